Background: an optimization exercise with open tools, aiming at small area and a short achievable clock period. Do not read the settings as production practice. RTL that was checked went through simulation tests only; none was proved equivalent to the original. The runs stand in the order in which they began. Some may have run side by side, so a run need not build on the results above it, and the first need not be the original design. Not every run is shown, and edits may drop behaviour that the tests do not exercise. The RTL of runs 5 to 10, 18 to 20, 26 to 28 and 31 was laid out without a check of its function. No activity file was given, so power comes from the tool's default toggle rates.

## design/flow/config.mk

```make
export PLATFORM = sky130hd
export DESIGN_NAME = m6502_org
export DESIGN_NICKNAME = m6502_org
export VERILOG_FILES = /design/flow/design.v
export SDC_FILE = /design/flow/constraint.sdc
export NUM_CORES = 4
export LEC_CHECK = 0
export CAP_MARGIN = 20
export CORE_MARGIN = 2
export CORE_UTILIZATION = 40
export PLACE_DENSITY = 0.6
export SLEW_MARGIN = 20
```

## design/flow/constraint.sdc

```tcl
create_clock -name core_clock -period 10.0 [get_ports {clk}]
set_input_delay 2.0000 -clock core_clock [delete_from_list [all_inputs] [get_ports {clk}]]
set_output_delay 2.0000 -clock core_clock [all_outputs]
set_load 0.01 [all_outputs]
```

## design/flow/design.v

```verilog
`timescale 1 ns / 1 ns 
module add4rpl (a,
   b,
   cin,
   cout,
   sum);
input   [3:0] a;  
input   [3:0] b;  
input   cin;  
output  cout;  
output  [3:0] sum;  
wire    cout; 
wire    [3:0] sum; 
wire    [3:0] cry;  
assign sum[0] = a[0] ^ b[0] ^ cry[0]; 
assign sum[1] = a[1] ^ b[1] ^ cry[1]; 
assign sum[2] = a[2] ^ b[2] ^ cry[2]; 
assign sum[3] = a[3] ^ b[3] ^ cry[3]; 
assign cry[0] = cin; 
assign cry[1] = a[0] & b[0] | cry[0] & a[0] | cry[0] & b[0]; 
assign cry[2] = a[1] & b[1] | cry[1] & a[1] | cry[1] & b[1]; 
assign cry[3] = a[2] & b[2] | cry[2] & a[2] | cry[2] & b[2]; 
assign cout = a[3] & b[3] | cry[3] & a[3] | cry[3] & b[3]; 
endmodule  
`timescale 1 ns / 1 ns  
module addsub8 (a,
   b,
   cin,
   cout4,
   cout8,
   sub,
   sum);
input   [7:0] a;  
input   [7:0] b;  
input   cin;  
output  cout4;  
output  cout8;  
input   sub;  
output  [7:0] sum;  
wire    cout4; 
wire    cout8; 
wire    [7:0] sum; 
wire    [7:0] b_sub;  
wire    [7:0] sub_v;  
wire    cout4l;  
assign sub_v = {{{{{{{sub , sub} , sub} , sub} , sub} , sub} , sub} , sub}; 
assign b_sub = b ^ sub_v; 
assign cout4 = cout4l; 
add4rpl addh (.a(a[7:4]),
          .b(b_sub[7:4]),
          .cin(cout4l),
          .cout(cout8),
.sum(sum[7:4]));
add4rpl addl (.a(a[3:0]),
          .b(b_sub[3:0]),
          .cin(cin),
          .cout(cout4l),
          .sum(sum[3:0]));
endmodule  
`timescale 1 ns / 1 ns  
module alu_log (a,
   b,
   cin,
   cout,
   ctl,
   y);
input   [7:0] a;  
input   [7:0] b;  
input   cin;  
output  cout;  
input   [2:0] ctl;  
output  [7:0] y;  
wire    cout; 
wire    [7:0] y; 
assign y = ctl == 3'b 010 ? {a[6:0] , cin} : 
	ctl == 3'b 011 ? {cin , a[7:1]} : 
	ctl == 3'b 100 ? a & b : 
	ctl == 3'b 101 ? a | b : 
	ctl == 3'b 110 ? a ^ b : 
	~a & b; 
assign cout = ctl == 3'b 010 ? a[7] : 
	a[0]; 
endmodule  
`timescale 1 ns / 1 ns  
module bcd_adj (datai,
   datao,
   bcd_en,
   cin4,
   cin8,
   cout,
   sub);
input   [7:0] datai;  
output  [7:0] datao;  
input   bcd_en;  
input   cin4;  
input   cin8;  
output  cout;  
input   sub;  
wire    [7:0] datao; 
wire    cout; 
wire    [7:0] b;  
wire    cout4;  
wire    cin4l;  
wire    cout8;  
wire    gnd;  
wire    lo_adj;  
wire    hi_adj;  
wire    lo_adj_sub;  
wire    hi_adj_sub;  
assign lo_adj = bcd_en & ~sub & (cin4 | 
		datai[3] & ~(~datai[2] & ~datai[1])); 
assign lo_adj_sub = bcd_en & sub & ~cin4; 
assign hi_adj = bcd_en & ~sub & (cin8 | 
		datai[7] & ~(~cout4 & 
		~datai[6] & ~datai[5] | cout4 & ~datai[6] & ~datai[5] & ~datai[4])); 
assign hi_adj_sub = bcd_en & sub & ~cin8; 
assign b[7:4] = hi_adj_sub == 1'b 1 ? 4'b 1010 : 
	hi_adj == 1'b 1 ? 4'b 0110 : 
	4'b 0000; 
assign b[3:0] = lo_adj_sub == 1'b 1 ? 4'b 1010 : 
	lo_adj == 1'b 1 ? 4'b 0110 : 
	4'b 0000; 
assign cout = cin8 | cout8 & ~hi_adj_sub; 
assign cin4l = cout4 & ~lo_adj_sub; 
assign gnd = 1'b 0; 
add4rpl addh (.a(datai[7:4]),
          .b(b[7:4]),
          .cin(cin4l),
          .cout(cout8),
.sum(datao[7:4]));
add4rpl addl (.a(datai[3:0]),
          .b(b[3:0]),
.cin(gnd),
          .cout(cout4),
          .sum(datao[3:0]));
endmodule  
`timescale 1 ns / 1 ns  
module mx81_8 (a,
   b,
   c,
   d,
   e,
   f,
   g,
   h,
   s,
   y);
input   [7:0] a;  
input   [7:0] b;  
input   [7:0] c;  
input   [7:0] d;  
input   [7:0] e;  
input   [7:0] f;  
input   [7:0] g;  
input   [7:0] h;  
input   [2:0] s;  
output  [7:0] y;  
reg     [7:0] y; 
always @(a or b or c or d or e
 or f or g or h or s)
   begin
   case (s)
   3'b 000:
      begin
      y <= a;
      end
   3'b 001:
      begin
      y <= b;
      end
   3'b 010:
      begin
      y <= c;
      end
   3'b 011:
      begin
      y <= d;
      end
   3'b 100:
      begin
      y <= e;
      end
   3'b 101:
      begin
      y <= f;
      end
   3'b 110:
      begin
      y <= g;
      end
   3'b 111:
      begin
      y <= h;
      end
   default:
      begin
      y <= {{{{{{{1'b x , 1'b x} , 1'b x} , 1'b x} , 1'b x} , 1'b x} , 1'b x} , 1'b x};
      end
   endcase
   end
endmodule  
`timescale 1 ns / 1 ns  
module rg8l (di,
   ld,
   dout,
   clk);
input   [7:0] di;  
input   ld;  
output  [7:0] dout;  
input   clk;  
wire    [7:0] dout; 
reg     [7:0] ido;  
assign dout = ido; 
always @(posedge clk)
   begin : ff1
   if (ld == 1'b 1)
      begin
      ido <= di;
      end
   end
endmodule  
`timescale 1 ns / 1 ns  
module rg8l2 (dia,
   dib,
   lda,
   ldb,
   dout,
   clk);
input   [7:0] dia;  
input   [7:0] dib;  
input   lda;  
input   ldb;  
output  [7:0] dout;  
input   clk;  
wire    [7:0] dout; 
reg     [7:0] ido; 
wire    [7:0] idi; 
wire    ld; 
assign dout = ido; 
assign ld = lda | ldb; 
assign idi = lda == 1'b 1 ? dia : 
	dib; 
always @(posedge clk)
   begin : ff1
   if (ld == 1'b 1)
      begin
      ido <= idi;
      end
   end
endmodule  
`timescale 1 ns / 1 ns  
module s_reg (clk,
   reset,
   datai,
   datao,
   load,
   up,
   cnt_enb);
input   clk;  
input   reset; 
input   [7:0] datai;  
output  [7:0] datao;  
input   load;  
input   up;  
input   cnt_enb; 
wire    [7:0] datao; 
reg     [7:0] dataol;  
assign datao = dataol; 
always @(posedge clk)
   begin
   if (reset == 1'b 1)
      begin
      dataol <= 8'b 00000000;
      end
   else if (load == 1'b 1 )
      begin
      dataol <= datai;
      end
   else if (cnt_enb == 1'b 1 & up == 1'b 1 )
      begin
      dataol <= dataol + 1;
      end
   else if (cnt_enb == 1'b 1 & up == 1'b 0 )
      begin
      dataol <= dataol - 1;
      end
   else
      begin
      dataol <= dataol;
      end
   end
endmodule  
`timescale 1 ns / 1 ns  
module adl_mux (alu,
   pcl,
   dreg,
   sreg,
   clk,
   lreg_ld,
   sel,
   y);
input   [7:0] alu;  
input   [7:0] pcl;  
input   [7:0] dreg;  
input   [7:0] sreg;  
input   clk;  
input   lreg_ld;  
input   [1:0] sel;  
output  [7:0] y;  
wire    [7:0] y; 
wire    [7:0] lreg;  
assign y = sel == 2'b 00 ? pcl : 
	sel == 2'b 01 ? dreg : 
	sel == 2'b 10 ? sreg : 
	sel == 2'b 11 ? lreg : 
	{{{{{{{1'b x , 1'b x} , 1'b x} , 1'b x} , 1'b x} , 1'b x} , 1'b x} , 1'b x}; 
rg8l lrg (.di(alu),
          .ld(lreg_ld),
          .dout(lreg),
          .clk(clk));
endmodule  
`timescale 1 ns / 1 ns  
module adh_mux (alu,
   pch,
   dreg,
   sel,
   y);
input   [7:0] alu;  
input   [7:0] pch;  
input   [7:0] dreg;  
input   [3:0] sel;  
output  [7:0] y;  
parameter zero = 8'b 00000000;  
parameter one = 8'b 00000001;  
wire    [7:0] y; 
wire    [7:0] pre_y;  
assign y = sel == 4'b 0000 ? pch : 
	pre_y; 
assign pre_y[0] = (alu[0] & sel[3] | dreg[0] & sel[2] | sel[0]) & ~sel[1]; 
assign pre_y[1] = (alu[1] & sel[3] | dreg[1] & sel[2]) & ~(sel[1] | sel[0]); 
assign pre_y[2] = (alu[2] & sel[3] | dreg[2] & sel[2]) & ~(sel[1] | sel[0]); 
assign pre_y[3] = (alu[3] & sel[3] | dreg[3] & sel[2]) & ~(sel[1] | sel[0]); 
assign pre_y[4] = (alu[4] & sel[3] | dreg[4] & sel[2]) & ~(sel[1] | sel[0]); 
assign pre_y[5] = (alu[5] & sel[3] | dreg[5] & sel[2]) & ~(sel[1] | sel[0]); 
assign pre_y[6] = (alu[6] & sel[3] | dreg[6] & sel[2]) & ~(sel[1] | sel[0]); 
assign pre_y[7] = (alu[7] & sel[3] | dreg[7] & sel[2]) & ~(sel[1] | sel[0]); 
endmodule  
`timescale 1 ns / 1 ns  
module prog_cnt (clk,
   reset,
   alu,
   cntoh,
   cntol,
   datai,
   datao,
   prog_ctl);
input   clk;  
input   reset;  
input   [7:0] alu;  
output  [7:0] cntoh;  
output  [7:0] cntol;  
input   [7:0] datai;  
input   [7:0] datao;  
input   [6:0] prog_ctl;  
parameter RST_vec_hi = 8'b 11111111;  
parameter NMI_vec_lo = 8'b 11111010; 
parameter RST_vec_lo = 8'b 11111100; 
parameter IRQ_vec_lo = 8'b 11111110; 
wire    [7:0] cntoh; 
wire    [7:0] cntol; 
wire    [7:0] cntih;  
wire    [7:0] cntil;  
reg     [7:0] hreg;  
wire    [7:0] hreg_in;  
reg     [15:0] pc;  
assign cntoh = pc[15:8]; 
assign cntol = pc[7:0]; 
assign hreg_in = prog_ctl[3] == 1'b 1 ? datai : 
	alu; 
assign cntil = prog_ctl[6:5] == 2'b 10 ? RST_vec_lo : 
	prog_ctl[6:5] == 2'b 01 ? NMI_vec_lo : 
	prog_ctl[6:5] == 2'b 11 ? IRQ_vec_lo : 
	prog_ctl[4] == 1'b 1 ? alu : 
	hreg; 
assign cntih = prog_ctl[6:5] != 2'b 00 ? RST_vec_hi : 
	prog_ctl[3] == 1'b 1 ? datai : 
	datao; 
always @(posedge clk)
   begin : counter
   if (reset == 1'b 1)
      begin
      pc <= {RST_vec_hi , RST_vec_lo};
      end
   else if (prog_ctl[2] == 1'b 1 | prog_ctl[4] == 1'b 1 )
      begin
      pc <= {cntih , cntil};
      end
   else if (prog_ctl[0] == 1'b 1 )
      begin
      pc <= pc + 1;
      end
   else
      begin
      pc <= pc;
      end
   if (reset == 1'b 1)
      begin
      hreg <= RST_vec_lo;
      end
   else if (prog_ctl[1] == 1'b 1 )
      begin
      hreg <= hreg_in;
      end
   else
      begin
      hreg <= hreg;
      end
   end
endmodule  
`timescale 1 ns / 1 ns  
module m6502alu (clk,
   datai,
   datao,
   alu_ctl,
   alu_ld,
   alu2op,
   alu_out);
input   clk;  
input   [7:0] datai;  
input   [7:0] datao;  
input   [11:0] alu_ctl;  
input   [2:0] alu_ld;  
output  [5:0] alu2op;  
output  [7:0] alu_out;  
parameter zero = 8'b 00000000; 
parameter XES = 8'b xxxxxxxx; 
wire    [5:0] alu2op; 
wire    [7:0] alu_out; 
wire    [7:0] jreg;  
wire    [7:0] kreg;  
wire    [7:0] add_b;  
wire    [7:0] log_b_preinv;  
wire    [7:0] log_b;  
wire    [7:0] add_out;  
wire    [7:0] log_out;  
wire    [7:0] bcd_out;  
wire    [7:0] dcd;  
wire    [2:0] log_ctl;  
wire    [7:0] alu_outl;  
wire    add_sub;  
wire    add_cin;  
wire    add_cout4;  
wire    add_cout;  
wire    alu_cout;  
wire    log_cin;  
wire    log_cout;  
wire    bcd_en;  
wire    bcd_cout;  
wire    [7:0] sign_ext;  
wire    z_flag;  
wire    n_flag;  
wire    v_flag;  
wire    bra_carry;  
rg8l2 jrg (.dia(datai),
          .dib(datao),
          .lda(alu_ld[0]),
          .ldb(alu_ld[1]),
          .dout(jreg),
          .clk(clk));
rg8l krg (.di(datai),
          .ld(alu_ld[2]),
          .dout(kreg),
          .clk(clk));
addsub8 adder (.a(jreg),
          .b(add_b),
          .cin(add_cin),
          .cout4(add_cout4),
          .cout8(add_cout),
          .sub(add_sub),
          .sum(add_out));
alu_log logic_r (.a(jreg),
          .b(log_b),
          .cin(log_cin),
          .cout(log_cout),
          .ctl(log_ctl),
          .y(log_out));
bcd_adj bcd (.datai(add_out),
          .datao(bcd_out),
          .bcd_en(bcd_en),
          .cin4(add_cout4),
          .cin8(add_cout),
          .cout(bcd_cout),
          .sub(add_sub));
assign alu_outl = alu_ctl[5] == 1'b 1 ? zero : 
	alu_ctl[2:1] == 2'b 00 ? bcd_out : 
	log_out; 
assign alu_out = alu_outl; 
assign add_b = alu_ctl[7:6] == 2'b 00 ? zero : 
	alu_ctl[7:6] == 2'b 01 ? sign_ext : 
	alu_ctl[7:6] == 2'b 10 ? kreg : 
	alu_ctl[7:6] == 2'b 11 ? kreg : 
	XES; 
assign log_b_preinv = alu_ctl[7:6] == 2'b 00 ? zero : 
	alu_ctl[7:6] == 2'b 01 ? dcd : 
	alu_ctl[7:6] == 2'b 10 ? kreg : 
	alu_ctl[7:6] == 2'b 11 ? kreg : 
	XES; 
assign log_b = alu_ctl[11] == 1'b 1 ? ~log_b_preinv : 
	log_b_preinv; 
assign dcd[0] = alu_ctl[10:8] == 3'b 000 ? 1'b 1 : 
	1'b 0; 
assign dcd[1] = alu_ctl[10:8] == 3'b 001 ? 1'b 1 : 
	1'b 0; 
assign dcd[2] = alu_ctl[10:8] == 3'b 010 ? 1'b 1 : 
	1'b 0; 
assign dcd[3] = alu_ctl[10:8] == 3'b 011 ? 1'b 1 : 
	1'b 0; 
assign dcd[4] = alu_ctl[10:8] == 3'b 100 ? 1'b 1 : 
	1'b 0; 
assign dcd[5] = alu_ctl[10:8] == 3'b 101 ? 1'b 1 : 
	1'b 0; 
assign dcd[6] = alu_ctl[10:8] == 3'b 110 ? 1'b 1 : 
	1'b 0; 
assign dcd[7] = alu_ctl[10:8] == 3'b 111 ? 1'b 1 : 
	1'b 0; 
assign alu2op = {{{{{n_flag , v_flag} , add_cout} , bra_carry} , z_flag} , alu_cout}; 
assign bcd_en = alu_ctl[3]; 
assign sign_ext = {{{{{{{kreg[7] , kreg[7]} , kreg[7]} , kreg[7]} , kreg[7]} , kreg[7]} , kreg[7]} , 1'b 1}; 
assign z_flag = alu_outl == 8'b 00000000 ? 1'b 1 : 
	1'b 0; 
assign n_flag = alu_outl[7]; 
assign v_flag = (~alu_ctl[0] ^ jreg[7] ^ kreg[7]) & (add_out[7] ^ jreg[7]); 
assign add_sub = alu_ctl[0]; 
assign log_cin = add_cin; 
assign log_ctl = alu_ctl[2:0]; 
assign add_cin = alu_ctl[4]; 
assign alu_cout = alu_ctl[2:1] == 2'b 00 ? bcd_cout : 
	log_cout; 
assign bra_carry = add_cout ^ kreg[7] ^ jreg[7] & jreg[6] & jreg[5] & jreg[4] & jreg[3] & jreg[2] & jreg[1] & jreg[0]; 
endmodule  
`timescale 1 ns / 1 ns  
module op_dcd (clk,
   datai,
   irq_n,
   nmi_n,
   res_n,
   rdy,
   sob_n,
   sync,
   vpa,
   we_n,
   dataenb,
   alu_ctl,
   alu_ld,
   sreg_up,
   sreg_cen,
   prog_ctl,
   reset,
   rg_load,
   adl_sel,
   adh_sel,
   domux_sel,
   alu2op,
   psr,
   opcde,
   cycle);
input   clk;  
input   [7:0] datai;  
input   irq_n;  
input   nmi_n;  
input   res_n;  
input   rdy;  
input   sob_n;  
output  sync;  
output  vpa;  
output  we_n;  
output  dataenb;  
output  [11:0] alu_ctl;  
output  [2:0] alu_ld;  
output  sreg_up;  
output  sreg_cen;  
output  [6:0] prog_ctl;  
output  reset;  
output  [6:0] rg_load;  
output  [1:0] adl_sel;  
output  [3:0] adh_sel;  
output  [2:0] domux_sel;  
input   [5:0] alu2op;  
output  [7:0] psr;  
output  [7:0] opcde;  
output  [8:1] cycle;  
parameter BRK = 8'b 00000000; 
parameter ORAINX = 8'b 00000001; 
parameter TSBZPG = 8'b 00000100; 
parameter ORAZPG = 8'b 00000101; 
parameter ASLZPG = 8'b 00000110; 
parameter RMB0 = 8'b 00000111; 
parameter BBR0 = 8'b 00001111; 
parameter PHP = 8'b 00001000; 
parameter ORAIMM = 8'b 00001001; 
parameter ASLACC = 8'b 00001010; 
parameter TSBABS = 8'b 00001100; 
parameter ORAABS = 8'b 00001101; 
parameter ASLABS = 8'b 00001110; 
parameter BPL = 8'b 00010000; 
parameter ORAINY = 8'b 00010001; 
parameter ORAIND = 8'b 00010010; 
parameter TRBZPG = 8'b 00010100; 
parameter ORAZPX = 8'b 00010101; 
parameter ASLZPX = 8'b 00010110; 
parameter RMB1 = 8'b 00010111; 
parameter CLC = 8'b 00011000; 
parameter ORAABY = 8'b 00011001; 
parameter INCA = 8'b 00011010; 
parameter TRBABS = 8'b 00011100; 
parameter ORAABX = 8'b 00011101; 
parameter ASLABX = 8'b 00011110; 
parameter JSR = 8'b 00100000; 
parameter BITZPG = 8'b 00100100; 
parameter ROLZPG = 8'b 00100110; 
parameter RMB2 = 8'b 00100111; 
parameter PLP = 8'b 00101000; 
parameter ANDIMM = 8'b 00101001; 
parameter ROLACC = 8'b 00101010; 
parameter BITABS = 8'b 00101100; 
parameter BMI = 8'b 00110000; 
parameter BITZPX = 8'b 00110100; 
parameter ANDIND = 8'b 00110010; 
parameter RMB3 = 8'b 00110111; 
parameter SEC = 8'b 00111000; 
parameter DECA = 8'b 00111010; 
parameter BITABX = 8'b 00111100; 
parameter RTI = 8'b 01000000; 
parameter LSRZPG = 8'b 01000110; 
parameter RMB4 = 8'b 01000111; 
parameter LSRACC = 8'b 01001010; 
parameter PHA = 8'b 01001000; 
parameter EORIMM = 8'b 01001001; 
parameter JMP = 8'b 01001100; 
parameter BVC = 8'b 01010000; 
parameter EORIND = 8'b 01010010; 
parameter RMB5 = 8'b 01010111; 
parameter CLI = 8'b 01011000; 
parameter PHY = 8'b 01011010; 
parameter RTS = 8'b 01100000; 
parameter ADCINX = 8'b 01100001; 
parameter STZZPG = 8'b 01100100; 
parameter ADCZPG = 8'b 01100101; 
parameter RORZPG = 8'b 01100110; 
parameter RMB6 = 8'b 01100111; 
parameter RORACC = 8'b 01101010; 
parameter JMPIND = 8'b 01101100; 
parameter PLA = 8'b 01101000; 
parameter ADCIMM = 8'b 01101001; 
parameter BVS = 8'b 01110000; 
parameter ADCINY = 8'b 01110001; 
parameter ADCIND = 8'b 01110010; 
parameter STZZPX = 8'b 01110100; 
parameter RMB7 = 8'b 01110111; 
parameter SEI = 8'b 01111000; 
parameter PLY = 8'b 01111010; 
parameter JMPAIX = 8'b 01111100; 
parameter BRA = 8'b 10000000; 
parameter STAINX = 8'b 10000001; 
parameter STYZPG = 8'b 10000100; 
parameter STAZPG = 8'b 10000101; 
parameter STXZPG = 8'b 10000110; 
parameter SMB0 = 8'b 10000111; 
parameter DEY = 8'b 10001000; 
parameter BITIMM = 8'b 10001001; 
parameter TXA = 8'b 10001010; 
parameter STYABS = 8'b 10001100; 
parameter STAABS = 8'b 10001101; 
parameter STXABS = 8'b 10001110; 
parameter BCC = 8'b 10010000; 
parameter STAINY = 8'b 10010001; 
parameter STAIND = 8'b 10010010; 
parameter STYZPX = 8'b 10010100; 
parameter STAZPX = 8'b 10010101; 
parameter STXZPY = 8'b 10010110; 
parameter SMB1 = 8'b 10010111; 
parameter TYA = 8'b 10011000; 
parameter STAABY = 8'b 10011001; 
parameter TXS = 8'b 10011010; 
parameter STZABS = 8'b 10011100; 
parameter STAABX = 8'b 10011101; 
parameter STZABX = 8'b 10011110; 
parameter LDYIMM = 8'b 10100000; 
parameter LDXIMM = 8'b 10100010; 
parameter LDYZPG = 8'b 10100100; 
parameter LDXZPG = 8'b 10100110; 
parameter SMB2 = 8'b 10100111; 
parameter TAY = 8'b 10101000; 
parameter LDAIMM = 8'b 10101001; 
parameter TAX = 8'b 10101010; 
parameter LDYABS = 8'b 10101100; 
parameter LDXABS = 8'b 10101110; 
parameter BCS = 8'b 10110000; 
parameter LDAIND = 8'b 10110010; 
parameter LDYZPX = 8'b 10110100; 
parameter LDXZPY = 8'b 10110110; 
parameter SMB3 = 8'b 10110111; 
parameter CLV = 8'b 10111000; 
parameter TSX = 8'b 10111010; 
parameter LDYABX = 8'b 10111100; 
parameter LDXABY = 8'b 10111110; 
parameter CPYIMM = 8'b 11000000; 
parameter CPYZPG = 8'b 11000100; 
parameter DECZPG = 8'b 11000110; 
parameter SMB4 = 8'b 11000111; 
parameter INY = 8'b 11001000; 
parameter CMPIMM = 8'b 11001001; 
parameter DEX = 8'b 11001010; 
parameter CPYABS = 8'b 11001100; 
parameter DECABS = 8'b 11001110; 
parameter BNE = 8'b 11010000; 
parameter CMPIND = 8'b 11010010; 
parameter DECZPX = 8'b 11010110; 
parameter SMB5 = 8'b 11010111; 
parameter CLD = 8'b 11011000; 
parameter PHX = 8'b 11011010; 
parameter DECABX = 8'b 11011110; 
parameter CPXIMM = 8'b 11100000; 
parameter CPXZPG = 8'b 11100100; 
parameter INCZPG = 8'b 11100110; 
parameter SMB6 = 8'b 11100111; 
parameter CPXABS = 8'b 11101100; 
parameter INX = 8'b 11101000; 
parameter SBCIMM = 8'b 11101001; 
parameter NOP = 8'b 11101010; 
parameter INCABS = 8'b 11101110; 
parameter BEQ = 8'b 11110000; 
parameter SBCIND = 8'b 11110010; 
parameter INCZPX = 8'b 11110110; 
parameter SMB7 = 8'b 11110111; 
parameter SED = 8'b 11111000; 
parameter PLX = 8'b 11111010; 
parameter INCABX = 8'b 11111110; 
wire    sync; 
wire    vpa; 
wire    we_n; 
wire    dataenb; 
reg     [11:0] alu_ctl; 
wire    [2:0] alu_ld; 
wire    sreg_up; 
wire    sreg_cen; 
wire    [6:0] prog_ctl; 
wire    reset; 
wire    [6:0] rg_load; 
wire    [1:0] adl_sel; 
wire    [3:0] adh_sel; 
wire    [2:0] domux_sel; 
wire    [7:0] psr; 
wire    [7:0] opcde; 
wire    [8:1] cycle; 
wire    [7:0] opcode;  
wire    [7:0] opcode_in;  
wire    opcode_ld;  
wire    [8:1] state;  
wire    [8:1] state_in;  
wire    syncl;  
reg     wel_n;  
wire    we_d_n;  
wire    pc_load;  
wire    pc_h_load;  
wire    pc_cen;  
wire    pc_sel_datai;  
wire    [1:0] pc_vec_sel;  
wire    pcl_alu_ld;  
reg     [7:0] psrl;  
reg     sob_n_f;  
wire    aregd_load;  
wire    dregi_load;  
wire    drego_load;  
wire    sreg_load;  
wire    xreg_load;  
wire    yreg_load;  
wire    lreg_load;  
wire    jregi_load;  
wire    jrego_load;  
wire    kregi_load;  
reg     z_flag_f;  
reg     branch_carry_f;  
wire    adh_alu;  
wire    adh_dreg;  
wire    adh_zpg;  
wire    adh_onepg;  
wire    [2:0] domux_001; 
wire    [2:0] domux_010; 
wire    [2:0] domux_011; 
wire    [2:0] domux_100; 
wire    [2:0] domux_101; 
wire    [2:0] domux_110; 
wire    [2:0] domux_111; 
reg     resetl;  
wire    interrupt;  
reg     reset_proc;  
reg     nmi_proc;  
reg     irq_proc;  
reg     irq;  
wire    irq_pend;  
reg     nmi_pend;  
reg     nmi1;  
reg     nmi2;  
reg     addr_carry;  
wire    imp2psr;  
wire    imp2tx;  
wire    imp2inc;  
wire    imm_1_addr;  
wire    rel_addr;  
wire    zpg_1_addr;  
wire    zpx_1_addr;  
wire    abs_1_addr;  
wire    abx_1_addr;  
wire    aby_1_addr;  
wire    inx_1_addr;  
wire    iny_1_addr;  
wire    ind_1_addr;  
wire    imm_3_addr;  
wire    zpg_3_addr;  
wire    zpx_3_addr;  
wire    abs_3_addr;  
wire    abx_3_addr;  
wire    acc_addr;  
wire    zpg_rmw_addr;  
wire    zpx_rmw_addr;  
wire    abs_rmw_addr;  
wire    abx_rmw_addr;  
wire    type1_read;  
reg     type1_calc;  
wire    type2_read;  
reg     type2_calc;  
reg     type2_write;  
reg     type2_done;  
wire    type3_read;  
reg     type3_calc;  
wire    branch_take;  
wire    adc_op;  
wire    lda_op;  
wire    cmp_op;  
wire    cpx_op;  
wire    cpy_op;  
wire    ora_op;  
wire    and_op;  
wire    eor_op;  
wire    sta_op;  
wire    sbc_op;  
wire    asl_op;  
wire    lsr_op;  
wire    rol_op;  
wire    ror_op;  
wire    inc_op;  
wire    dec_op;  
wire    ldx_op;  
wire    ldy_op;  
wire    stx_op;  
wire    sty_op;  
wire    bit_op;  
wire    rmb_op;  
wire    smb_op;  
wire    bbx_op;  
wire    stz_op;  
wire    trb_op;  
wire    tsb_op;  
wire    [11:0] alu_ctl_d;  
wire    [1:0] alu_ctl_bsel;  
wire    alu_ctl_carry;  
wire    alu_ctl_bcd;  
wire    [2:0] alu_ctl_mode;  
wire    log_b_inv;  
assign psr = psrl; 
assign sync = syncl; 
assign we_d_n = opcode == BRK & reset_proc == 1'b 0 & 
		(state[1] == 1'b 1 | state[2] == 1'b 1 | state[3] == 1'b 1) | 
		(opcode == PHA | opcode == PHP | 
		opcode == PHX | opcode == PHY) & 
		state[1] == 1'b 1 | opcode == JSR & 
		(state[2] == 1'b 1 | state[3] == 1'b 1) | opcode == STAZPG & 
		state[1] == 1'b 1 | opcode == STAZPX & 
		state[2] == 1'b 1 | opcode == STAABS & 
		state[2] == 1'b 1 | opcode == STAABX & 
		state[2] == 1'b 1 | opcode == STAABY & 
		state[2] == 1'b 1 | opcode == STAIND & 
		state[3] == 1'b 1 | opcode == STAINX & 
		state[4] == 1'b 1 | opcode == STAINY & 
		state[3] == 1'b 1 | opcode == STXZPG & 
		state[1] == 1'b 1 | opcode == STXZPY & 
		state[2] == 1'b 1 | opcode == STXABS & 
		state[2] == 1'b 1 | opcode == STYZPG & 
		state[1] == 1'b 1 | opcode == STYZPX & 
		state[2] == 1'b 1 | opcode == STYABS & 
		state[2] == 1'b 1 | opcode == STZZPG & 
		state[1] == 1'b 1 | opcode == STZZPX & 
		state[2] == 1'b 1 | opcode == STZABS & 
		state[2] == 1'b 1 | opcode == STZABX & 
		state[3] == 1'b 1 | type2_calc == 1'b 1 ? 1'b 0 : 
	1'b 1; 
assign we_n = wel_n; 
assign dataenb = ~wel_n; 
assign reset = resetl; 
always @(posedge clk)
   begin : elr
   if (resetl == 1'b 1)
      begin
      psrl[7] <= 1'b 0;
      end
   else
      begin
      if (rdy == 1'b 1 & (
		(opcode == PLP | opcode == RTI) & 
		state[2] == 1'b 1 | type3_read == 1'b 1 & 
		bit_op == 1'b 1))
         begin
         psrl[7] <= datai[7];
         end
      else if (rdy == 1'b 1 & (type1_calc == 1'b 1 & 
		(adc_op == 1'b 1 | sbc_op == 1'b 1 | 
		asl_op == 1'b 1 | lsr_op == 1'b 1 | 
		ror_op == 1'b 1 | rol_op == 1'b 1 | 
		cmp_op == 1'b 1 | eor_op == 1'b 1 | 
		and_op == 1'b 1 | ora_op == 1'b 1 | 
		lda_op == 1'b 1) | type3_calc == 1'b 1 & 
		(cpx_op == 1'b 1 | cpy_op == 1'b 1 | 
		ldx_op == 1'b 1 | ldy_op == 1'b 1) | 
		type2_write == 1'b 1 & (asl_op == 1'b 1 | 
		lsr_op == 1'b 1 | ror_op == 1'b 1 | 
		rol_op == 1'b 1 | dec_op == 1'b 1 | 
		inc_op == 1'b 1) | state[2] == 1'b 1 & (imp2inc == 1'b 1 | 
		imp2tx == 1'b 1 & ~(opcode == 
		TXS)) | state[3] == 1'b 1 & (opcode == PLA | 
		opcode == PLX | opcode == PLY)) )
         begin
         psrl[7] <= alu2op[5];
         end
      else
         begin
         psrl[7] <= psrl[7];
         end
      end
   if (resetl == 1'b 1)
      begin
      psrl[6] <= 1'b 0;
      end
   else
      begin
      if (sob_n == 1'b 0 & sob_n_f == 1'b 1)
         begin
         psrl[6] <= 1'b 1;
         end
      else if (rdy == 1'b 1 & (
		(opcode == PLP | opcode == RTI) & 
		state[2] == 1'b 1 | type3_read == 1'b 1 & 
		bit_op == 1'b 1) )
         begin
         psrl[6] <= datai[6];
         end
      else if (rdy == 1'b 1 & opcode == CLV & 
		state[2] == 1'b 1 )
         begin
         psrl[6] <= 1'b 0;
         end
      else if (rdy == 1'b 1 & type1_calc == 1'b 1 & 
		(adc_op == 1'b 1 | sbc_op == 1'b 1) )
         begin
         psrl[6] <= alu2op[4];
         end
      else
         begin
         psrl[6] <= psrl[6];
         end
      end
   if (resetl == 1'b 1)
      begin
      psrl[5] <= 1'b 0;
      end
   else
      begin
      if (rdy == 1'b 1 & (opcode == PLP | 
		opcode == RTI) & state[2] == 1'b 1)
         begin
         psrl[5] <= datai[5];
         end
      else
         begin
         psrl[5] <= psrl[5];
         end
      end
   if (resetl == 1'b 1)
      begin
      psrl[4] <= 1'b 0;
      end
   else
      begin
      if (rdy == 1'b 1 & opcode == RTI & 
		state[2] == 1'b 1)
         begin
         psrl[4] <= 1'b 0;
         end
      else if (rdy == 1'b 1 & opcode == PLP & 
		state[2] == 1'b 1 )
         begin
         psrl[4] <= datai[4];
         end
      else if (rdy == 1'b 1 & opcode == BRK & 
		state[1] == 1'b 1 & interrupt == 1'b 0 )
         begin
         psrl[4] <= 1'b 1;
         end
      else
         begin
         psrl[4] <= psrl[4];
         end
      end
   if (resetl == 1'b 1)
      begin
      psrl[3] <= 1'b 0;
      end
   else
      begin
      if (rdy == 1'b 1 & (opcode == PLP | 
		opcode == RTI) & state[2] == 1'b 1)
         begin
         psrl[3] <= datai[3];
         end
      else if (rdy == 1'b 1 & opcode == CLD & 
		state[2] == 1'b 1 )
         begin
         psrl[3] <= 1'b 0;
         end
      else if (rdy == 1'b 1 & opcode == SED & 
		state[2] == 1'b 1 )
         begin
         psrl[3] <= 1'b 1;
         end
      else
         begin
         psrl[3] <= psrl[3];
         end
      end
   if (resetl == 1'b 1)
      begin
      psrl[2] <= 1'b 1;
      end
   else
      begin
      if (rdy == 1'b 1 & (opcode == PLP | 
		opcode == RTI) & state[2] == 1'b 1)
         begin
         psrl[2] <= datai[2];
         end
      else if (rdy == 1'b 1 & (state[5] == 1'b 1 & opcode == BRK | 
		opcode == SEI & state[2] == 1'b 1) )
         begin
         psrl[2] <= 1'b 1;
         end
      else if (rdy == 1'b 1 & opcode == CLI & 
		state[2] == 1'b 1 )
         begin
         psrl[2] <= 1'b 0;
         end
      else
         begin
         psrl[2] <= psrl[2];
         end
      end
   if (resetl == 1'b 1)
      begin
      psrl[1] <= 1'b 0;
      end
   else
      begin
      if (rdy == 1'b 1 & (opcode == PLP | 
		opcode == RTI) & state[2] == 1'b 1)
         begin
         psrl[1] <= datai[1];
         end
      else if (rdy == 1'b 1 & (type1_calc == 1'b 1 & 
		(adc_op == 1'b 1 | sbc_op == 1'b 1 | 
		asl_op == 1'b 1 | lsr_op == 1'b 1 | 
		ror_op == 1'b 1 | rol_op == 1'b 1 | 
		cmp_op == 1'b 1 | eor_op == 1'b 1 | 
		and_op == 1'b 1 | ora_op == 1'b 1 | 
		lda_op == 1'b 1) | type3_calc == 1'b 1 & 
		(cpx_op == 1'b 1 | cpy_op == 1'b 1 | 
		ldx_op == 1'b 1 | ldy_op == 1'b 1) | 
		type2_write == 1'b 1 & (asl_op == 1'b 1 | 
		lsr_op == 1'b 1 | ror_op == 1'b 1 | 
		rol_op == 1'b 1 | dec_op == 1'b 1 | 
		inc_op == 1'b 1) | state[2] == 1'b 1 & (imp2inc == 1'b 1 | 
		imp2tx == 1'b 1 & ~(opcode == 
		TXS)) | type3_calc == 1'b 1 & bit_op == 
		1'b 1 | type2_done == 1'b 1 & (tsb_op == 
		1'b 1 | trb_op == 1'b 1) | state[3] == 1'b 1 & (opcode == PLA | 
		opcode == PLX | opcode == PLY)) )
         begin
         psrl[1] <= alu2op[1];
         end
      else
         begin
         psrl[1] <= psrl[1];
         end
      end
   if (resetl == 1'b 1)
      begin
      psrl[0] <= 1'b 0;
      end
   else
      begin
      if (rdy == 1'b 1 & opcode == CLC & 
		state[2] == 1'b 1)
         begin
         psrl[0] <= 1'b 0;
         end
      else if (rdy == 1'b 1 & opcode == SEC & 
		state[2] == 1'b 1 )
         begin
         psrl[0] <= 1'b 1;
         end
      else if (rdy == 1'b 1 & (opcode == PLP | 
		opcode == RTI) & state[2] == 1'b 1 )
         begin
         psrl[0] <= datai[0];
         end
      else if (rdy == 1'b 1 & (type1_calc == 1'b 1 & 
		(adc_op == 1'b 1 | sbc_op == 1'b 1 | 
		asl_op == 1'b 1 | lsr_op == 1'b 1 | 
		ror_op == 1'b 1 | rol_op == 1'b 1 | 
		cmp_op == 1'b 1) | type3_calc == 1'b 1 & 
		(cpx_op == 1'b 1 | cpy_op == 1'b 1) | 
		type2_write == 1'b 1 & (asl_op == 1'b 1 | 
		lsr_op == 1'b 1 | ror_op == 1'b 1 | 
		rol_op == 1'b 1)) )
         begin
         psrl[0] <= alu2op[0];
         end
      else
         begin
         psrl[0] <= psrl[0];
         end
      end
   end
assign cycle = state; 
assign opcde = opcode; 
always @(posedge clk)
   begin : misc
   if (resetl == 1'b 1)
      begin
      reset_proc <= 1'b 1;
      end
   else if (state[6] == 1'b 1 )
      begin
      reset_proc <= 1'b 0;
      end
   if (irq_pend == 1'b 1 & syncl == 1'b 1 & 
		rdy == 1'b 1)
      begin
      irq_proc <= 1'b 1;
      end
   else if (state[6] == 1'b 1 | resetl == 1'b 1 )
      begin
      irq_proc <= 1'b 0;
      end
   if (nmi_pend == 1'b 1 & syncl == 1'b 1 & 
		rdy == 1'b 1)
      begin
      nmi_proc <= 1'b 1;
      end
   else if (state[6] == 1'b 1 | resetl == 1'b 1 )
      begin
      nmi_proc <= 1'b 0;
      end
   resetl <= ~res_n;
   irq <= ~irq_n;
   if (nmi2 == 1'b 0 & nmi1 == 1'b 1)
      begin
      nmi_pend <= 1'b 1;
      end
   else if (nmi_proc == 1'b 1 | resetl == 1'b 1 )
      begin
      nmi_pend <= 1'b 0;
      end
   nmi2 <= nmi1;
   nmi1 <= ~nmi_n;
   if (resetl == 1'b 1)
      begin
      addr_carry <= 1'b 0;
      end
   else if (rdy == 1'b 1 & (opcode == JMPAIX & 
		state[1] == 1'b 1 | iny_1_addr == 1'b 1 & 
		state[2] == 1'b 1 | abx_rmw_addr == 1'b 1 & 
		state[1] == 1'b 1 | abx_1_addr == 1'b 1 & 
		state[1] == 1'b 1 | abx_3_addr == 1'b 1 & 
		state[1] == 1'b 1 | aby_1_addr == 1'b 1 & 
		state[1] == 1'b 1) )
      begin
      addr_carry <= alu2op[3];
      end
   else
      begin
      addr_carry <= addr_carry;
      end
   end
always @(posedge clk)
   begin : pipe
   if (rdy == 1'b 1)
      begin
      alu_ctl <= alu_ctl_d;
      wel_n <= we_d_n;
      z_flag_f <= alu2op[1];
      branch_carry_f <= alu2op[2];
      type1_calc <= type1_read;
      type2_done <= type2_write;
      type2_write <= type2_calc;
      type2_calc <= type2_read;
      type3_calc <= type3_read;
      sob_n_f <= sob_n;
      end
   end
rg8l opcd (.di(opcode_in),
          .ld(opcode_ld),
          .dout(opcode),
          .clk(clk));
assign opcode_ld = syncl & rdy | resetl; 
assign opcode_in = resetl == 1'b 1 | nmi_pend == 1'b 1 | 
		irq_pend == 1'b 1 ? BRK : 
	datai; 
assign irq_pend = irq & ~psrl[2] & ~nmi_pend; 
rg8l st ( 
.di(state_in),
.ld(rdy),
.dout(state),
          .clk(clk));
assign state_in = opcode_ld == 1'b 1 ? 8'b 00000001 : 
	{state[7:1] , 1'b 0}; 
assign syncl = opcode == BRK & state[7] == 1'b 1 | opcode == RTI & 
		state[5] == 1'b 1 | opcode == RTS & 
		state[5] == 1'b 1 | opcode == JSR & 
		state[6] == 1'b 1 | opcode == JMPIND & 
		state[5] == 1'b 1 | opcode == JMPAIX & 
		state[6] == 1'b 1 | opcode == STZABX & 
		state[5] == 1'b 1 | state[4] == 1'b 1 & bbx_op == 1'b 1 & 
		branch_take == 1'b 0 | state[5] == 1'b 1 & bbx_op == 1'b 1 & 
		branch_carry_f == 1'b 0 | state[6] == 1'b 1 & bbx_op == 1'b 1 | 
		state[2] == 1'b 1 & rel_addr == 1'b 1 & 
		branch_take == 1'b 0 | state[3] == 1'b 1 & rel_addr == 1'b 1 & 
		branch_carry_f == 1'b 0 | state[4] == 1'b 1 & rel_addr == 1'b 1 | 
		state[3] == 1'b 1 & (opcode == JMP | 
		opcode == PLX | opcode == PLY | 
		opcode == PHX | opcode == PHY | 
		opcode == PLA | opcode == PLP | 
		opcode == PHA | opcode == PHP) | 
		state[2] == 1'b 1 & (opcode == NOP | 
		imp2psr == 1'b 1 | imp2tx == 1'b 1 | 
		imp2inc == 1'b 1) | type3_calc == 1'b 1 | 
		type2_done == 1'b 1 | type1_calc == 1'b 1 | 
		state[8] == 1'b 1 ? 1'b 1 : 
	1'b 0; 
assign domux_001 = opcode == TAY | opcode == TAX | 
		type1_read == 1'b 1 | acc_addr == 1'b 1 & 
		state[1] == 1'b 1 | 
		(tsb_op == 1'b 1 | trb_op == 1'b 1) & 
		type2_read == 1'b 1 | bit_op == 1'b 1 & 
		type3_read == 1'b 1 | 
		(opcode == INCA | opcode == DECA) & 
		state[1] == 1'b 1 | opcode == PHA & 
		state[2] == 1'b 1 ? 3'b 001 : 
	3'b 000; 
assign domux_010 = opcode == PHP & state[2] == 1'b 1 | opcode == BRK & 
		state[4] == 1'b 1 ? 3'b 010 : 
	3'b 000; 
assign domux_011 = opcode == TSX ? 3'b 011 : 
	3'b 000; 
assign domux_101 = opcode == PHY & state[2] == 1'b 1 | opcode == TYA | 
		cpy_op == 1'b 1 & type3_read == 1'b 1 | 
		sty_op == 1'b 1 & type3_read == 1'b 1 | 
		(opcode == INY | opcode == DEY) & 
		state[1] == 1'b 1 | aby_1_addr == 1'b 1 & 
		state[1] == 1'b 1 | iny_1_addr == 1'b 1 & 
		state[2] == 1'b 1 | opcode == TYA | 
		opcode == STXZPY & state[1] == 1'b 1 | opcode == LDXZPY & 
		state[1] == 1'b 1 | opcode == LDXABY & 
		state[1] == 1'b 1 ? 3'b 101 : 
	3'b 000; 
assign domux_100 = opcode == PHX & state[2] == 1'b 1 | cpx_op == 1'b 1 & 
		type3_read == 1'b 1 | stx_op == 1'b 1 & 
		type3_read == 1'b 1 | opcode == TXA | 
		opcode == TXS | 
		(opcode == INX | opcode == DEX) & 
		state[1] == 1'b 1 | opcode == JMPAIX & 
		state[1] == 1'b 1 | opcode == STZABX & 
		state[1] == 1'b 1 | zpx_rmw_addr == 1'b 1 & 
		state[1] == 1'b 1 | abx_rmw_addr == 1'b 1 & 
		state[1] == 1'b 1 | inx_1_addr == 1'b 1 & 
		state[1] == 1'b 1 | abx_1_addr == 1'b 1 & 
		state[1] == 1'b 1 | abx_3_addr == 1'b 1 & 
		state[1] == 1'b 1 | zpx_1_addr == 1'b 1 & 
		state[1] == 1'b 1 | zpx_3_addr == 1'b 1 & 
		state[1] == 1'b 1 ? 3'b 100 : 
	3'b 000; 
assign domux_110 = opcode == BRK & state[2] == 1'b 1 | bbx_op == 1'b 1 & 
		state[4] == 1'b 1 | rel_addr == 1'b 1 & 
		state[2] == 1'b 1 | opcode == JSR & 
		state[3] == 1'b 1 ? 3'b 110 : 
	3'b 000; 
assign domux_111 = opcode == BRK & state[3] == 1'b 1 | bbx_op == 1'b 1 & 
		state[3] == 1'b 1 | rel_addr == 1'b 1 & 
		state[1] == 1'b 1 | opcode == JSR & 
		state[4] == 1'b 1 ? 3'b 111 : 
	3'b 000; 
assign domux_sel = domux_001 | domux_010 | domux_011 | domux_100 | 
		domux_101 | domux_110 | domux_111; 
assign adh_alu = abx_3_addr == 1'b 1 & state[3] == 1'b 1 | 
		(abx_1_addr == 1'b 1 | aby_1_addr == 1'b 1) & 
		state[3] == 1'b 1 | iny_1_addr == 1'b 1 & 
		state[4] == 1'b 1 ? 1'b 1 : 
	1'b 0; 
assign adh_dreg = abs_rmw_addr == 1'b 1 & (state[3] == 1'b 1 | state[4] == 1'b 1 | state[5] == 1'b 1) | abx_rmw_addr == 1'b 1 & 
		(state[4] == 1'b 1 | state[5] == 1'b 1 | state[6] == 1'b 1) | opcode == STZABX & 
		state[4] == 1'b 1 | abs_1_addr == 1'b 1 & 
		state[3] == 1'b 1 | abs_3_addr == 1'b 1 & 
		state[3] == 1'b 1 | ind_1_addr == 1'b 1 & 
		state[4] == 1'b 1 | inx_1_addr == 1'b 1 & 
		state[5] == 1'b 1 ? 1'b 1 : 
	1'b 0; 
assign adh_zpg = zpg_rmw_addr == 1'b 1 & (state[2] == 1'b 1 | state[3] == 1'b 1 | state[4] == 1'b 1) | zpx_rmw_addr == 1'b 1 & 
		(state[3] == 1'b 1 | state[4] == 1'b 1 | state[5] == 1'b 1) | zpg_1_addr == 1'b 1 & 
		state[2] == 1'b 1 | zpg_3_addr == 1'b 1 & 
		state[2] == 1'b 1 | zpx_1_addr == 1'b 1 & 
		state[3] == 1'b 1 | zpx_3_addr == 1'b 1 & 
		state[3] == 1'b 1 | bbx_op == 1'b 1 & 
		state[2] == 1'b 1 | ind_1_addr == 1'b 1 & 
		(state[2] == 1'b 1 | state[3] == 1'b 1) | inx_1_addr == 1'b 1 & 
		(state[3] == 1'b 1 | state[4] == 1'b 1) | iny_1_addr == 1'b 1 & 
		(state[2] == 1'b 1 | state[3] == 1'b 1) ? 1'b 1 : 
	1'b 0; 
assign adh_onepg = opcode == BRK & (state[2] == 1'b 1 | state[3] == 1'b 1 | state[4] == 1'b 1) | 
		(opcode == PHA | opcode == PHP | 
		opcode == PLA | opcode == PLP | 
		opcode == PLX | opcode == PHX | 
		opcode == PLY | opcode == PHY) & 
		state[2] == 1'b 1 | opcode == RTI & 
		~(state[5] == 1'b 1) | opcode == RTS & 
		~(state[5] == 1'b 1) | opcode == JSR & 
		(state[3] == 1'b 1 | state[4] == 1'b 1) ? 1'b 1 : 
	1'b 0; 
assign adh_sel = {{{adh_alu , adh_dreg} , adh_zpg} , adh_onepg}; 
assign adl_sel = bbx_op == 1'b 1 & state[2] == 1'b 1 | zpg_1_addr == 1'b 1 & 
		state[2] == 1'b 1 | zpg_3_addr == 1'b 1 & 
		state[2] == 1'b 1 | iny_1_addr == 1'b 1 & 
		state[2] == 1'b 1 | ind_1_addr == 1'b 1 & 
		state[2] == 1'b 1 | 
		(type2_read == 1'b 1 | type2_calc == 1'b 1 | 
		type2_write == 1'b 1) & zpg_rmw_addr == 1'b 1 ? 2'b 01 : 
	opcode == BITABS & state[3] == 1'b 1 | opcode == STZABX & 
		state[4] == 1'b 1 | zpx_1_addr == 1'b 1 & 
		state[3] == 1'b 1 | zpx_3_addr == 1'b 1 & 
		state[3] == 1'b 1 | abs_1_addr == 1'b 1 & 
		state[3] == 1'b 1 | abs_3_addr == 1'b 1 & 
		state[3] == 1'b 1 | abx_1_addr == 1'b 1 & 
		state[3] == 1'b 1 | abx_3_addr == 1'b 1 & 
		state[3] == 1'b 1 | aby_1_addr == 1'b 1 & 
		state[3] == 1'b 1 | ind_1_addr == 1'b 1 & 
		(state[3] == 1'b 1 | state[4] == 1'b 1) | iny_1_addr == 1'b 1 & 
		(state[3] == 1'b 1 | state[4] == 1'b 1) | inx_1_addr == 1'b 1 & 
		(state[3] == 1'b 1 | state[4] == 1'b 1 | state[5] == 1'b 1) | type2_read == 1'b 1 | 
		type2_calc == 1'b 1 | type2_write == 1'b 1 ? 2'b 11 : 
	opcode == BRK & (state[2] == 1'b 1 | state[3] == 1'b 1 | state[4] == 1'b 1) | 
		(opcode == PHA | opcode == PHP | 
		opcode == PLA | opcode == PLP | 
		opcode == PLX | opcode == PHX | 
		opcode == PLY | opcode == PHY) & 
		state[2] == 1'b 1 | opcode == RTI & 
		~(state[5] == 1'b 1) | opcode == RTS & 
		~(state[5] == 1'b 1) | opcode == JSR & 
		(state[3] == 1'b 1 | state[4] == 1'b 1) ? 2'b 10 : 
	2'b 00; 
assign pc_cen = rdy == 1'b 1 & (syncl == 1'b 1 & 
		nmi_pend == 1'b 0 & irq_pend == 1'b 0 | 
		opcode == BRK & interrupt == 1'b 0 & 
		state[1] == 1'b 1 | opcode == BRK & 
		state[5] == 1'b 1 | imm_1_addr == 1'b 1 & 
		state[1] == 1'b 1 | imm_3_addr == 1'b 1 & 
		state[1] == 1'b 1 | bbx_op == 1'b 1 & 
		state[1] == 1'b 1 | bbx_op == 1'b 1 & 
		state[3] == 1'b 1 | rel_addr == 1'b 1 & 
		state[1] == 1'b 1 | zpg_1_addr == 1'b 1 & 
		state[1] == 1'b 1 | zpg_3_addr == 1'b 1 & 
		state[1] == 1'b 1 | zpg_rmw_addr == 1'b 1 & 
		state[1] == 1'b 1 | zpx_rmw_addr == 1'b 1 & 
		state[1] == 1'b 1 | zpx_1_addr == 1'b 1 & 
		state[1] == 1'b 1 | zpx_3_addr == 1'b 1 & 
		state[1] == 1'b 1 | iny_1_addr == 1'b 1 & 
		state[1] == 1'b 1 | ind_1_addr == 1'b 1 & 
		state[1] == 1'b 1 | 
		(abs_1_addr == 1'b 1 | abx_1_addr == 1'b 1 | 
		aby_1_addr == 1'b 1 | abs_3_addr == 1'b 1 | 
		abx_3_addr == 1'b 1 | opcode == STZABX | 
		abs_rmw_addr == 1'b 1 | abx_rmw_addr == 1'b 1) & 
		(state[1] == 1'b 1 | state[2] == 1'b 1) | inx_1_addr == 1'b 1 & 
		state[1] == 1'b 1 | opcode == JMPAIX & 
		(state[1] == 1'b 1 | state[4] == 1'b 1) | opcode == JSR & 
		state[1] == 1'b 1 | opcode == RTS & 
		state[4] == 1'b 1 | opcode == JMP & 
		state[1] == 1'b 1 | opcode == JMPIND & 
		(state[1] == 1'b 1 | state[3] == 1'b 1)) ? 1'b 1 : 
	1'b 0; 
assign pc_load = resetl == 1'b 1 | rdy == 1'b 1 & 
		(opcode == BRK & state[4] == 1'b 1 | opcode == BRK & 
		state[6] == 1'b 1 | bbx_op == 1'b 1 & 
		state[5] == 1'b 1 & branch_carry_f == 1'b 1 | 
		rel_addr == 1'b 1 & state[3] == 1'b 1 & branch_carry_f == 1'b 1 | 
		opcode == RTI & state[4] == 1'b 1 | opcode == RTS & 
		state[3] == 1'b 1 | opcode == JMP & 
		state[2] == 1'b 1 | opcode == JMPAIX & 
		state[3] == 1'b 1 | opcode == JMPAIX & 
		state[5] == 1'b 1 | opcode == JMPIND & 
		state[2] == 1'b 1 | opcode == JSR & 
		state[5] == 1'b 1 | opcode == JMPIND & 
		state[4] == 1'b 1) ? 1'b 1 : 
	1'b 0; 
assign pc_h_load = resetl == 1'b 1 | bbx_op == 1'b 1 & 
		state[4] == 1'b 1 | rel_addr == 1'b 1 & 
		state[2] == 1'b 1 | opcode == BRK & 
		state[5] == 1'b 1 | opcode == RTI & 
		state[3] == 1'b 1 | opcode == RTS & 
		state[2] == 1'b 1 | opcode == JMP & 
		state[1] == 1'b 1 | opcode == JMPIND & 
		state[1] == 1'b 1 | opcode == JMPAIX & 
		state[2] == 1'b 1 | opcode == JMPAIX & 
		state[4] == 1'b 1 | opcode == JSR & 
		state[1] == 1'b 1 | opcode == JMPIND & 
		state[3] == 1'b 1 ? 1'b 1 : 
	1'b 0; 
assign pc_sel_datai = bbx_op == 1'b 1 & (state[4] == 1'b 1 | state[5] == 1'b 1) | rel_addr == 1'b 1 & 
		(state[2] == 1'b 1 | state[3] == 1'b 1) | opcode == JMPAIX & 
		(state[2] == 1'b 1 | state[3] == 1'b 1) | opcode == JSR & 
		state[5] == 1'b 1 ? 1'b 0 : 
	1'b 1; 
assign pc_vec_sel = resetl == 1'b 1 | opcode == BRK & 
		state[4] == 1'b 1 & reset_proc == 1'b 1 ? 2'b 10 : 
	opcode == BRK & state[4] == 1'b 1 & nmi_proc == 1'b 1 ? 2'b 01 : 
	opcode == BRK & state[4] == 1'b 1 ? 2'b 11 : 
	2'b 00; 
assign vpa = opcode == BRK & (state[5] == 1'b 1 | state[6] == 1'b 1) ? 1'b 1 : 
	1'b 0; 
assign pcl_alu_ld = bbx_op == 1'b 1 & branch_take == 1'b 1 & 
		alu2op[2] == 1'b 0 & state[4] == 1'b 1 | rel_addr == 1'b 1 & 
		branch_take == 1'b 1 & alu2op[2] == 1'b 0 & state[2] == 1'b 1 ? 1'b 1 : 
	1'b 0; 
assign prog_ctl = {{{{{pc_vec_sel , pcl_alu_ld} , pc_sel_datai} , pc_load} , pc_h_load} , pc_cen}; 
assign sreg_cen = rdy == 1'b 1 & (opcode == BRK & 
		state[2] == 1'b 1 | opcode == BRK & 
		state[3] == 1'b 1 | opcode == BRK & 
		state[4] == 1'b 1 | 
		(opcode == PHA | opcode == PHP | 
		opcode == PHX | opcode == PHY) & 
		state[2] == 1'b 1 | opcode == RTI & 
		(state[1] == 1'b 1 | state[2] == 1'b 1 | state[3] == 1'b 1) | opcode == RTS & 
		(state[1] == 1'b 1 | state[2] == 1'b 1) | opcode == JSR & 
		(state[3] == 1'b 1 | state[4] == 1'b 1) | 
		(opcode == PLA | opcode == PLP | 
		opcode == PLX | opcode == PLY) & 
		state[1] == 1'b 1) ? 1'b 1 : 
	1'b 0; 
assign sreg_up = opcode == RTS | opcode == RTI | 
		(opcode == PLA | opcode == PLP | 
		opcode == PLX | opcode == PLY) & 
		state[1] == 1'b 1 ? 1'b 1 : 
	1'b 0; 
assign interrupt = reset_proc | nmi_proc | irq_proc; 
assign aregd_load = resetl == 1'b 1 | type1_calc == 1'b 1 & 
		(adc_op == 1'b 1 | ora_op == 1'b 1 | 
		eor_op == 1'b 1 | and_op == 1'b 1 | 
		sbc_op == 1'b 1 | lda_op == 1'b 1 | 
		acc_addr == 1'b 1) | 
		(opcode == DECA | opcode == INCA) & 
		state[2] == 1'b 1 | 
		(opcode == TXA | opcode == TYA) & 
		state[1] == 1'b 1 | opcode == PLA & 
		state[3] == 1'b 1 ? 1'b 1 : 
	1'b 0; 
assign dregi_load = rdy == 1'b 1 & (bbx_op == 1'b 1 & 
		state[1] == 1'b 1 | zpg_1_addr == 1'b 1 & 
		state[1] == 1'b 1 | zpg_3_addr == 1'b 1 & 
		state[1] == 1'b 1 | abs_1_addr == 1'b 1 & 
		state[2] == 1'b 1 | abs_3_addr == 1'b 1 & 
		state[2] == 1'b 1 | abs_rmw_addr == 1'b 1 & 
		state[2] == 1'b 1 | zpg_rmw_addr == 1'b 1 & 
		state[1] == 1'b 1 | ind_1_addr == 1'b 1 & 
		state[1] == 1'b 1 | ind_1_addr == 1'b 1 & 
		state[3] == 1'b 1 | inx_1_addr == 1'b 1 & 
		state[4] == 1'b 1 | iny_1_addr == 1'b 1 & 
		state[1] == 1'b 1) ? 1'b 1 : 
	1'b 0; 
assign drego_load = resetl == 1'b 1 | rdy == 1'b 1 & 
		(opcode == STZABX & state[3] == 1'b 1 | abx_rmw_addr == 1'b 1 & 
		state[3] == 1'b 1) ? 1'b 1 : 
	1'b 0; 
assign sreg_load = opcode == TXS & state[1] == 1'b 1 ? 1'b 1 : 
	1'b 0; 
assign xreg_load = resetl == 1'b 1 | type3_calc == 1'b 1 & 
		ldx_op == 1'b 1 | opcode == PLX & 
		state[3] == 1'b 1 | 
		(opcode == INX | opcode == DEX) & 
		state[2] == 1'b 1 | 
		(opcode == TAX | opcode == TSX) & 
		state[1] == 1'b 1 ? 1'b 1 : 
	1'b 0; 
assign yreg_load = resetl == 1'b 1 | type3_calc == 1'b 1 & 
		ldy_op == 1'b 1 | 
		(opcode == INY | opcode == DEY) & 
		state[2] == 1'b 1 | opcode == PLY & 
		state[3] == 1'b 1 | opcode == TAY & 
		state[1] == 1'b 1 ? 1'b 1 : 
	1'b 0; 
assign lreg_load = resetl == 1'b 1 | rdy == 1'b 1 & 
		(abs_1_addr == 1'b 1 & state[2] == 1'b 1 | abs_3_addr == 1'b 1 & 
		state[2] == 1'b 1 | zpx_rmw_addr == 1'b 1 & 
		state[2] == 1'b 1 | abs_rmw_addr == 1'b 1 & 
		state[2] == 1'b 1 | abx_rmw_addr == 1'b 1 & 
		state[2] == 1'b 1 | 
		(abx_1_addr == 1'b 1 | aby_1_addr == 1'b 1 | 
		abx_3_addr == 1'b 1 | opcode == STZABX) & 
		state[2] == 1'b 1 | inx_1_addr == 1'b 1 & 
		(state[2] == 1'b 1 | state[3] == 1'b 1 | state[4] == 1'b 1) | iny_1_addr == 1'b 1 & 
		(state[2] == 1'b 1 | state[3] == 1'b 1) | ind_1_addr == 1'b 1 & 
		(state[2] == 1'b 1 | state[3] == 1'b 1) | opcode == BITABS & 
		state[2] == 1'b 1 | zpx_1_addr == 1'b 1 & 
		state[2] == 1'b 1 | zpx_3_addr == 1'b 1 & 
		state[2] == 1'b 1) ? 1'b 1 : 
	1'b 0; 
assign rg_load = {{{{{{lreg_load , yreg_load} , xreg_load} , sreg_load} , drego_load} , dregi_load} , aregd_load}; 
assign alu_ctl_d = {{{{{{log_b_inv , opcode[6:4]} , alu_ctl_bsel} , resetl} , alu_ctl_carry} , alu_ctl_bcd} , alu_ctl_mode}; 
assign alu_ctl_mode = trb_op == 1'b 1 & type2_calc == 1'b 1 ? 3'b 111 : 
	type1_read == 1'b 1 & eor_op == 1'b 1 ? 3'b 110 : 
	opcode == STZZPG & state[1] == 1'b 1 | opcode == STZZPX & 
		state[2] == 1'b 1 | opcode == STZABS & 
		state[2] == 1'b 1 | opcode == STZABX & 
		state[3] == 1'b 1 | bbx_op == 1'b 1 & 
		state[2] == 1'b 1 | type1_read == 1'b 1 & 
		and_op == 1'b 1 | bit_op == 1'b 1 & 
		type3_read == 1'b 1 | trb_op == 1'b 1 & 
		type2_write == 1'b 1 | tsb_op == 1'b 1 & 
		type2_write == 1'b 1 | rmb_op == 1'b 1 & 
		type2_calc == 1'b 1 ? 3'b 100 : 
	(type1_read == 1'b 1 | type2_read == 1'b 1 | 
		type2_calc == 1'b 1) & (asl_op == 1'b 1 | 
		rol_op == 1'b 1) ? 3'b 010 : 
	(type1_read == 1'b 1 | type2_read == 1'b 1 | 
		type2_calc == 1'b 1) & (lsr_op == 1'b 1 | 
		ror_op == 1'b 1) ? 3'b 011 : 
	(type2_read == 1'b 1 | type2_calc == 1'b 1) & 
		dec_op == 1'b 1 | 
		(opcode == DEX | opcode == DEY | 
		opcode == DECA) & state[1] == 1'b 1 | type1_read == 1'b 1 & 
		(sbc_op == 1'b 1 | cmp_op == 1'b 1) | 
		type3_read == 1'b 1 & (cpx_op == 1'b 1 | 
		cpy_op == 1'b 1) ? 3'b 001 : 
	bbx_op == 1'b 1 & (state[3] == 1'b 1 | state[4] == 1'b 1) | rel_addr == 1'b 1 & 
		(state[1] == 1'b 1 | state[2] == 1'b 1) | 
		(opcode == INX | opcode == INY | 
		opcode == INCA) & state[1] == 1'b 1 | opcode == JMPAIX & 
		(state[1] == 1'b 1 | state[2] == 1'b 1) | zpx_1_addr == 1'b 1 & 
		state[1] == 1'b 1 | zpx_3_addr == 1'b 1 & 
		state[1] == 1'b 1 | inx_1_addr == 1'b 1 & 
		(state[1] == 1'b 1 | state[2] == 1'b 1) | 
		(abx_1_addr == 1'b 1 | aby_1_addr == 1'b 1 | 
		abx_3_addr == 1'b 1 | opcode == STZABX) & 
		(state[1] == 1'b 1 | state[2] == 1'b 1) | ind_1_addr == 1'b 1 & 
		state[1] == 1'b 1 | iny_1_addr == 1'b 1 & 
		(state[1] == 1'b 1 | state[2] == 1'b 1 | state[3] == 1'b 1) | zpx_rmw_addr == 1'b 1 & 
		state[1] == 1'b 1 | abx_rmw_addr == 1'b 1 & 
		(state[1] == 1'b 1 | state[2] == 1'b 1) | 
		(type2_read == 1'b 1 | type2_calc == 1'b 1) & 
		inc_op == 1'b 1 | type1_read == 1'b 1 & 
		adc_op == 1'b 1 ? 3'b 000 : 
	3'b 101; 
assign alu_ctl_bcd = psrl[3] == 1'b 1 & type1_read == 1'b 1 & 
		(adc_op == 1'b 1 | sbc_op == 1'b 1) ? 1'b 1 : 
	1'b 0; 
assign alu_ctl_carry = (opcode == INX | opcode == INY | 
		opcode == INCA) & state[1] == 1'b 1 | bbx_op == 1'b 1 & 
		state[3] == 1'b 1 | rel_addr == 1'b 1 & 
		state[1] == 1'b 1 | inx_1_addr == 1'b 1 & 
		state[2] == 1'b 1 | iny_1_addr == 1'b 1 & 
		state[1] == 1'b 1 | ind_1_addr == 1'b 1 & 
		state[1] == 1'b 1 | 
		(type2_read == 1'b 1 | type2_calc == 1'b 1) & 
		inc_op == 1'b 1 | type1_read == 1'b 1 & 
		cmp_op == 1'b 1 | type3_read == 1'b 1 & 
		(cpx_op == 1'b 1 | cpy_op == 1'b 1) ? 1'b 1 : 
	type1_read == 1'b 1 & (adc_op == 1'b 1 | 
		sbc_op == 1'b 1) | 
		(type2_read == 1'b 1 | type2_calc == 1'b 1 | 
		type1_read == 1'b 1) & (ror_op == 1'b 1 | 
		rol_op == 1'b 1) ? psrl[0] : 
	opcode == JMPAIX & state[2] == 1'b 1 | abx_rmw_addr == 1'b 1 & 
		state[2] == 1'b 1 | iny_1_addr == 1'b 1 & 
		state[3] == 1'b 1 | 
		(abx_1_addr == 1'b 1 | aby_1_addr == 1'b 1 | 
		abx_3_addr == 1'b 1 | opcode == STZABX) & 
		state[2] == 1'b 1 ? alu2op[3] : 
	1'b 0; 
assign alu_ctl_bsel = bbx_op == 1'b 1 & state[4] == 1'b 1 | rel_addr == 1'b 1 & 
		state[2] == 1'b 1 | bbx_op == 1'b 1 & 
		state[2] == 1'b 1 | smb_op == 1'b 1 & 
		type2_calc == 1'b 1 | rmb_op == 1'b 1 & 
		type2_calc == 1'b 1 ? 2'b 01 : 
	type1_read == 1'b 1 & ~(lda_op == 
		1'b 1) | type3_read == 1'b 1 & (cpx_op == 
		1'b 1 | cpy_op == 1'b 1 | bit_op == 
		1'b 1) | opcode == JMPAIX & state[1] == 1'b 1 | opcode == STZABX & 
		state[1] == 1'b 1 | bbx_op == 1'b 1 & 
		state[3] == 1'b 1 | trb_op == 1'b 1 & 
		(type2_calc == 1'b 1 | type2_write == 1'b 1) | 
		tsb_op == 1'b 1 & (type2_calc == 1'b 1 | 
		type2_write == 1'b 1) | rel_addr == 1'b 1 & 
		state[1] == 1'b 1 | inx_1_addr == 1'b 1 & 
		(state[1] == 1'b 1 | state[2] == 1'b 1) | abx_3_addr == 1'b 1 & 
		state[1] == 1'b 1 | abx_1_addr == 1'b 1 & 
		state[1] == 1'b 1 | aby_1_addr == 1'b 1 & 
		state[1] == 1'b 1 | iny_1_addr == 1'b 1 & 
		state[2] == 1'b 1 | zpx_rmw_addr == 1'b 1 & 
		state[1] == 1'b 1 | abx_rmw_addr == 1'b 1 & 
		state[1] == 1'b 1 | zpx_3_addr == 1'b 1 & 
		state[1] == 1'b 1 | zpx_1_addr == 1'b 1 & 
		state[1] == 1'b 1 ? 2'b 10 : 
	2'b 00; 
assign log_b_inv = rmb_op == 1'b 1 & type2_calc == 1'b 1 ? 1'b 1 : 
	1'b 0; 
assign jregi_load = rdy == 1'b 1 & (type2_read == 1'b 1 & 
		~(tsb_op == 1'b 1 | trb_op == 
		1'b 1) | opcode == JMPAIX & state[2] == 1'b 1 | opcode == JSR & 
		state[2] == 1'b 1 | 
		(opcode == PLA | opcode == PLX | 
		opcode == PLY) & state[2] == 1'b 1 | opcode == STZABX & 
		state[2] == 1'b 1 | bbx_op == 1'b 1 & 
		state[2] == 1'b 1 | abs_1_addr == 1'b 1 & 
		state[1] == 1'b 1 | abs_3_addr == 1'b 1 & 
		state[1] == 1'b 1 | inx_1_addr == 1'b 1 & 
		state[3] == 1'b 1 | ind_1_addr == 1'b 1 & 
		(state[1] == 1'b 1 | state[2] == 1'b 1) | iny_1_addr == 1'b 1 & 
		(state[1] == 1'b 1 | state[3] == 1'b 1) | 
		(abx_1_addr == 1'b 1 | aby_1_addr == 1'b 1) & 
		state[2] == 1'b 1 | abx_3_addr == 1'b 1 & 
		state[2] == 1'b 1 | abs_rmw_addr == 1'b 1 & 
		state[1] == 1'b 1 | abx_rmw_addr == 1'b 1 & 
		state[2] == 1'b 1 | lda_op == 1'b 1 & 
		type1_read == 1'b 1 | ldx_op == 1'b 1 & 
		type3_read == 1'b 1 | ldy_op == 1'b 1 & 
		type3_read == 1'b 1) ? 1'b 1 : 
	1'b 0; 
assign jrego_load = resetl == 1'b 1 | rdy == 1'b 1 & 
		(state[1] == 1'b 1 & (imp2inc == 1'b 1 | 
		imp2tx == 1'b 1) | opcode == STZABX & 
		state[1] == 1'b 1 | type1_read == 1'b 1 | 
		type3_read == 1'b 1 | type2_read == 1'b 1 & 
		(tsb_op == 1'b 1 | trb_op == 1'b 1) | 
		zpx_1_addr == 1'b 1 & state[1] == 1'b 1 | zpx_3_addr == 1'b 1 & 
		state[1] == 1'b 1 | abx_1_addr == 1'b 1 & 
		state[1] == 1'b 1 | abx_3_addr == 1'b 1 & 
		state[1] == 1'b 1 | aby_1_addr == 1'b 1 & 
		state[1] == 1'b 1 | inx_1_addr == 1'b 1 & 
		state[1] == 1'b 1 | iny_1_addr == 1'b 1 & 
		state[2] == 1'b 1 | zpx_rmw_addr == 1'b 1 & 
		state[1] == 1'b 1 | abx_rmw_addr == 1'b 1 & 
		state[1] == 1'b 1 | opcode == JMPAIX & 
		state[1] == 1'b 1 | bbx_op == 1'b 1 & 
		(state[3] == 1'b 1 | state[4] == 1'b 1) | rel_addr == 1'b 1 & 
		(state[1] == 1'b 1 | state[2] == 1'b 1)) ? 1'b 1 : 
	1'b 0; 
assign kregi_load = resetl == 1'b 1 | rdy == 1'b 1 & 
		(type1_read == 1'b 1 | type3_read == 1'b 1 | 
		opcode == JMPAIX & state[1] == 1'b 1 | opcode == STZABX & 
		state[1] == 1'b 1 | bbx_op == 1'b 1 & 
		state[3] == 1'b 1 | type2_read == 1'b 1 & 
		(tsb_op == 1'b 1 | trb_op == 1'b 1) | 
		rel_addr == 1'b 1 & state[1] == 1'b 1 | zpx_rmw_addr == 1'b 1 & 
		state[1] == 1'b 1 | abx_rmw_addr == 1'b 1 & 
		state[1] == 1'b 1 | zpx_1_addr == 1'b 1 & 
		state[1] == 1'b 1 | zpx_3_addr == 1'b 1 & 
		state[1] == 1'b 1 | abx_1_addr == 1'b 1 & 
		state[1] == 1'b 1 | abx_3_addr == 1'b 1 & 
		state[1] == 1'b 1 | aby_1_addr == 1'b 1 & 
		state[1] == 1'b 1 | iny_1_addr == 1'b 1 & 
		state[2] == 1'b 1 | inx_1_addr == 1'b 1 & 
		state[1] == 1'b 1) ? 1'b 1 : 
	1'b 0; 
assign alu_ld = {{kregi_load , jrego_load} , jregi_load}; 
assign imp2psr = opcode == CLC | opcode == SEC | 
		opcode == CLI | opcode == SEI | 
		opcode == CLV | opcode == CLD | 
		opcode == SED ? 1'b 1 : 
	1'b 0; 
assign imp2tx = opcode == TXA | opcode == TXS | 
		opcode == TAX | opcode == TSX | 
		opcode == TYA | opcode == TAY ? 1'b 1 : 
	1'b 0; 
assign imp2inc = opcode == DECA | opcode == INCA | 
		opcode == DEX | opcode == DEY | 
		opcode == INX | opcode == INY ? 1'b 1 : 
	1'b 0; 
assign imm_1_addr = opcode[4:0] == 5'b 01001 ? 1'b 1 : 
	1'b 0; 
assign rel_addr = opcode[4:0] == BPL[4:0] | opcode == BRA ? 1'b 1 : 
	1'b 0; 
assign branch_take = opcode[3] == BPL[3] & (opcode[7:5] == BPL[7:5] & psrl[7] == 1'b 0 | opcode[7:5] == BMI[7:5] & psrl[7] == 1'b 1 | opcode[7:5] == BVC[7:5] & psrl[6] == 1'b 0 | opcode[7:5] == BVS[7:5] & psrl[6] == 1'b 1 | opcode[7:5] == BCC[7:5] & psrl[0] == 1'b 0 | opcode[7:5] == BCS[7:5] & psrl[0] == 1'b 1 | opcode[7:5] == BNE[7:5] & psrl[1] == 1'b 0 | opcode[7:5] == BEQ[7:5] & psrl[1] == 1'b 1 | opcode[7:4] == BRA[7:4]) | opcode[3] == BBR0[3] & ~z_flag_f == opcode[7] ? 1'b 1 : 
	1'b 0; 
assign zpg_1_addr = opcode[4:0] == ADCZPG[4:0] ? 1'b 1 : 
	1'b 0; 
assign zpx_1_addr = opcode[4:0] == ORAZPX[4:0] ? 1'b 1 : 
	1'b 0; 
assign abs_1_addr = opcode[4:0] == ORAABS[4:0] ? 1'b 1 : 
	1'b 0; 
assign abx_1_addr = opcode[4:0] == ORAABX[4:0] ? 1'b 1 : 
	1'b 0; 
assign aby_1_addr = opcode[4:0] == ORAABY[4:0] ? 1'b 1 : 
	1'b 0; 
assign inx_1_addr = opcode[4:0] == ADCINX[4:0] ? 1'b 1 : 
	1'b 0; 
assign iny_1_addr = opcode[4:0] == ADCINY[4:0] ? 1'b 1 : 
	1'b 0; 
assign ind_1_addr = opcode[4:0] == ADCIND[4:0] ? 1'b 1 : 
	1'b 0; 
assign acc_addr = opcode[7] == ASLACC[7] & opcode[4:0] == ASLACC[4:0] ? 1'b 1 : 
	1'b 0; 
assign zpg_rmw_addr = opcode[7] == ASLZPG[7] & opcode[4:0] == ASLZPG[4:0] | opcode == DECZPG | opcode == 
		INCZPG | rmb_op == 1'b 1 | smb_op == 
		1'b 1 | opcode == TRBZPG | opcode == 
		TSBZPG ? 1'b 1 : 
	1'b 0; 
assign zpx_rmw_addr = opcode[7] == ASLZPX[7] & opcode[4:0] == ASLZPX[4:0] | opcode == DECZPX | opcode == 
		INCZPX ? 1'b 1 : 
	1'b 0; 
assign abs_rmw_addr = opcode[7] == ASLABS[7] & opcode[4:0] == ASLABS[4:0] | opcode == DECABS | opcode == 
		INCABS | opcode == TRBABS | opcode == 
		TSBABS ? 1'b 1 : 
	1'b 0; 
assign abx_rmw_addr = opcode[7] == ASLABX[7] & opcode[4:0] == ASLABX[4:0] | opcode == DECABX | opcode == 
		INCABX ? 1'b 1 : 
	1'b 0; 
assign imm_3_addr = opcode == LDYIMM | opcode == LDXIMM | 
		opcode == CPXIMM | opcode == CPYIMM | 
		opcode == BITIMM ? 1'b 1 : 
	1'b 0; 
assign zpg_3_addr = opcode == BITZPG | opcode == STYZPG | 
		opcode == LDYZPG | opcode == CPYZPG | 
		opcode == CPXZPG | opcode == LDXZPG | 
		opcode == STXZPG | opcode == STZZPG ? 1'b 1 : 
	1'b 0; 
assign zpx_3_addr = opcode == LDXZPY | opcode == LDYZPX | 
		opcode == STXZPY | opcode == STYZPX | 
		opcode == BITZPX | opcode == STZZPX ? 1'b 1 : 
	1'b 0; 
assign abs_3_addr = opcode == STYABS | opcode == STXABS | 
		opcode == CPXABS | opcode == CPYABS | 
		opcode == BITABS | opcode == LDXABS | 
		opcode == LDYABS | opcode == STZABS ? 1'b 1 : 
	1'b 0; 
assign abx_3_addr = opcode == LDYABX | opcode == LDXABY | 
		opcode == BITABX ? 1'b 1 : 
	1'b 0; 
assign type1_read = imm_1_addr == 1'b 1 & state[1] == 1'b 1 | acc_addr == 1'b 1 & 
		state[1] == 1'b 1 | inx_1_addr == 1'b 1 & 
		state[5] == 1'b 1 | iny_1_addr == 1'b 1 & 
		state[4] == 1'b 1 | ind_1_addr == 1'b 1 & 
		state[4] == 1'b 1 | zpx_1_addr == 1'b 1 & 
		state[3] == 1'b 1 | abs_1_addr == 1'b 1 & 
		state[3] == 1'b 1 | abx_1_addr == 1'b 1 & 
		state[3] == 1'b 1 | aby_1_addr == 1'b 1 & 
		state[3] == 1'b 1 | zpg_1_addr == 1'b 1 & 
		state[2] == 1'b 1 ? 1'b 1 : 
	1'b 0; 
assign type2_read = zpg_rmw_addr == 1'b 1 & state[2] == 1'b 1 | zpx_rmw_addr == 1'b 1 & 
		state[3] == 1'b 1 | abs_rmw_addr == 1'b 1 & 
		state[3] == 1'b 1 | abx_rmw_addr == 1'b 1 & 
		state[4] == 1'b 1 ? 1'b 1 : 
	1'b 0; 
assign type3_read = imm_3_addr & state[1] | zpg_3_addr & state[2] | zpx_3_addr & state[3] | abs_3_addr & state[3] | abx_3_addr & state[3]; 
assign adc_op = opcode[7:5] == ADCIMM[7:5] & opcode[1:0] == ADCIMM[1:0] | opcode == ADCIND ? 1'b 1 : 
	1'b 0; 
assign sbc_op = opcode[7:5] == SBCIMM[7:5] & opcode[1:0] == SBCIMM[1:0] | opcode == SBCIND ? 1'b 1 : 
	1'b 0; 
assign ora_op = opcode[7:5] == ORAIMM[7:5] & opcode[1:0] == ORAIMM[1:0] | opcode == ORAIND ? 1'b 1 : 
	1'b 0; 
assign and_op = opcode[7:5] == ANDIMM[7:5] & opcode[1:0] == ANDIMM[1:0] | opcode == ANDIND ? 1'b 1 : 
	1'b 0; 
assign eor_op = opcode[7:5] == EORIMM[7:5] & opcode[1:0] == EORIMM[1:0] | opcode == EORIND ? 1'b 1 : 
	1'b 0; 
assign sta_op = opcode[7:5] == STAZPG[7:5] & opcode[1:0] == STAZPG[1:0] | opcode == STAIND ? 1'b 1 : 
	1'b 0; 
assign lda_op = opcode[7:5] == LDAIMM[7:5] & opcode[1:0] == LDAIMM[1:0] | opcode == LDAIND ? 1'b 1 : 
	1'b 0; 
assign cmp_op = opcode[7:5] == CMPIMM[7:5] & opcode[1:0] == CMPIMM[1:0] | opcode == CMPIND ? 1'b 1 : 
	1'b 0; 
assign asl_op = opcode[7:5] == ASLZPG[7:5] & opcode[2:0] == ASLZPG[2:0] | opcode == ASLACC ? 1'b 1 : 
	1'b 0; 
assign lsr_op = opcode[7:5] == LSRZPG[7:5] & opcode[2:0] == LSRZPG[2:0] | opcode == LSRACC ? 1'b 1 : 
	1'b 0; 
assign ror_op = opcode[7:5] == RORZPG[7:5] & opcode[2:0] == RORZPG[2:0] | opcode == RORACC ? 1'b 1 : 
	1'b 0; 
assign rol_op = opcode[7:5] == ROLZPG[7:5] & opcode[2:0] == ROLZPG[2:0] | opcode == ROLACC ? 1'b 1 : 
	1'b 0; 
assign inc_op = opcode[7:5] == INCZPG[7:5] & opcode[2:0] == INCZPG[2:0] ? 1'b 1 : 
	1'b 0; 
assign dec_op = opcode[7:5] == DECZPG[7:5] & opcode[2:0] == DECZPG[2:0] ? 1'b 1 : 
	1'b 0; 
assign cpx_op = opcode == CPXIMM | opcode == CPXZPG | 
		opcode == CPXABS ? 1'b 1 : 
	1'b 0; 
assign cpy_op = opcode == CPYIMM | opcode == CPYZPG | 
		opcode == CPYABS ? 1'b 1 : 
	1'b 0; 
assign ldx_op = opcode == LDXIMM | opcode == LDXZPG | 
		opcode == LDXZPY | opcode == LDXABS | 
		opcode == LDXABY ? 1'b 1 : 
	1'b 0; 
assign ldy_op = opcode == LDYIMM | opcode == LDYZPG | 
		opcode == LDYZPX | opcode == LDYABS | 
		opcode == LDYABX ? 1'b 1 : 
	1'b 0; 
assign stx_op = opcode == STXZPG | opcode == STXZPY | 
		opcode == STXABS ? 1'b 1 : 
	1'b 0; 
assign sty_op = opcode == STYZPG | opcode == STYZPX | 
		opcode == STYABS ? 1'b 1 : 
	1'b 0; 
assign bit_op = opcode == BITZPG | opcode == BITABS | 
		opcode == BITIMM | opcode == BITZPX | 
		opcode == BITABX ? 1'b 1 : 
	1'b 0; 
assign rmb_op = opcode == RMB0 | opcode == RMB1 | 
		opcode == RMB2 | opcode == RMB3 | 
		opcode == RMB4 | opcode == RMB5 | 
		opcode == RMB6 | opcode == RMB7 ? 1'b 1 : 
	1'b 0; 
assign smb_op = opcode == SMB0 | opcode == SMB1 | 
		opcode == SMB2 | opcode == SMB3 | 
		opcode == SMB4 | opcode == SMB5 | 
		opcode == SMB6 | opcode == SMB7 ? 1'b 1 : 
	1'b 0; 
assign bbx_op = opcode[3:0] == BBR0[3:0] ? 1'b 1 : 
	1'b 0; 
assign stz_op = opcode == STZZPG | opcode == STZZPX | 
		opcode == STZABS | opcode == STZABX ? 1'b 1 : 
	1'b 0; 
assign trb_op = opcode == TRBZPG | opcode == TRBABS ? 1'b 1 : 
	1'b 0; 
assign tsb_op = opcode == TSBZPG | opcode == TSBABS ? 1'b 1 : 
	1'b 0; 
endmodule  
`timescale 1 ns / 1 ns  
module m6502_org (clk,
   addr,
   dataenb,
   datai,
   datao,
   irq_n,
   nmi_n,
   sob_n,
   res_n,
   rdy,
   vpa,
   sync,
   we_n
   );
parameter LEFT = 0;
parameter RIGHT = 1;
input   clk;  
output  [15:0] addr;  
output  dataenb;  
input   [7:0] datai;  
output  [7:0] datao;  
input   irq_n;  
input   nmi_n;  
input   sob_n;  
input   res_n;  
input   rdy;  
output  vpa;  
output  sync;  
output  we_n;  
wire    [15:0] addr; 
wire    dataenb; 
wire    [7:0] datao; 
wire    vpa; 
wire    sync; 
wire    we_n; 
wire    [7:0] areg; 
wire    [7:0] sreg; 
wire    [7:0] xreg; 
wire    [7:0] yreg; 
wire    [7:0] pch; 
wire    [7:0] pcl; 
wire    [7:0] alu_out; 
wire    [7:0] dreg; 
wire    [7:0] psr; 
wire    [7:0] addrh;  
wire    [7:0] addrl;  
wire    [7:0] dataol;  
wire    [7:0] xregl;  
wire    [7:0] yregl;  
wire    [7:0] sregl;  
wire    [7:0] aregl;  
wire    [7:0] dregl;  
wire    [7:0] alu_outl;  
wire    [7:0] pchl;  
wire    [7:0] pcll;  
wire    [7:0] psrl;  
wire    [11:0] alu_ctl;  
wire    [5:0] alu2op;  
wire    [2:0] alu_ld;  
wire    [6:0] rg_load;  
wire    sreg_up;  
wire    sreg_cen;  
wire    [6:0] pc_ctl;  
wire    [1:0] adl_sel;  
wire    [3:0] adh_sel;  
wire    [2:0] domux_sel;  
wire    reset;  
wire    [7:0] opcde;  
wire    [8:1] cycle;  
assign areg = aregl; 
assign xreg = xregl; 
assign yreg = yregl; 
assign sreg = sregl; 
assign dreg = dregl; 
assign pch = pchl; 
assign pcl = pcll; 
assign psr = psrl; 
assign alu_out = alu_outl; 
assign datao = dataol; 
assign addr = {addrh , addrl}; 
op_dcd sm (.clk(clk),
          .datai(datai),
          .irq_n(irq_n),
          .nmi_n(nmi_n),
          .res_n(res_n),
          .rdy(rdy),
          .sob_n(sob_n),
          .sync(sync),
          .vpa(vpa),
.we_n(we_n),
          .dataenb(dataenb),
          .alu_ctl(alu_ctl),
          .alu_ld(alu_ld),
          .sreg_up(sreg_up),
          .sreg_cen(sreg_cen),
          .prog_ctl(pc_ctl),
          .reset(reset),
          .rg_load(rg_load),
          .adl_sel(adl_sel),
          .adh_sel(adh_sel),
          .domux_sel(domux_sel),
          .alu2op(alu2op),
          .psr(psrl),
          .opcde(opcde),
.cycle(cycle));
m6502alu alu (.clk(clk),
          .datai(datai),
          .datao(dataol),
          .alu_ctl(alu_ctl),
          .alu_ld(alu_ld),
          .alu2op(alu2op),
.alu_out(alu_outl));
rg8l arg (.di(dataol),
          .ld(rg_load[0]),
          .dout(aregl),
.clk(clk));
rg8l2 drg (.dia(datai),
          .dib(dataol),
          .lda(rg_load[1]),
          .ldb(rg_load[2]),
          .dout(dregl),
.clk(clk));
s_reg srg (.datai(dataol),
          .datao(sregl),
          .load(rg_load[3]),
          .up(sreg_up),
          .cnt_enb(sreg_cen),
          .reset(reset),
.clk(clk));
rg8l xrg (.di(dataol),
          .ld(rg_load[4]),
          .dout(xregl),
.clk(clk));
rg8l yrg (.di(dataol),
          .ld(rg_load[5]),
          .dout(yregl),
.clk(clk));
prog_cnt pc (.clk(clk),
          .reset(reset),
          .alu(alu_outl),
          .cntoh(pchl),
          .cntol(pcll),
          .datai(datai),
          .datao(dataol),
.prog_ctl(pc_ctl));
mx81_8 domx ( 
.a(alu_outl),
.b(aregl),
.c(psrl),
          .d(sregl),
          .e(xregl),
          .f(yregl),
          .g(pchl),
          .h(pcll),
          .s(domux_sel),
.y(dataol));
adl_mux adlmx (.alu(alu_outl),
          .pcl(pcll),
          .dreg(dregl),
          .sreg(sregl),
          .clk(clk),
          .lreg_ld(rg_load[6]),
          .sel(adl_sel),
.y(addrl));
adh_mux adhmx (.alu(alu_outl),
          .pch(pchl),
          .dreg(dregl),
          .sel(adh_sel),
          .y(addrh));
endmodule  
```

## design/flow/run.sh

```bash
#!/bin/bash
# synth_recipe.tcl (not shown) runs the flow's synth.tcl, then flattens the netlist and writes it again
# the make line also repeats each setting of config.mk as NAME=value (left out here)
make -C /OpenROAD-flow-scripts/flow DESIGN_CONFIG=/design/flow/config.mk WORK_HOME=/design/flow/orfs CLKGATE_MAP_FILE= SYNTH_SCRIPT=/design/flow/synth_recipe.tcl finish
```

==> results of run 1 <==
==> worst reg2reg max path: cells and delay by family (launching register included) <==
kind	cells	cell delay [ns]
AOI/OAI and AO/OA	6	0.73
xor gates and xnor gates	1	0.22
adders and majority gates	11	3.93
buffers and inverters	7	0.57
DFF	1	0.49
and+or+nand+nor	6	1.15
==> per-stage QoR <==
step | worst slack, ns | instances
after floorplan | 0.715 | 1432
after global placement | 0.790 | 1798
after detailed placement | 0.587 | 1798
after CTS | 0.0953 | 1830
after global routing | 0.185 | 1833
final | 0.557 | 1833
==> Yosys cell counts (12+ instances only) <==
master      n  area [um2]
o31ai_1    12        90.1
clkbuf_1   56         210
a221o_1    12         120
or2_2      12        75.1
inv_1      59         221
dfxtp_1    48         961
nand2b_1   32         200
nand3_1    53         265
a21o_1     24         180
o21ai_0    87         435
mux2_2     13         146
nor2b_1    18         113
a211oi_1   22         165
buf_2      28         140
a31oi_1    17         106
or3_1      15        93.8
a22oi_1    15         113
xor2_1     15         131
a21oi_1    97         485
ha_1       33         413
xnor2_1    24         210
nand2_1   176         661
nor3_1     29         145
nor2_1    114         428
edfxtp_1   93        2790
mux2i_1    36         360
nand4_1    20         125
a221oi_1   15         131
fa_1       14         280
and2_1     29         181
==> flip-flops by register name, indices dropped and copies added, names as in the netlist, 8 cells and up <==
| name | flops |
|---|---|
| xrg.ido | 8 |
| sm.psrl | 8 |
| sm.opcd.ido | 8 |
| alu.krg.ido | 8 |
| pc.pc | 16 |
| adlmx.lrg.ido | 8 |
| alu.jrg.ido | 8 |
| srg.dataol | 8 |
| sm.alu_ctl | 12 |
| sm.st.ido | 8 |
| yrg.ido | 8 |
| drg.ido | 8 |
| arg.ido | 8 |
| pc.hreg | 8 |
==> area by class of cell <==
| cell class | instances | area (um2) | area share (%) |
|---|---|---|---|
| tap | 384 | 480 | 3.65 |
| multi-input combinational | 1128 | 7340 | 55.7 |
| clock inverter | 11 | 118 | 0.893 |
| sequential | 141 | 3750 | 28.5 |
| timing repair buffer | 87 | 756 | 5.74 |
| inverter | 61 | 229 | 1.74 |
| clock buffer | 21 | 493 | 3.74 |
==> worst max path at each step <==
stage | endpoint | slack, ns | depth (start not counted)
after floorplan | datao[7] | 0.71 | 31
after global placement | datao[7] | 0.79 | 31
after detailed placement | datao[7] | 0.59 | 31
after CTS | datao[7] | 0.1 | 31
after global routing | datao[7] | 0.18 | 31
final | datao[6] | 0.56 | 29
==> power breakdown <==
part	leakage (nW)	total (mW)	internal [mW]	switching (mW)
combinational	3.45	1.16	0.443	0.713
clock	0.294	0.678	0.386	0.292
sequential	1.33	0.881	0.770	0.111
==> cells by family (layout without fill, tap and decap cells) <==
logic type / count (synthesis) / in the layout / share of synthesized area, %
AOI/OAI and AO/OA: 422 / 422 / 24.4
xor gates and xnor gates: 39 / 39 / 2.91
adders and majority gates: 47 / 47 / 5.90
buffers and inverters: 163 / 180 / 5.80
DFF: 141 / 141 / 31.9
muxes: 49 / 49 / 4.31
and+or+nand+nor: 571 / 571 / 24.7
==> what timing repair did <==
| action | CTS | global route |
|---|---|---|
| gates resized for setup | 0 | 5 |
| endpoints found under the setup margin | 0 | 2 |
| hold endpoints to repair | 0 | 0 |
| buffers inserted | 0 | 3 |
==> metal layers <==
metal,vias to the layer above,track usage (%),part of all wire [%]
met1,5859,46.3,42
li1,5333,-,-
met2,887,47.7,43
met3,144,5.71,11
met4,2,13.8,4.7
met5,-,0,0.026
==> results.cfg, run 1 <==
[clock_network]
cts_root_buf = clkbuf_16
cts_buffer_depth = 2
cts_inserted_buffers = 17
clk_latency_ns = 0.44
h-tree-depth = 4
clk_pin_slew_ns = 0.06
cts_hold_buf = 0
cts_tree = yes
clock-sinks = 141

[setup_path]
cp_common_cell = fa_1
path_buf_inv = 8
arrival_ns = 7.44
r2r_slack_ns = 2.83
reg2reg_depth = 31
setup.worst_path.end_class = primary output
cp.required_ns = 8.00
r2r_end = sm.psrl[1]
worstSetupStartpoint = sm.alu_ctl[7]
worstSetupStartpointType = flop
crit_path_max_fanout = 7
crit_family = adder cells
crit_type = flop to primary output
slowest_stage = clkdlybuf4s50_1
rr_startpoint = sm.alu_ctl[7]
cp_slowest_stage_delay_ns = 0.55

[timing]
finalMaxSlewViolations = 0
clock_skew_ns = 0.0167
fmax_ghz = 0.106
holdWs_ns = 0.351
relSlewSlack_pct = 23.2
min_period_ns = 9.44
fin_crit_sh_pct = 94.4
hold_viol = 0
worstMarginPinSlew_ns = 1.14
setup_viol = 0
fin_setup_tns_ns = 0
grt_setup_unrepaired = no

[routing]
drt_iter0_markers = 2196
antenna_left = 0
vias_per_cell = 6.67
firstDrtPassIters = 6
drt-total-wl_um = 49700
vias = 12225
drc = 0
wire_per_inst_um = 27.1

[place]
gp_congestion = 1.02
io_buffers = 41
dpl-instance-area_mm2 = 0.0125
hpwlAfterDp_um = 36100

[worst_hold_path]
worstHoldStart = sm.nmi1
min_path_cells = 0
hp-class = flop to flop
hold_end = sm.nmi2

[floorplan]
boundaryPins = 42
die_w_um = 175
start_util_pct = 40.7
num_rows = 62
die_area_mm2 = 0.0308
die_h_um = 175
coreArea_mm2 = 0.0289

[finish]
mostFrequentLayoutCells = nand2_1, nor2_1, a21oi_1
diodes = 0
drive_above_1_share_pct = 8.97
layout_commonest_cell = nand2_1
final_area_mm2 = 0.0132
final_nets = 1497
final_util_pct = 45.7
n_fill_cell = 2854
area_growth_syn_to_layout_pct = 12.1

[grt]
grt_pass1_wl_um = 74500
grt_usage_pct = 32.3
gr-total-overflow = 0
grt_antenna_before_repair = 1
grt_start_max_net_pins = 52
first_global_vias = 11282

[power_and_ir_drop]
p_leak_nw = 5.08
fin_total_pwr_mw = 2.71
ir_drop_mv = 0.112
power_density_mw_per_mm2 = 206

[synthesis]
synth-main-ff-cell = edfxtp_1
synth_edf_count = 93
synthCells = 1432
synth-warning-count = 6
synthArstFlopShare_pct = 0
ys_seq_elements = 141
avgSynthCellArea_um2 = 8.21
ys_types = 94
synth_area_mm2 = 0.0118
yosysSeqAreaShare_pct = 31.9

[status]
outcome = complete, no violations

[flow_run]
max_cap_viol_count = 0
==> inputs of run 2 (changes only) <==
--- a/design/flow/design.v
+++ b/design/flow/design.v
@@ -417,126 +417,110 @@
       end
    end
 endmodule  
-`timescale 1 ns / 1 ns  
+`timescale 1 ns / 1 ns
 module m6502alu (clk,
    datai,
    datao,
    alu_ctl,
+   alu_ctl_nx,
    alu_ld,
    alu2op,
    alu_out);
-input   clk;  
-input   [7:0] datai;  
-input   [7:0] datao;  
-input   [11:0] alu_ctl;  
-input   [2:0] alu_ld;  
-output  [5:0] alu2op;  
-output  [7:0] alu_out;  
-parameter zero = 8'b 00000000; 
-parameter XES = 8'b xxxxxxxx; 
-wire    [5:0] alu2op; 
-wire    [7:0] alu_out; 
-wire    [7:0] jreg;  
-wire    [7:0] kreg;  
-wire    [7:0] add_b;  
-wire    [7:0] log_b_preinv;  
-wire    [7:0] log_b;  
-wire    [7:0] add_out;  
-wire    [7:0] log_out;  
-wire    [7:0] bcd_out;  
-wire    [7:0] dcd;  
-wire    [2:0] log_ctl;  
-wire    [7:0] alu_outl;  
-wire    add_sub;  
-wire    add_cin;  
-wire    add_cout4;  
-wire    add_cout;  
-wire    alu_cout;  
-wire    log_cin;  
-wire    log_cout;  
-wire    bcd_en;  
-wire    bcd_cout;  
-wire    [7:0] sign_ext;  
-wire    z_flag;  
-wire    n_flag;  
-wire    v_flag;  
-wire    bra_carry;  
-rg8l2 jrg (.dia(datai),
-          .dib(datao),
-          .lda(alu_ld[0]),
-          .ldb(alu_ld[1]),
-          .dout(jreg),
-          .clk(clk));
-rg8l krg (.di(datai),
-          .ld(alu_ld[2]),
-          .dout(kreg),
-          .clk(clk));
-addsub8 adder (.a(jreg),
-          .b(add_b),
-          .cin(add_cin),
-          .cout4(add_cout4),
-          .cout8(add_cout),
-          .sub(add_sub),
-          .sum(add_out));
-alu_log logic_r (.a(jreg),
-          .b(log_b),
-          .cin(log_cin),
-          .cout(log_cout),
-          .ctl(log_ctl),
-          .y(log_out));
-bcd_adj bcd (.datai(add_out),
-          .datao(bcd_out),
-          .bcd_en(bcd_en),
-          .cin4(add_cout4),
-          .cin8(add_cout),
-          .cout(bcd_cout),
-          .sub(add_sub));
-assign alu_outl = alu_ctl[5] == 1'b 1 ? zero : 
-	alu_ctl[2:1] == 2'b 00 ? bcd_out : 
-	log_out; 
-assign alu_out = alu_outl; 
-assign add_b = alu_ctl[7:6] == 2'b 00 ? zero : 
-	alu_ctl[7:6] == 2'b 01 ? sign_ext : 
-	alu_ctl[7:6] == 2'b 10 ? kreg : 
-	alu_ctl[7:6] == 2'b 11 ? kreg : 
-	XES; 
-assign log_b_preinv = alu_ctl[7:6] == 2'b 00 ? zero : 
-	alu_ctl[7:6] == 2'b 01 ? dcd : 
-	alu_ctl[7:6] == 2'b 10 ? kreg : 
-	alu_ctl[7:6] == 2'b 11 ? kreg : 
-	XES; 
-assign log_b = alu_ctl[11] == 1'b 1 ? ~log_b_preinv : 
-	log_b_preinv; 
-assign dcd[0] = alu_ctl[10:8] == 3'b 000 ? 1'b 1 : 
-	1'b 0; 
-assign dcd[1] = alu_ctl[10:8] == 3'b 001 ? 1'b 1 : 
-	1'b 0; 
-assign dcd[2] = alu_ctl[10:8] == 3'b 010 ? 1'b 1 : 
-	1'b 0; 
-assign dcd[3] = alu_ctl[10:8] == 3'b 011 ? 1'b 1 : 
-	1'b 0; 
-assign dcd[4] = alu_ctl[10:8] == 3'b 100 ? 1'b 1 : 
-	1'b 0; 
-assign dcd[5] = alu_ctl[10:8] == 3'b 101 ? 1'b 1 : 
-	1'b 0; 
-assign dcd[6] = alu_ctl[10:8] == 3'b 110 ? 1'b 1 : 
-	1'b 0; 
-assign dcd[7] = alu_ctl[10:8] == 3'b 111 ? 1'b 1 : 
-	1'b 0; 
-assign alu2op = {{{{{n_flag , v_flag} , add_cout} , bra_carry} , z_flag} , alu_cout}; 
-assign bcd_en = alu_ctl[3]; 
-assign sign_ext = {{{{{{{kreg[7] , kreg[7]} , kreg[7]} , kreg[7]} , kreg[7]} , kreg[7]} , kreg[7]} , 1'b 1}; 
-assign z_flag = alu_outl == 8'b 00000000 ? 1'b 1 : 
-	1'b 0; 
-assign n_flag = alu_outl[7]; 
-assign v_flag = (~alu_ctl[0] ^ jreg[7] ^ kreg[7]) & (add_out[7] ^ jreg[7]); 
-assign add_sub = alu_ctl[0]; 
-assign log_cin = add_cin; 
-assign log_ctl = alu_ctl[2:0]; 
-assign add_cin = alu_ctl[4]; 
-assign alu_cout = alu_ctl[2:1] == 2'b 00 ? bcd_cout : 
-	log_cout; 
-assign bra_carry = add_cout ^ kreg[7] ^ jreg[7] & jreg[6] & jreg[5] & jreg[4] & jreg[3] & jreg[2] & jreg[1] & jreg[0]; 
+input   clk;
+input   [7:0] datai;
+input   [7:0] datao;
+input   [11:0] alu_ctl;
+input   [11:0] alu_ctl_nx;    
+input   [2:0] alu_ld;
+output  [5:0] alu2op;
+output  [7:0] alu_out;
+reg     [7:0] jreg;
+reg     [7:0] kreg;
+reg     [7:0] bx;      
+function [7:0] addb;
+   input [11:0] ctl;
+   input [7:0]  k;
+   reg   [7:0]  b;
+   begin
+      b = ctl[7:6] == 2'b00 ? 8'h00 :
+          ctl[7:6] == 2'b01 ? {{7{k[7]}}, 1'b1} : k;
+      addb = b ^ {8{ctl[0]}};
+   end
+endfunction
+wire [7:0] kreg_nx = alu_ld[2] ? datai : kreg;
+always @(posedge clk) begin
+   if (alu_ld[0] | alu_ld[1])
+      jreg <= alu_ld[0] ? datai : datao;
+   kreg <= kreg_nx;
+   bx   <= addb(alu_ctl_nx, kreg_nx);
+end
+wire       sub    = alu_ctl[0];
+wire       cin    = alu_ctl[4];
+wire       bcd_en = alu_ctl[3];
+wire [1:0] bsel   = alu_ctl[7:6];
+wire       addbcd = bcd_en & ~sub;
+wire       subbcd = bcd_en & sub;
+wire [4:0] lo_sum = {1'b0, jreg[3:0]} + {1'b0, bx[3:0]} + {4'b0, cin};
+wire [3:0] sl = lo_sum[3:0];
+wire       c4 = lo_sum[4];           
+wire       sl_ge10 = sl[3] & (sl[2] | sl[1]);
+wire [3:0] lo_b = subbcd & ~c4 ? 4'b1010 :
+                  addbcd & (c4 | sl_ge10) ? 4'b0110 : 4'b0000;
+wire [3:0] out_lo = sl + lo_b;
+wire       cin4l = addbcd & sl_ge10;
+function [5:0] hi_bcd;    
+   input [3:0] j;
+   input [3:0] b;
+   input       k;         
+   input       m;         
+   input       aen;       
+   input       sen;       
+   reg   [4:0] hs;
+   reg         hadj, hadj_sub;
+   reg   [3:0] hb;
+   reg   [4:0] hf;
+   begin
+      hs       = {1'b0, j} + {1'b0, b} + {4'b0, k};
+      hadj     = aen & (hs[4] | hs[3] & (hs[2] | hs[1] | m & hs[0]));
+      hadj_sub = sen & ~hs[4];
+      hb       = hadj_sub ? 4'b1010 : hadj ? 4'b0110 : 4'b0000;
+      hf       = {1'b0, hs[3:0]} + {1'b0, hb} + {4'b0, m};
+      hi_bcd   = {hs[4], hs[4] | hf[4] & ~hadj_sub, hf[3:0]};
+   end
+endfunction
+wire [5:0] h00 = hi_bcd(jreg[7:4], bx[7:4], 1'b0, 1'b0, addbcd, subbcd);
+wire [5:0] h01 = hi_bcd(jreg[7:4], bx[7:4], 1'b0, 1'b1, addbcd, subbcd);
+wire [5:0] h10 = hi_bcd(jreg[7:4], bx[7:4], 1'b1, 1'b0, addbcd, subbcd);
+wire [5:0] h11 = hi_bcd(jreg[7:4], bx[7:4], 1'b1, 1'b1, addbcd, subbcd);
+wire [5:0] hsel = c4 ? (cin4l ? h11 : h10) : (cin4l ? h01 : h00);
+wire [3:0] out_hi   = hsel[3:0];
+wire       bcd_cout = hsel[4];
+wire [4:0] hb0 = {1'b0, jreg[7:4]} + {1'b0, bx[7:4]};
+wire [4:0] hb1 = {1'b0, jreg[7:4]} + {1'b0, bx[7:4]} + 5'd1;
+wire       add_cout = c4 ? hb1[4] : hb0[4];
+wire       add_out7 = c4 ? hb1[3] : hb0[3];
+wire [7:0] dcd = 8'b1 << alu_ctl[10:8];
+wire [7:0] log_b_preinv = bsel == 2'b00 ? 8'h00 :
+                          bsel == 2'b01 ? dcd : kreg;
+wire [7:0] log_b = alu_ctl[11] ? ~log_b_preinv : log_b_preinv;
+wire [2:0] log_ctl = alu_ctl[2:0];
+wire [7:0] log_out = log_ctl == 3'b010 ? {jreg[6:0], cin} :
+                     log_ctl == 3'b011 ? {cin, jreg[7:1]} :
+                     log_ctl == 3'b100 ? jreg & log_b :
+                     log_ctl == 3'b101 ? jreg | log_b :
+                     log_ctl == 3'b110 ? jreg ^ log_b :
+                     ~jreg & log_b;
+wire log_cout = log_ctl == 3'b010 ? jreg[7] : jreg[0];
+wire arith = alu_ctl[2:1] == 2'b00;
+wire [7:0] alu_outl = alu_ctl[5] ? 8'h00 :
+                      arith ? {out_hi, out_lo} : log_out;
+assign alu_out = alu_outl;
+wire alu_cout  = arith ? bcd_cout : log_cout;
+wire z_flag    = alu_outl == 8'h00;
+wire n_flag    = alu_outl[7];
+wire v_flag    = (~sub ^ jreg[7] ^ kreg[7]) & (add_out7 ^ jreg[7]);
+wire bra_carry = add_cout ^ kreg[7] ^ (&jreg);
+assign alu2op = {n_flag, v_flag, add_cout, bra_carry, z_flag, alu_cout};
 endmodule  
 `timescale 1 ns / 1 ns  
 module op_dcd (clk,
@@ -563,7 +547,8 @@
    alu2op,
    psr,
    opcde,
-   cycle);
+   cycle,
+   alu_ctl_nx);
 input   clk;  
 input   [7:0] datai;  
 input   irq_n;  
@@ -576,6 +561,7 @@
 output  we_n;  
 output  dataenb;  
 output  [11:0] alu_ctl;  
+output  [11:0] alu_ctl_nx;  
 output  [2:0] alu_ld;  
 output  sreg_up;  
 output  sreg_cen;  
@@ -868,6 +854,7 @@
 wire    alu_ctl_bcd;  
 wire    [2:0] alu_ctl_mode;  
 wire    log_b_inv;  
+assign alu_ctl_nx = rdy ? alu_ctl_d : alu_ctl;
 assign psr = psrl; 
 assign sync = syncl; 
 assign we_d_n = opcode == BRK & reset_proc == 1'b 0 & 
@@ -1907,6 +1894,7 @@
 wire    [7:0] pcll;  
 wire    [7:0] psrl;  
 wire    [11:0] alu_ctl;  
+wire    [11:0] alu_ctl_nx;  
 wire    [5:0] alu2op;  
 wire    [2:0] alu_ld;  
 wire    [6:0] rg_load;  
@@ -1942,6 +1930,7 @@
 .we_n(we_n),
           .dataenb(dataenb),
           .alu_ctl(alu_ctl),
+          .alu_ctl_nx(alu_ctl_nx),
           .alu_ld(alu_ld),
           .sreg_up(sreg_up),
           .sreg_cen(sreg_cen),
@@ -1959,6 +1948,7 @@
           .datai(datai),
           .datao(dataol),
           .alu_ctl(alu_ctl),
+          .alu_ctl_nx(alu_ctl_nx),
           .alu_ld(alu_ld),
           .alu2op(alu2op),
 .alu_out(alu_outl));
--- a/design/flow/config.mk
+++ b/design/flow/config.mk
@@ -5,8 +5,10 @@
 export SDC_FILE = /design/flow/constraint.sdc
 export NUM_CORES = 4
 export LEC_CHECK = 0
+export ABC_AREA = 1
 export CAP_MARGIN = 20
 export CORE_MARGIN = 2
 export CORE_UTILIZATION = 40
 export PLACE_DENSITY = 0.6
+export SETUP_SLACK_MARGIN = 4
 export SLEW_MARGIN = 20
==> results.cfg, run 2 <==
[finish]
diodes = 0
stdcell_count = 2432
final_nets = 2089
drive_above_1_share_pct = 16.0
area_growth_syn_to_layout_pct = 20.0
largestRegisters = pc.pc (16), sm.alu_ctl (12)
mostFrequentLayoutCells = nand2_1, inv_1, nor2_1
largest_register_ffs = 16
largest-register = pc.pc
layout_commonest_cell = nand2_1

[synthesis]
avgSynthCellArea_um2 = 6.61
synthTopCellsByArea = edfxtp_1, nand2_1, dfxtp_1, inv_1, nor2_1
synth_area_mm2 = 0.0126
synthArstFlopShare_pct = 0
synth-warning-count = 7
synth_edf_count = 82
yosys.area_share.adder_pct = 6.22
synthSimpleGateAreaFrac_pct = 34.1
synth_largest_area_cell = edfxtp_1
synthCells = 1912
ys_seq_elements = 149
synth_most_common_cell = nand2_1
synth_top_family_by_area = simple AND/OR/NAND/NOR gates
synth_top_area_share_pct = 19.5
synth-main-ff-cell = edfxtp_1
synthMuxAreaShare_pct = 0
synth-xor-area-share_pct = 2.43
synth_commonest_cells = nand2_1, inv_1, nor2_1
synth-compound-area-share_pct = 17.2
ys_types = 61
yosysSeqAreaShare_pct = 30.1

[setup_path]
setup.worst_path.end_class = primary output
r2r_end = pc.pc[7]
worstPathCellList = ha_4 > fa_2 > ha_4 > nand3_4 > inv_2 > nand3_2 > nand2_2 > nand2_4 > a21oi_2 > inv_1 > nand2_1 > ha_2 > inv_2 > fa_2 > nand2_2 > o21ai_2 > a21oi_1 > o21ai_1 > a21oi_2 > nor2_4 > nand2_1 > nand3_4 > clkdlybuf4s15_2
arrival_ns = 4.20
crit_type = flop to primary output
cp.required_ns = 8.00
worstSetupStartpointType = flop
rr_startpoint = alu.jreg[4]
r2r_slack_ns = 4.54
cp_slowest_stage_delay_ns = 0.65
slowest_stage = fa_2
reg2reg_depth = 19
crit_path_max_fanout = 4

[place]
post-place-ws_ns = 3.08
place_inst = 2313
hpwlAfterDp_um = 40600
io_buffers = 41
gp_congestion = 1.01

[timing]
grt_setup_unrepaired = yes
clock_skew_ns = 0.0145
finalMaxSlewViolations = 0
min_period_ns = 6.20
fin_setup_tns_ns = 0
setup_viol = 0
fin_crit_sh_pct = 62.0
hold_viol = 0
relSlewSlack_pct = 21.9
worstMarginPinSlew_ns = 1.17
fmax_ghz = 0.161
layout_setup_ws_ns = 3.80

[worst_hold_path]
worstHoldStart = sm.nmi1
hold_end = sm.nmi2
hp-class = flop to flop
min_path_cells = 0

[routing]
drt_iter0_markers = 1763
antenna_left = 0
drt-total-wl_um = 54200
vias_per_cell = 5.82
firstDrtPassIters = 6
drc = 0
vias = 14164
wire_per_inst_um = 22.3

[flow_run]
max_cap_viol_count = 0

[clock_network]
cts_buffer_depth = 2
clk_latency_ns = 0.45
cts_root_buf = clkbuf_16
clock-sinks = 149
h-tree-depth = 4
clk_pin_slew_ns = 0.07
cts_inserted_buffers = 17
cts_tree = yes

[power_and_ir_drop]
fin_total_pwr_mw = 3.78
seq_power_share_pct = 25.3
clkPwrFrac_pct = 17.2
p_sw_share_pct = 47.1
p_leak_nw = 7.18
ir_drop_mv = 0.170
combinationalPowerShare_pct = 57.5
power_density_mw_per_mm2 = 249
p_int_mw = 2.00
p_sw_mw = 1.78

[floorplan]
die_w_um = 182
coreArea_mm2 = 0.0313
start_util_pct = 40.4
boundaryPins = 42
num_rows = 65
die_h_um = 182
die_area_mm2 = 0.0330

[grt]
grt_pass1_wl_um = 82000
gr-total-overflow = 0
first_global_vias = 13395
grt_util_met3_pct = 5.09
grt_start_max_net_pins = 45
busiest_layer = met2
grt_usage_pct = 32.9
grtUsageMet1_pct = 43.7
grt_util_met2_pct = 53.4
grt_antenna_before_repair = 1

[status]
outcome = complete, no violations
[run 2: changes by cell type after synthesis, moves of 36 or more]
cell,before,now
mux2i_1,36,0
o21ai_0,87,152
inv_1,59,244
nand3_1,53,109
nor2_1,114,215
nand2_1,176,508
[run 2: how the worst max path moves through the flow]
stage	to	slack, ns	startpoint
2_1_floorplan	addr[10]	4.10	sm.alu_ctl[4]
3_3_place_gp	addr[15]	3.16	alu.jreg[4]
3_5_place_dp	datao[2]	3.08	sm.alu_ctl[4]
4_1_cts	datao[7]	3.88	alu.jreg[4]
5_1_grt	addr[15]	3.56	alu.jreg[4]
6_report	datao[7]	3.80	alu.jreg[4]
[run 2: timing repair]
action | CTS | global route
pin swaps | 34 | 30
setup endpoints to repair | 24 | 24
gates resized for setup | 148 | 64
setup buffers | 62 | 23
hold buffers | 0 | 0
cloned | 2 | 0
[run 2: stage by stage]
step	utilization, %	hold slack (ns)	cell area, um2
floorplan	-	0.331	12600
global placement	42.7	0.340	13400
detailed placement	42.7	0.344	13400
CTS	47.2	0.356	14800
global route	48.4	0.364	15200
finish	48.4	0.354	15200
[run 2: layout make-up]
type | count | area [um2]
clock buffers | 23 | 478
clock inverters | 9 | 93.8
fillers | 3216 | 16100
inverters | 260 | 996
multi-input cells | 1450 | 8150
flip-flops and latches | 149 | 3800
well taps | 402 | 503
repair buffers | 139 | 1140
[run 2: worst max-delay path, delay by kind of cell, from the launching register on]
kind | cells | cell delay (ns)
AO/OA/AOI/OAI | 5 | 0.63
adder cells (fa/ha/maj) | 5 | 1.54
buffers and inverters | 4 | 0.42
flip-flops | 1 | 0.43
AND/OR/NAND/NOR | 9 | 0.72
[run 2: routing by layer]
| metal | routed length [um] | part of all wire [%] | vias up |
|---|---|---|---|
| met5 | 11 | 0.020 | - |
| met4 | 2290 | 4.2 | 2 |
| met3 | 4520 | 8.3 | 136 |
| met2 | 24700 | 46 | 719 |
| met1 | 22600 | 42 | 6718 |
| li1 | - | - | 6589 |
[run 2: logic make-up (layout without fill, tap and decap cells)]
logic type      Yosys count  count (layout)
buf+inv                 315             431
xor+xnor                 35              35
flops                   149             149
fa+ha+maj                58              58
simple gates            989             991
compound gates          366             366
[run 2: power by group through the flow]
stage               combinational, mW  clock, mW  sequential [mW]
floorplan                        1.19          0            0.909
global placement                 1.74          0            0.964
detailed placement               1.74          0            0.966
CTS                              2.02      0.656            0.948
global route                     2.39      0.682            0.967
finish                           2.17      0.651            0.955
==> inputs of run 3 (changes only) <==
--- a/design/flow/design.v
+++ b/design/flow/design.v
@@ -460,45 +460,56 @@
 wire [1:0] bsel   = alu_ctl[7:6];
 wire       addbcd = bcd_en & ~sub;
 wire       subbcd = bcd_en & sub;
-wire [4:0] lo_sum = {1'b0, jreg[3:0]} + {1'b0, bx[3:0]} + {4'b0, cin};
-wire [3:0] sl = lo_sum[3:0];
-wire       c4 = lo_sum[4];           
+wire [7:0] p = jreg ^ bx;
+wire [7:0] g = jreg & bx;
+wire c1 = g[0] | p[0] & cin;
+wire c2 = g[1] | p[1] & g[0] | p[1] & p[0] & cin;
+wire c3 = g[2] | p[2] & g[1] | p[2] & p[1] & g[0] | p[2] & p[1] & p[0] & cin;
+wire c4 = g[3] | p[3] & g[2] | p[3] & p[2] & g[1] | p[3] & p[2] & p[1] & g[0] |
+          p[3] & p[2] & p[1] & p[0] & cin;           
+wire [3:0] sl = p[3:0] ^ {c3, c2, c1, cin};
 wire       sl_ge10 = sl[3] & (sl[2] | sl[1]);
-wire [3:0] lo_b = subbcd & ~c4 ? 4'b1010 :
-                  addbcd & (c4 | sl_ge10) ? 4'b0110 : 4'b0000;
-wire [3:0] out_lo = sl + lo_b;
+wire lo_a6 = addbcd & (c4 | sl_ge10);
+wire lo_aa = subbcd & ~c4;
+wire [3:0] lo6 = {sl[3] ^ (sl[2] | sl[1]), ~(sl[2] ^ sl[1]), ~sl[1], sl[0]};
+wire [3:0] loa = {~(sl[3] ^ (sl[2] & sl[1])), sl[2] ^ sl[1], ~sl[1], sl[0]};
+wire [3:0] out_lo = lo_aa ? loa : lo_a6 ? lo6 : sl;
 wire       cin4l = addbcd & sl_ge10;
-function [5:0] hi_bcd;    
-   input [3:0] j;
-   input [3:0] b;
-   input       k;         
-   input       m;         
-   input       aen;       
-   input       sen;       
-   reg   [4:0] hs;
+wire h5g = g[4];
+wire h5p = p[4];
+wire h6g = g[5] | p[5] & g[4];
+wire h6p = p[5] & p[4];
+wire h7g = g[6] | p[6] & g[5] | p[6] & p[5] & g[4];
+wire h7p = p[6] & p[5] & p[4];
+wire h8g = g[7] | p[7] & g[6] | p[7] & p[6] & g[5] | p[7] & p[6] & p[5] & g[4];
+wire h8p = p[7] & p[6] & p[5] & p[4];
+wire [4:0] hs0 = {h8g,       p[7:4] ^ {h7g, h6g, h5g, 1'b0}};
+wire [4:0] hs1 = {h8g | h8p, p[7:4] ^ {h7g | h7p, h6g | h6p, h5g | h5p, 1'b1}};
+function [4:0] hi_bcd;    
+   input [4:0] hs;
+   input       m;
+   input       aen;
+   input       sen;
    reg         hadj, hadj_sub;
    reg   [3:0] hb;
    reg   [4:0] hf;
    begin
-      hs       = {1'b0, j} + {1'b0, b} + {4'b0, k};
       hadj     = aen & (hs[4] | hs[3] & (hs[2] | hs[1] | m & hs[0]));
       hadj_sub = sen & ~hs[4];
       hb       = hadj_sub ? 4'b1010 : hadj ? 4'b0110 : 4'b0000;
       hf       = {1'b0, hs[3:0]} + {1'b0, hb} + {4'b0, m};
-      hi_bcd   = {hs[4], hs[4] | hf[4] & ~hadj_sub, hf[3:0]};
+      hi_bcd   = {hs[4] | hf[4] & ~hadj_sub, hf[3:0]};
    end
 endfunction
-wire [5:0] h00 = hi_bcd(jreg[7:4], bx[7:4], 1'b0, 1'b0, addbcd, subbcd);
-wire [5:0] h01 = hi_bcd(jreg[7:4], bx[7:4], 1'b0, 1'b1, addbcd, subbcd);
-wire [5:0] h10 = hi_bcd(jreg[7:4], bx[7:4], 1'b1, 1'b0, addbcd, subbcd);
-wire [5:0] h11 = hi_bcd(jreg[7:4], bx[7:4], 1'b1, 1'b1, addbcd, subbcd);
-wire [5:0] hsel = c4 ? (cin4l ? h11 : h10) : (cin4l ? h01 : h00);
+wire [4:0] h00 = hi_bcd(hs0, 1'b0, addbcd, subbcd);
+wire [4:0] h01 = hi_bcd(hs0, 1'b1, addbcd, subbcd);
+wire [4:0] h10 = hi_bcd(hs1, 1'b0, addbcd, subbcd);
+wire [4:0] h11 = hi_bcd(hs1, 1'b1, addbcd, subbcd);
+wire [4:0] hsel = c4 ? (cin4l ? h11 : h10) : (cin4l ? h01 : h00);
 wire [3:0] out_hi   = hsel[3:0];
 wire       bcd_cout = hsel[4];
-wire [4:0] hb0 = {1'b0, jreg[7:4]} + {1'b0, bx[7:4]};
-wire [4:0] hb1 = {1'b0, jreg[7:4]} + {1'b0, bx[7:4]} + 5'd1;
-wire       add_cout = c4 ? hb1[4] : hb0[4];
-wire       add_out7 = c4 ? hb1[3] : hb0[3];
+wire       add_cout = c4 ? hs1[4] : hs0[4];
+wire       add_out7 = c4 ? hs1[3] : hs0[3];
 wire [7:0] dcd = 8'b1 << alu_ctl[10:8];
 wire [7:0] log_b_preinv = bsel == 2'b00 ? 8'h00 :
                           bsel == 2'b01 ? dcd : kreg;
==> results.cfg, run 3 <==
[status]
outcome = complete, no violations

[finish]
diodes = 0
drive_above_1_share_pct = 17.3
largest-register = pc.pc
stdcell_count = 2391
largestRegisters = pc.pc (16), sm.alu_ctl (12)
mostFrequentLayoutCells = nand2_1, inv_1, nor2_1
final_nets = 2056
layout_commonest_cell = nand2_1
largest_register_ffs = 16
area_growth_syn_to_layout_pct = 22.8
n_fill_cell = 3133

[clock_network]
cts_inserted_buffers = 17
clk_pin_slew_ns = 0.07
cts_root_buf = clkbuf_16
clk_latency_ns = 0.46
clock-sinks = 149
cts_buffer_depth = 2
cts_tree = yes
h-tree-depth = 4

[power_and_ir_drop]
p_sw_mw = 1.71
seq_power_share_pct = 24.8
p_sw_share_pct = 45.2
power_density_mw_per_mm2 = 248
clkPwrFrac_pct = 18.3
p_leak_nw = 7.22
ir_drop_mv = 0.159
p_int_mw = 2.08
combinationalPowerShare_pct = 56.9

[synthesis]
synth_edf_count = 82
ys_types = 64
synth_most_common_cell = nand2_1
synthArstFlopShare_pct = 0
synth_largest_area_cell = edfxtp_1
synth-main-ff-cell = edfxtp_1
synthCells = 1853
avgSynthCellArea_um2 = 6.70
synthTopCellsByArea = edfxtp_1, nand2_1, dfxtp_1, inv_1, nor2_1
synth_commonest_cells = nand2_1, inv_1, nor2_1
synth_top_area_share_pct = 19.8
synth_area_mm2 = 0.0124
synth-warning-count = 7
ys_seq_elements = 149
yosysSeqAreaShare_pct = 30.6

[timing]
fmax_ghz = 0.161
fin_setup_tns_ns = 0
grt_setup_unrepaired = yes
hold_viol = 0
relSlewSlack_pct = 28.1
clock_skew_ns = 0.0150
setup_viol = 0
fin_crit_sh_pct = 62.0
worstMarginPinSlew_ns = 1.08
finalMaxSlewViolations = 0
min_period_ns = 6.20

[setup_path]
crit_type = flop to primary output
setup.worst_path.end_class = primary output
arrival_ns = 4.20
cp.required_ns = 8.00
crit_path_max_fanout = 3
worstSetupStartpointType = flop

[floorplan]
start_util_pct = 40.6
die_h_um = 180
coreArea_mm2 = 0.0306
num_rows = 64
die_w_um = 180
boundaryPins = 42
die_area_mm2 = 0.0325

[grt]
gr-total-overflow = 0
grt_usage_pct = 32.6
first_global_vias = 13241
grt_start_max_net_pins = 30
grt_pass1_wl_um = 80800
grt_antenna_before_repair = 0

[routing]
drc = 0
wire_per_inst_um = 22.6
antenna_left = 0
vias = 14059
drt-total-wl_um = 54000
firstDrtPassIters = 8
drt_iter0_markers = 1727
vias_per_cell = 5.88

[place]
io_buffers = 41
hpwlAfterDp_um = 40400
gp_congestion = 1.02
place_inst = 2254

[worst_hold_path]
hp-class = flop to flop

[flow_run]
max_cap_viol_count = 0
## run 3: final timing paths
path	start	to	slack, ns	cells past startpoint
worst max-delay path	alu.jreg[5]	addr[15]	3.80	27
worst min register to register	sm.nmi1	sm.nmi2	0.35	0
worst max register to register	sm.opcd.ido[3]	srg.dataol[7]	5.08	28
worst min-delay path	sm.nmi1	sm.nmi2	0.35	0
## run 3: power groups by stage
stage,clock network [mW],registers (mW),logic (mW)
3_5_place_dp,0,0.956,1.60
4_1_cts,0.694,0.936,1.86
5_1_grt,0.715,0.952,2.36
2_1_floorplan,0,0.896,1.09
3_3_place_gp,0,0.956,1.58
6_report,0.692,0.941,2.15
## run 3: repair_timing
action | in CTS | in global routing
resized for setup | 125 | 97
endpoints found under the setup margin | 24 | 24
buffers inserted | 59 | 46
pin swaps | 34 | 42
hold buffers | 0 | 0
## run 3: through the flow
stage	instance area, um2	total power [mW]	hold slack (ns)	util (%)	setup WS [ns]
6_report	15200	3.79	0.351	49.8	3.80
5_1_grt	15200	4.03	0.365	49.8	3.58
4_1_cts	14600	3.48	0.354	47.7	3.86
3_5_place_dp	13200	2.56	0.342	43.1	3.17
3_3_place_gp	13200	2.54	0.335	43.1	3.23
2_1_floorplan	12400	1.98	0.331	-	4.45
## run 3: worst max-delay path, stage by stage, from the launching register on
cell and delay, ns:
edfxtp_1 0.47, ha_4 0.32, a21oi_2 0.05, o21bai_1 0.20
inv_2 0.09, nor2_4 0.15, nor2_2 0.07, o21ai_2 0.07
inv_1 0.08, nand2_1 0.09, a21oi_2 0.08, inv_2 0.11
o31ai_4 0.08, nor2_2 0.11, inv_1 0.05, ha_1 0.28
a21oi_2 0.12, nor2_1 0.05, o31ai_2 0.20, xnor2_1 0.16
nand2_1 0.07, o211ai_1 0.11, nand3_2 0.12, buf_6 0.15
o21ai_2 0.10, nand2_1 0.09, o21ai_1 0.09, buf_2 0.15
## run 3: layout make-up
type / instances / area, um2 / area share [%]
Multi-Input combinational cell: 1406 / 8060 / 52.8
Sequential cell: 149 / 3800 / 25.0
Clock inverter: 11 / 134 / 0.878
Timing Repair Buffer: 157 / 1310 / 8.62
Clock buffer: 21 / 472 / 3.09
Tap cell: 396 / 495 / 3.25
Inverter: 251 / 968 / 6.35
## run 3: metal layers
| metal | vias to the layer above | track usage [%] | routed length, um |
|---|---|---|---|
| li1 | 6443 | - | - |
| met1 | 6707 | 42.5 | 22000 |
| met2 | 752 | 52.5 | 24700 |
| met3 | 157 | 5.98 | 4640 |
| met4 | 0 | 14.8 | 2690 |
| met5 | - | 0 | 0 |
## run 3: cell families after synthesis
logic type	Yosys count	share of synthesized area (%)
adder cells (fa/ha/maj)	60	6.47
buffers and inverters	298	9.37
XOR/XNOR	46	3.25
flip-flops	149	30.6
AO/OA/AOI/OAI	358	17.2
AND/OR/NAND/NOR	942	33.1
==> inputs of run 4 (changes only) <==
==> design/flow/flow/run.sh (new file) <==
#!/bin/bash
set -e
cp standard.sh standard_copy.sh.txt
export BUFFER_PORTS_ARGS="-buffer_cell sky130_fd_sc_hd__buf_4"
bash standard.sh > standard.log 2>&1
==> design/flow/standard.sh (new file) <==
#!/bin/bash
# synth_recipe.tcl (not shown) runs the flow's synth.tcl, then flattens the netlist and writes it again
# the make line also repeats each setting of config.mk as NAME=value (left out here)
make -C /OpenROAD-flow-scripts/flow DESIGN_CONFIG=/design/flow/config.mk WORK_HOME=/design/flow/orfs CLKGATE_MAP_FILE= SYNTH_SCRIPT=/design/flow/synth_recipe.tcl "${@:-finish}"
removed: design/flow/run.sh
==> results.cfg, run 4 <==
[status]
outcome = complete, no violations

[synthesis]
synth_top_area_share_pct = 19.8
yosysSeqAreaShare_pct = 30.6
synth-main-ff-cell = edfxtp_1
ys_types = 64
synth_commonest_cells = nand2_1, inv_1, nor2_1
synth_most_common_cell = nand2_1
synthTopCellsByArea = edfxtp_1, nand2_1, dfxtp_1, inv_1, nor2_1
synthCells = 1853
ys_seq_elements = 149
synth-warning-count = 7
synth_largest_area_cell = edfxtp_1
avgSynthCellArea_um2 = 6.70
synthArstFlopShare_pct = 0
synth_edf_count = 82
synth_area_mm2 = 0.0124

[timing]
min_period_ns = 6.04
finalMaxSlewViolations = 0
clock_skew_ns = 0.0183
fin_crit_sh_pct = 60.4
fmax_ghz = 0.166
worstMarginPinSlew_ns = 0.992
fin_setup_tns_ns = 0
hold_viol = 0
setup_viol = 0
relSlewSlack_pct = 33.6
grt_setup_unrepaired = yes

[finish]
largestRegisters = pc.pc (16), sm.alu_ctl (12)
n_fill_cell = 3175
area_growth_syn_to_layout_pct = 16.2
mostFrequentLayoutCells = nand2_1, inv_1, nor2_1
largest_register_ffs = 16
largest-register = pc.pc
diodes = 0
drive_above_1_share_pct = 14.8
final_nets = 2001
stdcell_count = 2336
layout_commonest_cell = nand2_1

[routing]
firstDrtPassIters = 8
drt-total-wl_um = 52000
drc = 0
drt_iter0_markers = 1625
wire_per_inst_um = 22.2
antenna_left = 0
vias_per_cell = 5.81
vias = 13566

[floorplan]
coreArea_mm2 = 0.0306
die_h_um = 180
boundaryPins = 42
start_util_pct = 40.6
die_area_mm2 = 0.0325
die_w_um = 180
num_rows = 64

[clock_network]
cts_inserted_buffers = 17
cts_root_buf = clkbuf_16
clk_pin_slew_ns = 0.07
clock-sinks = 149
h-tree-depth = 4
clk_latency_ns = 0.45
cts_buffer_depth = 2
cts_hold_buf = 0
cts_tree = yes

[place]
hpwlAfterDp_um = 40100
place_inst = 2252
gp_congestion = 1.02
io_buffers = 41

[setup_path]
setup.worst_path.end_class = primary output
crit_path_max_fanout = 4
path_depth = 22
cp_common_cell = nand2_1
cp.required_ns = 8.00
worstPathCellList = ha_2 > inv_2 > fa_2 > inv_2 > nor2_4 > nor2_4 > o21ai_0 > a21oi_1 > inv_1 > nand2_1 > ha_1 > inv_1 > fa_1 > nand2_1 > o21ai_0 > xor2_1 > o211ai_1 > nand3_2 > o21ai_1 > nand2_1 > o21ai_1 > buf_4
worstSetupStartpointType = flop
arrival_ns = 4.04
crit_family = adder cells
slowest_stage = fa_2
cp_slowest_stage_delay_ns = 0.42
reg2reg_depth = 29
path_buf_inv = 5
crit_type = flop to primary output

[worst_hold_path]
min_path_cells = 0
hp-class = flop to flop

[grt]
grt_antenna_before_repair = 0
grt_start_max_net_pins = 45
first_global_vias = 12832
grt_usage_pct = 31.5
grt_pass1_wl_um = 78300
gr-total-overflow = 0

[power_and_ir_drop]
power_density_mw_per_mm2 = 244
p_leak_nw = 6.85
ir_drop_mv = 0.158

[flow_run]
max_cap_viol_count = 0
==> run 4: cell counts after synthesis <==
Identical to the previous run, type by type.
==> run 4: power breakdown <==
part | internal, mW | total (mW) | switching [mW]
clock | 0.350 | 0.646 | 0.295
combinational | 0.712 | 1.92 | 1.21
sequential | 0.822 | 0.950 | 0.128
total | 1.88 | 3.52 | 1.63
==> run 4: what timing repair did <==
item	4_1_cts	5_1_grt
setup endpoints to repair	23	24
pin swaps	22	17
setup buffers	27	24
gates resized for setup	61	49
==> run 4: layout make-up <==
type                       instances  area [um2]  area share, %
sequential                       149        3800           26.4
clock buffer                      18         429           2.98
timing repair buffer             102         782           5.42
multi-input combinational       1406        7820           54.2
inverter                         251         948           6.57
clock inverter                    14         143          0.989
tap                              396         495           3.43
==> run 4: through the flow <==
step           worst slack (ns)  hold WS (ns)  instance area (um2)  power (mW)  util [%]
6_report                   3.96         0.356                14400        3.52      47.2
5_1_grt                    3.69         0.364                14400        3.76      47.2
4_1_cts                    3.96         0.356                14100        3.35      46.0
3_5_place_dp               3.53         0.344                13100        2.52      42.7
3_3_place_gp               3.64         0.336                13100        2.51      42.7
2_1_floorplan              4.45         0.331                12400        1.98         -
==> run 4: metal layers <==
layer	routed length (um)	GRT usage (%)
met2	23400	50.8
met3	4200	5.03
met5	0	0
met4	2810	14.5
met1	21500	41.5
==> run 4: kinds of logic after synthesis <==
kind of cell    after synthesis  share of synthesized area [%]
buf+inv                     298                           9.37
xor+xnor                     46                           3.25
flops                       149                           30.6
simple gates                942                           33.1
compound gates              358                           17.2
fa+ha+maj                    60                           6.47
==> run 4: worst paths after layout <==
| check | from | endpoint | slack (ns) |
|---|---|---|---|
| setup / recovery | alu.jreg[4] | addr[15] | 3.96 |
| hold / removal | sm.nmi1 | sm.nmi2 | 0.36 |
| setup reg to reg | sm.opcd.ido[2] | srg.dataol[7] | 5.04 |
| hold reg to reg | sm.nmi1 | sm.nmi2 | 0.36 |
==> inputs of run 5 (changes only) <==
--- a/design/flow/design.v
+++ b/design/flow/design.v
@@ -425,7 +425,8 @@
    alu_ctl_nx,
    alu_ld,
    alu2op,
-   alu_out);
+   alu_out,
+   alu_bin);
 input   clk;
 input   [7:0] datai;
 input   [7:0] datao;
@@ -434,6 +435,7 @@
 input   [2:0] alu_ld;
 output  [5:0] alu2op;
 output  [7:0] alu_out;
+output  [7:0] alu_bin;       
 reg     [7:0] jreg;
 reg     [7:0] kreg;
 reg     [7:0] bx;      
@@ -526,6 +528,9 @@
 wire [7:0] alu_outl = alu_ctl[5] ? 8'h00 :
                       arith ? {out_hi, out_lo} : log_out;
 assign alu_out = alu_outl;
+wire [3:0] hbin_s = c4 ? hs1[3:0] : hs0[3:0];
+assign alu_bin = alu_ctl[5] ? 8'h00 :
+                 arith ? {hbin_s, sl} : log_out;
 wire alu_cout  = arith ? bcd_cout : log_cout;
 wire z_flag    = alu_outl == 8'h00;
 wire n_flag    = alu_outl[7];
@@ -734,7 +739,7 @@
 parameter PLX = 8'b 11111010; 
 parameter INCABX = 8'b 11111110; 
 wire    sync; 
-wire    vpa; 
+reg     vpa; 
 wire    we_n; 
 wire    dataenb; 
 reg     [11:0] alu_ctl; 
@@ -744,9 +749,9 @@
 wire    [6:0] prog_ctl; 
 wire    reset; 
 wire    [6:0] rg_load; 
-wire    [1:0] adl_sel; 
-wire    [3:0] adh_sel; 
-wire    [2:0] domux_sel; 
+reg     [1:0] adl_sel; 
+reg     [3:0] adh_sel; 
+reg     [2:0] domux_sel; 
 wire    [7:0] psr; 
 wire    [7:0] opcde; 
 wire    [8:1] cycle; 
@@ -778,17 +783,6 @@
 wire    kregi_load;  
 reg     z_flag_f;  
 reg     branch_carry_f;  
-wire    adh_alu;  
-wire    adh_dreg;  
-wire    adh_zpg;  
-wire    adh_onepg;  
-wire    [2:0] domux_001; 
-wire    [2:0] domux_010; 
-wire    [2:0] domux_011; 
-wire    [2:0] domux_100; 
-wire    [2:0] domux_101; 
-wire    [2:0] domux_110; 
-wire    [2:0] domux_111; 
 reg     resetl;  
 wire    interrupt;  
 reg     reset_proc;  
@@ -1253,125 +1247,6 @@
 		type2_done == 1'b 1 | type1_calc == 1'b 1 | 
 		state[8] == 1'b 1 ? 1'b 1 : 
 	1'b 0; 
-assign domux_001 = opcode == TAY | opcode == TAX | 
-		type1_read == 1'b 1 | acc_addr == 1'b 1 & 
-		state[1] == 1'b 1 | 
-		(tsb_op == 1'b 1 | trb_op == 1'b 1) & 
-		type2_read == 1'b 1 | bit_op == 1'b 1 & 
-		type3_read == 1'b 1 | 
-		(opcode == INCA | opcode == DECA) & 
-		state[1] == 1'b 1 | opcode == PHA & 
-		state[2] == 1'b 1 ? 3'b 001 : 
-	3'b 000; 
-assign domux_010 = opcode == PHP & state[2] == 1'b 1 | opcode == BRK & 
-		state[4] == 1'b 1 ? 3'b 010 : 
-	3'b 000; 
-assign domux_011 = opcode == TSX ? 3'b 011 : 
-	3'b 000; 
-assign domux_101 = opcode == PHY & state[2] == 1'b 1 | opcode == TYA | 
-		cpy_op == 1'b 1 & type3_read == 1'b 1 | 
-		sty_op == 1'b 1 & type3_read == 1'b 1 | 
-		(opcode == INY | opcode == DEY) & 
-		state[1] == 1'b 1 | aby_1_addr == 1'b 1 & 
-		state[1] == 1'b 1 | iny_1_addr == 1'b 1 & 
-		state[2] == 1'b 1 | opcode == TYA | 
-		opcode == STXZPY & state[1] == 1'b 1 | opcode == LDXZPY & 
-		state[1] == 1'b 1 | opcode == LDXABY & 
-		state[1] == 1'b 1 ? 3'b 101 : 
-	3'b 000; 
-assign domux_100 = opcode == PHX & state[2] == 1'b 1 | cpx_op == 1'b 1 & 
-		type3_read == 1'b 1 | stx_op == 1'b 1 & 
-		type3_read == 1'b 1 | opcode == TXA | 
-		opcode == TXS | 
-		(opcode == INX | opcode == DEX) & 
-		state[1] == 1'b 1 | opcode == JMPAIX & 
-		state[1] == 1'b 1 | opcode == STZABX & 
-		state[1] == 1'b 1 | zpx_rmw_addr == 1'b 1 & 
-		state[1] == 1'b 1 | abx_rmw_addr == 1'b 1 & 
-		state[1] == 1'b 1 | inx_1_addr == 1'b 1 & 
-		state[1] == 1'b 1 | abx_1_addr == 1'b 1 & 
-		state[1] == 1'b 1 | abx_3_addr == 1'b 1 & 
-		state[1] == 1'b 1 | zpx_1_addr == 1'b 1 & 
-		state[1] == 1'b 1 | zpx_3_addr == 1'b 1 & 
-		state[1] == 1'b 1 ? 3'b 100 : 
-	3'b 000; 
-assign domux_110 = opcode == BRK & state[2] == 1'b 1 | bbx_op == 1'b 1 & 
-		state[4] == 1'b 1 | rel_addr == 1'b 1 & 
-		state[2] == 1'b 1 | opcode == JSR & 
-		state[3] == 1'b 1 ? 3'b 110 : 
-	3'b 000; 
-assign domux_111 = opcode == BRK & state[3] == 1'b 1 | bbx_op == 1'b 1 & 
-		state[3] == 1'b 1 | rel_addr == 1'b 1 & 
-		state[1] == 1'b 1 | opcode == JSR & 
-		state[4] == 1'b 1 ? 3'b 111 : 
-	3'b 000; 
-assign domux_sel = domux_001 | domux_010 | domux_011 | domux_100 | 
-		domux_101 | domux_110 | domux_111; 
-assign adh_alu = abx_3_addr == 1'b 1 & state[3] == 1'b 1 | 
-		(abx_1_addr == 1'b 1 | aby_1_addr == 1'b 1) & 
-		state[3] == 1'b 1 | iny_1_addr == 1'b 1 & 
-		state[4] == 1'b 1 ? 1'b 1 : 
-	1'b 0; 
-assign adh_dreg = abs_rmw_addr == 1'b 1 & (state[3] == 1'b 1 | state[4] == 1'b 1 | state[5] == 1'b 1) | abx_rmw_addr == 1'b 1 & 
-		(state[4] == 1'b 1 | state[5] == 1'b 1 | state[6] == 1'b 1) | opcode == STZABX & 
-		state[4] == 1'b 1 | abs_1_addr == 1'b 1 & 
-		state[3] == 1'b 1 | abs_3_addr == 1'b 1 & 
-		state[3] == 1'b 1 | ind_1_addr == 1'b 1 & 
-		state[4] == 1'b 1 | inx_1_addr == 1'b 1 & 
-		state[5] == 1'b 1 ? 1'b 1 : 
-	1'b 0; 
-assign adh_zpg = zpg_rmw_addr == 1'b 1 & (state[2] == 1'b 1 | state[3] == 1'b 1 | state[4] == 1'b 1) | zpx_rmw_addr == 1'b 1 & 
-		(state[3] == 1'b 1 | state[4] == 1'b 1 | state[5] == 1'b 1) | zpg_1_addr == 1'b 1 & 
-		state[2] == 1'b 1 | zpg_3_addr == 1'b 1 & 
-		state[2] == 1'b 1 | zpx_1_addr == 1'b 1 & 
-		state[3] == 1'b 1 | zpx_3_addr == 1'b 1 & 
-		state[3] == 1'b 1 | bbx_op == 1'b 1 & 
-		state[2] == 1'b 1 | ind_1_addr == 1'b 1 & 
-		(state[2] == 1'b 1 | state[3] == 1'b 1) | inx_1_addr == 1'b 1 & 
-		(state[3] == 1'b 1 | state[4] == 1'b 1) | iny_1_addr == 1'b 1 & 
-		(state[2] == 1'b 1 | state[3] == 1'b 1) ? 1'b 1 : 
-	1'b 0; 
-assign adh_onepg = opcode == BRK & (state[2] == 1'b 1 | state[3] == 1'b 1 | state[4] == 1'b 1) | 
-		(opcode == PHA | opcode == PHP | 
-		opcode == PLA | opcode == PLP | 
-		opcode == PLX | opcode == PHX | 
-		opcode == PLY | opcode == PHY) & 
-		state[2] == 1'b 1 | opcode == RTI & 
-		~(state[5] == 1'b 1) | opcode == RTS & 
-		~(state[5] == 1'b 1) | opcode == JSR & 
-		(state[3] == 1'b 1 | state[4] == 1'b 1) ? 1'b 1 : 
-	1'b 0; 
-assign adh_sel = {{{adh_alu , adh_dreg} , adh_zpg} , adh_onepg}; 
-assign adl_sel = bbx_op == 1'b 1 & state[2] == 1'b 1 | zpg_1_addr == 1'b 1 & 
-		state[2] == 1'b 1 | zpg_3_addr == 1'b 1 & 
-		state[2] == 1'b 1 | iny_1_addr == 1'b 1 & 
-		state[2] == 1'b 1 | ind_1_addr == 1'b 1 & 
-		state[2] == 1'b 1 | 
-		(type2_read == 1'b 1 | type2_calc == 1'b 1 | 
-		type2_write == 1'b 1) & zpg_rmw_addr == 1'b 1 ? 2'b 01 : 
-	opcode == BITABS & state[3] == 1'b 1 | opcode == STZABX & 
-		state[4] == 1'b 1 | zpx_1_addr == 1'b 1 & 
-		state[3] == 1'b 1 | zpx_3_addr == 1'b 1 & 
-		state[3] == 1'b 1 | abs_1_addr == 1'b 1 & 
-		state[3] == 1'b 1 | abs_3_addr == 1'b 1 & 
-		state[3] == 1'b 1 | abx_1_addr == 1'b 1 & 
-		state[3] == 1'b 1 | abx_3_addr == 1'b 1 & 
-		state[3] == 1'b 1 | aby_1_addr == 1'b 1 & 
-		state[3] == 1'b 1 | ind_1_addr == 1'b 1 & 
-		(state[3] == 1'b 1 | state[4] == 1'b 1) | iny_1_addr == 1'b 1 & 
-		(state[3] == 1'b 1 | state[4] == 1'b 1) | inx_1_addr == 1'b 1 & 
-		(state[3] == 1'b 1 | state[4] == 1'b 1 | state[5] == 1'b 1) | type2_read == 1'b 1 | 
-		type2_calc == 1'b 1 | type2_write == 1'b 1 ? 2'b 11 : 
-	opcode == BRK & (state[2] == 1'b 1 | state[3] == 1'b 1 | state[4] == 1'b 1) | 
-		(opcode == PHA | opcode == PHP | 
-		opcode == PLA | opcode == PLP | 
-		opcode == PLX | opcode == PHX | 
-		opcode == PLY | opcode == PHY) & 
-		state[2] == 1'b 1 | opcode == RTI & 
-		~(state[5] == 1'b 1) | opcode == RTS & 
-		~(state[5] == 1'b 1) | opcode == JSR & 
-		(state[3] == 1'b 1 | state[4] == 1'b 1) ? 2'b 10 : 
-	2'b 00; 
 assign pc_cen = rdy == 1'b 1 & (syncl == 1'b 1 & 
 		nmi_pend == 1'b 0 & irq_pend == 1'b 0 | 
 		opcode == BRK & interrupt == 1'b 0 & 
@@ -1439,8 +1314,6 @@
 	opcode == BRK & state[4] == 1'b 1 & nmi_proc == 1'b 1 ? 2'b 01 : 
 	opcode == BRK & state[4] == 1'b 1 ? 2'b 11 : 
 	2'b 00; 
-assign vpa = opcode == BRK & (state[5] == 1'b 1 | state[6] == 1'b 1) ? 1'b 1 : 
-	1'b 0; 
 assign pcl_alu_ld = bbx_op == 1'b 1 & branch_take == 1'b 1 & 
 		alu2op[2] == 1'b 0 & state[4] == 1'b 1 | rel_addr == 1'b 1 & 
 		branch_take == 1'b 1 & alu2op[2] == 1'b 0 & state[2] == 1'b 1 ? 1'b 1 : 
@@ -1846,6 +1719,539 @@
 	1'b 0; 
 assign tsb_op = opcode == TSBZPG | opcode == TSBABS ? 1'b 1 : 
 	1'b 0; 
+wire    [1:0] adl_sel_a, adl_sel_b, adl_sel_c;
+wire    [3:0] adh_sel_a, adh_sel_b, adh_sel_c;
+wire    [2:0] domux_sel_a, domux_sel_b, domux_sel_c;
+wire    vpa_a, vpa_b, vpa_c;
+op_sel sel_a (.opcode(opcode_in), .state(8'b 00000001),
+          .type2_calc(type2_read), .type2_write(type2_calc),
+          .adl_sel(adl_sel_a), .adh_sel(adh_sel_a), .domux_sel(domux_sel_a), .vpa(vpa_a));
+op_sel sel_b (.opcode(opcode), .state({state[7:1], 1'b 0}),
+          .type2_calc(type2_read), .type2_write(type2_calc),
+          .adl_sel(adl_sel_b), .adh_sel(adh_sel_b), .domux_sel(domux_sel_b), .vpa(vpa_b));
+op_sel sel_c (.opcode(BRK), .state(state),
+          .type2_calc(type2_calc), .type2_write(type2_write),
+          .adl_sel(adl_sel_c), .adh_sel(adh_sel_c), .domux_sel(domux_sel_c), .vpa(vpa_c));
+always @(posedge clk)
+   begin : selr
+   if (rdy == 1'b 1)
+      begin
+      if (opcode_ld == 1'b 1)
+         begin
+         adl_sel <= adl_sel_a; adh_sel <= adh_sel_a; domux_sel <= domux_sel_a; vpa <= vpa_a;
+         end
+      else
+         begin
+         adl_sel <= adl_sel_b; adh_sel <= adh_sel_b; domux_sel <= domux_sel_b; vpa <= vpa_b;
+         end
+      end
+   else if (opcode_ld == 1'b 1)
+      begin
+      adl_sel <= adl_sel_c; adh_sel <= adh_sel_c; domux_sel <= domux_sel_c; vpa <= vpa_c;
+      end
+   end
+endmodule  
+`timescale 1 ns / 1 ns
+module op_sel (opcode, state, type2_calc, type2_write, adl_sel, adh_sel, domux_sel, vpa);
+input   [7:0] opcode;
+input   [8:1] state;
+input   type2_calc;
+input   type2_write;
+output  [1:0] adl_sel;
+output  [3:0] adh_sel;
+output  [2:0] domux_sel;
+output  vpa;
+parameter BRK = 8'b 00000000;
+parameter ORAINX = 8'b 00000001;
+parameter TSBZPG = 8'b 00000100;
+parameter ORAZPG = 8'b 00000101;
+parameter ASLZPG = 8'b 00000110;
+parameter RMB0 = 8'b 00000111;
+parameter BBR0 = 8'b 00001111;
+parameter PHP = 8'b 00001000;
+parameter ORAIMM = 8'b 00001001;
+parameter ASLACC = 8'b 00001010;
+parameter TSBABS = 8'b 00001100;
+parameter ORAABS = 8'b 00001101;
+parameter ASLABS = 8'b 00001110;
+parameter BPL = 8'b 00010000;
+parameter ORAINY = 8'b 00010001;
+parameter ORAIND = 8'b 00010010;
+parameter TRBZPG = 8'b 00010100;
+parameter ORAZPX = 8'b 00010101;
+parameter ASLZPX = 8'b 00010110;
+parameter RMB1 = 8'b 00010111;
+parameter CLC = 8'b 00011000;
+parameter ORAABY = 8'b 00011001;
+parameter INCA = 8'b 00011010;
+parameter TRBABS = 8'b 00011100;
+parameter ORAABX = 8'b 00011101;
+parameter ASLABX = 8'b 00011110;
+parameter JSR = 8'b 00100000;
+parameter BITZPG = 8'b 00100100;
+parameter ROLZPG = 8'b 00100110;
+parameter RMB2 = 8'b 00100111;
+parameter PLP = 8'b 00101000;
+parameter ANDIMM = 8'b 00101001;
+parameter ROLACC = 8'b 00101010;
+parameter BITABS = 8'b 00101100;
+parameter BMI = 8'b 00110000;
+parameter BITZPX = 8'b 00110100;
+parameter ANDIND = 8'b 00110010;
+parameter RMB3 = 8'b 00110111;
+parameter SEC = 8'b 00111000;
+parameter DECA = 8'b 00111010;
+parameter BITABX = 8'b 00111100;
+parameter RTI = 8'b 01000000;
+parameter LSRZPG = 8'b 01000110;
+parameter RMB4 = 8'b 01000111;
+parameter LSRACC = 8'b 01001010;
+parameter PHA = 8'b 01001000;
+parameter EORIMM = 8'b 01001001;
+parameter JMP = 8'b 01001100;
+parameter BVC = 8'b 01010000;
+parameter EORIND = 8'b 01010010;
+parameter RMB5 = 8'b 01010111;
+parameter CLI = 8'b 01011000;
+parameter PHY = 8'b 01011010;
+parameter RTS = 8'b 01100000;
+parameter ADCINX = 8'b 01100001;
+parameter STZZPG = 8'b 01100100;
+parameter ADCZPG = 8'b 01100101;
+parameter RORZPG = 8'b 01100110;
+parameter RMB6 = 8'b 01100111;
+parameter RORACC = 8'b 01101010;
+parameter JMPIND = 8'b 01101100;
+parameter PLA = 8'b 01101000;
+parameter ADCIMM = 8'b 01101001;
+parameter BVS = 8'b 01110000;
+parameter ADCINY = 8'b 01110001;
+parameter ADCIND = 8'b 01110010;
+parameter STZZPX = 8'b 01110100;
+parameter RMB7 = 8'b 01110111;
+parameter SEI = 8'b 01111000;
+parameter PLY = 8'b 01111010;
+parameter JMPAIX = 8'b 01111100;
+parameter BRA = 8'b 10000000;
+parameter STAINX = 8'b 10000001;
+parameter STYZPG = 8'b 10000100;
+parameter STAZPG = 8'b 10000101;
+parameter STXZPG = 8'b 10000110;
+parameter SMB0 = 8'b 10000111;
+parameter DEY = 8'b 10001000;
+parameter BITIMM = 8'b 10001001;
+parameter TXA = 8'b 10001010;
+parameter STYABS = 8'b 10001100;
+parameter STAABS = 8'b 10001101;
+parameter STXABS = 8'b 10001110;
+parameter BCC = 8'b 10010000;
+parameter STAINY = 8'b 10010001;
+parameter STAIND = 8'b 10010010;
+parameter STYZPX = 8'b 10010100;
+parameter STAZPX = 8'b 10010101;
+parameter STXZPY = 8'b 10010110;
+parameter SMB1 = 8'b 10010111;
+parameter TYA = 8'b 10011000;
+parameter STAABY = 8'b 10011001;
+parameter TXS = 8'b 10011010;
+parameter STZABS = 8'b 10011100;
+parameter STAABX = 8'b 10011101;
+parameter STZABX = 8'b 10011110;
+parameter LDYIMM = 8'b 10100000;
+parameter LDXIMM = 8'b 10100010;
+parameter LDYZPG = 8'b 10100100;
+parameter LDXZPG = 8'b 10100110;
+parameter SMB2 = 8'b 10100111;
+parameter TAY = 8'b 10101000;
+parameter LDAIMM = 8'b 10101001;
+parameter TAX = 8'b 10101010;
+parameter LDYABS = 8'b 10101100;
+parameter LDXABS = 8'b 10101110;
+parameter BCS = 8'b 10110000;
+parameter LDAIND = 8'b 10110010;
+parameter LDYZPX = 8'b 10110100;
+parameter LDXZPY = 8'b 10110110;
+parameter SMB3 = 8'b 10110111;
+parameter CLV = 8'b 10111000;
+parameter TSX = 8'b 10111010;
+parameter LDYABX = 8'b 10111100;
+parameter LDXABY = 8'b 10111110;
+parameter CPYIMM = 8'b 11000000;
+parameter CPYZPG = 8'b 11000100;
+parameter DECZPG = 8'b 11000110;
+parameter SMB4 = 8'b 11000111;
+parameter INY = 8'b 11001000;
+parameter CMPIMM = 8'b 11001001;
+parameter DEX = 8'b 11001010;
+parameter CPYABS = 8'b 11001100;
+parameter DECABS = 8'b 11001110;
+parameter BNE = 8'b 11010000;
+parameter CMPIND = 8'b 11010010;
+parameter DECZPX = 8'b 11010110;
+parameter SMB5 = 8'b 11010111;
+parameter CLD = 8'b 11011000;
+parameter PHX = 8'b 11011010;
+parameter DECABX = 8'b 11011110;
+parameter CPXIMM = 8'b 11100000;
+parameter CPXZPG = 8'b 11100100;
+parameter INCZPG = 8'b 11100110;
+parameter SMB6 = 8'b 11100111;
+parameter CPXABS = 8'b 11101100;
+parameter INX = 8'b 11101000;
+parameter SBCIMM = 8'b 11101001;
+parameter NOP = 8'b 11101010;
+parameter INCABS = 8'b 11101110;
+parameter BEQ = 8'b 11110000;
+parameter SBCIND = 8'b 11110010;
+parameter INCZPX = 8'b 11110110;
+parameter SMB7 = 8'b 11110111;
+parameter SED = 8'b 11111000;
+parameter PLX = 8'b 11111010;
+parameter INCABX = 8'b 11111110;
+wire    [2:0] domux_001;
+wire    [2:0] domux_010;
+wire    [2:0] domux_011;
+wire    [2:0] domux_101;
+wire    [2:0] domux_100;
+wire    [2:0] domux_110;
+wire    [2:0] domux_111;
+wire    adh_alu;
+wire    adh_dreg;
+wire    adh_zpg;
+wire    adh_onepg;
+wire    imp2psr;
+wire    imp2tx;
+wire    imp2inc;
+wire    imm_1_addr;
+wire    rel_addr;
+wire    zpg_1_addr;
+wire    zpx_1_addr;
+wire    abs_1_addr;
+wire    abx_1_addr;
+wire    aby_1_addr;
+wire    inx_1_addr;
+wire    iny_1_addr;
+wire    ind_1_addr;
+wire    acc_addr;
+wire    zpg_rmw_addr;
+wire    zpx_rmw_addr;
+wire    abs_rmw_addr;
+wire    abx_rmw_addr;
+wire    imm_3_addr;
+wire    zpg_3_addr;
+wire    zpx_3_addr;
+wire    abs_3_addr;
+wire    abx_3_addr;
+wire    type1_read;
+wire    type2_read;
+wire    type3_read;
+wire    adc_op;
+wire    sbc_op;
+wire    ora_op;
+wire    and_op;
+wire    eor_op;
+wire    sta_op;
+wire    lda_op;
+wire    cmp_op;
+wire    asl_op;
+wire    lsr_op;
+wire    ror_op;
+wire    rol_op;
+wire    inc_op;
+wire    dec_op;
+wire    cpx_op;
+wire    cpy_op;
+wire    ldx_op;
+wire    ldy_op;
+wire    stx_op;
+wire    sty_op;
+wire    bit_op;
+wire    rmb_op;
+wire    smb_op;
+wire    bbx_op;
+wire    stz_op;
+wire    trb_op;
+wire    tsb_op;
+assign imp2psr = opcode == CLC | opcode == SEC | 
+		opcode == CLI | opcode == SEI | 
+		opcode == CLV | opcode == CLD | 
+		opcode == SED ? 1'b 1 : 
+	1'b 0;
+assign imp2tx = opcode == TXA | opcode == TXS | 
+		opcode == TAX | opcode == TSX | 
+		opcode == TYA | opcode == TAY ? 1'b 1 : 
+	1'b 0;
+assign imp2inc = opcode == DECA | opcode == INCA | 
+		opcode == DEX | opcode == DEY | 
+		opcode == INX | opcode == INY ? 1'b 1 : 
+	1'b 0;
+assign imm_1_addr = opcode[4:0] == 5'b 01001 ? 1'b 1 : 
+	1'b 0;
+assign rel_addr = opcode[4:0] == BPL[4:0] | opcode == BRA ? 1'b 1 : 
+	1'b 0;
+assign zpg_1_addr = opcode[4:0] == ADCZPG[4:0] ? 1'b 1 : 
+	1'b 0;
+assign zpx_1_addr = opcode[4:0] == ORAZPX[4:0] ? 1'b 1 : 
+	1'b 0;
+assign abs_1_addr = opcode[4:0] == ORAABS[4:0] ? 1'b 1 : 
+	1'b 0;
+assign abx_1_addr = opcode[4:0] == ORAABX[4:0] ? 1'b 1 : 
+	1'b 0;
+assign aby_1_addr = opcode[4:0] == ORAABY[4:0] ? 1'b 1 : 
+	1'b 0;
+assign inx_1_addr = opcode[4:0] == ADCINX[4:0] ? 1'b 1 : 
+	1'b 0;
+assign iny_1_addr = opcode[4:0] == ADCINY[4:0] ? 1'b 1 : 
+	1'b 0;
+assign ind_1_addr = opcode[4:0] == ADCIND[4:0] ? 1'b 1 : 
+	1'b 0;
+assign acc_addr = opcode[7] == ASLACC[7] & opcode[4:0] == ASLACC[4:0] ? 1'b 1 : 
+	1'b 0;
+assign zpg_rmw_addr = opcode[7] == ASLZPG[7] & opcode[4:0] == ASLZPG[4:0] | opcode == DECZPG | opcode == 
+		INCZPG | rmb_op == 1'b 1 | smb_op == 
+		1'b 1 | opcode == TRBZPG | opcode == 
+		TSBZPG ? 1'b 1 : 
+	1'b 0;
+assign zpx_rmw_addr = opcode[7] == ASLZPX[7] & opcode[4:0] == ASLZPX[4:0] | opcode == DECZPX | opcode == 
+		INCZPX ? 1'b 1 : 
+	1'b 0;
+assign abs_rmw_addr = opcode[7] == ASLABS[7] & opcode[4:0] == ASLABS[4:0] | opcode == DECABS | opcode == 
+		INCABS | opcode == TRBABS | opcode == 
+		TSBABS ? 1'b 1 : 
+	1'b 0;
+assign abx_rmw_addr = opcode[7] == ASLABX[7] & opcode[4:0] == ASLABX[4:0] | opcode == DECABX | opcode == 
+		INCABX ? 1'b 1 : 
+	1'b 0;
+assign imm_3_addr = opcode == LDYIMM | opcode == LDXIMM | 
+		opcode == CPXIMM | opcode == CPYIMM | 
+		opcode == BITIMM ? 1'b 1 : 
+	1'b 0;
+assign zpg_3_addr = opcode == BITZPG | opcode == STYZPG | 
+		opcode == LDYZPG | opcode == CPYZPG | 
+		opcode == CPXZPG | opcode == LDXZPG | 
+		opcode == STXZPG | opcode == STZZPG ? 1'b 1 : 
+	1'b 0;
+assign zpx_3_addr = opcode == LDXZPY | opcode == LDYZPX | 
+		opcode == STXZPY | opcode == STYZPX | 
+		opcode == BITZPX | opcode == STZZPX ? 1'b 1 : 
+	1'b 0;
+assign abs_3_addr = opcode == STYABS | opcode == STXABS | 
+		opcode == CPXABS | opcode == CPYABS | 
+		opcode == BITABS | opcode == LDXABS | 
+		opcode == LDYABS | opcode == STZABS ? 1'b 1 : 
+	1'b 0;
+assign abx_3_addr = opcode == LDYABX | opcode == LDXABY | 
+		opcode == BITABX ? 1'b 1 : 
+	1'b 0;
+assign type1_read = imm_1_addr == 1'b 1 & state[1] == 1'b 1 | acc_addr == 1'b 1 & 
+		state[1] == 1'b 1 | inx_1_addr == 1'b 1 & 
+		state[5] == 1'b 1 | iny_1_addr == 1'b 1 & 
+		state[4] == 1'b 1 | ind_1_addr == 1'b 1 & 
+		state[4] == 1'b 1 | zpx_1_addr == 1'b 1 & 
+		state[3] == 1'b 1 | abs_1_addr == 1'b 1 & 
+		state[3] == 1'b 1 | abx_1_addr == 1'b 1 & 
+		state[3] == 1'b 1 | aby_1_addr == 1'b 1 & 
+		state[3] == 1'b 1 | zpg_1_addr == 1'b 1 & 
+		state[2] == 1'b 1 ? 1'b 1 : 
+	1'b 0;
+assign type2_read = zpg_rmw_addr == 1'b 1 & state[2] == 1'b 1 | zpx_rmw_addr == 1'b 1 & 
+		state[3] == 1'b 1 | abs_rmw_addr == 1'b 1 & 
+		state[3] == 1'b 1 | abx_rmw_addr == 1'b 1 & 
+		state[4] == 1'b 1 ? 1'b 1 : 
+	1'b 0;
+assign type3_read = imm_3_addr & state[1] | zpg_3_addr & state[2] | zpx_3_addr & state[3] | abs_3_addr & state[3] | abx_3_addr & state[3];
+assign adc_op = opcode[7:5] == ADCIMM[7:5] & opcode[1:0] == ADCIMM[1:0] | opcode == ADCIND ? 1'b 1 : 
+	1'b 0;
+assign sbc_op = opcode[7:5] == SBCIMM[7:5] & opcode[1:0] == SBCIMM[1:0] | opcode == SBCIND ? 1'b 1 : 
+	1'b 0;
+assign ora_op = opcode[7:5] == ORAIMM[7:5] & opcode[1:0] == ORAIMM[1:0] | opcode == ORAIND ? 1'b 1 : 
+	1'b 0;
+assign and_op = opcode[7:5] == ANDIMM[7:5] & opcode[1:0] == ANDIMM[1:0] | opcode == ANDIND ? 1'b 1 : 
+	1'b 0;
+assign eor_op = opcode[7:5] == EORIMM[7:5] & opcode[1:0] == EORIMM[1:0] | opcode == EORIND ? 1'b 1 : 
+	1'b 0;
+assign sta_op = opcode[7:5] == STAZPG[7:5] & opcode[1:0] == STAZPG[1:0] | opcode == STAIND ? 1'b 1 : 
+	1'b 0;
+assign lda_op = opcode[7:5] == LDAIMM[7:5] & opcode[1:0] == LDAIMM[1:0] | opcode == LDAIND ? 1'b 1 : 
+	1'b 0;
+assign cmp_op = opcode[7:5] == CMPIMM[7:5] & opcode[1:0] == CMPIMM[1:0] | opcode == CMPIND ? 1'b 1 : 
+	1'b 0;
+assign asl_op = opcode[7:5] == ASLZPG[7:5] & opcode[2:0] == ASLZPG[2:0] | opcode == ASLACC ? 1'b 1 : 
+	1'b 0;
+assign lsr_op = opcode[7:5] == LSRZPG[7:5] & opcode[2:0] == LSRZPG[2:0] | opcode == LSRACC ? 1'b 1 : 
+	1'b 0;
+assign ror_op = opcode[7:5] == RORZPG[7:5] & opcode[2:0] == RORZPG[2:0] | opcode == RORACC ? 1'b 1 : 
+	1'b 0;
+assign rol_op = opcode[7:5] == ROLZPG[7:5] & opcode[2:0] == ROLZPG[2:0] | opcode == ROLACC ? 1'b 1 : 
+	1'b 0;
+assign inc_op = opcode[7:5] == INCZPG[7:5] & opcode[2:0] == INCZPG[2:0] ? 1'b 1 : 
+	1'b 0;
+assign dec_op = opcode[7:5] == DECZPG[7:5] & opcode[2:0] == DECZPG[2:0] ? 1'b 1 : 
+	1'b 0;
+assign cpx_op = opcode == CPXIMM | opcode == CPXZPG | 
+		opcode == CPXABS ? 1'b 1 : 
+	1'b 0;
+assign cpy_op = opcode == CPYIMM | opcode == CPYZPG | 
+		opcode == CPYABS ? 1'b 1 : 
+	1'b 0;
+assign ldx_op = opcode == LDXIMM | opcode == LDXZPG | 
+		opcode == LDXZPY | opcode == LDXABS | 
+		opcode == LDXABY ? 1'b 1 : 
+	1'b 0;
+assign ldy_op = opcode == LDYIMM | opcode == LDYZPG | 
+		opcode == LDYZPX | opcode == LDYABS | 
+		opcode == LDYABX ? 1'b 1 : 
+	1'b 0;
+assign stx_op = opcode == STXZPG | opcode == STXZPY | 
+		opcode == STXABS ? 1'b 1 : 
+	1'b 0;
+assign sty_op = opcode == STYZPG | opcode == STYZPX | 
+		opcode == STYABS ? 1'b 1 : 
+	1'b 0;
+assign bit_op = opcode == BITZPG | opcode == BITABS | 
+		opcode == BITIMM | opcode == BITZPX | 
+		opcode == BITABX ? 1'b 1 : 
+	1'b 0;
+assign rmb_op = opcode == RMB0 | opcode == RMB1 | 
+		opcode == RMB2 | opcode == RMB3 | 
+		opcode == RMB4 | opcode == RMB5 | 
+		opcode == RMB6 | opcode == RMB7 ? 1'b 1 : 
+	1'b 0;
+assign smb_op = opcode == SMB0 | opcode == SMB1 | 
+		opcode == SMB2 | opcode == SMB3 | 
+		opcode == SMB4 | opcode == SMB5 | 
+		opcode == SMB6 | opcode == SMB7 ? 1'b 1 : 
+	1'b 0;
+assign bbx_op = opcode[3:0] == BBR0[3:0] ? 1'b 1 : 
+	1'b 0;
+assign stz_op = opcode == STZZPG | opcode == STZZPX | 
+		opcode == STZABS | opcode == STZABX ? 1'b 1 : 
+	1'b 0;
+assign trb_op = opcode == TRBZPG | opcode == TRBABS ? 1'b 1 : 
+	1'b 0;
+assign tsb_op = opcode == TSBZPG | opcode == TSBABS ? 1'b 1 : 
+	1'b 0;
+assign domux_001 = opcode == TAY | opcode == TAX | 
+		type1_read == 1'b 1 | acc_addr == 1'b 1 & 
+		state[1] == 1'b 1 | 
+		(tsb_op == 1'b 1 | trb_op == 1'b 1) & 
+		type2_read == 1'b 1 | bit_op == 1'b 1 & 
+		type3_read == 1'b 1 | 
+		(opcode == INCA | opcode == DECA) & 
+		state[1] == 1'b 1 | opcode == PHA & 
+		state[2] == 1'b 1 ? 3'b 001 : 
+	3'b 000;
+assign domux_010 = opcode == PHP & state[2] == 1'b 1 | opcode == BRK & 
+		state[4] == 1'b 1 ? 3'b 010 : 
+	3'b 000;
+assign domux_011 = opcode == TSX ? 3'b 011 : 
+	3'b 000;
+assign domux_101 = opcode == PHY & state[2] == 1'b 1 | opcode == TYA | 
+		cpy_op == 1'b 1 & type3_read == 1'b 1 | 
+		sty_op == 1'b 1 & type3_read == 1'b 1 | 
+		(opcode == INY | opcode == DEY) & 
+		state[1] == 1'b 1 | aby_1_addr == 1'b 1 & 
+		state[1] == 1'b 1 | iny_1_addr == 1'b 1 & 
+		state[2] == 1'b 1 | opcode == TYA | 
+		opcode == STXZPY & state[1] == 1'b 1 | opcode == LDXZPY & 
+		state[1] == 1'b 1 | opcode == LDXABY & 
+		state[1] == 1'b 1 ? 3'b 101 : 
+	3'b 000;
+assign domux_100 = opcode == PHX & state[2] == 1'b 1 | cpx_op == 1'b 1 & 
+		type3_read == 1'b 1 | stx_op == 1'b 1 & 
+		type3_read == 1'b 1 | opcode == TXA | 
+		opcode == TXS | 
+		(opcode == INX | opcode == DEX) & 
+		state[1] == 1'b 1 | opcode == JMPAIX & 
+		state[1] == 1'b 1 | opcode == STZABX & 
+		state[1] == 1'b 1 | zpx_rmw_addr == 1'b 1 & 
+		state[1] == 1'b 1 | abx_rmw_addr == 1'b 1 & 
+		state[1] == 1'b 1 | inx_1_addr == 1'b 1 & 
+		state[1] == 1'b 1 | abx_1_addr == 1'b 1 & 
+		state[1] == 1'b 1 | abx_3_addr == 1'b 1 & 
+		state[1] == 1'b 1 | zpx_1_addr == 1'b 1 & 
+		state[1] == 1'b 1 | zpx_3_addr == 1'b 1 & 
+		state[1] == 1'b 1 ? 3'b 100 : 
+	3'b 000;
+assign domux_110 = opcode == BRK & state[2] == 1'b 1 | bbx_op == 1'b 1 & 
+		state[4] == 1'b 1 | rel_addr == 1'b 1 & 
+		state[2] == 1'b 1 | opcode == JSR & 
+		state[3] == 1'b 1 ? 3'b 110 : 
+	3'b 000;
+assign domux_111 = opcode == BRK & state[3] == 1'b 1 | bbx_op == 1'b 1 & 
+		state[3] == 1'b 1 | rel_addr == 1'b 1 & 
+		state[1] == 1'b 1 | opcode == JSR & 
+		state[4] == 1'b 1 ? 3'b 111 : 
+	3'b 000;
+assign domux_sel = domux_001 | domux_010 | domux_011 | domux_100 | 
+		domux_101 | domux_110 | domux_111;
+assign adh_alu = abx_3_addr == 1'b 1 & state[3] == 1'b 1 | 
+		(abx_1_addr == 1'b 1 | aby_1_addr == 1'b 1) & 
+		state[3] == 1'b 1 | iny_1_addr == 1'b 1 & 
+		state[4] == 1'b 1 ? 1'b 1 : 
+	1'b 0;
+assign adh_dreg = abs_rmw_addr == 1'b 1 & (state[3] == 1'b 1 | state[4] == 1'b 1 | state[5] == 1'b 1) | abx_rmw_addr == 1'b 1 & 
+		(state[4] == 1'b 1 | state[5] == 1'b 1 | state[6] == 1'b 1) | opcode == STZABX & 
+		state[4] == 1'b 1 | abs_1_addr == 1'b 1 & 
+		state[3] == 1'b 1 | abs_3_addr == 1'b 1 & 
+		state[3] == 1'b 1 | ind_1_addr == 1'b 1 & 
+		state[4] == 1'b 1 | inx_1_addr == 1'b 1 & 
+		state[5] == 1'b 1 ? 1'b 1 : 
+	1'b 0;
+assign adh_zpg = zpg_rmw_addr == 1'b 1 & (state[2] == 1'b 1 | state[3] == 1'b 1 | state[4] == 1'b 1) | zpx_rmw_addr == 1'b 1 & 
+		(state[3] == 1'b 1 | state[4] == 1'b 1 | state[5] == 1'b 1) | zpg_1_addr == 1'b 1 & 
+		state[2] == 1'b 1 | zpg_3_addr == 1'b 1 & 
+		state[2] == 1'b 1 | zpx_1_addr == 1'b 1 & 
+		state[3] == 1'b 1 | zpx_3_addr == 1'b 1 & 
+		state[3] == 1'b 1 | bbx_op == 1'b 1 & 
+		state[2] == 1'b 1 | ind_1_addr == 1'b 1 & 
+		(state[2] == 1'b 1 | state[3] == 1'b 1) | inx_1_addr == 1'b 1 & 
+		(state[3] == 1'b 1 | state[4] == 1'b 1) | iny_1_addr == 1'b 1 & 
+		(state[2] == 1'b 1 | state[3] == 1'b 1) ? 1'b 1 : 
+	1'b 0;
+assign adh_onepg = opcode == BRK & (state[2] == 1'b 1 | state[3] == 1'b 1 | state[4] == 1'b 1) | 
+		(opcode == PHA | opcode == PHP | 
+		opcode == PLA | opcode == PLP | 
+		opcode == PLX | opcode == PHX | 
+		opcode == PLY | opcode == PHY) & 
+		state[2] == 1'b 1 | opcode == RTI & 
+		~(state[5] == 1'b 1) | opcode == RTS & 
+		~(state[5] == 1'b 1) | opcode == JSR & 
+		(state[3] == 1'b 1 | state[4] == 1'b 1) ? 1'b 1 : 
+	1'b 0;
+assign adh_sel = {{{adh_alu , adh_dreg} , adh_zpg} , adh_onepg};
+assign adl_sel = bbx_op == 1'b 1 & state[2] == 1'b 1 | zpg_1_addr == 1'b 1 & 
+		state[2] == 1'b 1 | zpg_3_addr == 1'b 1 & 
+		state[2] == 1'b 1 | iny_1_addr == 1'b 1 & 
+		state[2] == 1'b 1 | ind_1_addr == 1'b 1 & 
+		state[2] == 1'b 1 | 
+		(type2_read == 1'b 1 | type2_calc == 1'b 1 | 
+		type2_write == 1'b 1) & zpg_rmw_addr == 1'b 1 ? 2'b 01 : 
+	opcode == BITABS & state[3] == 1'b 1 | opcode == STZABX & 
+		state[4] == 1'b 1 | zpx_1_addr == 1'b 1 & 
+		state[3] == 1'b 1 | zpx_3_addr == 1'b 1 & 
+		state[3] == 1'b 1 | abs_1_addr == 1'b 1 & 
+		state[3] == 1'b 1 | abs_3_addr == 1'b 1 & 
+		state[3] == 1'b 1 | abx_1_addr == 1'b 1 & 
+		state[3] == 1'b 1 | abx_3_addr == 1'b 1 & 
+		state[3] == 1'b 1 | aby_1_addr == 1'b 1 & 
+		state[3] == 1'b 1 | ind_1_addr == 1'b 1 & 
+		(state[3] == 1'b 1 | state[4] == 1'b 1) | iny_1_addr == 1'b 1 & 
+		(state[3] == 1'b 1 | state[4] == 1'b 1) | inx_1_addr == 1'b 1 & 
+		(state[3] == 1'b 1 | state[4] == 1'b 1 | state[5] == 1'b 1) | type2_read == 1'b 1 | 
+		type2_calc == 1'b 1 | type2_write == 1'b 1 ? 2'b 11 : 
+	opcode == BRK & (state[2] == 1'b 1 | state[3] == 1'b 1 | state[4] == 1'b 1) | 
+		(opcode == PHA | opcode == PHP | 
+		opcode == PLA | opcode == PLP | 
+		opcode == PLX | opcode == PHX | 
+		opcode == PLY | opcode == PHY) & 
+		state[2] == 1'b 1 | opcode == RTI & 
+		~(state[5] == 1'b 1) | opcode == RTS & 
+		~(state[5] == 1'b 1) | opcode == JSR & 
+		(state[3] == 1'b 1 | state[4] == 1'b 1) ? 2'b 10 : 
+	2'b 00;
+assign vpa = opcode == BRK & (state[5] == 1'b 1 | state[6] == 1'b 1) ? 1'b 1 : 
+	1'b 0;
 endmodule  
 `timescale 1 ns / 1 ns  
 module m6502_org (clk,
@@ -1901,6 +2307,8 @@
 wire    [7:0] aregl;  
 wire    [7:0] dregl;  
 wire    [7:0] alu_outl;  
+wire    [7:0] alu_binl;  
+wire    [7:0] dataop;  
 wire    [7:0] pchl;  
 wire    [7:0] pcll;  
 wire    [7:0] psrl;  
@@ -1927,7 +2335,7 @@
 assign pcl = pcll; 
 assign psr = psrl; 
 assign alu_out = alu_outl; 
-assign datao = dataol; 
+assign datao = dataop; 
 assign addr = {addrh , addrl}; 
 op_dcd sm (.clk(clk),
           .datai(datai),
@@ -1962,6 +2370,7 @@
           .alu_ctl_nx(alu_ctl_nx),
           .alu_ld(alu_ld),
           .alu2op(alu2op),
+          .alu_bin(alu_binl),
 .alu_out(alu_outl));
 rg8l arg (.di(dataol),
           .ld(rg_load[0]),
@@ -1996,6 +2405,16 @@
           .datai(datai),
           .datao(dataol),
 .prog_ctl(pc_ctl));
+mx81_8 domxp (.a(alu_binl),
+          .b(aregl),
+          .c(psrl),
+          .d(sregl),
+          .e(xregl),
+          .f(yregl),
+          .g(pchl),
+          .h(pcll),
+          .s(domux_sel),
+          .y(dataop));
 mx81_8 domx ( 
 .a(alu_outl),
 .b(aregl),
@@ -2015,7 +2434,7 @@
           .lreg_ld(rg_load[6]),
           .sel(adl_sel),
 .y(addrl));
-adh_mux adhmx (.alu(alu_outl),
+adh_mux adhmx (.alu(alu_binl),
           .pch(pchl),
           .dreg(dregl),
           .sel(adh_sel),
--- a/design/flow/config.mk
+++ b/design/flow/config.mk
@@ -10,5 +10,5 @@
 export CORE_MARGIN = 2
 export CORE_UTILIZATION = 40
 export PLACE_DENSITY = 0.6
-export SETUP_SLACK_MARGIN = 4
+export SETUP_SLACK_MARGIN = 3
 export SLEW_MARGIN = 20
==> results.cfg, run 5 <==
[clock_network]
postCtsResizedCells = 0
cts_buffer_depth = 2
clock-sinks = 159
h-tree-depth = 4
cts_root_buf = clkbuf_16
cts_inserted_buffers = 17
cts_tree = yes
post_cts_buffers = 0
clk_pin_slew_ns = 0.07
clk_latency_ns = 0.46
cts_hold_buf = 0

[routing]
vias_per_cell = 5.88
wire_per_inst_um = 22.4
firstDrtPassIters = 7
vias = 15395
drc = 0
antenna_left = 0
drt_iter0_markers = 1912
drt-total-wl_um = 58700

[grt]
busiest_layer = met2
grt_antenna_before_repair = 2
grt_pass1_wl_um = 88500
grt_util_met2_pct = 50.0
grt_util_met3_pct = 7.17
grt_usage_pct = 32.8
first_global_vias = 14362
grtUsageMet1_pct = 45.6
grt_start_max_net_pins = 49
gr-total-overflow = 0

[setup_path]
reg2reg_depth = 20
rr_startpoint = alu.jreg[4]
crit_path_max_fanout = 8
slowest_stage = dfxtp_1
worstSetupStartpointType = flop
critical_path.endpoint = datao[0]
crit_type = flop to primary output
worstSetupStartpoint = sm.alu_ctl[7]
cp_common_cell = nand2_1
worstPathCellList = inv_1 > nand2_1 > nor2_1 > a32o_1 > xor2_1 > inv_1 > ha_1 > o211ai_1 > nand3_1 > nand3_1 > nand2_1 > nand2_1 > nand2_1 > inv_1 > nand2_1 > nand2_1 > buf_4
path_buf_inv = 4
cp.required_ns = 8.00
setup.worst_path.end_class = primary output
crit_family = simple AND/OR/NAND/NOR gates
r2r_slack_ns = 5.25
r2r_end = drg.ido[5]
arrival_ns = 3.55
path_depth = 17
cp_slowest_stage_delay_ns = 0.33

[finish]
layout_commonest_cell = nand2_1
n_fill_cell = 3561
seq_area_mm2 = 0.00410
largestRegisters = pc.pc (16), sm.alu_ctl (12)
drive_above_1_share_pct = 6.87
largest-register = pc.pc
mostFrequentLayoutCells = nand2_1, inv_1, nor2_1
multi_input_area_mm2 = 0.00826
largest_register_ffs = 16
final_nets = 2230
final_util_pct = 44.7
area_growth_syn_to_layout_pct = 9.45

[floorplan]
die_h_um = 189
die_area_mm2 = 0.0358
coreArea_mm2 = 0.0336
start_util_pct = 40.8
num_rows = 67
die_w_um = 189
boundaryPins = 42

[status]
outcome = complete, no violations

[flow_run]
max_cap_viol_count = 0

[synthesis]
ys_types = 59
yosysSeqAreaShare_pct = 29.9
synthCells = 2141
synth-main-ff-cell = edfxtp_1
ys_seq_elements = 159
avgSynthCellArea_um2 = 6.41
synth_area_mm2 = 0.0137
synth_edf_count = 92
synthArstFlopShare_pct = 0
synth_top_area_share_pct = 20.1
synth-warning-count = 7
synth_commonest_cells = nand2_1, inv_1, nor2_1
synthTopCellsByArea = edfxtp_1, nand2_1, dfxtp_1, inv_1, nor2_1
synth_largest_area_cell = edfxtp_1
synth_most_common_cell = nand2_1

[place]
hpwlAfterDp_um = 46200
io_buffers = 41
gp_congestion = 1.03

[timing]
setup_viol = 0
worstMarginPinSlew_ns = 1.17
finalMaxSlewViolations = 0
fin_setup_tns_ns = 0
clock_skew_ns = 0.0214
grt_setup_unrepaired = no
fin_crit_sh_pct = 55.5
relSlewSlack_pct = 21.7
hold_viol = 0
min_period_ns = 5.55
fmax_ghz = 0.180
holdWs_ns = 0.364

[worst_hold_path]
hp-class = flop to flop

[power_and_ir_drop]
ir_drop_mv = 0.138
fin_total_pwr_mw = 3.25
p_leak_nw = 7.22
power_density_mw_per_mm2 = 217
-- run 5: cell types whose count changed in the layout (fill, tap and decap cells not counted), sizes merged, moves of 7 or more --
cell,before,now
nand3b,1,10
and2,2,9
a31oi,18,9
buf,101,51
a21oi,76,89
xnor2,15,4
xor2,31,20
edfxtp,82,92
nand2,502,633
inv,255,286
nand3,128,188
o211ai,37,30
nor2,226,270
-- run 5: kinds of logic after synthesis --
group | after synthesis | share of synthesized area [%]
xor+xnor | 24 | 1.53
buf+inv | 339 | 9.87
simple gates | 1184 | 36.8
compound gates | 375 | 16.0
fa+ha+maj | 60 | 5.85
flops | 159 | 29.9
-- run 5: report_power, final --
group	total (mW)	leakage (nW)	switching [mW]	internal (mW)
Clock	0.708	0.309	0.341	0.367
Combinational	1.56	5.42	1.07	0.488
Sequential	0.987	1.50	0.138	0.849
-- run 5: how the worst min path moves through the flow --
stage | startpoint | to | slack (ns) | depth (start not counted)
after floorplan | sm.nmi1 | sm.nmi2 | 0.33 | 0
after global routing | sm.nmi1 | sm.nmi2 | 0.37 | 0
after global placement | sm.nmi1 | sm.nmi2 | 0.35 | 0
after detailed placement | sm.nmi1 | sm.nmi2 | 0.36 | 0
final | sm.nmi1 | sm.nmi2 | 0.36 | 0
after CTS | sm.nmi1 | sm.nmi2 | 0.37 | 0
-- run 5: final cells by class --
type                            instances  share of cell area, %
Clock inverter                         15                   1.40
Timing Repair Buffer                   51                   2.55
Antenna cell                            1                 0.0167
Clock buffer                           17                   2.83
Tap cell                              448                   3.73
Multi-Input combinational cell       1643                   55.0
Inverter                              284                   7.12
Sequential cell                       159                   27.3
-- run 5: metrics by stage --
stage	cells	cell area (um2)	setup slack, ns
floorplan	2141	13700	5.70
global placement	2585	14400	5.10
detailed placement	2585	14400	5.01
CTS	2617	15000	4.50
global route	2617	15000	4.21
finish	2618	15000	4.45
-- run 5: routing by layer --
| metal | up-vias | wire length (um) | share of wire [%] |
|---|---|---|---|
| met4 | 2 | 1920 | 3.3 |
| met2 | 882 | 25300 | 43 |
| met1 | 7234 | 25600 | 44 |
| met3 | 129 | 5900 | 10 |
| met5 | - | 11 | 0.019 |
| li1 | 7148 | - | - |
==> inputs of run 6 (changes only) <==
--- a/design/flow/config.mk
+++ b/design/flow/config.mk
@@ -10,5 +10,5 @@
 export CORE_MARGIN = 2
 export CORE_UTILIZATION = 40
 export PLACE_DENSITY = 0.6
-export SETUP_SLACK_MARGIN = 3
+export SETUP_SLACK_MARGIN = 4
 export SLEW_MARGIN = 20
==> results.cfg, run 6 <==
[clock_network]
cts_hold_buf = 0
clock-sinks = 159
post_cts_buffers = 0
clk_pin_slew_ns = 0.07
cts_tree = yes
cts_buffer_depth = 2
clk_latency_ns = 0.46
postCtsResizedCells = 0
cts_root_buf = clkbuf_16
cts_inserted_buffers = 17
h-tree-depth = 4

[floorplan]
die_w_um = 189
start_util_pct = 40.8
coreArea_mm2 = 0.0336
boundaryPins = 42
die_area_mm2 = 0.0358
die_h_um = 189
num_rows = 67

[routing]
vias_per_cell = 5.88
firstDrtPassIters = 7
drt-met1-wl_um = 25600
vias = 15395
antenna_left = 0
met3_wirelength_um = 5900
wl_met2_um = 25300
wire_per_inst_um = 22.4
top_layer = met5
drt-total-wl_um = 58700
drc = 0
drt_iter0_markers = 1912

[synthesis]
synthTopCellsByArea = edfxtp_1, nand2_1, dfxtp_1, inv_1, nor2_1
synth-xor-area-share_pct = 1.53
synthArstFlopShare_pct = 0
synth_area_mm2 = 0.0137
synth_largest_area_cell = edfxtp_1
yosysSeqAreaShare_pct = 29.9
ys_types = 59
yosys.area_share.adder_pct = 5.85
synth_edf_count = 92
synth_top_area_share_pct = 20.1
avgSynthCellArea_um2 = 6.41
synth_top_family_by_area = simple AND/OR/NAND/NOR gates
synth_commonest_cells = nand2_1, inv_1, nor2_1
synth-main-ff-cell = edfxtp_1
synth_most_common_cell = nand2_1
synthMuxAreaShare_pct = 0
synth-compound-area-share_pct = 16.0
synth-warning-count = 7
synthSimpleGateAreaFrac_pct = 36.8
synthCells = 2141
ys_seq_elements = 159

[finish]
area_growth_syn_to_layout_pct = 9.45
stdcell_count = 2618
largestRegisters = pc.pc (16), sm.alu_ctl (12)
largest_register_ffs = 16
layout_commonest_cell = nand2_1
final_nets = 2230
final_util_pct = 44.7
drive_above_1_share_pct = 6.87
mostFrequentLayoutCells = nand2_1, inv_1, nor2_1
largest-register = pc.pc
n_fill_cell = 3561

[setup_path]
crit_family = simple AND/OR/NAND/NOR gates
crit_type = flop to primary output
worstPathCellList = inv_1 > nand2_1 > nor2_1 > a32o_1 > xor2_1 > inv_1 > ha_1 > o211ai_1 > nand3_1 > nand3_1 > nand2_1 > nand2_1 > nand2_1 > inv_1 > nand2_1 > nand2_1 > buf_4
cp_slowest_stage_delay_ns = 0.33
path_buf_inv = 4
cp.required_ns = 8.00
arrival_ns = 3.55
setup.worst_path.end_class = primary output
worstSetupStartpointType = flop
cp_common_cell = nand2_1
slowest_stage = dfxtp_1
crit_path_max_fanout = 8

[timing]
fmax_ghz = 0.180
setup_viol = 0
grt_setup_unrepaired = no
fin_crit_sh_pct = 55.5
layout_setup_ws_ns = 4.45
holdWs_ns = 0.364
hold_viol = 0
clock_skew_ns = 0.0214
finalMaxSlewViolations = 0
min_period_ns = 5.55
fin_setup_tns_ns = 0
worstMarginPinSlew_ns = 1.17
relSlewSlack_pct = 21.7

[grt]
gr-total-overflow = 0
grt_usage_pct = 32.8
first_global_vias = 14362
grt_antenna_before_repair = 2
grt_pass1_wl_um = 88500
grt_start_max_net_pins = 49

[power_and_ir_drop]
p_leak_nw = 7.22
power_density_mw_per_mm2 = 217
ir_drop_mv = 0.138

[worst_hold_path]
hp-class = flop to flop

[place]
gp_congestion = 1.03
place_inst = 2585
post-place-ws_ns = 5.01
hpwlAfterDp_um = 46200
io_buffers = 41

[flow_run]
max_cap_viol_count = 0

[status]
outcome = complete, no violations
## run 6: cell counts after synthesis
No cell type changed its count.
## run 6: logic make-up after synthesis
kind of cell               count (synthesis)
and+or+nand+nor                         1184
AOI/OAI and AO/OA                        375
DFF                                      159
adders and majority gates                 60
xor gates and xnor gates                  24
buffers and inverters                    339
## run 6: power by group
part | internal [mW] | switching, mW | leakage, nW
Combinational | 0.488 | 1.07 | 5.42
Sequential | 0.849 | 0.138 | 1.50
Clock | 0.367 | 0.341 | 0.309
Total | 1.70 | 1.55 | 7.22
## run 6: final timing paths
check                                    from  depth (start not counted)  slack (ns)    endpoint
worst min-delay path                  sm.nmi1                          0        0.36     sm.nmi2
worst min register to register        sm.nmi1                          0        0.36     sm.nmi2
worst max-delay path            sm.alu_ctl[7]                         17        4.45    datao[0]
worst max register to register    alu.jreg[4]                         20        5.25  drg.ido[5]
## run 6: routing by layer
metal / track usage [%] / vias to the layer above
met4: 11.6 / 2
met1: 45.6 / 7234
met2: 50.0 / 882
li1: - / 7148
met5: 0 / -
met3: 7.17 / 129
## run 6: area by class of cell
cell class              instances  area, um2  share of cell area, %
flip-flops and latches        159       4100                   27.3
repair buffers                 51        383                   2.55
diodes                          1       2.50                 0.0167
inverters                     284       1070                   7.12
multi-input cells            1643       8260                   55.0
clock buffers                  17        425                   2.83
well taps                     448        561                   3.73
clock inverters                15        210                   1.40
## run 6: metrics by stage
stage,instance area (um2),power [mW]
2_1_floorplan,13700,2.00
3_3_place_gp,14400,2.51
3_5_place_dp,14400,2.52
4_1_cts,15000,3.23
5_1_grt,15000,3.48
6_report,15000,3.25
==> inputs of run 7 (changes only) <==
--- a/design/flow/config.mk
+++ b/design/flow/config.mk
@@ -10,5 +10,5 @@
 export CORE_MARGIN = 2
 export CORE_UTILIZATION = 40
 export PLACE_DENSITY = 0.6
-export SETUP_SLACK_MARGIN = 4
+export SETUP_SLACK_MARGIN = 5
 export SLEW_MARGIN = 20
==> results.cfg, run 7 <==
[status]
outcome = complete, no violations

[floorplan]
start_util_pct = 40.8
boundaryPins = 42
num_rows = 67
die_area_mm2 = 0.0358
die_w_um = 189
die_h_um = 189
coreArea_mm2 = 0.0336

[setup_path]
worstSetupStartpointType = flop
rr_startpoint = sm.alu_ctl[8]
r2r_slack_ns = 5.08
arrival_ns = 3.07
cp.required_ns = 8.00
crit_path_max_fanout = 3
reg2reg_depth = 34
setup.worst_path.end_class = primary output
crit_type = flop to primary output
r2r_end = alu.jreg[7]

[finish]
area_growth_syn_to_layout_pct = 15.6
layout_commonest_cell = nand2_1
final_util_pct = 47.2
n_fill_cell = 3497
largest-register = pc.pc
largestRegisters = pc.pc (16), sm.alu_ctl (12)
seq_area_mm2 = 0.00411
drive_above_1_share_pct = 13.0
multi_input_area_mm2 = 0.00858
diodes = 0
largest_register_ffs = 16
mostFrequentLayoutCells = nand2_1, inv_1, nor2_1
final_nets = 2293

[synthesis]
synth_commonest_cells = nand2_1, inv_1, nor2_1
yosysSeqAreaShare_pct = 29.9
synth_largest_area_cell = edfxtp_1
synth_edf_count = 92
ys_seq_elements = 159
synth_area_mm2 = 0.0137
ys_types = 59
synth-warning-count = 7
synth-main-ff-cell = edfxtp_1
synth_most_common_cell = nand2_1
synthTopCellsByArea = edfxtp_1, nand2_1, dfxtp_1, inv_1, nor2_1
synthArstFlopShare_pct = 0
avgSynthCellArea_um2 = 6.41
synth_top_area_share_pct = 20.1
synthCells = 2141

[routing]
firstDrtPassIters = 7
vias_per_cell = 5.88
drt_iter0_markers = 1945
antenna_left = 0
wire_per_inst_um = 22.3
drc = 0
drt-total-wl_um = 59800
vias = 15766

[worst_hold_path]
hold_end = sm.nmi2
worstHoldStart = sm.nmi1
min_path_cells = 0
hp-class = flop to flop

[grt]
busiest_layer = met2
grt_start_max_net_pins = 49
first_global_vias = 14679
grt_pass1_wl_um = 89800
grt_antenna_before_repair = 1
grt_util_met2_pct = 50.9
grtUsageMet1_pct = 46.5
grt_util_met3_pct = 6.38
gr-total-overflow = 0
grt_usage_pct = 33.2

[clock_network]
clk_pin_slew_ns = 0.07
cts_hold_buf = 0
h-tree-depth = 4
cts_tree = yes
cts_inserted_buffers = 17
clk_latency_ns = 0.46
cts_root_buf = clkbuf_16
cts_buffer_depth = 2
clock-sinks = 159

[place]
gp_congestion = 1.03
hpwlAfterDp_um = 46200
io_buffers = 41

[timing]
relSlewSlack_pct = 25.9
hold_viol = 0
setup_viol = 0
clock_skew_ns = 0.0201
min_period_ns = 5.07
finalMaxSlewViolations = 0
fmax_ghz = 0.197
fin_crit_sh_pct = 50.7
worstMarginPinSlew_ns = 1.11
grt_setup_unrepaired = yes
fin_setup_tns_ns = 0

[flow_run]
max_cap_viol_count = 0

[power_and_ir_drop]
power_density_mw_per_mm2 = 219
p_leak_nw = 7.61
ir_drop_mv = 0.154
==> run 7: cell counts after synthesis <==
Identical to the previous run, type by type.
==> run 7: per-layer routing <==
metal	routed length, um	up-vias	part of all wire, %
met2	26100	902	44
met5	13	-	0.022
met3	5860	127	9.8
met1	25900	7451	43
met4	1960	2	3.3
li1	-	7284	-
==> run 7: stage by stage <==
stage | cell area (um2) | setup slack [ns] | hold WS (ns) | std cells | power [mW]
after floorplan | 13700 | 5.70 | 0.331 | 2141 | 2.00
after CTS | 15500 | 4.94 | 0.366 | 2667 | 3.34
after global routing | 15900 | 4.77 | 0.370 | 2680 | 3.70
after detailed placement | 14400 | 5.01 | 0.356 | 2585 | 2.52
final | 15900 | 4.93 | 0.364 | 2680 | 3.47
after global placement | 14400 | 5.10 | 0.351 | 2585 | 2.51
==> run 7: cell families after synthesis <==
| group | count (synthesis) | synth area share [%] |
|---|---|---|
| buffers and inverters | 339 | 9.87 |
| XOR/XNOR | 24 | 1.53 |
| adder cells (fa/ha/maj) | 60 | 5.85 |
| flip-flops | 159 | 29.9 |
| AND/OR/NAND/NOR | 1184 | 36.8 |
| AO/OA/AOI/OAI | 375 | 16.0 |
==> run 7: worst max path at each step <==
stage                        from        to  slack [ns]  cells past startpoint
floorplan           sm.alu_ctl[7]  datao[0]        5.70                     17
global placement    sm.alu_ctl[7]  datao[0]        5.10                     17
detailed placement  sm.alu_ctl[7]  datao[0]        5.01                     17
CTS                 sm.alu_ctl[9]  addr[14]        4.94                     19
global route        sm.alu_ctl[8]  addr[14]        4.77                     18
finish              sm.alu_ctl[8]  addr[14]        4.93                     20
==> run 7: layout make-up <==
class / count / area share (%)
Clock buffer: 17 / 2.68
Sequential cell: 159 / 25.9
Clock inverter: 15 / 1.33
Inverter: 284 / 6.78
Multi-Input combinational cell: 1643 / 54.1
Timing Repair Buffer: 114 / 5.67
Tap cell: 448 / 3.54
==> run 7: timing repair <==
action / 4_1_cts / 5_1_grt
gates resized for setup: 47 / 68
pin swaps: 34 / 33
setup buffers: 50 / 13
setup endpoints to repair: 17 / 30
==> run 7: report_power, final <==
part	total, mW	switching [mW]	internal, mW
Sequential	0.984	0.135	0.850
Combinational	1.78	1.15	0.624
Clock	0.711	0.343	0.367
==> run 7: critical path, cell delays in order (launching register included) <==
cell	delay, ns
edfxtp_1	0.47
nor2_4	0.17
nand2_2	0.07
o21ai_2	0.07
xor2_1	0.27
inv_1	0.10
buf_4	0.14
buf_4	0.12
buf_4	0.12
ha_1	0.19
nand2_1	0.09
nand3_2	0.10
nand2_2	0.11
nand2_2	0.07
nand2_2	0.08
nor2_4	0.04
nand2_1	0.06
o21ai_1	0.06
nand2_1	0.06
o21ai_1	0.06
buf_4	0.15
==> inputs of run 8 (changes only) <==
--- a/design/flow/config.mk
+++ b/design/flow/config.mk
@@ -10,5 +10,5 @@
 export CORE_MARGIN = 2
 export CORE_UTILIZATION = 40
 export PLACE_DENSITY = 0.6
-export SETUP_SLACK_MARGIN = 5
+export SETUP_SLACK_MARGIN = 4.7
 export SLEW_MARGIN = 20
==> results.cfg, run 8 <==
[status]
outcome = complete, no violations

[power_and_ir_drop]
ir_drop_mv = 0.140
power_density_mw_per_mm2 = 217
p_leak_nw = 7.31

[clock_network]
cts_tree = yes
clock-sinks = 159
cts_buffer_depth = 2
cts_inserted_buffers = 17
clk_latency_ns = 0.47
cts_root_buf = clkbuf_16
clk_pin_slew_ns = 0.07
h-tree-depth = 4
cts_hold_buf = 0

[timing]
worstMarginPinSlew_ns = 1.18
relSlewSlack_pct = 20.8
min_period_ns = 5.20
clock_skew_ns = 0.0256
fmax_ghz = 0.192
grt_setup_unrepaired = yes
hold_viol = 0
setup_viol = 0
fin_crit_sh_pct = 52.0
finalMaxSlewViolations = 0
fin_setup_tns_ns = 0

[finish]
final_nets = 2241
mostFrequentLayoutCells = nand2_1, inv_1, nor2_1
drive_above_1_share_pct = 9.04
stdcell_count = 2629
layout_commonest_cell = nand2_1
seq_area_mm2 = 0.00411
multi_input_area_mm2 = 0.00841
n_fill_cell = 3543
largestRegisters = pc.pc (16), sm.alu_ctl (12)
largest_register_ffs = 16
area_growth_syn_to_layout_pct = 11.2
largest-register = pc.pc

[place]
place_inst = 2585
hpwlAfterDp_um = 46200
gp_congestion = 1.03
io_buffers = 41

[synthesis]
synth_area_mm2 = 0.0137
ys_seq_elements = 159
synth_most_common_cell = nand2_1
yosysSeqAreaShare_pct = 29.9
synthTopCellsByArea = edfxtp_1, nand2_1, dfxtp_1, inv_1, nor2_1
synthCells = 2141
synth_commonest_cells = nand2_1, inv_1, nor2_1
synth_top_area_share_pct = 20.1
synth-warning-count = 7
synth-main-ff-cell = edfxtp_1
ys_types = 59
avgSynthCellArea_um2 = 6.41
synthArstFlopShare_pct = 0
synth_edf_count = 92
synth_largest_area_cell = edfxtp_1

[routing]
vias_per_cell = 5.87
drt-total-wl_um = 58900
antenna_left = 0
drt_iter0_markers = 1900
vias = 15432
wire_per_inst_um = 22.4
firstDrtPassIters = 6
drc = 0

[setup_path]
path_buf_inv = 3
cp.required_ns = 8.00
cp_slowest_stage_delay_ns = 0.44
setup.worst_path.end_class = primary output
worstPathCellList = inv_1 > nor2_2 > nand2_2 > o21ai_2 > xor2_1 > inv_1 > ha_1 > o211ai_1 > nand3_1 > nand2_1 > nand2_1 > nand2_2 > nand2_1 > nor2_2 > nand2_1 > o21ai_0 > a22o_1 > buf_6
slowest_stage = edfxtp_1
crit_family = simple AND/OR/NAND/NOR gates
worstSetupStartpointType = flop
cp_common_cell = nand2_1
crit_type = flop to primary output
crit_path_max_fanout = 3
arrival_ns = 3.20

[floorplan]
coreArea_mm2 = 0.0336
die_w_um = 189
boundaryPins = 42
num_rows = 67
die_area_mm2 = 0.0358
start_util_pct = 40.8
die_h_um = 189

[flow_run]
max_cap_viol_count = 0

[grt]
gr-total-overflow = 0
grt_pass1_wl_um = 88600
first_global_vias = 14371
grt_usage_pct = 32.8
grt_antenna_before_repair = 2
grt_start_max_net_pins = 49

[worst_hold_path]
hp-class = flop to flop
-- run 8: cell count changes in the layout (fill, tap and decap cells not counted), moves of 3 or more --
| cell | change |
|---|---|
| nand2_2 | -11 |
| nor2_2 | -3 |
| ha_4 | -4 |
| o21ai_2 | -7 |
| inv_2 | -6 |
| buf_6 | -4 |
| o21ai_0 | +9 |
| buf_4 | -46 |
| nand2_1 | +12 |
| ha_1 | +6 |
| inv_1 | +6 |
| nor2_1 | +3 |
-- run 8: final cells by class --
cell class	count	share of cell area, %
flip-flops and latches	159	26.9
diodes	1	0.0164
clock inverters	15	1.38
clock buffers	17	2.79
inverters	284	7.04
repair buffers	62	3.07
well taps	448	3.67
multi-input cells	1643	55.1
-- run 8: what timing repair did --
action,4_1_cts,5_1_grt
resized for setup,4,54
endpoints found under the setup margin,8,17
buffers inserted,1,10
pin swaps,1,16
-- run 8: worst reg2reg max path, cell delays in order, from the launching register on --
cell and delay [ns]:
edfxtp_1 0.47, ha_1 0.26, fa_1 0.44, nand2_1 0.10
inv_1 0.04, nor2_1 0.18, inv_1 0.13, nand2_1 0.08
nand2_1 0.05, a21oi_1 0.18, inv_1 0.11, nand2_1 0.11
nor2_1 0.08, inv_1 0.06, ha_1 0.21, nand2_1 0.06
inv_1 0.04, o21ai_0 0.16, nand2_1 0.11, nand3_1 0.08
nand3_1 0.08, nand3_1 0.10, nand3_1 0.33, o21ai_1 0.80
nand2_1 0.11, nand2_1 0.12, nand3_1 0.08, o21ai_1 0.08
-- run 8: kinds of logic (layout without fill, tap and decap cells) --
group | count (synthesis) | after routing | share of synthesized area, %
AOI/OAI and AO/OA | 375 | 375 | 16.0
xor gates and xnor gates | 24 | 24 | 1.53
adders and majority gates | 60 | 60 | 5.85
buffers and inverters | 339 | 378 | 9.87
DFF | 159 | 159 | 29.9
other | 0 | 1 | 0
and+or+nand+nor | 1184 | 1184 | 36.8
-- run 8: final timing paths --
check	from	to	slack (ns)	depth (start not counted)
worst min register to register	sm.nmi1	sm.nmi2	0.36	0
worst min-delay path	sm.nmi1	sm.nmi2	0.36	0
worst max register to register	alu.jreg[4]	pc.pc[15]	5.30	27
worst max-delay path	sm.alu_ctl[8]	addr[13]	4.80	18
-- run 8: through the flow --
step / util, % / area [um2] / worst slack, ns / power [mW] / hold WS, ns
2_1_floorplan: - / 13700 / 5.70 / 2.00 / 0.331
3_3_place_gp: 42.8 / 14400 / 5.10 / 2.51 / 0.351
3_5_place_dp: 42.8 / 14400 / 5.01 / 2.52 / 0.356
4_1_cts: 44.7 / 15000 / 4.65 / 3.23 / 0.366
5_1_grt: 45.4 / 15300 / 4.58 / 3.54 / 0.370
6_report: 45.4 / 15300 / 4.80 / 3.31 / 0.364
-- run 8: routing by layer --
layer,track usage (%),up-vias,routed length (um)
li1,-,7187,-
met1,45.6,7225,25500
met2,50.1,878,25500
met3,7.17,140,5910
met4,11.4,2,1970
met5,0,-,11
-- run 8: power by group --
part           internal [mW]  switching [mW]  total, mW  leakage (nW)
clock                  0.367           0.340      0.707         0.309
sequential             0.850           0.138      0.988          1.50
combinational          0.515            1.10       1.61          5.50
==> inputs of run 9 (changes only) <==
--- a/design/flow/design.v
+++ b/design/flow/design.v
@@ -439,6 +439,7 @@
 reg     [7:0] jreg;
 reg     [7:0] kreg;
 reg     [7:0] bx;      
+reg     [7:0] log_b;   
 function [7:0] addb;
    input [11:0] ctl;
    input [7:0]  k;
@@ -449,12 +450,23 @@
       addb = b ^ {8{ctl[0]}};
    end
 endfunction
+function [7:0] logb;
+   input [11:0] ctl;
+   input [7:0]  k;
+   reg   [7:0]  b;
+   begin
+      b = ctl[7:6] == 2'b00 ? 8'h00 :
+          ctl[7:6] == 2'b01 ? 8'b1 << ctl[10:8] : k;
+      logb = ctl[11] ? ~b : b;
+   end
+endfunction
 wire [7:0] kreg_nx = alu_ld[2] ? datai : kreg;
 always @(posedge clk) begin
    if (alu_ld[0] | alu_ld[1])
       jreg <= alu_ld[0] ? datai : datao;
    kreg <= kreg_nx;
    bx   <= addb(alu_ctl_nx, kreg_nx);
+   log_b <= logb(alu_ctl_nx, kreg_nx);
 end
 wire       sub    = alu_ctl[0];
 wire       cin    = alu_ctl[4];
@@ -512,10 +524,6 @@
 wire       bcd_cout = hsel[4];
 wire       add_cout = c4 ? hs1[4] : hs0[4];
 wire       add_out7 = c4 ? hs1[3] : hs0[3];
-wire [7:0] dcd = 8'b1 << alu_ctl[10:8];
-wire [7:0] log_b_preinv = bsel == 2'b00 ? 8'h00 :
-                          bsel == 2'b01 ? dcd : kreg;
-wire [7:0] log_b = alu_ctl[11] ? ~log_b_preinv : log_b_preinv;
 wire [2:0] log_ctl = alu_ctl[2:0];
 wire [7:0] log_out = log_ctl == 3'b010 ? {jreg[6:0], cin} :
                      log_ctl == 3'b011 ? {cin, jreg[7:1]} :
==> results.cfg, run 9 <==
[synthesis]
synth_edf_count = 88
synth_most_common_cell = nand2_1
synth_largest_area_cell = edfxtp_1
avgSynthCellArea_um2 = 6.41
synth_area_mm2 = 0.0139
synthTopCellsByArea = edfxtp_1, nand2_1, dfxtp_1, nand3_1, inv_1
synth-main-ff-cell = edfxtp_1
yosysSeqAreaShare_pct = 30.4
synth_commonest_cells = nand2_1, inv_1, nor2_1
synthArstFlopShare_pct = 0
synthCells = 2170
synth_top_area_share_pct = 19.0
synth-warning-count = 7
ys_seq_elements = 167
ys_types = 55

[finish]
largestRegisters = pc.pc (16), sm.alu_ctl (12)
final_nets = 2276
multi_input_area_mm2 = 0.00836
n_fill_cell = 3730
diodes = 0
area_growth_syn_to_layout_pct = 10.4
layout_commonest_cell = nand2_1
mostFrequentLayoutCells = nand2_1, inv_1, nor2_1
largest-register = pc.pc
seq_area_mm2 = 0.00423
final_util_pct = 44.6
largest_register_ffs = 16
drive_above_1_share_pct = 7.72

[grt]
gr-total-overflow = 0
grt_antenna_before_repair = 2
grt_pass1_wl_um = 91500
grt_start_max_net_pins = 51
grt_usage_pct = 33.9
first_global_vias = 14558

[floorplan]
coreArea_mm2 = 0.0344
boundaryPins = 42
die_h_um = 190
die_w_um = 190
die_area_mm2 = 0.0363
num_rows = 68
start_util_pct = 40.4

[timing]
grt_setup_unrepaired = yes
min_period_ns = 5.16
worstMarginPinSlew_ns = 1.09
fin_crit_sh_pct = 51.6
fin_setup_tns_ns = 0
hold_viol = 0
fmax_ghz = 0.194
relSlewSlack_pct = 26.8
clock_skew_ns = 0.0173
setup_viol = 0
finalMaxSlewViolations = 0

[clock_network]
h-tree-depth = 4
cts_buffer_depth = 2
cts_inserted_buffers = 17
clk_latency_ns = 0.46
cts_root_buf = clkbuf_16
cts_tree = yes
clk_pin_slew_ns = 0.07
clock-sinks = 167

[routing]
firstDrtPassIters = 6
drt_iter0_markers = 2013
drt-total-wl_um = 61300
vias = 15657
vias_per_cell = 5.86
drc = 0
wire_per_inst_um = 23.0
antenna_left = 0

[place]
gp_congestion = 1.02
io_buffers = 41
hpwlAfterDp_um = 48400

[setup_path]
crit_path_max_fanout = 15
cp_slowest_stage_delay_ns = 0.51
cp_common_cell = nand2_1
worstSetupStartpointType = flop
slowest_stage = edfxtp_1
crit_type = flop to primary output
setup.worst_path.end_class = primary output
cp.required_ns = 8.00
worstPathCellList = ha_1 > nand2_1 > inv_1 > a21oi_1 > nand3_4 > nand2_1 > o21ai_2 > o211ai_1 > o22ai_1 > nand2_1 > o21ai_0 > buf_4
arrival_ns = 3.16

[power_and_ir_drop]
p_leak_nw = 7.33
power_density_mw_per_mm2 = 212
ir_drop_mv = 0.130

[flow_run]
max_cap_viol_count = 0

[status]
outcome = complete, no violations

[worst_hold_path]
hp-class = flop to flop
run 9: changes by cell type after synthesis, moves of 6 or more:
cell,previous run,this run
a21oi_1,88,100
and2_1,9,1
dfxtp_1,67,79
inv_1,259,267
nand2_1,614,637
nand3_1,180,201
nand3b_1,10,3
nand4_1,29,41
nor2_1,256,220
nor3_1,27,35
o211ai_1,30,19
o21ai_0,141,157
o22ai_1,15,21
run 9: what timing repair did:
action                     in CTS  in global routing
hold buffers                    0                  0
setup endpoints to repair       2                 15
setup buffers                   0                 18
gates resized for setup         2                  9
gates cloned                    0                  0
pin swaps                       0                  1
run 9: per-layer routing:
metal | part of all wire (%) | vias up | wire (um) | global-route usage [%]
met5 | 0.031 | - | 19 | 0
met4 | 5.2 | 4 | 3160 | 15.6
met3 | 9.3 | 186 | 5730 | 6.68
met2 | 45 | 885 | 27500 | 54.3
met1 | 41 | 7280 | 24900 | 43.9
li1 | - | 7302 | - | -
run 9: cell families (layout without fill, tap and decap cells):
family | count (synthesis) | count (layout) | share of synthesized area, %
DFF | 167 | 167 | 30.4
and+or+nand+nor | 1186 | 1186 | 36.2
xor gates and xnor gates | 23 | 23 | 1.45
buffers and inverters | 344 | 389 | 9.86
adders and majority gates | 60 | 60 | 5.78
AOI/OAI and AO/OA | 390 | 390 | 16.3
run 9: area by class of cell:
type                            instances  area share [%]
Multi-Input combinational cell       1659            54.5
Sequential cell                       167            27.5
Inverter                              289            7.07
Tap cell                              455            3.71
Timing Repair Buffer                   68            3.33
Clock buffer                           18            2.80
Clock inverter                         14            1.03
run 9: per-stage QoR:
step / power [mW] / cell area, um2 / hold WS, ns / cells / setup slack [ns]
global route: 3.47 / 15300 / 0.368 / 2670 / 4.64
detailed placement: 2.51 / 14600 / 0.348 / 2620 / 5.07
CTS: 3.19 / 15200 / 0.360 / 2652 / 4.70
global placement: 2.50 / 14600 / 0.340 / 2620 / 5.06
finish: 3.25 / 15300 / 0.359 / 2670 / 4.84
floorplan: 2.01 / 13900 / 0.331 / 2170 / 5.97
run 9: worst max-delay path, delay by kind of cell, from the launching register on:
family                     cells  cell delay [ns]
AOI/OAI and AO/OA              5             0.99
and+or+nand+nor                4             0.60
adders and majority gates      1             0.40
DFF                            1             0.51
buffers and inverters          2             0.20
run 9: power breakdown:
| part | leakage (nW) | switching, mW | internal [mW] |
|---|---|---|---|
| sequential | 1.56 | 0.124 | 0.887 |
| combinational | 5.48 | 1.07 | 0.491 |
| clock | 0.288 | 0.349 | 0.335 |
| total | 7.33 | 1.54 | 1.71 |
run 9: final timing paths:
kind                from   endpoint  slack (ns)  cells past startpoint
max          alu.jreg[2]   addr[15]        4.84                     12
min              sm.nmi1    sm.nmi2        0.36                      0
max reg2reg  alu.jreg[4]  pc.pc[15]        5.08                     25
min reg2reg      sm.nmi1    sm.nmi2        0.36                      0
==> inputs of run 10 (changes only) <==
--- a/design/flow/config.mk
+++ b/design/flow/config.mk
@@ -10,5 +10,5 @@
 export CORE_MARGIN = 2
 export CORE_UTILIZATION = 40
 export PLACE_DENSITY = 0.6
-export SETUP_SLACK_MARGIN = 4.7
+export SETUP_SLACK_MARGIN = 5
 export SLEW_MARGIN = 20
==> results.cfg, run 10 <==
[status]
outcome = complete, no violations

[finish]
area_growth_syn_to_layout_pct = 12.9
mostFrequentLayoutCells = nand2_1, inv_1, nor2_1
drive_above_1_share_pct = 9.83
largest-register = pc.pc
layout_commonest_cell = nand2_1
largest_register_ffs = 16
final_area_mm2 = 0.0157
final_nets = 2299
stdcell_count = 2694
largestRegisters = pc.pc (16), sm.alu_ctl (12)

[setup_path]
setup.worst_path.end_class = primary output
worstSetupStartpointType = flop
crit_path_max_fanout = 7
arrival_ns = 2.95
r2r_end = pc.pc[14]
reg2reg_depth = 21
path_buf_inv = 4
crit_family = simple AND/OR/NAND/NOR gates
r2r_slack_ns = 5.31
crit_type = flop to primary output
cp_slowest_stage_delay_ns = 0.51
cp.required_ns = 8.00
cp_common_cell = nand2_1
worstPathCellList = buf_4 > nor2_2 > nand2_2 > nand2_1 > nand2_1 > inv_2 > nand2_1 > nand2_1 > nand2_1 > nand2_1 > nor2_4 > inv_1 > buf_4
rr_startpoint = alu.jreg[5]
slowest_stage = edfxtp_1
path_depth = 13

[routing]
firstDrtPassIters = 9
wire_per_inst_um = 23.0
vias = 15816
antenna_left = 0
drc = 0
drt_iter0_markers = 2027
drt-total-wl_um = 62100
vias_per_cell = 5.87

[place]
io_buffers = 41
gp_congestion = 1.02
post-place-ws_ns = 5.07
place_inst = 2620
hpwlAfterDp_um = 48400
dpl-instance-area_mm2 = 0.0146

[synthesis]
synth_edf_count = 88
synthArstFlopShare_pct = 0
avgSynthCellArea_um2 = 6.41
synth_top_area_share_pct = 19.0
synth-main-ff-cell = edfxtp_1
yosysSeqAreaShare_pct = 30.4
synth-warning-count = 7
synth_most_common_cell = nand2_1
synthCells = 2170
ys_seq_elements = 167
ys_types = 55
synth_largest_area_cell = edfxtp_1
synthTopCellsByArea = edfxtp_1, nand2_1, dfxtp_1, nand3_1, inv_1
synth_area_mm2 = 0.0139
synth_commonest_cells = nand2_1, inv_1, nor2_1

[power_and_ir_drop]
ir_drop_mv = 0.144
power_density_mw_per_mm2 = 215
p_leak_nw = 7.49

[worst_hold_path]
hold_end = sm.nmi2
worstHoldStart = sm.nmi1
hp-class = flop to flop
min_path_cells = 0

[timing]
fin_setup_tns_ns = 0
relSlewSlack_pct = 28.8
worstMarginPinSlew_ns = 1.06
grt_setup_unrepaired = yes
fmax_ghz = 0.202
fin_crit_sh_pct = 49.5
setup_viol = 0
min_period_ns = 4.95
clock_skew_ns = 0.0185
finalMaxSlewViolations = 0
hold_viol = 0
layout_setup_ws_ns = 5.05

[floorplan]
num_rows = 68
die_area_mm2 = 0.0363
die_w_um = 190
boundaryPins = 42
start_util_pct = 40.4
coreArea_mm2 = 0.0344
die_h_um = 190

[grt]
first_global_vias = 14645
grt_antenna_before_repair = 1
grt_pass1_wl_um = 91800
grt_start_max_net_pins = 51
gr-total-overflow = 0
grt_usage_pct = 34.0

[clock_network]
cts_tree = yes
cts_buffer_depth = 2
clk_latency_ns = 0.46
clock-sinks = 167
cts_root_buf = clkbuf_16
clk_pin_slew_ns = 0.09
cts_inserted_buffers = 17
h-tree-depth = 4

[flow_run]
max_cap_viol_count = 0
run 10: cell counts after synthesis:
No cell type changed its count.
run 10: per-layer routing:
layer / vias up / routed length (um) / track usage, %
li1: 7347 / - / -
met1: 7374 / 25400 / 44.3
met2: 901 / 27800 / 54.5
met3: 192 / 5490 / 6.13
met4: 2 / 3320 / 16.2
met5: - / 13 / 0
run 10: kinds of logic after synthesis:
group                      synth area share, %
and+or+nand+nor                           36.2
AOI/OAI and AO/OA                         16.3
buffers and inverters                     9.86
DFF                                       30.4
adders and majority gates                 5.78
xor gates and xnor gates                  1.45
run 10: worst register-to-register path, stage by stage, from the launching register on:
cell	delay [ns]
edfxtp_1	0.52
ha_1	0.40
nand2_1	0.09
nor2_1	0.16
inv_1	0.09
o21ai_0	0.39
inv_1	0.08
a21oi_1	0.22
inv_1	0.12
o21ai_0	0.10
ha_1	0.20
inv_1	0.06
fa_1	0.42
nand2_1	0.07
o211ai_1	0.10
o211ai_1	0.12
nand3_1	0.32
o21ai_1	0.76
nand2_1	0.11
nand3_1	0.17
nand3_1	0.09
nand2_1	0.08
run 10: timing repair:
action / CTS / global route
pin swaps: 5 / 6
setup buffers: 15 / 26
endpoints found under the setup margin: 15 / 18
resized for setup: 15 / 29
hold buffers: 0 / 0
run 10: through the flow:
stage / hold slack, ns / utilization, % / power (mW)
2_1_floorplan: 0.331 / - / 2.01
3_3_place_gp: 0.340 / 42.4 / 2.50
3_5_place_dp: 0.348 / 42.4 / 2.51
4_1_cts: 0.360 / 44.6 / 3.24
5_1_grt: 0.368 / 45.7 / 3.59
6_report: 0.359 / 45.7 / 3.38
run 10: final cells by class:
type / count / area, um2
antenna: 1 / 2.50
clock inverter: 14 / 158
sequential: 167 / 4230
clock buffer: 18 / 429
inverter: 289 / 1080
multi-input combinational: 1659 / 8490
timing repair buffer: 91 / 737
tap: 455 / 569
fill: 3672 / 18700
run 10: worst max-delay path by stage:
stage	startpoint	endpoint	slack (ns)
floorplan	rdy	srg.dataol[7]	5.97
global placement	rdy	sm.domux_sel[2]	5.06
detailed placement	rdy	srg.dataol[7]	5.07
CTS	alu.jreg[1]	addr[15]	4.87
global route	alu.jreg[4]	addr[14]	4.93
finish	sm.opcd.ido[4]	sync	5.05
run 10: power breakdown:
| group | switching (mW) | internal (mW) | total, mW |
|---|---|---|---|
| Clock | 0.350 | 0.335 | 0.685 |
| Combinational | 1.11 | 0.576 | 1.69 |
| Sequential | 0.121 | 0.887 | 1.01 |
| Total | 1.58 | 1.80 | 3.38 |
==> inputs of run 11 (changes only) <==
--- a/design/flow/design.v
+++ b/design/flow/design.v
@@ -768,7 +768,7 @@
 wire    opcode_ld;  
 wire    [8:1] state;  
 wire    [8:1] state_in;  
-wire    syncl;  
+reg     syncl;  
 reg     wel_n;  
 wire    we_d_n;  
 wire    pc_load;  
@@ -778,6 +778,7 @@
 wire    [1:0] pc_vec_sel;  
 wire    pcl_alu_ld;  
 reg     [7:0] psrl;  
+reg     [7:0] psr_nx;  
 reg     sob_n_f;  
 wire    aregd_load;  
 wire    dregi_load;  
@@ -898,11 +899,11 @@
 assign we_n = wel_n; 
 assign dataenb = ~wel_n; 
 assign reset = resetl; 
-always @(posedge clk)
+always @(*)
    begin : elr
    if (resetl == 1'b 1)
       begin
-      psrl[7] <= 1'b 0;
+      psr_nx[7] = 1'b 0;
       end
    else
       begin
@@ -911,7 +912,7 @@
 		state[2] == 1'b 1 | type3_read == 1'b 1 & 
 		bit_op == 1'b 1))
          begin
-         psrl[7] <= datai[7];
+         psr_nx[7] = datai[7];
          end
       else if (rdy == 1'b 1 & (type1_calc == 1'b 1 & 
 		(adc_op == 1'b 1 | sbc_op == 1'b 1 | 
@@ -930,149 +931,149 @@
 		TXS)) | state[3] == 1'b 1 & (opcode == PLA | 
 		opcode == PLX | opcode == PLY)) )
          begin
-         psrl[7] <= alu2op[5];
+         psr_nx[7] = alu2op[5];
          end
       else
          begin
-         psrl[7] <= psrl[7];
+         psr_nx[7] = psrl[7];
          end
       end
    if (resetl == 1'b 1)
       begin
-      psrl[6] <= 1'b 0;
+      psr_nx[6] = 1'b 0;
       end
    else
       begin
       if (sob_n == 1'b 0 & sob_n_f == 1'b 1)
          begin
-         psrl[6] <= 1'b 1;
+         psr_nx[6] = 1'b 1;
          end
       else if (rdy == 1'b 1 & (
 		(opcode == PLP | opcode == RTI) & 
 		state[2] == 1'b 1 | type3_read == 1'b 1 & 
 		bit_op == 1'b 1) )
          begin
-         psrl[6] <= datai[6];
+         psr_nx[6] = datai[6];
          end
       else if (rdy == 1'b 1 & opcode == CLV & 
 		state[2] == 1'b 1 )
          begin
-         psrl[6] <= 1'b 0;
+         psr_nx[6] = 1'b 0;
          end
       else if (rdy == 1'b 1 & type1_calc == 1'b 1 & 
 		(adc_op == 1'b 1 | sbc_op == 1'b 1) )
          begin
-         psrl[6] <= alu2op[4];
+         psr_nx[6] = alu2op[4];
          end
       else
          begin
-         psrl[6] <= psrl[6];
+         psr_nx[6] = psrl[6];
          end
       end
    if (resetl == 1'b 1)
       begin
-      psrl[5] <= 1'b 0;
+      psr_nx[5] = 1'b 0;
       end
    else
       begin
       if (rdy == 1'b 1 & (opcode == PLP | 
 		opcode == RTI) & state[2] == 1'b 1)
          begin
-         psrl[5] <= datai[5];
+         psr_nx[5] = datai[5];
          end
       else
          begin
-         psrl[5] <= psrl[5];
+         psr_nx[5] = psrl[5];
          end
       end
    if (resetl == 1'b 1)
       begin
-      psrl[4] <= 1'b 0;
+      psr_nx[4] = 1'b 0;
       end
    else
       begin
       if (rdy == 1'b 1 & opcode == RTI & 
 		state[2] == 1'b 1)
          begin
-         psrl[4] <= 1'b 0;
+         psr_nx[4] = 1'b 0;
          end
       else if (rdy == 1'b 1 & opcode == PLP & 
 		state[2] == 1'b 1 )
          begin
-         psrl[4] <= datai[4];
+         psr_nx[4] = datai[4];
          end
       else if (rdy == 1'b 1 & opcode == BRK & 
 		state[1] == 1'b 1 & interrupt == 1'b 0 )
          begin
-         psrl[4] <= 1'b 1;
+         psr_nx[4] = 1'b 1;
          end
       else
          begin
-         psrl[4] <= psrl[4];
+         psr_nx[4] = psrl[4];
          end
       end
    if (resetl == 1'b 1)
       begin
-      psrl[3] <= 1'b 0;
+      psr_nx[3] = 1'b 0;
       end
    else
       begin
       if (rdy == 1'b 1 & (opcode == PLP | 
 		opcode == RTI) & state[2] == 1'b 1)
          begin
-         psrl[3] <= datai[3];
+         psr_nx[3] = datai[3];
          end
       else if (rdy == 1'b 1 & opcode == CLD & 
 		state[2] == 1'b 1 )
          begin
-         psrl[3] <= 1'b 0;
+         psr_nx[3] = 1'b 0;
          end
       else if (rdy == 1'b 1 & opcode == SED & 
 		state[2] == 1'b 1 )
          begin
-         psrl[3] <= 1'b 1;
+         psr_nx[3] = 1'b 1;
          end
       else
          begin
-         psrl[3] <= psrl[3];
+         psr_nx[3] = psrl[3];
          end
       end
    if (resetl == 1'b 1)
       begin
-      psrl[2] <= 1'b 1;
+      psr_nx[2] = 1'b 1;
       end
    else
       begin
       if (rdy == 1'b 1 & (opcode == PLP | 
 		opcode == RTI) & state[2] == 1'b 1)
          begin
-         psrl[2] <= datai[2];
+         psr_nx[2] = datai[2];
          end
       else if (rdy == 1'b 1 & (state[5] == 1'b 1 & opcode == BRK | 
 		opcode == SEI & state[2] == 1'b 1) )
          begin
-         psrl[2] <= 1'b 1;
+         psr_nx[2] = 1'b 1;
          end
       else if (rdy == 1'b 1 & opcode == CLI & 
 		state[2] == 1'b 1 )
          begin
-         psrl[2] <= 1'b 0;
+         psr_nx[2] = 1'b 0;
          end
       else
          begin
-         psrl[2] <= psrl[2];
+         psr_nx[2] = psrl[2];
          end
       end
    if (resetl == 1'b 1)
       begin
-      psrl[1] <= 1'b 0;
+      psr_nx[1] = 1'b 0;
       end
    else
       begin
       if (rdy == 1'b 1 & (opcode == PLP | 
 		opcode == RTI) & state[2] == 1'b 1)
          begin
-         psrl[1] <= datai[1];
+         psr_nx[1] = datai[1];
          end
       else if (rdy == 1'b 1 & (type1_calc == 1'b 1 & 
 		(adc_op == 1'b 1 | sbc_op == 1'b 1 | 
@@ -1093,33 +1094,33 @@
 		1'b 1 | trb_op == 1'b 1) | state[3] == 1'b 1 & (opcode == PLA | 
 		opcode == PLX | opcode == PLY)) )
          begin
-         psrl[1] <= alu2op[1];
+         psr_nx[1] = alu2op[1];
          end
       else
          begin
-         psrl[1] <= psrl[1];
+         psr_nx[1] = psrl[1];
          end
       end
    if (resetl == 1'b 1)
       begin
-      psrl[0] <= 1'b 0;
+      psr_nx[0] = 1'b 0;
       end
    else
       begin
       if (rdy == 1'b 1 & opcode == CLC & 
 		state[2] == 1'b 1)
          begin
-         psrl[0] <= 1'b 0;
+         psr_nx[0] = 1'b 0;
          end
       else if (rdy == 1'b 1 & opcode == SEC & 
 		state[2] == 1'b 1 )
          begin
-         psrl[0] <= 1'b 1;
+         psr_nx[0] = 1'b 1;
          end
       else if (rdy == 1'b 1 & (opcode == PLP | 
 		opcode == RTI) & state[2] == 1'b 1 )
          begin
-         psrl[0] <= datai[0];
+         psr_nx[0] = datai[0];
          end
       else if (rdy == 1'b 1 & (type1_calc == 1'b 1 & 
 		(adc_op == 1'b 1 | sbc_op == 1'b 1 | 
@@ -1131,14 +1132,16 @@
 		lsr_op == 1'b 1 | ror_op == 1'b 1 | 
 		rol_op == 1'b 1)) )
          begin
-         psrl[0] <= alu2op[0];
+         psr_nx[0] = alu2op[0];
          end
       else
          begin
-         psrl[0] <= psrl[0];
+         psr_nx[0] = psrl[0];
          end
       end
    end
+always @(posedge clk)
+   psrl <= psr_nx;
 assign cycle = state; 
 assign opcde = opcode; 
 always @(posedge clk)
@@ -1232,29 +1235,6 @@
           .clk(clk));
 assign state_in = opcode_ld == 1'b 1 ? 8'b 00000001 : 
 	{state[7:1] , 1'b 0}; 
-assign syncl = opcode == BRK & state[7] == 1'b 1 | opcode == RTI & 
-		state[5] == 1'b 1 | opcode == RTS & 
-		state[5] == 1'b 1 | opcode == JSR & 
-		state[6] == 1'b 1 | opcode == JMPIND & 
-		state[5] == 1'b 1 | opcode == JMPAIX & 
-		state[6] == 1'b 1 | opcode == STZABX & 
-		state[5] == 1'b 1 | state[4] == 1'b 1 & bbx_op == 1'b 1 & 
-		branch_take == 1'b 0 | state[5] == 1'b 1 & bbx_op == 1'b 1 & 
-		branch_carry_f == 1'b 0 | state[6] == 1'b 1 & bbx_op == 1'b 1 | 
-		state[2] == 1'b 1 & rel_addr == 1'b 1 & 
-		branch_take == 1'b 0 | state[3] == 1'b 1 & rel_addr == 1'b 1 & 
-		branch_carry_f == 1'b 0 | state[4] == 1'b 1 & rel_addr == 1'b 1 | 
-		state[3] == 1'b 1 & (opcode == JMP | 
-		opcode == PLX | opcode == PLY | 
-		opcode == PHX | opcode == PHY | 
-		opcode == PLA | opcode == PLP | 
-		opcode == PHA | opcode == PHP) | 
-		state[2] == 1'b 1 & (opcode == NOP | 
-		imp2psr == 1'b 1 | imp2tx == 1'b 1 | 
-		imp2inc == 1'b 1) | type3_calc == 1'b 1 | 
-		type2_done == 1'b 1 | type1_calc == 1'b 1 | 
-		state[8] == 1'b 1 ? 1'b 1 : 
-	1'b 0; 
 assign pc_cen = rdy == 1'b 1 & (syncl == 1'b 1 & 
 		nmi_pend == 1'b 0 & irq_pend == 1'b 0 | 
 		opcode == BRK & interrupt == 1'b 0 & 
@@ -1758,6 +1738,23 @@
       adl_sel <= adl_sel_c; adh_sel <= adh_sel_c; domux_sel <= domux_sel_c; vpa <= vpa_c;
       end
    end
+wire    sync_b;
+op_sync syn_b (.opcode(opcode_ld == 1'b 1 ? BRK : opcode),
+          .state(rdy == 1'b 1 ? {state[7:1], 1'b 0} : state),
+          .psr(psr_nx),
+          .z_flag_f(rdy == 1'b 1 ? alu2op[1] : z_flag_f),
+          .branch_carry_f(rdy == 1'b 1 ? alu2op[2] : branch_carry_f),
+          .type1_calc(rdy == 1'b 1 ? type1_read : type1_calc),
+          .type2_done(rdy == 1'b 1 ? type2_write : type2_done),
+          .type3_calc(rdy == 1'b 1 ? type3_read : type3_calc),
+          .syncl(sync_b));
+always @(posedge clk)
+   begin : syncr
+   if (rdy == 1'b 1 & opcode_ld == 1'b 1)
+      syncl <= type1_read | type2_write | type3_read;
+   else
+      syncl <= sync_b;
+   end
 endmodule  
 `timescale 1 ns / 1 ns
 module op_sel (opcode, state, type2_calc, type2_write, adl_sel, adh_sel, domux_sel, vpa);
@@ -2261,6 +2258,215 @@
 assign vpa = opcode == BRK & (state[5] == 1'b 1 | state[6] == 1'b 1) ? 1'b 1 : 
 	1'b 0;
 endmodule  
+`timescale 1 ns / 1 ns
+module op_sync (opcode, state, psr, z_flag_f, branch_carry_f, type1_calc, type2_done, type3_calc, syncl);
+input   [7:0] opcode;
+input   [8:1] state;
+input   [7:0] psr;
+input   z_flag_f;
+input   branch_carry_f;
+input   type1_calc;
+input   type2_done;
+input   type3_calc;
+output  syncl;
+wire    [7:0] psrl;
+assign psrl = psr;
+parameter BRK = 8'b 00000000;
+parameter ORAINX = 8'b 00000001;
+parameter TSBZPG = 8'b 00000100;
+parameter ORAZPG = 8'b 00000101;
+parameter ASLZPG = 8'b 00000110;
+parameter RMB0 = 8'b 00000111;
+parameter BBR0 = 8'b 00001111;
+parameter PHP = 8'b 00001000;
+parameter ORAIMM = 8'b 00001001;
+parameter ASLACC = 8'b 00001010;
+parameter TSBABS = 8'b 00001100;
+parameter ORAABS = 8'b 00001101;
+parameter ASLABS = 8'b 00001110;
+parameter BPL = 8'b 00010000;
+parameter ORAINY = 8'b 00010001;
+parameter ORAIND = 8'b 00010010;
+parameter TRBZPG = 8'b 00010100;
+parameter ORAZPX = 8'b 00010101;
+parameter ASLZPX = 8'b 00010110;
+parameter RMB1 = 8'b 00010111;
+parameter CLC = 8'b 00011000;
+parameter ORAABY = 8'b 00011001;
+parameter INCA = 8'b 00011010;
+parameter TRBABS = 8'b 00011100;
+parameter ORAABX = 8'b 00011101;
+parameter ASLABX = 8'b 00011110;
+parameter JSR = 8'b 00100000;
+parameter BITZPG = 8'b 00100100;
+parameter ROLZPG = 8'b 00100110;
+parameter RMB2 = 8'b 00100111;
+parameter PLP = 8'b 00101000;
+parameter ANDIMM = 8'b 00101001;
+parameter ROLACC = 8'b 00101010;
+parameter BITABS = 8'b 00101100;
+parameter BMI = 8'b 00110000;
+parameter BITZPX = 8'b 00110100;
+parameter ANDIND = 8'b 00110010;
+parameter RMB3 = 8'b 00110111;
+parameter SEC = 8'b 00111000;
+parameter DECA = 8'b 00111010;
+parameter BITABX = 8'b 00111100;
+parameter RTI = 8'b 01000000;
+parameter LSRZPG = 8'b 01000110;
+parameter RMB4 = 8'b 01000111;
+parameter LSRACC = 8'b 01001010;
+parameter PHA = 8'b 01001000;
+parameter EORIMM = 8'b 01001001;
+parameter JMP = 8'b 01001100;
+parameter BVC = 8'b 01010000;
+parameter EORIND = 8'b 01010010;
+parameter RMB5 = 8'b 01010111;
+parameter CLI = 8'b 01011000;
+parameter PHY = 8'b 01011010;
+parameter RTS = 8'b 01100000;
+parameter ADCINX = 8'b 01100001;
+parameter STZZPG = 8'b 01100100;
+parameter ADCZPG = 8'b 01100101;
+parameter RORZPG = 8'b 01100110;
+parameter RMB6 = 8'b 01100111;
+parameter RORACC = 8'b 01101010;
+parameter JMPIND = 8'b 01101100;
+parameter PLA = 8'b 01101000;
+parameter ADCIMM = 8'b 01101001;
+parameter BVS = 8'b 01110000;
+parameter ADCINY = 8'b 01110001;
+parameter ADCIND = 8'b 01110010;
+parameter STZZPX = 8'b 01110100;
+parameter RMB7 = 8'b 01110111;
+parameter SEI = 8'b 01111000;
+parameter PLY = 8'b 01111010;
+parameter JMPAIX = 8'b 01111100;
+parameter BRA = 8'b 10000000;
+parameter STAINX = 8'b 10000001;
+parameter STYZPG = 8'b 10000100;
+parameter STAZPG = 8'b 10000101;
+parameter STXZPG = 8'b 10000110;
+parameter SMB0 = 8'b 10000111;
+parameter DEY = 8'b 10001000;
+parameter BITIMM = 8'b 10001001;
+parameter TXA = 8'b 10001010;
+parameter STYABS = 8'b 10001100;
+parameter STAABS = 8'b 10001101;
+parameter STXABS = 8'b 10001110;
+parameter BCC = 8'b 10010000;
+parameter STAINY = 8'b 10010001;
+parameter STAIND = 8'b 10010010;
+parameter STYZPX = 8'b 10010100;
+parameter STAZPX = 8'b 10010101;
+parameter STXZPY = 8'b 10010110;
+parameter SMB1 = 8'b 10010111;
+parameter TYA = 8'b 10011000;
+parameter STAABY = 8'b 10011001;
+parameter TXS = 8'b 10011010;
+parameter STZABS = 8'b 10011100;
+parameter STAABX = 8'b 10011101;
+parameter STZABX = 8'b 10011110;
+parameter LDYIMM = 8'b 10100000;
+parameter LDXIMM = 8'b 10100010;
+parameter LDYZPG = 8'b 10100100;
+parameter LDXZPG = 8'b 10100110;
+parameter SMB2 = 8'b 10100111;
+parameter TAY = 8'b 10101000;
+parameter LDAIMM = 8'b 10101001;
+parameter TAX = 8'b 10101010;
+parameter LDYABS = 8'b 10101100;
+parameter LDXABS = 8'b 10101110;
+parameter BCS = 8'b 10110000;
+parameter LDAIND = 8'b 10110010;
+parameter LDYZPX = 8'b 10110100;
+parameter LDXZPY = 8'b 10110110;
+parameter SMB3 = 8'b 10110111;
+parameter CLV = 8'b 10111000;
+parameter TSX = 8'b 10111010;
+parameter LDYABX = 8'b 10111100;
+parameter LDXABY = 8'b 10111110;
+parameter CPYIMM = 8'b 11000000;
+parameter CPYZPG = 8'b 11000100;
+parameter DECZPG = 8'b 11000110;
+parameter SMB4 = 8'b 11000111;
+parameter INY = 8'b 11001000;
+parameter CMPIMM = 8'b 11001001;
+parameter DEX = 8'b 11001010;
+parameter CPYABS = 8'b 11001100;
+parameter DECABS = 8'b 11001110;
+parameter BNE = 8'b 11010000;
+parameter CMPIND = 8'b 11010010;
+parameter DECZPX = 8'b 11010110;
+parameter SMB5 = 8'b 11010111;
+parameter CLD = 8'b 11011000;
+parameter PHX = 8'b 11011010;
+parameter DECABX = 8'b 11011110;
+parameter CPXIMM = 8'b 11100000;
+parameter CPXZPG = 8'b 11100100;
+parameter INCZPG = 8'b 11100110;
+parameter SMB6 = 8'b 11100111;
+parameter CPXABS = 8'b 11101100;
+parameter INX = 8'b 11101000;
+parameter SBCIMM = 8'b 11101001;
+parameter NOP = 8'b 11101010;
+parameter INCABS = 8'b 11101110;
+parameter BEQ = 8'b 11110000;
+parameter SBCIND = 8'b 11110010;
+parameter INCZPX = 8'b 11110110;
+parameter SMB7 = 8'b 11110111;
+parameter SED = 8'b 11111000;
+parameter PLX = 8'b 11111010;
+parameter INCABX = 8'b 11111110;
+wire    imp2psr;
+wire    imp2tx;
+wire    imp2inc;
+wire    rel_addr;
+wire    bbx_op;
+wire    branch_take;
+assign imp2psr = opcode == CLC | opcode == SEC | 
+		opcode == CLI | opcode == SEI | 
+		opcode == CLV | opcode == CLD | 
+		opcode == SED ? 1'b 1 : 
+	1'b 0;
+assign imp2tx = opcode == TXA | opcode == TXS | 
+		opcode == TAX | opcode == TSX | 
+		opcode == TYA | opcode == TAY ? 1'b 1 : 
+	1'b 0;
+assign imp2inc = opcode == DECA | opcode == INCA | 
+		opcode == DEX | opcode == DEY | 
+		opcode == INX | opcode == INY ? 1'b 1 : 
+	1'b 0;
+assign rel_addr = opcode[4:0] == BPL[4:0] | opcode == BRA ? 1'b 1 : 
+	1'b 0;
+assign bbx_op = opcode[3:0] == BBR0[3:0] ? 1'b 1 : 
+	1'b 0;
+assign branch_take = opcode[3] == BPL[3] & (opcode[7:5] == BPL[7:5] & psrl[7] == 1'b 0 | opcode[7:5] == BMI[7:5] & psrl[7] == 1'b 1 | opcode[7:5] == BVC[7:5] & psrl[6] == 1'b 0 | opcode[7:5] == BVS[7:5] & psrl[6] == 1'b 1 | opcode[7:5] == BCC[7:5] & psrl[0] == 1'b 0 | opcode[7:5] == BCS[7:5] & psrl[0] == 1'b 1 | opcode[7:5] == BNE[7:5] & psrl[1] == 1'b 0 | opcode[7:5] == BEQ[7:5] & psrl[1] == 1'b 1 | opcode[7:4] == BRA[7:4]) | opcode[3] == BBR0[3] & ~z_flag_f == opcode[7] ? 1'b 1 : 
+	1'b 0;
+assign syncl = opcode == BRK & state[7] == 1'b 1 | opcode == RTI & 
+		state[5] == 1'b 1 | opcode == RTS & 
+		state[5] == 1'b 1 | opcode == JSR & 
+		state[6] == 1'b 1 | opcode == JMPIND & 
+		state[5] == 1'b 1 | opcode == JMPAIX & 
+		state[6] == 1'b 1 | opcode == STZABX & 
+		state[5] == 1'b 1 | state[4] == 1'b 1 & bbx_op == 1'b 1 & 
+		branch_take == 1'b 0 | state[5] == 1'b 1 & bbx_op == 1'b 1 & 
+		branch_carry_f == 1'b 0 | state[6] == 1'b 1 & bbx_op == 1'b 1 | 
+		state[2] == 1'b 1 & rel_addr == 1'b 1 & 
+		branch_take == 1'b 0 | state[3] == 1'b 1 & rel_addr == 1'b 1 & 
+		branch_carry_f == 1'b 0 | state[4] == 1'b 1 & rel_addr == 1'b 1 | 
+		state[3] == 1'b 1 & (opcode == JMP | 
+		opcode == PLX | opcode == PLY | 
+		opcode == PHX | opcode == PHY | 
+		opcode == PLA | opcode == PLP | 
+		opcode == PHA | opcode == PHP) | 
+		state[2] == 1'b 1 & (opcode == NOP | 
+		imp2psr == 1'b 1 | imp2tx == 1'b 1 | 
+		imp2inc == 1'b 1) | type3_calc == 1'b 1 | 
+		type2_done == 1'b 1 | type1_calc == 1'b 1 | 
+		state[8] == 1'b 1 ? 1'b 1 : 
+	1'b 0;
+endmodule  
 `timescale 1 ns / 1 ns  
 module m6502_org (clk,
    addr,
@@ -2413,7 +2619,8 @@
           .datai(datai),
           .datao(dataol),
 .prog_ctl(pc_ctl));
-mx81_8 domxp (.a(alu_binl),
+wire    [7:0] dataor;  
+mx81_8 domr (.a(8'h 00),
           .b(aregl),
           .c(psrl),
           .d(sregl),
@@ -2422,18 +2629,9 @@
           .g(pchl),
           .h(pcll),
           .s(domux_sel),
-          .y(dataop));
-mx81_8 domx ( 
-.a(alu_outl),
-.b(aregl),
-.c(psrl),
-          .d(sregl),
-          .e(xregl),
-          .f(yregl),
-          .g(pchl),
-          .h(pcll),
-          .s(domux_sel),
-.y(dataol));
+          .y(dataor));
+assign dataol = domux_sel == 3'b 000 ? alu_outl : dataor;
+assign dataop = domux_sel == 3'b 000 ? alu_binl : dataor;
 adl_mux adlmx (.alu(alu_outl),
           .pcl(pcll),
           .dreg(dregl),
--- a/design/flow/config.mk
+++ b/design/flow/config.mk
@@ -10,5 +10,5 @@
 export CORE_MARGIN = 2
 export CORE_UTILIZATION = 40
 export PLACE_DENSITY = 0.6
-export SETUP_SLACK_MARGIN = 5
+export SETUP_SLACK_MARGIN = 4.7
 export SLEW_MARGIN = 20
==> results.cfg, run 11 <==
[grt]
grt_start_max_net_pins = 55
gr-total-overflow = 0
grt_antenna_before_repair = 0
grt_usage_pct = 32.2
first_global_vias = 14076
grt_pass1_wl_um = 87300

[floorplan]
die_w_um = 190
die_h_um = 190
num_rows = 68
coreArea_mm2 = 0.0344
start_util_pct = 40.4
die_area_mm2 = 0.0362
boundaryPins = 42

[place]
gp_congestion = 1.02
place_inst = 2514
dpl-instance-area_mm2 = 0.0146
io_buffers = 41
hpwlAfterDp_um = 46100
post-place-ws_ns = 4.50

[synthesis]
ys_seq_elements = 168
synth_commonest_cells = nand2_1, inv_1, nor2_1
synth-warning-count = 7
synth_largest_area_cell = edfxtp_1
synthSimpleGateAreaFrac_pct = 31.0
ys_types = 69
synth-main-ff-cell = dfxtp_1
yosysSeqAreaShare_pct = 30.2
synth-compound-area-share_pct = 19.7
synthCells = 2068
synthArstFlopShare_pct = 0
synth_top_area_share_pct = 18.0
synth_top_family_by_area = simple AND/OR/NAND/NOR gates
synth_area_mm2 = 0.0139
synth_most_common_cell = nand2_1
yosys.area_share.adder_pct = 5.79
synthMuxAreaShare_pct = 0
synth_edf_count = 83
synthTopCellsByArea = edfxtp_1, dfxtp_1, nand2_1, inv_1, nor2_1
avgSynthCellArea_um2 = 6.71
synth-xor-area-share_pct = 2.72

[clock_network]
cts_tree = yes
cts_hold_buf = 0
cts_buffer_depth = 2
cts_inserted_buffers = 17
clock-sinks = 168
cts_root_buf = clkbuf_16
clk_latency_ns = 0.45
h-tree-depth = 4
clk_pin_slew_ns = 0.08

[setup_path]
setup.worst_path.end_class = flop
crit_path_max_fanout = 54
worstSetupStartpointType = primary input
cp.required_ns = 10.33
arrival_ns = 5.44
crit_type = primary input to flop
rr_startpoint = alu.jreg[4]
worstSetupStartpoint = rdy

[power_and_ir_drop]
p_leak_nw = 6.91
combinationalPowerShare_pct = 51.7
ir_drop_mv = 0.183
seq_power_share_pct = 29.1
p_sw_share_pct = 47.6
power_density_mw_per_mm2 = 234
p_sw_mw = 1.70
clkPwrFrac_pct = 19.3
p_int_mw = 1.87
fin_total_pwr_mw = 3.58

[worst_hold_path]
worstHoldStart = sm.nmi1
hp-class = flop to flop

[finish]
final_util_pct = 44.4
layout_commonest_cell = nand2_1
area_growth_syn_to_layout_pct = 9.96
mostFrequentLayoutCells = nand2_1, inv_1, nor2_1
largest-register = pc.pc
final_area_mm2 = 0.0153
stdcell_count = 2553
diodes = 0
largestRegisters = pc.pc (16), sm.alu_ctl (12)
drive_above_1_share_pct = 9.20
final_nets = 2159
largest_register_ffs = 16

[timing]
min_period_ns = 5.11
fmax_ghz = 0.196
fin_crit_sh_pct = 51.1
layout_setup_ws_ns = 4.89
finalMaxSlewViolations = 0
hold_viol = 0
worstMarginPinSlew_ns = 1.10
setup_viol = 0
holdWs_ns = 0.355
grt_setup_unrepaired = yes
relSlewSlack_pct = 26.4
clock_skew_ns = 0.0230
fin_setup_tns_ns = 0

[flow_run]
max_cap_viol_count = 0

[routing]
firstDrtPassIters = 6
drt_iter0_markers = 1831
drc = 0
wire_per_inst_um = 23.0
drt-total-wl_um = 58600
vias = 15057
antenna_left = 0
vias_per_cell = 5.90

[status]
outcome = complete, no violations
## run 11: cells by family after synthesis
kind of cell | after synthesis
compound gates | 442
xor+xnor | 43
fa+ha+maj | 60
buf+inv | 375
flops | 168
simple gates | 980
## run 11: metal layers
layer  wire [um]  vias to the layer above  share of wire [%]  GRT usage, %
met2       27100                      818                 46          53.1
met1       24300                     7071                 41          42.4
li1            -                     7031                  -             -
met4        2360                        0                4.0          14.1
met5           0                        -                  0             0
met3        4950                      137                8.4          4.03
## run 11: worst paths after layout
kind,end,slack [ns],cells past startpoint
hold / removal,sm.nmi2,0.36,0
setup / recovery,sm.syncl,4.89,11
hold reg to reg,sm.nmi2,0.36,0
setup reg to reg,pc.pc[14],5.06,21
## run 11: power by group through the flow
stage,logic [mW],clock network (mW),registers [mW]
final,1.85,0.689,1.04
after global routing,2.04,0.719,1.05
after CTS,1.80,0.691,1.04
after detailed placement,1.79,0,1.05
after global placement,1.77,0,1.05
after floorplan,1.27,0,0.981
## run 11: layout make-up
type,instances,area [um2]
clock buffers,17,425
clock inverters,15,168
fillers,3729,19100
inverters,314,1190
multi-input cells,1525,8260
flip-flops and latches,168,4190
well taps,455,569
repair buffers,59,443
## run 11: critical path, cell delays in order
cell,delay [ns]
buf_4,0.18
buf_4,0.33
nand2_1,0.20
inv_1,0.05
nor2_1,0.75
inv_1,0.78
nor2_1,0.32
o311ai_0,0.19
or3_1,0.38
a21oi_1,0.14
a21oi_1,0.08
## run 11: timing repair
item	in CTS	in global routing
setup buffers	0	7
setup endpoints to repair	2	17
resized for setup	2	11
==> inputs of run 12 (changes only) <==
--- a/design/flow/config.mk
+++ b/design/flow/config.mk
@@ -10,5 +10,5 @@
 export CORE_MARGIN = 2
 export CORE_UTILIZATION = 40
 export PLACE_DENSITY = 0.6
-export SETUP_SLACK_MARGIN = 4.7
+export SETUP_SLACK_MARGIN = 5
 export SLEW_MARGIN = 20
==> results.cfg, run 12 <==
[status]
outcome = complete, no violations

[clock_network]
cts_hold_buf = 0
cts_buffer_depth = 2
cts_inserted_buffers = 17
cts_root_buf = clkbuf_16
h-tree-depth = 4
clock-sinks = 168
clk_pin_slew_ns = 0.08
cts_tree = yes
clk_latency_ns = 0.45

[routing]
vias_per_cell = 5.89
wire_per_inst_um = 23.0
drt-total-wl_um = 59000
top_layer = met4
drt-met1-wl_um = 24700
drc = 0
firstDrtPassIters = 6
wl_met2_um = 27300
antenna_left = 0
vias = 15143
drt_iter0_markers = 1898
met3_wirelength_um = 4560

[finish]
diodes = 0
mostFrequentLayoutCells = nand2_1, inv_1, nor2_1
final_util_pct = 45.1
final_nets = 2175
stdcell_count = 2569
largest_register_ffs = 16
layout_commonest_cell = nand2_1
n_fill_cell = 3719
largestRegisters = pc.pc (16), sm.alu_ctl (12)
drive_above_1_share_pct = 10.9
final_area_mm2 = 0.0155
area_growth_syn_to_layout_pct = 11.7
largest-register = pc.pc

[timing]
worstMarginPinSlew_ns = 1.16
fmax_ghz = 0.204
relSlewSlack_pct = 22.4
hold_viol = 0
min_period_ns = 4.91
grt_setup_unrepaired = yes
finalMaxSlewViolations = 0
clock_skew_ns = 0.0234
fin_crit_sh_pct = 49.1
fin_setup_tns_ns = 0
setup_viol = 0

[floorplan]
die_w_um = 190
die_area_mm2 = 0.0362
die_h_um = 190
boundaryPins = 42
num_rows = 68
start_util_pct = 40.4
coreArea_mm2 = 0.0344

[grt]
grt_pass1_wl_um = 87600
gr-total-overflow = 0
grt_start_max_net_pins = 55
grt_usage_pct = 32.3
grt_antenna_before_repair = 0
first_global_vias = 14129

[synthesis]
synth-xor-area-share_pct = 2.72
synth-main-ff-cell = dfxtp_1
yosysSeqAreaShare_pct = 30.2
synthArstFlopShare_pct = 0
synth_top_family_by_area = simple AND/OR/NAND/NOR gates
synthSimpleGateAreaFrac_pct = 31.0
synth-compound-area-share_pct = 19.7
synthCells = 2068
yosys.area_share.adder_pct = 5.79
synth_largest_area_cell = edfxtp_1
synth_most_common_cell = nand2_1
synth_area_mm2 = 0.0139
synthTopCellsByArea = edfxtp_1, dfxtp_1, nand2_1, inv_1, nor2_1
synth_commonest_cells = nand2_1, inv_1, nor2_1
synth-warning-count = 7
synth_edf_count = 83
synth_top_area_share_pct = 18.0
ys_types = 69
ys_seq_elements = 168
avgSynthCellArea_um2 = 6.71
synthMuxAreaShare_pct = 0

[setup_path]
worstSetupStartpoint = alu.jreg[4]
worstPathCellList = ha_1 > inv_1 > fa_1 > nor2_1 > inv_1 > nand3_1 > inv_2 > a21oi_1 > o21ai_1 > nand3_2 > o22ai_1 > nand2_1 > o21ai_0 > buf_4
cp_common_cell = inv_1
arrival_ns = 2.91
path_buf_inv = 4
cp_slowest_stage_delay_ns = 0.44
crit_family = adder cells
crit_type = flop to primary output
cp.required_ns = 8.00
crit_path_max_fanout = 4
slowest_stage = fa_1
rr_startpoint = sm.opcd.ido[5]
worstSetupStartpointType = flop
setup.worst_path.end_class = primary output

[place]
hpwlAfterDp_um = 46100
gp_congestion = 1.02
place_inst = 2514
io_buffers = 41
dpl-instance-area_mm2 = 0.0146

[power_and_ir_drop]
p_leak_nw = 7.00
power_density_mw_per_mm2 = 237
ir_drop_mv = 0.177

[worst_hold_path]
worstHoldStart = sm.nmi1
hp-class = flop to flop

[flow_run]
max_cap_viol_count = 0
run 12: cell counts after synthesis:
No cell type changed its count.
run 12: timing repair:
item / in CTS / in global routing
endpoints found under the hold margin: 0 / 0
buffers inserted: 3 / 18
gates cloned: 1 / 1
endpoints found under the setup margin: 16 / 38
pin swaps: 1 / 1
resized for setup: 15 / 31
run 12: cell type report:
cell class / instances / area, um2 / share of cell area (%)
Inverter: 314 / 1200 / 7.75
Sequential cell: 168 / 4200 / 27.1
Clock buffer: 17 / 425 / 2.75
Clock inverter: 15 / 168 / 1.08
Tap cell: 455 / 569 / 3.67
Timing Repair Buffer: 73 / 548 / 3.54
Timing Repair inverter: 1 / 5.00 / 0.0323
Multi-Input combinational cell: 1526 / 8380 / 54.1
run 12: layer usage:
metal | vias up | track usage (%)
met3 | 141 | 3.72
met4 | 0 | 13.9
met1 | 7160 | 42.6
li1 | 7047 | -
met5 | - | 0
met2 | 795 | 53.5
run 12: final timing paths:
kind | to | slack [ns] | cells past startpoint
setup / recovery | addr[14] | 5.09 | 14
hold / removal | sm.nmi2 | 0.36 | 0
setup reg to reg | srg.dataol[6] | 5.39 | 21
hold reg to reg | sm.nmi2 | 0.36 | 0
run 12: through the flow:
stage | power (mW) | worst slack (ns) | hold WS, ns
floorplan | 2.25 | 5.54 | 0.331
global placement | 2.82 | 4.71 | 0.337
detailed placement | 2.83 | 4.50 | 0.345
CTS | 3.55 | 5.00 | 0.358
global route | 3.92 | 4.93 | 0.362
finish | 3.68 | 5.09 | 0.358
run 12: where the power goes:
part	leakage (nW)	total [mW]	internal (mW)	switching [mW]
Combinational	5.15	1.95	0.652	1.30
Clock	0.288	0.692	0.375	0.317
Sequential	1.56	1.04	0.903	0.132
run 12: cell families after synthesis:
kind of cell / Yosys count
AOI/OAI and AO/OA: 442
xor gates and xnor gates: 43
adders and majority gates: 60
buffers and inverters: 375
DFF: 168
and+or+nand+nor: 980
run 12: worst register-to-register path: stages, from the launching register on:
cell	delay, ns
edfxtp_1	0.75
inv_2	0.27
nor2_1	0.30
nand2_2	0.21
nor2_1	0.38
nand2_1	0.11
o21ai_0	0.09
a221oi_1	0.07
nand3_1	0.08
nand2_1	0.10
inv_1	0.29
o21ai_2	0.25
ha_1	0.42
a21oi_1	0.16
inv_1	0.05
a31oi_1	0.20
nor2_1	0.07
o21ai_0	0.19
nand2_1	0.09
xor2_1	0.12
o21ai_0	0.11
a211oi_1	0.22
==> inputs of run 13 (changes only) <==
--- a/design/flow/config.mk
+++ b/design/flow/config.mk
@@ -8,7 +8,7 @@
 export ABC_AREA = 1
 export CAP_MARGIN = 20
 export CORE_MARGIN = 2
-export CORE_UTILIZATION = 40
-export PLACE_DENSITY = 0.6
+export CORE_UTILIZATION = 55
+export PLACE_DENSITY = 0.75
 export SETUP_SLACK_MARGIN = 5
 export SLEW_MARGIN = 20
==> results.cfg, run 13 <==
[clock_network]
cts_buffer_depth = 2
clk_latency_ns = 0.44
h-tree-depth = 4
clk_pin_slew_ns = 0.08
clock-sinks = 168
cts_root_buf = clkbuf_16
cts_tree = yes
cts_inserted_buffers = 17

[synthesis]
synth_edf_count = 83
synth_top_area_share_pct = 18.0
synth-main-ff-cell = dfxtp_1
ys_seq_elements = 168
synth_area_mm2 = 0.0139
synthTopCellsByArea = edfxtp_1, dfxtp_1, nand2_1, inv_1, nor2_1
synth_largest_area_cell = edfxtp_1
ys_types = 69
yosysSeqAreaShare_pct = 30.2
synth_most_common_cell = nand2_1
synth_commonest_cells = nand2_1, inv_1, nor2_1
synthArstFlopShare_pct = 0
avgSynthCellArea_um2 = 6.71
synth-warning-count = 7
synthCells = 2068

[grt]
grt_pass1_wl_um = 86300
gr-total-overflow = 0
grt_start_max_net_pins = 38
grt_usage_pct = 43.4
grt_antenna_before_repair = 0
first_global_vias = 14581

[routing]
drc = 0
wire_per_inst_um = 24.2
antenna_left = 0
firstDrtPassIters = 7
drt_iter0_markers = 2536
vias = 16063
vias_per_cell = 6.55
drt-total-wl_um = 59400

[timing]
hold_viol = 0
finalMaxSlewViolations = 0
min_period_ns = 4.92
relSlewSlack_pct = 25.4
fin_crit_sh_pct = 49.2
holdWs_ns = 0.358
fmax_ghz = 0.203
worstMarginPinSlew_ns = 1.12
fin_setup_tns_ns = 0
clock_skew_ns = 0.0185
grt_setup_unrepaired = yes
setup_viol = 0

[place]
gp_congestion = 1.05
hpwlAfterDp_um = 45000
io_buffers = 41

[finish]
mostFrequentLayoutCells = nand2_1, inv_1, nor2_1
area_growth_syn_to_layout_pct = 10.6
drive_above_1_share_pct = 10.8
layout_commonest_cell = nand2_1
largestRegisters = pc.pc (16), sm.alu_ctl (12)
largest-register = pc.pc
final_nets = 2181
largest_register_ffs = 16

[floorplan]
die_area_mm2 = 0.0265
start_util_pct = 55.6
coreArea_mm2 = 0.0250
boundaryPins = 42
die_h_um = 163
die_w_um = 163
num_rows = 58

[status]
outcome = complete, no violations

[power_and_ir_drop]
power_density_mw_per_mm2 = 239
ir_drop_mv = 0.266
p_leak_nw = 7.03

[setup_path]
setup.worst_path.end_class = primary output
crit_path_max_fanout = 4
cp.required_ns = 8.00
worstSetupStartpointType = flop
crit_type = flop to primary output
arrival_ns = 2.92

[worst_hold_path]
hp-class = flop to flop

[flow_run]
max_cap_viol_count = 0
-- run 13: cell count changes in the layout (fill, tap and decap cells not counted), sizes merged, moves of 2 or more --
cell	before	now
clkinvlp	5	1
inv	309	312
clkinv	14	16
buf	73	81
bufinv	2	0
-- run 13: per-layer routing --
metal  GRT usage, %  up-vias  share of wire, %
met5              0        -                 0
met4           30.9        0               8.7
met3           7.23      329                11
met2           70.4     1302                45
met1           52.3     7334                36
li1               -     7098                 -
-- run 13: timing repair --
item / 4_1_cts / 5_1_grt
endpoints found under the hold margin: 0 / 0
gates resized for setup: 7 / 24
buffers inserted: 0 / 21
pin swaps: 0 / 1
hold buffers: 0 / 0
endpoints found under the setup margin: 8 / 27
cloned: 0 / 0
-- run 13: final timing paths --
check | from | end | slack (ns) | cells past startpoint
worst max-delay path | alu.jreg[4] | addr[14] | 5.08 | 15
worst min-delay path | sm.nmi1 | sm.nmi2 | 0.36 | 0
worst max register to register | alu.jreg[4] | sm.syncl | 5.22 | 28
worst min register to register | sm.nmi1 | sm.nmi2 | 0.36 | 0
-- run 13: stage by stage --
step                      std cells  setup WS (ns)  total power, mW  instance area (um2)  utilization, %
after CTS                      2429           4.98             3.49                15100            60.4
after detailed placement       2397           4.92             2.81                14500            57.9
final                          2451           5.08             3.67                15300            61.4
after global placement         2397           4.98             2.74                14500            57.9
after global routing           2450           4.81             3.86                15300            61.4
after floorplan                2068           5.54             2.25                13900               -
-- run 13: power breakdown --
part           leakage [nW]  internal, mW  switching, mW
Clock                 0.296         0.341          0.334
Sequential             1.56         0.903          0.127
Combinational          5.18         0.643           1.32
Total                  7.03          1.89           1.78
-- run 13: logic make-up (layout without fill, tap and decap cells) --
group / count (synthesis) / count (layout) / share of synthesized area, %
flops: 168 / 168 / 30.2
other cells: 0 / 1 / 0
xor+xnor: 43 / 43 / 2.72
simple gates: 980 / 980 / 31.0
buf+inv: 375 / 427 / 10.5
fa+ha+maj: 60 / 60 / 5.79
compound gates: 442 / 442 / 19.7
-- run 13: layout make-up --
| type | count | area [um2] |
|---|---|---|
| tap | 330 | 413 |
| fill | 2313 | 9630 |
| inverter | 314 | 1190 |
| sequential | 168 | 4200 |
| timing repair buffer | 81 | 608 |
| clock inverter | 15 | 178 |
| clock buffer | 17 | 425 |
| antenna | 1 | 2.50 |
| multi-input combinational | 1525 | 8320 |
-- run 13: critical path, stage by stage (launching register included) --
cell and delay, ns:
edfxtp_1 0.43, ha_1 0.22, inv_1 0.07, fa_1 0.45, inv_1 0.07, nor2_1 0.05, nand2_1 0.06, nand3_1 0.13
inv_2 0.12, a21oi_1 0.06, o21ai_0 0.11, nand3_1 0.21, o22ai_1 0.18, nand2_1 0.08, o21ai_0 0.10, buf_4 0.15
==> inputs of run 14 (changes only) <==
==> design/flow/config.mk (replaced) <==
export PLATFORM = sky130hd
export DESIGN_NAME = m6502_org
export DESIGN_NICKNAME = m6502_org
export VERILOG_FILES = /design/flow/design.v
export SDC_FILE = /design/flow/constraint.sdc
export NUM_CORES = 4
export LEC_CHECK = 0
export ABC_AREA = 1
export CAP_MARGIN = 5
export CORE_MARGIN = 2
export CORE_UTILIZATION = 40
export PLACE_DENSITY = 0.6
export SETUP_SLACK_MARGIN = 5
export SLEW_MARGIN = 5
==> results.cfg, run 14 <==
[timing]
relSlewSlack_pct = 22.4
clock_skew_ns = 0.0234
hold_viol = 0
fin_crit_sh_pct = 49.1
min_period_ns = 4.91
fmax_ghz = 0.204
layout_setup_ws_ns = 5.09
finalMaxSlewViolations = 0
setup_viol = 0
grt_setup_unrepaired = yes
fin_setup_tns_ns = 0
worstMarginPinSlew_ns = 1.16

[finish]
final_util_pct = 45.1
final_area_mm2 = 0.0155
final_nets = 2175
largestRegisters = pc.pc (16), sm.alu_ctl (12)
diodes = 0
layout_commonest_cell = nand2_1
area_growth_syn_to_layout_pct = 11.7
largest_register_ffs = 16
mostFrequentLayoutCells = nand2_1, inv_1, nor2_1
drive_above_1_share_pct = 10.9
largest-register = pc.pc

[setup_path]
worstSetupStartpointType = flop
rr_startpoint = sm.opcd.ido[5]
crit_type = flop to primary output
setup.worst_path.end_class = primary output
cp.required_ns = 8.00
arrival_ns = 2.91
reg2reg_depth = 21
r2r_end = srg.dataol[6]
r2r_slack_ns = 5.39
crit_path_max_fanout = 4

[grt]
grt_usage_pct = 32.3
grt_antenna_before_repair = 0
first_global_vias = 14129
grt_start_max_net_pins = 55
grt_pass1_wl_um = 87600
gr-total-overflow = 0

[clock_network]
cts_tree = yes
clock-sinks = 168
cts_root_buf = clkbuf_16
cts_hold_buf = 0
cts_buffer_depth = 2
h-tree-depth = 4
clk_pin_slew_ns = 0.08
clk_latency_ns = 0.45
cts_inserted_buffers = 17

[synthesis]
synth_top_area_share_pct = 18.0
synth_edf_count = 83
synthCells = 2068
synth_commonest_cells = nand2_1, inv_1, nor2_1
synth_most_common_cell = nand2_1
synth_area_mm2 = 0.0139
yosysSeqAreaShare_pct = 30.2
synthArstFlopShare_pct = 0
ys_seq_elements = 168
synth-main-ff-cell = dfxtp_1
synthTopCellsByArea = edfxtp_1, dfxtp_1, nand2_1, inv_1, nor2_1
avgSynthCellArea_um2 = 6.71
synth-warning-count = 7
ys_types = 69
synth_largest_area_cell = edfxtp_1

[power_and_ir_drop]
fin_total_pwr_mw = 3.68
ir_drop_mv = 0.177
p_leak_nw = 7.00
power_density_mw_per_mm2 = 237

[floorplan]
die_area_mm2 = 0.0362
coreArea_mm2 = 0.0344
boundaryPins = 42
start_util_pct = 40.4
num_rows = 68
die_w_um = 190
die_h_um = 190

[worst_hold_path]
hp-class = flop to flop
worstHoldStart = sm.nmi1
min_path_cells = 0
hold_end = sm.nmi2

[place]
gp_congestion = 1.02
io_buffers = 41
hpwlAfterDp_um = 46100
dpl-instance-area_mm2 = 0.0146
post-place-ws_ns = 4.50

[status]
outcome = complete, no violations

[routing]
firstDrtPassIters = 6
drc = 0
vias_per_cell = 5.89
wire_per_inst_um = 23.0
vias = 15143
antenna_left = 0
drt-total-wl_um = 59000
drt_iter0_markers = 1898

[flow_run]
max_cap_viol_count = 0
[run 14: cell types whose count changed in the layout (fill, tap and decap cells not counted), moves of 3 or more]
cell	before	now
buf_4	81	73
clkinv_8	3	0
clkinvlp_4	1	4
nand3_2	5	8
o21ai_0	160	157
[run 14: worst max-delay path by stage]
stage / start / end
finish: alu.jreg[4] / addr[14]
global route: alu.jreg[4] / addr[14]
CTS: sm.alu_ctl[2] / addr[11]
detailed placement: rdy / sm.syncl
global placement: rdy / sm.syncl
floorplan: rdy / srg.dataol[6]
[run 14: cells by family after synthesis]
kind of cell / share of synthesized area (%)
buf+inv: 10.5
flops: 30.2
simple gates: 31.0
fa+ha+maj: 5.79
compound gates: 19.7
xor+xnor: 2.72
[run 14: worst max-delay path, cell delays in order, from the launching register on]
cell	delay, ns
edfxtp_1	0.42
ha_1	0.22
inv_1	0.07
fa_1	0.44
nor2_1	0.19
inv_1	0.06
nand3_1	0.17
inv_2	0.09
a21oi_1	0.17
o21ai_1	0.11
nand3_2	0.12
o22ai_1	0.09
nand2_1	0.07
o21ai_0	0.09
buf_4	0.16
[run 14: power breakdown]
group | internal (mW) | switching, mW | total, mW
clock | 0.375 | 0.317 | 0.692
sequential | 0.903 | 0.132 | 1.04
combinational | 0.652 | 1.30 | 1.95
total | 1.93 | 1.74 | 3.68
[run 14: area by class of cell]
cell class	instances	area [um2]
Clock buffer	17	425
Tap cell	455	569
Multi-Input combinational cell	1526	8380
Timing Repair inverter	1	5.00
Timing Repair Buffer	73	548
Fill cell	3719	18900
Inverter	314	1200
Clock inverter	15	168
Sequential cell	168	4200
[run 14: through the flow]
| stage | instances | hold slack (ns) |
|---|---|---|
| 5_1_grt | 2569 | 0.362 |
| 6_report | 2569 | 0.358 |
| 2_1_floorplan | 2068 | 0.331 |
| 4_1_cts | 2550 | 0.358 |
| 3_5_place_dp | 2514 | 0.345 |
| 3_3_place_gp | 2514 | 0.337 |
[run 14: timing repair]
item                       4_1_cts  5_1_grt
gates cloned                     1        1
pin swaps                        1        1
gates resized for setup         15       31
buffers inserted                 3       18
setup endpoints to repair       16       38
[run 14: per-layer routing]
layer	share of wire [%]	track usage (%)	up-vias
li1	-	-	7047
met1	42	42.6	7160
met2	46	53.5	795
met3	7.7	3.72	141
met4	4.1	13.9	0
met5	0	0	-
==> inputs of run 15 (changes only) <==
--- a/design/flow/config.mk
+++ b/design/flow/config.mk
@@ -6,9 +6,12 @@
 export NUM_CORES = 4
 export LEC_CHECK = 0
 export ABC_AREA = 1
-export CAP_MARGIN = 5
+export CAP_MARGIN = 20
 export CORE_MARGIN = 2
 export CORE_UTILIZATION = 40
+export CTS_BUF_LIST = sky130_fd_sc_hd__clkbuf_8
+export CTS_CLUSTER_DIAMETER = 100
+export CTS_CLUSTER_SIZE = 30
 export PLACE_DENSITY = 0.6
 export SETUP_SLACK_MARGIN = 5
-export SLEW_MARGIN = 5
+export SLEW_MARGIN = 20
==> results.cfg, run 15 <==
[grt]
grt_usage_pct = 32.3
grtUsageMet1_pct = 42.7
grt_pass1_wl_um = 87800
gr-total-overflow = 0
grt_antenna_before_repair = 0
busiest_layer = met2
grt_start_max_net_pins = 55
grt_util_met3_pct = 4.01
first_global_vias = 14132
grt_util_met2_pct = 53.4

[routing]
drt-total-wl_um = 58900
firstDrtPassIters = 9
vias = 15138
drt_iter0_markers = 1979
antenna_left = 0
drc = 0
wire_per_inst_um = 22.9
vias_per_cell = 5.89

[floorplan]
die_w_um = 190
boundaryPins = 42
die_h_um = 190
num_rows = 68
start_util_pct = 40.4
die_area_mm2 = 0.0362
coreArea_mm2 = 0.0344

[status]
outcome = complete, no violations

[power_and_ir_drop]
power_density_mw_per_mm2 = 230
p_leak_nw = 6.90
clkPwrFrac_pct = 14.8
p_sw_share_pct = 49.1
combinationalPowerShare_pct = 55.8
p_int_mw = 1.79
ir_drop_mv = 0.179
p_sw_mw = 1.73
seq_power_share_pct = 29.4

[synthesis]
synth_edf_count = 83
synthCells = 2068
synth_commonest_cells = nand2_1, inv_1, nor2_1
synth-main-ff-cell = dfxtp_1
ys_types = 69
ys_seq_elements = 168
synthTopCellsByArea = edfxtp_1, dfxtp_1, nand2_1, inv_1, nor2_1
synth_largest_area_cell = edfxtp_1
yosysSeqAreaShare_pct = 30.2
synthArstFlopShare_pct = 0
synth_top_area_share_pct = 18.0
avgSynthCellArea_um2 = 6.71
synth-warning-count = 7
synth_most_common_cell = nand2_1
synth_area_mm2 = 0.0139

[clock_network]
clock-sinks = 168
clk_pin_slew_ns = 0.11
cts_inserted_buffers = 17
cts_tree = yes
cts_buffer_depth = 2
cts_root_buf = clkbuf_8
clk_latency_ns = 0.51
h-tree-depth = 4

[setup_path]
crit_path_max_fanout = 10
cp.required_ns = 8.00
r2r_end = srg.dataol[6]
setup.worst_path.end_class = primary output
crit_type = flop to primary output
worstSetupStartpoint = alu.jreg[4]
critical_path.endpoint = addr[15]
rr_startpoint = sm.opcd.ido[7]
worstSetupStartpointType = flop
arrival_ns = 2.90
r2r_slack_ns = 5.24
reg2reg_depth = 20

[place]
place_inst = 2514
gp_congestion = 1.02
io_buffers = 41
dpl-instance-area_mm2 = 0.0146
hpwlAfterDp_um = 46100

[timing]
hold_viol = 0
clock_skew_ns = 0.0325
setup_viol = 0
fin_setup_tns_ns = 0
fin_crit_sh_pct = 49.0
finalMaxSlewViolations = 0
relSlewSlack_pct = 23.0
worstMarginPinSlew_ns = 1.15
fmax_ghz = 0.204
min_period_ns = 4.90
grt_setup_unrepaired = yes

[finish]
area_growth_syn_to_layout_pct = 10.2
mostFrequentLayoutCells = nand2_1, inv_1, nor2_1
layout_commonest_cell = nand2_1
largest_register_ffs = 16
final_nets = 2174
seq_area_mm2 = 0.00420
multi_input_area_mm2 = 0.00837
largest-register = pc.pc
n_fill_cell = 3748
largestRegisters = pc.pc (16), sm.alu_ctl (12)
final_util_pct = 44.5
final_area_mm2 = 0.0153
drive_above_1_share_pct = 10.8
stdcell_count = 2568
diodes = 0

[flow_run]
max_cap_viol_count = 0

[worst_hold_path]
hp-class = flop to flop
-- run 15: final cells by class --
type	count	area share, %
Clock buffer	17	1.53
Timing Repair Buffer	73	3.57
Multi-Input combinational cell	1525	54.8
Clock inverter	15	1.10
Inverter	314	7.83
Timing Repair inverter	1	0.0327
Tap cell	455	3.72
Sequential cell	168	27.4
-- run 15: critical path: stages (launching register included) --
cell      delay [ns]
edfxtp_1        0.44
inv_1           0.16
ha_4            0.40
nand3_1         0.16
nand3_1         0.12
nand2_1         0.07
nand2_1         0.15
nand2_1         0.10
nand3_1         0.09
nand3_1         0.17
o21ai_0         0.22
nand2_1         0.07
o21ai_0         0.12
buf_4           0.17
-- run 15: how the worst min path moves through the flow --
stage	startpoint	end	slack (ns)	cells after the start
3_3_place_gp	sm.nmi1	sm.nmi2	0.34	0
5_1_grt	sm.nmi1	sm.nmi2	0.37	0
3_5_place_dp	sm.nmi1	sm.nmi2	0.34	0
6_report	sm.nmi1	sm.nmi2	0.36	0
2_1_floorplan	sm.nmi1	sm.nmi2	0.33	0
4_1_cts	sm.nmi1	sm.nmi2	0.36	0
-- run 15: power groups by stage --
stage	Clock, mW	Combinational [mW]	Sequential, mW
after global placement	0	1.77	1.05
after CTS	0.524	1.85	1.03
after floorplan	0	1.27	0.981
after detailed placement	0	1.79	1.05
after global routing	0.552	2.16	1.05
final	0.522	1.96	1.03
-- run 15: kinds of logic (layout without fill, tap and decap cells) --
kind of cell | after synthesis | in the layout | share of synthesized area (%)
flip-flops | 168 | 168 | 30.2
AO/OA/AOI/OAI | 442 | 442 | 19.7
AND/OR/NAND/NOR | 980 | 980 | 31.0
adder cells (fa/ha/maj) | 60 | 60 | 5.79
XOR/XNOR | 43 | 43 | 2.72
buffers and inverters | 375 | 420 | 10.5
-- run 15: routing by layer --
layer / vias up / wire length, um
li1: 7065 / -
met1: 7090 / 24700
met2: 829 / 27100
met3: 154 / 4550
met4: 0 / 2540
met5: - / 0
-- run 15: through the flow --
stage	hold slack [ns]	power, mW	setup slack [ns]
2_1_floorplan	0.331	2.25	5.54
3_3_place_gp	0.337	2.82	4.71
3_5_place_dp	0.345	2.83	4.50
6_report	0.361	3.52	5.10
4_1_cts	0.363	3.41	5.02
5_1_grt	0.367	3.76	4.89
-- run 15: repair_timing --
item / CTS / global route
gates cloned: 0 / 1
gates resized for setup: 19 / 25
hold buffers: 0 / 0
setup endpoints to repair: 15 / 26
pin swaps: 2 / 4
buffers inserted: 8 / 13
==> inputs of run 16 (changes only) <==
==> design/flow/flow/run.sh (replaced) <==
#!/bin/bash
set -e
cp standard.sh standard_copy.sh.txt
export BUFFER_PORTS_ARGS="-buffer_cell sky130_fd_sc_hd__buf_4"
export SETUP_SLACK_MARGIN=5.5
bash standard.sh > standard.log 2>&1
--- a/design/flow/config.mk
+++ b/design/flow/config.mk
@@ -9,9 +9,5 @@
 export CAP_MARGIN = 20
 export CORE_MARGIN = 2
 export CORE_UTILIZATION = 40
-export CTS_BUF_LIST = sky130_fd_sc_hd__clkbuf_8
-export CTS_CLUSTER_DIAMETER = 100
-export CTS_CLUSTER_SIZE = 30
 export PLACE_DENSITY = 0.6
-export SETUP_SLACK_MARGIN = 5
 export SLEW_MARGIN = 20
==> results.cfg, run 16 <==
[worst_hold_path]
hp-class = flop to flop
min_path_cells = 0

[setup_path]
rr_startpoint = alu.jreg[4]
r2r_end = sm.syncl
cp.required_ns = 8.00
worstSetupStartpointType = flop
r2r_slack_ns = 5.54
worstSetupStartpoint = alu.jreg[4]
reg2reg_depth = 22
critical_path.endpoint = addr[14]
setup.worst_path.end_class = primary output
crit_path_max_fanout = 4
crit_type = flop to primary output
arrival_ns = 2.68

[timing]
grt_setup_unrepaired = yes
min_period_ns = 4.68
finalMaxSlewViolations = 0
worstMarginPinSlew_ns = 1.18
fmax_ghz = 0.214
relSlewSlack_pct = 21.1
hold_viol = 0
setup_viol = 0
fin_crit_sh_pct = 46.8
fin_setup_tns_ns = 0
clock_skew_ns = 0.0199
layout_setup_ws_ns = 5.32

[routing]
wire_per_inst_um = 23.3
firstDrtPassIters = 9
drt-total-wl_um = 61300
vias = 15698
vias_per_cell = 5.96
antenna_left = 0
drt_iter0_markers = 1644
drc = 0

[finish]
largest-register = pc.pc
stdcell_count = 2632
layout_commonest_cell = nand2_1
diodes = 0
area_growth_syn_to_layout_pct = 19.2
largest_register_ffs = 16
drive_above_1_share_pct = 17.4
largestRegisters = pc.pc (16), sm.alu_ctl (12)
final_util_pct = 48.1
mostFrequentLayoutCells = nand2_1, inv_1, nor2_1
final_nets = 2238

[grt]
grt_antenna_before_repair = 0
grt_pass1_wl_um = 89900
grt_usage_pct = 33.1
gr-total-overflow = 0
first_global_vias = 14641
grt_start_max_net_pins = 55

[floorplan]
num_rows = 68
boundaryPins = 42
die_area_mm2 = 0.0362
coreArea_mm2 = 0.0344
die_h_um = 190
start_util_pct = 40.4
die_w_um = 190

[synthesis]
synth_area_mm2 = 0.0139
yosysSeqAreaShare_pct = 30.2
synth_largest_area_cell = edfxtp_1
synthTopCellsByArea = edfxtp_1, dfxtp_1, nand2_1, inv_1, nor2_1
synth-main-ff-cell = dfxtp_1
avgSynthCellArea_um2 = 6.71
ys_seq_elements = 168
synth_commonest_cells = nand2_1, inv_1, nor2_1
synth_edf_count = 83
synthCells = 2068
ys_types = 69
synthArstFlopShare_pct = 0
synth_most_common_cell = nand2_1
synth_top_area_share_pct = 18.0
synth-warning-count = 7

[place]
post-place-ws_ns = 4.50
io_buffers = 41
place_inst = 2514
gp_congestion = 1.02
hpwlAfterDp_um = 46100

[clock_network]
clk_pin_slew_ns = 0.08
h-tree-depth = 4
cts_inserted_buffers = 17
cts_root_buf = clkbuf_16
cts_buffer_depth = 2
cts_tree = yes
clock-sinks = 168
clk_latency_ns = 0.45
cts_hold_buf = 0

[power_and_ir_drop]
power_density_mw_per_mm2 = 252
p_leak_nw = 7.42
ir_drop_mv = 0.184
fin_total_pwr_mw = 4.17

[status]
outcome = complete, no violations

[flow_run]
max_cap_viol_count = 0
run 16: timing repair:
item,4_1_cts,5_1_grt
setup endpoints to repair,77,57
cloned,3,0
buffers inserted,54,29
gates resized for setup,117,85
pin swaps,24,26
run 16: cells by family after synthesis:
family | after synthesis | share of synthesized area, %
compound gates | 442 | 19.7
xor+xnor | 43 | 2.72
fa+ha+maj | 60 | 5.79
buf+inv | 375 | 10.5
flops | 168 | 30.2
simple gates | 980 | 31.0
run 16: worst min-delay path by stage:
stage / slack (ns) / start / end
after floorplan: 0.33 / sm.nmi1 / sm.nmi2
after global placement: 0.34 / sm.nmi1 / sm.nmi2
after detailed placement: 0.34 / sm.nmi1 / sm.nmi2
after CTS: 0.36 / sm.nmi1 / sm.nmi2
after global routing: 0.36 / sm.nmi1 / sm.nmi2
final: 0.36 / sm.nmi1 / sm.nmi2
run 16: layout make-up:
type | count | area (um2)
timing repair buffer | 136 | 1120
inverter | 314 | 1220
sequential | 168 | 4200
tap | 455 | 569
clock buffer | 17 | 425
multi-input combinational | 1526 | 8830
fill | 3602 | 17800
clock inverter | 15 | 168
timing repair inverter | 1 | 5.00
run 16: where the power goes:
group	switching (mW)	internal, mW
sequential	0.128	0.904
clock	0.319	0.375
combinational	1.51	0.936
run 16: metrics by stage:
step,area [um2],hold WS (ns)
floorplan,13900,0.331
global placement,14600,0.337
detailed placement,14600,0.345
CTS,16000,0.358
global route,16500,0.362
finish,16500,0.356
run 16: critical path, cell delays in order, from the launching register on:
cell and delay, ns:
edfxtp_1 0.44, ha_2 0.22, inv_1 0.06, fa_2 0.39, inv_1 0.06, nor2_1 0.05, nor2_2 0.14, inv_2 0.08
o21ai_2 0.17, nand3_2 0.14, o22ai_1 0.17, nand2_1 0.07, o21ai_0 0.10, buf_4 0.16
run 16: metal layers:
metal | GRT usage, % | vias to the layer above | wire length [um]
li1 | - | 7203 | -
met1 | 42.7 | 7417 | 25100
met2 | 55.1 | 888 | 28400
met3 | 4.53 | 190 | 4980
met4 | 15.2 | 0 | 2900
met5 | 0 | - | 0
==> inputs of run 17 (changes only) <==
==> design/flow/flow/run.sh (replaced) <==
#!/bin/bash
set -e
cp standard.sh standard_copy.sh.txt
export BUFFER_PORTS_ARGS="-buffer_cell sky130_fd_sc_hd__buf_4"
bash standard.sh > standard.log 2>&1
--- a/design/flow/config.mk
+++ b/design/flow/config.mk
@@ -5,9 +5,9 @@
 export SDC_FILE = /design/flow/constraint.sdc
 export NUM_CORES = 4
 export LEC_CHECK = 0
-export ABC_AREA = 1
 export CAP_MARGIN = 20
 export CORE_MARGIN = 2
 export CORE_UTILIZATION = 40
 export PLACE_DENSITY = 0.6
+export SETUP_SLACK_MARGIN = 5
 export SLEW_MARGIN = 20
==> results.cfg, run 17 <==
[setup_path]
worstSetupStartpoint = alu.jreg[0]
crit_path_max_fanout = 7
arrival_ns = 2.98
cp_slowest_stage_delay_ns = 0.54
cp.required_ns = 8.00
rr_startpoint = sm.opcd.ido[1]
worstSetupStartpointType = flop
crit_type = flop to primary output
slowest_stage = edfxtp_1
r2r_slack_ns = 5.20
r2r_end = alu.jreg[4]
critical_path.endpoint = datao[0]
reg2reg_depth = 10
setup.worst_path.end_class = primary output
worstPathCellList = fa_1 > o221ai_1 > a211o_2 > inv_1 > mux4_2 > mux2_4 > buf_4

[routing]
firstDrtPassIters = 5
vias_per_cell = 6.50
drc = 0
drt_iter0_markers = 1802
drt-total-wl_um = 58100
wire_per_inst_um = 26.9
vias = 14062
antenna_left = 0

[finish]
final_area_mm2 = 0.0158
largest-register = pc.pc
final_nets = 1770
area_growth_syn_to_layout_pct = 12.0
mostFrequentLayoutCells = nand2_1, nor2_1, buf_4
drive_above_1_share_pct = 16.7
layout_commonest_cell = nand2_1
largestRegisters = pc.pc (16), sm.alu_ctl (12)
largest_register_ffs = 16

[floorplan]
num_rows = 68
coreArea_mm2 = 0.0347
die_h_um = 192
boundaryPins = 42
die_area_mm2 = 0.0369
start_util_pct = 40.7
die_w_um = 192

[timing]
fmax_ghz = 0.201
setup_viol = 0
holdWs_ns = 0.353
relSlewSlack_pct = 22.8
min_period_ns = 4.98
worstMarginPinSlew_ns = 1.15
layout_setup_ws_ns = 5.02
grt_setup_unrepaired = yes
hold_viol = 0
finalMaxSlewViolations = 0
fin_crit_sh_pct = 49.8
fin_setup_tns_ns = 0
clock_skew_ns = 0.0216

[synthesis]
synth_commonest_cells = nand2_1, nor2_1, a21oi_1
synth_top_area_share_pct = 17.6
synthTopCellsByArea = edfxtp_1, dfxtp_1, ha_1, nand2_1, nor2_1
synth_largest_area_cell = edfxtp_1
synthArstFlopShare_pct = 0
ys_seq_elements = 168
synth_area_mm2 = 0.0141
yosys.area_share.adder_pct = 5.75
synth-main-ff-cell = dfxtp_1
synth-warning-count = 7
synth_most_common_cell = nand2_1
ys_types = 115
avgSynthCellArea_um2 = 8.40
synth_top_family_by_area = compound AO/OA/AOI/OAI gates
synth-compound-area-share_pct = 26.3
synth-xor-area-share_pct = 2.57
synthMuxAreaShare_pct = 8.44
synth_edf_count = 83
synthCells = 1683
synthSimpleGateAreaFrac_pct = 20.9
yosysSeqAreaShare_pct = 29.7

[grt]
first_global_vias = 13464
grt_start_max_net_pins = 66
grt_usage_pct = 31.8
busiest_layer = met2
grt_util_met3_pct = 5.43
gr-total-overflow = 0
grt_util_met2_pct = 50.1
grt_antenna_before_repair = 1
grt_pass1_wl_um = 87300
grtUsageMet1_pct = 42.2

[clock_network]
cts_tree = yes
clk_pin_slew_ns = 0.09
h-tree-depth = 4
clk_latency_ns = 0.47
cts_hold_buf = 0
cts_inserted_buffers = 17
cts_buffer_depth = 2
clock-sinks = 168
cts_root_buf = clkbuf_16

[power_and_ir_drop]
fin_total_pwr_mw = 3.92
p_leak_nw = 6.23
power_density_mw_per_mm2 = 247
ir_drop_mv = 0.245

[flow_run]
max_cap_viol_count = 0

[place]
post-place-ws_ns = 4.81
gp_congestion = 0.986
io_buffers = 41
dpl-instance-area_mm2 = 0.0147
hpwlAfterDp_um = 42900

[status]
outcome = complete, no violations

[worst_hold_path]
hp-class = flop to flop
[run 17: worst min-delay path by stage]
stage | startpoint | to | cells past startpoint
6_report | sm.nmi1 | sm.nmi2 | 0
5_1_grt | sm.nmi1 | sm.nmi2 | 0
3_3_place_gp | sm.nmi1 | sm.nmi2 | 0
2_1_floorplan | sm.nmi1 | sm.nmi2 | 0
3_5_place_dp | sm.nmi1 | sm.nmi2 | 0
4_1_cts | sm.nmi1 | sm.nmi2 | 0
[run 17: power by group]
group	switching [mW]	total (mW)	internal (mW)
clock	0.358	0.721	0.363
combinational	1.29	2.18	0.882
sequential	0.135	1.02	0.886
total	1.79	3.92	2.13
[run 17: per-layer routing]
metal	vias to the layer above	wire [um]	share of wire (%)
met4	0	3070	5.3
met2	814	26300	45
met5	-	0	0
li1	6299	-	-
met1	6789	23900	41
met3	160	4900	8.4
[run 17: final cells by class]
cell class              instances  area, um2
fillers                      3395      18900
multi-input cells            1298       9200
flip-flops and latches        168       4200
repair buffers                115        876
well taps                     455        569
clock buffers                  17        425
inverters                      96        364
clock inverters                15        203
diodes                          1       2.50
[run 17: worst max-delay path: cells and delay by family, from the launching register on]
kind / cells / cell delay (ns)
buffers and inverters: 2 / 0.26
DFF: 1 / 0.54
adders and majority gates: 1 / 0.48
AOI/OAI and AO/OA: 2 / 0.42
muxes: 2 / 0.80
[run 17: cell families (layout without fill, tap and decap cells)]
group                      Yosys count  count (layout)
other                                0               1
adders and majority gates           61              61
buffers and inverters              217             243
AOI/OAI and AO/OA                  520             520
and+or+nand+nor                    584             584
muxes                               93              93
DFF                                168             168
xor gates and xnor gates            40              40
[run 17: what timing repair did]
| action | CTS | global route |
|---|---|---|
| pin swaps | 2 | 9 |
| gates cloned | 0 | 0 |
| setup buffers | 10 | 30 |
| endpoints found under the hold margin | 0 | 0 |
| endpoints found under the setup margin | 15 | 21 |
| gates resized for setup | 9 | 25 |
[run 17: through the flow]
stage	cells	util, %
finish	2165	45.6
global route	2164	45.6
CTS	2133	44.5
detailed placement	2091	42.4
global placement	2091	42.4
floorplan	1683	-
==> inputs of run 18 (changes only) <==
--- a/design/flow/design.v
+++ b/design/flow/design.v
@@ -515,11 +515,8 @@
       hi_bcd   = {hs[4] | hf[4] & ~hadj_sub, hf[3:0]};
    end
 endfunction
-wire [4:0] h00 = hi_bcd(hs0, 1'b0, addbcd, subbcd);
-wire [4:0] h01 = hi_bcd(hs0, 1'b1, addbcd, subbcd);
-wire [4:0] h10 = hi_bcd(hs1, 1'b0, addbcd, subbcd);
-wire [4:0] h11 = hi_bcd(hs1, 1'b1, addbcd, subbcd);
-wire [4:0] hsel = c4 ? (cin4l ? h11 : h10) : (cin4l ? h01 : h00);
+wire [4:0] hs  = c4 ? hs1 : hs0;
+wire [4:0] hsel = hi_bcd(hs, cin4l, addbcd, subbcd);
 wire [3:0] out_hi   = hsel[3:0];
 wire       bcd_cout = hsel[4];
 wire       add_cout = c4 ? hs1[4] : hs0[4];
--- a/design/flow/config.mk
+++ b/design/flow/config.mk
@@ -5,6 +5,7 @@
 export SDC_FILE = /design/flow/constraint.sdc
 export NUM_CORES = 4
 export LEC_CHECK = 0
+export ABC_AREA = 1
 export CAP_MARGIN = 20
 export CORE_MARGIN = 2
 export CORE_UTILIZATION = 40
==> results.cfg, run 18 <==
[status]
outcome = complete, no violations

[power_and_ir_drop]
power_density_mw_per_mm2 = 218
fin_total_pwr_mw = 3.34
ir_drop_mv = 0.155
p_leak_nw = 6.95

[floorplan]
die_w_um = 188
die_h_um = 188
start_util_pct = 40.6
die_area_mm2 = 0.0354
boundaryPins = 42
num_rows = 67
coreArea_mm2 = 0.0334

[setup_path]
crit_path_max_fanout = 6
r2r_slack_ns = 5.17
path_buf_inv = 3
setup.worst_path.end_class = primary output
worstPathCellList = ha_4 > inv_1 > nor2_2 > nand3_2 > nand3_4 > buf_4 > xor2_1 > o211ai_1 > o22ai_1 > nand2_1 > o21ai_0 > buf_4
worstSetupStartpointType = flop
crit_family = simple AND/OR/NAND/NOR gates
arrival_ns = 2.89
cp_common_cell = buf_4
cp.required_ns = 8.00
crit_type = flop to primary output
cp_slowest_stage_delay_ns = 0.49
slowest_stage = edfxtp_1

[finish]
mostFrequentLayoutCells = nand2_1, inv_1, nor2_1
diodes = 0
drive_above_1_share_pct = 10.4
largest_register_ffs = 16
final_nets = 2172
final_area_mm2 = 0.0153
largestRegisters = pc.pc (16), sm.alu_ctl (12)
area_growth_syn_to_layout_pct = 12.6
layout_commonest_cell = nand2_1
largest-register = pc.pc

[timing]
layout_setup_ws_ns = 5.11
worstMarginPinSlew_ns = 0.980
fin_crit_sh_pct = 48.9
finalMaxSlewViolations = 0
setup_viol = 0
clock_skew_ns = 0.0237
fin_setup_tns_ns = 0
fmax_ghz = 0.205
min_period_ns = 4.89
hold_viol = 0
grt_setup_unrepaired = yes
relSlewSlack_pct = 34.1
holdWs_ns = 0.358

[synthesis]
synth_edf_count = 83
avgSynthCellArea_um2 = 6.60
synthArstFlopShare_pct = 0
synth_most_common_cell = nand2_1
synth_largest_area_cell = edfxtp_1
synth_commonest_cells = nand2_1, inv_1, nor2_1
synthCells = 2056
synth-main-ff-cell = dfxtp_1
synth_area_mm2 = 0.0136
ys_types = 65
synth_top_area_share_pct = 18.4
ys_seq_elements = 168
synth-warning-count = 7
yosysSeqAreaShare_pct = 30.9
synthTopCellsByArea = edfxtp_1, nand2_1, dfxtp_1, inv_1, o21ai_0

[grt]
grt_util_met2_pct = 51.8
busiest_layer = met2
grt_antenna_before_repair = 0
first_global_vias = 14191
grt_usage_pct = 32.7
grt_pass1_wl_um = 87900
grtUsageMet1_pct = 43.1
grt_start_max_net_pins = 58
grt_util_met3_pct = 5.25
gr-total-overflow = 0

[clock_network]
cts_buffer_depth = 2
cts_root_buf = clkbuf_16
cts_inserted_buffers = 17
cts_tree = yes
cts_hold_buf = 0
clk_latency_ns = 0.45
h-tree-depth = 4
clk_pin_slew_ns = 0.07
clock-sinks = 168

[place]
dpl-instance-area_mm2 = 0.0143
hpwlAfterDp_um = 45900
gp_congestion = 1.08
post-place-ws_ns = 4.56
io_buffers = 41

[routing]
drc = 0
vias = 15353
wire_per_inst_um = 22.9
drt-total-wl_um = 58900
vias_per_cell = 5.98
firstDrtPassIters = 8
antenna_left = 0
drt_iter0_markers = 2181

[worst_hold_path]
hp-class = flop to flop

[flow_run]
max_cap_viol_count = 0
==> run 18: cell types whose count changed in the layout (fill, tap and decap cells not counted), sizes merged, moves of 30 or more <==
cell	change
inv	+200
mux2	-30
mux2i	-45
nand2	+356
nand3	+111
nor2	+81
o21ai	+75
==> run 18: cell type report <==
type	count	area [um2]
Clock inverter	13	97.6
Timing Repair Buffer	87	661
Fill cell	3501	18200
Clock buffer	19	433
Multi-Input combinational cell	1528	8180
Sequential cell	168	4200
Inverter	304	1160
Tap cell	448	561
==> run 18: through the flow <==
step	utilization, %	std cells
floorplan	-	2056
global placement	42.7	2503
detailed placement	42.8	2504
CTS	44.8	2548
global route	45.7	2567
finish	45.7	2567
==> run 18: final timing paths <==
path / start / end / cells past startpoint
min reg2reg: sm.nmi1 / sm.nmi2 / 0
max reg2reg: sm.opcd.ido[7] / srg.dataol[7] / 27
max: alu.jreg[1] / addr[12] / 12
min: sm.nmi1 / sm.nmi2 / 0
==> run 18: power by group <==
part           internal (mW)  switching, mW
combinational          0.580           1.10
sequential             0.899          0.139
clock                  0.320          0.305
total                   1.80           1.54
==> run 18: metal layers <==
metal / routed length (um) / share of wire, %
met5: 0 / 0
met2: 26100 / 44
met1: 24300 / 41
met4: 3560 / 6.1
met3: 4930 / 8.4
==> run 18: timing repair <==
action                     CTS  global route
hold endpoints to repair     0             0
gates cloned                 0             0
resized for setup           12            43
setup buffers               12            18
pin swaps                    2            10
setup endpoints to repair   19            24
==> run 18: kinds of logic (layout without fill, tap and decap cells) <==
logic type | count (synthesis) | in the layout | synth area share (%)
and+or+nand+nor | 1018 | 1018 | 32.3
AOI/OAI and AO/OA | 428 | 428 | 19.5
buffers and inverters | 360 | 423 | 10.3
DFF | 168 | 168 | 30.9
adders and majority gates | 52 | 52 | 5.01
xor gates and xnor gates | 29 | 29 | 1.87
muxes | 1 | 1 | 0.0737
==> inputs of run 19 (changes only) <==
--- a/design/flow/config.mk
+++ b/design/flow/config.mk
@@ -9,6 +9,7 @@
 export CAP_MARGIN = 20
 export CORE_MARGIN = 2
 export CORE_UTILIZATION = 40
+export CTS_BUF_LIST = sky130_fd_sc_hd__clkbuf_8 sky130_fd_sc_hd__clkbuf_16
 export PLACE_DENSITY = 0.6
 export SETUP_SLACK_MARGIN = 5
 export SLEW_MARGIN = 20
==> results.cfg, run 19 <==
[floorplan]
boundaryPins = 42
die_w_um = 188
coreArea_mm2 = 0.0334
num_rows = 67
start_util_pct = 40.6
die_h_um = 188
die_area_mm2 = 0.0354

[routing]
vias = 15418
drc = 0
drt-total-wl_um = 58900
top_layer = met4
wl_met2_um = 26200
antenna_left = 0
vias_per_cell = 6.00
firstDrtPassIters = 7
drt-met1-wl_um = 24100
drt_iter0_markers = 2119
met3_wirelength_um = 5230
wire_per_inst_um = 22.9

[timing]
relSlewSlack_pct = 34.0
fin_crit_sh_pct = 48.8
clock_skew_ns = 0.0238
fmax_ghz = 0.205
hold_viol = 0
grt_setup_unrepaired = yes
holdWs_ns = 0.358
fin_setup_tns_ns = 0
min_period_ns = 4.88
finalMaxSlewViolations = 0
setup_viol = 0
worstMarginPinSlew_ns = 0.980
layout_setup_ws_ns = 5.12

[power_and_ir_drop]
power_density_mw_per_mm2 = 218
p_leak_nw = 6.96
ir_drop_mv = 0.154
fin_total_pwr_mw = 3.33

[status]
outcome = complete, no violations

[clock_network]
cts_hold_buf = 0
cts_buffer_depth = 2
h-tree-depth = 4
cts_inserted_buffers = 17
clk_latency_ns = 0.45
clock-sinks = 168
clk_pin_slew_ns = 0.08
cts_tree = yes
cts_root_buf = clkbuf_16

[synthesis]
synth-warning-count = 7
yosysSeqAreaShare_pct = 30.9
synth_top_area_share_pct = 18.4
synth_most_common_cell = nand2_1
synth_commonest_cells = nand2_1, inv_1, nor2_1
avgSynthCellArea_um2 = 6.60
synth_edf_count = 83
synthArstFlopShare_pct = 0
synth_largest_area_cell = edfxtp_1
synth_area_mm2 = 0.0136
ys_seq_elements = 168
synthCells = 2056
synth-main-ff-cell = dfxtp_1
synthTopCellsByArea = edfxtp_1, nand2_1, dfxtp_1, inv_1, o21ai_0
ys_types = 65

[grt]
grt_start_max_net_pins = 58
grt_usage_pct = 32.7
grt_pass1_wl_um = 87900
first_global_vias = 14187
gr-total-overflow = 0
grt_antenna_before_repair = 0

[setup_path]
crit_type = flop to primary output
worstSetupStartpointType = flop
slowest_stage = edfxtp_1
arrival_ns = 2.88
cp.required_ns = 8.00
cp_common_cell = buf_4
cp_slowest_stage_delay_ns = 0.49
r2r_slack_ns = 5.17
worstPathCellList = ha_4 > inv_1 > nor2_2 > nand3_2 > nand3_4 > buf_4 > xor2_1 > o211ai_1 > o22ai_1 > nand2_1 > o21ai_0 > buf_4
crit_path_max_fanout = 6
setup.worst_path.end_class = primary output

[finish]
mostFrequentLayoutCells = nand2_1, inv_1, nor2_1
largestRegisters = pc.pc (16), sm.alu_ctl (12)
largest_register_ffs = 16
area_growth_syn_to_layout_pct = 12.7
layout_commonest_cell = nand2_1
largest-register = pc.pc
drive_above_1_share_pct = 10.4
final_area_mm2 = 0.0153
final_nets = 2172

[place]
io_buffers = 41
gp_congestion = 1.08
post-place-ws_ns = 4.56
dpl-instance-area_mm2 = 0.0143
hpwlAfterDp_um = 45900

[worst_hold_path]
hp-class = flop to flop

[flow_run]
max_cap_viol_count = 0
run 19: changes by cell type in the layout (fill, tap and decap cells not counted):
cell	delta
clkbuf_1	-2
inv_1	+2
diode_2	+1
run 19: per-layer routing:
| metal | GRT usage [%] | up-vias |
|---|---|---|
| met2 | 51.8 | 920 |
| li1 | - | 7049 |
| met4 | 16.9 | 0 |
| met3 | 5.25 | 196 |
| met5 | 0 | - |
| met1 | 43.1 | 7253 |
run 19: worst max-delay path, delay by kind of cell, from the launching register on:
kind,cells,cell delay (ns)
AOI/OAI and AO/OA,3,0.46
xor gates and xnor gates,1,0.28
adders and majority gates,1,0.36
buffers and inverters,3,0.34
DFF,1,0.49
and+or+nand+nor,4,0.53
run 19: worst paths after layout:
check / startpoint / end / cells past startpoint
max: alu.jreg[1] / addr[12] / 12
min: sm.nmi1 / sm.nmi2 / 0
max reg2reg: sm.opcd.ido[7] / srg.dataol[7] / 27
min reg2reg: sm.nmi1 / sm.nmi2 / 0
run 19: logic make-up after synthesis:
group / Yosys count / share of synthesized area, %
adder cells (fa/ha/maj): 52 / 5.01
buffers and inverters: 360 / 10.3
AO/OA/AOI/OAI: 428 / 19.5
XOR/XNOR: 29 / 1.87
AND/OR/NAND/NOR: 1018 / 32.3
multiplexers: 1 / 0.0737
flip-flops: 168 / 30.9
run 19: through the flow:
step / utilization, % / std cells
2_1_floorplan: - / 2056
3_3_place_gp: 42.7 / 2503
3_5_place_dp: 42.8 / 2504
4_1_cts: 44.8 / 2548
5_1_grt: 45.7 / 2567
6_report: 45.7 / 2568
run 19: final cells by class:
cell class / instances / area [um2]
Clock inverter: 15 / 105
Inverter: 304 / 1160
Fill cell: 3502 / 18200
Clock buffer: 17 / 425
Sequential cell: 168 / 4200
Tap cell: 448 / 561
Multi-Input combinational cell: 1528 / 8180
Timing Repair Buffer: 87 / 661
Antenna cell: 1 / 2.50
run 19: timing repair:
| item | in CTS | in global routing |
|---|---|---|
| setup endpoints to repair | 19 | 24 |
| pin swaps | 2 | 10 |
| gates resized for setup | 12 | 43 |
| buffers inserted | 12 | 18 |
run 19: report_power, final:
part,internal [mW],switching [mW],leakage (nW)
registers,0.898,0.139,1.56
clock network,0.318,0.306,0.256
logic,0.580,1.09,5.14
==> inputs of run 20 (changes only) <==
==> design/flow/flow/run.sh (replaced) <==
#!/bin/bash
set -e
cp standard.sh standard_copy.sh.txt
export BUFFER_PORTS_ARGS="-buffer_cell sky130_fd_sc_hd__buf_2"
bash standard.sh > standard.log 2>&1
--- a/design/flow/config.mk
+++ b/design/flow/config.mk
@@ -9,7 +9,6 @@
 export CAP_MARGIN = 20
 export CORE_MARGIN = 2
 export CORE_UTILIZATION = 40
-export CTS_BUF_LIST = sky130_fd_sc_hd__clkbuf_8 sky130_fd_sc_hd__clkbuf_16
 export PLACE_DENSITY = 0.6
 export SETUP_SLACK_MARGIN = 5
 export SLEW_MARGIN = 20
==> results.cfg, run 20 <==
[synthesis]
synthCells = 2056
synth_commonest_cells = nand2_1, inv_1, nor2_1
synthTopCellsByArea = edfxtp_1, nand2_1, dfxtp_1, inv_1, o21ai_0
synth-warning-count = 7
ys_seq_elements = 168
synth_top_family_by_area = simple AND/OR/NAND/NOR gates
yosys.area_share.adder_pct = 5.01
synthMuxAreaShare_pct = 0.0737
synth_most_common_cell = nand2_1
synth-xor-area-share_pct = 1.87
yosysSeqAreaShare_pct = 30.9
avgSynthCellArea_um2 = 6.60
synthArstFlopShare_pct = 0
synthSimpleGateAreaFrac_pct = 32.3
synth_edf_count = 83
synth-compound-area-share_pct = 19.5
ys_types = 65
synth-main-ff-cell = dfxtp_1
synth_largest_area_cell = edfxtp_1
synth_area_mm2 = 0.0136
synth_top_area_share_pct = 18.4

[setup_path]
cp.required_ns = 8.00
crit_family = compound AO/OA/AOI/OAI gates
arrival_ns = 2.90
reg2reg_depth = 22
crit_path_max_fanout = 4
setup.worst_path.end_class = primary output
slowest_stage = edfxtp_1
worstPathCellList = ha_4 > nand2_2 > nor2_1 > nor2_2 > nand3_2 > a31o_2 > xnor2_1 > inv_1 > o211ai_1 > buf_4 > o22ai_1 > nand2_1 > o21ai_0 > buf_2
path_buf_inv = 3
worstSetupStartpointType = flop
cp_slowest_stage_delay_ns = 0.51
path_depth = 14
crit_type = flop to primary output

[power_and_ir_drop]
p_leak_nw = 6.95
combinationalPowerShare_pct = 49.2
p_int_mw = 1.81
clkPwrFrac_pct = 19.7
ir_drop_mv = 0.138
power_density_mw_per_mm2 = 219
fin_total_pwr_mw = 3.34
p_sw_share_pct = 45.9
p_sw_mw = 1.54
seq_power_share_pct = 31.1

[timing]
grt_setup_unrepaired = yes
fin_crit_sh_pct = 49.0
worstMarginPinSlew_ns = 1.24
relSlewSlack_pct = 16.5
fmax_ghz = 0.204
clock_skew_ns = 0.0118
min_period_ns = 4.90
hold_viol = 0
setup_viol = 0
finalMaxSlewViolations = 0
fin_setup_tns_ns = 0

[routing]
drt-met1-wl_um = 24400
top_layer = met4
drt-total-wl_um = 58800
vias_per_cell = 5.98
antenna_left = 0
met3_wirelength_um = 4940
wl_met2_um = 26200
drc = 0
vias = 15345
drt_iter0_markers = 1730
wire_per_inst_um = 22.9
firstDrtPassIters = 6

[grt]
gr-total-overflow = 0
first_global_vias = 14158
grt_start_max_net_pins = 45
grt_usage_pct = 32.7
grt_antenna_before_repair = 0
grt_pass1_wl_um = 87500

[worst_hold_path]
hp-class = flop to flop
min_path_cells = 0

[finish]
final_area_mm2 = 0.0152
multi_input_area_mm2 = 0.00819
largest_register_ffs = 16
largest-register = pc.pc
n_fill_cell = 3510
mostFrequentLayoutCells = nand2_1, inv_1, nor2_1
final_nets = 2171
drive_above_1_share_pct = 10.4
diodes = 0
area_growth_syn_to_layout_pct = 12.2
seq_area_mm2 = 0.00420
largestRegisters = pc.pc (16), sm.alu_ctl (12)
layout_commonest_cell = nand2_1

[floorplan]
start_util_pct = 40.6
die_h_um = 188
die_area_mm2 = 0.0354
num_rows = 67
boundaryPins = 42
coreArea_mm2 = 0.0334
die_w_um = 188

[place]
hpwlAfterDp_um = 45800
dpl-instance-area_mm2 = 0.0142
io_buffers = 41
gp_congestion = 1.08

[clock_network]
cts_tree = yes
clk_latency_ns = 0.46
clk_pin_slew_ns = 0.07
cts_inserted_buffers = 17
h-tree-depth = 4
cts_root_buf = clkbuf_16
clock-sinks = 168
cts_buffer_depth = 2

[status]
outcome = complete, no violations

[flow_run]
max_cap_viol_count = 0
-- run 20: per-stage QoR --
stage	hold WS, ns	util (%)	setup slack, ns	cells
detailed placement	0.344	42.4	4.26	2503
floorplan	0.331	-	5.17	2056
finish	0.355	45.5	5.10	2566
global placement	0.337	42.4	4.33	2502
CTS	0.357	44.5	4.92	2548
global route	0.359	45.5	4.91	2566
-- run 20: layout make-up --
cell class / count / area share (%)
Clock inverter: 9 / 0.427
Timing Repair Buffer: 86 / 3.69
Tap cell: 448 / 3.68
Clock buffer: 23 / 3.24
Multi-Input combinational cell: 1528 / 53.8
Sequential cell: 168 / 27.5
Inverter: 304 / 7.65
-- run 20: cell families (layout without fill, tap and decap cells) --
kind of cell	after synthesis	in the layout
compound gates	428	428
xor+xnor	29	29
fa+ha+maj	52	52
buf+inv	360	422
flops	168	168
mux	1	1
simple gates	1018	1018
-- run 20: power by group through the flow --
stage / Sequential, mW / Combinational (mW) / Clock, mW
finish: 1.04 / 1.64 / 0.659
global placement: 1.05 / 1.41 / 0
global route: 1.05 / 1.82 / 0.681
CTS: 1.03 / 1.49 / 0.655
floorplan: 0.979 / 1.01 / 0
detailed placement: 1.05 / 1.43 / 0
-- run 20: final timing paths --
check                    from   endpoint  slack (ns)
setup / recovery  alu.jreg[2]   addr[14]        5.10
hold / removal        sm.nmi1    sm.nmi2        0.35
setup reg to reg  alu.jreg[0]  pc.pc[14]        5.25
hold reg to reg       sm.nmi1    sm.nmi2        0.35
-- run 20: what timing repair did --
| action | 4_1_cts | 5_1_grt |
|---|---|---|
| gates resized for setup | 13 | 46 |
| buffers inserted | 13 | 16 |
| endpoints found under the setup margin | 19 | 29 |
| hold buffers | 0 | 0 |
| pin swaps | 3 | 10 |
-- run 20: worst register-to-register path, stage by stage, from the launching register on --
cell and delay (ns):
edfxtp_1 0.52, buf_4 0.20, fa_1 0.40, xor2_2 0.27, inv_1 0.09, ha_1 0.18
inv_1 0.05, ha_1 0.13, inv_1 0.06, nor2_1 0.11, ha_1 0.22, o31ai_2 0.07
a21oi_1 0.18, nor2_1 0.10, fa_1 0.39, nand2_1 0.09, a21oi_1 0.06, nand3b_1 0.31
o21ai_1 0.76, nand2_1 0.12, nand3_1 0.14, o211ai_1 0.09, o21ai_0 0.11
-- run 20: per-layer routing --
metal	vias up	track usage [%]
met1	7202	43.5
li1	7072	-
met5	-	0
met4	0	16.5
met2	886	52.1
met3	185	4.19
==> inputs of run 21 (changes only) <==
--- a/design/flow/design.v
+++ b/design/flow/design.v
@@ -266,6 +266,24 @@
 wire    [7:0] datao; 
 reg     [7:0] dataol;  
 assign datao = dataol; 
+wire    [7:0] s_inc; 
+wire    [7:0] s_dec; 
+genvar  gi;
+generate
+   for (gi = 0; gi < 8; gi = gi + 1)
+      begin : incdec
+      if (gi == 0)
+         begin : b0
+         assign s_inc[0] = ~dataol[0];
+         assign s_dec[0] = ~dataol[0];
+         end
+      else
+         begin : bn
+         assign s_inc[gi] = dataol[gi] ^ (&dataol[gi - 1:0]);
+         assign s_dec[gi] = dataol[gi] ^ ~(|dataol[gi - 1:0]);
+         end
+      end
+endgenerate
 always @(posedge clk)
    begin
    if (reset == 1'b 1)
@@ -276,17 +294,9 @@
       begin
       dataol <= datai;
       end
-   else if (cnt_enb == 1'b 1 & up == 1'b 1 )
-      begin
-      dataol <= dataol + 1;
-      end
-   else if (cnt_enb == 1'b 1 & up == 1'b 0 )
-      begin
-      dataol <= dataol - 1;
-      end
-   else
+   else if (cnt_enb == 1'b 1 )
       begin
-      dataol <= dataol;
+      dataol <= up == 1'b 1 ? s_inc : s_dec;
       end
    end
 endmodule  
==> design/flow/flow/run.sh (replaced) <==
#!/bin/bash
set -e
cp standard.sh standard_copy.sh.txt
export BUFFER_PORTS_ARGS="-buffer_cell sky130_fd_sc_hd__buf_4"
bash standard.sh > standard.log 2>&1
==> results.cfg, run 21 <==
[power_and_ir_drop]
power_density_mw_per_mm2 = 215
seq_power_share_pct = 31.2
fin_total_pwr_mw = 3.24
p_sw_share_pct = 45.6
clkPwrFrac_pct = 21.6
p_leak_nw = 6.89
p_int_mw = 1.76
ir_drop_mv = 0.134
p_sw_mw = 1.48
combinationalPowerShare_pct = 47.2

[routing]
antenna_left = 0
wl_met2_um = 26400
wire_per_inst_um = 23.8
drt-total-wl_um = 60000
vias = 14958
met3_wirelength_um = 5230
vias_per_cell = 5.92
drt_iter0_markers = 1902
top_layer = met5
drc = 0
firstDrtPassIters = 8
drt-met1-wl_um = 25000

[synthesis]
avgSynthCellArea_um2 = 6.63
synth_edf_count = 83
synth_most_common_cell = nand2_1
synthCells = 2020
synthArstFlopShare_pct = 0
synth-main-ff-cell = dfxtp_1
ys_seq_elements = 168
synth_area_mm2 = 0.0134
ys_types = 67
synth_top_area_share_pct = 18.6
synthTopCellsByArea = edfxtp_1, nand2_1, dfxtp_1, inv_1, nor2_1
synth_commonest_cells = nand2_1, inv_1, nor2_1
synth-warning-count = 7
yosysSeqAreaShare_pct = 31.3
synth_largest_area_cell = edfxtp_1

[setup_path]
r2r_end = pc.pc[15]
worstSetupStartpointType = flop
rr_startpoint = alu.jreg[0]
cp_slowest_stage_delay_ns = 0.47
cp.required_ns = 8.00
reg2reg_depth = 26
arrival_ns = 2.86
worstPathCellList = inv_1 > nand3_2 > inv_2 > nand2_1 > nand3_1 > nand2_1 > a21oi_1 > o21ai_0 > o21ai_0 > nand2_1 > o21ai_0 > buf_4
slowest_stage = edfxtp_1
crit_type = flop to primary output
crit_path_max_fanout = 9
r2r_slack_ns = 5.24
setup.worst_path.end_class = primary output

[timing]
clock_skew_ns = 0.0240
fmax_ghz = 0.206
relSlewSlack_pct = 33.9
layout_setup_ws_ns = 5.14
fin_crit_sh_pct = 48.6
worstMarginPinSlew_ns = 0.985
min_period_ns = 4.86
setup_viol = 0
fin_setup_tns_ns = 0
hold_viol = 0
grt_setup_unrepaired = no
holdWs_ns = 0.362
finalMaxSlewViolations = 0

[floorplan]
coreArea_mm2 = 0.0328
start_util_pct = 40.8
die_w_um = 187
die_h_um = 187
boundaryPins = 42
num_rows = 66
die_area_mm2 = 0.0349

[grt]
first_global_vias = 13956
grt_usage_pct = 33.7
grt_antenna_before_repair = 1
gr-total-overflow = 0
grt_start_max_net_pins = 50
grt_pass1_wl_um = 88700

[status]
outcome = complete, no violations

[finish]
final_nets = 2129
layout_commonest_cell = nand2_1
largest_register_ffs = 16
largest-register = pc.pc
drive_above_1_share_pct = 10.3
largestRegisters = pc.pc (16), sm.alu_ctl (12)
final_util_pct = 45.9
n_fill_cell = 3477
diodes = 0
mostFrequentLayoutCells = nand2_1, inv_1, nor2_1
final_area_mm2 = 0.0151
stdcell_count = 2525
area_growth_syn_to_layout_pct = 12.5

[clock_network]
h-tree-depth = 4
cts_hold_buf = 0
cts_inserted_buffers = 17
clock-sinks = 168
cts_root_buf = clkbuf_16
clk_pin_slew_ns = 0.09
cts_buffer_depth = 2
clk_latency_ns = 0.46
cts_tree = yes

[flow_run]
max_cap_viol_count = 0

[worst_hold_path]
min_path_cells = 0
hold_end = sm.nmi2
worstHoldStart = sm.nmi1
hp-class = flop to flop

[place]
post-place-ws_ns = 4.79
place_inst = 2467
hpwlAfterDp_um = 46500
dpl-instance-area_mm2 = 0.0141
io_buffers = 41
gp_congestion = 1.09
## run 21: kinds of logic (layout without fill, tap and decap cells)
family	after synthesis	in the layout	synth area share [%]
buf+inv	361	424	10.6
compound gates	417	417	19.1
xor+xnor	36	36	2.36
simple gates	993	993	32.3
fa+ha+maj	45	45	4.38
flops	168	168	31.3
## run 21: worst max path at each step
stage / from / end / slack [ns] / depth (start not counted)
floorplan: alu.jreg[1] / sm.syncl / 5.65 / 30
global placement: rdy / sm.domux_sel[0] / 4.80 / 9
detailed placement: rdy / sm.domux_sel[0] / 4.79 / 9
CTS: alu.jreg[2] / addr[14] / 5.02 / 13
global route: alu.jreg[0] / sm.syncl / 4.94 / 33
finish: sm.alu_ctl[1] / addr[9] / 5.14 / 12
## run 21: layer usage
metal	GRT usage (%)	vias up
li1	-	6913
met1	44.6	6930
met2	53.4	932
met3	5.40	181
met4	16.8	2
met5	0	-
## run 21: what timing repair did
item | CTS | global route
pin swaps | 0 | 4
setup endpoints to repair | 15 | 41
setup buffers | 6 | 20
resized for setup | 5 | 23
## run 21: final cells by class
cell class	instances	area (um2)	area share [%]
multi-input cells	1491	7890	52.4
flip-flops and latches	168	4200	27.9
clock inverters	13	134	0.889
well taps	442	553	3.67
repair buffers	84	643	4.27
inverters	308	1160	7.71
clock buffers	19	475	3.16
## run 21: power by group through the flow
| stage | registers (mW) | logic (mW) | clock network [mW] |
|---|---|---|---|
| 2_1_floorplan | 0.968 | 0.967 | 0 |
| 3_3_place_gp | 1.03 | 1.38 | 0 |
| 3_5_place_dp | 1.03 | 1.39 | 0 |
| 4_1_cts | 1.01 | 1.42 | 0.706 |
| 5_1_grt | 1.02 | 1.69 | 0.732 |
| 6_report | 1.01 | 1.53 | 0.699 |
## run 21: critical path: cells and delay by family (launching register included)
family	cells	cell delay, ns
AOI/OAI and AO/OA	4	0.78
buffers and inverters	3	0.61
DFF	1	0.47
and+or+nand+nor	5	0.54
==> inputs of run 22 (changes only) <==
==> design/flow/flow/run.sh (replaced) <==
#!/bin/bash
set -e
cp standard.sh standard_copy.sh.txt
export BUFFER_PORTS_ARGS="-buffer_cell sky130_fd_sc_hd__buf_2"
bash standard.sh > standard.log 2>&1
==> results.cfg, run 22 <==
[place]
io_buffers = 41
gp_congestion = 1.04
place_inst = 2467
dpl-instance-area_mm2 = 0.0140
hpwlAfterDp_um = 45200

[grt]
first_global_vias = 13923
gr-total-overflow = 0
grt_pass1_wl_um = 86900
grt_start_max_net_pins = 37
grt_antenna_before_repair = 0
grt_usage_pct = 32.8

[routing]
drc = 0
antenna_left = 0
drt_iter0_markers = 2215
wire_per_inst_um = 23.2
vias_per_cell = 5.99
drt-total-wl_um = 58400
vias = 15073
firstDrtPassIters = 7

[clock_network]
cts_inserted_buffers = 17
clk_latency_ns = 0.45
cts_buffer_depth = 2
h-tree-depth = 4
cts_root_buf = clkbuf_16
cts_tree = yes
clock-sinks = 168
clk_pin_slew_ns = 0.09

[finish]
diodes = 0
mostFrequentLayoutCells = nand2_1, inv_1, nor2_1
drive_above_1_share_pct = 9.88
layout_commonest_cell = nand2_1
stdcell_count = 2517
final_nets = 2121
largest_register_ffs = 16
largestRegisters = pc.pc (16), sm.alu_ctl (12)
area_growth_syn_to_layout_pct = 11.1
largest-register = pc.pc
final_area_mm2 = 0.0149

[synthesis]
synthTopCellsByArea = edfxtp_1, nand2_1, dfxtp_1, inv_1, nor2_1
synth_area_mm2 = 0.0134
yosysSeqAreaShare_pct = 31.3
ys_types = 67
synth_most_common_cell = nand2_1
synth-warning-count = 7
avgSynthCellArea_um2 = 6.63
synth_commonest_cells = nand2_1, inv_1, nor2_1
synth_edf_count = 83
synthArstFlopShare_pct = 0
synth-main-ff-cell = dfxtp_1
synth_top_area_share_pct = 18.6
synthCells = 2020
synth_largest_area_cell = edfxtp_1
ys_seq_elements = 168

[setup_path]
rr_startpoint = sm.alu_ctl[4]
cp.required_ns = 8.00
reg2reg_depth = 28
r2r_end = sm.syncl
crit_path_max_fanout = 16
setup.worst_path.end_class = primary output
r2r_slack_ns = 5.18
arrival_ns = 2.89
crit_type = flop to primary output
worstSetupStartpointType = flop

[timing]
min_period_ns = 4.89
setup_viol = 0
finalMaxSlewViolations = 0
worstMarginPinSlew_ns = 1.01
clock_skew_ns = 0.0156
fin_crit_sh_pct = 48.9
grt_setup_unrepaired = yes
fmax_ghz = 0.204
fin_setup_tns_ns = 0
relSlewSlack_pct = 31.8
hold_viol = 0

[power_and_ir_drop]
p_leak_nw = 6.81
p_sw_share_pct = 46.0
p_sw_mw = 1.48
combinationalPowerShare_pct = 46.7
seq_power_share_pct = 31.6
power_density_mw_per_mm2 = 216
clkPwrFrac_pct = 21.7
ir_drop_mv = 0.112
p_int_mw = 1.74

[status]
outcome = complete, no violations

[floorplan]
die_w_um = 187
boundaryPins = 42
coreArea_mm2 = 0.0328
num_rows = 66
die_area_mm2 = 0.0349
die_h_um = 187
start_util_pct = 40.8

[worst_hold_path]
worstHoldStart = sm.nmi1
hold_end = sm.nmi2
min_path_cells = 0
hp-class = flop to flop

[flow_run]
max_cap_viol_count = 0
run 22: cell counts after synthesis:
Identical to the previous run, type by type.
run 22: layout make-up:
cell class                      count  area [um2]
Fill cell                        3469       17900
Multi-Input combinational cell   1491        7880
Sequential cell                   168        4200
Inverter                          308        1160
Tap cell                          442         553
Timing Repair Buffer               76         480
Clock buffer                       17         425
Clock inverter                     15         176
run 22: worst max-delay path by stage:
stage,startpoint,to,slack [ns],depth (start not counted)
2_1_floorplan,alu.jreg[1],sm.syncl,5.65,30
3_3_place_gp,alu.jreg[1],pc.pc[15],5.03,25
3_5_place_dp,alu.jreg[1],pc.pc[15],4.95,25
4_1_cts,sm.alu_ctl[1],datao[0],4.98,14
5_1_grt,alu.jreg[1],sm.syncl,4.90,30
6_report,sm.alu_ctl[2],datao[0],5.11,12
run 22: critical path, stage by stage (launching register included):
cell	delay [ns]
edfxtp_1	0.53
buf_4	0.23
nor2_1	0.05
buf_4	0.20
inv_1	0.28
nor2_1	0.07
nor2_1	0.09
nand2_1	0.20
inv_1	0.20
nor2_1	0.07
a31oi_1	0.16
buf_4	0.21
buf_2	0.16
run 22: metal layers:
metal  vias to the layer above  wire (um)  global-route usage (%)  share of wire (%)
li1                       6912          -                       -                  -
met1                      6970      23600                    42.8                 40
met2                       973      25600                    51.3                 44
met3                       218       5420                    5.87                9.3
met4                         0       3820                    18.3                6.5
met5                         -          0                       0                  0
run 22: cells by family (layout without fill, tap and decap cells):
kind of cell	after synthesis	in the layout	synth area share (%)
XOR/XNOR	36	36	2.36
AND/OR/NAND/NOR	993	993	32.3
flip-flops	168	168	31.3
buffers and inverters	361	416	10.6
adder cells (fa/ha/maj)	45	45	4.38
AO/OA/AOI/OAI	417	417	19.1
run 22: through the flow:
step / setup slack [ns] / utilization, % / power, mW / hold WS (ns)
final: 5.11 / 45.4 / 3.21 / 0.358
after global routing: 4.90 / 45.4 / 3.40 / 0.376
after CTS: 4.98 / 44.8 / 3.10 / 0.359
after detailed placement: 4.95 / 42.8 / 2.39 / 0.344
after global placement: 5.03 / 42.8 / 2.38 / 0.339
after floorplan: 5.65 / - / 1.94 / 0.331
run 22: power by group through the flow:
stage | clock (mW) | sequential (mW) | combinational (mW)
2_1_floorplan | 0 | 0.968 | 0.967
3_3_place_gp | 0 | 1.03 | 1.35
3_5_place_dp | 0 | 1.03 | 1.36
4_1_cts | 0.698 | 1.01 | 1.39
5_1_grt | 0.721 | 1.03 | 1.65
6_report | 0.697 | 1.02 | 1.50
run 22: what timing repair did:
| item | in CTS | in global routing |
|---|---|---|
| gates resized for setup | 7 | 21 |
| pin swaps | 1 | 3 |
| cloned | 0 | 0 |
| setup endpoints to repair | 16 | 50 |
| setup buffers | 5 | 13 |
| hold buffers | 0 | 0 |
==> inputs of run 23 (changes only) <==
==> design/flow/flow/run.sh (replaced) <==
#!/bin/bash
set -e
export BUFFER_PORTS_ARGS="-buffer_cell sky130_fd_sc_hd__buf_2"
bash standard.sh > standard.log 2>&1
==> results.cfg, run 23 <==
[setup_path]
crit_path_max_fanout = 16
cp_common_cell = nor2_1
rr_startpoint = sm.alu_ctl[4]
arrival_ns = 2.89
critical_path.endpoint = datao[0]
worstSetupStartpointType = flop
worstPathCellList = buf_4 > nor2_1 > buf_4 > inv_1 > nor2_1 > nor2_1 > nand2_1 > inv_1 > nor2_1 > a31oi_1 > buf_4 > buf_2
reg2reg_depth = 28
path_depth = 12
setup.worst_path.end_class = primary output
cp_slowest_stage_delay_ns = 0.53
worstSetupStartpoint = sm.alu_ctl[2]
r2r_end = sm.syncl
crit_family = buffers and inverters
r2r_slack_ns = 5.18
crit_type = flop to primary output
cp.required_ns = 8.00
slowest_stage = edfxtp_1
path_buf_inv = 6

[power_and_ir_drop]
p_leak_nw = 6.81
p_sw_mw = 1.48
p_sw_share_pct = 46.0
fin_total_pwr_mw = 3.21
ir_drop_mv = 0.112
combinationalPowerShare_pct = 46.7
p_int_mw = 1.74
clkPwrFrac_pct = 21.7
seq_power_share_pct = 31.6
power_density_mw_per_mm2 = 216

[clock_network]
cts_tree = yes
clock-sinks = 168
clk_pin_slew_ns = 0.09
clk_latency_ns = 0.45
cts_hold_buf = 0
cts_root_buf = clkbuf_16
cts_inserted_buffers = 17
cts_buffer_depth = 2
h-tree-depth = 4

[timing]
fmax_ghz = 0.204
fin_crit_sh_pct = 48.9
min_period_ns = 4.89
layout_setup_ws_ns = 5.11
holdWs_ns = 0.358
setup_viol = 0
fin_setup_tns_ns = 0
clock_skew_ns = 0.0156
relSlewSlack_pct = 31.8
worstMarginPinSlew_ns = 1.01
grt_setup_unrepaired = yes
finalMaxSlewViolations = 0
hold_viol = 0

[floorplan]
start_util_pct = 40.8
die_area_mm2 = 0.0349
die_h_um = 187
die_w_um = 187
num_rows = 66
coreArea_mm2 = 0.0328
boundaryPins = 42

[place]
hpwlAfterDp_um = 45200
gp_congestion = 1.04
io_buffers = 41
dpl-instance-area_mm2 = 0.0140
place_inst = 2467
post-place-ws_ns = 4.95

[synthesis]
synth-warning-count = 7
synth_top_area_share_pct = 18.6
synth_commonest_cells = nand2_1, inv_1, nor2_1
ys_types = 67
synth_most_common_cell = nand2_1
ys_seq_elements = 168
synth_edf_count = 83
synth_largest_area_cell = edfxtp_1
synth_area_mm2 = 0.0134
synthArstFlopShare_pct = 0
avgSynthCellArea_um2 = 6.63
synthTopCellsByArea = edfxtp_1, nand2_1, dfxtp_1, inv_1, nor2_1
synth-main-ff-cell = dfxtp_1
synthCells = 2020
yosysSeqAreaShare_pct = 31.3

[grt]
grt_pass1_wl_um = 86900
grt_start_max_net_pins = 37
grt_util_met2_pct = 51.3
grt_util_met3_pct = 5.87
grt_antenna_before_repair = 0
grt_usage_pct = 32.8
grtUsageMet1_pct = 42.8
gr-total-overflow = 0
busiest_layer = met2
first_global_vias = 13923

[finish]
largest-register = pc.pc
final_util_pct = 45.4
mostFrequentLayoutCells = nand2_1, inv_1, nor2_1
final_area_mm2 = 0.0149
diodes = 0
largestRegisters = pc.pc (16), sm.alu_ctl (12)
final_nets = 2121
layout_commonest_cell = nand2_1
drive_above_1_share_pct = 9.88
stdcell_count = 2517
area_growth_syn_to_layout_pct = 11.1
largest_register_ffs = 16

[routing]
drc = 0
vias_per_cell = 5.99
firstDrtPassIters = 7
vias = 15073
drt-total-wl_um = 58400
antenna_left = 0
wire_per_inst_um = 23.2
drt_iter0_markers = 2215

[flow_run]
max_cap_viol_count = 0

[status]
outcome = complete, no violations

[worst_hold_path]
hp-class = flop to flop
-- run 23: what timing repair did --
action,4_1_cts,5_1_grt
buffers inserted,5,13
endpoints found under the setup margin,16,50
gates resized for setup,7,21
pin swaps,1,3
-- run 23: power groups by stage --
stage / sequential (mW) / clock [mW] / combinational, mW
after floorplan: 0.968 / 0 / 0.967
after global placement: 1.03 / 0 / 1.35
after detailed placement: 1.03 / 0 / 1.36
after CTS: 1.01 / 0.698 / 1.39
after global routing: 1.03 / 0.721 / 1.65
final: 1.02 / 0.697 / 1.50
-- run 23: how the worst min path moves through the flow --
stage	startpoint	to	cells past startpoint
final	sm.nmi1	sm.nmi2	0
after global routing	sm.nmi1	sm.nmi2	0
after CTS	sm.nmi1	sm.nmi2	0
after detailed placement	sm.nmi1	sm.nmi2	0
after global placement	sm.nmi1	sm.nmi2	0
after floorplan	sm.nmi1	sm.nmi2	0
-- run 23: kinds of logic (layout without fill, tap and decap cells) --
family	Yosys count	after routing	share of synthesized area (%)
flip-flops	168	168	31.3
buffers and inverters	361	416	10.6
AND/OR/NAND/NOR	993	993	32.3
adder cells (fa/ha/maj)	45	45	4.38
XOR/XNOR	36	36	2.36
AO/OA/AOI/OAI	417	417	19.1
-- run 23: metal layers --
| layer | vias up | routed length (um) |
|---|---|---|
| met5 | - | 0 |
| met4 | 0 | 3820 |
| met3 | 218 | 5420 |
| met2 | 973 | 25600 |
| met1 | 6970 | 23600 |
| li1 | 6912 | - |
-- run 23: cell type report --
cell class              count  area (um2)
multi-input cells        1491        7880
clock inverters            15         176
inverters                 308        1160
repair buffers             76         480
clock buffers              17         425
flip-flops and latches    168        4200
well taps                 442         553
fillers                  3469       17900
-- run 23: worst reg2reg max path: cells and delay by family (launching register included) --
kind	cells	cell delay, ns
compound gates	8	1.13
buf+inv	3	0.21
flops	1	0.52
simple gates	11	1.35
xor+xnor	1	0.20
fa+ha+maj	5	1.29
==> inputs of run 24 (changes only) <==
==> design/flow/flow/run.sh (replaced) <==
#!/bin/bash
set -e
export BUFFER_PORTS_ARGS="-buffer_cell sky130_fd_sc_hd__buf_1"
bash standard.sh > standard.log 2>&1
==> results.cfg, run 24 <==
[power_and_ir_drop]
p_sw_share_pct = 45.8
fin_total_pwr_mw = 3.19
seq_power_share_pct = 31.6
p_sw_mw = 1.46
clkPwrFrac_pct = 22.1
power_density_mw_per_mm2 = 216
combinationalPowerShare_pct = 46.3
p_leak_nw = 6.69
p_int_mw = 1.73
ir_drop_mv = 0.129

[setup_path]
slowest_stage = edfxtp_1
cp_slowest_stage_delay_ns = 0.40
crit_type = flop to primary output
cp_common_cell = nand2_1
setup.worst_path.end_class = primary output
worstPathCellList = ha_2 > nand2_1 > nor2_1 > nand3_1 > nand3_4 > nand3_1 > nand2_1 > xor2_2 > o21bai_1 > o22ai_1 > nand2_1 > o21ai_0 > buf_1
worstSetupStartpointType = flop
crit_path_max_fanout = 8
cp.required_ns = 8.00
arrival_ns = 2.87

[timing]
relSlewSlack_pct = 37.8
grt_setup_unrepaired = yes
fin_crit_sh_pct = 48.7
min_period_ns = 4.87
hold_viol = 0
fin_setup_tns_ns = 0
fmax_ghz = 0.205
layout_setup_ws_ns = 5.13
finalMaxSlewViolations = 0
worstMarginPinSlew_ns = 0.927
clock_skew_ns = 0.0216
setup_viol = 0

[synthesis]
synthTopCellsByArea = edfxtp_1, nand2_1, dfxtp_1, inv_1, nor2_1
synth_edf_count = 83
synth_top_area_share_pct = 18.6
synth_commonest_cells = nand2_1, inv_1, nor2_1
synth_area_mm2 = 0.0134
synth-warning-count = 7
yosysSeqAreaShare_pct = 31.3
synth_most_common_cell = nand2_1
ys_types = 67
ys_seq_elements = 168
synth_largest_area_cell = edfxtp_1
synthArstFlopShare_pct = 0
avgSynthCellArea_um2 = 6.63
synthCells = 2020
synth-main-ff-cell = dfxtp_1

[finish]
largest-register = pc.pc
layout_commonest_cell = nand2_1
final_area_mm2 = 0.0148
largest_register_ffs = 16
area_growth_syn_to_layout_pct = 10.7
final_nets = 2125
diodes = 0
final_util_pct = 45.2
largestRegisters = pc.pc (16), sm.alu_ctl (12)
mostFrequentLayoutCells = nand2_1, inv_1, nor2_1
drive_above_1_share_pct = 8.08

[routing]
firstDrtPassIters = 6
drt-total-wl_um = 58300
drt_iter0_markers = 2109
wire_per_inst_um = 23.1
vias_per_cell = 5.97
vias = 15052
antenna_left = 0
drc = 0

[grt]
grt_pass1_wl_um = 87400
grt_start_max_net_pins = 50
first_global_vias = 14114
grt_antenna_before_repair = 0
grt_usage_pct = 32.9
gr-total-overflow = 0

[clock_network]
cts_root_buf = clkbuf_16
clk_latency_ns = 0.46
cts_inserted_buffers = 17
cts_buffer_depth = 2
clock-sinks = 168
h-tree-depth = 4
cts_hold_buf = 0
cts_tree = yes
clk_pin_slew_ns = 0.07

[place]
gp_congestion = 1.06
io_buffers = 41
post-place-ws_ns = 4.80
hpwlAfterDp_um = 44900
dpl-instance-area_mm2 = 0.0140

[floorplan]
coreArea_mm2 = 0.0328
die_w_um = 187
boundaryPins = 42
die_h_um = 187
num_rows = 66
die_area_mm2 = 0.0349
start_util_pct = 40.8

[status]
outcome = complete, no violations

[flow_run]
max_cap_viol_count = 0

[worst_hold_path]
hp-class = flop to flop
==> run 24: worst max-delay path, delay by kind of cell, from the launching register on <==
family,cells,cell delay [ns]
AND/OR/NAND/NOR,7,0.80
AO/OA/AOI/OAI,3,0.41
flip-flops,1,0.40
adder cells (fa/ha/maj),1,0.39
XOR/XNOR,1,0.23
buffers and inverters,1,0.18
==> run 24: final timing paths <==
check             cells past startpoint  endpoint         from  slack, ns
setup / recovery                     13  addr[14]  alu.jreg[2]       5.13
hold / removal                        0   sm.nmi2      sm.nmi1       0.36
setup reg to reg                     30  sm.syncl  alu.jreg[0]       5.16
hold reg to reg                       0   sm.nmi2      sm.nmi1       0.36
==> run 24: repair_timing <==
| item | 4_1_cts | 5_1_grt |
|---|---|---|
| buffers inserted | 2 | 21 |
| gates resized for setup | 6 | 20 |
| cloned | 0 | 0 |
| setup endpoints to repair | 16 | 40 |
| endpoints found under the hold margin | 0 | 0 |
| pin swaps | 0 | 3 |
==> run 24: power groups by stage <==
stage          clock, mW  combinational [mW]  sequential [mW]
6_report           0.706                1.48             1.01
5_1_grt            0.734                1.63             1.02
4_1_cts            0.705                1.38             1.01
3_5_place_dp           0                1.36             1.03
3_3_place_gp           0                1.34             1.03
2_1_floorplan          0               0.967            0.968
==> run 24: metal layers <==
layer / up-vias / track usage, % / routed length, um / share of wire (%)
met5: - / 0 / 0 / 0
met4: 0 / 18.1 / 3410 / 5.8
met3: 200 / 5.08 / 5100 / 8.7
met2: 910 / 51.6 / 25800 / 44
met1: 7025 / 43.4 / 24000 / 41
li1: 6917 / - / - / -
==> run 24: cell families (layout without fill, tap and decap cells) <==
kind of cell | after synthesis | after routing | share of synthesized area (%)
fa+ha+maj | 45 | 45 | 4.38
simple gates | 993 | 993 | 32.3
xor+xnor | 36 | 36 | 2.36
compound gates | 417 | 417 | 19.1
buf+inv | 361 | 420 | 10.6
flops | 168 | 168 | 31.3
==> run 24: final cells by class <==
class | count | area [um2]
flip-flops and latches | 168 | 4200
fillers | 3486 | 18000
multi-input cells | 1491 | 7850
clock buffers | 18 | 429
inverters | 308 | 1160
clock inverters | 14 | 163
repair buffers | 80 | 464
well taps | 442 | 553
==> run 24: per-stage QoR <==
| stage | instances | hold WS, ns |
|---|---|---|
| 2_1_floorplan | 2020 | 0.331 |
| 3_3_place_gp | 2466 | 0.343 |
| 3_5_place_dp | 2466 | 0.351 |
| 4_1_cts | 2500 | 0.361 |
| 5_1_grt | 2521 | 0.373 |
| 6_report | 2521 | 0.358 |
==> inputs of run 25 (changes only) <==
==> design/flow/flow/run.sh (replaced) <==
#!/bin/bash
set -e
export BUFFER_PORTS_ARGS="-buffer_cell sky130_fd_sc_hd__buf_2"
bash standard.sh > standard.log 2>&1
--- a/design/flow/config.mk
+++ b/design/flow/config.mk
@@ -9,6 +9,6 @@
 export CAP_MARGIN = 20
 export CORE_MARGIN = 2
 export CORE_UTILIZATION = 40
-export PLACE_DENSITY = 0.6
+export PLACE_DENSITY = 0.5
 export SETUP_SLACK_MARGIN = 5
 export SLEW_MARGIN = 20
==> results.cfg, run 25 <==
[synthesis]
synth_top_area_share_pct = 18.6
synth-compound-area-share_pct = 19.1
synth-warning-count = 7
yosys.area_share.adder_pct = 4.38
avgSynthCellArea_um2 = 6.63
synth_edf_count = 83
ys_seq_elements = 168
synthArstFlopShare_pct = 0
yosysSeqAreaShare_pct = 31.3
synthSimpleGateAreaFrac_pct = 32.3
synthMuxAreaShare_pct = 0
ys_types = 67
synth-xor-area-share_pct = 2.36
synth_commonest_cells = nand2_1, inv_1, nor2_1
synthCells = 2020
synth_area_mm2 = 0.0134
synth_top_family_by_area = simple AND/OR/NAND/NOR gates
synth_most_common_cell = nand2_1
synth-main-ff-cell = dfxtp_1
synthTopCellsByArea = edfxtp_1, nand2_1, dfxtp_1, inv_1, nor2_1
synth_largest_area_cell = edfxtp_1

[grt]
grt_start_max_net_pins = 59
grt_pass1_wl_um = 89300
grt_usage_pct = 34.0
grt_util_met3_pct = 4.17
first_global_vias = 13842
grt_util_met2_pct = 53.2
busiest_layer = met2
grt_antenna_before_repair = 1
grtUsageMet1_pct = 47.0
gr-total-overflow = 0

[floorplan]
boundaryPins = 42
start_util_pct = 40.8
coreArea_mm2 = 0.0328
die_area_mm2 = 0.0349
die_h_um = 187
die_w_um = 187
num_rows = 66

[routing]
drt_iter0_markers = 1877
vias_per_cell = 5.92
vias = 14891
wire_per_inst_um = 24.0
firstDrtPassIters = 7
drc = 0
drt-total-wl_um = 60200
antenna_left = 0

[setup_path]
worstSetupStartpoint = alu.jreg[0]
setup.worst_path.end_class = primary output
rr_startpoint = alu.jreg[0]
arrival_ns = 2.91
crit_path_max_fanout = 6
r2r_end = sm.syncl
worstSetupStartpointType = flop
r2r_slack_ns = 5.21
cp.required_ns = 8.00
crit_type = flop to primary output
reg2reg_depth = 30

[clock_network]
clk_pin_slew_ns = 0.08
cts_root_buf = clkbuf_16
clk_latency_ns = 0.47
cts_inserted_buffers = 17
h-tree-depth = 4
clock-sinks = 168
cts_tree = yes
cts_buffer_depth = 2

[place]
io_buffers = 41
hpwlAfterDp_um = 47000
place_inst = 2466
dpl-instance-area_mm2 = 0.0140
gp_congestion = 0.991

[flow_run]
max_cap_viol_count = 0

[status]
outcome = complete, no violations

[worst_hold_path]
hold_end = sm.nmi2
min_path_cells = 0
worstHoldStart = sm.nmi1
hp-class = flop to flop

[finish]
diodes = 0
final_area_mm2 = 0.0149
layout_commonest_cell = nand2_1
stdcell_count = 2514
n_fill_cell = 3503
seq_area_mm2 = 0.00420
largestRegisters = pc.pc (16), sm.alu_ctl (12)
largest-register = pc.pc
final_nets = 2118
largest_register_ffs = 16
final_util_pct = 45.3
area_growth_syn_to_layout_pct = 11.0
mostFrequentLayoutCells = nand2_1, inv_1, nor2_1
multi_input_area_mm2 = 0.00790
drive_above_1_share_pct = 9.85

[timing]
fmax_ghz = 0.204
relSlewSlack_pct = 25.0
setup_viol = 0
fin_setup_tns_ns = 0
finalMaxSlewViolations = 0
grt_setup_unrepaired = yes
fin_crit_sh_pct = 49.1
clock_skew_ns = 0.0335
min_period_ns = 4.91
worstMarginPinSlew_ns = 1.11
hold_viol = 0

[power_and_ir_drop]
fin_total_pwr_mw = 3.24
ir_drop_mv = 0.150
p_leak_nw = 6.79
power_density_mw_per_mm2 = 218
## run 25: cell types whose count changed in the layout (fill, tap and decap cells not counted), moves of 2 or more
cell	delta
inv_2	-2
buf_1	-40
bufinv_16	-2
buf_4	-5
clkbuf_16	+2
o21ai_2	+2
o21ai_1	-3
inv_1	+2
buf_2	+41
ha_4	+3
ha_1	-2
clkinvlp_4	-2
## run 25: logic make-up (layout without fill, tap and decap cells)
kind of cell,after synthesis,after routing
AND/OR/NAND/NOR,993,993
flip-flops,168,168
XOR/XNOR,36,36
buffers and inverters,361,413
adder cells (fa/ha/maj),45,45
AO/OA/AOI/OAI,417,417
## run 25: per-stage QoR
step,hold slack [ns],worst slack [ns]
CTS,0.353,5.00
floorplan,0.331,5.65
global route,0.362,4.81
detailed placement,0.336,4.78
global placement,0.335,4.76
finish,0.352,5.09
## run 25: worst max-delay path, cell delays in order, from the launching register on
cell and delay (ns):
edfxtp_1 0.51, buf_4 0.17, buf_4 0.09, inv_1 0.06, ha_1 0.27, nand4_1 0.09, nand3_1 0.10, nand3_1 0.07
nand3_1 0.07, nand2_1 0.06, nand2_1 0.06, nand2_1 0.18, inv_1 0.21, nor2_1 0.09, a31oi_2 0.25, buf_2 0.18
## run 25: final cells by class
| type | count | share of cell area, % |
|---|---|---|
| flip-flops and latches | 168 | 28.2 |
| multi-input cells | 1491 | 53.2 |
| clock inverters | 12 | 0.809 |
| inverters | 308 | 7.80 |
| repair buffers | 73 | 3.00 |
| well taps | 442 | 3.72 |
| clock buffers | 20 | 3.23 |
## run 25: per-layer routing
layer  part of all wire, %  vias to the layer above  routed length [um]
met1                    44                     7036               26200
li1                      -                     6890                   -
met5                     0                        -                   0
met2                    44                      811               26400
met3                   7.8                      154                4720
met4                   4.8                        0                2890
## run 25: worst max path at each step
stage                                  to  slack [ns]
after floorplan                  sm.syncl        5.65
after global placement    sm.domux_sel[0]        4.76
after detailed placement  sm.domux_sel[0]        4.78
after CTS                        addr[15]        5.00
after global routing             sm.syncl        4.81
final                            datao[0]        5.09
## run 25: timing repair
item                       CTS  global route
hold buffers                 0             0
gates resized for setup      6            23
setup endpoints to repair   16            51
pin swaps                    0             2
buffers inserted             3            13
## run 25: report_power, final
group	internal [mW]	switching [mW]	total, mW
clock network	0.361	0.340	0.701
logic	0.487	1.02	1.51
registers	0.892	0.134	1.03
total	1.74	1.50	3.24
==> inputs of run 26 (changes only) <==
--- a/design/flow/design.v
+++ b/design/flow/design.v
@@ -766,7 +766,7 @@
 wire    [6:0] rg_load; 
 reg     [1:0] adl_sel; 
 reg     [3:0] adh_sel; 
-reg     [2:0] domux_sel; 
+wire    [2:0] domux_sel; 
 wire    [7:0] psr; 
 wire    [7:0] opcde; 
 wire    [8:1] cycle; 
@@ -1727,22 +1727,25 @@
 op_sel sel_c (.opcode(BRK), .state(state),
           .type2_calc(type2_calc), .type2_write(type2_write),
           .adl_sel(adl_sel_c), .adh_sel(adh_sel_c), .domux_sel(domux_sel_c), .vpa(vpa_c));
+op_sel sel_d (.opcode(opcode), .state(state),
+          .type2_calc(type2_calc), .type2_write(type2_write),
+          .adl_sel(), .adh_sel(), .domux_sel(domux_sel), .vpa());
 always @(posedge clk)
    begin : selr
    if (rdy == 1'b 1)
       begin
       if (opcode_ld == 1'b 1)
          begin
-         adl_sel <= adl_sel_a; adh_sel <= adh_sel_a; domux_sel <= domux_sel_a; vpa <= vpa_a;
+         adl_sel <= adl_sel_a; adh_sel <= adh_sel_a; vpa <= vpa_a;
          end
       else
          begin
-         adl_sel <= adl_sel_b; adh_sel <= adh_sel_b; domux_sel <= domux_sel_b; vpa <= vpa_b;
+         adl_sel <= adl_sel_b; adh_sel <= adh_sel_b; vpa <= vpa_b;
          end
       end
    else if (opcode_ld == 1'b 1)
       begin
-      adl_sel <= adl_sel_c; adh_sel <= adh_sel_c; domux_sel <= domux_sel_c; vpa <= vpa_c;
+      adl_sel <= adl_sel_c; adh_sel <= adh_sel_c; vpa <= vpa_c;
       end
    end
 wire    sync_b;
--- a/design/flow/config.mk
+++ b/design/flow/config.mk
@@ -9,6 +9,6 @@
 export CAP_MARGIN = 20
 export CORE_MARGIN = 2
 export CORE_UTILIZATION = 40
-export PLACE_DENSITY = 0.5
+export PLACE_DENSITY = 0.6
 export SETUP_SLACK_MARGIN = 5
 export SLEW_MARGIN = 20
==> results.cfg, run 26 <==
[status]
outcome = complete, no violations

[timing]
fin_crit_sh_pct = 55.0
setup_viol = 0
finalMaxSlewViolations = 0
relSlewSlack_pct = 32.4
fin_setup_tns_ns = 0
grt_setup_unrepaired = yes
min_period_ns = 5.50
worstMarginPinSlew_ns = 1.00
clock_skew_ns = 0.0301
fmax_ghz = 0.182
hold_viol = 0

[setup_path]
setup.worst_path.end_class = primary output
worstSetupStartpointType = flop
cp_slowest_stage_delay_ns = 0.58
worstPathCellList = nand2_4 > buf_12 > nor2_4 > buf_4 > o21ai_2 > nand2_1 > nand2_1 > nand2_1 > inv_1 > nand2_4 > nor2_8 > buf_6 > nor2_8 > nand2_2 > nor2_2 > nor2_1 > nand2_1 > nand2_2 > o31ai_2 > buf_2
rr_startpoint = sm.opcd.ido[0]
worstSetupStartpoint = sm.opcd.ido[7]
cp.required_ns = 8.00
crit_type = flop to primary output
crit_path_max_fanout = 8
slowest_stage = edfxtp_1
arrival_ns = 3.50
cp_common_cell = nand2_1

[grt]
grt_usage_pct = 35.7
grt_pass1_wl_um = 93600
grt_antenna_before_repair = 0
grt_start_max_net_pins = 36
first_global_vias = 14875
gr-total-overflow = 0

[clock_network]
h-tree-depth = 4
cts_tree = yes
cts_root_buf = clkbuf_16
clock-sinks = 165
cts_hold_buf = 0
cts_buffer_depth = 2
clk_pin_slew_ns = 0.09
cts_inserted_buffers = 17
clk_latency_ns = 0.47

[floorplan]
boundaryPins = 42
coreArea_mm2 = 0.0326
die_h_um = 186
die_w_um = 186
die_area_mm2 = 0.0347
start_util_pct = 40.8
num_rows = 66

[power_and_ir_drop]
p_leak_nw = 7.99
p_sw_mw = 1.86
ir_drop_mv = 0.142
power_density_mw_per_mm2 = 228
seq_power_share_pct = 27.3
p_sw_share_pct = 47.6
clkPwrFrac_pct = 17.1
p_int_mw = 2.04
combinationalPowerShare_pct = 55.6

[routing]
vias_per_cell = 5.96
wire_per_inst_um = 23.8
drt-total-wl_um = 64300
drc = 0
drt_iter0_markers = 2103
antenna_left = 0
vias = 16124
firstDrtPassIters = 8

[synthesis]
synth_largest_area_cell = edfxtp_1
synthArstFlopShare_pct = 0
synth-warning-count = 7
synth_top_area_share_pct = 18.1
synth_area_mm2 = 0.0133
avgSynthCellArea_um2 = 6.52
synthMuxAreaShare_pct = 0.0753
yosysSeqAreaShare_pct = 30.9
synth_most_common_cell = nand2_1
ys_types = 66
synth-main-ff-cell = dfxtp_1
synth_edf_count = 80
synth_top_family_by_area = simple AND/OR/NAND/NOR gates
synthCells = 2039
synth-compound-area-share_pct = 16.3
synthTopCellsByArea = edfxtp_1, nand2_1, dfxtp_1, nor2_1, inv_1
ys_seq_elements = 165
yosys.area_share.adder_pct = 4.40
synth-xor-area-share_pct = 2.57
synthSimpleGateAreaFrac_pct = 36.5
synth_commonest_cells = nand2_1, nor2_1, inv_1

[finish]
drive_above_1_share_pct = 24.1
largest-register = pc.pc
final_area_mm2 = 0.0171
layout_commonest_cell = nand2_1
largestRegisters = pc.pc (16), sm.alu_ctl (12)
final_nets = 2309
largest_register_ffs = 16
n_fill_cell = 3216
mostFrequentLayoutCells = nand2_1, inv_1, nor2_1
stdcell_count = 2705
area_growth_syn_to_layout_pct = 28.7
diodes = 0

[worst_hold_path]
hp-class = flop to flop
worstHoldStart = sm.nmi1

[place]
gp_congestion = 1.03
io_buffers = 41
hpwlAfterDp_um = 46500
dpl-instance-area_mm2 = 0.0139
place_inst = 2479

[flow_run]
max_cap_viol_count = 0
run 26: cell types whose count changed in the layout (fill, tap and decap cells not counted), sizes merged, moves of 8 or more:
| cell | before | now |
|---|---|---|
| buf | 73 | 245 |
| nand2 | 482 | 606 |
| inv | 313 | 246 |
| nand3 | 163 | 132 |
| o22ai | 40 | 15 |
| nand4 | 24 | 40 |
| nor2 | 246 | 262 |
| a21oi | 83 | 97 |
| clkinv | 5 | 15 |
| o21ai | 175 | 185 |
| o211ai | 18 | 9 |
| a31oi | 16 | 8 |
| clkinvlp | 2 | 10 |
| nor3 | 42 | 34 |
run 26: stage by stage:
step / util, % / setup WS, ns / hold WS, ns / total power, mW
2_1_floorplan: - / 5.52 / 0.331 / 2.18
3_3_place_gp: 42.6 / 4.18 / 0.335 / 2.71
3_5_place_dp: 42.6 / 4.10 / 0.344 / 2.74
4_1_cts: 49.4 / 4.63 / 0.356 / 3.63
5_1_grt: 52.5 / 4.37 / 0.370 / 4.13
6_report: 52.5 / 4.50 / 0.355 / 3.90
run 26: path summary, 6_finish.rpt:
check             slack (ns)  cells after the start  endpoint
setup reg to reg        4.63                     44  sm.syncl
hold reg to reg         0.35                      0   sm.nmi2
hold / removal          0.35                      0   sm.nmi2
setup / recovery        4.50                     20  datao[3]
run 26: layer usage:
layer / routed length, um / GRT usage, % / vias up / share of wire (%)
met5: 0 / 0 / - / 0
met4: 4560 / 21.9 / 0 / 7.1
met3: 5920 / 5.85 / 275 / 9.2
met2: 28400 / 56.1 / 1086 / 44
met1: 25400 / 45.9 / 7571 / 40
li1: - / - / 7192 / -
run 26: area by class of cell:
type | instances | area, um2 | area share [%]
multi-input cells | 1562 | 8920 | 52.1
flip-flops and latches | 165 | 4110 | 24.0
repair buffers | 245 | 1950 | 11.4
inverters | 259 | 1020 | 5.95
well taps | 442 | 553 | 3.23
clock buffers | 19 | 433 | 2.53
clock inverters | 13 | 126 | 0.739
run 26: logic make-up after synthesis:
logic type	count (synthesis)
simple gates	1105
buf+inv	313
compound gates	371
mux	1
xor+xnor	39
flops	165
fa+ha+maj	45
run 26: power groups by stage:
stage	Combinational (mW)	Clock, mW	Sequential, mW
floorplan	1.18	0	1.00
global placement	1.63	0	1.08
detailed placement	1.65	0	1.08
CTS	1.90	0.666	1.06
global route	2.36	0.693	1.07
finish	2.17	0.667	1.06
run 26: timing repair:
item                                    CTS  global route
gates resized for setup                 173           127
cloned                                    1             0
pin swaps                                62            87
setup buffers                           131            61
endpoints found under the setup margin   29            63
run 26: worst max-delay path, delay by kind of cell, from the launching register on:
| family | cells | cell delay, ns |
|---|---|---|
| buffers and inverters | 5 | 0.74 |
| DFF | 1 | 0.58 |
| and+or+nand+nor | 13 | 1.56 |
| AOI/OAI and AO/OA | 2 | 0.15 |
==> inputs of run 27 (changes only) <==
--- a/design/flow/design.v
+++ b/design/flow/design.v
@@ -448,7 +448,8 @@
 output  [7:0] alu_bin;       
 reg     [7:0] jreg;
 reg     [7:0] kreg;
-reg     [7:0] bx;      
+reg     [7:0] p;       
+reg     [7:0] g;       
 reg     [7:0] log_b;   
 function [7:0] addb;
    input [11:0] ctl;
@@ -471,11 +472,14 @@
    end
 endfunction
 wire [7:0] kreg_nx = alu_ld[2] ? datai : kreg;
+wire [7:0] jreg_nx = alu_ld[0] | alu_ld[1] ? (alu_ld[0] ? datai : datao) : jreg;
+wire [7:0] bx_nx = addb(alu_ctl_nx, kreg_nx);
 always @(posedge clk) begin
    if (alu_ld[0] | alu_ld[1])
       jreg <= alu_ld[0] ? datai : datao;
    kreg <= kreg_nx;
-   bx   <= addb(alu_ctl_nx, kreg_nx);
+   p    <= jreg_nx ^ bx_nx;
+   g    <= jreg_nx & bx_nx;
    log_b <= logb(alu_ctl_nx, kreg_nx);
 end
 wire       sub    = alu_ctl[0];
@@ -484,8 +488,6 @@
 wire [1:0] bsel   = alu_ctl[7:6];
 wire       addbcd = bcd_en & ~sub;
 wire       subbcd = bcd_en & sub;
-wire [7:0] p = jreg ^ bx;
-wire [7:0] g = jreg & bx;
 wire c1 = g[0] | p[0] & cin;
 wire c2 = g[1] | p[1] & g[0] | p[1] & p[0] & cin;
 wire c3 = g[2] | p[2] & g[1] | p[2] & p[1] & g[0] | p[2] & p[1] & p[0] & cin;
@@ -766,7 +768,7 @@
 wire    [6:0] rg_load; 
 reg     [1:0] adl_sel; 
 reg     [3:0] adh_sel; 
-wire    [2:0] domux_sel; 
+reg     [2:0] domux_sel; 
 wire    [7:0] psr; 
 wire    [7:0] opcde; 
 wire    [8:1] cycle; 
@@ -1727,25 +1729,22 @@
 op_sel sel_c (.opcode(BRK), .state(state),
           .type2_calc(type2_calc), .type2_write(type2_write),
           .adl_sel(adl_sel_c), .adh_sel(adh_sel_c), .domux_sel(domux_sel_c), .vpa(vpa_c));
-op_sel sel_d (.opcode(opcode), .state(state),
-          .type2_calc(type2_calc), .type2_write(type2_write),
-          .adl_sel(), .adh_sel(), .domux_sel(domux_sel), .vpa());
 always @(posedge clk)
    begin : selr
    if (rdy == 1'b 1)
       begin
       if (opcode_ld == 1'b 1)
          begin
-         adl_sel <= adl_sel_a; adh_sel <= adh_sel_a; vpa <= vpa_a;
+         adl_sel <= adl_sel_a; adh_sel <= adh_sel_a; domux_sel <= domux_sel_a; vpa <= vpa_a;
          end
       else
          begin
-         adl_sel <= adl_sel_b; adh_sel <= adh_sel_b; vpa <= vpa_b;
+         adl_sel <= adl_sel_b; adh_sel <= adh_sel_b; domux_sel <= domux_sel_b; vpa <= vpa_b;
          end
       end
    else if (opcode_ld == 1'b 1)
       begin
-      adl_sel <= adl_sel_c; adh_sel <= adh_sel_c; vpa <= vpa_c;
+      adl_sel <= adl_sel_c; adh_sel <= adh_sel_c; domux_sel <= domux_sel_c; vpa <= vpa_c;
       end
    end
 wire    sync_b;
==> results.cfg, run 27 <==
[grt]
grt_antenna_before_repair = 1
first_global_vias = 14040
grt_usage_pct = 33.9
grt_start_max_net_pins = 63
gr-total-overflow = 0
grt_pass1_wl_um = 89300

[setup_path]
cp.required_ns = 8.00
worstSetupStartpointType = flop
setup.worst_path.end_class = primary output
crit_path_max_fanout = 16
cp_slowest_stage_delay_ns = 0.49
slowest_stage = nor2_2
worstPathCellList = buf_4 > nor2_2 > inv_1 > nor2_1 > nor2_1 > nand2_1 > inv_1 > nand2_1 > o21ai_0 > buf_4 > buf_2
path_buf_inv = 5
crit_family = simple AND/OR/NAND/NOR gates
arrival_ns = 2.86
crit_type = flop to primary output

[status]
outcome = complete, no violations

[clock_network]
cts_root_buf = clkbuf_16
clk_pin_slew_ns = 0.07
clk_latency_ns = 0.48
h-tree-depth = 4
cts_inserted_buffers = 17
clock-sinks = 176
cts_tree = yes
cts_buffer_depth = 2
cts_hold_buf = 0

[timing]
clock_skew_ns = 0.0252
grt_setup_unrepaired = yes
setup_viol = 0
holdWs_ns = 0.352
fmax_ghz = 0.206
fin_crit_sh_pct = 48.6
relSlewSlack_pct = 27.7
fin_setup_tns_ns = 0
worstMarginPinSlew_ns = 1.08
min_period_ns = 4.86
layout_setup_ws_ns = 5.14
hold_viol = 0
finalMaxSlewViolations = 0

[floorplan]
boundaryPins = 42
coreArea_mm2 = 0.0327
start_util_pct = 40.8
die_h_um = 187
die_w_um = 187
die_area_mm2 = 0.0348
num_rows = 66

[power_and_ir_drop]
ir_drop_mv = 0.136
power_density_mw_per_mm2 = 221
seq_power_share_pct = 33.7
combinationalPowerShare_pct = 43.7
p_int_mw = 1.74
p_leak_nw = 6.53
clkPwrFrac_pct = 22.6
p_sw_mw = 1.50
fin_total_pwr_mw = 3.24
p_sw_share_pct = 46.2

[synthesis]
synth-warning-count = 7
synth_edf_count = 75
ys_seq_elements = 176
synth_largest_area_cell = edfxtp_1
synthCells = 1993
synth-main-ff-cell = dfxtp_1
synthTopCellsByArea = edfxtp_1, dfxtp_1, nand2_1, inv_1, o21ai_0
avgSynthCellArea_um2 = 6.70
synthArstFlopShare_pct = 0
yosysSeqAreaShare_pct = 32.0
synth_top_area_share_pct = 16.9
synth_most_common_cell = nand2_1
ys_types = 63
synth_commonest_cells = nand2_1, inv_1, nor2_1
synth_area_mm2 = 0.0133

[finish]
final_nets = 2079
n_fill_cell = 3498
layout_commonest_cell = nand2_1
diodes = 0
area_growth_syn_to_layout_pct = 10.0
largest_register_ffs = 16
largest-register = pc.pc
drive_above_1_share_pct = 8.65
mostFrequentLayoutCells = nand2_1, inv_1, nor2_1
largestRegisters = pc.pc (16), sm.alu_ctl (12)

[routing]
wire_per_inst_um = 24.2
antenna_left = 0
drt_iter0_markers = 1870
drc = 0
vias = 15016
firstDrtPassIters = 6
drt-total-wl_um = 60000
vias_per_cell = 6.06

[worst_hold_path]
hp-class = flop to flop

[place]
io_buffers = 41
post-place-ws_ns = 4.94
gp_congestion = 1.02
hpwlAfterDp_um = 46700

[flow_run]
max_cap_viol_count = 0
-- run 27: path summary, 6_finish.rpt --
kind	start	to	slack (ns)	cells after the start
worst max-delay path	sm.alu_ctl[1]	datao[0]	5.14	11
worst min register to register	sm.nmi1	sm.nmi2	0.35	0
worst min-delay path	sm.nmi1	sm.nmi2	0.35	0
worst max register to register	sm.opcd.ido[4]	alu.p[3]	5.15	17
-- run 27: area by class of cell --
cell class / instances / area [um2] / share of cell area [%]
clock buffer: 17 / 425 / 2.90
tap: 442 / 553 / 3.77
clock inverter: 15 / 189 / 1.29
timing repair buffer: 62 / 363 / 2.47
inverter: 305 / 1150 / 7.83
multi-input combinational: 1460 / 7730 / 52.6
sequential: 176 / 4280 / 29.1
-- run 27: logic make-up (layout without fill, tap and decap cells) --
| family | count (synthesis) | in the layout | share of synthesized area [%] |
|---|---|---|---|
| simple gates | 904 | 904 | 29.1 |
| flops | 176 | 176 | 32.0 |
| fa+ha+maj | 43 | 43 | 4.09 |
| compound gates | 470 | 470 | 21.6 |
| xor+xnor | 43 | 43 | 2.82 |
| buf+inv | 357 | 399 | 10.4 |
-- run 27: power groups by stage --
stage	clock network [mW]	registers (mW)	logic [mW]
final	0.732	1.09	1.42
after global routing	0.763	1.11	1.57
after CTS	0.735	1.09	1.37
after detailed placement	0	1.10	1.36
after global placement	0	1.10	1.35
after floorplan	0	1.03	0.927
-- run 27: per-stage QoR --
stage,utilization [%],cells,cell area (um2)
floorplan,-,1993,13300
global placement,42.7,2438,14000
detailed placement,42.7,2438,14000
CTS,44.7,2470,14600
global route,44.9,2477,14700
finish,44.9,2477,14700
-- run 27: routing by layer --
| layer | GRT usage [%] | vias up | share of wire [%] |
|---|---|---|---|
| li1 | - | 6857 | - |
| met1 | 45.2 | 7001 | 42 |
| met5 | 0 | - | 0 |
| met4 | 18.3 | 0 | 5.9 |
| met2 | 52.5 | 979 | 43 |
| met3 | 5.57 | 179 | 9.2 |
-- run 27: timing repair --
item / 4_1_cts / 5_1_grt
gates resized for setup: 5 / 10
setup endpoints to repair: 14 / 36
buffers inserted: 0 / 7
pin swaps: 0 / 1
==> inputs of run 28 (changes only) <==
--- a/design/flow/config.mk
+++ b/design/flow/config.mk
@@ -9,6 +9,6 @@
 export CAP_MARGIN = 20
 export CORE_MARGIN = 2
 export CORE_UTILIZATION = 40
-export PLACE_DENSITY = 0.6
+export PLACE_DENSITY = 0.7
 export SETUP_SLACK_MARGIN = 5
 export SLEW_MARGIN = 20
==> results.cfg, run 28 <==
[setup_path]
path_depth = 9
cp_slowest_stage_delay_ns = 0.56
setup.worst_path.end_class = primary output
crit_type = flop to primary output
worstSetupStartpointType = flop
crit_path_max_fanout = 16
crit_family = simple AND/OR/NAND/NOR gates
slowest_stage = edfxtp_1
arrival_ns = 2.95
worstPathCellList = nor2_2 > inv_1 > nor2_1 > nor2_1 > nand2_1 > inv_1 > nand2_1 > o21ai_0 > buf_2
reg2reg_depth = 27
cp.required_ns = 8.00
path_buf_inv = 3

[clock_network]
cts_tree = yes
clock-sinks = 176
h-tree-depth = 4
cts_buffer_depth = 2
cts_root_buf = clkbuf_16
cts_inserted_buffers = 17
cts_hold_buf = 0
clk_latency_ns = 0.46
clk_pin_slew_ns = 0.07

[synthesis]
synth_largest_area_cell = edfxtp_1
synth_area_mm2 = 0.0133
synthTopCellsByArea = edfxtp_1, dfxtp_1, nand2_1, inv_1, o21ai_0
synth_commonest_cells = nand2_1, inv_1, nor2_1
synth_most_common_cell = nand2_1
synth_top_area_share_pct = 16.9
synth-warning-count = 7
ys_types = 63
ys_seq_elements = 176
synth-main-ff-cell = dfxtp_1
synthCells = 1993
synth_edf_count = 75
yosysSeqAreaShare_pct = 32.0
avgSynthCellArea_um2 = 6.70
synthArstFlopShare_pct = 0

[place]
gp_congestion = 1.05
post-place-ws_ns = 4.53
io_buffers = 41
hpwlAfterDp_um = 45900

[routing]
firstDrtPassIters = 5
vias = 15145
drt-total-wl_um = 58700
drt_iter0_markers = 1866
drc = 0
wire_per_inst_um = 23.7
vias_per_cell = 6.12
antenna_left = 0

[power_and_ir_drop]
p_leak_nw = 6.48
p_sw_mw = 1.46
p_int_mw = 1.69
clkPwrFrac_pct = 20.5
seq_power_share_pct = 34.6
combinationalPowerShare_pct = 44.9
power_density_mw_per_mm2 = 216
fin_total_pwr_mw = 3.15
p_sw_share_pct = 46.4
ir_drop_mv = 0.146

[status]
outcome = complete, no violations

[timing]
clock_skew_ns = 0.0146
fin_setup_tns_ns = 0
hold_viol = 0
relSlewSlack_pct = 31.4
fmax_ghz = 0.202
finalMaxSlewViolations = 0
grt_setup_unrepaired = yes
worstMarginPinSlew_ns = 1.02
fin_crit_sh_pct = 49.5
setup_viol = 0
min_period_ns = 4.95
layout_setup_ws_ns = 5.05

[finish]
largest_register_ffs = 16
mostFrequentLayoutCells = nand2_1, inv_1, nor2_1
seq_area_mm2 = 0.00428
final_nets = 2077
largest-register = pc.pc
multi_input_area_mm2 = 0.00775
n_fill_cell = 3464
largestRegisters = pc.pc (16), sm.alu_ctl (12)
area_growth_syn_to_layout_pct = 9.46
drive_above_1_share_pct = 8.66
layout_commonest_cell = nand2_1

[floorplan]
num_rows = 66
coreArea_mm2 = 0.0327
die_h_um = 187
die_area_mm2 = 0.0348
die_w_um = 187
start_util_pct = 40.8
boundaryPins = 42

[flow_run]
max_cap_viol_count = 0

[grt]
first_global_vias = 13966
grt_usage_pct = 33.0
grt_start_max_net_pins = 64
gr-total-overflow = 0
grt_antenna_before_repair = 1
grt_pass1_wl_um = 87100

[worst_hold_path]
min_path_cells = 0
hp-class = flop to flop
-- run 28: cell counts after synthesis --
Identical to the previous run, type by type.
-- run 28: final timing paths --
kind / from / endpoint / slack [ns]
hold reg to reg: sm.nmi1 / sm.nmi2 / 0.35
setup / recovery: sm.alu_ctl[2] / datao[0] / 5.05
hold / removal: sm.nmi1 / sm.nmi2 / 0.35
setup reg to reg: sm.alu_ctl[4] / pc.pc[15] / 5.23
-- run 28: kinds of logic (layout without fill, tap and decap cells) --
group	Yosys count	in the layout	synth area share (%)
flip-flops	176	176	32.0
adder cells (fa/ha/maj)	43	43	4.09
other	0	1	0
AND/OR/NAND/NOR	904	904	29.1
XOR/XNOR	43	43	2.82
AO/OA/AOI/OAI	470	470	21.6
buffers and inverters	357	397	10.4
-- run 28: final cells by class --
cell class                      count  area share [%]
Multi-Input combinational cell   1460            53.0
Sequential cell                   176            29.3
Inverter                          305            7.88
Tap cell                          442            3.79
Clock buffer                       21            3.08
Timing Repair Buffer               60            2.38
Clock inverter                     11           0.548
Antenna cell                        1          0.0171
-- run 28: per-stage QoR --
stage          instances  hold slack (ns)  cell area (um2)  utilization, %
2_1_floorplan       1993            0.331            13300               -
3_3_place_gp        2435            0.341            14000            42.7
3_5_place_dp        2435            0.345            14000            42.7
4_1_cts             2469            0.358            14500            44.4
5_1_grt             2475            0.364            14600            44.7
6_report            2476            0.355            14600            44.7
-- run 28: layer usage --
layer	vias to the layer above	GRT usage [%]	wire length [um]
met3	208	6.62	5990
met1	7048	42.9	23500
met2	1030	51.1	25600
met4	0	18.7	3630
met5	-	0	0
li1	6859	-	-
-- run 28: power groups by stage --
stage | combinational, mW | clock (mW) | sequential [mW]
finish | 1.41 | 0.647 | 1.09
global route | 1.56 | 0.673 | 1.10
CTS | 1.35 | 0.646 | 1.09
detailed placement | 1.34 | 0 | 1.10
global placement | 1.31 | 0 | 1.10
floorplan | 0.927 | 0 | 1.03
-- run 28: what timing repair did --
action                     CTS  global route
setup endpoints to repair   14            21
buffers inserted             2             6
cloned                       0             0
gates resized for setup      9            11
pin swaps                    0             1
==> inputs of run 29 (changes only) <==
--- a/design/flow/design.v
+++ b/design/flow/design.v
@@ -448,8 +448,7 @@
 output  [7:0] alu_bin;       
 reg     [7:0] jreg;
 reg     [7:0] kreg;
-reg     [7:0] p;       
-reg     [7:0] g;       
+reg     [7:0] bx;      
 reg     [7:0] log_b;   
 function [7:0] addb;
    input [11:0] ctl;
@@ -472,14 +471,11 @@
    end
 endfunction
 wire [7:0] kreg_nx = alu_ld[2] ? datai : kreg;
-wire [7:0] jreg_nx = alu_ld[0] | alu_ld[1] ? (alu_ld[0] ? datai : datao) : jreg;
-wire [7:0] bx_nx = addb(alu_ctl_nx, kreg_nx);
 always @(posedge clk) begin
    if (alu_ld[0] | alu_ld[1])
       jreg <= alu_ld[0] ? datai : datao;
    kreg <= kreg_nx;
-   p    <= jreg_nx ^ bx_nx;
-   g    <= jreg_nx & bx_nx;
+   bx   <= addb(alu_ctl_nx, kreg_nx);
    log_b <= logb(alu_ctl_nx, kreg_nx);
 end
 wire       sub    = alu_ctl[0];
@@ -488,6 +484,8 @@
 wire [1:0] bsel   = alu_ctl[7:6];
 wire       addbcd = bcd_en & ~sub;
 wire       subbcd = bcd_en & sub;
+wire [7:0] p = jreg ^ bx;
+wire [7:0] g = jreg & bx;
 wire c1 = g[0] | p[0] & cin;
 wire c2 = g[1] | p[1] & g[0] | p[1] & p[0] & cin;
 wire c3 = g[2] | p[2] & g[1] | p[2] & p[1] & g[0] | p[2] & p[1] & p[0] & cin;
==> results.cfg, run 29 <==
[place]
io_buffers = 41
gp_congestion = 1.10
hpwlAfterDp_um = 44900

[floorplan]
die_area_mm2 = 0.0349
start_util_pct = 40.8
coreArea_mm2 = 0.0328
num_rows = 66
boundaryPins = 42
die_h_um = 187
die_w_um = 187

[routing]
drt-total-wl_um = 57300
antenna_left = 0
drt_iter0_markers = 2311
drc = 0
firstDrtPassIters = 6
vias_per_cell = 5.99
wire_per_inst_um = 22.8
vias = 15047

[status]
outcome = complete, no violations

[timing]
min_period_ns = 4.86
hold_viol = 0
relSlewSlack_pct = 38.0
setup_viol = 0
finalMaxSlewViolations = 0
fin_crit_sh_pct = 48.6
fmax_ghz = 0.206
grt_setup_unrepaired = yes
fin_setup_tns_ns = 0
worstMarginPinSlew_ns = 0.923
clock_skew_ns = 0.0243
holdWs_ns = 0.352

[synthesis]
synth_edf_count = 83
synth_most_common_cell = nand2_1
synth-warning-count = 7
synth_area_mm2 = 0.0134
ys_seq_elements = 168
ys_types = 67
synthCells = 2020
synth_top_area_share_pct = 18.6
yosysSeqAreaShare_pct = 31.3
synthArstFlopShare_pct = 0
synth_largest_area_cell = edfxtp_1
synth-main-ff-cell = dfxtp_1
synthTopCellsByArea = edfxtp_1, nand2_1, dfxtp_1, inv_1, nor2_1
avgSynthCellArea_um2 = 6.63
synth_commonest_cells = nand2_1, inv_1, nor2_1

[clock_network]
clk_pin_slew_ns = 0.06
clock-sinks = 168
cts_buffer_depth = 2
h-tree-depth = 4
cts_tree = yes
cts_root_buf = clkbuf_16
cts_inserted_buffers = 17
clk_latency_ns = 0.47

[setup_path]
reg2reg_depth = 29
cp_slowest_stage_delay_ns = 0.42
worstPathCellList = ha_2 > nand2_1 > nor2_1 > nand3_1 > nand3_4 > nand3_1 > nand2_1 > xor2_2 > o21bai_1 > o22ai_1 > nand2_1 > o21ai_0 > buf_2
r2r_end = sm.syncl
worstSetupStartpointType = flop
cp.required_ns = 8.00
crit_type = flop to primary output
crit_path_max_fanout = 8
arrival_ns = 2.86
rr_startpoint = alu.jreg[0]
r2r_slack_ns = 5.22
cp_common_cell = nand2_1
setup.worst_path.end_class = primary output
path_buf_inv = 1
crit_family = simple AND/OR/NAND/NOR gates
slowest_stage = edfxtp_1

[finish]
largestRegisters = pc.pc (16), sm.alu_ctl (12)
diodes = 0
seq_area_mm2 = 0.00420
n_fill_cell = 3422
multi_input_area_mm2 = 0.00788
drive_above_1_share_pct = 9.71
mostFrequentLayoutCells = nand2_1, inv_1, nor2_1
layout_commonest_cell = nand2_1
area_growth_syn_to_layout_pct = 10.7
largest_register_ffs = 16
final_nets = 2117
largest-register = pc.pc

[grt]
grt_util_met3_pct = 5.05
grt_antenna_before_repair = 1
first_global_vias = 13810
grt_usage_pct = 32.2
grt_start_max_net_pins = 49
gr-total-overflow = 0
grt_pass1_wl_um = 85800
busiest_layer = met2
grt_util_met2_pct = 50.7
grtUsageMet1_pct = 42.4

[flow_run]
max_cap_viol_count = 0

[power_and_ir_drop]
ir_drop_mv = 0.125
power_density_mw_per_mm2 = 213
p_leak_nw = 6.78

[worst_hold_path]
hold_end = sm.nmi2
worstHoldStart = sm.nmi1
hp-class = flop to flop
min_path_cells = 0
[run 29: changes by cell type in the layout (fill, tap and decap cells not counted), sizes merged, moves of 14 or more]
cell and delta:
o211ai -14, nand3 +28, dfxtp -16, o21ai -47, o221ai -22, nor2 +19
nand2 +43
[run 29: how the worst max path moves through the flow]
stage	from	slack, ns	depth (start not counted)	to
global route	alu.jreg[0]	4.77	29	sm.syncl
finish	alu.jreg[2]	5.14	13	addr[14]
detailed placement	rdy	4.61	12	sm.syncl
CTS	sm.alu_ctl[1]	4.93	14	datao[0]
floorplan	alu.jreg[1]	5.65	30	sm.syncl
global placement	rdy	4.63	12	sm.syncl
[run 29: power by group]
part           internal [mW]  switching [mW]
Sequential             0.892           0.124
Clock                  0.354           0.310
Combinational          0.477            1.00
[run 29: timing repair]
action                                  CTS  global route
endpoints found under the hold margin     0             0
endpoints found under the setup margin   17            45
buffers inserted                          0            18
gates resized for setup                   6            20
pin swaps                                 0             5
hold buffers                              0             0
cloned                                    0             0
[run 29: final cells by class]
class,instances,area share [%]
Inverter,308,7.85
Multi-Input combinational cell,1491,53.2
Sequential cell,168,28.3
Clock inverter,12,0.777
Clock buffer,20,3.02
Tap cell,442,3.73
Timing Repair Buffer,72,3.13
[run 29: worst register-to-register path, delay by kind of cell, from the launching register on]
family | cells | cell delay [ns]
flip-flops | 1 | 0.46
AND/OR/NAND/NOR | 14 | 1.88
AO/OA/AOI/OAI | 8 | 1.12
buffers and inverters | 2 | 0.11
adder cells (fa/ha/maj) | 5 | 1.16
[run 29: cell families after synthesis]
kind of cell    count (synthesis)  synth area share, %
compound gates                417                 19.1
xor+xnor                       36                 2.36
fa+ha+maj                      45                 4.38
buf+inv                       361                 10.6
flops                         168                 31.3
simple gates                  993                 32.3
[run 29: per-stage QoR]
stage / util [%] / worst slack [ns] / power (mW) / cells / cell area [um2]
2_1_floorplan: - / 5.65 / 1.94 / 2020 / 13400
3_3_place_gp: 42.7 / 4.63 / 2.35 / 2463 / 14000
3_5_place_dp: 42.7 / 4.61 / 2.38 / 2463 / 14000
4_1_cts: 44.4 / 4.93 / 3.05 / 2495 / 14600
5_1_grt: 45.2 / 4.77 / 3.36 / 2513 / 14800
6_report: 45.2 / 5.14 / 3.16 / 2513 / 14800
[run 29: layer usage]
layer / part of all wire, % / up-vias
met1: 40 / 6985
li1: - / 6881
met5: 0.023 / -
met3: 9.5 / 196
met2: 44 / 983
met4: 6.3 / 2
==> inputs of run 30 (changes only) <==
--- a/design/flow/config.mk
+++ b/design/flow/config.mk
@@ -9,6 +9,7 @@
 export CAP_MARGIN = 20
 export CORE_MARGIN = 2
 export CORE_UTILIZATION = 40
+export GPL_ROUTABILITY_DRIVEN = 0
 export PLACE_DENSITY = 0.7
 export SETUP_SLACK_MARGIN = 5
 export SLEW_MARGIN = 20
==> results.cfg, run 30 <==
[status]
outcome = complete, no violations

[finish]
largest_register_ffs = 16
area_growth_syn_to_layout_pct = 10.4
final_util_pct = 45.1
mostFrequentLayoutCells = nand2_1, inv_1, nor2_1
largest-register = pc.pc
largestRegisters = pc.pc (16), sm.alu_ctl (12)
final_nets = 2112
layout_commonest_cell = nand2_1
n_fill_cell = 3328
diodes = 0
drive_above_1_share_pct = 9.29

[floorplan]
die_w_um = 187
die_area_mm2 = 0.0349
start_util_pct = 40.8
coreArea_mm2 = 0.0328
die_h_um = 187
boundaryPins = 42
num_rows = 66

[synthesis]
synthCells = 2020
synth-warning-count = 7
synth_largest_area_cell = edfxtp_1
synth-main-ff-cell = dfxtp_1
avgSynthCellArea_um2 = 6.63
synthTopCellsByArea = edfxtp_1, nand2_1, dfxtp_1, inv_1, nor2_1
synth_edf_count = 83
ys_types = 67
synth_commonest_cells = nand2_1, inv_1, nor2_1
synthArstFlopShare_pct = 0
synth_area_mm2 = 0.0134
synth_most_common_cell = nand2_1
ys_seq_elements = 168
yosysSeqAreaShare_pct = 31.3
synth_top_area_share_pct = 18.6

[timing]
fmax_ghz = 0.205
relSlewSlack_pct = 31.4
fin_crit_sh_pct = 48.8
clock_skew_ns = 0.0171
grt_setup_unrepaired = yes
finalMaxSlewViolations = 0
hold_viol = 0
setup_viol = 0
fin_setup_tns_ns = 0
min_period_ns = 4.88
holdWs_ns = 0.354
worstMarginPinSlew_ns = 1.02

[grt]
grt_antenna_before_repair = 1
first_global_vias = 13858
grt_pass1_wl_um = 78900
gr-total-overflow = 0
grt_start_max_net_pins = 58
grt_usage_pct = 28.8

[clock_network]
cts_tree = yes
cts_buffer_depth = 2
clk_pin_slew_ns = 0.08
cts_root_buf = clkbuf_16
clk_latency_ns = 0.45
cts_inserted_buffers = 17
clock-sinks = 168
h-tree-depth = 4

[power_and_ir_drop]
p_leak_nw = 6.76
fin_total_pwr_mw = 3.15
ir_drop_mv = 0.142
power_density_mw_per_mm2 = 213

[setup_path]
crit_type = flop to primary output
worstSetupStartpointType = flop
crit_path_max_fanout = 8
setup.worst_path.end_class = primary output
reg2reg_depth = 30
cp.required_ns = 8.00
arrival_ns = 2.88

[flow_run]
max_cap_viol_count = 0

[place]
hpwlAfterDp_um = 39100
io_buffers = 41

[routing]
drt_iter0_markers = 3068
firstDrtPassIters = 14
drt-total-wl_um = 51800
vias = 15194
antenna_left = 0
vias_per_cell = 6.06
wire_per_inst_um = 20.6
drc = 0

[worst_hold_path]
hp-class = flop to flop
min_path_cells = 0
## run 30: cell counts after synthesis
No cell type changed its count.
## run 30: area by class of cell
| type | count | area, um2 | share of cell area, % |
|---|---|---|---|
| multi-input cells | 1491 | 7870 | 53.3 |
| flip-flops and latches | 168 | 4200 | 28.4 |
| inverters | 308 | 1160 | 7.84 |
| well taps | 442 | 553 | 3.74 |
| clock buffers | 17 | 425 | 2.88 |
| repair buffers | 67 | 413 | 2.79 |
| clock inverters | 15 | 158 | 1.07 |
## run 30: worst max-delay path, stage by stage, from the launching register on
cell and delay (ns):
edfxtp_1 0.44, ha_1 0.36, nand2_1 0.10, nor2_2 0.14, nand3_2 0.12, nand3_4 0.17, inv_1 0.06, nand2_1 0.08
nand2_1 0.13, o211ai_1 0.34, o22ai_1 0.15, nand2_1 0.08, o21ai_0 0.11, buf_2 0.16
## run 30: stage by stage
stage / worst slack (ns) / instances / cell area, um2
final: 5.12 / 2508 / 14800
after floorplan: 5.65 / 2020 / 13400
after CTS: 5.00 / 2495 / 14600
after detailed placement: 5.10 / 2460 / 14000
after global placement: 5.22 / 2460 / 14000
after global routing: 4.88 / 2508 / 14800
## run 30: cells by family (layout without fill, tap and decap cells)
logic type      Yosys count  after routing  share of synthesized area, %
buf+inv                 361            407                          10.6
compound gates          417            417                          19.1
xor+xnor                 36             36                          2.36
flops                   168            168                          31.3
fa+ha+maj                45             45                          4.38
simple gates            993            993                          32.3
## run 30: per-layer routing
layer  wire, um  GRT usage (%)
met5          0          0.962
met1      19700           37.7
met4       3680           16.2
met3       7100           7.84
met2      21300           42.6
## run 30: report_power, final
part,internal [mW],leakage (nW),total (mW),switching (mW)
Combinational,0.469,4.92,1.45,0.984
Clock,0.334,0.280,0.676,0.343
Sequential,0.892,1.56,1.02,0.126
Total,1.69,6.76,3.15,1.45
## run 30: what timing repair did
action,CTS,global route
resized for setup,3,18
pin swaps,0,4
setup buffers,3,13
hold buffers,0,0
setup endpoints to repair,14,33
## run 30: worst paths after layout
path	start	endpoint	slack, ns
worst max register to register	alu.jreg[1]	sm.syncl	5.15
worst max-delay path	alu.jreg[3]	addr[15]	5.12
worst min-delay path	sm.nmi1	sm.nmi2	0.35
worst min register to register	sm.nmi1	sm.nmi2	0.35
==> inputs of run 31 (changes only) <==
--- a/design/flow/design.v
+++ b/design/flow/design.v
@@ -754,7 +754,7 @@
 parameter PLX = 8'b 11111010; 
 parameter INCABX = 8'b 11111110; 
 wire    sync; 
-reg     vpa; 
+wire    vpa; 
 wire    we_n; 
 wire    dataenb; 
 reg     [11:0] alu_ctl; 
@@ -765,7 +765,7 @@
 wire    reset; 
 wire    [6:0] rg_load; 
 reg     [1:0] adl_sel; 
-reg     [3:0] adh_sel; 
+wire    [3:0] adh_sel; 
 reg     [2:0] domux_sel; 
 wire    [7:0] psr; 
 wire    [7:0] opcde; 
@@ -1727,22 +1727,25 @@
 op_sel sel_c (.opcode(BRK), .state(state),
           .type2_calc(type2_calc), .type2_write(type2_write),
           .adl_sel(adl_sel_c), .adh_sel(adh_sel_c), .domux_sel(domux_sel_c), .vpa(vpa_c));
+op_sel sel_d (.opcode(opcode), .state(state),
+          .type2_calc(type2_calc), .type2_write(type2_write),
+          .adl_sel(), .adh_sel(adh_sel), .domux_sel(), .vpa(vpa));
 always @(posedge clk)
    begin : selr
    if (rdy == 1'b 1)
       begin
       if (opcode_ld == 1'b 1)
          begin
-         adl_sel <= adl_sel_a; adh_sel <= adh_sel_a; domux_sel <= domux_sel_a; vpa <= vpa_a;
+         adl_sel <= adl_sel_a; domux_sel <= domux_sel_a;
          end
       else
          begin
-         adl_sel <= adl_sel_b; adh_sel <= adh_sel_b; domux_sel <= domux_sel_b; vpa <= vpa_b;
+         adl_sel <= adl_sel_b; domux_sel <= domux_sel_b;
          end
       end
    else if (opcode_ld == 1'b 1)
       begin
-      adl_sel <= adl_sel_c; adh_sel <= adh_sel_c; domux_sel <= domux_sel_c; vpa <= vpa_c;
+      adl_sel <= adl_sel_c; domux_sel <= domux_sel_c;
       end
    end
 wire    sync_b;
--- a/design/flow/config.mk
+++ b/design/flow/config.mk
@@ -9,7 +9,6 @@
 export CAP_MARGIN = 20
 export CORE_MARGIN = 2
 export CORE_UTILIZATION = 40
-export GPL_ROUTABILITY_DRIVEN = 0
 export PLACE_DENSITY = 0.7
 export SETUP_SLACK_MARGIN = 5
 export SLEW_MARGIN = 20
==> results.cfg, run 31 <==
[setup_path]
reg2reg_depth = 21
setup.worst_path.end_class = primary output
slowest_stage = edfxtp_1
rr_startpoint = alu.jreg[2]
worstPathCellList = buf_4 > nor2_4 > nand2_1 > nor2_4 > a21oi_2 > o2111ai_4 > nor2_4 > buf_4 > nand2_1 > o21ai_0 > buf_2
arrival_ns = 2.98
crit_path_max_fanout = 7
crit_type = flop to primary output
worstSetupStartpoint = sm.opcd.ido[0]
cp_common_cell = nor2_4
cp_slowest_stage_delay_ns = 0.50
worstSetupStartpointType = flop
r2r_end = pc.pc[13]
critical_path.endpoint = addr[9]
cp.required_ns = 8.00
r2r_slack_ns = 5.24

[floorplan]
start_util_pct = 40.4
die_area_mm2 = 0.0343
num_rows = 66
die_w_um = 185
boundaryPins = 42
coreArea_mm2 = 0.0325
die_h_um = 185

[timing]
fmax_ghz = 0.201
grt_setup_unrepaired = yes
fin_setup_tns_ns = 0
finalMaxSlewViolations = 0
fin_crit_sh_pct = 49.8
relSlewSlack_pct = 27.1
min_period_ns = 4.98
hold_viol = 0
clock_skew_ns = 0.0223
setup_viol = 0
worstMarginPinSlew_ns = 1.09

[routing]
drc = 0
vias = 15106
drt-total-wl_um = 57500
wire_per_inst_um = 22.9
vias_per_cell = 6.02
drt_iter0_markers = 2247
antenna_left = 0
firstDrtPassIters = 7

[clock_network]
cts_buffer_depth = 2
h-tree-depth = 4
cts_tree = yes
clk_latency_ns = 0.46
cts_hold_buf = 0
clk_pin_slew_ns = 0.09
clock-sinks = 163
cts_inserted_buffers = 17
cts_root_buf = clkbuf_16

[power_and_ir_drop]
ir_drop_mv = 0.157
p_leak_nw = 6.80
power_density_mw_per_mm2 = 220

[finish]
area_growth_syn_to_layout_pct = 16.0
stdcell_count = 2508
largest-register = pc.pc
largestRegisters = pc.pc (16), sm.alu_ctl (12)
drive_above_1_share_pct = 14.4
mostFrequentLayoutCells = nand2_1, inv_1, nor2_1
largest_register_ffs = 16
layout_commonest_cell = nand2_1
final_nets = 2111

[worst_hold_path]
hp-class = flop to flop
worstHoldStart = sm.nmi1

[place]
gp_congestion = 1.09
place_inst = 2417
hpwlAfterDp_um = 44000
io_buffers = 41

[synthesis]
synth_edf_count = 78
synth_largest_area_cell = edfxtp_1
synthArstFlopShare_pct = 0
avgSynthCellArea_um2 = 6.62
synthTopCellsByArea = edfxtp_1, dfxtp_1, nand2_1, inv_1, o21ai_0
synthCells = 1982
synth_commonest_cells = nand2_1, inv_1, nor2_1
synth-main-ff-cell = dfxtp_1
ys_types = 55
ys_seq_elements = 163
synth_most_common_cell = nand2_1
synth-warning-count = 7
synth_area_mm2 = 0.0131
yosysSeqAreaShare_pct = 30.8
synth_top_area_share_pct = 17.8

[grt]
gr-total-overflow = 0
first_global_vias = 13769
grt_antenna_before_repair = 1
grt_start_max_net_pins = 49
grt_pass1_wl_um = 84500
grt_usage_pct = 33.2

[status]
outcome = complete, no violations

[flow_run]
max_cap_viol_count = 0
-- run 31: cell count changes after synthesis, moves of 8 or more --
cell | previous run | this run
a21oi_2 | 4 | 12
clkbuf_1 | 26 | 38
inv_1 | 292 | 279
inv_2 | 12 | 22
nand2_1 | 460 | 423
nand3_1 | 158 | 142
nor2_1 | 228 | 218
o21ai_0 | 159 | 168
o21ai_1 | 15 | 23
-- run 31: layer usage --
layer  global-route usage, %  part of all wire (%)  up-vias  wire [um]
met5                       0                     0        -          0
met4                    18.4                   6.6        0       3780
met3                    5.78                    11      238       6200
met2                    52.0                    43     1057      24900
met1                    43.4                    39     6978      22500
li1                        -                     -     6833          -
-- run 31: layout make-up --
type,count,area [um2]
Sequential cell,163,4050
Antenna cell,1,2.50
Timing Repair Buffer,113,759
Multi-Input combinational cell,1450,8110
Tap cell,442,553
Fill cell,3243,17200
Clock buffer,17,425
Clock inverter,15,158
Inverter,307,1170
-- run 31: power breakdown --
group / internal (mW) / total (mW) / switching, mW
sequential: 0.866 / 0.986 / 0.120
clock: 0.336 / 0.686 / 0.350
combinational: 0.589 / 1.68 / 1.09
total: 1.79 / 3.35 / 1.56
-- run 31: worst min-delay path by stage --
stage | end | slack (ns) | cells past startpoint
finish | sm.nmi2 | 0.35 | 0
global route | sm.nmi2 | 0.37 | 0
CTS | sm.nmi2 | 0.36 | 0
detailed placement | sm.nmi2 | 0.34 | 0
global placement | sm.nmi2 | 0.34 | 0
floorplan | sm.nmi2 | 0.33 | 0
-- run 31: kinds of logic (layout without fill, tap and decap cells) --
kind of cell | Yosys count | count (layout) | share of synthesized area [%]
compound gates | 452 | 452 | 21.2
xor+xnor | 47 | 47 | 3.14
fa+ha+maj | 45 | 45 | 4.46
buf+inv | 369 | 452 | 10.9
flops | 163 | 163 | 30.8
other cells | 0 | 1 | 0
simple gates | 906 | 906 | 29.4
-- run 31: what timing repair did --
| action | in CTS | in global routing |
|---|---|---|
| endpoints found under the setup margin | 16 | 26 |
| gates cloned | 0 | 0 |
| resized for setup | 27 | 91 |
| pin swaps | 3 | 17 |
| setup buffers | 27 | 30 |
-- run 31: through the flow --
step / setup WS [ns] / power (mW) / area (um2) / util [%] / hold slack, ns
after floorplan: 5.74 / 1.93 / 13100 / - / 0.331
after global placement: 4.71 / 2.35 / 13700 / 42.2 / 0.335
after detailed placement: 4.66 / 2.38 / 13700 / 42.2 / 0.343
after CTS: 4.99 / 3.11 / 14600 / 45.0 / 0.357
after global routing: 4.90 / 3.55 / 15200 / 46.9 / 0.369
final: 5.02 / 3.35 / 15200 / 46.9 / 0.354
-- run 31: critical path: cells and delay by family (launching register included) --
family | cells | cell delay (ns)
simple gates | 5 | 0.95
compound gates | 3 | 0.57
buf+inv | 3 | 0.51
flops | 1 | 0.50
==> inputs of run 32 (changes only) <==
--- a/design/flow/design.v
+++ b/design/flow/design.v
@@ -754,7 +754,7 @@
 parameter PLX = 8'b 11111010; 
 parameter INCABX = 8'b 11111110; 
 wire    sync; 
-wire    vpa; 
+reg     vpa; 
 wire    we_n; 
 wire    dataenb; 
 reg     [11:0] alu_ctl; 
@@ -765,7 +765,7 @@
 wire    reset; 
 wire    [6:0] rg_load; 
 reg     [1:0] adl_sel; 
-wire    [3:0] adh_sel; 
+reg     [3:0] adh_sel; 
 reg     [2:0] domux_sel; 
 wire    [7:0] psr; 
 wire    [7:0] opcde; 
@@ -1727,25 +1727,22 @@
 op_sel sel_c (.opcode(BRK), .state(state),
           .type2_calc(type2_calc), .type2_write(type2_write),
           .adl_sel(adl_sel_c), .adh_sel(adh_sel_c), .domux_sel(domux_sel_c), .vpa(vpa_c));
-op_sel sel_d (.opcode(opcode), .state(state),
-          .type2_calc(type2_calc), .type2_write(type2_write),
-          .adl_sel(), .adh_sel(adh_sel), .domux_sel(), .vpa(vpa));
 always @(posedge clk)
    begin : selr
    if (rdy == 1'b 1)
       begin
       if (opcode_ld == 1'b 1)
          begin
-         adl_sel <= adl_sel_a; domux_sel <= domux_sel_a;
+         adl_sel <= adl_sel_a; adh_sel <= adh_sel_a; domux_sel <= domux_sel_a; vpa <= vpa_a;
          end
       else
          begin
-         adl_sel <= adl_sel_b; domux_sel <= domux_sel_b;
+         adl_sel <= adl_sel_b; adh_sel <= adh_sel_b; domux_sel <= domux_sel_b; vpa <= vpa_b;
          end
       end
    else if (opcode_ld == 1'b 1)
       begin
-      adl_sel <= adl_sel_c; domux_sel <= domux_sel_c;
+      adl_sel <= adl_sel_c; adh_sel <= adh_sel_c; domux_sel <= domux_sel_c; vpa <= vpa_c;
       end
    end
 wire    sync_b;
--- a/design/flow/config.mk
+++ b/design/flow/config.mk
@@ -12,3 +12,4 @@
 export PLACE_DENSITY = 0.7
 export SETUP_SLACK_MARGIN = 5
 export SLEW_MARGIN = 20
+export SYNTH_HIERARCHICAL = 1
==> results.cfg, run 32 <==
[timing]
fin_crit_sh_pct = 49.2
relSlewSlack_pct = 28.9
hold_viol = 0
fmax_ghz = 0.203
clock_skew_ns = 0.0236
fin_setup_tns_ns = 0
grt_setup_unrepaired = yes
setup_viol = 0
finalMaxSlewViolations = 0
worstMarginPinSlew_ns = 1.07
min_period_ns = 4.92

[finish]
final_nets = 3198
largest-register = pc.pc
drive_above_1_share_pct = 7.74
area_growth_syn_to_layout_pct = 6.31
layout_commonest_cell = nand2_1
final_area_mm2 = 0.0192
mostFrequentLayoutCells = nand2_1, nor2_1, inv_1
largest_register_ffs = 16
largestRegisters = pc.pc (16), sm.alu_ctl (12)

[synthesis]
synthCells = 3133
synth_area_mm2 = 0.0181
synth-warning-count = 13
avgSynthCellArea_um2 = 5.77

[place]
hpwlAfterDp_um = 54200
dpl-instance-area_mm2 = 0.0185
io_buffers = 41
gp_congestion = 1.04

[power_and_ir_drop]
p_leak_nw = 9.63
ir_drop_mv = 0.215
power_density_mw_per_mm2 = 188

[grt]
grt_start_max_net_pins = 52
gr-total-overflow = 0
grt_antenna_before_repair = 2
first_global_vias = 19006
grt_pass1_wl_um = 108000
grt_usage_pct = 29.3

[clock_network]
cts_root_buf = clkbuf_16
cts_tree = yes
clk_pin_slew_ns = 0.08
cts_buffer_depth = 2
clock-sinks = 168
clk_latency_ns = 0.47
cts_inserted_buffers = 17
h-tree-depth = 4
cts_hold_buf = 0

[floorplan]
boundaryPins = 42
die_area_mm2 = 0.0469
die_h_um = 217
coreArea_mm2 = 0.0444
die_w_um = 217
num_rows = 77
start_util_pct = 40.7

[routing]
vias = 20915
drt_iter0_markers = 2558
drc = 0
drt-total-wl_um = 70000
vias_per_cell = 5.58
antenna_left = 0
wire_per_inst_um = 18.7
firstDrtPassIters = 8

[setup_path]
crit_path_max_fanout = 7
worstSetupStartpointType = flop
cp_slowest_stage_delay_ns = 0.51
cp.required_ns = 10.40
slowest_stage = edfxtp_1
setup.worst_path.end_class = flop
cp_common_cell = nand2_1
arrival_ns = 5.32
crit_type = flop to flop

[status]
outcome = complete, no violations

[flow_run]
max_cap_viol_count = 0

[worst_hold_path]
hp-class = flop to flop
[run 32: metrics by stage]
stage	hold slack (ns)	worst slack, ns	util (%)	power, mW	cells
floorplan	0.331	5.61	-	2.33	3186
global placement	0.373	5.09	41.7	2.82	3708
detailed placement	0.373	5.00	41.7	2.82	3708
CTS	0.392	4.97	43.0	3.52	3741
global route	0.399	4.67	43.2	3.85	3744
finish	0.402	5.08	43.3	3.62	3745
[run 32: cell type report]
type | count | area (um2)
diodes | 1 | 2.50
inverters | 380 | 1430
flip-flops and latches | 168 | 4150
clock inverters | 14 | 163
fillers | 4909 | 25200
repair buffers | 63 | 370
clock buffers | 18 | 429
well taps | 592 | 741
multi-input cells | 2509 | 11900
[run 32: layer usage]
metal  part of all wire [%]  global-route usage (%)  vias to the layer above  wire length, um
li1                       -                       -                    10068                -
met1                     41                    38.9                     9353            28600
met2                     44                    46.9                     1259            30700
met3                     10                    5.07                      233             7280
met4                    4.9                    12.8                        2             3450
met5                  0.013                       0                        -                9
[run 32: worst paths after layout]
kind                             startpoint       end  slack (ns)  cells past startpoint
worst max-delay path            alu.jreg[0]  sm.syncl        5.08                     38
worst min register to register      sm.nmi1   sm.nmi2        0.40                      0
worst min-delay path                sm.nmi1   sm.nmi2        0.40                      0
worst max register to register  alu.jreg[0]  sm.syncl        5.08                     38
[run 32: critical path, delay by kind of cell (launching register included)]
kind | cells | cell delay [ns]
adder cells (fa/ha/maj) | 5 | 1.12
buffers and inverters | 5 | 0.51
AND/OR/NAND/NOR | 23 | 1.95
XOR/XNOR | 1 | 0.15
AO/OA/AOI/OAI | 4 | 0.61
flip-flops | 1 | 0.51
[run 32: what timing repair did]
| item | 4_1_cts | 5_1_grt |
|---|---|---|
| setup buffers | 1 | 3 |
| gates resized for setup | 3 | 20 |
| pin swaps | 0 | 2 |
| setup endpoints to repair | 14 | 58 |
[run 32: power by group]
part	internal (mW)	leakage [nW]	switching, mW
Combinational	0.552	7.79	1.28
Sequential	0.909	1.55	0.184
Clock	0.376	0.293	0.316

## port drivers added, routing unchanged
Ports are ideal in the flow. The routed layouts listed here were re-timed in OpenROAD.
Step 1, drivers: a clkbuf_16 drives clk and a buf_2 each remaining input, both assumed.
Step 2, shift: input delay + t, output delay - t, t = (earliest + latest rising clock arrival at the registers) / 2. This alone moves slack from input paths to output paths.
a / b / c = ideal / step 1 / step 2; a / b = the first two.
run	shift t [ns]	setup WS [ns]	slew at the worst register clock pin (ns)
run 1	0.487	0.557 / 0.506 / 0.994	0.08 / 0.08
run 2	0.490	3.795 / 3.743 / 4.234	0.07 / 0.07
run 3	0.501	3.803 / 3.751 / 4.252	0.08 / 0.08
run 4	0.489	3.960 / 3.907 / 4.396	0.08 / 0.08
run 5	0.506	4.454 / 4.400 / 4.906	0.09 / 0.09
run 6	0.506	4.454 / 4.400 / 4.906	0.09 / 0.09
run 7	0.506	4.930 / 4.877 / 5.079	0.08 / 0.08
run 8	0.511	4.795 / 4.740 / 5.214	0.09 / 0.09
run 9	0.506	4.844 / 4.789 / 5.085	0.09 / 0.09
run 10	0.508	5.048 / 4.994 / 5.091	0.09 / 0.09
run 11	0.495	4.888 / 4.844 / 4.428	0.08 / 0.08
run 12	0.502	5.095 / 5.035 / 4.899	0.08 / 0.08
run 13	0.486	5.079 / 5.025 / 4.754	0.08 / 0.08
run 14	0.502	5.095 / 5.035 / 4.899	0.08 / 0.08
run 15	0.541	5.098 / 5.047 / 4.644	0.12 / 0.12
run 16	0.498	5.323 / 5.268 / 5.272	0.08 / 0.08
run 17	0.516	5.021 / 4.965 / 4.952	0.09 / 0.09
run 18	0.496	5.113 / 5.060 / 4.711	0.08 / 0.08
run 19	0.494	5.118 / 5.065 / 4.703	0.08 / 0.08
run 20	0.503	5.102 / 5.049 / 4.735	0.07 / 0.07
run 21	0.506	5.145 / 5.089 / 4.689	0.09 / 0.09
run 22	0.499	5.107 / 5.051 / 4.883	0.09 / 0.09
run 23	0.499	5.107 / 5.051 / 4.883	0.09 / 0.09
run 24	0.506	5.129 / 5.072 / 4.821	0.09 / 0.09
run 25	0.511	5.095 / 5.041 / 4.735	0.10 / 0.10
run 26	0.504	4.497 / 4.446 / 4.630	0.09 / 0.09
run 27	0.520	5.141 / 5.085 / 5.067	0.09 / 0.09
run 28	0.508	5.049 / 4.992 / 4.985	0.08 / 0.08
run 29	0.511	5.136 / 5.078 / 4.757	0.09 / 0.09
run 30	0.492	5.124 / 5.077 / 5.014	0.08 / 0.08
run 31	0.500	5.018 / 4.967 / 5.061	0.09 / 0.09
run 32	0.512	5.078 / 5.026 / 4.807	0.08 / 0.08
After both steps setup and hold are still met in every run listed. The setup slack of run 11, which loses most, moves by -0.044 ns with the drivers and by -0.460 ns with both steps.
